This is an optimization exercise on Yosys and OpenROAD, whose aim is small area, not a production implementation. Only simulation tests tie the RTL to the original design; equivalence was not proved. Runs are listed by start time; runs that overlapped did not see each other's results, and the first one shown may already differ from the original design. Not every run is shown, and edits may drop behaviour that the tests do not exercise. Power figures rest on the tool's default switching activity, not on a simulated workload.

### design.v
module comp_cic_rom
#(parameter ADDR_WIDTH=13,  
  parameter DATA_WIDTH=14)  
(
	input [ADDR_WIDTH-1:0] ic_addr,			 
	input clk, 
	output signed [DATA_WIDTH-1:0] od_rom		 
);
reg signed [DATA_WIDTH-1:0] rom [0:2**ADDR_WIDTH-1];
logic [DATA_WIDTH-1:0] b0_rom_r;
initial begin
    $readmemb("rom_coefs_comp_cic.mem", rom);
end
always_ff@ (posedge clk) 
    b0_rom_r <= rom[ic_addr];
assign od_rom = b0_rom_r;
endmodule
module comp_cic_control #(parameter Num_coef = 17) (
    input clk, 
    input ic_rst, 
    input ic_val_data, 
    output reg oc_val_data, 
    output reg oc_en_acc, 
    output reg oc_rst_acc, 
    output reg oc_en_reg, 
    output [$clog2(Num_coef)-1:0] oc_addr 
);
enum logic [2:0] {IDLE, START_COUNTER, WAIT, FINISH_COUNTER, DONE} state;
logic [$clog2(Num_coef)-1:0] counter;
always_comb begin
    case(state)
    IDLE: begin
        oc_en_acc = 0;
        oc_rst_acc = 1;
        oc_en_reg = 0;
        oc_val_data = 0;
    end
    START_COUNTER: begin
        oc_en_acc = 0;
        oc_rst_acc = 1;
        oc_en_reg = 0;
        oc_val_data = 0;
    end
    WAIT: begin
        oc_en_acc = 1;
        oc_rst_acc = 0;
        oc_en_reg = 0;
        oc_val_data = 0;
    end
    FINISH_COUNTER: begin
        oc_en_acc = 1;
        oc_rst_acc = 0;
        oc_en_reg = 0;
        oc_val_data = 0;
    end
    DONE: begin 
        oc_en_acc = 0;
        oc_rst_acc = 0;
        oc_en_reg = 1;
        oc_val_data = 1;
    end
    default: begin
        oc_en_acc = 0;
        oc_rst_acc = 1;
        oc_en_reg = 0;
        oc_val_data = 0;
    end
    endcase
end
always_ff @(posedge clk) begin
    if(ic_rst) begin
        state <= IDLE;
    end else begin
        case(state)
        IDLE: begin
            if(ic_val_data) begin
                state <= START_COUNTER;
            end else begin
                state <= IDLE;
            end
        end
        START_COUNTER: state <= WAIT; 
        WAIT: begin
            if(counter == Num_coef - 1) begin
                state <= FINISH_COUNTER;
            end else begin
                state <= WAIT;
            end
        end
        FINISH_COUNTER: state <= DONE;
        DONE: state <= IDLE;
        default: state <= IDLE;
        endcase
    end
end
always_ff @(posedge clk) begin
    if(ic_rst) begin
        counter <= 0;
    end else begin
        if(state == IDLE) begin
            counter <= 0;
        end
        if(state == START_COUNTER || state == WAIT) begin
            if(counter < Num_coef - 1) begin
                counter <= counter + 1;
            end
        end
    end
end
assign oc_addr = counter;
endmodule
module comp_cic_reg_desp #(parameter Win = 16, parameter Num_coef = 17) (
    input clk,
    input ic_rst,
    input [Win-1:0] id_data,
    input ic_val_data,
    input [$clog2(Num_coef)-1:0] ic_addr,
    output [Win-1:0] od_reg_desp
);
logic [Num_coef-1:0][Win-1:0] desp_reg_r;  
logic [Win-1:0] reg_desp_out;
always_ff @(posedge clk) begin
    if(ic_rst) begin
        desp_reg_r <= '0;
    end else if(ic_val_data) begin
        for(int i = Num_coef-1; i >= 1; i--) begin
            desp_reg_r[i] <= desp_reg_r[i-1];    
        end
        desp_reg_r[0] <= id_data;
    end
    reg_desp_out <= desp_reg_r[ic_addr];
end
assign od_reg_desp = reg_desp_out;
endmodule
module comp_cic_mac #(
    parameter Win = 16, 
    parameter Wcoef = 18, 
    parameter Wmultout = 34, 
    parameter Waccum = 34) (
    input signed [Win-1:0] ic_reg_desp,
    input signed [Wcoef-1:0] ic_rom_coef,
    input clk,
    input ic_en_acc,
    input ic_rst_acc,
    output signed [Waccum-1:0] od_out
);
    logic signed [Wmultout-1:0] mult_res_s;
    logic signed [Waccum-1:0] accum_r;
    assign mult_res_s = ic_reg_desp * ic_rom_coef;
    always_ff @(posedge clk) begin
        if(ic_rst_acc) begin
            accum_r <= 0;
        end else begin
            if(ic_en_acc) begin
                accum_r <= accum_r + mult_res_s;  
            end
        end
    end
    assign od_out = accum_r;
endmodule
module comp_cic_pc
#(  parameter Win=16,      
    parameter Wcoef = 18,  
    parameter Num_coef=17)    
(input  signed [Win-1:0] id_data_filter,  
 input ic_val_data,
 input ic_rst,
 input  clk, 
 output signed [Win+Wcoef-1:0] od_data_filter,  
 output oc_val_data); 
logic [$clog2(Num_coef)-1:0] control_addr_s;
logic control_en_acc_s;
logic control_rst_acc_s;
logic control_en_reg_s;
logic control_control_val_data_s;
comp_cic_control #(.Num_coef(Num_coef)) control (
    .clk(clk),
    .ic_rst(ic_rst),
    .ic_val_data(ic_val_data),
    .oc_addr(control_addr_s),
    .oc_en_acc(control_en_acc_s),
    .oc_rst_acc(control_rst_acc_s),
    .oc_en_reg(control_en_reg_s),
    .oc_val_data(control_control_val_data_s)
);
logic signed [Win-1:0] reg_desp_s;
comp_cic_reg_desp #(.Win(Win), .Num_coef(Num_coef)) reg_desp (
    .clk(clk),
    .ic_rst(ic_rst),
    .id_data(id_data_filter),
    .ic_val_data(ic_val_data),
    .ic_addr(control_addr_s),
    .od_reg_desp(reg_desp_s)
);
logic signed [Wcoef-1:0] current_coef_s;
comp_cic_rom #(.ADDR_WIDTH($clog2(Num_coef)), .DATA_WIDTH(Wcoef)) rom (
    .clk(clk),
    .ic_addr(control_addr_s),
    .od_rom(current_coef_s)
);
logic signed [Win+Wcoef-1:0] mac_od_out_s;
comp_cic_mac #(
    .Win(Win), 
    .Wcoef(Wcoef), 
    .Wmultout(Win+Wcoef), 
    .Waccum(Win+Wcoef)) mac (
        .clk(clk),
        .ic_reg_desp(reg_desp_s),
        .ic_rom_coef(current_coef_s),
        .ic_en_acc(control_en_acc_s),
        .ic_rst_acc(control_rst_acc_s),
        .od_out(mac_od_out_s)
    );
logic signed [Win+Wcoef-1:0] od_data_r;
logic oc_val_data_r;
always_ff @(posedge clk) begin
    if(control_en_reg_s) begin
        od_data_r <= mac_od_out_s;        
    end
    if(ic_rst) begin
        oc_val_data_r <= 1'b0;
    end else begin
        oc_val_data_r <= control_control_val_data_s;
    end
end
assign od_data_filter = od_data_r;
assign oc_val_data = oc_val_data_r;
function integer log2;
   input integer value;
   begin
     value = value-1;
     for (log2=0; value>0; log2=log2+1)
       value = value>>1;
   end
 endfunction
endmodule
module comp_cic
#(  parameter Win=16,      
    parameter Wcoef = 18,  
    parameter Wout = 18,   
    parameter Num_coef=17)    
(input  signed [Win-1:0] id_data_filter,  
 input ic_val_data,
 input ic_rst,
 input  clk, 
 output signed [Wout-1:0] od_data_filter,  
 output oc_val_data); 
logic [Win+Wcoef-1:0] out_data_s;
logic out_val_s;
comp_cic_pc #(.Win(Win), .Wcoef(Wcoef), .Num_coef(Num_coef)) UUT (
	.id_data_filter(id_data_filter),
	.ic_val_data(ic_val_data),
	.ic_rst(ic_rst),
	.clk(clk),
	.od_data_filter(out_data_s),
	.oc_val_data(out_val_s)
);
assign od_data_filter = out_data_s[31+3-1:30-15+1];        
assign oc_val_data = out_val_s;
function integer log2;
   input integer value;
   begin
     value = value-1;
     for (log2=0; value>0; log2=log2+1)
       value = value>>1;
   end
 endfunction
endmodule
### rom_coefs_comp_cic.mem
000000001011110001
000000001101000100
111111101101111001
000000010111001011
111111101010111101
111111111110001010
000001010001111100
111010100000101101
011000101111011010
111010100000101101
000001010001111100
111111111110001010
111111101010111101
000000010111001011
111111101101111001
000000001101000100
000000001011110001
000000000000000000
000000000000000000
000000000000000000
000000000000000000
000000000000000000
000000000000000000
000000000000000000
000000000000000000
000000000000000000
000000000000000000
000000000000000000
000000000000000000
000000000000000000
000000000000000000
000000000000000000
### constraint.sdc
create_clock -name core_clock -period 10.0 [get_ports {clk}]
set_input_delay 2.0000 -clock core_clock [delete_from_list [all_inputs] [get_ports {clk}]]
set_output_delay 2.0000 -clock core_clock [all_outputs]
set_load 0.01 [all_outputs]
### run.sh
#!/bin/bash
# synth_recipe.tcl (not shown) runs the flow's synth.tcl, then flattens the netlist and writes it again
# the make line also repeats each setting of config.mk as NAME=value (left out here)
make -C /OpenROAD-flow-scripts/flow DESIGN_CONFIG=/design/flow/config.mk WORK_HOME=/design/flow/orfs CLKGATE_MAP_FILE= SYNTH_SCRIPT=/design/flow/synth_recipe.tcl finish
### config.mk
export PLATFORM = sky130hd
export DESIGN_NAME = comp_cic
export DESIGN_NICKNAME = comp_cic
export VERILOG_FILES = /design/flow/design.v
export SDC_FILE = /design/flow/constraint.sdc
export NUM_CORES = 4
export LEC_CHECK = 0
export CAP_MARGIN = 20
export CORE_MARGIN = 2
export CORE_UTILIZATION = 40
export SLEW_MARGIN = 20
export SYNTH_MEMORY_MAX_BITS = 4096
==> results by group, run 1 <==
Pwr
  • Reg power frac: 34.0%
  • Switch Pwr: 1.64 mW
  • Internal Pwr Total: 3.10 mW
  • Worst vdd ir: 0.104 mV
  • Pwr dens: roughly 160 nW/um^2
  • Switch share: 34.6%
  • Lkg Pwr: 13.1 nW
  • Combinational share of power: 32.4%
  • Clock share of power: 33.6%

Yosys
  • Count of cell types in the netlist: 56
  • Share of the synthesized area in the top cell type: around a quarter
  • Number of synthesized flops with an enable pin: 18
  • Yosys top cell by area: dfxtp_1
  • Synth Warn #: 5
  • Synthesis-stage register bit count: 364
  • Register area share after synthesis: 28.5%
  • Syn Area/Cell: about 10 sq um
  • Synth Flop Type: dfxtp_1
  • Post-Syn Area: about 26000 sq um
  • Cell count after synthesis: roughly 2500
  • Synth top area cells: dfxtp_1 (26%), fa_1 (25%), mux2i_1 (11%)
  • Synthesized Nets: approximately 3000
  • Ys async rst share: 0%

Drt
  • 1st-iter DRT viols: 1000
  • DR pass1 iterations: 7
  • Vias: 17000
  • DR vias/cell: 5.00
  • ANT nets after route: 0
  • Wire per inst: about 17 microns
  • # DRC: 0
  • Post-Route WL: 56200 microns

Final layout
  • Share of cells above drive strength 1: 7.12%
  • P&R area growth vs syn: 9.84%
  • Most common cell after layout, fill and taps aside: inv_1
  • Diode count: 0
  • Post-route cell area: roughly 29000 sq um
  • NumNets Final: 2960
  • Non-filler instance count after layout: approximately 3400
  • Leading cell types in the layout, fill and taps excluded: inv_1 (396), dfxtp_1 (343), fa_1 (321), nor2_1 (306), mux2i_1 (276)

Floorplan
  • Total core area: approximately 65000 sq um
  • Die Span Y: 260 microns
  • Die Width: 260 microns
  • Row count: just over 90
  • Starting Density: 40.5%
  • IO Pins: 38
  • Die area: 67500 sq um

Global routing
  • Gr usage total: 17.3%
  • Initial antenna violation count: 2
  • Gr ovfl total: 0
  • Global-route wire length before repair: 94800 microns
  • Vias in the first global route: ~18000
  • Maximum number of pins on one net before global-route repair: ~200

Critical path
  • Kind of critical path: reg2reg
  • FF-to-FF setup slack: ~3.1 ns
  • FF-to-FF path depth: 20
  • Worst path arrival time: 7.36 ns
  • CP most frequent cell: fa_1
  • Slowest library cell on the worst path: dfxtp_1
  • Crit path max fanout: 15
  • RR Startpoint: UUT.reg_desp.reg_desp_out[7]
  • Crit start category: register
  • Worst-path cell chain: nand2_1 -> fa_1 -> inv_1 -> fa_1 -> fa_1 -> fa_1 -> fa_1 -> inv_1 -> fa_1 -> inv_1 -> ha_1 -> and3_1 -> nand2_1 -> o21ai_0 -> o221a_2 -> nor3_2 -> o21ai_2 -> a2111oi_1 -> or4_1 -> nand3_1
  • CP required: 10.47 ns
  • RR Endpoint: UUT.mac.accum_r[32]
  • Crit end category: register
  • Slowest cell delay on critical path: 0.77 ns

Timing
  • Setup TNS: 0 ns
  • Worst-Margin Slew: 1.08 ns
  • F_max: 145 MHz
  • Final clock skew: 0.0256 ns
  • Unrepaired setup endpoints after global routing: no
  • Setup WS post-layout: 3.11 ns
  • Max transition margin: 27.9%
  • Final hold violations: 0
  • Min Tclk post-route: 6.89 ns
  • Period utilisation layout: between 60 and 70%
  • Max Slew Vio Count: 0
  • Final setup fails: 0

Clocking
  • TritonCTS clock tree: built
  • Cts hold-fix bufs: 0
  • Clk root buf: clkbuf_16
  • Max clock buf depth: 3
  • TritonCTS buffer count: 42
  • # resized after CTS: 0
  • Clock latency (worst-skew pair): 0.59 ns
  • Sink Count: 364
  • H-tree Lvls: 2
  • Clock Pin Slew Worst Setup and Hold Paths: around 0.06 ns
  • Post-CTS setup buffer count: 0

Place
  • Pre-CTS setup slack: ~3.0 ns
  • Post-DP Area: roughly 27000 sq um
  • Dpl cells: 3320
  • Dpl hpwl: approximately 40000 microns
  • Routability Congestion: 0.862
  • Port Buf Inserts: 37

Hold path
  • Worst hold start: UUT.reg_desp.desp_reg_r[269]
  • WHS Path Cells: 2
  • Worst min-delay path category: reg2reg
  • Hold endpoint: UUT.reg_desp.reg_desp_out[13]

Status
  • Status: finished clean

Run
  • Max-cap violations: 0
[layout make-up]
class	instances	area, sq um
well taps	855	1070
flip-flops and latches	364	7480
inverters	396	1490
fillers	6036	35800
clock buffers	63	1290
clock inverters	12	164
repair buffers	51	518
multi-input cells	1655	16700
[power groups by stage]
stage | clock (mW) | combinational (mW) | sequential [mW]
floorplan | 0 | 1.23 | 1.58
global placement | 0 | 1.50 | 1.64
detailed placement | 0 | 1.54 | 1.64
CTS | 1.63 | 1.54 | 1.61
global route | 1.70 | 1.77 | 1.62
finish | 1.59 | 1.53 | 1.61
[routing by layer]
metal | share of wire, % | GRT usage (%) | up-vias
met5 | 0 | 0 | -
met4 | 2.4 | 4.84 | 0
li1 | - | - | 8043
met3 | 3.5 | 2.07 | 88
met2 | 49 | 30.3 | 263
met1 | 45 | 22.7 | 8592
[metrics by stage]
step                      util [%]  power, mW  hold WS, ns
after floorplan                  -       2.80        0.424
after global placement        42.2       3.14        0.444
after detailed placement      42.2       3.18        0.455
after CTS                     44.5       4.79        0.467
after global routing          44.5       5.09        0.489
final                         44.5       4.74        0.462
[worst max-delay path by stage]
stage	startpoint	to	slack, ns
after detailed placement	UUT.reg_desp.reg_desp_out[8]	UUT.mac.accum_r[32]	3.03
after global routing	UUT.rom.b0_rom_r[10]	UUT.mac.accum_r[33]	2.60
after global placement	UUT.reg_desp.reg_desp_out[8]	UUT.mac.accum_r[32]	3.16
after CTS	UUT.reg_desp.reg_desp_out[8]	UUT.mac.accum_r[32]	3.02
after floorplan	UUT.rom.b0_rom_r[13]	UUT.mac.accum_r[32]	3.78
final	UUT.reg_desp.reg_desp_out[7]	UUT.mac.accum_r[32]	3.11
[Yosys cell counts (20+ instances only)]
cell        n
a21oi_1    39
and2_1    105
buf_1      29
clkbuf_1   96
dfxtp_1   346
fa_1      321
ha_1      110
inv_1     396
mux2i_1   276
mux4_2     82
nand2_1   188
nand2b_1   20
nor2_1    306
o21ai_0    58
xnor2_1    22
[worst max-delay path, delay by kind of cell (launching register included)]
kind	cells	cell delay, ns
simple gates	6	1.28
compound gates	4	1.15
flops	1	0.77
fa+ha+maj	7	3.43
buf+inv	3	0.14
[sequential cells by signal (all words and copies together), names as in the netlist]
name                       count
UUT.control.counter            5
UUT.control.state              3
UUT.mac.accum_r               34
UUT.oc_val_data_r              1
UUT.od_data_r                 18
UUT.reg_desp.desp_reg_r      272
UUT.reg_desp.reg_desp_out     16
UUT.rom.b0_rom_r              15
[kinds of logic (layout without fill, tap and decap cells)]
group	Yosys count	count (layout)	share of synthesized area [%]
flip-flops	364	364	28.5
adder cells (fa/ha/maj)	431	431	29.8
buffers and inverters	527	522	7.59
AO/OA/AOI/OAI	156	156	3.79
AND/OR/NAND/NOR	671	671	11.3
multiplexers	358	358	17.6
XOR/XNOR	39	39	1.31
==> run 2: changes to the inputs <==
==> design.v (replaced) <==
module comp_cic_mac (
  input  [8:0] t,
  input  [18:0] rin,
  output [18:0] rn
);
  wire s1;
  wire c2;
  assign s1 = rin[1] ^ t[0];
  assign c2 = rin[1] & t[0];
  wire s3;
  wire c4;
  assign s3 = rin[3] ^ t[1];
  assign c4 = rin[3] & t[1];
  wire s5;
  wire c6;
  assign s5 = rin[11] ^ t[0] ^ t[1];
  assign c6 = (rin[11] & t[0]) | (rin[11] & t[1]) | (t[0] & t[1]);
  wire s7;
  wire c8;
  assign s7 = t[2] ^ ~t[3] ^ t[4];
  assign c8 = (t[2] & ~t[3]) | (t[2] & t[4]) | (~t[3] & t[4]);
  wire s9;
  wire c10;
  assign s9 = rin[2] ^ t[5];
  assign c10 = rin[2] & t[5];
  wire s11;
  wire c12;
  assign s11 = ~t[3] ^ ~t[4] ^ ~t[6];
  assign c12 = (~t[3] & ~t[4]) | (~t[3] & ~t[6]) | (~t[4] & ~t[6]);
  wire s13;
  wire c14;
  assign s13 = ~t[7] ^ 1'b1;
  assign c14 = ~t[7] & 1'b1;
  wire s15;
  wire c16;
  assign s15 = rin[4] ^ ~t[2] ^ t[5];
  assign c16 = (rin[4] & ~t[2]) | (rin[4] & t[5]) | (~t[2] & t[5]);
  wire s17;
  wire c18;
  assign s17 = ~t[8] ^ 1'b1 ^ c4;
  assign c18 = (~t[8] & 1'b1) | (~t[8] & c4) | (1'b1 & c4);
  wire s19;
  wire c20;
  assign s19 = rin[5] ^ ~t[0] ^ t[3];
  assign c20 = (rin[5] & ~t[0]) | (rin[5] & t[3]) | (~t[0] & t[3]);
  wire s21;
  wire c22;
  assign s21 = ~t[7] ^ 1'b1;
  assign c22 = ~t[7] & 1'b1;
  wire s23;
  wire c24;
  assign s23 = rin[6] ^ ~t[8];
  assign c24 = rin[6] & ~t[8];
  wire s25;
  wire c26;
  assign s25 = rin[7] ^ t[1] ^ ~t[3];
  assign c26 = (rin[7] & t[1]) | (rin[7] & ~t[3]) | (t[1] & ~t[3]);
  wire s27;
  wire c28;
  assign s27 = ~t[4] ^ t[7];
  assign c28 = ~t[4] & t[7];
  wire s29;
  wire c30;
  assign s29 = rin[8] ^ ~t[2] ^ ~t[5];
  assign c30 = (rin[8] & ~t[2]) | (rin[8] & ~t[5]) | (~t[2] & ~t[5]);
  wire s31;
  wire c32;
  assign s31 = t[6] ^ 1'b1;
  assign c32 = t[6] & 1'b1;
  wire s33;
  wire c34;
  assign s33 = rin[9] ^ ~t[0] ^ ~t[1];
  assign c34 = (rin[9] & ~t[0]) | (rin[9] & ~t[1]) | (~t[0] & ~t[1]);
  wire s35;
  wire c36;
  assign s35 = ~t[4] ^ 1'b1;
  assign c36 = ~t[4] & 1'b1;
  wire s37;
  wire c38;
  assign s37 = rin[10] ^ ~t[3];
  assign c38 = rin[10] & ~t[3];
  wire s39;
  wire c40;
  assign s39 = ~t[2] ^ ~t[4] ^ t[6];
  assign c40 = (~t[2] & ~t[4]) | (~t[2] & t[6]) | (~t[4] & t[6]);
  wire s41;
  wire c42;
  assign s41 = ~t[8] ^ 1'b1;
  assign c42 = ~t[8] & 1'b1;
  wire s43;
  wire c44;
  assign s43 = rin[12] ^ t[3] ^ t[7];
  assign c44 = (rin[12] & t[3]) | (rin[12] & t[7]) | (t[3] & t[7]);
  wire s45;
  wire c46;
  assign s45 = t[7] ^ 1'b1;
  assign c46 = t[7] & 1'b1;
  wire s47;
  wire c48;
  assign s47 = t[8] ^ c2 ^ s9;
  assign c48 = (t[8] & c2) | (t[8] & s9) | (c2 & s9);
  wire s49;
  wire c50;
  assign s49 = s3 ^ s11 ^ s13;
  assign c50 = (s3 & s11) | (s3 & s13) | (s11 & s13);
  wire s51;
  wire c52;
  assign s51 = s15 ^ s17 ^ c12;
  assign c52 = (s15 & s17) | (s15 & c12) | (s17 & c12);
  wire s53;
  wire c54;
  assign s53 = s19 ^ s21 ^ c16;
  assign c54 = (s19 & s21) | (s19 & c16) | (s21 & c16);
  wire s55;
  wire c56;
  assign s55 = 1'b1 ^ s23 ^ c20;
  assign c56 = (1'b1 & s23) | (1'b1 & c20) | (s23 & c20);
  wire s57;
  wire c58;
  assign s57 = 1'b1 ^ s25 ^ s27;
  assign c58 = (1'b1 & s25) | (1'b1 & s27) | (s25 & s27);
  wire s59;
  wire c60;
  assign s59 = s29 ^ s31 ^ c26;
  assign c60 = (s29 & s31) | (s29 & c26) | (s31 & c26);
  wire s61;
  wire c62;
  assign s61 = s33 ^ s35 ^ c30;
  assign c62 = (s33 & s35) | (s33 & c30) | (s35 & c30);
  wire s63;
  wire c64;
  assign s63 = 1'b1 ^ s37 ^ c34;
  assign c64 = (1'b1 & s37) | (1'b1 & c34) | (s37 & c34);
  wire s65;
  wire c66;
  assign s65 = s5 ^ s39 ^ s41;
  assign c66 = (s5 & s39) | (s5 & s41) | (s39 & s41);
  wire s67;
  wire c68;
  assign s67 = c6 ^ s43 ^ c40;
  assign c68 = (c6 & s43) | (c6 & c40) | (s43 & c40);
  wire s69;
  wire c70;
  assign s69 = rin[13] ^ t[6] ^ t[8];
  assign c70 = (rin[13] & t[6]) | (rin[13] & t[8]) | (t[6] & t[8]);
  wire s71;
  wire c72;
  assign s71 = s1 ^ s7;
  assign c72 = s1 & s7;
  wire s73;
  wire c74;
  assign s73 = c8 ^ s47 ^ c46;
  assign c74 = (c8 & s47) | (c8 & c46) | (s47 & c46);
  wire s75;
  wire c76;
  assign s75 = c10 ^ s49 ^ c48;
  assign c76 = (c10 & s49) | (c10 & c48) | (s49 & c48);
  wire s77;
  wire c78;
  assign s77 = c14 ^ s51 ^ c50;
  assign c78 = (c14 & s51) | (c14 & c50) | (s51 & c50);
  wire s79;
  wire c80;
  assign s79 = c18 ^ s53 ^ c52;
  assign c80 = (c18 & s53) | (c18 & c52) | (s53 & c52);
  wire s81;
  wire c82;
  assign s81 = c22 ^ s55 ^ c54;
  assign c82 = (c22 & s55) | (c22 & c54) | (s55 & c54);
  wire s83;
  wire c84;
  assign s83 = c24 ^ s57 ^ c56;
  assign c84 = (c24 & s57) | (c24 & c56) | (s57 & c56);
  wire s85;
  wire c86;
  assign s85 = c28 ^ s59 ^ c58;
  assign c86 = (c28 & s59) | (c28 & c58) | (s59 & c58);
  wire s87;
  wire c88;
  assign s87 = c32 ^ s61 ^ c60;
  assign c88 = (c32 & s61) | (c32 & c60) | (s61 & c60);
  wire s89;
  wire c90;
  assign s89 = c36 ^ s63 ^ c62;
  assign c90 = (c36 & s63) | (c36 & c62) | (s63 & c62);
  wire s91;
  wire c92;
  assign s91 = c38 ^ s65 ^ c64;
  assign c92 = (c38 & s65) | (c38 & c64) | (s65 & c64);
  wire s93;
  wire c94;
  assign s93 = c42 ^ s67 ^ c66;
  assign c94 = (c42 & s67) | (c42 & c66) | (s67 & c66);
  wire s95;
  wire c96;
  assign s95 = c44 ^ s69 ^ c68;
  assign c96 = (c44 & s69) | (c44 & c68) | (s69 & c68);
  wire s97;
  wire c98;
  assign s97 = rin[14] ^ t[7] ^ c70;
  assign c98 = (rin[14] & t[7]) | (rin[14] & c70) | (t[7] & c70);
  wire s99;
  wire c100;
  assign s99 = rin[15] ^ 1'b1;
  assign c100 = rin[15] & 1'b1;
  wire s101;
  wire c102;
  assign s101 = rin[16] ^ ~t[7] ^ ~t[8];
  assign c102 = (rin[16] & ~t[7]) | (rin[16] & ~t[8]) | (~t[7] & ~t[8]);
  wire s103;
  wire c104;
  assign s103 = rin[18] ^ t[8];
  assign c104 = rin[18] & t[8];
  wire s105;
  wire c106;
  assign s105 = rin[18] ^ 1'b1;
  assign c106 = rin[18] & 1'b1;
  wire s107;
  wire c108;
  assign s107 = s45 ^ s71;
  assign c108 = s45 & s71;
  wire s109;
  wire c110;
  assign s109 = s73 ^ c72 ^ c108;
  assign c110 = (s73 & c72) | (s73 & c108) | (c72 & c108);
  wire s111;
  wire c112;
  assign s111 = s75 ^ c74 ^ c110;
  assign c112 = (s75 & c74) | (s75 & c110) | (c74 & c110);
  wire s113;
  wire c114;
  assign s113 = s77 ^ c76 ^ c112;
  assign c114 = (s77 & c76) | (s77 & c112) | (c76 & c112);
  wire s115;
  wire c116;
  assign s115 = s79 ^ c78 ^ c114;
  assign c116 = (s79 & c78) | (s79 & c114) | (c78 & c114);
  wire s117;
  wire c118;
  assign s117 = s81 ^ c80 ^ c116;
  assign c118 = (s81 & c80) | (s81 & c116) | (c80 & c116);
  wire s119;
  wire c120;
  assign s119 = s83 ^ c82 ^ c118;
  assign c120 = (s83 & c82) | (s83 & c118) | (c82 & c118);
  wire s121;
  wire c122;
  assign s121 = s85 ^ c84 ^ c120;
  assign c122 = (s85 & c84) | (s85 & c120) | (c84 & c120);
  wire s123;
  wire c124;
  assign s123 = s87 ^ c86 ^ c122;
  assign c124 = (s87 & c86) | (s87 & c122) | (c86 & c122);
  wire s125;
  wire c126;
  assign s125 = s89 ^ c88 ^ c124;
  assign c126 = (s89 & c88) | (s89 & c124) | (c88 & c124);
  wire s127;
  wire c128;
  assign s127 = s91 ^ c90 ^ c126;
  assign c128 = (s91 & c90) | (s91 & c126) | (c90 & c126);
  wire s129;
  wire c130;
  assign s129 = s93 ^ c92 ^ c128;
  assign c130 = (s93 & c92) | (s93 & c128) | (c92 & c128);
  wire s131;
  wire c132;
  assign s131 = s95 ^ c94 ^ c130;
  assign c132 = (s95 & c94) | (s95 & c130) | (c94 & c130);
  wire s133;
  wire c134;
  assign s133 = s97 ^ c96 ^ c132;
  assign c134 = (s97 & c96) | (s97 & c132) | (c96 & c132);
  wire s135;
  wire c136;
  assign s135 = s99 ^ c98 ^ c134;
  assign c136 = (s99 & c98) | (s99 & c134) | (c98 & c134);
  wire s137;
  wire c138;
  assign s137 = s101 ^ c100 ^ c136;
  assign c138 = (s101 & c100) | (s101 & c136) | (c100 & c136);
  wire s139;
  wire c140;
  assign s139 = rin[17] ^ c102 ^ c138;
  assign c140 = (rin[17] & c102) | (rin[17] & c138) | (c102 & c138);
  wire s141;
  wire c142;
  assign s141 = 1'b1 ^ s103 ^ c140;
  assign c142 = (1'b1 & s103) | (1'b1 & c140) | (s103 & c140);
  wire s143;
  wire c144;
  assign s143 = s105 ^ c104 ^ c142;
  assign c144 = (s105 & c104) | (s105 & c142) | (c104 & c142);
  assign rn[0] = s107;
  assign rn[1] = s109;
  assign rn[2] = s111;
  assign rn[3] = s113;
  assign rn[4] = s115;
  assign rn[5] = s117;
  assign rn[6] = s119;
  assign rn[7] = s121;
  assign rn[8] = s123;
  assign rn[9] = s125;
  assign rn[10] = s127;
  assign rn[11] = s129;
  assign rn[12] = s131;
  assign rn[13] = s133;
  assign rn[14] = s135;
  assign rn[15] = s137;
  assign rn[16] = s139;
  assign rn[17] = s141;
  assign rn[18] = s143;
endmodule
module comp_cic
#(  parameter Win=16,
    parameter Wcoef = 18,
    parameter Wout = 18,
    parameter Num_coef=17)
(input  signed [Win-1:0] id_data_filter,
 input ic_val_data,
 input ic_rst,
 input  clk,
 output signed [Wout-1:0] od_data_filter,
 output oc_val_data);
logic [1:0] ph;           
logic [1:0] qc;           
logic run, tail, pend, vld;
logic [4:0] cnt;          
logic [15:0] xin;         
logic [255:0] ring;       
logic [8:0] cr;           
logic [18:0] acc;
wire start = (ic_val_data | pend) & (ph == 2'd3);
wire l15   = run & (qc == 2'd3) & (ph == 2'd3);
wire first = run & (qc == 2'd0) & (ph == 2'd0);
wire inbit = xin[{qc, ph}];
logic [16:0] tap;
always_comb begin
    tap[0] = inbit & run;
    for (int w = 1; w <= 16; w++)
        tap[w] = ring[(w-1)*16 + qc*4] & run & (cnt >= w);
end
logic [8:0] t, crn;
always_comb begin
    for (int k = 0; k <= 8; k++) begin
        logic a, b, c;
        a = tap[k];
        b = (k < 8) ? tap[16-k] : 1'b0;
        c = cr[k];
        t[k] = a ^ b ^ c;
        if (l15) crn[k] = (a ~^ b) ? ~a : c;    
        else     crn[k] = (a & b) | (a & c) | (b & c);
    end
end
logic [18:0] rin, rn;
assign rin = first ? 19'd46524 : acc;
comp_cic_mac tree (.t(t), .rin(rin), .rn(rn));
always_ff @(posedge clk) begin
    cr  <= crn;
    acc <= rn;
    if (ic_val_data) xin <= id_data_filter;
    for (int w = 1; w <= 16; w++)
        for (int q = 0; q < 4; q++) begin
            ring[(w-1)*16 + q*4 +: 3] <= ring[(w-1)*16 + q*4 + 1 +: 3];
            if (run && qc == q)
                ring[(w-1)*16 + q*4 + 3] <= (w == 1) ? inbit : ring[(w-2)*16 + q*4];
            else
                ring[(w-1)*16 + q*4 + 3] <= ring[(w-1)*16 + q*4];
        end
end
always_ff @(posedge clk) begin
    if (ic_rst) begin
        ph <= 2'd0; qc <= 2'd0;
        run <= 1'b0; tail <= 1'b0; pend <= 1'b0; vld <= 1'b0;
        cnt <= 5'd0;
    end else begin
        ph   <= ph + 2'd1;
        tail <= l15;
        vld  <= tail;
        if (start) begin
            run <= 1'b1; pend <= 1'b0;
        end else if (ic_val_data)
            pend <= 1'b1;
        if (run && ph == 2'd3) begin
            qc <= qc + 2'd1;
            if (qc == 2'd3) begin
                run <= 1'b0;
                if (!cnt[4]) cnt <= cnt + 5'd1;
            end
        end
    end
end
assign od_data_filter = acc[17:0];
assign oc_val_data = vld;
endmodule
removed: rom_coefs_comp_cic.mem
==> run 2 against run 1 <==
- register-to-register slack worse by 2.7 ns
- power down 36%
- sequential power down 16%
- sequential share of layout area up 28 points
- final cell count down 66%
- combinational power down 64%
- area after synthesis down 60%
- die area down 59%
- critical path depth up 10
- routed wire length down 69%
- worst setup slack worse by 2.7 ns
- non-clock buffer count up 2
- largest power group unchanged
- highest routed layer unchanged
==> results by group, run 2 <==
Yosys
  • Syn Area/Cell: around 14 sq um
  • Synth Warn #: 1
  • Synthesized Nets: 847
  • Share of the synthesized area in the top cell type: 55.0%
  • Count of cell types in the netlist: 45
  • Yosys top cell by area: dfxtp_1
  • Most frequent cell after synthesis: dfxtp_1
  • Synth top area cells: dfxtp_1 (55%), fa_1 (9.9%), edfxtp_1 (7.2%)
  • Synth Flop Type: dfxtp_1
  • Number of synthesized flops with an enable pin: 25
  • Register area share after synthesis: 62.2%
  • Cell count after synthesis: 743
  • Synthesis-stage register bit count: 313
  • Post-Syn Area: 10500 sq um
  • Synth cell count leaders: dfxtp_1 (288), inv_1 (62), mux2_1 (58)
  • Ys async rst share: 0%

Global routing
  • Global-route wire length before repair: 28300 microns
  • Maximum number of pins on one net before global-route repair: 20
  • Vias in the first global route: 5207
  • Gr ovfl total: 0
  • Gr usage total: 12.9%
  • Initial antenna violation count: 0

Final layout
  • Flip-flop count of the largest register after layout: 256
  • NumNets Final: approximately 890
  • Most common cell after layout, fill and taps aside: dfxtp_1
  • P&R area growth vs syn: 15.9%
  • Non-filler instance count after layout: 1143
  • Top reg by flops: ring
  • Share of cells above drive strength 1: 11.6%
  • Diode count: 0
  • Leading cell types in the layout, fill and taps excluded: dfxtp_1 (285), inv_1 (60), mux2_1 (58), fa_1 (52), nand2_1 (38)
  • Largest regs: ring: 256 flops, acc: 19 flops, xin: 16 flops
  • Post-route cell area: 12100 sq um

Critical path
  • Crit path max fanout: 8
  • Slowest library cell on the worst path: fa_1
  • CP required: 10.41 ns
  • Worst path arrival time: 10.01 ns
  • Crit start category: register
  • Slowest cell delay on critical path: 0.56 ns
  • Kind of critical path: reg2reg
  • CP startpoint: qc[0]
  • CP most frequent cell: fa_1
  • Crit end category: register
  • RR Startpoint: qc[0]

Place
  • Dpl cells: about 1100
  • Pre-CTS setup slack: 0.248 ns
  • Port Buf Inserts: 37
  • Dpl hpwl: 12300 microns
  • Routability Congestion: 0.808
  • Post-DP Area: 11100 sq um

Floorplan
  • Die area: 27500 sq um
  • Die Width: 166 microns
  • Starting Density: 40.4%
  • Die Span Y: approximately 170 microns
  • IO Pins: 38
  • Total core area: 25900 sq um
  • Row count: 59

Clocking
  • Clock latency (worst-skew pair): roughly 0.56 ns
  • H-tree Lvls: 1
  • Sink Count: 313
  • TritonCTS buffer count: 30
  • Max clock buf depth: 3
  • Clock Pin Slew Worst Setup and Hold Paths: 0.06 ns
  • Clk root buf: clkbuf_16
  • TritonCTS clock tree: built

Drt
  • DR pass1 iterations: 4
  • DR vias/cell: about 4.4
  • Vias: 5009
  • Wire per inst: 15.3 microns
  • ANT nets after route: 0
  • 1st-iter DRT viols: 163
  • Post-Route WL: 17500 microns
  • # DRC: 0

Timing
  • Max transition margin: 49.4%
  • Max Slew Vio Count: 0
  • Min Tclk post-route: 9.60 ns
  • Final clock skew: about 0.035 ns
  • Worst-Margin Slew: 0.756 ns
  • Setup WS post-layout: approximately 0.4 ns
  • F_max: 104 MHz
  • Final hold violations: 0
  • Setup TNS: 0 ns
  • Final setup fails: 0
  • Period utilisation layout: between 90% and 100%

Pwr
  • Worst vdd ir: 0.184 mV
  • Power, Total: 3.02 mW
  • Lkg Pwr: ~5.2 nW
  • Pwr dens: 248 nW/um^2

Run
  • Max-cap violations: 0

Hold path
  • Worst hold start: ring[14]
  • Worst min-delay path category: reg2reg

Status
  • Status: finished clean
run 2: cell count changes in the layout (fill, tap and decap cells not counted), moves of 65 or more:
| cell | delta |
|---|---|
| inv_1 | -336 |
| nor2_1 | -281 |
| mux2i_1 | -270 |
| fa_1 | -269 |
| nand2_1 | -150 |
| and2_1 | -101 |
| ha_1 | -77 |
| mux4_2 | -65 |
run 2: cell type report:
cell class | instances | area [sq um]
Clock inverter | 12 | 140
Sequential cell | 313 | 6520
Multi-Input combinational cell | 326 | 3480
Timing Repair Buffer | 53 | 507
Tap cell | 335 | 419
Fill cell | 2287 | 13800
Inverter | 63 | 239
Clock buffer | 41 | 842
run 2: kinds of logic after synthesis:
kind of cell / Yosys count / synth area share [%]
flip-flops: 313 / 62.2
buffers and inverters: 104 / 4.69
AND/OR/NAND/NOR: 104 / 4.74
adder cells (fa/ha/maj): 87 / 14.1
multiplexers: 83 / 10.7
AO/OA/AOI/OAI: 40 / 2.64
XOR/XNOR: 12 / 1.00
run 2: where the power goes:
part,switching [mW],total [mW],internal (mW)
combinational,0.274,0.551,0.277
sequential,0.0292,1.36,1.34
clock,0.460,1.10,0.642
total,0.763,3.02,2.25
run 2: worst max-delay path: cells and delay by family (launching register included):
family,cells,cell delay [ns]
multiplexers,1,0.52
buffers and inverters,7,0.52
AND/OR/NAND/NOR,1,0.24
adder cells (fa/ha/maj),21,7.80
flip-flops,1,0.36
run 2: final timing paths:
path                   end  slack, ns  depth (start not counted)
hold reg to reg   ring[13]       0.30                          0
setup / recovery   acc[17]       0.40                         30
setup reg to reg   acc[17]       0.40                         30
hold / removal    ring[13]       0.30                          0
run 2: layer usage:
layer  wire (microns)  global-route usage, %  vias up
met5                0                      0        -
met4              369                   3.71        0
met3              544                   2.26       26
met2             7770                   20.4       69
met1             8860                   18.4     2417
li1                 -                      -     2497
run 2: per-stage QoR:
stage	hold WS, ns	utilization [%]
4_1_cts	0.296	46.7
2_1_floorplan	0.310	-
5_1_grt	0.324	46.9
3_3_place_gp	0.310	42.9
6_report	0.304	46.9
3_5_place_dp	0.312	42.9
run 2: timing repair:
action,4_1_cts,5_1_grt
setup endpoints to repair,0,2
hold buffers,0,0
buffers inserted,0,1
gates resized for setup,0,10
==> run 3: changes to the inputs <==
--- a/config.mk
+++ b/config.mk
@@ -5,6 +5,7 @@
 export SDC_FILE = /design/flow/constraint.sdc
 export NUM_CORES = 4
 export LEC_CHECK = 0
+export ABC_AREA = 1
 export CAP_MARGIN = 20
 export CORE_MARGIN = 2
 export CORE_UTILIZATION = 40
==> run 3 against run 2 <==
- sequential share of layout area decreased by 0.62 points
- clock skew decreased by 0.018 ns
- combinational power increased by 5.4%
- global-route usage increased by 1.4 points
- hold slack improved by 0.013 ns
- synthesized cell count increased by 36%
- largest cell class unchanged
==> results by group, run 3 <==
Timing
  • Worst-Margin Slew: 0.759 ns
  • Unrepaired setup endpoints after global routing: no
  • F_max: 105 MHz
  • Final clock skew: between 0.015 and 0.02 ns
  • Setup TNS: 0 ns
  • Max transition margin: 49.3%
  • Max Slew Vio Count: 0
  • Final hold violations: 0
  • Period utilisation layout: around 96%
  • Final setup fails: 0
  • Min Tclk post-route: 9.55 ns

Drt
  • DR vias/cell: around 4.4
  • ANT nets after route: 0
  • DR pass1 iterations: 15
  • 1st-iter DRT viols: 390
  • Vias: 6156
  • # DRC: 0
  • Wire per inst: 13.9 microns
  • Post-Route WL: 19400 microns

Floorplan
  • IO Pins: 38
  • Total core area: 26100 sq um
  • Row count: 59
  • Die Width: 168 microns
  • Starting Density: ~41%
  • Die area: 28100 sq um
  • Die Span Y: ~170 microns

Yosys
  • Post-Syn Area: 10700 sq um
  • Number of synthesized flops with an enable pin: 25
  • Cell count after synthesis: 1009
  • Yosys top cell by area: dfxtp_1
  • Syn Area/Cell: about 11 sq um
  • Ys async rst share: 0%
  • Synth Flop Type: dfxtp_1
  • Register area share after synthesis: 60.9%
  • Synth cell count leaders: dfxtp_1 (288), nand2_1 (224), inv_1 (138)
  • Share of the synthesized area in the top cell type: 53.9%
  • Synthesis-stage register bit count: 313
  • Synth Warn #: 1
  • Synthesized Nets: ~1100
  • Synth top area cells: dfxtp_1 (54%), fa_1 (9.7%), nand2_1 (7.9%)
  • Count of cell types in the netlist: 32
  • Most frequent cell after synthesis: dfxtp_1

Critical path
  • CP required: 10.42 ns
  • Buf+Inv Stages, Crit Path: 7
  • Slowest cell delay on critical path: 0.58 ns
  • Worst path arrival time: 9.97 ns
  • Kind of critical path: reg2reg
  • CP most frequent cell: fa_1
  • Crit start category: register
  • Slowest library cell on the worst path: fa_1
  • CP top delay family: adder cells
  • Worst path depth: 30
  • Crit end category: register
  • FF-to-FF path depth: 30
  • Crit path max fanout: 44

Pwr
  • Clock share of power: 36.3%
  • Worst vdd ir: 0.153 mV
  • Combinational share of power: 18.5%
  • Reg power frac: 45.2%
  • Lkg Pwr: roughly 5.5 nW
  • Pwr dens: 256 nW/um^2
  • Power, Total: 3.14 mW
  • Switch share: approximately a quarter
  • Switch Pwr: 807 uW
  • Internal Pwr Total: ~2.3 mW

Final layout
  • Leading cell types in the layout, fill and taps excluded: dfxtp_1 (286), nand2_1 (224), inv_1 (138), o21ai_0 (73), fa_1 (51)
  • Top reg by flops: ring
  • NumNets Final: 1144
  • Diode count: 0
  • Filler instances: ~2400
  • Flip-flop count of the largest register after layout: 256
  • Share of cells above drive strength 1: roughly 7.7%
  • Largest regs: ring: 256 flops, acc: 19 flops, xin: 16 flops
  • P&R area growth vs syn: 14.9%
  • Most common cell after layout, fill and taps aside: dfxtp_1

Clocking
  • Sink Count: 313
  • TritonCTS buffer count: 29
  • Clock latency (worst-skew pair): 0.55 ns
  • H-tree Lvls: 1
  • TritonCTS clock tree: built
  • Clock Pin Slew Worst Setup and Hold Paths: approximately 0.060 ns
  • Max clock buf depth: 3
  • Clk root buf: clkbuf_16

Global routing
  • Vias in the first global route: 5979
  • Initial antenna violation count: 0
  • Global-route wire length before repair: approximately 32000 microns
  • Gr ovfl total: 0
  • Gr usage total: 14.3%
  • Maximum number of pins on one net before global-route repair: 45

Hold path
  • Worst min-delay path category: reg2reg
  • WHS Path Cells: 0

Place
  • Routability Congestion: 0.827
  • Dpl hpwl: 14100 microns
  • Port Buf Inserts: 37

Run
  • Max-cap violations: 0

Status
  • Status: finished clean
[run 3: cell types whose count changed after synthesis, moves of 7 or more]
cell	before	now
a21oi_1	9	42
and3_1	9	1
inv_1	62	138
inv_2	0	9
mux2_1	58	0
mux4_2	17	0
nand2_1	38	224
nand3_1	2	24
nor2_1	25	17
nor2b_1	10	0
o21ai_0	4	73
or2_1	7	0
xnor2_1	8	1
[run 3: kinds of logic after synthesis]
family	share of synthesized area, %
simple gates	10.7
xor+xnor	0.491
buf+inv	8.07
flops	60.9
compound gates	6.24
fa+ha+maj	13.6
[run 3: routing by layer]
layer	up-vias	track usage [%]	wire [microns]
met4	0	5.60	670
li1	3162	-	-
met2	98	22.2	8450
met3	48	2.46	722
met1	2848	20.1	9560
met5	-	0	0
[run 3: metrics by stage]
step	instance area [sq um]	std cells	utilization, %	setup slack [ns]	hold WS, ns
after floorplan	10700	1009	-	0.736	0.310
after global placement	11300	1344	43.1	0.423	0.310
after detailed placement	11300	1344	43.1	0.326	0.312
after CTS	12300	1397	47.0	0.313	0.324
after global routing	12300	1397	47.0	0.00790	0.327
final	12300	1397	47.0	0.448	0.317
[run 3: final cells by class]
| type | count | area (sq um) | share of cell area [%] |
|---|---|---|---|
| Clock buffer | 40 | 858 | 6.99 |
| Clock inverter | 13 | 161 | 1.31 |
| Tap cell | 335 | 419 | 3.41 |
| Timing Repair Buffer | 46 | 442 | 3.59 |
| Multi-Input combinational cell | 501 | 3320 | 27.0 |
| Inverter | 149 | 567 | 4.61 |
| Sequential cell | 313 | 6520 | 53.1 |
[run 3: power by group through the flow]
| stage | Clock (mW) | Combinational (mW) | Sequential [mW] |
|---|---|---|---|
| finish | 1.14 | 0.581 | 1.42 |
| global route | 1.22 | 0.690 | 1.43 |
| CTS | 1.17 | 0.597 | 1.42 |
| detailed placement | 0 | 0.596 | 1.45 |
| global placement | 0 | 0.582 | 1.45 |
| floorplan | 0 | 0.456 | 1.43 |
[run 3: repair_timing]
item	4_1_cts	5_1_grt
hold buffers	0	0
setup buffers	0	0
gates resized for setup	0	8
setup endpoints to repair	0	2
[run 3: final timing paths]
kind	from	to	slack, ns
setup / recovery	qc[0]	acc[17]	0.45
hold / removal	ring[38]	ring[37]	0.32
setup reg to reg	qc[0]	acc[17]	0.45
hold reg to reg	ring[38]	ring[37]	0.32
==> run 4: changes to the inputs <==
--- a/design.v
+++ b/design.v
@@ -338,7 +338,7 @@
 always_comb begin
     tap[0] = inbit & run;
     for (int w = 1; w <= 16; w++)
-        tap[w] = ring[(w-1)*16 + qc*4] & run & (cnt >= w);
+        tap[w] = ring[(w-1)*16] & run & (cnt >= w);
 end
 logic [8:0] t, crn;
 always_comb begin
@@ -362,10 +362,12 @@
     for (int w = 1; w <= 16; w++)
         for (int q = 0; q < 4; q++) begin
             ring[(w-1)*16 + q*4 +: 3] <= ring[(w-1)*16 + q*4 + 1 +: 3];
-            if (run && qc == q)
-                ring[(w-1)*16 + q*4 + 3] <= (w == 1) ? inbit : ring[(w-2)*16 + q*4];
-            else
+            if (!run)
                 ring[(w-1)*16 + q*4 + 3] <= ring[(w-1)*16 + q*4];
+            else if (q < 3)
+                ring[(w-1)*16 + q*4 + 3] <= ring[(w-1)*16 + q*4 + 4];
+            else
+                ring[(w-1)*16 + q*4 + 3] <= (w == 1) ? inbit : ring[(w-2)*16];
         end
 end
 always_ff @(posedge clk) begin
==> flow/run.sh (new file) <==
#!/bin/bash
# The standard layout (standard.sh), with the clock tree built from
# clkbuf_4 cells and no dummy loads, and buf_1 cells as the port buffers.
set -euo pipefail
export CTS_ARGS="-sink_clustering_enable -repair_clock_nets -dont_use_dummy_load -buf_list sky130_fd_sc_hd__clkbuf_4"
export BUFFER_PORTS_ARGS="-buffer_cell sky130_fd_sc_hd__buf_1"
bash standard.sh > standard_flow.log 2>&1
==> standard.sh (new file) <==
#!/bin/bash
# synth_recipe.tcl (not shown) runs the flow's synth.tcl, then flattens the netlist and writes it again
# the make line also repeats each setting of config.mk as NAME=value (left out here)
make -C /OpenROAD-flow-scripts/flow DESIGN_CONFIG=/design/flow/config.mk WORK_HOME=/design/flow/orfs CLKGATE_MAP_FILE= SYNTH_SCRIPT=/design/flow/synth_recipe.tcl "${@:-finish}"
--- a/config.mk
+++ b/config.mk
@@ -5,7 +5,6 @@
 export SDC_FILE = /design/flow/constraint.sdc
 export NUM_CORES = 4
 export LEC_CHECK = 0
-export ABC_AREA = 1
 export CAP_MARGIN = 20
 export CORE_MARGIN = 2
 export CORE_UTILIZATION = 40
removed: run.sh
==> run 4 against run 3 <==
- global-route usage decreased by 2.4 points
- non-clock buffer count increased by 8
- clock-buffer cell count increased by 38
- largest power group unchanged
- clock power decreased by 33%
- combinational power decreased by 8.4%
- worst setup slack got worse by 0.040 ns
- critical path depth increased by 1
- critical path type unchanged
==> results by group, run 4 <==
Status
  • Status: finished clean

Final layout
  • Filler instances: 2240
  • Largest regs: ring: 256 flops, acc: 19 flops, xin: 16 flops
  • P&R area growth vs syn: 10.4%
  • Top reg by flops: ring
  • Most common cell after layout, fill and taps aside: dfxtp_1
  • Final core utilization: 45.1%
  • Multi-input logic area: around 3000 sq um
  • Post-route cell area: 11000 sq um
  • Flip-flop count of the largest register after layout: 256
  • NumNets Final: 934
  • Leading cell types in the layout, fill and taps excluded: dfxtp_1 (285), inv_1 (78), clkbuf_4 (78), mux2_2 (51), fa_1 (50)
  • Non-filler instance count after layout: 1155
  • Share of cells above drive strength 1: 18.7%
  • Register area: 6520 sq um

Clocking
  • Clk root buf: clkbuf_4
  • Max clock buf depth: 3
  • TritonCTS buffer count: 78
  • Clock Pin Slew Worst Setup and Hold Paths: ~0.060 ns
  • Clock latency (worst-skew pair): 0.67 ns
  • Sink Count: 313
  • TritonCTS clock tree: built
  • Cts hold-fix bufs: 0
  • H-tree Lvls: 3

Drt
  • DR pass1 iterations: 4
  • # DRC: 0
  • ANT nets after route: 0
  • Wire per inst: 12.5 microns
  • Post-Route WL: 14500 microns
  • 1st-iter DRT viols: between 150 and 200
  • Vias: 4920
  • DR vias/cell: roughly 4.3

Pwr
  • Reg power frac: 55.6%
  • Internal Pwr Total: between 2 and 2.5 mW
  • Switch Pwr: 769 uW
  • Pwr dens: 264 nW/um^2
  • Combinational share of power: 18.3%
  • Lkg Pwr: ~4.7 nW
  • Clock share of power: 26.1%
  • Power, Total: between 2 and 3 mW
  • Worst vdd ir: around 0.14 mV
  • Switch share: 26.4%

Timing
  • Max transition margin: 43.3%
  • Final setup fails: 0
  • Final clock skew: 0.0831 ns
  • Final hold violations: 0
  • F_max: 104 MHz
  • Period utilisation layout: 95.9%
  • WHS: around 0.26 ns
  • Setup WS post-layout: 0.408 ns
  • Worst-Margin Slew: 0.851 ns
  • Setup TNS: 0 ns
  • Max Slew Vio Count: 0
  • Min Tclk post-route: 9.59 ns

Place
  • Post-DP Area: 10400 sq um
  • Port Buf Inserts: 37
  • Dpl cells: 1076
  • Dpl hpwl: 9770 microns
  • Routability Congestion: 0.784
  • Pre-CTS setup slack: 0.318 ns

Critical path
  • Slowest cell delay on critical path: 0.58 ns
  • Slowest library cell on the worst path: fa_2
  • CP most frequent cell: fa_1
  • Crit path max fanout: 3
  • CP required: 10.51 ns
  • Worst path arrival time: ~10 ns
  • Crit start category: register
  • CP startpoint: xin[13]
  • Kind of critical path: reg2reg
  • RR Startpoint: xin[13]
  • Crit end category: register

Global routing
  • Gr ovfl total: 0
  • Vias in the first global route: ~5100
  • Global-route wire length before repair: 24600 microns
  • Initial antenna violation count: 1
  • Maximum number of pins on one net before global-route repair: 23
  • Gr usage total: 12.0%

Yosys
  • Synthesis-stage register bit count: 313
  • Post-Synth XOR/XNOR Area: between 1 and 1.5%
  • Ys async rst share: 0%
  • Synthesized Nets: 840
  • Synth cell count leaders: dfxtp_1 (288), inv_1 (78), fa_1 (52)
  • Synth Warn #: 1
  • Post-Syn Area: between 10000 and 15000 sq um
  • Synth Flop Type: dfxtp_1
  • Syn Area/Cell: 13.6 sq um
  • Register area share after synthesis: 65.1%
  • Post-synthesis adder-cell area fraction: 14.5%
  • Most frequent cell after synthesis: dfxtp_1
  • Count of cell types in the netlist: 39
  • Share of the synthesized area in the top cell type: 57.6%
  • Synth Area in Compound Gates: around 3%
  • Largest family of logic cells by synthesized area: adder cells
  • Simple-gate portion of the synthesized area: under 10%
  • Post-synthesis mux area share: 6.44%
  • Cell count after synthesis: 738
  • Number of synthesized flops with an enable pin: 25
  • Yosys top cell by area: dfxtp_1
  • Synth top area cells: dfxtp_1 (58%), fa_1 (10%), edfxtp_1 (7.5%)

Floorplan
  • Die Span Y: 162 microns
  • Total core area: 24500 sq um
  • Starting Density: 40.9%
  • IO Pins: 38
  • Row count: 57
  • Die area: 26300 sq um
  • Die Width: 162 microns

Hold path
  • Worst hold start: ring[54]
  • Worst min-delay path category: reg2reg

Run
  • Max-cap violations: 0
[run 4: changes by cell type after synthesis, sizes merged, moves of 3 or more]
cell and delta:
nand2 -185, nand3 -18, nor2b +3, o21ai -55, nand2b +9, xnor2 +6, buf -12, and2 +8
clkbuf +6, a21oi -23, mux2 +52, inv -71
[run 4: logic make-up (layout without fill, tap and decap cells)]
logic type,after synthesis,after routing
DFF,313,313
buffers and inverters,118,210
and+or+nand+nor,101,101
adders and majority gates,85,85
muxes,55,55
AOI/OAI and AO/OA,54,54
xor gates and xnor gates,12,12
other,0,1
[run 4: critical path, delay by kind of cell (launching register included)]
family          cells  cell delay (ns)
compound gates      2             0.29
fa+ha+maj          21             7.72
buf+inv             6             0.37
flops               1             0.37
mux                 1             0.47
simple gates        1             0.21
[run 4: routing by layer]
metal,vias up,wire length [microns],GRT usage [%]
li1,2502,-,-
met4,0,401,7.12
met2,96,6180,17.3
met1,2287,7180,15.7
met3,35,715,3.93
met5,-,0,0
[run 4: worst paths after layout]
| kind | endpoint | slack [ns] | cells after the start |
|---|---|---|---|
| worst max-delay path | acc[17] | 0.41 | 31 |
| worst max register to register | acc[17] | 0.41 | 31 |
| worst min-delay path | ring[53] | 0.26 | 0 |
| worst min register to register | ring[53] | 0.26 | 0 |
[run 4: layout make-up]
| type | instances | area share [%] |
|---|---|---|
| Sequential cell | 313 | 59.1 |
| Multi-Input combinational cell | 307 | 26.9 |
| Clock buffer | 78 | 5.30 |
| Tap cell | 324 | 3.67 |
| Inverter | 78 | 2.65 |
| Timing Repair Buffer | 54 | 2.41 |
| Antenna cell | 1 | 0.0227 |
[run 4: power groups by stage]
stage / Clock [mW] / Sequential, mW / Combinational [mW]
after CTS: 0.807 / 1.62 / 0.547
final: 0.761 / 1.62 / 0.532
after detailed placement: 0 / 1.65 / 0.544
after global routing: 0.864 / 1.65 / 0.650
after global placement: 0 / 1.64 / 0.537
after floorplan: 0 / 1.61 / 0.470
[run 4: what timing repair did]
item | 4_1_cts | 5_1_grt
endpoints found under the setup margin | 0 | 2
gates resized for setup | 0 | 4
setup buffers | 0 | 0
==> run 5: changes to the inputs <==
==> run.sh (new file) <==
#!/bin/bash
# synth_recipe.tcl (not shown) runs the flow's synth.tcl, then flattens the netlist and writes it again
# the make line also repeats each setting of config.mk as NAME=value (left out here)
make -C /OpenROAD-flow-scripts/flow DESIGN_CONFIG=/design/flow/config.mk WORK_HOME=/design/flow/orfs CLKGATE_MAP_FILE= SYNTH_SCRIPT=/design/flow/synth_recipe.tcl finish
removed: flow/run.sh
removed: standard.sh
==> run 5 against run 4 <==
- synthesized cell count unchanged
- non-clock buffer count fell by 3
- power grew 16%
- largest cell class unchanged
- combinational power up 11%
- sequential share of layout area is 3.5 points lower
- highest routed layer unchanged
- clock-buffer cell count is 39 lower
==> results by group, run 5 <==
Global routing
  • Global-route wire length before repair: 24700 microns
  • Maximum number of pins on one net before global-route repair: 28
  • Gr ovfl total: 0
  • Initial antenna violation count: 0
  • Gr usage total: 11.7%
  • Vias in the first global route: about 4900

Critical path
  • CP startpoint: ph[0]
  • Slowest cell delay on critical path: 0.59 ns
  • RR Startpoint: ph[0]
  • CP most frequent cell: fa_1
  • Crit path max fanout: 3
  • Crit start category: register
  • Crit end category: register
  • Kind of critical path: reg2reg
  • CP required: 10.42 ns
  • Slowest library cell on the worst path: fa_2
  • Worst path arrival time: 9.94 ns

Floorplan
  • IO Pins: 38
  • Row count: between 50 and 60
  • Die Width: 162 microns
  • Die area: 26300 sq um
  • Starting Density: 40.9%
  • Die Span Y: 162 microns
  • Total core area: 24500 sq um

Drt
  • Vias: approximately 4700
  • ANT nets after route: 0
  • DR pass1 iterations: 4
  • Post-Route WL: 14600 microns
  • DR vias/cell: 4.19
  • # DRC: 0
  • 1st-iter DRT viols: 243
  • Wire per inst: 12.9 microns

Final layout
  • Diode count: 0
  • Most common cell after layout, fill and taps aside: dfxtp_1
  • Share of cells above drive strength 1: 16.3%
  • P&R area growth vs syn: 17.2%
  • NumNets Final: 883
  • Filler instances: 2140
  • Largest regs: ring: 256 flops, acc: 19 flops, xin: 16 flops
  • Post-route cell area: ~12000 sq um
  • Top reg by flops: ring
  • Final core utilization: about 48%
  • Flip-flop count of the largest register after layout: 256
  • Leading cell types in the layout, fill and taps excluded: dfxtp_1 (285), inv_1 (78), mux2_2 (51), fa_1 (48), nand2_1 (43)

Yosys
  • Post-Syn Area: 10000 sq um
  • Number of synthesized flops with an enable pin: 25
  • Ys async rst share: 0%
  • Synth Flop Type: dfxtp_1
  • Synth cell count leaders: dfxtp_1 (288), inv_1 (78), fa_1 (52)
  • Register area share after synthesis: 65.1%
  • Most frequent cell after synthesis: dfxtp_1
  • Yosys top cell by area: dfxtp_1
  • Synthesis-stage register bit count: 313
  • Syn Area/Cell: ~14 sq um
  • Synth Warn #: 1
  • Synthesized Nets: 840
  • Synth top area cells: dfxtp_1 (58%), fa_1 (10%), edfxtp_1 (7.5%)
  • Share of the synthesized area in the top cell type: 57.6%
  • Cell count after synthesis: 738
  • Count of cell types in the netlist: 39

Clocking
  • TritonCTS clock tree: built
  • Clk root buf: clkbuf_16
  • Clock Pin Slew Worst Setup and Hold Paths: 0.06 ns
  • TritonCTS buffer count: 30
  • Clock latency (worst-skew pair): 0.55 ns
  • Sink Count: 313
  • H-tree Lvls: 1
  • Max clock buf depth: 3
  • Cts hold-fix bufs: 0

Timing
  • Worst-Margin Slew: 0.752 ns
  • Period utilisation layout: 95.2%
  • Final setup fails: 0
  • Min Tclk post-route: 9.52 ns
  • Final clock skew: 0.0126 ns
  • Max Slew Vio Count: 0
  • WHS: 0.317 ns
  • Setup TNS: 0 ns
  • Final hold violations: 0
  • Max transition margin: 49.7%
  • Unrepaired setup endpoints after global routing: no
  • F_max: 105 MHz

Hold path
  • Worst hold start: ring[218]
  • Worst min-delay path category: reg2reg

Pwr
  • Lkg Pwr: 4.94 nW
  • Power, Total: 3.38 mW
  • Pwr dens: 288 nW/um^2
  • Worst vdd ir: 0.151 mV

Place
  • Dpl hpwl: 9840 microns
  • Routability Congestion: 0.762
  • Post-DP Area: 10600 sq um
  • Port Buf Inserts: 37

Run
  • Max-cap violations: 0

Status
  • Status: finished clean
-- run 5: critical path, delay by kind of cell (launching register included) --
| kind | cells | cell delay [ns] |
|---|---|---|
| buffers and inverters | 6 | 0.37 |
| AOI/OAI and AO/OA | 2 | 0.30 |
| muxes | 1 | 0.52 |
| DFF | 1 | 0.37 |
| adders and majority gates | 21 | 7.64 |
| and+or+nand+nor | 1 | 0.20 |
-- run 5: where the power goes --
group	switching (mW)	leakage, nW	internal [mW]
Combinational	0.285	1.78	0.304
Sequential	0.0816	2.64	1.54
Clock	0.461	0.519	0.707
Total	0.828	4.94	2.55
-- run 5: cell families (layout without fill, tap and decap cells) --
| kind of cell | after synthesis | count (layout) | synth area share, % |
|---|---|---|---|
| flops | 313 | 313 | 65.1 |
| buf+inv | 118 | 183 | 5.25 |
| simple gates | 101 | 101 | 4.68 |
| fa+ha+maj | 85 | 85 | 14.5 |
| mux | 55 | 55 | 6.44 |
| compound gates | 54 | 54 | 2.95 |
| xor+xnor | 12 | 12 | 1.05 |
-- run 5: area by class of cell --
class                      count  area (sq um)  share of cell area [%]
multi-input combinational    307          2990                    25.5
tap                          324           405                    3.46
sequential                   313          6520                    55.6
clock buffer                  39           857                    7.31
inverter                      78           293                    2.50
timing repair buffer          51           475                    4.05
clock inverter                15           190                    1.62
-- run 5: path summary, 6_finish.rpt --
check                                  to  slack (ns)  cells past startpoint
worst max-delay path              acc[17]        0.48                     31
worst min-delay path            ring[217]        0.32                      0
worst max register to register    acc[17]        0.48                     31
worst min register to register  ring[217]        0.32                      0
-- run 5: metal layers --
layer | part of all wire (%) | up-vias | GRT usage, %
li1 | - | 2414 | -
met1 | 50 | 2187 | 16.3
met2 | 42 | 87 | 18.1
met3 | 4.6 | 34 | 2.66
met4 | 2.5 | 0 | 4.02
met5 | 0 | - | 0
-- run 5: metrics by stage --
stage                     instances  setup WS [ns]
after CTS                      1126          0.262
after detailed placement       1072          0.276
after global placement         1072          0.388
final                          1127          0.478
after floorplan                 738          0.466
after global routing           1127         0.0449
-- run 5: timing repair --
action | CTS | global route
setup endpoints to repair | 0 | 2
resized for setup | 0 | 9
buffers inserted | 0 | 1
==> run 6: changes to the inputs <==
==> flow/run.sh (new file) <==
#!/bin/bash
# The standard layout (standard.sh), with the clock tree built from
# clkbuf_4 cells and no dummy loads, and buf_1 cells as the port buffers.
set -euo pipefail
export CTS_ARGS="-sink_clustering_enable -repair_clock_nets -dont_use_dummy_load -buf_list sky130_fd_sc_hd__clkbuf_8 -sink_clustering_size 20 -sink_clustering_max_diameter 100"
export BUFFER_PORTS_ARGS="-buffer_cell sky130_fd_sc_hd__buf_1"
bash standard.sh > standard_flow.log 2>&1
==> standard.sh (new file) <==
#!/bin/bash
# synth_recipe.tcl (not shown) runs the flow's synth.tcl, then flattens the netlist and writes it again
# the make line also repeats each setting of config.mk as NAME=value (left out here)
make -C /OpenROAD-flow-scripts/flow DESIGN_CONFIG=/design/flow/config.mk WORK_HOME=/design/flow/orfs CLKGATE_MAP_FILE= SYNTH_SCRIPT=/design/flow/synth_recipe.tcl "${@:-finish}"
removed: run.sh
==> run 6 against run 5 <==
- clock-buffer cell count fell by 19
- via count fell by 2.0%
- cell area fell by 8.4%
- die area did not move
- still clean on timing, DRC and antenna
- synthesized cell count did not move
- area after synthesis did not move
- register-to-register slack got worse by 0.10 ns
- clock power fell by 55%
- sequential power barely moved
- power fell by 21%
==> results by group, run 6 <==
Floorplan
  • Die Span Y: 162 microns
  • IO Pins: 38
  • Total core area: 24500 sq um
  • Starting Density: 40.9%
  • Die area: ~26000 sq um
  • Die Width: 162 microns
  • Row count: 57

Yosys
  • Syn Area/Cell: 13.6 sq um
  • Number of synthesized flops with an enable pin: 25
  • Share of the synthesized area in the top cell type: about 58%
  • Synth Warn #: 1
  • Ys async rst share: 0%
  • Post-Syn Area: between 10000 and 15000 sq um
  • Count of cell types in the netlist: 39
  • Cell count after synthesis: approximately 740
  • Register area share after synthesis: between 60 and 70%
  • Synthesis-stage register bit count: 313
  • Synth top area cells: dfxtp_1 (58%), fa_1 (10%), edfxtp_1 (7.5%)
  • Most frequent cell after synthesis: dfxtp_1
  • Synth cell count leaders: dfxtp_1 (288), inv_1 (78), fa_1 (52)
  • Synthesized Nets: 840
  • Yosys top cell by area: dfxtp_1
  • Synth Flop Type: dfxtp_1

Global routing
  • Gr ovfl total: 0
  • Met1 Use GR: about 16%
  • Global-route wire length before repair: 23600 microns
  • Grt peak-use layer: met2
  • Initial antenna violation count: 0
  • Met2 usage in global routing: 17.1%
  • Met3 Resource Use GR: under 10%
  • Gr usage total: 11.2%
  • Maximum number of pins on one net before global-route repair: 23
  • Vias in the first global route: 4597

Drt
  • Post-Route WL: 13900 microns
  • 1st-iter DRT viols: 207
  • DR vias/cell: 4.22
  • Vias: around 4600
  • # DRC: 0
  • Wire per inst: roughly 13 microns
  • DR pass1 iterations: 4
  • ANT nets after route: 0

Final layout
  • Top reg by flops: ring
  • Largest regs: ring: 256 flops, acc: 19 flops, xin: 16 flops
  • NumNets Final: 877
  • Final core utilization: 43.9%
  • P&R area growth vs syn: 7.41%
  • Share of cells above drive strength 1: 13.1%
  • Most common cell after layout, fill and taps aside: dfxtp_1
  • Filler instances: 2242
  • Flip-flop count of the largest register after layout: 256
  • Multi-input logic area: 2970 sq um
  • Register area: approximately 6500 sq um
  • Leading cell types in the layout, fill and taps excluded: dfxtp_1 (283), inv_1 (78), mux2_2 (51), fa_1 (49), nand2_1 (43)
  • Diode count: 0

Critical path
  • Slowest cell delay on critical path: 0.58 ns
  • Crit path max fanout: 3
  • Buf+Inv Stages, Crit Path: 6
  • Slowest library cell on the worst path: fa_2
  • CP most frequent cell: fa_1
  • CP required: between 10 and 15 ns
  • Crit end category: register
  • Crit start category: register
  • Kind of critical path: reg2reg
  • Worst path arrival time: roughly 10 ns
  • CP top delay family: adder cells

Timing
  • Setup WS post-layout: 0.374 ns
  • Min Tclk post-route: 9.63 ns
  • F_max: about 100 MHz
  • Unrepaired setup endpoints after global routing: no
  • Period utilisation layout: between 90% and 100%
  • Final clock skew: 0.0612 ns
  • Final setup fails: 0
  • Max transition margin: a little over two fifths
  • Worst-Margin Slew: a little under 0.9 ns
  • Final hold violations: 0
  • Setup TNS: 0 ns
  • Max Slew Vio Count: 0

Clocking
  • Clk root buf: clkbuf_8
  • Max clock buf depth: 3
  • Clock latency (worst-skew pair): approximately 0.53 ns
  • TritonCTS clock tree: built
  • TritonCTS buffer count: 20
  • Clock Pin Slew Worst Setup and Hold Paths: 0.11 ns
  • H-tree Lvls: 1
  • Sink Count: 313

Pwr
  • Clock share of power: 19.8%
  • Combinational share of power: 19.9%
  • Internal Pwr Total: 1.97 mW
  • Switch share: 26.5%
  • Pwr dens: 249 nW/um^2
  • Worst vdd ir: roughly 0.16 mV
  • Switch Pwr: roughly 710 uW
  • Lkg Pwr: 4.48 nW
  • Reg power frac: 60.4%

Hold path
  • Worst min-delay path category: reg2reg

Place
  • Dpl hpwl: 9770 microns
  • Port Buf Inserts: 37
  • Pre-CTS setup slack: 0.318 ns
  • Routability Congestion: between 0.7 and 0.8

Run
  • Max-cap violations: 0

Status
  • Status: finished clean
[run 6: metrics by stage]
stage                     cells  power (mW)  instance area, sq um  hold slack [ns]
after global routing       1097        2.90                 10700            0.281
after global placement     1076        2.18                 10400            0.310
after CTS                  1096        2.73                 10700            0.281
after floorplan             738        2.08                 10000            0.310
after detailed placement   1076        2.19                 10400            0.312
final                      1097        2.68                 10700            0.278
[run 6: timing repair]
| item | in CTS | in global routing |
|---|---|---|
| setup buffers | 0 | 1 |
| hold buffers | 0 | 0 |
| gates resized for setup | 0 | 8 |
| endpoints found under the setup margin | 0 | 2 |
[run 6: cell families after synthesis]
kind of cell / Yosys count / share of synthesized area (%)
and+or+nand+nor: 101 / 4.68
adders and majority gates: 85 / 14.5
xor gates and xnor gates: 12 / 1.05
muxes: 55 / 6.44
AOI/OAI and AO/OA: 54 / 2.95
DFF: 313 / 65.1
buffers and inverters: 118 / 5.25
[run 6: worst paths after layout]
| kind | from | slack (ns) | endpoint | cells after the start |
|---|---|---|---|---|
| max | ph[0] | 0.37 | acc[17] | 31 |
| min | ring[90] | 0.28 | ring[89] | 0 |
| max reg2reg | ph[0] | 0.37 | acc[17] | 31 |
| min reg2reg | ring[90] | 0.28 | ring[89] | 0 |
[run 6: worst register-to-register path: cells and delay by family (launching register included)]
kind            cells  cell delay, ns
buf+inv             6            0.37
simple gates        1            0.21
fa+ha+maj          21            7.72
mux                 1            0.50
flops               1            0.38
compound gates      2            0.29
[run 6: final cells by class]
cell class,instances,area share [%]
inverter,78,2.73
multi-input combinational,307,27.6
timing repair buffer,55,2.55
clock buffer,20,2.56
sequential,313,60.8
tap,324,3.77
[run 6: power by group through the flow]
stage / Combinational [mW] / Sequential [mW] / Clock [mW]
after detailed placement: 0.544 / 1.65 / 0
after global placement: 0.537 / 1.64 / 0
after floorplan: 0.470 / 1.61 / 0
after CTS: 0.547 / 1.62 / 0.562
after global routing: 0.650 / 1.65 / 0.603
final: 0.532 / 1.62 / 0.529
[run 6: metal layers]
layer / vias to the layer above / routed length, microns
met1: 2171 / 7270
met2: 58 / 5840
met4: 0 / 399
li1: 2369 / -
met3: 28 / 421
met5: - / 0
==> run 7: changes to the inputs <==
==> design.v (replaced) <==
module comp_cic_mac (
  input  [8:0] t,
  input  [18:0] rin,
  output [18:0] rn
);
  wire s1;
  wire c2;
  assign s1 = rin[11] ^ t[0];
  assign c2 = rin[11] & t[0];
  wire s3;
  wire c4;
  assign s3 = rin[1] ^ t[0] ^ t[2];
  assign c4 = (rin[1] & t[0]) | (rin[1] & t[2]) | (t[0] & t[2]);
  wire s5;
  wire c6;
  assign s5 = rin[2] ^ ~t[4];
  assign c6 = rin[2] & ~t[4];
  wire s7;
  wire c8;
  assign s7 = rin[3] ^ t[1] ^ ~t[3];
  assign c8 = (rin[3] & t[1]) | (rin[3] & ~t[3]) | (t[1] & ~t[3]);
  wire s9;
  wire c10;
  assign s9 = ~t[6] ^ ~t[7];
  assign c10 = ~t[6] & ~t[7];
  wire s11;
  wire c12;
  assign s11 = rin[4] ^ ~t[2];
  assign c12 = rin[4] & ~t[2];
  wire s13;
  wire c14;
  assign s13 = rin[5] ^ ~t[0];
  assign c14 = rin[5] & ~t[0];
  wire s15;
  wire c16;
  assign s15 = rin[7] ^ t[1];
  assign c16 = rin[7] & t[1];
  wire s17;
  wire c18;
  assign s17 = rin[8] ^ ~t[2];
  assign c18 = rin[8] & ~t[2];
  wire s19;
  wire c20;
  assign s19 = rin[9] ^ ~t[0];
  assign c20 = rin[9] & ~t[0];
  wire s21;
  wire c22;
  assign s21 = t[1] ^ ~t[2] ^ ~t[4];
  assign c22 = (t[1] & ~t[2]) | (t[1] & ~t[4]) | (~t[2] & ~t[4]);
  wire s23;
  wire c24;
  assign s23 = rin[12] ^ ~t[3];
  assign c24 = rin[12] & ~t[3];
  wire s25;
  wire c26;
  assign s25 = rin[13] ^ t[3];
  assign c26 = rin[13] & t[3];
  wire s27;
  wire c28;
  assign s27 = ~t[3] ^ ~t[4];
  assign c28 = ~t[3] & ~t[4];
  wire s29;
  wire c30;
  assign s29 = t[5] ^ ~t[8] ^ s5;
  assign c30 = (t[5] & ~t[8]) | (t[5] & s5) | (~t[8] & s5);
  wire s31;
  wire c32;
  assign s31 = ~t[8] ^ s7 ^ s9;
  assign c32 = (~t[8] & s7) | (~t[8] & s9) | (s7 & s9);
  wire s33;
  wire c34;
  assign s33 = t[5] ^ s11 ^ c8;
  assign c34 = (t[5] & s11) | (t[5] & c8) | (s11 & c8);
  wire s35;
  wire c36;
  assign s35 = t[3] ^ ~t[7] ^ s13;
  assign c36 = (t[3] & ~t[7]) | (t[3] & s13) | (~t[7] & s13);
  wire s37;
  wire c38;
  assign s37 = rin[6] ^ ~t[8];
  assign c38 = rin[6] & ~t[8];
  wire s39;
  wire c40;
  assign s39 = ~t[3] ^ ~t[4] ^ t[7];
  assign c40 = (~t[3] & ~t[4]) | (~t[3] & t[7]) | (~t[4] & t[7]);
  wire s41;
  wire c42;
  assign s41 = ~t[5] ^ t[6] ^ s17;
  assign c42 = (~t[5] & t[6]) | (~t[5] & s17) | (t[6] & s17);
  wire s43;
  wire c44;
  assign s43 = ~t[1] ^ ~t[4] ^ s19;
  assign c44 = (~t[1] & ~t[4]) | (~t[1] & s19) | (~t[4] & s19);
  wire s45;
  wire c46;
  assign s45 = rin[10] ^ ~t[3];
  assign c46 = rin[10] & ~t[3];
  wire s47;
  wire c48;
  assign s47 = t[6] ^ ~t[8] ^ s1;
  assign c48 = (t[6] & ~t[8]) | (t[6] & s1) | (~t[8] & s1);
  wire s49;
  wire c50;
  assign s49 = t[7] ^ c2 ^ s23;
  assign c50 = (t[7] & c2) | (t[7] & s23) | (c2 & s23);
  wire s51;
  wire c52;
  assign s51 = t[6] ^ t[8] ^ s25;
  assign c52 = (t[6] & t[8]) | (t[6] & s25) | (t[8] & s25);
  wire s53;
  wire c54;
  assign s53 = rin[14] ^ t[7];
  assign c54 = rin[14] & t[7];
  wire s55;
  wire c56;
  assign s55 = t[7] ^ s3;
  assign c56 = t[7] & s3;
  wire s57;
  wire c58;
  assign s57 = c4 ^ s29 ^ c28;
  assign c58 = (c4 & s29) | (c4 & c28) | (s29 & c28);
  wire s59;
  wire c60;
  assign s59 = c6 ^ s31 ^ c30;
  assign c60 = (c6 & s31) | (c6 & c30) | (s31 & c30);
  wire s61;
  wire c62;
  assign s61 = c10 ^ s33 ^ c32;
  assign c62 = (c10 & s33) | (c10 & c32) | (s33 & c32);
  wire s63;
  wire c64;
  assign s63 = c12 ^ s35 ^ c34;
  assign c64 = (c12 & s35) | (c12 & c34) | (s35 & c34);
  wire s65;
  wire c66;
  assign s65 = c14 ^ s37 ^ c36;
  assign c66 = (c14 & s37) | (c14 & c36) | (s37 & c36);
  wire s67;
  wire c68;
  assign s67 = s15 ^ s39 ^ c38;
  assign c68 = (s15 & s39) | (s15 & c38) | (s39 & c38);
  wire s69;
  wire c70;
  assign s69 = c16 ^ s41 ^ c40;
  assign c70 = (c16 & s41) | (c16 & c40) | (s41 & c40);
  wire s71;
  wire c72;
  assign s71 = c18 ^ s43 ^ c42;
  assign c72 = (c18 & s43) | (c18 & c42) | (s43 & c42);
  wire s73;
  wire c74;
  assign s73 = c20 ^ s45 ^ c44;
  assign c74 = (c20 & s45) | (c20 & c44) | (s45 & c44);
  wire s75;
  wire c76;
  assign s75 = s21 ^ s47 ^ c46;
  assign c76 = (s21 & s47) | (s21 & c46) | (s47 & c46);
  wire s77;
  wire c78;
  assign s77 = c22 ^ s49 ^ c48;
  assign c78 = (c22 & s49) | (c22 & c48) | (s49 & c48);
  wire s79;
  wire c80;
  assign s79 = c24 ^ s51 ^ c50;
  assign c80 = (c24 & s51) | (c24 & c50) | (s51 & c50);
  wire s81;
  wire c82;
  assign s81 = c26 ^ s53 ^ c52;
  assign c82 = (c26 & s53) | (c26 & c52) | (s53 & c52);
  wire s83;
  wire c84;
  assign s83 = rin[15] ^ 1'b1 ^ c54;
  assign c84 = (rin[15] & 1'b1) | (rin[15] & c54) | (1'b1 & c54);
  wire s85;
  wire c86;
  assign s85 = rin[16] ^ ~t[7] ^ ~t[8];
  assign c86 = (rin[16] & ~t[7]) | (rin[16] & ~t[8]) | (~t[7] & ~t[8]);
  wire s87;
  wire c88;
  assign s87 = s27 ^ s55;
  assign c88 = s27 & s55;
  wire s89;
  wire c90;
  assign s89 = s57 ^ c56 ^ c88;
  assign c90 = (s57 & c56) | (s57 & c88) | (c56 & c88);
  wire s91;
  wire c92;
  assign s91 = s59 ^ c58 ^ c90;
  assign c92 = (s59 & c58) | (s59 & c90) | (c58 & c90);
  wire s93;
  wire c94;
  assign s93 = s61 ^ c60 ^ c92;
  assign c94 = (s61 & c60) | (s61 & c92) | (c60 & c92);
  wire s95;
  wire c96;
  assign s95 = s63 ^ c62 ^ c94;
  assign c96 = (s63 & c62) | (s63 & c94) | (c62 & c94);
  wire s97;
  wire c98;
  assign s97 = s65 ^ c64 ^ c96;
  assign c98 = (s65 & c64) | (s65 & c96) | (c64 & c96);
  wire s99;
  wire c100;
  assign s99 = s67 ^ c66 ^ c98;
  assign c100 = (s67 & c66) | (s67 & c98) | (c66 & c98);
  wire s101;
  wire c102;
  assign s101 = s69 ^ c68 ^ c100;
  assign c102 = (s69 & c68) | (s69 & c100) | (c68 & c100);
  wire s103;
  wire c104;
  assign s103 = s71 ^ c70 ^ c102;
  assign c104 = (s71 & c70) | (s71 & c102) | (c70 & c102);
  wire s105;
  wire c106;
  assign s105 = s73 ^ c72 ^ c104;
  assign c106 = (s73 & c72) | (s73 & c104) | (c72 & c104);
  wire s107;
  wire c108;
  assign s107 = s75 ^ c74 ^ c106;
  assign c108 = (s75 & c74) | (s75 & c106) | (c74 & c106);
  wire s109;
  wire c110;
  assign s109 = s77 ^ c76 ^ c108;
  assign c110 = (s77 & c76) | (s77 & c108) | (c76 & c108);
  wire s111;
  wire c112;
  assign s111 = s79 ^ c78 ^ c110;
  assign c112 = (s79 & c78) | (s79 & c110) | (c78 & c110);
  wire s113;
  wire c114;
  assign s113 = s81 ^ c80 ^ c112;
  assign c114 = (s81 & c80) | (s81 & c112) | (c80 & c112);
  wire s115;
  wire c116;
  assign s115 = s83 ^ c82 ^ c114;
  assign c116 = (s83 & c82) | (s83 & c114) | (c82 & c114);
  wire s117;
  wire c118;
  assign s117 = s85 ^ c84 ^ c116;
  assign c118 = (s85 & c84) | (s85 & c116) | (c84 & c116);
  wire s119;
  wire c120;
  assign s119 = rin[17] ^ c86 ^ c118;
  assign c120 = (rin[17] & c86) | (rin[17] & c118) | (c86 & c118);
  wire s121;
  wire c122;
  assign s121 = rin[18] ^ ~t[8] ^ c120;
  assign c122 = (rin[18] & ~t[8]) | (rin[18] & c120) | (~t[8] & c120);
  wire s123;
  wire c124;
  assign s123 = rin[18] ^ ~t[8] ^ c122;
  assign c124 = (rin[18] & ~t[8]) | (rin[18] & c122) | (~t[8] & c122);
  assign rn[0] = s87;
  assign rn[1] = s89;
  assign rn[2] = s91;
  assign rn[3] = s93;
  assign rn[4] = s95;
  assign rn[5] = s97;
  assign rn[6] = s99;
  assign rn[7] = s101;
  assign rn[8] = s103;
  assign rn[9] = s105;
  assign rn[10] = s107;
  assign rn[11] = s109;
  assign rn[12] = s111;
  assign rn[13] = s113;
  assign rn[14] = s115;
  assign rn[15] = s117;
  assign rn[16] = s119;
  assign rn[17] = s121;
  assign rn[18] = s123;
endmodule
module comp_cic
#(  parameter Win=16,
    parameter Wcoef = 18,
    parameter Wout = 18,
    parameter Num_coef=17)
(input  signed [Win-1:0] id_data_filter,
 input ic_val_data,
 input ic_rst,
 input  clk,
 output signed [Wout-1:0] od_data_filter,
 output oc_val_data);
logic [1:0] ph;           
logic [1:0] qc;           
logic run, tail, pend, vld;
logic [4:0] cnt;          
logic [15:0] xin;         
logic [255:0] ring;       
logic [8:0] cr;           
logic [18:0] acc;
wire start = (ic_val_data | pend) & (ph == 2'd3);
wire l15   = run & (qc == 2'd3) & (ph == 2'd3);
wire first = run & (qc == 2'd0) & (ph == 2'd0);
wire inbit = xin[{qc, ph}];
logic [16:0] tap;
always_comb begin
    tap[0] = inbit & run;
    for (int w = 1; w <= 16; w++)
        tap[w] = ring[(w-1)*16] & run & (cnt >= w);
end
logic [8:0] t, crn;
always_comb begin
    for (int k = 0; k <= 8; k++) begin
        logic a, b, c;
        a = tap[k];
        b = (k < 8) ? tap[16-k] : 1'b0;
        c = cr[k];
        t[k] = a ^ b ^ c;
        if (l15) crn[k] = (a ~^ b) ? ~a : c;    
        else     crn[k] = (a & b) | (a & c) | (b & c);
    end
end
logic [18:0] rin, rn;
assign rin = first ? 19'd46524 : acc;
comp_cic_mac tree (.t(t), .rin(rin), .rn(rn));
always_ff @(posedge clk) begin
    cr  <= crn;
    acc <= rn;
    if (ic_val_data) xin <= id_data_filter;
    for (int w = 1; w <= 16; w++)
        for (int q = 0; q < 4; q++) begin
            ring[(w-1)*16 + q*4 +: 3] <= ring[(w-1)*16 + q*4 + 1 +: 3];
            if (!run)
                ring[(w-1)*16 + q*4 + 3] <= ring[(w-1)*16 + q*4];
            else if (q < 3)
                ring[(w-1)*16 + q*4 + 3] <= ring[(w-1)*16 + q*4 + 4];
            else
                ring[(w-1)*16 + q*4 + 3] <= (w == 1) ? inbit : ring[(w-2)*16];
        end
end
always_ff @(posedge clk) begin
    if (ic_rst) begin
        ph <= 2'd0; qc <= 2'd0;
        run <= 1'b0; tail <= 1'b0; pend <= 1'b0; vld <= 1'b0;
        cnt <= 5'd0;
    end else begin
        ph   <= ph + 2'd1;
        tail <= l15;
        vld  <= tail;
        if (start) begin
            run <= 1'b1; pend <= 1'b0;
        end else if (ic_val_data)
            pend <= 1'b1;
        if (run && ph == 2'd3) begin
            qc <= qc + 2'd1;
            if (qc == 2'd3) begin
                run <= 1'b0;
                if (!cnt[4]) cnt <= cnt + 5'd1;
            end
        end
    end
end
assign od_data_filter = acc[17:0];
assign oc_val_data = vld;
endmodule
==> flow/run.sh (replaced) <==
#!/bin/bash
# The standard layout (standard.sh), with the clock tree built from
# clkbuf_8 cells in clusters of up to 20 sinks and no dummy loads, and buf_1 cells as the port buffers.
set -euo pipefail
export CTS_ARGS="-sink_clustering_enable -repair_clock_nets -dont_use_dummy_load -buf_list sky130_fd_sc_hd__clkbuf_16 -sink_clustering_size 30 -sink_clustering_max_diameter 100"
export BUFFER_PORTS_ARGS="-buffer_cell sky130_fd_sc_hd__buf_1"
bash standard.sh > standard_flow.log 2>&1
==> run 7 against run 6 <==
- still clean
- flip-flop and latch count did not move
- synthesized cell count fell by 3.9%
- cell area fell by 1.4%
- die area fell by 1.5%
- maximum frequency rose by 1.2%
- critical path type unchanged
==> results by group, run 7 <==
Place
  • Dpl hpwl: between 9000 and 10000 microns
  • Port Buf Inserts: 37
  • Post-DP Area: between 10000 and 15000 sq um
  • Dpl cells: roughly 1000
  • Routability Congestion: roughly 0.78

Floorplan
  • Die Span Y: 161 microns
  • IO Pins: 38
  • Starting Density: approximately 40%
  • Die area: roughly 26000 sq um
  • Row count: between 50 and 60
  • Die Width: 161 microns
  • Total core area: 24200 sq um

Critical path
  • Crit start category: register
  • Slowest library cell on the worst path: fa_1
  • Crit path max fanout: 11
  • Crit end category: register
  • CP most frequent cell: fa_1
  • Worst path arrival time: 9.85 ns
  • Kind of critical path: reg2reg
  • Slowest cell delay on critical path: ~0.53 ns
  • CP required: 10.34 ns

Final layout
  • Filler instances: 2224
  • Most common cell after layout, fill and taps aside: dfxtp_1
  • Diode count: 0
  • Share of cells above drive strength 1: between 10% and 20%
  • Flip-flop count of the largest register after layout: ~260
  • Non-filler instance count after layout: 1053
  • Top reg by flops: ring
  • NumNets Final: 835
  • Post-route cell area: 10600 sq um
  • Largest regs: ring: 256 flops, acc: 19 flops, xin: 16 flops
  • Leading cell types in the layout, fill and taps excluded: dfxtp_1 (286), inv_1 (68), fa_1 (52), mux2_2 (50), nand2_1 (41)
  • P&R area growth vs syn: 7.51%

Yosys
  • Number of synthesized flops with an enable pin: 25
  • Post-Syn Area: 9850 sq um
  • Syn Area/Cell: approximately 14 sq um
  • Synth top area cells: dfxtp_1 (59%), fa_1 (11%), edfxtp_1 (7.6%)
  • Ys async rst share: 0%
  • Synth Warn #: 1
  • Synth Flop Type: dfxtp_1
  • Cell count after synthesis: 709
  • Most frequent cell after synthesis: dfxtp_1
  • Synthesis-stage register bit count: 313
  • Count of cell types in the netlist: 36
  • Register area share after synthesis: about two thirds
  • Share of the synthesized area in the top cell type: 58.5%
  • Yosys top cell by area: dfxtp_1
  • Synth cell count leaders: dfxtp_1 (288), inv_1 (68), fa_1 (52)
  • Synthesized Nets: 813

Timing
  • Period utilisation layout: a little over nine tenths
  • Final hold violations: 0
  • Min Tclk post-route: around 9.5 ns
  • Unrepaired setup endpoints after global routing: no
  • Final setup fails: 0
  • Worst-Margin Slew: ~0.84 ns
  • Max Slew Vio Count: 0
  • Final clock skew: 0.0285 ns
  • Max transition margin: ~44%
  • WHS: 0.324 ns
  • Setup TNS: 0 ns
  • F_max: 105 MHz

Pwr
  • Pwr dens: 262 nW/um^2
  • Lkg Pwr: between 4 and 5 nW
  • Worst vdd ir: about 0.12 mV

Global routing
  • Global-route wire length before repair: 22900 microns
  • Maximum number of pins on one net before global-route repair: 31
  • Gr ovfl total: 0
  • Initial antenna violation count: 0
  • Vias in the first global route: 4480
  • Gr usage total: 10.9%

Drt
  • Vias: 4494
  • # DRC: 0
  • DR vias/cell: 4.27
  • 1st-iter DRT viols: ~270
  • Wire per inst: 13.1 microns
  • Post-Route WL: 13800 microns
  • DR pass1 iterations: 6
  • ANT nets after route: 0

Clocking
  • Max clock buf depth: 3
  • Sink Count: 313
  • H-tree Lvls: 1
  • Clock Pin Slew Worst Setup and Hold Paths: 0.10 ns
  • Clk root buf: clkbuf_16
  • Post-CTS setup buffer count: 0
  • TritonCTS buffer count: 14
  • Clock latency (worst-skew pair): 0.48 ns
  • TritonCTS clock tree: built

Status
  • Status: finished clean

Run
  • Max-cap violations: 0

Hold path
  • Worst min-delay path category: reg2reg
## run 7: where the power goes
group / switching, mW / internal, mW
logic: 0.293 / 0.264
registers: 0.0833 / 1.54
clock network: 0.346 / 0.254
total: 0.721 / 2.06
## run 7: layer usage
layer  part of all wire, %  vias up  global-route usage (%)
met4                   1.5        0                    2.68
li1                      -     2258                       -
met1                    53     2158                    16.4
met3                   3.8       16                    1.81
met5                     0        -                       0
met2                    42       62                    16.5
## run 7: timing repair
item                                    in CTS  in global routing
resized for setup                            0                  1
endpoints found under the setup margin       0                  1
hold buffers                                 0                  0
## run 7: kinds of logic (layout without fill, tap and decap cells)
logic type                 count (synthesis)  in the layout  synth area share (%)
buffers and inverters                    106            126                  4.75
adders and majority gates                 85             85                  14.8
xor gates and xnor gates                   6              6                 0.533
DFF                                      313            313                  66.2
muxes                                     56             56                  6.72
AOI/OAI and AO/OA                         47             47                  2.63
and+or+nand+nor                           96             96                  4.46
## run 7: cell type report
class                           instances  area (sq um)  area share (%)
Clock buffer                           14           350            3.31
Inverter                               68           255            2.41
Multi-Input combinational cell        290          2870            27.1
Sequential cell                       313          6520            61.6
Tap cell                              324           405            3.83
Timing Repair Buffer                   44           191            1.81
## run 7: metrics by stage
step / setup WS [ns] / power [mW] / utilization (%)
2_1_floorplan: 0.599 / 2.09 / -
3_3_place_gp: 0.512 / 2.21 / 42.2
3_5_place_dp: 0.383 / 2.22 / 42.2
4_1_cts: 0.352 / 2.83 / 43.7
5_1_grt: 0.0802 / 2.98 / 43.7
6_report: 0.486 / 2.78 / 43.7
## run 7: worst paths after layout
| check | to | cells past startpoint | slack [ns] | startpoint |
|---|---|---|---|---|
| setup / recovery | acc[17] | 30 | 0.49 | cnt[1] |
| hold / removal | ring[217] | 0 | 0.32 | ring[218] |
| setup reg to reg | acc[17] | 30 | 0.49 | cnt[1] |
| hold reg to reg | ring[217] | 0 | 0.32 | ring[218] |
## run 7: critical path, delay by kind of cell (launching register included)
kind / cells / cell delay, ns
DFF: 1 / 0.44
adders and majority gates: 21 / 7.98
buffers and inverters: 6 / 0.41
and+or+nand+nor: 2 / 0.41
AOI/OAI and AO/OA: 1 / 0.11
==> run 8: changes to the inputs <==
==> flow/run.sh (replaced) <==
#!/bin/bash
# The standard layout (standard.sh), with the clock tree built from
# clkbuf_8 cells in clusters of up to 20 sinks and no dummy loads, and buf_1 cells as the port buffers.
set -euo pipefail
export CTS_ARGS="-sink_clustering_enable -repair_clock_nets -dont_use_dummy_load -buf_list sky130_fd_sc_hd__clkbuf_8 -sink_clustering_size 16 -sink_clustering_max_diameter 60"
export BUFFER_PORTS_ARGS="-buffer_cell sky130_fd_sc_hd__buf_1"
bash standard.sh > standard_flow.log 2>&1
==> run 8 against run 7 <==
- power down 0.77%
- die area unchanged
- hold slack worse by 0.0056 ns
- via count up 0.73%
- register-to-register slack about the same
- core utilization about the same
- final cell count up 1.0%
- clock skew up 0.017 ns
- clock-buffer cell count up 11
- critical path type unchanged
- largest cell class unchanged
==> results by group, run 8 <==
Yosys
  • Synth Area in Compound Gates: about 2.6%
  • Synth top area cells: dfxtp_1 (59%), fa_1 (11%), edfxtp_1 (7.6%)
  • Post-Syn Area: roughly 9900 sq um
  • Syn Area/Cell: about 14 sq um
  • Ys async rst share: 0%
  • Post-synthesis adder-cell area fraction: 14.8%
  • Share of the synthesized area in the top cell type: between 50% and 60%
  • Number of synthesized flops with an enable pin: 25
  • Synth cell count leaders: dfxtp_1 (288), inv_1 (68), fa_1 (52)
  • Synth Flop Type: dfxtp_1
  • Post-synthesis mux area share: 6.72%
  • Most frequent cell after synthesis: dfxtp_1
  • Cell count after synthesis: 709
  • Register area share after synthesis: 66.2%
  • Simple-gate portion of the synthesized area: 4.46%
  • Largest family of logic cells by synthesized area: adder cells
  • Post-Synth XOR/XNOR Area: less than 1%
  • Synthesis-stage register bit count: 313
  • Synthesized Nets: 813
  • Synth Warn #: 1
  • Count of cell types in the netlist: 36
  • Yosys top cell by area: dfxtp_1

Global routing
  • Gr ovfl total: 0
  • Initial antenna violation count: 0
  • Gr usage total: 11.2%
  • Global-route wire length before repair: 23200 microns
  • Vias in the first global route: 4583
  • Maximum number of pins on one net before global-route repair: 23

Pwr
  • Pwr dens: 260 nW/um^2
  • Worst vdd ir: 0.126 mV
  • Lkg Pwr: roughly 4.4 nW

Drt
  • Top layer in use: met4
  • ANT nets after route: 0
  • DR pass1 iterations: 4
  • 1st-iter DRT viols: between 150 and 200
  • Metal1 wirelength: 7340 microns
  • DR vias/cell: roughly 4.3
  • Met2 WL: between 5000 and 6000 microns
  • Post-Route WL: 13900 microns
  • # DRC: 0
  • Routed wl met3: 438 microns
  • Vias: 4527
  • Wire per inst: 13.1 microns

Clocking
  • Cts hold-fix bufs: 0
  • Max clock buf depth: 3
  • Clock latency (worst-skew pair): 0.54 ns
  • Clock Pin Slew Worst Setup and Hold Paths: 0.09 ns
  • TritonCTS clock tree: built
  • H-tree Lvls: 1
  • Clk root buf: clkbuf_8
  • TritonCTS buffer count: 25
  • Sink Count: 313

Floorplan
  • IO Pins: 38
  • Starting Density: 40.6%
  • Die Width: 161 microns
  • Die Span Y: 161 microns
  • Total core area: 24200 sq um
  • Die area: 25900 sq um
  • Row count: 57

Critical path
  • FF-to-FF setup slack: 0.48 ns
  • CP required: 10.38 ns
  • Kind of critical path: reg2reg
  • Crit start category: register
  • Crit end category: register
  • Crit path max fanout: 11
  • RR Startpoint: cnt[1]
  • Slowest cell delay on critical path: ~0.53 ns
  • Slowest library cell on the worst path: fa_1
  • CP most frequent cell: fa_1
  • CP startpoint: cnt[1]
  • Worst path arrival time: between 9 and 10 ns

Timing
  • Final clock skew: 0.0457 ns
  • Final setup fails: 0
  • Max Slew Vio Count: 0
  • Setup WS post-layout: roughly 0.48 ns
  • Worst-Margin Slew: 0.853 ns
  • Setup TNS: 0 ns
  • Min Tclk post-route: 9.52 ns
  • Final hold violations: 0
  • Max transition margin: 43.2%
  • Period utilisation layout: between 90% and 100%
  • Unrepaired setup endpoints after global routing: no
  • F_max: ~110 MHz

Final layout
  • Share of cells above drive strength 1: 12.0%
  • Largest regs: ring: 256 flops, acc: 19 flops, xin: 16 flops
  • Final core utilization: 43.6%
  • NumNets Final: 846
  • Leading cell types in the layout, fill and taps excluded: dfxtp_1 (286), inv_1 (68), fa_1 (52), mux2_2 (50), nand2_1 (41)
  • Top reg by flops: ring
  • P&R area growth vs syn: 7.44%
  • Diode count: 0
  • Most common cell after layout, fill and taps aside: dfxtp_1
  • Flip-flop count of the largest register after layout: 256

Place
  • Pre-CTS setup slack: 0.383 ns
  • Dpl hpwl: 9750 microns
  • Routability Congestion: just under 0.8
  • Port Buf Inserts: 37

Hold path
  • Worst min-delay path category: reg2reg
  • Worst hold start: ring[6]

Status
  • Status: finished clean

Run
  • Max-cap violations: 0
-- run 8: final cells by class --
type / count / area, sq um
multi-input combinational: 290 / 2870
tap: 324 / 405
clock buffer: 25 / 344
fill: 2230 / 13700
sequential: 313 / 6520
inverter: 68 / 255
timing repair buffer: 44 / 191
-- run 8: metal layers --
layer,vias up,track usage [%]
met5,-,0
met2,53,16.7
li1,2276,-
met3,24,2.30
met4,0,3.41
met1,2174,16.4
-- run 8: report_power, final --
| group | leakage (nW) | internal [mW] | switching, mW |
|---|---|---|---|
| Sequential | 2.64 | 1.54 | 0.0830 |
| Clock | 0.180 | 0.224 | 0.354 |
| Combinational | 1.57 | 0.264 | 0.293 |
| Total | 4.39 | 2.03 | 0.730 |
-- run 8: what timing repair did --
item / CTS / global route
endpoints found under the setup margin: 0 / 1
setup buffers: 0 / 0
resized for setup: 0 / 1
endpoints found under the hold margin: 0 / 0
-- run 8: final timing paths --
kind	to	depth (start not counted)
worst max-delay path	acc[17]	30
worst min-delay path	ring[5]	0
worst max register to register	acc[17]	30
worst min register to register	ring[5]	0
-- run 8: stage by stage --
step	area, sq um	power (mW)	hold WS, ns	cells
finish	10600	2.76	0.318	1064
global route	10600	2.96	0.328	1064
CTS	10600	2.81	0.324	1064
detailed placement	10200	2.22	0.312	1039
global placement	10200	2.21	0.310	1039
floorplan	9850	2.09	0.310	709
-- run 8: kinds of logic (layout without fill, tap and decap cells) --
logic type | count (synthesis) | in the layout
AO/OA/AOI/OAI | 47 | 47
XOR/XNOR | 6 | 6
adder cells (fa/ha/maj) | 85 | 85
buffers and inverters | 106 | 137
flip-flops | 313 | 313
multiplexers | 56 | 56
AND/OR/NAND/NOR | 96 | 96
-- run 8: critical path, delay by kind of cell (launching register included) --
family                     cells  cell delay (ns)
DFF                            1             0.43
AOI/OAI and AO/OA              1             0.11
adders and majority gates     21             7.97
and+or+nand+nor                2             0.43
buffers and inverters          6             0.42
==> run 9: changes to the inputs <==
==> flow/run.sh (replaced) <==
#!/bin/bash
# The standard layout (standard.sh), with the clock tree built from
# clkbuf_8 cells in clusters of up to 20 sinks and no dummy loads, and buf_1 cells as the port buffers.
set -euo pipefail
export CTS_ARGS="-sink_clustering_enable -repair_clock_nets -dont_use_dummy_load -buf_list sky130_fd_sc_hd__clkbuf_8 -sink_clustering_size 24 -sink_clustering_max_diameter 50"
export BUFFER_PORTS_ARGS="-buffer_cell sky130_fd_sc_hd__buf_1"
bash standard.sh > standard_flow.log 2>&1
==> run 9 against run 8 <==
- maximum frequency decreased by 0.97%
- critical path type unchanged
- critical endpoint unchanged
- critical path depth unchanged
- core utilization increased by 0.11 points
- still clean on timing, DRC and antenna
- area after synthesis unchanged
- largest power group unchanged
- hold slack got worse by 0.094 ns
==> results by group, run 9 <==
Yosys
  • Synth Warn #: 1
  • Synth Area in Compound Gates: 2.63%
  • Post-Synth XOR/XNOR Area: 0.533%
  • Most frequent cell after synthesis: dfxtp_1
  • Register area share after synthesis: between 60 and 70%
  • Share of the synthesized area in the top cell type: 58.5%
  • Synthesized Nets: approximately 810
  • Ys async rst share: 0%
  • Synth top area cells: dfxtp_1 (59%), fa_1 (11%), edfxtp_1 (7.6%)
  • Yosys top cell by area: dfxtp_1
  • Cell count after synthesis: 709
  • Syn Area/Cell: 13.9 sq um
  • Post-synthesis adder-cell area fraction: between 10 and 15%
  • Largest family of logic cells by synthesized area: adder cells
  • Synth cell count leaders: dfxtp_1 (288), inv_1 (68), fa_1 (52)
  • Post-synthesis mux area share: ~6.7%
  • Post-Syn Area: 9850 sq um
  • Count of cell types in the netlist: 36
  • Simple-gate portion of the synthesized area: 4.46%
  • Synth Flop Type: dfxtp_1
  • Number of synthesized flops with an enable pin: 25
  • Synthesis-stage register bit count: ~310

Timing
  • Unrepaired setup endpoints after global routing: no
  • Max transition margin: 42.4%
  • Final clock skew: 0.0836 ns
  • Max Slew Vio Count: 0
  • WHS: about 0.22 ns
  • Setup WS post-layout: 0.385 ns
  • Min Tclk post-route: 9.61 ns
  • Final setup fails: 0
  • Worst-Margin Slew: 0.864 ns
  • Setup TNS: 0 ns
  • Period utilisation layout: 96.1%
  • F_max: 104 MHz
  • Final hold violations: 0

Global routing
  • Met3 Resource Use GR: 2.48%
  • Grt peak-use layer: met2
  • Initial antenna violation count: 0
  • Maximum number of pins on one net before global-route repair: 25
  • Met2 usage in global routing: between 10% and 20%
  • Global-route wire length before repair: approximately 23000 microns
  • Gr ovfl total: 0
  • Met1 Use GR: 16.4%
  • Vias in the first global route: around 4600
  • Gr usage total: 11.2%

Drt
  • ANT nets after route: 0
  • Post-Route WL: 14000 microns
  • DR pass1 iterations: 4
  • # DRC: 0
  • Wire per inst: 13.2 microns
  • DR vias/cell: 4.27
  • Vias: 4554
  • 1st-iter DRT viols: 204

Clocking
  • Sink Count: 313
  • Clk root buf: clkbuf_8
  • Clock Pin Slew Worst Setup and Hold Paths: ~0.13 ns
  • TritonCTS clock tree: built
  • H-tree Lvls: 1
  • # resized after CTS: 0
  • Clock latency (worst-skew pair): 0.56 ns
  • Post-CTS setup buffer count: 0
  • Max clock buf depth: 3
  • Cts hold-fix bufs: 0
  • TritonCTS buffer count: 27

Critical path
  • Slowest library cell on the worst path: dfxtp_1
  • CP most frequent cell: fa_1
  • Worst path arrival time: 10.04 ns
  • Crit path max fanout: 11
  • Crit end category: register
  • Crit start category: register
  • Slowest cell delay on critical path: ~0.53 ns
  • Kind of critical path: reg2reg
  • CP required: 10.42 ns

Final layout
  • Most common cell after layout, fill and taps aside: dfxtp_1
  • Largest regs: ring: 256 flops, acc: 19 flops, xin: 16 flops
  • Diode count: 0
  • NumNets Final: between 800 and 900
  • Post-route cell area: ~11000 sq um
  • P&R area growth vs syn: 7.71%
  • Top reg by flops: ring
  • Flip-flop count of the largest register after layout: 256
  • Non-filler instance count after layout: 1066
  • Final core utilization: 43.8%
  • Share of cells above drive strength 1: 12.1%
  • Leading cell types in the layout, fill and taps excluded: dfxtp_1 (287), inv_1 (68), fa_1 (52), mux2_2 (50), nand2_1 (41)

Pwr
  • Power, Total: ~2.8 mW
  • Lkg Pwr: 4.40 nW
  • Worst vdd ir: 0.126 mV
  • Pwr dens: 262 nW/um^2

Hold path
  • Worst min-delay path category: reg2reg

Floorplan
  • Die area: 25900 sq um
  • IO Pins: 38
  • Row count: between 50 and 60
  • Total core area: 24200 sq um
  • Die Width: 161 microns
  • Die Span Y: 161 microns
  • Starting Density: 40.6%

Run
  • Max-cap violations: 0

Place
  • Routability Congestion: approximately 0.78
  • Port Buf Inserts: 37
  • Dpl cells: 1039
  • Dpl hpwl: 9750 microns
  • Pre-CTS setup slack: 0.383 ns
  • Post-DP Area: 10200 sq um

Status
  • Status: finished clean
-- run 9: critical path: cells and delay by family (launching register included) --
kind / cells / cell delay (ns)
adders and majority gates: 21 / 7.99
and+or+nand+nor: 2 / 0.41
DFF: 1 / 0.53
AOI/OAI and AO/OA: 1 / 0.12
buffers and inverters: 6 / 0.44
-- run 9: per-layer routing --
layer  wire length, microns  vias to the layer above  part of all wire [%]
met5                      0                        -                     0
met4                    344                        0                   2.4
met3                    484                       28                   3.4
met2                   5860                       54                    42
met1                   7360                     2186                    52
li1                       -                     2286                     -
-- run 9: layout make-up --
cell class | count | area, sq um
well taps | 324 | 405
inverters | 68 | 255
clock buffers | 27 | 372
flip-flops and latches | 313 | 6520
fillers | 2233 | 13600
multi-input cells | 290 | 2870
repair buffers | 44 | 191
-- run 9: where the power goes --
group	internal [mW]	total [mW]	switching, mW
clock network	0.240	0.600	0.360
logic	0.265	0.558	0.293
registers	1.54	1.62	0.0832
total	2.04	2.78	0.737
-- run 9: path summary, 6_finish.rpt --
| kind | startpoint | to | slack, ns | depth (start not counted) |
|---|---|---|---|---|
| setup / recovery | cnt[1] | acc[17] | 0.39 | 30 |
| hold / removal | ring[58] | ring[57] | 0.22 | 0 |
| setup reg to reg | cnt[1] | acc[17] | 0.39 | 30 |
| hold reg to reg | ring[58] | ring[57] | 0.22 | 0 |
-- run 9: logic make-up after synthesis --
family | after synthesis
compound gates | 47
xor+xnor | 6
fa+ha+maj | 85
buf+inv | 106
flops | 313
mux | 56
simple gates | 96
==> run 10: changes to the inputs <==
==> design.v (replaced) <==
module comp_cic_mac (
  input  [8:0] t,
  input  [18:0] rin,
  output [18:0] rn
);
  wire s1;
  wire c2;
  assign s1 = rin[1] ^ t[0] ^ t[2];
  assign c2 = (rin[1] & t[0]) | (rin[1] & t[2]) | (t[0] & t[2]);
  wire s3;
  wire c4;
  assign s3 = ~t[3] ^ ~t[4] ^ t[7];
  assign c4 = (~t[3] & ~t[4]) | (~t[3] & t[7]) | (~t[4] & t[7]);
  wire s5;
  wire c6;
  assign s5 = rin[2] ^ ~t[4] ^ t[5];
  assign c6 = (rin[2] & ~t[4]) | (rin[2] & t[5]) | (~t[4] & t[5]);
  wire s7;
  wire c8;
  assign s7 = rin[3] ^ t[1] ^ ~t[3];
  assign c8 = (rin[3] & t[1]) | (rin[3] & ~t[3]) | (t[1] & ~t[3]);
  wire s9;
  wire c10;
  assign s9 = ~t[6] ^ ~t[7] ^ ~t[8];
  assign c10 = (~t[6] & ~t[7]) | (~t[6] & ~t[8]) | (~t[7] & ~t[8]);
  wire s11;
  wire c12;
  assign s11 = rin[4] ^ ~t[2] ^ t[5];
  assign c12 = (rin[4] & ~t[2]) | (rin[4] & t[5]) | (~t[2] & t[5]);
  wire s13;
  wire c14;
  assign s13 = rin[5] ^ ~t[0] ^ t[3];
  assign c14 = (rin[5] & ~t[0]) | (rin[5] & t[3]) | (~t[0] & t[3]);
  wire s15;
  wire c16;
  assign s15 = rin[7] ^ t[1] ^ ~t[3];
  assign c16 = (rin[7] & t[1]) | (rin[7] & ~t[3]) | (t[1] & ~t[3]);
  wire s17;
  wire c18;
  assign s17 = rin[8] ^ ~t[2] ^ ~t[5];
  assign c18 = (rin[8] & ~t[2]) | (rin[8] & ~t[5]) | (~t[2] & ~t[5]);
  wire s19;
  wire c20;
  assign s19 = rin[9] ^ ~t[0] ^ ~t[1];
  assign c20 = (rin[9] & ~t[0]) | (rin[9] & ~t[1]) | (~t[0] & ~t[1]);
  wire s21;
  wire c22;
  assign s21 = rin[11] ^ t[0] ^ t[1];
  assign c22 = (rin[11] & t[0]) | (rin[11] & t[1]) | (t[0] & t[1]);
  wire s23;
  wire c24;
  assign s23 = ~t[2] ^ ~t[4] ^ t[6];
  assign c24 = (~t[2] & ~t[4]) | (~t[2] & t[6]) | (~t[4] & t[6]);
  wire s25;
  wire c26;
  assign s25 = rin[12] ^ ~t[3] ^ t[7];
  assign c26 = (rin[12] & ~t[3]) | (rin[12] & t[7]) | (~t[3] & t[7]);
  wire s27;
  wire c28;
  assign s27 = rin[13] ^ t[3] ^ t[6];
  assign c28 = (rin[13] & t[3]) | (rin[13] & t[6]) | (t[3] & t[6]);
  wire s29;
  wire c30;
  assign s29 = rin[16] ^ ~t[7] ^ ~t[8];
  assign c30 = (rin[16] & ~t[7]) | (rin[16] & ~t[8]) | (~t[7] & ~t[8]);
  wire s31;
  wire c32;
  assign s31 = c2 ^ c4 ^ s5;
  assign c32 = (c2 & c4) | (c2 & s5) | (c4 & s5);
  wire s33;
  wire c34;
  assign s33 = c6 ^ s7 ^ s9;
  assign c34 = (c6 & s7) | (c6 & s9) | (s7 & s9);
  wire s35;
  wire c36;
  assign s35 = c8 ^ c10 ^ s11;
  assign c36 = (c8 & c10) | (c8 & s11) | (c10 & s11);
  wire s37;
  wire c38;
  assign s37 = c12 ^ s13 ^ ~t[7];
  assign c38 = (c12 & s13) | (c12 & ~t[7]) | (s13 & ~t[7]);
  wire s39;
  wire c40;
  assign s39 = c14 ^ rin[6] ^ ~t[8];
  assign c40 = (c14 & rin[6]) | (c14 & ~t[8]) | (rin[6] & ~t[8]);
  wire s41;
  wire c42;
  assign s41 = s15 ^ ~t[4] ^ t[7];
  assign c42 = (s15 & ~t[4]) | (s15 & t[7]) | (~t[4] & t[7]);
  wire s43;
  wire c44;
  assign s43 = c16 ^ s17 ^ t[6];
  assign c44 = (c16 & s17) | (c16 & t[6]) | (s17 & t[6]);
  wire s45;
  wire c46;
  assign s45 = c18 ^ s19 ^ ~t[4];
  assign c46 = (c18 & s19) | (c18 & ~t[4]) | (s19 & ~t[4]);
  wire s47;
  wire c48;
  assign s47 = c20 ^ rin[10] ^ ~t[3];
  assign c48 = (c20 & rin[10]) | (c20 & ~t[3]) | (rin[10] & ~t[3]);
  wire s49;
  wire c50;
  assign s49 = s21 ^ s23 ^ ~t[8];
  assign c50 = (s21 & s23) | (s21 & ~t[8]) | (s23 & ~t[8]);
  wire s51;
  wire c52;
  assign s51 = c22 ^ c24 ^ s25;
  assign c52 = (c22 & c24) | (c22 & s25) | (c24 & s25);
  wire s53;
  wire c54;
  assign s53 = c26 ^ s27 ^ t[8];
  assign c54 = (c26 & s27) | (c26 & t[8]) | (s27 & t[8]);
  wire s55;
  wire c56;
  assign s55 = c28 ^ rin[14] ^ t[7];
  assign c56 = (c28 & rin[14]) | (c28 & t[7]) | (rin[14] & t[7]);
  wire s57;
  wire c58;
  assign s57 = c56 ^ rin[15] ^ 1'b1;
  assign c58 = (c56 & rin[15]) | (c56 & 1'b1) | (rin[15] & 1'b1);
  wire s59;
  wire c60;
  assign s59 = s1 ^ s3;
  assign c60 = s1 & s3;
  wire s61;
  wire c62;
  assign s61 = s31 ^ ~t[8] ^ c60;
  assign c62 = (s31 & ~t[8]) | (s31 & c60) | (~t[8] & c60);
  wire s63;
  wire c64;
  assign s63 = c32 ^ s33 ^ c62;
  assign c64 = (c32 & s33) | (c32 & c62) | (s33 & c62);
  wire s65;
  wire c66;
  assign s65 = c34 ^ s35 ^ c64;
  assign c66 = (c34 & s35) | (c34 & c64) | (s35 & c64);
  wire s67;
  wire c68;
  assign s67 = c36 ^ s37 ^ c66;
  assign c68 = (c36 & s37) | (c36 & c66) | (s37 & c66);
  wire s69;
  wire c70;
  assign s69 = c38 ^ s39 ^ c68;
  assign c70 = (c38 & s39) | (c38 & c68) | (s39 & c68);
  wire s71;
  wire c72;
  assign s71 = c40 ^ s41 ^ c70;
  assign c72 = (c40 & s41) | (c40 & c70) | (s41 & c70);
  wire s73;
  wire c74;
  assign s73 = c42 ^ s43 ^ c72;
  assign c74 = (c42 & s43) | (c42 & c72) | (s43 & c72);
  wire s75;
  wire c76;
  assign s75 = c44 ^ s45 ^ c74;
  assign c76 = (c44 & s45) | (c44 & c74) | (s45 & c74);
  wire s77;
  wire c78;
  assign s77 = c46 ^ s47 ^ c76;
  assign c78 = (c46 & s47) | (c46 & c76) | (s47 & c76);
  wire s79;
  wire c80;
  assign s79 = c48 ^ s49 ^ c78;
  assign c80 = (c48 & s49) | (c48 & c78) | (s49 & c78);
  wire s81;
  wire c82;
  assign s81 = c50 ^ s51 ^ c80;
  assign c82 = (c50 & s51) | (c50 & c80) | (s51 & c80);
  wire s83;
  wire c84;
  assign s83 = c52 ^ s53 ^ c82;
  assign c84 = (c52 & s53) | (c52 & c82) | (s53 & c82);
  wire s85;
  wire c86;
  assign s85 = c54 ^ s55 ^ c84;
  assign c86 = (c54 & s55) | (c54 & c84) | (s55 & c84);
  wire s87;
  wire c88;
  assign s87 = s57 ^ c86;
  assign c88 = s57 & c86;
  wire s89;
  wire c90;
  assign s89 = c58 ^ s29 ^ c88;
  assign c90 = (c58 & s29) | (c58 & c88) | (s29 & c88);
  wire s91;
  wire c92;
  assign s91 = c30 ^ rin[17] ^ c90;
  assign c92 = (c30 & rin[17]) | (c30 & c90) | (rin[17] & c90);
  wire s93;
  wire c94;
  assign s93 = rin[18] ^ ~t[8] ^ c92;
  assign c94 = (rin[18] & ~t[8]) | (rin[18] & c92) | (~t[8] & c92);
  wire s95;
  wire c96;
  assign s95 = rin[18] ^ ~t[8] ^ c94;
  assign c96 = (rin[18] & ~t[8]) | (rin[18] & c94) | (~t[8] & c94);
  assign rn[0] = s59;
  assign rn[1] = s61;
  assign rn[2] = s63;
  assign rn[3] = s65;
  assign rn[4] = s67;
  assign rn[5] = s69;
  assign rn[6] = s71;
  assign rn[7] = s73;
  assign rn[8] = s75;
  assign rn[9] = s77;
  assign rn[10] = s79;
  assign rn[11] = s81;
  assign rn[12] = s83;
  assign rn[13] = s85;
  assign rn[14] = s87;
  assign rn[15] = s89;
  assign rn[16] = s91;
  assign rn[17] = s93;
  assign rn[18] = s95;
endmodule
module comp_cic
#(  parameter Win=16,
    parameter Wcoef = 18,
    parameter Wout = 18,
    parameter Num_coef=17)
(input  signed [Win-1:0] id_data_filter,
 input ic_val_data,
 input ic_rst,
 input  clk,
 output signed [Wout-1:0] od_data_filter,
 output oc_val_data);
logic [1:0] ph;           
logic [1:0] qc;           
logic run, tail, pend, vld;
logic [4:0] cnt;          
logic [15:0] xin;         
logic [255:0] ring;       
logic [8:0] cr;           
logic [18:0] acc;
wire start = (ic_val_data | pend) & (ph == 2'd3);
wire l15   = run & (qc == 2'd3) & (ph == 2'd3);
wire first = run & (qc == 2'd0) & (ph == 2'd0);
wire inbit = xin[{qc, ph}];
logic [16:0] tap;
always_comb begin
    tap[0] = inbit & run;
    for (int w = 1; w <= 16; w++)
        tap[w] = ring[(w-1)*16] & run & (cnt >= w);
end
logic [8:0] t, crn;
always_comb begin
    for (int k = 0; k <= 8; k++) begin
        logic a, b, c;
        a = tap[k];
        b = (k < 8) ? tap[16-k] : 1'b0;
        c = cr[k];
        t[k] = a ^ b ^ c;
        if (l15) crn[k] = (a ~^ b) ? ~a : c;    
        else     crn[k] = (a & b) | (a & c) | (b & c);
    end
end
logic [18:0] rin, rn;
assign rin = first ? 19'd46524 : acc;
comp_cic_mac tree (.t(t), .rin(rin), .rn(rn));
always_ff @(posedge clk) begin
    cr  <= crn;
    acc <= rn;
    if (ic_val_data) xin <= id_data_filter;
    for (int w = 1; w <= 16; w++)
        for (int q = 0; q < 4; q++) begin
            ring[(w-1)*16 + q*4 +: 3] <= ring[(w-1)*16 + q*4 + 1 +: 3];
            if (!run)
                ring[(w-1)*16 + q*4 + 3] <= ring[(w-1)*16 + q*4];
            else if (q < 3)
                ring[(w-1)*16 + q*4 + 3] <= ring[(w-1)*16 + q*4 + 4];
            else
                ring[(w-1)*16 + q*4 + 3] <= (w == 1) ? inbit : ring[(w-2)*16];
        end
end
always_ff @(posedge clk) begin
    if (ic_rst) begin
        ph <= 2'd0; qc <= 2'd0;
        run <= 1'b0; tail <= 1'b0; pend <= 1'b0; vld <= 1'b0;
        cnt <= 5'd0;
    end else begin
        ph   <= ph + 2'd1;
        tail <= l15;
        vld  <= tail;
        if (start) begin
            run <= 1'b1; pend <= 1'b0;
        end else if (ic_val_data)
            pend <= 1'b1;
        if (run && ph == 2'd3) begin
            qc <= qc + 2'd1;
            if (qc == 2'd3) begin
                run <= 1'b0;
                if (!cnt[4]) cnt <= cnt + 5'd1;
            end
        end
    end
end
assign od_data_filter = acc[17:0];
assign oc_val_data = vld;
endmodule
==> flow/run.sh (replaced) <==
#!/bin/bash
# The standard layout (standard.sh), with the clock tree built from
# clkbuf_8 cells in clusters of up to 16 sinks and no dummy loads, and buf_1 cells as the port buffers.
set -euo pipefail
export CTS_ARGS="-sink_clustering_enable -repair_clock_nets -dont_use_dummy_load -buf_list sky130_fd_sc_hd__clkbuf_8 -sink_clustering_size 16 -sink_clustering_max_diameter 60"
export BUFFER_PORTS_ARGS="-buffer_cell sky130_fd_sc_hd__buf_1"
bash standard.sh > standard_flow.log 2>&1
==> run 10 against run 9 <==
- power down 7.4%
- clock-buffer cell count down 4
- area after synthesis down 1.9%
- critical endpoint unchanged
- die area down 1.8%
- highest routed layer unchanged
- synthesized cell count down 2.4%
- register-to-register slack better by 0.17 ns
- flip-flop and latch count unchanged
- worst setup slack better by 0.17 ns
- sequential power about the same
- non-clock buffer count down 4
- clock skew down 0.069 ns
- largest cell class unchanged
- hold slack better by 0.10 ns
==> results by group, run 10 <==
Timing
  • Final setup fails: 0
  • Period utilisation layout: between 90% and 100%
  • Max transition margin: about two fifths
  • WHS: 0.324 ns
  • F_max: 106 MHz
  • Worst-Margin Slew: 0.882 ns
  • Final clock skew: around 0.015 ns
  • Unrepaired setup endpoints after global routing: no
  • Setup TNS: 0 ns
  • Min Tclk post-route: 9.45 ns
  • Max Slew Vio Count: 0
  • Final hold violations: 0

Critical path
  • Buf+Inv Stages, Crit Path: 4
  • CP endpoint: acc[17]
  • FF-to-FF setup slack: 0.55 ns
  • Kind of critical path: reg2reg
  • Crit start category: register
  • RR Startpoint: ph[0]
  • CP most frequent cell: fa_1
  • Slowest library cell on the worst path: fa_1
  • Worst path arrival time: 9.86 ns
  • CP required: 10.41 ns
  • CP startpoint: ph[0]
  • CP top delay family: adder cells
  • FF-to-FF path depth: 28
  • Crit path max fanout: 8
  • RR Endpoint: acc[17]
  • Slowest cell delay on critical path: 0.58 ns
  • Crit end category: register
  • Worst path depth: 28

Hold path
  • Worst min-delay path category: reg2reg

Global routing
  • Maximum number of pins on one net before global-route repair: 42
  • Global-route wire length before repair: 24000 microns
  • Initial antenna violation count: 0
  • Gr usage total: between 10% and 20%
  • Vias in the first global route: 4727
  • Gr ovfl total: 0

Floorplan
  • Die area: between 20000 and 30000 sq um
  • Row count: 56
  • Total core area: 23600 sq um
  • Starting Density: around two fifths
  • Die Width: around 160 microns
  • Die Span Y: 159 microns
  • IO Pins: 38

Yosys
  • Post-Syn Area: 9670 sq um
  • Yosys top cell by area: dfxtp_1
  • Synth cell count leaders: dfxtp_1 (288), inv_1 (63), fa_1 (50), mux2_2 (50), nand2_1 (39)
  • Synth top area cells: dfxtp_1 (60%), fa_1 (10%), edfxtp_1 (7.8%)
  • Number of synthesized flops with an enable pin: 25
  • Synth Flop Type: dfxtp_1
  • Synth Warn #: 1
  • Ys async rst share: 0%
  • Most frequent cell after synthesis: dfxtp_1
  • Syn Area/Cell: 14.0 sq um
  • Cell count after synthesis: 692
  • Share of the synthesized area in the top cell type: 59.6%
  • Synthesis-stage register bit count: 313
  • Count of cell types in the netlist: 38
  • Register area share after synthesis: 67.4%
  • Synthesized Nets: roughly 800

Final layout
  • Share of cells above drive strength 1: 11.7%
  • Diode count: 0
  • NumNets Final: 808
  • Leading cell types in the layout, fill and taps excluded: dfxtp_1 (286), inv_1 (63), mux2_2 (50), fa_1 (50), nand2_1 (39)
  • Flip-flop count of the largest register after layout: 256
  • P&R area growth vs syn: 6.90%
  • Largest regs: ring: 256 flops, acc: 19 flops, xin: 16 flops
  • Top reg by flops: ring
  • Most common cell after layout, fill and taps aside: dfxtp_1

Place
  • Port Buf Inserts: 37
  • Routability Congestion: 0.801
  • Dpl hpwl: roughly 9700 microns

Clocking
  • TritonCTS clock tree: built
  • Cts hold-fix bufs: 0
  • Clock Pin Slew Worst Setup and Hold Paths: 0.10 ns
  • Post-CTS setup buffer count: 0
  • Sink Count: 313
  • Max clock buf depth: 3
  • Clk root buf: clkbuf_8
  • H-tree Lvls: 1
  • Clock latency (worst-skew pair): 0.53 ns
  • TritonCTS buffer count: 23

Pwr
  • Lkg Pwr: 4.22 nW
  • Pwr dens: 249 nW/um^2
  • Worst vdd ir: 0.0829 mV

Drt
  • ANT nets after route: 0
  • DR pass1 iterations: 4
  • 1st-iter DRT viols: between 150 and 200
  • Post-Route WL: 14100 microns
  • DR vias/cell: 4.28
  • Vias: between 4000 and 5000
  • Wire per inst: 13.6 microns
  • # DRC: 0

Run
  • Max-cap violations: 0

Status
  • Status: finished clean
[run 10: changes by cell type after synthesis, moves of 3 or more]
cell,before,now
a21oi_1,16,13
nor2_1,19,28
ha_1,33,20
nand2b_1,10,6
inv_1,68,63
[run 10: per-stage QoR]
step	total power [mW]	area, sq um	setup WS, ns	util [%]	std cells
finish	2.57	10300	0.551	43.8	1036
global route	2.75	10300	0.145	43.8	1036
CTS	2.61	10300	0.390	43.8	1036
detailed placement	2.06	10000	0.397	42.4	1013
global placement	2.03	10000	0.548	42.4	1013
floorplan	1.96	9670	0.902	-	692
[run 10: worst min-delay path by stage]
stage	startpoint	end	slack, ns	cells past startpoint
2_1_floorplan	ring[1]	ring[0]	0.31	0
3_3_place_gp	ring[57]	ring[56]	0.31	0
3_5_place_dp	ring[121]	ring[120]	0.31	0
4_1_cts	ring[238]	ring[237]	0.33	0
5_1_grt	ring[39]	ring[38]	0.34	0
6_report	ring[238]	ring[237]	0.32	0
[run 10: kinds of logic after synthesis]
| family | count (synthesis) | share of synthesized area [%] |
|---|---|---|
| AND/OR/NAND/NOR | 97 | 4.48 |
| buffers and inverters | 101 | 4.67 |
| XOR/XNOR | 9 | 0.815 |
| adder cells (fa/ha/maj) | 72 | 13.1 |
| AO/OA/AOI/OAI | 43 | 2.54 |
| flip-flops | 313 | 67.4 |
| multiplexers | 57 | 6.95 |
[run 10: report_power, final]
group          internal, mW  switching, mW  total [mW]
sequential             1.52         0.0852        1.60
combinational         0.194          0.222       0.416
clock                 0.207          0.348       0.555
[run 10: repair_timing]
action | in CTS | in global routing
hold endpoints to repair | 0 | 0
setup endpoints to repair | 0 | 1
gates resized for setup | 0 | 1
[run 10: final cells by class]
cell class,instances,area (sq um)
Fill cell,2139,13300
Inverter,63,236
Sequential cell,313,6520
Clock buffer,23,317
Tap cell,319,399
Timing Repair Buffer,40,161
Multi-Input combinational cell,278,2700
[run 10: per-layer routing]
layer,up-vias,share of wire (%),GRT usage (%)
met5,-,0,0
met4,0,1.8,3.14
met3,28,4.2,2.32
met2,59,45,18.4
met1,2156,49,16.1
li1,2195,-,-
==> run 11: changes to the inputs <==
==> flow/run.sh (replaced) <==
#!/bin/bash
# The standard layout (standard.sh), with the clock tree built from
# clkbuf_8 cells in clusters of up to 16 sinks and no dummy loads, and buf_1 cells as the port buffers.
set -euo pipefail
export CTS_ARGS="-sink_clustering_enable -repair_clock_nets -dont_use_dummy_load -buf_list sky130_fd_sc_hd__clkbuf_16 -sink_clustering_size 24 -sink_clustering_max_diameter 50"
export BUFFER_PORTS_ARGS="-buffer_cell sky130_fd_sc_hd__buf_1"
bash standard.sh > standard_flow.log 2>&1
==> run 11 against run 10 <==
- final cell count up 0.19%
- sequential power about the same
- power up 10%
- first-iteration DRC count up 17%
- flip-flop and latch count unchanged
- area after synthesis unchanged
- clock power up 48%
- sequential share of layout area down 1.8 points
- cell area up 3.0%
- hold slack worse by 0.039 ns
- worst setup slack worse by 0.028 ns
- critical endpoint unchanged
- largest power group unchanged
==> results by group, run 11 <==
Yosys
  • Post-synthesis mux area share: a little under 7%
  • Synth Flop Type: dfxtp_1
  • Share of the synthesized area in the top cell type: 59.6%
  • Synthesized Nets: roughly 780
  • Simple-gate portion of the synthesized area: 4.48%
  • Yosys top cell by area: dfxtp_1
  • Post-Synth XOR/XNOR Area: less than 1%
  • Synth top area cells: dfxtp_1 (60%), fa_1 (10%), edfxtp_1 (7.8%)
  • Most frequent cell after synthesis: dfxtp_1
  • Number of synthesized flops with an enable pin: 25
  • Cell count after synthesis: 692
  • Synth cell count leaders: dfxtp_1 (288), inv_1 (63), fa_1 (50), mux2_2 (50), nand2_1 (39)
  • Synth Area in Compound Gates: 2.54%
  • Post-synthesis adder-cell area fraction: 13.1%
  • Largest family of logic cells by synthesized area: adder cells
  • Ys async rst share: 0%
  • Count of cell types in the netlist: 38
  • Post-Syn Area: 9670 sq um
  • Synth Warn #: 1
  • Syn Area/Cell: ~14 sq um
  • Register area share after synthesis: 67.4%
  • Synthesis-stage register bit count: 313

Drt
  • DR vias/cell: around 4.3
  • Vias: 4424
  • # DRC: 0
  • 1st-iter DRT viols: 189
  • DR pass1 iterations: 4
  • Wire per inst: about 14 microns
  • Post-Route WL: 14200 microns
  • ANT nets after route: 0

Clocking
  • Clk root buf: clkbuf_16
  • TritonCTS buffer count: 25
  • Cts hold-fix bufs: 0
  • Max clock buf depth: 3
  • TritonCTS clock tree: built
  • Sink Count: 313
  • Clock Pin Slew Worst Setup and Hold Paths: 0.08 ns
  • H-tree Lvls: 1
  • Clock latency (worst-skew pair): ~0.52 ns

Critical path
  • Crit path max fanout: 8
  • Crit end category: register
  • Slowest library cell on the worst path: fa_1
  • CP required: 10.36 ns
  • CP most frequent cell: fa_1
  • Slowest cell delay on critical path: 0.58 ns
  • Worst path arrival time: a little under 10 ns
  • Buf+Inv Stages, Crit Path: 4
  • Kind of critical path: reg2reg
  • Crit start category: register
  • CP top delay family: adder cells

Final layout
  • Top reg by flops: ring
  • Leading cell types in the layout, fill and taps excluded: dfxtp_1 (286), inv_1 (63), mux2_2 (50), fa_1 (50), nand2_1 (39)
  • Share of cells above drive strength 1: 12.0%
  • Diode count: 0
  • Largest regs: ring: 256 flops, acc: 19 flops, xin: 16 flops
  • Flip-flop count of the largest register after layout: ~260
  • Most common cell after layout, fill and taps aside: dfxtp_1
  • P&R area growth vs syn: 10.1%
  • NumNets Final: 810
  • Non-filler instance count after layout: 1038
  • Post-route cell area: about 11000 sq um

Timing
  • Final setup fails: 0
  • Max transition margin: about 40%
  • F_max: 106 MHz
  • Period utilisation layout: between 90 and 100%
  • Final clock skew: 0.0431 ns
  • Max Slew Vio Count: 0
  • Final hold violations: 0
  • Min Tclk post-route: 9.48 ns
  • Setup TNS: 0 ns
  • Unrepaired setup endpoints after global routing: no
  • Worst-Margin Slew: 0.882 ns

Floorplan
  • IO Pins: 38
  • Row count: 56
  • Starting Density: between 40% and 50%
  • Die Span Y: 159 microns
  • Die area: roughly 25000 sq um
  • Total core area: 23600 sq um
  • Die Width: 159 microns

Place
  • Post-DP Area: 10000 sq um
  • Port Buf Inserts: 37
  • Dpl hpwl: 9750 microns
  • Dpl cells: 1013
  • Routability Congestion: 0.801

Pwr
  • Pwr dens: 267 nW/um^2
  • Worst vdd ir: around 0.12 mV
  • Lkg Pwr: 4.37 nW

Global routing
  • Initial antenna violation count: 0
  • Gr usage total: 11.7%
  • Met3 Resource Use GR: 2.40%
  • Grt peak-use layer: met2
  • Vias in the first global route: 4761
  • Met2 usage in global routing: 18.7%
  • Maximum number of pins on one net before global-route repair: 42
  • Met1 Use GR: 16.1%
  • Global-route wire length before repair: 24400 microns
  • Gr ovfl total: 0

Run
  • Max-cap violations: 0

Status
  • Status: finished clean

Hold path
  • Worst min-delay path category: reg2reg
==> run 11: worst register-to-register path: cells and delay by family, from the launching register on <==
family          cells  cell delay, ns
fa+ha+maj          20            7.39
compound gates      1            0.23
flops               1            0.46
simple gates        1            0.11
mux                 2            0.80
buf+inv             4            0.33
==> run 11: kinds of logic (layout without fill, tap and decap cells) <==
family,count (synthesis),in the layout
compound gates,43,43
xor+xnor,9,9
fa+ha+maj,72,72
buf+inv,101,128
flops,313,313
mux,57,57
simple gates,97,97
==> run 11: metal layers <==
metal  vias up  wire (microns)
met5         -               0
met4         0             280
met3        25             509
met2        55            6420
met1      2137            7020
li1       2207               -
==> run 11: layout make-up <==
| class | count | area [sq um] |
|---|---|---|
| Fill cell | 2110 | 13000 |
| Sequential cell | 313 | 6520 |
| Multi-Input combinational cell | 278 | 2700 |
| Clock buffer | 25 | 626 |
| Tap cell | 319 | 399 |
| Inverter | 63 | 236 |
| Timing Repair Buffer | 40 | 161 |
==> run 11: final timing paths <==
kind	to	startpoint	slack [ns]	cells after the start
worst max-delay path	acc[17]	ph[0]	0.52	28
worst min-delay path	ring[73]	ring[74]	0.29	0
worst max register to register	acc[17]	ph[0]	0.52	28
worst min register to register	ring[73]	ring[74]	0.29	0
==> run 11: per-stage QoR <==
stage / power [mW] / utilization (%) / hold slack, ns / setup WS, ns
final: 2.84 / 45.1 / 0.285 / 0.523
after global routing: 3.03 / 45.1 / 0.290 / 0.129
after CTS: 2.88 / 45.1 / 0.290 / 0.361
after detailed placement: 2.06 / 42.4 / 0.312 / 0.397
after global placement: 2.03 / 42.4 / 0.310 / 0.548
after floorplan: 1.96 / - / 0.310 / 0.902
==> run 11: repair_timing <==
action,4_1_cts,5_1_grt
endpoints found under the setup margin,0,1
hold endpoints to repair,0,0
gates resized for setup,0,1
setup buffers,0,0
==> run 11: power by group <==
| group | switching (mW) | internal (mW) | total, mW |
|---|---|---|---|
| registers | 0.0854 | 1.52 | 1.61 |
| logic | 0.221 | 0.193 | 0.415 |
| clock network | 0.383 | 0.438 | 0.821 |
| total | 0.690 | 2.15 | 2.84 |
==> run 12: changes to the inputs <==
==> flow/run.sh (replaced) <==
#!/bin/bash
# The standard layout (standard.sh), with the clock tree built from
# clkbuf_8 cells in clusters of up to 16 sinks and no dummy loads, and buf_1 cells as the port buffers.
set -euo pipefail
export CTS_ARGS="-sink_clustering_enable -repair_clock_nets -dont_use_dummy_load -buf_list sky130_fd_sc_hd__clkbuf_8 -sink_clustering_size 18 -sink_clustering_max_diameter 50"
export BUFFER_PORTS_ARGS="-buffer_cell sky130_fd_sc_hd__buf_1"
bash standard.sh > standard_flow.log 2>&1
==> run 12 against run 11 <==
- hold slack hardly changed
- synthesized cell count unchanged
- sequential power about the same
- worst setup slack worse by 0.028 ns
- area after synthesis is the same
- combinational power about the same
- first-iteration DRC count is 5.8% higher
- clock-buffer cell count stayed put
- die area stayed put
- critical endpoint unchanged
==> results by group, run 12 <==
Global routing
  • Grt peak-use layer: met2
  • Gr ovfl total: 0
  • Met2 usage in global routing: 18.5%
  • Gr usage total: 11.7%
  • Maximum number of pins on one net before global-route repair: between 40 and 50
  • Met3 Resource Use GR: 2.29%
  • Met1 Use GR: 16.1%
  • Global-route wire length before repair: 24300 microns
  • Initial antenna violation count: 0
  • Vias in the first global route: 4753

Drt
  • # DRC: 0
  • DR pass1 iterations: 4
  • Post-Route WL: 14200 microns
  • ANT nets after route: 0
  • DR vias/cell: 4.28
  • Wire per inst: roughly 14 microns
  • 1st-iter DRT viols: 200
  • Vias: 4438

Final layout
  • NumNets Final: 810
  • Share of cells above drive strength 1: 12.0%
  • Post-route cell area: ~10000 sq um
  • Most common cell after layout, fill and taps aside: dfxtp_1
  • P&R area growth vs syn: 7.18%
  • Largest regs: ring: 256 flops, acc: 19 flops, xin: 16 flops
  • Flip-flop count of the largest register after layout: about 260
  • Top reg by flops: ring
  • Diode count: 0
  • Leading cell types in the layout, fill and taps excluded: dfxtp_1 (286), inv_1 (63), mux2_2 (50), fa_1 (50), nand2_1 (39)

Timing
  • Min Tclk post-route: 9.50 ns
  • Period utilisation layout: 95.0%
  • Final setup fails: 0
  • Final hold violations: 0
  • F_max: 105 MHz
  • Max transition margin: 41.9%
  • Final clock skew: 0.0573 ns
  • Max Slew Vio Count: 0
  • Setup TNS: 0 ns
  • Worst-Margin Slew: between 0.8 and 0.9 ns
  • Unrepaired setup endpoints after global routing: no

Yosys
  • Yosys top cell by area: dfxtp_1
  • Count of cell types in the netlist: 38
  • Most frequent cell after synthesis: dfxtp_1
  • Synth top area cells: dfxtp_1 (60%), fa_1 (10%), edfxtp_1 (7.8%)
  • Synth Flop Type: dfxtp_1
  • Register area share after synthesis: 67.4%
  • Syn Area/Cell: 14.0 sq um
  • Ys async rst share: 0%
  • Post-Syn Area: between 9000 and 10000 sq um
  • Synthesis-stage register bit count: 313
  • Number of synthesized flops with an enable pin: 25
  • Share of the synthesized area in the top cell type: between 50% and 60%
  • Synth cell count leaders: dfxtp_1 (288), inv_1 (63), fa_1 (50), mux2_2 (50), nand2_1 (39)
  • Synth Warn #: 1
  • Cell count after synthesis: ~700
  • Synthesized Nets: 781

Floorplan
  • Starting Density: 40.9%
  • Die Span Y: 159 microns
  • Row count: 56
  • Total core area: 23600 sq um
  • Die area: approximately 25000 sq um
  • IO Pins: 38
  • Die Width: 159 microns

Critical path
  • FF-to-FF path depth: 28
  • CP most frequent cell: fa_1
  • Slowest cell delay on critical path: 0.58 ns
  • Worst path arrival time: 9.90 ns
  • Crit path max fanout: 8
  • Slowest library cell on the worst path: fa_1
  • RR Startpoint: ph[0]
  • FF-to-FF setup slack: 0.50 ns
  • CP required: slightly above 10 ns
  • Crit start category: register
  • Kind of critical path: reg2reg
  • RR Endpoint: acc[17]
  • Crit end category: register

Pwr
  • Lkg Pwr: 4.24 nW
  • Worst vdd ir: around 0.09 mV
  • Pwr dens: 251 nW/um^2

Clocking
  • Clock Pin Slew Worst Setup and Hold Paths: 0.08 ns
  • Sink Count: roughly 310
  • TritonCTS buffer count: 25
  • Clk root buf: clkbuf_8
  • Clock latency (worst-skew pair): 0.57 ns
  • Max clock buf depth: 3
  • H-tree Lvls: 1
  • Post-CTS setup buffer count: 0
  • TritonCTS clock tree: built

Place
  • Routability Congestion: 0.801
  • Post-DP Area: approximately 10000 sq um
  • Port Buf Inserts: 37
  • Dpl hpwl: 9750 microns

Run
  • Max-cap violations: 0

Hold path
  • WHS Path Cells: 0
  • Hold endpoint: ring[14]
  • Worst hold start: ring[15]
  • Worst min-delay path category: reg2reg

Status
  • Status: finished clean
-- run 12: repair_timing --
item	in CTS	in global routing
hold buffers	0	0
resized for setup	0	1
hold endpoints to repair	0	0
endpoints found under the setup margin	0	2
-- run 12: power breakdown --
group / total (mW) / internal [mW] / switching, mW
Combinational: 0.418 / 0.195 / 0.223
Clock: 0.580 / 0.223 / 0.357
Sequential: 1.60 / 1.52 / 0.0847
-- run 12: cell type report --
class,count,area (sq um)
clock buffers,25,344
fillers,2128,13300
well taps,319,399
inverters,63,236
flip-flops and latches,313,6520
repair buffers,40,161
multi-input cells,278,2700
-- run 12: cell families (layout without fill, tap and decap cells) --
| logic type | after synthesis | in the layout | synth area share [%] |
|---|---|---|---|
| flops | 313 | 313 | 67.4 |
| mux | 57 | 57 | 6.95 |
| fa+ha+maj | 72 | 72 | 13.1 |
| buf+inv | 101 | 128 | 4.67 |
| compound gates | 43 | 43 | 2.54 |
| xor+xnor | 9 | 9 | 0.815 |
| simple gates | 97 | 97 | 4.48 |
-- run 12: worst max path at each step --
| stage | from | endpoint | slack, ns | cells past startpoint |
|---|---|---|---|---|
| 4_1_cts | ph[0] | acc[17] | 0.32 | 28 |
| 2_1_floorplan | ph[0] | acc[17] | 0.90 | 29 |
| 5_1_grt | ph[0] | acc[17] | 0.1 | 28 |
| 3_3_place_gp | ph[0] | acc[17] | 0.55 | 28 |
| 3_5_place_dp | ph[0] | acc[17] | 0.40 | 28 |
| 6_report | ph[0] | acc[17] | 0.50 | 28 |
-- run 12: worst max-delay path: cells and delay by family (launching register included) --
| kind | cells | cell delay (ns) |
|---|---|---|
| mux | 2 | 0.80 |
| flops | 1 | 0.46 |
| compound gates | 1 | 0.22 |
| simple gates | 1 | 0.11 |
| buf+inv | 4 | 0.33 |
| fa+ha+maj | 20 | 7.40 |
-- run 12: metal layers --
layer  vias to the layer above  part of all wire (%)  wire length [microns]
li1                       2196                     -                      -
met1                      2153                    49                   6940
met2                        55                    44                   6310
met3                        34                   4.0                    574
met4                         0                   2.7                    386
met5                         -                     0                      0
-- run 12: through the flow --
step	hold WS [ns]	utilization [%]	total power, mW	setup WS (ns)	instances
CTS	0.286	43.9	2.64	0.317	1038
global route	0.286	43.9	2.78	0.0950	1038
finish	0.285	43.9	2.60	0.495	1038
detailed placement	0.312	42.4	2.06	0.397	1013
floorplan	0.310	-	1.96	0.902	692
global placement	0.310	42.4	2.03	0.548	1013
==> run 13: changes to the inputs <==
==> flow/run.sh (replaced) <==
#!/bin/bash
# The standard layout (standard.sh) with these changes:
# - after the standard synthesis, flow/invpol.py rewrites the netlist to
#   remove inverters between full adders (it only re-polarises full adders
#   and rebuilds inverters; registers are untouched);
# - the clock tree is built from clkbuf_8 cells in clusters of up to 16 sinks,
#   without dummy loads;
# - the port buffers are buf_1 cells.
set -euo pipefail
export CTS_ARGS="-sink_clustering_enable -repair_clock_nets -dont_use_dummy_load -buf_list sky130_fd_sc_hd__clkbuf_8 -sink_clustering_size 16 -sink_clustering_max_diameter 60"
export BUFFER_PORTS_ARGS="-buffer_cell sky130_fd_sc_hd__buf_1"
bash standard.sh synth > standard_synth.log 2>&1
NET=orfs/results/$FLOW_PLATFORM/comp_cic/base/1_2_yosys.v
cp "$NET" 1_2_yosys.before_invpol.v
python3 flow/invpol.py "$NET" > invpol.log 2>&1
rm -f orfs/results/$FLOW_PLATFORM/comp_cic/base/1_synth.odb orfs/results/$FLOW_PLATFORM/comp_cic/base/1_synth.sdc
bash standard.sh > standard_flow.log 2>&1
==> flow/invpol.py (new file) <==
#!/usr/bin/env python3
"""Inverter clean-up on a flat sky130hd netlist written by Yosys.

A full adder is self-dual: FA(~a, ~b, ~c) = ~FA(a, b, c) on both outputs.
Synthesis leaves inverters between full adders.  This script chooses, for
every full adder, whether to use it as is or in its dual form (inverted
inputs and outputs), so that as few logic values as possible are needed in
both polarities, and then rebuilds the inverters: one inv_1 per value that is
needed in the polarity its driver does not give.  Registers, ports and all
other cells are left as they are.

usage: invpol.py NETLIST.v   (rewrites the file in place; prints a summary)
"""
import re
import sys
import random

OUT_PINS = {'X', 'Y', 'Q', 'Q_N', 'SUM', 'COUT', 'HI', 'LO'}
INV = re.compile(r'sky130_fd_sc_hd__inv_\d+$')
FA = re.compile(r'sky130_fd_sc_hd__fa_\d+$')

path = sys.argv[1]
text = open(path).read()
m = re.search(r'^module .*?;\n', text, re.S | re.M)
head_end = m.end()
end = text.rindex('endmodule')
body = text[head_end:end]

cell_re = re.compile(r'^  (sky130_fd_sc_hd__\w+) (\S+|\\\S+ ) \(\n(.*?)\n  \);\n', re.S | re.M)
pin_re = re.compile(r'\.(\w+)\((.*?)\)(?:,|$)', re.M)

cells = []
decl_lines = []
pos = 0
for cm in cell_re.finditer(body):
    decl_lines.append(body[pos:cm.start()])
    pos = cm.end()
    ctype, name, pins_txt = cm.group(1), cm.group(2), cm.group(3)
    pins = [(p, n.strip() if not n.strip().startswith('\\') else n.lstrip()) for p, n in pin_re.findall(pins_txt)]
    # keep escaped names exactly (they end with a space)
    pins = []
    for line in pins_txt.split('\n'):
        pm = re.match(r'\s*\.(\w+)\((.*)\),?$', line)
        assert pm, line
        pins.append([pm.group(1), pm.group(2)])
    cells.append({'type': ctype, 'name': name, 'pins': pins})
rest = body[pos:]
assert rest.strip() == '', rest[:200]
decls = ''.join(decl_lines)

ports_out = set()
ports_in = set()
for dm in re.finditer(r'^\s*(input|output)\s*(\[(\d+):(\d+)\])?\s*(\S+);', text[:head_end] + decls, re.M):
    kind, rng, hi, lo, nm = dm.groups()
    names = [nm] if not rng else ['%s[%d]' % (nm, i) for i in range(int(lo), int(hi) + 1)]
    (ports_out if kind == 'output' else ports_in).update(names)

def is_port(n):
    return n in ports_out or n in ports_in

# drivers
driver = {}
for c in cells:
    for p, n in c['pins']:
        if p in OUT_PINS:
            driver[n] = (c, p)

# inverters we may remove: inv cells with plain internal nets on both sides
def removable(c):
    if not INV.match(c['type']):
        return False
    d = dict(c['pins'])
    return not is_port(d['A']) and not is_port(d['Y'])

rem = [c for c in cells if removable(c)]
rem_ids = set(id(c) for c in rem)

root_cache = {}
def root(n):
    """(root net, parity) of net n through removable inverters."""
    if n in root_cache:
        return root_cache[n]
    d = driver.get(n)
    if d and id(d[0]) in rem_ids:
        r, par = root(dict(d[0]['pins'])['A'])
        res = (r, par ^ 1)
    else:
        res = (n, 0)
    root_cache[n] = res
    return res

fas = [c for c in cells if FA.match(c['type'])]
fa_idx = {id(c): i for i, c in enumerate(fas)}
# demands: list of (root, parity, fa index or -1)
demands = []
for c in cells:
    if id(c) in rem_ids:
        continue
    for k, (p, n) in enumerate(c['pins']):
        if p in OUT_PINS:
            continue
        if n.startswith("1'") or n not in driver and not is_port(n):
            continue
        r, par = root(n)
        demands.append((r, par, fa_idx.get(id(c), -1), c, k))
for n in ports_out:
    if n in driver and id(driver[n][0]) in rem_ids:
        raise SystemExit('output port driven by a removable inverter')

# root provider: FA output roots depend on the FA's flip
prov_fa = {}
for i, c in enumerate(fas):
    for p, n in c['pins']:
        if p in OUT_PINS:
            prov_fa[n] = i

by_root = {}
for d in demands:
    by_root.setdefault(d[0], []).append(d)
fa_roots = {i: set() for i in range(len(fas))}
for r, ds in by_root.items():
    if r in prov_fa:
        fa_roots[prov_fa[r]].add(r)
    for d in ds:
        if d[2] >= 0:
            fa_roots[d[2]].add(r)

def root_cost(r, flip):
    pi = flip[prov_fa[r]] if r in prov_fa else 0
    need = set(d[1] ^ (flip[d[2]] if d[2] >= 0 else 0) for d in by_root[r])
    return 1 if (pi ^ 1) in need else 0

def total(flip):
    return sum(root_cost(r, flip) for r in by_root)

best_flip = [0] * len(fas)
best = total(best_flip)
start_cost = best
rng = random.Random(1)
for trial in range(40):
    flip = [0] * len(fas) if trial == 0 else [rng.randint(0, 1) for _ in fas]
    cur = total(flip)
    improved = True
    while improved:
        improved = False
        order = list(range(len(fas)))
        rng.shuffle(order)
        for i in order:
            rs = fa_roots[i]
            before = sum(root_cost(r, flip) for r in rs)
            flip[i] ^= 1
            after = sum(root_cost(r, flip) for r in rs)
            if after < before:
                cur += after - before
                improved = True
            else:
                flip[i] ^= 1
    if cur < best:
        best, best_flip = cur, flip[:]
flip = best_flip

# rebuild: remove removable inverters, add one inverter per root needing it
new_cells = [c for c in cells if id(c) not in rem_ids]
inv_net = {}
new_wires = []
added = []
for r, ds in sorted(by_root.items()):
    pi = flip[prov_fa[r]] if r in prov_fa else 0
    for d in ds:
        want = d[1] ^ (flip[d[2]] if d[2] >= 0 else 0)
        c, k = d[3], d[4]
        if want == pi:
            c['pins'][k][1] = r
        else:
            if r not in inv_net:
                nn = '_invpol_%d_' % len(inv_net)
                inv_net[r] = nn
                new_wires.append('  wire %s;\n' % nn)
                added.append({'type': 'sky130_fd_sc_hd__inv_1', 'name': '_invpol_cell_%d_' % len(added),
                              'pins': [['A', r], ['Y', nn]]})
            c['pins'][k][1] = inv_net[r]
new_cells += added

out = [text[:head_end], decls]
out += new_wires
for c in new_cells:
    out.append('  %s %s (\n%s\n  );\n' % (c['type'], c['name'],
               ',\n'.join('    .%s(%s)' % (p, n) for p, n in c['pins'])))
out.append(text[end:])
open(path, 'w').write(''.join(out))
print('full adders: %d, flipped: %d' % (len(fas), sum(flip)))
print('inverters removed: %d, added: %d (values needing an inverter: %d before the search, %d after)'
      % (len(rem), len(added), start_cost, best))
==> run 13 against run 12 <==
- still clean
- clock skew is 0.0093 ns lower
- power is 0.41% lower
- combinational power hardly changed
- area after synthesis is 0.58% lower
- final cell count is 0.77% lower
- hold slack worse by 0.019 ns
- global-route usage is 0.35 points lower
- non-clock buffer count is 7 higher
- sequential power hardly changed
- critical path type unchanged
- critical endpoint unchanged
- largest power group unchanged
- highest routed layer unchanged
==> results by group, run 13 <==
Status
  • Status: finished clean

Final layout
  • Final core utilization: 44.1%
  • Diode count: 0
  • Most common cell after layout, fill and taps aside: dfxtp_1
  • Flip-flop count of the largest register after layout: 256
  • Top reg by flops: ring
  • Largest regs: ring: 256 flops, acc: 19 flops, xin: 16 flops
  • NumNets Final: 802
  • Share of cells above drive strength 1: approximately 14%
  • Leading cell types in the layout, fill and taps excluded: dfxtp_1 (285), mux2_2 (50), inv_1 (48), fa_1 (45), nand2_1 (39)
  • P&R area growth vs syn: 8.07%

Clocking
  • TritonCTS clock tree: built
  • H-tree Lvls: 1
  • Clock latency (worst-skew pair): 0.54 ns
  • Max clock buf depth: 3
  • Clock Pin Slew Worst Setup and Hold Paths: 0.10 ns
  • Clk root buf: clkbuf_8
  • Cts hold-fix bufs: 0
  • Sink Count: 313
  • TritonCTS buffer count: 25

Pwr
  • Lkg Pwr: 4.20 nW
  • Worst vdd ir: around 0.081 mV
  • Pwr dens: 249 nW/um^2

Hold path
  • Worst min-delay path category: reg2reg

Place
  • Routability Congestion: 0.821
  • Port Buf Inserts: 37
  • Dpl hpwl: 9650 microns

Drt
  • 1st-iter DRT viols: 162
  • # DRC: 0
  • ANT nets after route: 0
  • DR vias/cell: 4.33
  • Vias: approximately 4500
  • Wire per inst: between 10 and 15 microns
  • DR pass1 iterations: 4
  • Post-Route WL: 14000 microns

Global routing
  • Global-route wire length before repair: 23800 microns
  • Gr usage total: 11.4%
  • Vias in the first global route: 4847
  • Initial antenna violation count: 0
  • Maximum number of pins on one net before global-route repair: between 40 and 50
  • Gr ovfl total: 0

Timing
  • Min Tclk post-route: 9.70 ns
  • Max Slew Vio Count: 0
  • Final setup fails: 0
  • Max transition margin: 39.6%
  • Period utilisation layout: just under 100%
  • Worst-Margin Slew: ~0.91 ns
  • F_max: around 100 MHz
  • Unrepaired setup endpoints after global routing: no
  • Final hold violations: 0
  • Setup TNS: 0 ns
  • Final clock skew: 0.0480 ns

Floorplan
  • Die Span Y: 159 microns
  • Die Width: 159 microns
  • Row count: 56
  • Total core area: 23500 sq um
  • Die area: approximately 25000 sq um
  • Starting Density: roughly two fifths
  • IO Pins: 38

Critical path
  • Slowest library cell on the worst path: fa_2
  • Worst path arrival time: 10.11 ns
  • Slowest cell delay on critical path: 0.52 ns
  • RR Startpoint: ph[0]
  • CP required: 10.41 ns
  • Kind of critical path: reg2reg
  • CP startpoint: ph[0]
  • FF-to-FF setup slack: 0.30 ns
  • Worst-path cell chain: mux4_2 -> mux2_2 -> a22oi_2 -> nor2b_1 -> fa_2 -> fa_2 -> fa_1 -> fa_1 -> fa_1 -> fa_1 -> fa_1 -> fa_1 -> fa_1 -> fa_1 -> fa_1 -> fa_1 -> fa_1 -> fa_1 -> fa_1 -> fa_1 -> ha_1 -> fa_1 -> fa_2 -> fa_1
  • FF-to-FF path depth: 24
  • Crit path max fanout: 4
  • CP most frequent cell: fa_1
  • Crit end category: register
  • Crit start category: register
  • CP endpoint: acc[17]
  • RR Endpoint: acc[17]

Run
  • Max-cap violations: 0

Yosys
  • Synth Warn #: 1
  • Post-Syn Area: just under 10000 sq um
  • Cell count after synthesis: 677
  • Syn Area/Cell: roughly 14 sq um
  • Synthesized Nets: around 770
run 13: what timing repair did:
action                     CTS  global route
setup endpoints to repair    0             2
resized for setup            0             8
buffers inserted             0             1
run 13: layout make-up:
type | count | area, sq um
fill | 2161 | 13200
sequential | 313 | 6530
multi-input combinational | 278 | 2710
tap | 319 | 399
clock buffer | 25 | 344
timing repair buffer | 47 | 226
inverter | 48 | 180
run 13: where the power goes:
part	leakage (nW)	internal, mW	switching, mW
Clock	0.180	0.223	0.354
Combinational	1.38	0.199	0.219
Sequential	2.64	1.52	0.0773
Total	4.20	1.94	0.650
run 13: how the worst min path moves through the flow:
stage               from   endpoint  slack (ns)  depth (start not counted)
6_report       ring[145]  ring[144]        0.27                          0
3_5_place_dp   ring[249]  ring[248]        0.31                          0
5_1_grt        ring[145]  ring[144]        0.26                          0
2_1_floorplan    ring[1]    ring[0]        0.31                          0
4_1_cts        ring[145]  ring[144]        0.27                          0
3_3_place_gp   ring[195]  ring[194]        0.31                          0
run 13: worst max-delay path, delay by kind of cell (launching register included):
family	cells	cell delay, ns
simple gates	1	0.11
flops	1	0.39
fa+ha+maj	20	8.09
compound gates	1	0.21
mux	2	0.77
run 13: metal layers:
layer	GRT usage (%)	wire length (microns)
met2	19.1	6480
met4	2.85	297
met1	14.8	6600
met5	0	0
met3	2.74	584
run 13: stage by stage:
step                hold WS (ns)  instance area [sq um]  worst slack (ns)  instances  total power, mW
global route               0.264                  10400          0.000791       1030             2.77
global placement           0.310                  10000             0.182       1004             2.02
CTS                        0.265                  10400           0.00669       1029             2.64
floorplan                  0.310                   9610             0.386        677             1.95
finish                     0.266                  10400             0.301       1030             2.59
detailed placement         0.312                  10000            0.0304       1004             2.05
==> run 14: changes to the inputs <==
==> flow/run.sh (replaced) <==
#!/bin/bash
# The standard layout (standard.sh), with the clock tree built from
# clkbuf_8 cells in clusters of up to 16 sinks and no dummy loads, and buf_1 cells as the port buffers.
set -euo pipefail
export CTS_ARGS="-sink_clustering_enable -repair_clock_nets -dont_use_dummy_load -buf_list sky130_fd_sc_hd__clkbuf_4 -sink_clustering_size 10 -sink_clustering_max_diameter 40"
export BUFFER_PORTS_ARGS="-buffer_cell sky130_fd_sc_hd__buf_1"
bash standard.sh > standard_flow.log 2>&1
removed: flow/invpol.py
==> run 14 against run 13 <==
- flip-flop and latch count is the same
- combinational power down 1%
- area after synthesis up 0.59%
- hold slack better by 0.027 ns
- clock-buffer cell count rose by 16
- sequential power about the same
- core utilization decreased by 0.39 points
- worst setup slack gained 0.19 ns
- largest power group unchanged
- global-route usage grew 0.57 points
- final cell count grew 2.3%
- power down 0.83%
- clock power is 4.3% lower
==> results by group, run 14 <==
Status
  • Status: finished clean

Clocking
  • TritonCTS clock tree: built
  • TritonCTS buffer count: 41
  • Clock latency (worst-skew pair): 0.65 ns
  • Clock Pin Slew Worst Setup and Hold Paths: 0.10 ns
  • Clk root buf: clkbuf_4
  • H-tree Lvls: 2
  • Cts hold-fix bufs: 0
  • Max clock buf depth: 3
  • Sink Count: 313

Final layout
  • Leading cell types in the layout, fill and taps excluded: dfxtp_1 (286), inv_1 (63), mux2_2 (50), fa_1 (50), clkbuf_4 (41)
  • Share of cells above drive strength 1: 13.9%
  • Multi-input logic area: 2700 sq um
  • Register area: around 6500 sq um
  • Post-route cell area: 10300 sq um
  • Diode count: 0
  • Final core utilization: 43.7%
  • Most common cell after layout, fill and taps aside: dfxtp_1
  • Flip-flop count of the largest register after layout: 256
  • Filler instances: 2144
  • Top reg by flops: ring
  • P&R area growth vs syn: 6.81%
  • Largest regs: ring: 256 flops, acc: 19 flops, xin: 16 flops
  • NumNets Final: 826

Yosys
  • Synth cell count leaders: dfxtp_1 (288), inv_1 (63), fa_1 (50), mux2_2 (50), nand2_1 (39)
  • Post-Syn Area: roughly 9700 sq um
  • Most frequent cell after synthesis: dfxtp_1
  • Register area share after synthesis: between 60% and 70%
  • Synth Warn #: 1
  • Synth Area in Compound Gates: ~2.5%
  • Ys async rst share: 0%
  • Synthesis-stage register bit count: 313
  • Synth Flop Type: dfxtp_1
  • Post-synthesis mux area share: 6.95%
  • Count of cell types in the netlist: 38
  • Cell count after synthesis: around 700
  • Number of synthesized flops with an enable pin: 25
  • Share of the synthesized area in the top cell type: 59.6%
  • Simple-gate portion of the synthesized area: 4.48%
  • Synth top area cells: dfxtp_1 (60%), fa_1 (10%), edfxtp_1 (7.8%)
  • Synthesized Nets: between 700 and 800
  • Syn Area/Cell: roughly 14 sq um
  • Largest family of logic cells by synthesized area: adder cells
  • Yosys top cell by area: dfxtp_1
  • Post-synthesis adder-cell area fraction: 13.1%
  • Post-Synth XOR/XNOR Area: 0.815%

Pwr
  • Pwr dens: about 250 nW/um^2
  • Lkg Pwr: 4.25 nW
  • Worst vdd ir: between 0.09 and 0.1 mV

Hold path
  • Worst min-delay path category: reg2reg

Critical path
  • Crit start category: register
  • Slowest library cell on the worst path: fa_1
  • Worst path arrival time: 9.99 ns
  • Crit end category: register
  • Crit path max fanout: 8
  • CP required: 10.47 ns
  • Slowest cell delay on critical path: ~0.58 ns
  • CP most frequent cell: fa_1
  • Kind of critical path: reg2reg

Floorplan
  • Die Span Y: between 150 and 200 microns
  • Row count: 56
  • Die Width: 159 microns
  • Total core area: approximately 24000 sq um
  • IO Pins: 38
  • Die area: 25400 sq um
  • Starting Density: 40.9%

Drt
  • 1st-iter DRT viols: ~150
  • # DRC: 0
  • Wire per inst: 13.5 microns
  • DR pass1 iterations: 4
  • DR vias/cell: 4.28
  • ANT nets after route: 0
  • Post-Route WL: about 14000 microns
  • Vias: ~4500

Timing
  • Max Slew Vio Count: 0
  • Final hold violations: 0
  • Worst-Margin Slew: 0.868 ns
  • Setup TNS: 0 ns
  • Max transition margin: 42.1%
  • WHS: 0.293 ns
  • Min Tclk post-route: approximately 9.5 ns
  • F_max: 105 MHz
  • Final clock skew: 0.0701 ns
  • Period utilisation layout: between 90% and 100%
  • Final setup fails: 0
  • Unrepaired setup endpoints after global routing: no

Place
  • Routability Congestion: approximately 0.8
  • Post-DP Area: 10000 sq um
  • Dpl hpwl: 9750 microns
  • Port Buf Inserts: 37

Global routing
  • Initial antenna violation count: 0
  • Gr ovfl total: 0
  • Maximum number of pins on one net before global-route repair: 42
  • Global-route wire length before repair: 24600 microns
  • Vias in the first global route: roughly 5000
  • Gr usage total: 11.9%

Run
  • Max-cap violations: 0
[run 14: area by class of cell]
class / instances / share of cell area, %
sequential: 313 / 63.2
multi-input combinational: 278 / 26.1
tap: 319 / 3.87
clock buffer: 41 / 2.98
inverter: 63 / 2.29
timing repair buffer: 40 / 1.56
[run 14: cell families after synthesis]
logic type | count (synthesis)
flops | 313
buf+inv | 101
simple gates | 97
fa+ha+maj | 72
mux | 57
compound gates | 43
xor+xnor | 9
[run 14: worst max-delay path: cells and delay by family, from the launching register on]
| kind | cells | cell delay, ns |
|---|---|---|
| compound gates | 1 | 0.22 |
| mux | 2 | 0.80 |
| flops | 1 | 0.47 |
| simple gates | 1 | 0.11 |
| buf+inv | 4 | 0.33 |
| fa+ha+maj | 20 | 7.39 |
[run 14: worst paths after layout]
path | startpoint | to | slack (ns) | cells past startpoint
setup reg to reg | ph[0] | acc[17] | 0.49 | 28
setup / recovery | ph[0] | acc[17] | 0.49 | 28
hold / removal | ring[85] | ring[84] | 0.29 | 0
hold reg to reg | ring[85] | ring[84] | 0.29 | 0
[run 14: power by group]
part | switching (mW) | leakage, nW | internal [mW] | total (mW)
combinational | 0.221 | 1.42 | 0.193 | 0.414
sequential | 0.0846 | 2.64 | 1.52 | 1.60
clock | 0.363 | 0.189 | 0.189 | 0.552
total | 0.668 | 4.25 | 1.90 | 2.57
[run 14: metal layers]
layer	up-vias	part of all wire, %	track usage, %
met5	-	0	0
met4	0	2.6	4.42
met3	36	4.2	3.18
met2	67	44	18.4
met1	2165	49	16.1
li1	2247	-	-
[run 14: timing repair]
| item | in CTS | in global routing |
|---|---|---|
| gates resized for setup | 0 | 1 |
| buffers inserted | 0 | 0 |
| endpoints found under the setup margin | 0 | 1 |
[run 14: through the flow]
stage          power [mW]  setup WS [ns]  instances
6_report             2.57          0.488       1054
5_1_grt              2.76          0.106       1054
4_1_cts              2.61          0.327       1054
3_5_place_dp         2.06          0.397       1013
3_3_place_gp         2.03          0.548       1013
2_1_floorplan        1.96          0.902        692
==> run 15: changes to the inputs <==
--- a/design.v
+++ b/design.v
@@ -229,7 +229,7 @@
 logic [1:0] ph;           
 logic [1:0] qc;           
 logic run, tail, pend, vld;
-logic [4:0] cnt;          
+logic fresh;              
 logic [15:0] xin;         
 logic [255:0] ring;       
 logic [8:0] cr;           
@@ -238,11 +238,12 @@
 wire l15   = run & (qc == 2'd3) & (ph == 2'd3);
 wire first = run & (qc == 2'd0) & (ph == 2'd0);
 wire inbit = xin[{qc, ph}];
+wire rd = run & ~fresh;
 logic [16:0] tap;
 always_comb begin
     tap[0] = inbit & run;
     for (int w = 1; w <= 16; w++)
-        tap[w] = ring[(w-1)*16] & run & (cnt >= w);
+        tap[w] = ring[(w-1)*16] & rd;
 end
 logic [8:0] t, crn;
 always_comb begin
@@ -271,14 +272,14 @@
             else if (q < 3)
                 ring[(w-1)*16 + q*4 + 3] <= ring[(w-1)*16 + q*4 + 4];
             else
-                ring[(w-1)*16 + q*4 + 3] <= (w == 1) ? inbit : ring[(w-2)*16];
+                ring[(w-1)*16 + q*4 + 3] <= (w == 1) ? inbit : tap[w-1];
         end
 end
 always_ff @(posedge clk) begin
     if (ic_rst) begin
         ph <= 2'd0; qc <= 2'd0;
         run <= 1'b0; tail <= 1'b0; pend <= 1'b0; vld <= 1'b0;
-        cnt <= 5'd0;
+        fresh <= 1'b1;
     end else begin
         ph   <= ph + 2'd1;
         tail <= l15;
@@ -291,7 +292,7 @@
             qc <= qc + 2'd1;
             if (qc == 2'd3) begin
                 run <= 1'b0;
-                if (!cnt[4]) cnt <= cnt + 5'd1;
+                fresh <= 1'b0;
             end
         end
     end
==> flow/run.sh (replaced) <==
#!/bin/bash
# The standard layout (standard.sh), with the clock tree built from
# clkbuf_8 cells in clusters of up to 16 sinks and no dummy loads, and buf_1 cells as the port buffers.
set -euo pipefail
export CTS_ARGS="-sink_clustering_enable -repair_clock_nets -dont_use_dummy_load -buf_list sky130_fd_sc_hd__clkbuf_8 -sink_clustering_size 16 -sink_clustering_max_diameter 60"
export BUFFER_PORTS_ARGS="-buffer_cell sky130_fd_sc_hd__buf_1"
bash standard.sh > standard_flow.log 2>&1
==> run 15 against run 14 <==
- sequential share of layout area up 0.74 points
- register-to-register slack better by 0.10 ns
- worst setup slack better by 0.10 ns
- final cell count down 6.7%
- via count down 6.6%
- power down 8.6%
- non-clock buffer count up 1
- critical path type unchanged
==> results by group, run 15 <==
Yosys
  • Post-Syn Area: 9380 sq um
  • Number of synthesized flops with an enable pin: 25
  • Synthesized Nets: 718
  • Syn Area/Cell: 14.9 sq um
  • Synth Warn #: 1
  • Cell count after synthesis: between 600 and 700
  • Yosys top cell by area: dfxtp_1
  • Synthesis-stage register bit count: just over 300
  • Synth Flop Type: dfxtp_1
  • Count of cell types in the netlist: 35
  • Synth cell count leaders: dfxtp_1 (284), inv_1 (51), fa_1 (50)
  • Register area share after synthesis: 68.6%
  • Synth top area cells: dfxtp_1 (61%), fa_1 (11%), edfxtp_1 (8.0%)
  • Share of the synthesized area in the top cell type: roughly 61%
  • Most frequent cell after synthesis: dfxtp_1
  • Ys async rst share: 0%

Final layout
  • Post-route cell area: 10100 sq um
  • Flip-flop count of the largest register after layout: ~260
  • Most common cell after layout, fill and taps aside: dfxtp_1
  • Largest regs: ring: 256 flops, acc: 19 flops, xin: 16 flops
  • Leading cell types in the layout, fill and taps excluded: dfxtp_1 (283), inv_1 (51), fa_1 (50), mux2_2 (48), buf_1 (37)
  • Top reg by flops: ring
  • Share of cells above drive strength 1: 12.7%
  • Final core utilization: 43.3%
  • Non-filler instance count after layout: around 980
  • P&R area growth vs syn: 7.43%
  • NumNets Final: approximately 750
  • Diode count: 0

Drt
  • Wire per inst: 14.3 microns
  • Vias: 4216
  • ANT nets after route: 0
  • 1st-iter DRT viols: 186
  • DR vias/cell: 4.29
  • Post-Route WL: 14100 microns
  • DR pass1 iterations: 6
  • # DRC: 0

Clocking
  • Clk root buf: clkbuf_8
  • Sink Count: a little over 300
  • TritonCTS buffer count: 24
  • Max clock buf depth: 3
  • Cts hold-fix bufs: 0
  • Clock latency (worst-skew pair): 0.54 ns
  • # resized after CTS: 0
  • Post-CTS setup buffer count: 0
  • H-tree Lvls: 1
  • TritonCTS clock tree: built
  • Clock Pin Slew Worst Setup and Hold Paths: 0.09 ns

Global routing
  • Maximum number of pins on one net before global-route repair: 24
  • Global-route wire length before repair: 23700 microns
  • Gr usage total: around an eighth
  • Initial antenna violation count: 0
  • Vias in the first global route: 4630
  • Gr ovfl total: 0

Floorplan
  • Die Width: 157 microns
  • Total core area: 23300 sq um
  • Die area: 24700 sq um
  • Starting Density: a little over 40%
  • IO Pins: 38
  • Die Span Y: between 150 and 200 microns
  • Row count: 56

Timing
  • Final clock skew: 0.0326 ns
  • WHS: around 0.31 ns
  • Setup TNS: 0 ns
  • Min Tclk post-route: about 9.4 ns
  • Period utilisation layout: 94.1%
  • Final hold violations: 0
  • Unrepaired setup endpoints after global routing: no
  • Max transition margin: 40.6%
  • Final setup fails: 0
  • Max Slew Vio Count: 0
  • F_max: 106 MHz
  • Setup WS post-layout: 0.591 ns
  • Worst-Margin Slew: 0.891 ns

Critical path
  • Crit path max fanout: 7
  • Crit start category: register
  • Crit end category: register
  • Kind of critical path: reg2reg
  • CP required: 10.40 ns
  • Worst path arrival time: ~10 ns

Hold path
  • Worst min-delay path category: reg2reg

Place
  • Dpl cells: roughly 960
  • Port Buf Inserts: 37
  • Routability Congestion: 0.816
  • Pre-CTS setup slack: about 0.57 ns
  • Dpl hpwl: 9940 microns
  • Post-DP Area: 9740 sq um

Run
  • Max-cap violations: 0

Pwr
  • Lkg Pwr: 4.21 nW
  • Power, Total: 2.35 mW
  • Pwr dens: 233 nW/um^2
  • Worst vdd ir: between 0.09 and 0.1 mV

Status
  • Status: finished clean
run 15: changes by cell type after synthesis, sizes merged, moves of 4 or more:
| cell | before | now |
|---|---|---|
| nor2 | 28 | 13 |
| a21o | 1 | 13 |
| clkbuf | 15 | 6 |
| dfxtp | 288 | 284 |
| o21ai | 21 | 7 |
| inv | 63 | 51 |
| a21oi | 13 | 8 |
| nand2 | 39 | 26 |
| and2 | 4 | 16 |
run 15: kinds of logic after synthesis:
logic type,synth area share [%]
AND/OR/NAND/NOR,3.96
AO/OA/AOI/OAI,2.62
multiplexers,6.94
adder cells (fa/ha/maj),13.2
buffers and inverters,4.20
flip-flops,68.6
XOR/XNOR,0.467
run 15: worst paths after layout:
kind	from	to	slack (ns)	cells past startpoint
min reg2reg	ring[5]	ring[4]	0.31	0
max	ph[0]	acc[17]	0.59	27
max reg2reg	ph[0]	acc[17]	0.59	27
min	ring[5]	ring[4]	0.31	0
run 15: report_power, final:
part | total, mW | leakage [nW] | switching (mW) | internal [mW]
registers | 1.39 | 2.57 | 0.0402 | 1.35
clock network | 0.560 | 0.173 | 0.345 | 0.215
logic | 0.400 | 1.46 | 0.220 | 0.180
total | 2.35 | 4.21 | 0.606 | 1.74
run 15: area by class of cell:
type	count	area, sq um
clock buffers	24	330
fillers	2152	13200
inverters	51	191
multi-input cells	239	2550
flip-flops and latches	309	6440
well taps	319	399
repair buffers	41	169
run 15: critical path: stages, from the launching register on:
cell and delay, ns:
dfxtp_1 0.53, mux4_2 0.58, a22oi_2 0.20, a21oi_1 0.14, fa_1 0.63, inv_1 0.12, maj3_1 0.38, fa_1 0.59
fa_1 0.19, fa_1 0.17, inv_1 0.05, fa_1 0.38, fa_1 0.40, fa_1 0.39, fa_1 0.39, fa_1 0.39
fa_1 0.41, fa_1 0.41, fa_1 0.40, fa_1 0.39, fa_1 0.41, fa_1 0.37, ha_1 0.20, fa_1 0.36
inv_1 0.09, fa_1 0.17, inv_1 0.07, fa_1 0.42
run 15: metal layers:
metal	wire (microns)	GRT usage (%)
met5	0	0
met1	6590	15.9
met2	6460	20.1
met3	652	2.70
met4	347	4.42
==> run 16: changes to the inputs <==
==> design.v (replaced) <==
module comp_cic_mac (
  input  [8:0] t,
  input  [18:0] rin,
  output [18:0] rn
);
  wire s1;
  wire c2;
  assign s1 = rin[1] ^ t[0] ^ t[2];
  assign c2 = (rin[1] & t[0]) | (rin[1] & t[2]) | (t[0] & t[2]);
  wire s3;
  wire c4;
  assign s3 = ~t[3] ^ t[4] ^ t[7];
  assign c4 = (~t[3] & t[4]) | (~t[3] & t[7]) | (t[4] & t[7]);
  wire s5;
  wire c6;
  assign s5 = rin[2] ^ t[5] ^ t[8];
  assign c6 = (rin[2] & t[5]) | (rin[2] & t[8]) | (t[5] & t[8]);
  wire s7;
  wire c8;
  assign s7 = rin[3] ^ t[1] ^ ~t[3];
  assign c8 = (rin[3] & t[1]) | (rin[3] & ~t[3]) | (t[1] & ~t[3]);
  wire s9;
  wire c10;
  assign s9 = ~t[4] ^ ~t[6] ^ t[7];
  assign c10 = (~t[4] & ~t[6]) | (~t[4] & t[7]) | (~t[6] & t[7]);
  wire s11;
  wire c12;
  assign s11 = rin[4] ^ t[2] ^ t[5];
  assign c12 = (rin[4] & t[2]) | (rin[4] & t[5]) | (t[2] & t[5]);
  wire s13;
  wire c14;
  assign s13 = rin[5] ^ ~t[0] ^ ~t[2];
  assign c14 = (rin[5] & ~t[0]) | (rin[5] & ~t[2]) | (~t[0] & ~t[2]);
  wire s15;
  wire c16;
  assign s15 = rin[6] ^ t[7] ^ ~t[8];
  assign c16 = (rin[6] & t[7]) | (rin[6] & ~t[8]) | (t[7] & ~t[8]);
  wire s17;
  wire c18;
  assign s17 = rin[7] ^ t[1] ^ ~t[3];
  assign c18 = (rin[7] & t[1]) | (rin[7] & ~t[3]) | (t[1] & ~t[3]);
  wire s19;
  wire c20;
  assign s19 = rin[8] ^ ~t[2] ^ ~t[5];
  assign c20 = (rin[8] & ~t[2]) | (rin[8] & ~t[5]) | (~t[2] & ~t[5]);
  wire s21;
  wire c22;
  assign s21 = rin[9] ^ t[0] ^ ~t[1];
  assign c22 = (rin[9] & t[0]) | (rin[9] & ~t[1]) | (t[0] & ~t[1]);
  wire s23;
  wire c24;
  assign s23 = rin[10] ^ t[0] ^ ~t[3];
  assign c24 = (rin[10] & t[0]) | (rin[10] & ~t[3]) | (t[0] & ~t[3]);
  wire s25;
  wire c26;
  assign s25 = rin[11] ^ t[1] ^ ~t[2];
  assign c26 = (rin[11] & t[1]) | (rin[11] & ~t[2]) | (t[1] & ~t[2]);
  wire s27;
  wire c28;
  assign s27 = ~t[4] ^ t[6] ^ t[8];
  assign c28 = (~t[4] & t[6]) | (~t[4] & t[8]) | (t[6] & t[8]);
  wire s29;
  wire c30;
  assign s29 = rin[12] ^ t[3] ^ t[7];
  assign c30 = (rin[12] & t[3]) | (rin[12] & t[7]) | (t[3] & t[7]);
  wire s31;
  wire c32;
  assign s31 = rin[13] ^ t[6] ^ 1'b1;
  assign c32 = (rin[13] & t[6]) | (rin[13] & 1'b1) | (t[6] & 1'b1);
  wire s33;
  wire c34;
  assign s33 = rin[15] ^ ~t[7] ^ 1'b1;
  assign c34 = (rin[15] & ~t[7]) | (rin[15] & 1'b1) | (~t[7] & 1'b1);
  wire s35;
  wire c36;
  assign s35 = rin[16] ^ ~t[8] ^ 1'b1;
  assign c36 = (rin[16] & ~t[8]) | (rin[16] & 1'b1) | (~t[8] & 1'b1);
  wire s37;
  wire c38;
  assign s37 = c2 ^ c4 ^ s5;
  assign c38 = (c2 & c4) | (c2 & s5) | (c4 & s5);
  wire s39;
  wire c40;
  assign s39 = c6 ^ s7 ^ s9;
  assign c40 = (c6 & s7) | (c6 & s9) | (s7 & s9);
  wire s41;
  wire c42;
  assign s41 = c8 ^ c10 ^ s11;
  assign c42 = (c8 & c10) | (c8 & s11) | (c10 & s11);
  wire s43;
  wire c44;
  assign s43 = c12 ^ s13 ^ t[3];
  assign c44 = (c12 & s13) | (c12 & t[3]) | (s13 & t[3]);
  wire s45;
  wire c46;
  assign s45 = c16 ^ s17 ^ ~t[4];
  assign c46 = (c16 & s17) | (c16 & ~t[4]) | (s17 & ~t[4]);
  wire s47;
  wire c48;
  assign s47 = c18 ^ s19 ^ t[6];
  assign c48 = (c18 & s19) | (c18 & t[6]) | (s19 & t[6]);
  wire s49;
  wire c50;
  assign s49 = c20 ^ s21 ^ ~t[4];
  assign c50 = (c20 & s21) | (c20 & ~t[4]) | (s21 & ~t[4]);
  wire s51;
  wire c52;
  assign s51 = c24 ^ s25 ^ s27;
  assign c52 = (c24 & s25) | (c24 & s27) | (s25 & s27);
  wire s53;
  wire c54;
  assign s53 = c26 ^ c28 ^ s29;
  assign c54 = (c26 & c28) | (c26 & s29) | (c28 & s29);
  wire s55;
  wire c56;
  assign s55 = c32 ^ rin[14] ^ ~t[7];
  assign c56 = (c32 & rin[14]) | (c32 & ~t[7]) | (rin[14] & ~t[7]);
  wire s57;
  wire c58;
  assign s57 = c40 ^ s41 ^ t[7];
  assign c58 = (c40 & s41) | (c40 & t[7]) | (s41 & t[7]);
  wire s59;
  wire c60;
  assign s59 = c44 ^ c14 ^ s15;
  assign c60 = (c44 & c14) | (c44 & s15) | (c14 & s15);
  wire s61;
  wire c62;
  assign s61 = c50 ^ c22 ^ s23;
  assign c62 = (c50 & c22) | (c50 & s23) | (c22 & s23);
  wire s63;
  wire c64;
  assign s63 = c52 ^ s53 ^ t[8];
  assign c64 = (c52 & s53) | (c52 & t[8]) | (s53 & t[8]);
  wire s65;
  wire c66;
  assign s65 = c54 ^ c30 ^ s31;
  assign c66 = (c54 & c30) | (c54 & s31) | (c30 & s31);
  wire s67;
  wire c68;
  assign s67 = c58 ^ c42 ^ s43;
  assign c68 = (c58 & c42) | (c58 & s43) | (c42 & s43);
  wire s69;
  wire c70;
  assign s69 = s1 ^ s3;
  assign c70 = s1 & s3;
  wire s71;
  wire c72;
  assign s71 = s37 ^ c70;
  assign c72 = s37 & c70;
  wire s73;
  wire c74;
  assign s73 = c38 ^ s39 ^ c72;
  assign c74 = (c38 & s39) | (c38 & c72) | (s39 & c72);
  wire s75;
  wire c76;
  assign s75 = s57 ^ ~t[8] ^ c74;
  assign c76 = (s57 & ~t[8]) | (s57 & c74) | (~t[8] & c74);
  wire s77;
  wire c78;
  assign s77 = s67 ^ c76;
  assign c78 = s67 & c76;
  wire s79;
  wire c80;
  assign s79 = c68 ^ s59 ^ c78;
  assign c80 = (c68 & s59) | (c68 & c78) | (s59 & c78);
  wire s81;
  wire c82;
  assign s81 = c60 ^ s45 ^ c80;
  assign c82 = (c60 & s45) | (c60 & c80) | (s45 & c80);
  wire s83;
  wire c84;
  assign s83 = c46 ^ s47 ^ c82;
  assign c84 = (c46 & s47) | (c46 & c82) | (s47 & c82);
  wire s85;
  wire c86;
  assign s85 = c48 ^ s49 ^ c84;
  assign c86 = (c48 & s49) | (c48 & c84) | (s49 & c84);
  wire s87;
  wire c88;
  assign s87 = s61 ^ c86;
  assign c88 = s61 & c86;
  wire s89;
  wire c90;
  assign s89 = c62 ^ s51 ^ c88;
  assign c90 = (c62 & s51) | (c62 & c88) | (s51 & c88);
  wire s91;
  wire c92;
  assign s91 = s63 ^ c90;
  assign c92 = s63 & c90;
  wire s93;
  wire c94;
  assign s93 = c64 ^ s65 ^ c92;
  assign c94 = (c64 & s65) | (c64 & c92) | (s65 & c92);
  wire s95;
  wire c96;
  assign s95 = c66 ^ s55 ^ c94;
  assign c96 = (c66 & s55) | (c66 & c94) | (s55 & c94);
  wire s97;
  wire c98;
  assign s97 = c56 ^ s33 ^ c96;
  assign c98 = (c56 & s33) | (c56 & c96) | (s33 & c96);
  wire s99;
  wire c100;
  assign s99 = c34 ^ s35 ^ c98;
  assign c100 = (c34 & s35) | (c34 & c98) | (s35 & c98);
  wire s101;
  wire c102;
  assign s101 = c36 ^ rin[17] ^ c100;
  assign c102 = (c36 & rin[17]) | (c36 & c100) | (rin[17] & c100);
  wire s103;
  wire c104;
  assign s103 = rin[18] ^ ~t[8] ^ c102;
  assign c104 = (rin[18] & ~t[8]) | (rin[18] & c102) | (~t[8] & c102);
  wire s105;
  wire c106;
  assign s105 = rin[18] ^ ~t[8] ^ c104;
  assign c106 = (rin[18] & ~t[8]) | (rin[18] & c104) | (~t[8] & c104);
  assign rn[0] = s69;
  assign rn[1] = s71;
  assign rn[2] = s73;
  assign rn[3] = s75;
  assign rn[4] = s77;
  assign rn[5] = s79;
  assign rn[6] = s81;
  assign rn[7] = s83;
  assign rn[8] = s85;
  assign rn[9] = s87;
  assign rn[10] = s89;
  assign rn[11] = s91;
  assign rn[12] = s93;
  assign rn[13] = s95;
  assign rn[14] = s97;
  assign rn[15] = s99;
  assign rn[16] = s101;
  assign rn[17] = s103;
  assign rn[18] = s105;
endmodule
module comp_cic
#(  parameter Win=16,
    parameter Wcoef = 18,
    parameter Wout = 18,
    parameter Num_coef=17)
(input  signed [Win-1:0] id_data_filter,
 input ic_val_data,
 input ic_rst,
 input  clk,
 output signed [Wout-1:0] od_data_filter,
 output oc_val_data);
logic [1:0] ph;           
logic [1:0] qc;           
logic run, tail, pend, vld;
logic fresh;              
logic [15:0] xin;         
logic [255:0] ring;       
logic [8:0] cr;           
logic [18:0] acc;
wire start = (ic_val_data | pend) & (ph == 2'd3);
wire j15   = (qc == 2'd3) & (ph == 2'd3);
wire l15   = run & j15;
wire first = run & (qc == 2'd0) & (ph == 2'd0);
wire inbit = xin[{qc, ph}];
wire rd = run & ~fresh;
wire zb = run & fresh & j15;    
logic [16:0] tap;
always_comb begin
    tap[0] = inbit & run;
    for (int w = 1; w <= 16; w++)
        tap[w] = (ring[(w-1)*16] & rd) | zb;
end
logic [8:0] t, crn;
always_comb begin
    for (int k = 0; k <= 8; k++) begin
        logic a, b, c;
        a = tap[k];
        b = (k < 8) ? tap[16-k] : 1'b0;
        c = cr[k];
        t[k] = a ^ b ^ c;
        crn[k] = (a & b) | (a & c) | (b & c);
    end
end
logic [18:0] rin, rn;
assign rin = first ? 19'd490410 : acc;
comp_cic_mac tree (.t(t), .rin(rin), .rn(rn));
always_ff @(posedge clk) begin
    cr  <= crn;
    acc <= rn;
    if (ic_val_data) xin <= {~id_data_filter[15], id_data_filter[14:0]};
    for (int w = 1; w <= 16; w++)
        for (int q = 0; q < 4; q++) begin
            ring[(w-1)*16 + q*4 +: 3] <= ring[(w-1)*16 + q*4 + 1 +: 3];
            if (!run)
                ring[(w-1)*16 + q*4 + 3] <= ring[(w-1)*16 + q*4];
            else if (q < 3)
                ring[(w-1)*16 + q*4 + 3] <= ring[(w-1)*16 + q*4 + 4];
            else
                ring[(w-1)*16 + q*4 + 3] <= (w == 1) ? inbit : tap[w-1];
        end
end
always_ff @(posedge clk) begin
    if (ic_rst) begin
        ph <= 2'd0; qc <= 2'd0;
        run <= 1'b0; tail <= 1'b0; pend <= 1'b0; vld <= 1'b0;
        fresh <= 1'b1;
    end else begin
        ph   <= ph + 2'd1;
        tail <= l15;
        vld  <= tail;
        if (start) begin
            run <= 1'b1; pend <= 1'b0;
        end else if (ic_val_data)
            pend <= 1'b1;
        if (run && ph == 2'd3) begin
            qc <= qc + 2'd1;
            if (qc == 2'd3) begin
                run <= 1'b0;
                fresh <= 1'b0;
            end
        end
    end
end
assign od_data_filter = acc[17:0];
assign oc_val_data = vld;
endmodule
==> run 16 against run 15 <==
- still clean
- synthesized cell count is 3.5% lower
- combinational power increased by 2%
- clock skew is 0.032 ns higher
- hold slack worse by 0.027 ns
- area after synthesis is 2.2% lower
- clock power increased by 3.9%
- sequential power decreased by 4%
- clock-buffer cell count up 2
- critical path type unchanged
- highest routed layer unchanged
==> results by group, run 16 <==
Clocking
  • Clk root buf: clkbuf_8
  • Max clock buf depth: 3
  • Clock Pin Slew Worst Setup and Hold Paths: ~0.090 ns
  • H-tree Lvls: 1
  • TritonCTS clock tree: built
  • Sink Count: just over 300
  • # resized after CTS: 0
  • TritonCTS buffer count: 26
  • Clock latency (worst-skew pair): 0.55 ns
  • Post-CTS setup buffer count: 0
  • Cts hold-fix bufs: 0

Final layout
  • Post-route cell area: 9820 sq um
  • Share of cells above drive strength 1: between 10% and 20%
  • Top reg by flops: ring
  • Leading cell types in the layout, fill and taps excluded: dfxtp_1 (292), inv_1 (49), fa_1 (47), mux2_2 (37), buf_1 (37)
  • NumNets Final: 723
  • Largest regs: ring: 256 flops, acc: 19 flops, xin: 16 flops
  • P&R area growth vs syn: 7.15%
  • Flip-flop count of the largest register after layout: 256
  • Most common cell after layout, fill and taps aside: dfxtp_1
  • Diode count: 0

Drt
  • ANT nets after route: 0
  • # DRC: 0
  • 1st-iter DRT viols: 157
  • Vias: approximately 4000
  • Post-Route WL: ~13000 microns
  • Wire per inst: between 10 and 15 microns
  • DR vias/cell: roughly 4.3
  • DR pass1 iterations: 4

Yosys
  • Syn Area/Cell: around 15 sq um
  • Count of cell types in the netlist: 39
  • Synth top area cells: dfxtp_1 (64%), fa_1 (10%), edfxtp_1 (5.2%)
  • Number of synthesized flops with an enable pin: 16
  • Register area share after synthesis: 69.2%
  • Synth Flop Type: dfxtp_1
  • Synth cell count leaders: dfxtp_1 (293), inv_1 (49), fa_1 (47)
  • Yosys top cell by area: dfxtp_1
  • Cell count after synthesis: a little over 600
  • Most frequent cell after synthesis: dfxtp_1
  • Synthesis-stage register bit count: 309
  • Ys async rst share: 0%
  • Synthesized Nets: between 600 and 700
  • Synth Warn #: 1
  • Share of the synthesized area in the top cell type: 64.0%
  • Post-Syn Area: approximately 9000 sq um

Place
  • Port Buf Inserts: 37
  • Dpl hpwl: around 8800 microns
  • Post-DP Area: 9470 sq um
  • Routability Congestion: between 0.8 and 0.9

Timing
  • Final clock skew: 0.0646 ns
  • Min Tclk post-route: 9.11 ns
  • Period utilisation layout: 91.1%
  • Unrepaired setup endpoints after global routing: no
  • Max transition margin: 39.5%
  • Final hold violations: 0
  • F_max: 110 MHz
  • Worst-Margin Slew: 0.908 ns
  • Max Slew Vio Count: 0
  • Setup TNS: 0 ns
  • Final setup fails: 0

Floorplan
  • IO Pins: 38
  • Total core area: 22600 sq um
  • Die Width: 155 microns
  • Starting Density: between 40% and 50%
  • Row count: between 50 and 60
  • Die Span Y: 155 microns
  • Die area: about 24000 sq um

Global routing
  • Gr ovfl total: 0
  • Initial antenna violation count: 0
  • Maximum number of pins on one net before global-route repair: 35
  • Vias in the first global route: 4255
  • Global-route wire length before repair: 21700 microns
  • Gr usage total: between 10% and 20%

Critical path
  • CP required: 10.48 ns
  • CP most frequent cell: fa_1
  • Crit start category: register
  • FF-to-FF path depth: 31
  • Slowest library cell on the worst path: nor2_2
  • Crit path max fanout: 16
  • CP top delay family: adder cells
  • RR Endpoint: acc[17]
  • Buf+Inv Stages, Crit Path: 8
  • Crit end category: register
  • RR Startpoint: ph[1]
  • Kind of critical path: reg2reg
  • Worst path arrival time: 9.59 ns
  • FF-to-FF setup slack: 0.89 ns
  • Slowest cell delay on critical path: 0.59 ns

Pwr
  • Lkg Pwr: roughly 4.3 nW
  • Worst vdd ir: just over 0.1 mV
  • Power, Total: 2.33 mW
  • Pwr dens: 237 nW/um^2

Hold path
  • Worst hold start: ring[15]
  • Worst min-delay path category: reg2reg
  • Hold endpoint: ring[14]
  • WHS Path Cells: 0

Status
  • Status: finished clean

Run
  • Max-cap violations: 0
## run 16: changes by cell type after synthesis, moves of 11 or more
cell and change:
mux2_1 +12, and2_1 -15, a21o_1 +19, mux2_2 -11
nand2_1 -16
## run 16: how the worst max path moves through the flow
| stage | to | cells after the start | slack (ns) | start |
|---|---|---|---|---|
| finish | acc[17] | 31 | 0.89 | ph[1] |
| global route | acc[17] | 31 | 0.40 | ph[1] |
| CTS | acc[17] | 31 | 0.81 | ph[1] |
| detailed placement | acc[17] | 31 | 0.81 | ph[1] |
| global placement | acc[17] | 31 | 1.09 | ph[1] |
| floorplan | acc[17] | 33 | 1.82 | qc[0] |
## run 16: metal layers
layer,GRT usage [%],part of all wire [%]
met3,2.70,4.7
met4,3.19,1.7
met2,17.4,44
met1,15.5,50
met5,0,0
## run 16: cells by family (layout without fill, tap and decap cells)
family                     after synthesis  after routing  share of synthesized area (%)
buffers and inverters                   83            115                           4.38
xor gates and xnor gates                11             11                           1.05
and+or+nand+nor                         45             45                           2.37
AOI/OAI and AO/OA                       42             42                           3.38
adders and majority gates               64             64                           12.5
DFF                                    309            309                           69.2
muxes                                   55             55                           7.08
## run 16: report_power, final
| part | switching [mW] | internal, mW |
|---|---|---|
| registers | 0.0280 | 1.31 |
| clock network | 0.350 | 0.232 |
| logic | 0.228 | 0.180 |
| total | 0.606 | 1.72 |
## run 16: per-stage QoR
stage	setup WS, ns	hold WS [ns]	instances	utilization (%)
after global routing	0.396	0.304	926	43.5
final	0.890	0.285	926	43.5
after global placement	1.09	0.310	900	41.9
after floorplan	1.82	0.310	609	-
after detailed placement	0.814	0.312	900	41.9
after CTS	0.812	0.286	926	43.5
## run 16: cell type report
type / count / area, sq um
Inverter: 50 / 188
Timing Repair Buffer: 39 / 154
Multi-Input combinational cell: 217 / 2420
Tap cell: 285 / 357
Sequential cell: 309 / 6350
Fill cell: 2018 / 12700
Clock buffer: 26 / 358
## run 16: worst reg2reg max path: cells and delay by family, from the launching register on
family,cells,cell delay (ns)
DFF,1,0.54
buffers and inverters,8,0.75
AOI/OAI and AO/OA,1,0.20
adders and majority gates,20,6.83
and+or+nand+nor,2,0.76
==> run 17: changes to the inputs <==
==> flow/run.sh (replaced) <==
#!/bin/bash
# The standard layout (standard.sh) with these changes:
# - after the standard synthesis, flow/invpol.py rewrites the netlist to
#   remove inverters between full adders (it only re-polarises full adders
#   and rebuilds inverters; registers are untouched);
# - the clock tree is built from clkbuf_8 cells in clusters of up to 16 sinks,
#   without dummy loads;
# - the port buffers are buf_1 cells.
set -euo pipefail
export CTS_ARGS="-sink_clustering_enable -repair_clock_nets -dont_use_dummy_load -buf_list sky130_fd_sc_hd__clkbuf_8 -sink_clustering_size 16 -sink_clustering_max_diameter 60"
export BUFFER_PORTS_ARGS="-buffer_cell sky130_fd_sc_hd__buf_1"
bash standard.sh synth > standard_synth.log 2>&1
NET=orfs/results/$FLOW_PLATFORM/comp_cic/base/1_2_yosys.v
cp "$NET" 1_2_yosys.before_invpol.v
python3 flow/invpol.py "$NET" > invpol.log 2>&1
rm -f orfs/results/$FLOW_PLATFORM/comp_cic/base/1_synth.odb orfs/results/$FLOW_PLATFORM/comp_cic/base/1_synth.sdc
bash standard.sh > standard_flow.log 2>&1
==> flow/invpol.py (new file) <==
#!/usr/bin/env python3
"""Inverter clean-up on a flat sky130hd netlist written by Yosys.

A full adder is self-dual: FA(~a, ~b, ~c) = ~FA(a, b, c) on both outputs.
Synthesis leaves inverters between full adders.  This script chooses, for
every full adder, whether to use it as is or in its dual form (inverted
inputs and outputs), so that as few logic values as possible are needed in
both polarities, and then rebuilds the inverters: one inv_1 per value that is
needed in the polarity its driver does not give.  A half or full adder with
an unused output is then replaced by the gate for its used output (xor2,
and2 or maj3).  Registers, ports and all other cells are left as they are.

usage: invpol.py NETLIST.v   (rewrites the file in place; prints a summary)
"""
import re
import sys
import random

OUT_PINS = {'X', 'Y', 'Q', 'Q_N', 'SUM', 'COUT', 'HI', 'LO'}
INV = re.compile(r'sky130_fd_sc_hd__inv_\d+$')
FA = re.compile(r'sky130_fd_sc_hd__fa_\d+$')

path = sys.argv[1]
text = open(path).read()
m = re.search(r'^module .*?;\n', text, re.S | re.M)
head_end = m.end()
end = text.rindex('endmodule')
body = text[head_end:end]

cell_re = re.compile(r'^  (sky130_fd_sc_hd__\w+) (\S+|\\\S+ ) \(\n(.*?)\n  \);\n', re.S | re.M)
pin_re = re.compile(r'\.(\w+)\((.*?)\)(?:,|$)', re.M)

cells = []
decl_lines = []
pos = 0
for cm in cell_re.finditer(body):
    decl_lines.append(body[pos:cm.start()])
    pos = cm.end()
    ctype, name, pins_txt = cm.group(1), cm.group(2), cm.group(3)
    pins = [(p, n.strip() if not n.strip().startswith('\\') else n.lstrip()) for p, n in pin_re.findall(pins_txt)]
    # keep escaped names exactly (they end with a space)
    pins = []
    for line in pins_txt.split('\n'):
        pm = re.match(r'\s*\.(\w+)\((.*)\),?$', line)
        assert pm, line
        pins.append([pm.group(1), pm.group(2)])
    cells.append({'type': ctype, 'name': name, 'pins': pins})
rest = body[pos:]
assert rest.strip() == '', rest[:200]
decls = ''.join(decl_lines)

ports_out = set()
ports_in = set()
for dm in re.finditer(r'^\s*(input|output)\s*(\[(\d+):(\d+)\])?\s*(\S+);', text[:head_end] + decls, re.M):
    kind, rng, hi, lo, nm = dm.groups()
    names = [nm] if not rng else ['%s[%d]' % (nm, i) for i in range(int(lo), int(hi) + 1)]
    (ports_out if kind == 'output' else ports_in).update(names)

def is_port(n):
    return n in ports_out or n in ports_in

# drivers
driver = {}
for c in cells:
    for p, n in c['pins']:
        if p in OUT_PINS:
            driver[n] = (c, p)

# inverters we may remove: inv cells with plain internal nets on both sides
def removable(c):
    if not INV.match(c['type']):
        return False
    d = dict(c['pins'])
    return not is_port(d['A']) and not is_port(d['Y'])

rem = [c for c in cells if removable(c)]
rem_ids = set(id(c) for c in rem)

root_cache = {}
def root(n):
    """(root net, parity) of net n through removable inverters."""
    if n in root_cache:
        return root_cache[n]
    d = driver.get(n)
    if d and id(d[0]) in rem_ids:
        r, par = root(dict(d[0]['pins'])['A'])
        res = (r, par ^ 1)
    else:
        res = (n, 0)
    root_cache[n] = res
    return res

fas = [c for c in cells if FA.match(c['type'])]
fa_idx = {id(c): i for i, c in enumerate(fas)}
# demands: list of (root, parity, fa index or -1)
demands = []
for c in cells:
    if id(c) in rem_ids:
        continue
    for k, (p, n) in enumerate(c['pins']):
        if p in OUT_PINS:
            continue
        if n.startswith("1'") or n not in driver and not is_port(n):
            continue
        r, par = root(n)
        demands.append((r, par, fa_idx.get(id(c), -1), c, k))
for n in ports_out:
    if n in driver and id(driver[n][0]) in rem_ids:
        raise SystemExit('output port driven by a removable inverter')

# root provider: FA output roots depend on the FA's flip
prov_fa = {}
for i, c in enumerate(fas):
    for p, n in c['pins']:
        if p in OUT_PINS:
            prov_fa[n] = i

by_root = {}
for d in demands:
    by_root.setdefault(d[0], []).append(d)
fa_roots = {i: set() for i in range(len(fas))}
for r, ds in by_root.items():
    if r in prov_fa:
        fa_roots[prov_fa[r]].add(r)
    for d in ds:
        if d[2] >= 0:
            fa_roots[d[2]].add(r)

def root_cost(r, flip):
    pi = flip[prov_fa[r]] if r in prov_fa else 0
    need = set(d[1] ^ (flip[d[2]] if d[2] >= 0 else 0) for d in by_root[r])
    return 1 if (pi ^ 1) in need else 0

def total(flip):
    return sum(root_cost(r, flip) for r in by_root)

best_flip = [0] * len(fas)
best = total(best_flip)
start_cost = best
rng = random.Random(1)
for trial in range(40):
    flip = [0] * len(fas) if trial == 0 else [rng.randint(0, 1) for _ in fas]
    cur = total(flip)
    improved = True
    while improved:
        improved = False
        order = list(range(len(fas)))
        rng.shuffle(order)
        for i in order:
            rs = fa_roots[i]
            before = sum(root_cost(r, flip) for r in rs)
            flip[i] ^= 1
            after = sum(root_cost(r, flip) for r in rs)
            if after < before:
                cur += after - before
                improved = True
            else:
                flip[i] ^= 1
    if cur < best:
        best, best_flip = cur, flip[:]
flip = best_flip

# rebuild: remove removable inverters, add one inverter per root needing it
new_cells = [c for c in cells if id(c) not in rem_ids]
inv_net = {}
new_wires = []
added = []
for r, ds in sorted(by_root.items()):
    pi = flip[prov_fa[r]] if r in prov_fa else 0
    for d in ds:
        want = d[1] ^ (flip[d[2]] if d[2] >= 0 else 0)
        c, k = d[3], d[4]
        if want == pi:
            c['pins'][k][1] = r
        else:
            if r not in inv_net:
                nn = '_invpol_%d_' % len(inv_net)
                inv_net[r] = nn
                new_wires.append('  wire %s;\n' % nn)
                added.append({'type': 'sky130_fd_sc_hd__inv_1', 'name': '_invpol_cell_%d_' % len(added),
                              'pins': [['A', r], ['Y', nn]]})
            c['pins'][k][1] = inv_net[r]
new_cells += added

# cells with an unused output: half adder -> xor2 or and2, full adder -> maj3
loads = {}
for c in new_cells:
    for p, n in c['pins']:
        if p not in OUT_PINS:
            loads[n] = loads.get(n, 0) + 1
def unused(n):
    return loads.get(n, 0) == 0 and not is_port(n)
swapped = 0
for c in new_cells:
    d = dict(c['pins'])
    if re.match(r'sky130_fd_sc_hd__ha_\d+$', c['type']):
        if unused(d['COUT']) and not unused(d['SUM']):
            c['type'] = 'sky130_fd_sc_hd__xor2_1'
            c['pins'] = [['A', d['A']], ['B', d['B']], ['X', d['SUM']]]
            swapped += 1
        elif unused(d['SUM']) and not unused(d['COUT']):
            c['type'] = 'sky130_fd_sc_hd__and2_1'
            c['pins'] = [['A', d['A']], ['B', d['B']], ['X', d['COUT']]]
            swapped += 1
    elif FA.match(c['type']):
        if unused(d['SUM']) and not unused(d['COUT']):
            c['type'] = 'sky130_fd_sc_hd__maj3_1'
            c['pins'] = [['A', d['A']], ['B', d['B']], ['C', d['CIN']], ['X', d['COUT']]]
            swapped += 1

out = [text[:head_end], decls]
out += new_wires
for c in new_cells:
    out.append('  %s %s (\n%s\n  );\n' % (c['type'], c['name'],
               ',\n'.join('    .%s(%s)' % (p, n) for p, n in c['pins'])))
out.append(text[end:])
open(path, 'w').write(''.join(out))
print('full adders: %d, flipped: %d' % (len(fas), sum(flip)))
print('adders with an unused output replaced by a smaller cell: %d' % swapped)
print('inverters removed: %d, added: %d (values needing an inverter: %d before the search, %d after)'
      % (len(rem), len(added), start_cost, best))
==> run 17 against run 16 <==
- sequential share of layout area up 0.64 points
- clock power is essentially flat
- routed wire length rose by 5.3%
- critical path type unchanged
- highest routed layer unchanged
==> results by group, run 17 <==
Critical path
  • Crit end category: register
  • Slowest cell delay on critical path: 0.64 ns
  • CP required: 10.45 ns
  • Crit start category: register
  • Buf+Inv Stages, Crit Path: 2
  • Worst-path cell chain: inv_1 -> nor2_2 -> a21o_1 -> fa_1 -> inv_1 -> fa_1 -> fa_1 -> fa_1 -> fa_1 -> ha_1 -> fa_1 -> fa_1 -> fa_1 -> fa_1 -> ha_1 -> fa_1 -> ha_1 -> fa_1 -> fa_1 -> fa_1 -> fa_1 -> fa_1 -> fa_1
  • Worst path arrival time: 9.91 ns
  • CP most frequent cell: fa_1
  • Slowest library cell on the worst path: nor2_2
  • Worst path depth: 23
  • Kind of critical path: reg2reg
  • FF-to-FF path depth: 23
  • Crit path max fanout: 18
  • CP top delay family: adder cells

Drt
  • 1st-iter DRT viols: 165
  • Wire per inst: between 10 and 15 microns
  • Post-Route WL: 13500 microns
  • ANT nets after route: 0
  • # DRC: 0
  • DR vias/cell: 4.39
  • Vias: 3984
  • DR pass1 iterations: 4

Final layout
  • Largest regs: ring: 256 flops, acc: 19 flops, xin: 16 flops
  • Share of cells above drive strength 1: 11.9%
  • P&R area growth vs syn: 7.15%
  • Top reg by flops: ring
  • Flip-flop count of the largest register after layout: 256
  • Multi-input logic area: approximately 2400 sq um
  • Post-route cell area: a little under 10000 sq um
  • NumNets Final: 702
  • Diode count: 0
  • Leading cell types in the layout, fill and taps excluded: dfxtp_1 (292), fa_1 (46), mux2_2 (37), buf_1 (37)
  • Register area: between 6000 and 7000 sq um
  • Most common cell after layout, fill and taps aside: dfxtp_1
  • Filler instances: 2009

Pwr
  • Pwr dens: 237 nW/um^2
  • Combinational share of power: 16.8%
  • Reg power frac: 58.1%
  • Switch share: between 20% and 30%
  • Lkg Pwr: 4.17 nW
  • Worst vdd ir: ~0.093 mV
  • Internal Pwr Total: between 1.5 and 2 mW
  • Switch Pwr: between 500 and 600 uW
  • Clock share of power: roughly a quarter

Clocking
  • # resized after CTS: 0
  • TritonCTS buffer count: 25
  • H-tree Lvls: 1
  • Sink Count: roughly 310
  • Clk root buf: clkbuf_8
  • Clock Pin Slew Worst Setup and Hold Paths: approximately 0.09 ns
  • Cts hold-fix bufs: 0
  • Clock latency (worst-skew pair): 0.56 ns
  • Post-CTS setup buffer count: 0
  • TritonCTS clock tree: built
  • Max clock buf depth: 3

Timing
  • Period utilisation layout: 94.7%
  • Max transition margin: 39.5%
  • Setup WS post-layout: about 0.53 ns
  • Min Tclk post-route: 9.47 ns
  • Setup TNS: 0 ns
  • Unrepaired setup endpoints after global routing: no
  • Max Slew Vio Count: 0
  • Final hold violations: 0
  • Final setup fails: 0
  • F_max: 106 MHz
  • Final clock skew: between 0.05 and 0.06 ns
  • Worst-Margin Slew: 0.908 ns

Place
  • Routability Congestion: 0.829
  • Pre-CTS setup slack: 0.449 ns
  • Post-DP Area: 9380 sq um
  • Dpl hpwl: 9250 microns
  • Port Buf Inserts: 37

Global routing
  • Maximum number of pins on one net before global-route repair: 43
  • Initial antenna violation count: 0
  • Global-route wire length before repair: 22400 microns
  • Gr usage total: 11.7%
  • Vias in the first global route: 4296
  • Gr ovfl total: 0

Status
  • Status: finished clean

Hold path
  • Worst min-delay path category: reg2reg
  • WHS Path Cells: 0

Run
  • Max-cap violations: 0

Floorplan
  • IO Pins: 38
  • Die area: 23900 sq um
  • Row count: 55
  • Total core area: 22400 sq um
  • Starting Density: 40.5%
  • Die Span Y: 155 microns
  • Die Width: 155 microns

Yosys
  • Synthesized Nets: 668
  • Synth Warn #: 1
  • Post-Syn Area: 9080 sq um
  • Syn Area/Cell: 15.4 sq um
  • Cell count after synthesis: 591
[run 17: power by group through the flow]
stage / clock (mW) / sequential [mW] / combinational [mW]
5_1_grt: 0.651 / 1.35 / 0.457
6_report: 0.579 / 1.34 / 0.387
2_1_floorplan: 0 / 1.35 / 0.325
3_5_place_dp: 0 / 1.37 / 0.398
3_3_place_gp: 0 / 1.36 / 0.391
4_1_cts: 0.607 / 1.34 / 0.399
[run 17: cell type report]
type	count	share of cell area (%)
inverter	32	1.23
tap	285	3.67
multi-input combinational	217	24.7
clock buffer	25	3.54
sequential	309	65.2
timing repair buffer	40	1.66
[run 17: metrics by stage]
stage          hold slack [ns]  power, mW  utilization (%)  cells
2_1_floorplan            0.310       1.68                -    591
3_3_place_gp             0.310       1.76             41.8    883
3_5_place_dp             0.312       1.77             41.8    883
4_1_cts                  0.286       2.34             43.4    908
5_1_grt                  0.284       2.45             43.4    908
6_report                 0.284       2.30             43.4    908
[run 17: worst paths after layout]
path / startpoint / slack (ns) / end
setup / recovery: run / 0.53 / acc[17]
setup reg to reg: run / 0.53 / acc[17]
hold / removal: ring[35] / 0.28 / ring[34]
hold reg to reg: ring[35] / 0.28 / ring[34]
[run 17: metal layers]
metal	global-route usage (%)	vias up	share of wire (%)
met5	0	-	0
met4	3.88	0	2.9
met3	2.72	30	4.6
met2	19.0	75	45
met1	15.7	1933	48
li1	-	1946	-
==> run 18: changes to the inputs <==
--- a/flow/run.sh
+++ b/flow/run.sh
@@ -7,7 +7,7 @@
 #   without dummy loads;
 # - the port buffers are buf_1 cells.
 set -euo pipefail
-export CTS_ARGS="-sink_clustering_enable -repair_clock_nets -dont_use_dummy_load -buf_list sky130_fd_sc_hd__clkbuf_8 -sink_clustering_size 16 -sink_clustering_max_diameter 60"
+export CTS_ARGS="-sink_clustering_enable -repair_clock_nets -dont_use_dummy_load -buf_list sky130_fd_sc_hd__clkbuf_8 -sink_clustering_size 20 -sink_clustering_max_diameter 40"
 export BUFFER_PORTS_ARGS="-buffer_cell sky130_fd_sc_hd__buf_1"
 bash standard.sh synth > standard_synth.log 2>&1
 NET=orfs/results/$FLOW_PLATFORM/comp_cic/base/1_2_yosys.v
==> run 18 against run 17 <==
- critical endpoint unchanged
- routed wire length shrank 0.87%
- register-to-register slack lost 0.03 ns
- worst setup slack lost 0.032 ns
- clock-buffer cell count grew 6
==> results by group, run 18 <==
Final layout
  • Top reg by flops: ring
  • Filler instances: 2001
  • Flip-flop count of the largest register after layout: 256
  • Diode count: 0
  • Final core utilization: 43.7%
  • Share of cells above drive strength 1: 12.7%
  • P&R area growth vs syn: 8.06%
  • Post-route cell area: 9810 sq um
  • NumNets Final: slightly above 700
  • Largest regs: ring: 256 flops, acc: 19 flops, xin: 16 flops
  • Most common cell after layout, fill and taps aside: dfxtp_1
  • Leading cell types in the layout, fill and taps excluded: dfxtp_1 (292), fa_1 (46), mux2_2 (37), buf_1 (37)

Floorplan
  • Die area: roughly 24000 sq um
  • Row count: between 50 and 60
  • Total core area: 22400 sq um
  • Die Span Y: 155 microns
  • IO Pins: 38
  • Starting Density: 40.5%
  • Die Width: 155 microns

Critical path
  • FF-to-FF path depth: 23
  • Slowest library cell on the worst path: nor2_2
  • Slowest cell delay on critical path: 0.64 ns
  • Worst-path cell chain: inv_1 -> nor2_2 -> a21o_1 -> fa_1 -> inv_1 -> fa_1 -> fa_1 -> fa_1 -> fa_1 -> ha_1 -> fa_1 -> fa_1 -> fa_1 -> fa_1 -> ha_1 -> fa_1 -> ha_1 -> fa_1 -> fa_1 -> fa_1 -> fa_1 -> fa_1 -> fa_1
  • CP required: around 10 ns
  • Worst path arrival time: around 10 ns
  • CP startpoint: run
  • Crit end category: register
  • RR Startpoint: run
  • CP most frequent cell: fa_1
  • RR Endpoint: acc[17]
  • Crit path max fanout: 18
  • Kind of critical path: reg2reg
  • Crit start category: register
  • FF-to-FF setup slack: ~0.5 ns

Yosys
  • Post-Syn Area: 9080 sq um
  • Synth Warn #: 1
  • Syn Area/Cell: 15.4 sq um
  • Synthesized Nets: 668
  • Cell count after synthesis: a little under 600

Pwr
  • Pwr dens: 241 nW/um^2
  • Lkg Pwr: about 4.2 nW
  • Worst vdd ir: 0.100 mV

Timing
  • F_max: 105 MHz
  • Worst-Margin Slew: 0.899 ns
  • Setup WS post-layout: 0.501 ns
  • Final hold violations: 0
  • Max transition margin: 40.1%
  • Setup TNS: 0 ns
  • Max Slew Vio Count: 0
  • Period utilisation layout: 95.0%
  • Final clock skew: 0.105 ns
  • Final setup fails: 0
  • Min Tclk post-route: 9.50 ns
  • Unrepaired setup endpoints after global routing: no

Clocking
  • Sink Count: 309
  • Cts hold-fix bufs: 0
  • Clock latency (worst-skew pair): roughly 0.6 ns
  • Clk root buf: clkbuf_8
  • # resized after CTS: 0
  • Clock Pin Slew Worst Setup and Hold Paths: 0.08 ns
  • Max clock buf depth: 3
  • H-tree Lvls: 1
  • TritonCTS buffer count: 31
  • Post-CTS setup buffer count: 0
  • TritonCTS clock tree: built

Drt
  • Post-Route WL: roughly 13000 microns
  • Routed wl met3: around 610 microns
  • Wire per inst: 14.6 microns
  • Met2 WL: 6000 microns
  • Metal1 wirelength: around 6400 microns
  • DR vias/cell: 4.40
  • 1st-iter DRT viols: 132
  • # DRC: 0
  • Vias: 4019
  • ANT nets after route: 0
  • Top layer in use: met4
  • DR pass1 iterations: 4

Place
  • Routability Congestion: 0.829
  • Pre-CTS setup slack: between 0.4 and 0.5 ns
  • Post-DP Area: roughly 9400 sq um
  • Dpl hpwl: between 9000 and 10000 microns
  • Port Buf Inserts: 37

Global routing
  • Global-route wire length before repair: 22400 microns
  • Maximum number of pins on one net before global-route repair: 43
  • Initial antenna violation count: 0
  • Gr usage total: a little under an eighth
  • Gr ovfl total: 0
  • Vias in the first global route: 4338

Hold path
  • Hold endpoint: ring[36]
  • Worst hold start: ring[37]
  • WHS Path Cells: 0
  • Worst min-delay path category: reg2reg

Run
  • Max-cap violations: 0

Status
  • Status: finished clean
-- run 18: metal layers --
| metal | vias to the layer above | track usage, % |
|---|---|---|
| li1 | 1954 | - |
| met1 | 1968 | 15.6 |
| met2 | 68 | 18.7 |
| met3 | 29 | 2.55 |
| met4 | 0 | 4.81 |
| met5 | - | 0 |
-- run 18: how the worst max path moves through the flow --
stage,end,cells after the start
final,acc[17],23
after global routing,acc[17],23
after CTS,acc[17],23
after detailed placement,acc[17],23
after global placement,acc[17],24
after floorplan,acc[17],27
-- run 18: worst max-delay path, delay by kind of cell, from the launching register on --
kind / cells / cell delay, ns
adders and majority gates: 19 / 7.25
and+or+nand+nor: 1 / 0.64
AOI/OAI and AO/OA: 1 / 0.26
DFF: 1 / 0.54
buffers and inverters: 2 / 0.63
-- run 18: cell type report --
type	count	area (sq um)	share of cell area, %
inverter	32	120	1.22
sequential	309	6350	64.7
tap	285	357	3.63
clock buffer	31	427	4.35
multi-input combinational	217	2400	24.4
timing repair buffer	40	161	1.65
-- run 18: through the flow --
step                      hold WS (ns)  cells  power, mW
final                            0.229    914       2.36
after detailed placement         0.312    883       1.77
after floorplan                  0.310    591       1.68
after global placement           0.310    883       1.76
after global routing             0.235    914       2.51
after CTS                        0.231    914       2.40
-- run 18: power by group --
group	internal (mW)	switching [mW]	total (mW)	leakage, nW
Clock	0.273	0.360	0.633	0.223
Sequential	1.31	0.0297	1.34	2.53
Combinational	0.176	0.213	0.389	1.46
==> run 19: changes to the inputs <==
--- a/flow/run.sh
+++ b/flow/run.sh
@@ -7,7 +7,7 @@
 #   without dummy loads;
 # - the port buffers are buf_1 cells.
 set -euo pipefail
-export CTS_ARGS="-sink_clustering_enable -repair_clock_nets -dont_use_dummy_load -buf_list sky130_fd_sc_hd__clkbuf_8 -sink_clustering_size 20 -sink_clustering_max_diameter 40"
+export CTS_ARGS="-sink_clustering_enable -repair_clock_nets -dont_use_dummy_load -buf_list sky130_fd_sc_hd__clkbuf_8 -sink_clustering_size 20 -sink_clustering_max_diameter 50"
 export BUFFER_PORTS_ARGS="-buffer_cell sky130_fd_sc_hd__buf_1"
 bash standard.sh synth > standard_synth.log 2>&1
 NET=orfs/results/$FLOW_PLATFORM/comp_cic/base/1_2_yosys.v
==> run 19 against run 18 <==
- die area did not move
- power fell by 2.4%
- synthesized cell count stayed put
- non-clock buffer count unchanged
- area after synthesis stayed put
- critical endpoint unchanged
- highest routed layer unchanged
==> results by group, run 19 <==
Critical path
  • Slowest library cell on the worst path: nor2_2
  • Crit path max fanout: 16
  • Worst-path cell chain: and2_1 -> nand3_1 -> nor2_2 -> a21o_1 -> fa_1 -> inv_1 -> fa_1 -> fa_1 -> fa_1 -> fa_1 -> ha_1 -> fa_1 -> fa_1 -> fa_1 -> fa_1 -> ha_1 -> fa_1 -> ha_1 -> fa_1 -> fa_1 -> fa_1 -> fa_1 -> fa_1 -> fa_1
  • Worst path arrival time: 9.89 ns
  • Crit end category: register
  • Kind of critical path: reg2reg
  • CP required: roughly 10 ns
  • CP most frequent cell: fa_1
  • Slowest cell delay on critical path: 0.61 ns
  • Crit start category: register

Floorplan
  • Die area: 23900 sq um
  • Row count: 55
  • Total core area: 22400 sq um
  • Die Span Y: roughly 150 microns
  • Die Width: 155 microns
  • IO Pins: 38
  • Starting Density: 40.5%

Timing
  • Setup WS post-layout: 0.520 ns
  • Max Slew Vio Count: 0
  • Max transition margin: 40.8%
  • Final setup fails: 0
  • Final hold violations: 0
  • Period utilisation layout: 94.8%
  • Unrepaired setup endpoints after global routing: no
  • Worst-Margin Slew: 0.888 ns
  • F_max: 105 MHz
  • Setup TNS: 0 ns
  • Min Tclk post-route: ~9.5 ns
  • Final clock skew: 0.0648 ns

Final layout
  • Top reg by flops: ring
  • P&R area growth vs syn: 7.30%
  • NumNets Final: 703
  • Most common cell after layout, fill and taps aside: dfxtp_1
  • Share of cells above drive strength 1: 12.0%
  • Diode count: 0
  • Register area: 6350 sq um
  • Filler instances: 2013
  • Largest regs: ring: 256 flops, acc: 19 flops, xin: 16 flops
  • Leading cell types in the layout, fill and taps excluded: dfxtp_1 (292), fa_1 (46), mux2_2 (37), buf_1 (37)
  • Flip-flop count of the largest register after layout: 256
  • Multi-input logic area: 2400 sq um
  • Non-filler instance count after layout: 909

Global routing
  • Global-route wire length before repair: 22100 microns
  • Initial antenna violation count: 0
  • Vias in the first global route: 4286
  • Maximum number of pins on one net before global-route repair: 43
  • Gr ovfl total: 0
  • Gr usage total: 11.6%

Pwr
  • Pwr dens: between 200 and 250 nW/um^2
  • Lkg Pwr: roughly 4.2 nW
  • Worst vdd ir: 0.115 mV

Clocking
  • TritonCTS buffer count: 26
  • Post-CTS setup buffer count: 0
  • Sink Count: 309
  • Max clock buf depth: 3
  • Clk root buf: clkbuf_8
  • Cts hold-fix bufs: 0
  • Clock Pin Slew Worst Setup and Hold Paths: 0.10 ns
  • Clock latency (worst-skew pair): 0.57 ns
  • TritonCTS clock tree: built
  • H-tree Lvls: 1
  • # resized after CTS: 0

Drt
  • DR pass1 iterations: 4
  • Wire per inst: 14.6 microns
  • DR vias/cell: roughly 4.4
  • Post-Route WL: ~13000 microns
  • Vias: 3989
  • 1st-iter DRT viols: ~180
  • ANT nets after route: 0
  • # DRC: 0

Place
  • Port Buf Inserts: 37
  • Pre-CTS setup slack: 0.449 ns
  • Dpl hpwl: 9250 microns
  • Routability Congestion: just over 0.8
  • Dpl cells: 883

Hold path
  • Worst min-delay path category: reg2reg

Yosys
  • Post-Syn Area: around 9100 sq um
  • Syn Area/Cell: approximately 15 sq um
  • Cell count after synthesis: 591
  • Synthesized Nets: 668
  • Synth Warn #: 1

Status
  • Status: finished clean

Run
  • Max-cap violations: 0
run 19: worst max-delay path: cells and delay by family (launching register included):
kind	cells	cell delay, ns
adder cells (fa/ha/maj)	19	7.26
flip-flops	1	0.56
buffers and inverters	1	0.25
AND/OR/NAND/NOR	3	1.06
AO/OA/AOI/OAI	1	0.20
run 19: report_power, final:
part	switching [mW]	total, mW	internal (mW)
clock network	0.346	0.578	0.231
logic	0.213	0.388	0.175
registers	0.0294	1.34	1.31
run 19: path summary, 6_finish.rpt:
kind         startpoint        end  slack (ns)  depth (start not counted)
max reg2reg       ph[1]    acc[17]        0.52                         24
min           ring[141]  ring[140]        0.28                          0
max               ph[1]    acc[17]        0.52                         24
min reg2reg   ring[141]  ring[140]        0.28                          0
run 19: stage by stage:
step	utilization (%)	power [mW]	instance area [sq um]	hold WS (ns)
after CTS	43.4	2.34	9740	0.280
after detailed placement	41.8	1.77	9380	0.312
after floorplan	-	1.68	9080	0.310
after global routing	43.4	2.45	9740	0.274
after global placement	41.8	1.76	9380	0.310
final	43.4	2.30	9740	0.278
run 19: per-layer routing:
layer	share of wire (%)	global-route usage, %
met1	47	15.4
met4	3.0	4.06
met2	45	18.8
met5	0	0
met3	4.7	2.52
run 19: cell type report:
| cell class | instances | area share (%) |
|---|---|---|
| Clock buffer | 26 | 3.67 |
| Inverter | 32 | 1.23 |
| Multi-Input combinational cell | 217 | 24.6 |
| Sequential cell | 309 | 65.2 |
| Tap cell | 285 | 3.66 |
| Timing Repair Buffer | 40 | 1.66 |
==> run 20: changes to the inputs <==
--- a/design.v
+++ b/design.v
@@ -252,7 +252,7 @@
 logic fresh;              
 logic [15:0] xin;         
 logic [255:0] ring;       
-logic [8:0] cr;           
+logic [7:0] cr;           
 logic [18:0] acc;
 wire start = (ic_val_data | pend) & (ph == 2'd3);
 wire j15   = (qc == 2'd3) & (ph == 2'd3);
@@ -267,17 +267,18 @@
     for (int w = 1; w <= 16; w++)
         tap[w] = (ring[(w-1)*16] & rd) | zb;
 end
-logic [8:0] t, crn;
+logic [7:0] tp, crn;
 always_comb begin
-    for (int k = 0; k <= 8; k++) begin
+    for (int k = 0; k < 8; k++) begin
         logic a, b, c;
         a = tap[k];
-        b = (k < 8) ? tap[16-k] : 1'b0;
+        b = tap[16-k];
         c = cr[k];
-        t[k] = a ^ b ^ c;
+        tp[k] = a ^ b ^ c;
         crn[k] = (a & b) | (a & c) | (b & c);
     end
 end
+wire [8:0] t = {tap[8], tp};
 logic [18:0] rin, rn;
 assign rin = first ? 19'd490410 : acc;
 comp_cic_mac tree (.t(t), .rin(rin), .rn(rn));
--- a/flow/run.sh
+++ b/flow/run.sh
@@ -7,7 +7,7 @@
 #   without dummy loads;
 # - the port buffers are buf_1 cells.
 set -euo pipefail
-export CTS_ARGS="-sink_clustering_enable -repair_clock_nets -dont_use_dummy_load -buf_list sky130_fd_sc_hd__clkbuf_8 -sink_clustering_size 20 -sink_clustering_max_diameter 50"
+export CTS_ARGS="-sink_clustering_enable -repair_clock_nets -dont_use_dummy_load -buf_list sky130_fd_sc_hd__clkbuf_8 -sink_clustering_size 16 -sink_clustering_max_diameter 60"
 export BUFFER_PORTS_ARGS="-buffer_cell sky130_fd_sc_hd__buf_1"
 bash standard.sh synth > standard_synth.log 2>&1
 NET=orfs/results/$FLOW_PLATFORM/comp_cic/base/1_2_yosys.v
==> run 20 against run 19 <==
- still clean on timing, DRC and antenna
- power decreased by 1.1%
- via count decreased by 2.5%
- flip-flop and latch count decreased by 1
- hold slack improved by 0.040 ns
- clock-buffer cell count decreased by 2
- global-route usage decreased by 0.16 points
- core utilization increased by 0.50 points
- cell area decreased by 0.99%
- sequential power about the same
- combinational power increased by 3%
- critical path type unchanged
- critical endpoint unchanged
==> results by group, run 20 <==
Timing
  • Max transition margin: between 40 and 50%
  • Min Tclk post-route: between 9 and 10 ns
  • Setup TNS: 0 ns
  • Final clock skew: 0.0357 ns
  • F_max: ~110 MHz
  • Period utilisation layout: 93.2%
  • Max Slew Vio Count: 0
  • Worst-Margin Slew: 0.843 ns
  • WHS: ~0.32 ns
  • Final hold violations: 0
  • Unrepaired setup endpoints after global routing: no
  • Final setup fails: 0

Final layout
  • Diode count: 0
  • Top reg by flops: ring
  • Non-filler instance count after layout: 898
  • Share of cells above drive strength 1: 6.80%
  • P&R area growth vs syn: 7.00%
  • Flip-flop count of the largest register after layout: around 260
  • NumNets Final: 696
  • Filler instances: 1914
  • Leading cell types in the layout, fill and taps excluded: dfxtp_1 (291), fa_1 (46), mux2_1 (38), buf_1 (37), a21o_1 (31)
  • Most common cell after layout, fill and taps aside: dfxtp_1
  • Largest regs: ring: 256 flops, acc: 19 flops, xin: 16 flops

Yosys
  • Post-Syn Area: 9010 sq um
  • Syn Area/Cell: between 15 and 20 sq um
  • Synthesized Nets: 663
  • Synth Warn #: 1
  • Cell count after synthesis: 587

Global routing
  • Maximum number of pins on one net before global-route repair: 59
  • Met2 usage in global routing: 17.2%
  • Met1 Use GR: between 15 and 20%
  • Gr usage total: 11.4%
  • Grt peak-use layer: met2
  • Gr ovfl total: 0
  • Global-route wire length before repair: 21700 microns
  • Initial antenna violation count: 0
  • Vias in the first global route: roughly 4200
  • Met3 Resource Use GR: 2.62%

Clocking
  • Sink Count: 308
  • TritonCTS buffer count: 24
  • TritonCTS clock tree: built
  • Clock latency (worst-skew pair): around 0.53 ns
  • H-tree Lvls: 1
  • Clock Pin Slew Worst Setup and Hold Paths: 0.09 ns
  • Clk root buf: clkbuf_8
  • Post-CTS setup buffer count: 0
  • Max clock buf depth: 3
  • Cts hold-fix bufs: 0
  • # resized after CTS: 0

Hold path
  • Worst hold start: ring[86]
  • Worst min-delay path category: reg2reg
  • WHS Path Cells: 0
  • Hold endpoint: ring[85]

Place
  • Port Buf Inserts: 37
  • Dpl hpwl: 9000 microns
  • Dpl cells: 874
  • Routability Congestion: about 0.8

Critical path
  • Crit end category: register
  • FF-to-FF path depth: 23
  • CP required: 10.40 ns
  • Crit start category: register
  • Worst path arrival time: approximately 10 ns
  • FF-to-FF setup slack: 0.68 ns
  • RR Endpoint: acc[17]
  • Crit path max fanout: 9
  • RR Startpoint: ph[1]
  • Kind of critical path: reg2reg

Drt
  • Post-Route WL: 13000 microns
  • Wire per inst: about 14 microns
  • ANT nets after route: 0
  • # DRC: 0
  • Vias: 3889
  • DR vias/cell: 4.33
  • DR pass1 iterations: 4
  • 1st-iter DRT viols: 110

Status
  • Status: finished clean

Floorplan
  • Die area: 23800 sq um
  • IO Pins: 38
  • Die Span Y: 154 microns
  • Total core area: about 22000 sq um
  • Die Width: approximately 150 microns
  • Row count: 54
  • Starting Density: 41.1%

Run
  • Max-cap violations: 0

Pwr
  • Pwr dens: 236 nW/um^2
  • Lkg Pwr: 4.17 nW
  • Worst vdd ir: 0.105 mV
## run 20: final cells by class
| class | instances | area, sq um | area share, % |
|---|---|---|---|
| Tap cell | 280 | 350 | 3.63 |
| Clock buffer | 24 | 330 | 3.42 |
| Inverter | 30 | 113 | 1.17 |
| Sequential cell | 308 | 6330 | 65.6 |
| Timing Repair Buffer | 41 | 169 | 1.75 |
| Multi-Input combinational cell | 215 | 2360 | 24.4 |
## run 20: critical path: stages, from the launching register on
cell and delay, ns:
dfxtp_1 0.55, and2_1 0.31, and4_1 0.44, buf_4 0.25, a21o_1 0.15, fa_1 0.56, fa_1 0.61, fa_1 0.44
fa_1 0.41, fa_1 0.49, ha_1 0.22, fa_1 0.38, fa_1 0.38, fa_1 0.39, fa_1 0.39, ha_1 0.20
fa_1 0.37, ha_1 0.23, fa_1 0.39, fa_1 0.39, fa_1 0.41, fa_1 0.39, fa_1 0.40, fa_1 0.44
## run 20: how the worst max path moves through the flow
stage,from,to,slack (ns),cells past startpoint
2_1_floorplan,ph[0],acc[17],1.26,25
3_3_place_gp,ph[1],acc[17],0.83,23
3_5_place_dp,ph[1],acc[17],0.67,23
6_report,ph[1],acc[17],0.68,23
4_1_cts,ph[1],acc[17],0.61,23
5_1_grt,ph[1],acc[17],0.26,23
## run 20: per-stage QoR
step | total power, mW | util, % | area [sq um] | setup slack [ns]
after global placement | 1.76 | 42.4 | 9320 | 0.832
after floorplan | 1.66 | - | 9010 | 1.26
final | 2.28 | 43.9 | 9650 | 0.681
after detailed placement | 1.75 | 42.4 | 9320 | 0.668
after global routing | 2.42 | 43.9 | 9650 | 0.263
after CTS | 2.32 | 43.9 | 9650 | 0.613
## run 20: where the power goes
group	internal [mW]	total (mW)	switching [mW]
Sequential	1.30	1.32	0.0253
Clock	0.215	0.557	0.342
Combinational	0.178	0.400	0.222
Total	1.69	2.28	0.590
## run 20: per-layer routing
layer | up-vias | routed length [microns]
met3 | 21 | 687
li1 | 1912 | -
met4 | 0 | 206
met1 | 1889 | 6590
met5 | - | 0
met2 | 67 | 5510
==> run 21: changes to the inputs <==
--- a/flow/run.sh
+++ b/flow/run.sh
@@ -7,7 +7,7 @@
 #   without dummy loads;
 # - the port buffers are buf_1 cells.
 set -euo pipefail
-export CTS_ARGS="-sink_clustering_enable -repair_clock_nets -dont_use_dummy_load -buf_list sky130_fd_sc_hd__clkbuf_8 -sink_clustering_size 16 -sink_clustering_max_diameter 60"
+export CTS_ARGS="-sink_clustering_enable -repair_clock_nets -dont_use_dummy_load -buf_list sky130_fd_sc_hd__clkbuf_8 -sink_clustering_size 16 -sink_clustering_max_diameter 70"
 export BUFFER_PORTS_ARGS="-buffer_cell sky130_fd_sc_hd__buf_1"
 bash standard.sh synth > standard_synth.log 2>&1
 NET=orfs/results/$FLOW_PLATFORM/comp_cic/base/1_2_yosys.v
==> run 21 against run 20 <==
- critical path depth did not move
- routed wire length rose by 0.84%
- still clean
- core utilization is 0.063 points lower
- sequential power is essentially flat
- worst setup slack improved by 0.038 ns
- first-iteration DRC count decreased by 18%
- critical path type unchanged
- global-route usage is essentially flat
==> results by group, run 21 <==
Final layout
  • Non-filler instance count after layout: 897
  • Most common cell after layout, fill and taps aside: dfxtp_1
  • Diode count: 0
  • NumNets Final: a little under 700
  • Post-route cell area: 9630 sq um
  • Largest regs: ring: 256 flops, acc: 19 flops, xin: 16 flops
  • P&R area growth vs syn: 6.84%
  • Filler instances: 1911
  • Final core utilization: 43.9%
  • Share of cells above drive strength 1: 6.65%
  • Flip-flop count of the largest register after layout: 256
  • Top reg by flops: ring
  • Register area: approximately 6300 sq um
  • Multi-input logic area: 2360 sq um
  • Leading cell types in the layout, fill and taps excluded: dfxtp_1 (291), fa_1 (46), mux2_1 (38), buf_1 (37), a21o_1 (31)

Floorplan
  • Total core area: 22000 sq um
  • Row count: 54
  • Die area: 23800 sq um
  • IO Pins: 38
  • Die Width: ~150 microns
  • Die Span Y: between 150 and 200 microns
  • Starting Density: 41.1%

Place
  • Post-DP Area: 9320 sq um
  • Routability Congestion: 0.803
  • Dpl cells: around 900
  • Dpl hpwl: 9000 microns
  • Port Buf Inserts: 37

Critical path
  • Crit end category: register
  • Kind of critical path: reg2reg
  • Worst path arrival time: about 9.7 ns
  • CP required: 10.44 ns
  • Crit start category: register
  • Crit path max fanout: 9

Timing
  • Period utilisation layout: between 90 and 100%
  • Final clock skew: 0.0457 ns
  • Max Slew Vio Count: 0
  • F_max: 108 MHz
  • WHS: 0.271 ns
  • Worst-Margin Slew: between 0.8 and 0.9 ns
  • Max transition margin: a little over two fifths
  • Min Tclk post-route: 9.28 ns
  • Setup TNS: 0 ns
  • Unrepaired setup endpoints after global routing: no
  • Final hold violations: 0
  • Final setup fails: 0

Clocking
  • Clock Pin Slew Worst Setup and Hold Paths: 0.11 ns
  • H-tree Lvls: 1
  • Max clock buf depth: 3
  • Cts hold-fix bufs: 0
  • # resized after CTS: 0
  • Post-CTS setup buffer count: 0
  • Clk root buf: clkbuf_8
  • Sink Count: 308
  • TritonCTS clock tree: built
  • TritonCTS buffer count: 23
  • Clock latency (worst-skew pair): around 0.54 ns

Yosys
  • Post-Syn Area: 9010 sq um
  • Synthesized Nets: between 600 and 700
  • Synth Warn #: 1
  • Cell count after synthesis: 587
  • Syn Area/Cell: 15.4 sq um

Pwr
  • Pwr dens: 236 nW/um^2
  • Worst vdd ir: between 0.09 and 0.1 mV
  • Lkg Pwr: 4.17 nW

Global routing
  • Global-route wire length before repair: between 20000 and 25000 microns
  • Vias in the first global route: between 4000 and 5000
  • Maximum number of pins on one net before global-route repair: 59
  • Initial antenna violation count: 0
  • Gr ovfl total: 0
  • Gr usage total: 11.4%

Drt
  • ANT nets after route: 0
  • Wire per inst: 14.6 microns
  • 1st-iter DRT viols: 90
  • Vias: 3870
  • # DRC: 0
  • DR vias/cell: 4.31
  • Post-Route WL: around 13000 microns
  • DR pass1 iterations: 4

Hold path
  • Worst min-delay path category: reg2reg

Run
  • Max-cap violations: 0

Status
  • Status: finished clean
run 21: cell count changes in the layout (fill, tap and decap cells not counted):
| cell | before | now |
|---|---|---|
| clkbuf_8 | 24 | 23 |
run 21: worst paths after layout:
check                  from   endpoint  slack [ns]  cells after the start
hold reg to reg   ring[229]  ring[228]        0.27                      0
hold / removal    ring[229]  ring[228]        0.27                      0
setup reg to reg      ph[1]    acc[17]        0.72                     23
setup / recovery      ph[1]    acc[17]        0.72                     23
run 21: worst max-delay path: stages, from the launching register on:
cell and delay, ns:
dfxtp_1 0.55, and2_1 0.30, and4_1 0.44, buf_4 0.25, a21o_1 0.15, fa_1 0.56
fa_1 0.61, fa_1 0.44, fa_1 0.41, fa_1 0.49, ha_1 0.22, fa_1 0.38
fa_1 0.38, fa_1 0.39, fa_1 0.39, ha_1 0.20, fa_1 0.37, ha_1 0.23
fa_1 0.39, fa_1 0.39, fa_1 0.41, fa_1 0.39, fa_1 0.40, fa_1 0.44
run 21: area by class of cell:
| type | count | area share, % |
|---|---|---|
| repair buffers | 41 | 1.75 |
| flip-flops and latches | 308 | 65.7 |
| clock buffers | 23 | 3.29 |
| well taps | 280 | 3.64 |
| inverters | 30 | 1.17 |
| multi-input cells | 215 | 24.5 |
run 21: per-stage QoR:
step                      setup WS (ns)  power, mW
after floorplan                    1.26       1.66
after global placement            0.832       1.76
after detailed placement          0.668       1.75
after CTS                         0.682       2.31
after global routing              0.324       2.41
final                             0.719       2.27
run 21: per-layer routing:
layer / global-route usage [%] / routed length (microns)
met5: 0 / 0
met4: 3.47 / 249
met3: 2.48 / 690
met2: 17.0 / 5510
met1: 16.6 / 6660
run 21: power by group:
group | internal (mW) | switching, mW | leakage [nW]
combinational | 0.177 | 0.221 | 1.48
clock | 0.207 | 0.345 | 0.165
sequential | 1.30 | 0.0253 | 2.52
==> run 22: changes to the inputs <==
--- a/flow/run.sh
+++ b/flow/run.sh
@@ -7,7 +7,7 @@
 #   without dummy loads;
 # - the port buffers are buf_1 cells.
 set -euo pipefail
-export CTS_ARGS="-sink_clustering_enable -repair_clock_nets -dont_use_dummy_load -buf_list sky130_fd_sc_hd__clkbuf_8 -sink_clustering_size 16 -sink_clustering_max_diameter 70"
+export CTS_ARGS="-sink_clustering_enable -repair_clock_nets -dont_use_dummy_load -buf_list {sky130_fd_sc_hd__clkbuf_4 sky130_fd_sc_hd__clkbuf_8} -root_buf sky130_fd_sc_hd__clkbuf_8 -sink_clustering_buffer sky130_fd_sc_hd__clkbuf_4 -sink_clustering_size 12 -sink_clustering_max_diameter 50"
 export BUFFER_PORTS_ARGS="-buffer_cell sky130_fd_sc_hd__buf_1"
 bash standard.sh synth > standard_synth.log 2>&1
 NET=orfs/results/$FLOW_PLATFORM/comp_cic/base/1_2_yosys.v
==> run 22 against run 21 <==
- clock skew rose by 0.0047 ns
- first-iteration DRC count fell by 12%
- final cell count rose by 0.89%
- synthesized cell count did not move
- non-clock buffer count did not move
- critical path type unchanged
- critical endpoint unchanged
==> results by group, run 22 <==
Global routing
  • Initial antenna violation count: 0
  • Gr ovfl total: 0
  • Gr usage total: 11.4%
  • Global-route wire length before repair: between 20000 and 25000 microns
  • Vias in the first global route: 4185
  • Maximum number of pins on one net before global-route repair: 59

Critical path
  • Slowest cell delay on critical path: 0.61 ns
  • CP most frequent cell: fa_1
  • Crit path max fanout: 9
  • FF-to-FF setup slack: around 0.65 ns
  • RR Startpoint: ph[1]
  • RR Endpoint: acc[17]
  • CP required: a little over 10 ns
  • Worst path arrival time: around 10 ns
  • Slowest library cell on the worst path: fa_1
  • Crit start category: register
  • CP endpoint: acc[17]
  • FF-to-FF path depth: 23
  • CP startpoint: ph[1]
  • Crit end category: register
  • Kind of critical path: reg2reg
  • Worst-path cell chain: and2_1 -> and4_1 -> buf_4 -> a21o_1 -> fa_1 -> fa_1 -> fa_1 -> fa_1 -> fa_1 -> ha_1 -> fa_1 -> fa_1 -> fa_1 -> fa_1 -> ha_1 -> fa_1 -> ha_1 -> fa_1 -> fa_1 -> fa_1 -> fa_1 -> fa_1 -> fa_1

Timing
  • Setup WS post-layout: around 0.65 ns
  • Final clock skew: 0.0505 ns
  • Final setup fails: 0
  • Min Tclk post-route: 9.35 ns
  • Setup TNS: 0 ns
  • Final hold violations: 0
  • F_max: 107 MHz
  • Max transition margin: 43.9%
  • Period utilisation layout: 93.5%
  • Unrepaired setup endpoints after global routing: no
  • Max Slew Vio Count: 0
  • Worst-Margin Slew: 0.842 ns

Drt
  • # DRC: 0
  • Wire per inst: roughly 15 microns
  • Post-Route WL: between 10000 and 15000 microns
  • ANT nets after route: 0
  • DR pass1 iterations: 4
  • Vias: 3916
  • 1st-iter DRT viols: 79
  • DR vias/cell: 4.33

Pwr
  • Pwr dens: 232 nW/um^2
  • Lkg Pwr: approximately 4.2 nW
  • Worst vdd ir: 0.101 mV
  • Power, Total: between 2 and 2.5 mW

Yosys
  • Cell count after synthesis: 587
  • Syn Area/Cell: 15.4 sq um
  • Post-Syn Area: 9010 sq um
  • Synthesized Nets: 663
  • Synth Warn #: 1

Clocking
  • Max clock buf depth: 3
  • Clock latency (worst-skew pair): 0.54 ns
  • Post-CTS setup buffer count: 0
  • H-tree Lvls: 1
  • Clk root buf: clkbuf_8
  • Cts hold-fix bufs: 0
  • TritonCTS buffer count: 31
  • # resized after CTS: 0
  • TritonCTS clock tree: built
  • Clock Pin Slew Worst Setup and Hold Paths: 0.12 ns
  • Sink Count: 308

Place
  • Pre-CTS setup slack: 0.668 ns
  • Dpl cells: 874
  • Port Buf Inserts: 37
  • Routability Congestion: 0.803
  • Dpl hpwl: 9000 microns

Final layout
  • Most common cell after layout, fill and taps aside: dfxtp_1
  • Largest regs: ring: 256 flops, acc: 19 flops, xin: 16 flops
  • Top reg by flops: ring
  • Diode count: 0
  • Share of cells above drive strength 1: 7.84%
  • NumNets Final: 703
  • Flip-flop count of the largest register after layout: 256
  • Leading cell types in the layout, fill and taps excluded: dfxtp_1 (291), fa_1 (46), mux2_1 (38), buf_1 (37), a21o_1 (31)
  • Non-filler instance count after layout: 905
  • P&R area growth vs syn: 6.12%
  • Final core utilization: 43.6%
  • Filler instances: 1931

Floorplan
  • Row count: 54
  • Die Width: 154 microns
  • Starting Density: between 40% and 50%
  • Die area: 23800 sq um
  • IO Pins: 38
  • Total core area: between 20000 and 25000 sq um
  • Die Span Y: 154 microns

Hold path
  • Worst min-delay path category: reg2reg

Status
  • Status: finished clean

Run
  • Max-cap violations: 0
==> run 22: cell count changes in the layout (fill, tap and decap cells not counted), sizes merged <==
cell | previous run | this run
clkbuf | 23 | 31
==> run 22: critical path: cells and delay by family, from the launching register on <==
kind                       cells  cell delay [ns]
adders and majority gates     19             7.49
AOI/OAI and AO/OA              1             0.15
buffers and inverters          1             0.25
and+or+nand+nor                2             0.75
DFF                            1             0.56
==> run 22: how the worst min path moves through the flow <==
stage	from	endpoint	slack, ns	cells after the start
2_1_floorplan	ring[1]	ring[0]	0.31	0
3_3_place_gp	ring[142]	ring[141]	0.31	0
3_5_place_dp	ring[81]	ring[80]	0.31	0
4_1_cts	ring[173]	ring[172]	0.29	0
5_1_grt	ring[173]	ring[172]	0.30	0
6_report	ring[173]	ring[172]	0.29	0
==> run 22: cell type report <==
| cell class | count | area (sq um) | share of cell area, % |
|---|---|---|---|
| clock buffers | 31 | 251 | 2.63 |
| repair buffers | 41 | 169 | 1.77 |
| well taps | 280 | 350 | 3.66 |
| multi-input cells | 215 | 2360 | 24.6 |
| inverters | 30 | 113 | 1.18 |
| flip-flops and latches | 308 | 6330 | 66.1 |
==> run 22: per-layer routing <==
layer | routed length [microns] | global-route usage [%]
met1 | 6690 | 16.6
met2 | 5500 | 17.1
met3 | 751 | 2.79
met4 | 210 | 3.34
met5 | 0 | 0
==> run 22: per-stage QoR <==
stage                     area, sq um  hold slack, ns
final                            9570           0.291
after global routing             9570           0.299
after CTS                        9570           0.294
after detailed placement         9320           0.312
after global placement           9320           0.311
after floorplan                  9010           0.310
==> run 22: power by group <==
part	switching (mW)	leakage [nW]	internal [mW]
Sequential	0.0251	2.52	1.30
Clock	0.341	0.150	0.158
Combinational	0.221	1.48	0.177
Total	0.587	4.15	1.63
==> run 23: changes to the inputs <==
--- a/flow/run.sh
+++ b/flow/run.sh
@@ -7,7 +7,7 @@
 #   without dummy loads;
 # - the port buffers are buf_1 cells.
 set -euo pipefail
-export CTS_ARGS="-sink_clustering_enable -repair_clock_nets -dont_use_dummy_load -buf_list {sky130_fd_sc_hd__clkbuf_4 sky130_fd_sc_hd__clkbuf_8} -root_buf sky130_fd_sc_hd__clkbuf_8 -sink_clustering_buffer sky130_fd_sc_hd__clkbuf_4 -sink_clustering_size 12 -sink_clustering_max_diameter 50"
+export CTS_ARGS="-sink_clustering_enable -repair_clock_nets -dont_use_dummy_load -buf_list sky130_fd_sc_hd__clkbuf_16 -sink_clustering_size 30 -sink_clustering_max_diameter 50"
 export BUFFER_PORTS_ARGS="-buffer_cell sky130_fd_sc_hd__buf_1"
 bash standard.sh synth > standard_synth.log 2>&1
 NET=orfs/results/$FLOW_PLATFORM/comp_cic/base/1_2_yosys.v
==> run 23 against run 22 <==
- largest power group unchanged
- synthesized cell count stayed put
- routed wire length fell by 0.47%
- sequential share of layout area decreased by 2.5 points
- critical endpoint unchanged
- core utilization rose by 1.7 points
- critical path type unchanged
- global-route usage about the same
- still clean
- clock-buffer cell count is 6 lower
==> results by group, run 23 <==
Drt
  • Metal1 wirelength: 6650 microns
  • Vias: slightly below 4000
  • Routed wl met3: 653 microns
  • Post-Route WL: 13100 microns
  • DR pass1 iterations: 4
  • Met2 WL: 5580 microns
  • DR vias/cell: about 4.3
  • Top layer in use: met4
  • 1st-iter DRT viols: 107
  • # DRC: 0
  • ANT nets after route: 0
  • Wire per inst: 14.6 microns

Place
  • Routability Congestion: 0.803
  • Port Buf Inserts: 37
  • Dpl hpwl: 9000 microns
  • Post-DP Area: 9320 sq um
  • Dpl cells: 874

Final layout
  • Largest regs: ring: 256 flops, acc: 19 flops, xin: 16 flops
  • NumNets Final: 697
  • P&R area growth vs syn: 10.3%
  • Share of cells above drive strength 1: 6.95%
  • Filler instances: roughly 1900
  • Multi-input logic area: approximately 2400 sq um
  • Final core utilization: 45.3%
  • Non-filler instance count after layout: 899
  • Flip-flop count of the largest register after layout: 256
  • Top reg by flops: ring
  • Leading cell types in the layout, fill and taps excluded: dfxtp_1 (291), fa_1 (46), mux2_1 (38), buf_1 (37), a21o_1 (31)
  • Diode count: 0
  • Post-route cell area: 9940 sq um
  • Most common cell after layout, fill and taps aside: dfxtp_1
  • Register area: 6330 sq um

Clocking
  • TritonCTS buffer count: 25
  • H-tree Lvls: 1
  • Cts hold-fix bufs: 0
  • Clock latency (worst-skew pair): 0.52 ns
  • Max clock buf depth: 3
  • # resized after CTS: 0
  • Clk root buf: clkbuf_16
  • TritonCTS clock tree: built
  • Sink Count: 308
  • Post-CTS setup buffer count: 0
  • Clock Pin Slew Worst Setup and Hold Paths: 0.08 ns

Timing
  • Unrepaired setup endpoints after global routing: no
  • Final setup fails: 0
  • Period utilisation layout: 93.1%
  • Min Tclk post-route: just over 9 ns
  • Max transition margin: 42.4%
  • Final hold violations: 0
  • Max Slew Vio Count: 0
  • Worst-Margin Slew: 0.864 ns
  • Setup TNS: 0 ns
  • Final clock skew: 0.0404 ns
  • F_max: ~110 MHz

Floorplan
  • Die area: ~24000 sq um
  • Starting Density: 41.1%
  • Total core area: 22000 sq um
  • IO Pins: 38
  • Die Width: 154 microns
  • Row count: 54
  • Die Span Y: 154 microns

Yosys
  • Cell count after synthesis: ~590
  • Synth Warn #: 1
  • Synthesized Nets: 663
  • Post-Syn Area: 9010 sq um
  • Syn Area/Cell: roughly 15 sq um

Global routing
  • Vias in the first global route: 4177
  • Gr ovfl total: 0
  • Global-route wire length before repair: around 22000 microns
  • Initial antenna violation count: 0
  • Gr usage total: between 10% and 20%
  • Maximum number of pins on one net before global-route repair: just under 60

Critical path
  • CP most frequent cell: fa_1
  • Crit path max fanout: 9
  • Crit start category: register
  • Worst-path cell chain: and2_1 -> and4_1 -> buf_4 -> a21o_1 -> fa_1 -> fa_1 -> fa_1 -> fa_1 -> fa_1 -> ha_1 -> fa_1 -> fa_1 -> fa_1 -> fa_1 -> ha_1 -> fa_1 -> ha_1 -> fa_1 -> fa_1 -> fa_1 -> fa_1 -> fa_1 -> fa_1
  • FF-to-FF path depth: 23
  • Slowest cell delay on critical path: ~0.61 ns
  • RR Endpoint: acc[17]
  • Slowest library cell on the worst path: fa_1
  • CP required: around 10 ns
  • Kind of critical path: reg2reg
  • Worst path arrival time: 9.67 ns
  • RR Startpoint: ph[1]
  • FF-to-FF setup slack: 0.69 ns
  • Crit end category: register

Pwr
  • Worst vdd ir: 0.125 mV
  • Lkg Pwr: 4.31 nW
  • Pwr dens: 255 nW/um^2
  • Power, Total: 2.54 mW

Hold path
  • Hold endpoint: ring[156]
  • WHS Path Cells: 0
  • Worst min-delay path category: reg2reg
  • Worst hold start: ring[157]

Run
  • Max-cap violations: 0

Status
  • Status: finished clean
-- run 23: power breakdown --
part	internal, mW	total, mW	leakage [nW]	switching, mW
registers	1.30	1.32	2.52	0.0254
clock network	0.438	0.812	0.308	0.373
logic	0.178	0.401	1.48	0.223
total	1.91	2.54	4.31	0.622
-- run 23: area by class of cell --
class / instances / area share [%]
Sequential cell: 308 / 63.7
Multi-Input combinational cell: 215 / 23.7
Clock buffer: 25 / 6.29
Tap cell: 280 / 3.52
Timing Repair Buffer: 41 / 1.70
Inverter: 30 / 1.13
-- run 23: worst max path at each step --
stage / start / end / slack [ns] / cells after the start
floorplan: ph[0] / acc[17] / 1.26 / 25
global placement: ph[1] / acc[17] / 0.83 / 23
detailed placement: ph[1] / acc[17] / 0.67 / 23
CTS: ph[1] / acc[17] / 0.63 / 23
global route: ph[1] / acc[17] / 0.29 / 23
finish: ph[1] / acc[17] / 0.69 / 23
-- run 23: worst max-delay path: cells and delay by family (launching register included) --
kind                       cells  cell delay (ns)
DFF                            1             0.53
buffers and inverters          1             0.25
AOI/OAI and AO/OA              1             0.15
and+or+nand+nor                2             0.75
adders and majority gates     19             7.49
-- run 23: metrics by stage --
stage               worst slack, ns  hold WS (ns)
floorplan                      1.26         0.310
global placement              0.832         0.311
detailed placement            0.668         0.312
CTS                           0.631         0.315
global route                  0.293         0.308
finish                        0.687         0.307
-- run 23: routing by layer --
metal	vias up	track usage, %
li1	1926	-
met2	78	17.3
met4	0	3.34
met3	16	2.56
met5	-	0
met1	1859	16.5
==> run 24: changes to the inputs <==
--- a/flow/run.sh
+++ b/flow/run.sh
@@ -7,7 +7,7 @@
 #   without dummy loads;
 # - the port buffers are buf_1 cells.
 set -euo pipefail
-export CTS_ARGS="-sink_clustering_enable -repair_clock_nets -dont_use_dummy_load -buf_list sky130_fd_sc_hd__clkbuf_16 -sink_clustering_size 30 -sink_clustering_max_diameter 50"
+export CTS_ARGS="-sink_clustering_enable -repair_clock_nets -dont_use_dummy_load -buf_list {sky130_fd_sc_hd__clkbuf_4 sky130_fd_sc_hd__clkbuf_8} -root_buf sky130_fd_sc_hd__clkbuf_8 -sink_clustering_buffer sky130_fd_sc_hd__clkbuf_4 -sink_clustering_size 10 -sink_clustering_max_diameter 50"
 export BUFFER_PORTS_ARGS="-buffer_cell sky130_fd_sc_hd__buf_1"
 bash standard.sh synth > standard_synth.log 2>&1
 NET=orfs/results/$FLOW_PLATFORM/comp_cic/base/1_2_yosys.v
==> run 24 against run 23 <==
- die area is the same
- clock-buffer cell count grew 13
- power shrank 10%
- sequential power is essentially flat
- first-iteration DRC count shrank 5.6%
- non-clock buffer count is the same
- combinational power is essentially flat
- critical endpoint unchanged
- sequential share of layout area grew 2.0 points
- still clean
- largest cell class unchanged
- synthesized cell count is the same
==> results by group, run 24 <==
Status
  • Status: finished clean

Drt
  • Wire per inst: 14.6 microns
  • DR pass1 iterations: 4
  • Vias: 3956
  • 1st-iter DRT viols: 101
  • ANT nets after route: 0
  • # DRC: 0
  • DR vias/cell: 4.34
  • Post-Route WL: 13300 microns

Floorplan
  • Die Span Y: 154 microns
  • Total core area: 22000 sq um
  • Die Width: 154 microns
  • Row count: 54
  • IO Pins: 38
  • Starting Density: 41.1%
  • Die area: 23800 sq um

Critical path
  • Crit path max fanout: 9
  • Slowest library cell on the worst path: fa_1
  • CP most frequent cell: fa_1
  • Kind of critical path: reg2reg
  • RR Startpoint: ph[1]
  • Worst path arrival time: around 9.7 ns
  • CP required: about 10 ns
  • Worst-path cell chain: and2_1 -> and4_1 -> buf_4 -> a21o_1 -> fa_1 -> fa_1 -> fa_1 -> fa_1 -> fa_1 -> ha_1 -> fa_1 -> fa_1 -> fa_1 -> fa_1 -> ha_1 -> fa_1 -> ha_1 -> fa_1 -> fa_1 -> fa_1 -> fa_1 -> fa_1 -> fa_1
  • Crit start category: register
  • CP startpoint: ph[1]
  • Slowest cell delay on critical path: about 0.6 ns
  • CP top delay family: adder cells
  • Crit end category: register
  • Buf+Inv Stages, Crit Path: 1

Clocking
  • Clk root buf: clkbuf_8
  • TritonCTS clock tree: built
  • TritonCTS buffer count: 38
  • Cts hold-fix bufs: 0
  • Clock latency (worst-skew pair): 0.52 ns
  • Max clock buf depth: 3
  • Post-CTS setup buffer count: 0
  • H-tree Lvls: 2
  • Sink Count: about 310
  • # resized after CTS: 0
  • Clock Pin Slew Worst Setup and Hold Paths: 0.10 ns

Timing
  • Final hold violations: 0
  • WHS: 0.310 ns
  • Period utilisation layout: ~93%
  • F_max: 107 MHz
  • Final clock skew: 0.0375 ns
  • Max Slew Vio Count: 0
  • Final setup fails: 0
  • Worst-Margin Slew: 0.843 ns
  • Min Tclk post-route: 9.32 ns
  • Max transition margin: between 40% and 50%
  • Setup TNS: 0 ns
  • Unrepaired setup endpoints after global routing: no

Hold path
  • Worst min-delay path category: reg2reg
  • Worst hold start: ring[50]

Final layout
  • Non-filler instance count after layout: 912
  • Filler instances: 1911
  • Final core utilization: 43.9%
  • P&R area growth vs syn: 6.84%
  • Largest regs: ring: 256 flops, acc: 19 flops, xin: 16 flops
  • Most common cell after layout, fill and taps aside: dfxtp_1
  • NumNets Final: approximately 700
  • Share of cells above drive strength 1: 8.86%
  • Diode count: 0
  • Top reg by flops: ring
  • Leading cell types in the layout, fill and taps excluded: dfxtp_1 (291), fa_1 (46), mux2_1 (38), buf_1 (37), clkbuf_4 (33)
  • Flip-flop count of the largest register after layout: about 260

Yosys
  • Syn Area/Cell: ~15 sq um
  • Synthesized Nets: 663
  • Post-Syn Area: 9010 sq um
  • Cell count after synthesis: approximately 590
  • Synth Warn #: 1

Global routing
  • Initial antenna violation count: 0
  • Global-route wire length before repair: 22100 microns
  • Gr ovfl total: 0
  • Vias in the first global route: 4277
  • Gr usage total: approximately an eighth
  • Maximum number of pins on one net before global-route repair: roughly 60

Place
  • Port Buf Inserts: 37
  • Dpl hpwl: 9000 microns
  • Routability Congestion: 0.803
  • Dpl cells: 874

Pwr
  • Pwr dens: 236 nW/um^2
  • Worst vdd ir: 0.0908 mV
  • Lkg Pwr: approximately 4.2 nW

Run
  • Max-cap violations: 0
-- run 24: cell count changes in the layout (fill, tap and decap cells not counted), sizes merged --
cell,before,now
clkbuf,25,38
-- run 24: worst paths after layout --
| check | end | cells after the start | slack (ns) |
|---|---|---|---|
| max | acc[17] | 23 | 0.68 |
| min | ring[49] | 0 | 0.31 |
| max reg2reg | acc[17] | 23 | 0.68 |
| min reg2reg | ring[49] | 0 | 0.31 |
-- run 24: where the power goes --
group          total [mW]  internal (mW)  switching [mW]
combinational       0.398          0.177           0.221
clock               0.554          0.199           0.355
sequential           1.32           1.30          0.0250
-- run 24: layout make-up --
type / instances / area [sq um] / share of cell area [%]
multi-input combinational: 215 / 2360 / 24.5
sequential: 308 / 6330 / 65.7
timing repair buffer: 41 / 169 / 1.75
inverter: 30 / 113 / 1.17
clock buffer: 38 / 317 / 3.29
tap: 280 / 350 / 3.64
-- run 24: per-stage QoR --
stage                     setup WS (ns)  instance area, sq um  power [mW]
after floorplan                    1.26                  9010        1.66
after global placement            0.832                  9320        1.76
after detailed placement          0.668                  9320        1.75
after CTS                         0.632                  9630        2.32
after global routing              0.278                  9630        2.42
final                             0.678                  9630        2.27
-- run 24: per-layer routing --
layer | share of wire [%] | up-vias | track usage (%) | wire [microns]
li1 | - | 1954 | - | -
met1 | 51 | 1896 | 16.6 | 6760
met4 | 1.9 | 0 | 4.23 | 249
met5 | 0 | - | 0 | 0
met3 | 5.3 | 23 | 3.58 | 712
met2 | 42 | 83 | 17.2 | 5610
==> run 25: changes to the inputs <==
==> flow/run.sh (replaced) <==
#!/bin/bash
# The standard layout (standard.sh) with these changes:
# - after the standard synthesis, flow/invpol.py rewrites the netlist to
#   remove inverters between full adders and to replace adders with an
#   unused output by a smaller gate (it only re-polarises full adders,
#   rebuilds inverters and swaps those adders; registers are untouched);
# - the clock tree has clkbuf_4 cells driving clusters of up to 12 registers
#   and clkbuf_8 cells above them, without dummy loads;
# - the port buffers are buf_1 cells.
set -euo pipefail
export CTS_ARGS="-sink_clustering_enable -repair_clock_nets -dont_use_dummy_load -buf_list {sky130_fd_sc_hd__clkbuf_4 sky130_fd_sc_hd__clkbuf_8} -root_buf sky130_fd_sc_hd__clkbuf_8 -sink_clustering_buffer sky130_fd_sc_hd__clkbuf_4 -sink_clustering_size 12 -sink_clustering_max_diameter 50"
export BUFFER_PORTS_ARGS="-buffer_cell sky130_fd_sc_hd__buf_1"
bash standard.sh synth > standard_synth.log 2>&1
NET=orfs/results/$FLOW_PLATFORM/comp_cic/base/1_2_yosys.v
cp "$NET" 1_2_yosys.before_invpol.v
python3 flow/invpol.py "$NET" > invpol.log 2>&1
rm -f orfs/results/$FLOW_PLATFORM/comp_cic/base/1_synth.odb orfs/results/$FLOW_PLATFORM/comp_cic/base/1_synth.sdc
bash standard.sh > standard_flow.log 2>&1
==> run 25 against run 24 <==
- still clean on timing, DRC and antenna
- critical path type unchanged
- critical endpoint unchanged
- via count fell by 1.0%
- register-to-register slack got worse by 0.03 ns
- non-clock buffer count unchanged
- combinational power hardly changed
- global-route usage decreased by 0.35 points
==> results by group, run 25 <==
Status
  • Status: finished clean

Place
  • Pre-CTS setup slack: approximately 0.67 ns
  • Post-DP Area: 9320 sq um
  • Dpl hpwl: about 9000 microns
  • Port Buf Inserts: 37
  • Routability Congestion: 0.803
  • Dpl cells: 874

Global routing
  • Gr ovfl total: 0
  • Vias in the first global route: 4185
  • Maximum number of pins on one net before global-route repair: 59
  • Global-route wire length before repair: 21800 microns
  • Initial antenna violation count: 0
  • Gr usage total: a little under an eighth

Critical path
  • Slowest cell delay on critical path: 0.61 ns
  • CP top delay family: adder cells
  • Crit path max fanout: 9
  • Crit end category: register
  • Worst path arrival time: 9.75 ns
  • Worst-path cell chain: and2_1 -> and4_1 -> buf_4 -> a21o_1 -> fa_1 -> fa_1 -> fa_1 -> fa_1 -> fa_1 -> ha_1 -> fa_1 -> fa_1 -> fa_1 -> fa_1 -> ha_1 -> fa_1 -> ha_1 -> fa_1 -> fa_1 -> fa_1 -> fa_1 -> fa_1 -> fa_1
  • Kind of critical path: reg2reg
  • Slowest library cell on the worst path: fa_1
  • Buf+Inv Stages, Crit Path: 1
  • CP required: 10.39 ns
  • CP most frequent cell: fa_1
  • Crit start category: register

Final layout
  • Flip-flop count of the largest register after layout: approximately 260
  • Filler instances: 1931
  • Share of cells above drive strength 1: 7.84%
  • Largest regs: ring: 256 flops, acc: 19 flops, xin: 16 flops
  • Most common cell after layout, fill and taps aside: dfxtp_1
  • Top reg by flops: ring
  • Final core utilization: 43.6%
  • Post-route cell area: 9570 sq um
  • Non-filler instance count after layout: 905
  • NumNets Final: 703
  • Diode count: 0
  • Leading cell types in the layout, fill and taps excluded: dfxtp_1 (291), fa_1 (46), mux2_1 (38), buf_1 (37), a21o_1 (31)
  • P&R area growth vs syn: 6.12%

Drt
  • DR vias/cell: approximately 4.3
  • DR pass1 iterations: 4
  • Vias: 3916
  • 1st-iter DRT viols: 79
  • # DRC: 0
  • ANT nets after route: 0
  • Post-Route WL: about 13000 microns
  • Wire per inst: 14.5 microns

Pwr
  • Power, Total: 2.22 mW
  • Lkg Pwr: 4.15 nW
  • Worst vdd ir: between 0.1 and 0.15 mV
  • Pwr dens: around 230 nW/um^2

Clocking
  • Clk root buf: clkbuf_8
  • TritonCTS buffer count: 31
  • Cts hold-fix bufs: 0
  • # resized after CTS: 0
  • TritonCTS clock tree: built
  • Clock latency (worst-skew pair): between 0.5 and 0.6 ns
  • H-tree Lvls: 1
  • Sink Count: 308
  • Post-CTS setup buffer count: 0
  • Max clock buf depth: 3
  • Clock Pin Slew Worst Setup and Hold Paths: between 0.1 and 0.15 ns

Timing
  • Worst-Margin Slew: between 0.8 and 0.9 ns
  • Unrepaired setup endpoints after global routing: no
  • Max transition margin: 43.9%
  • Min Tclk post-route: 9.35 ns
  • Setup TNS: 0 ns
  • Final hold violations: 0
  • Max Slew Vio Count: 0
  • Period utilisation layout: 93.5%
  • WHS: 0.291 ns
  • Final setup fails: 0
  • Final clock skew: ~0.05 ns
  • F_max: 107 MHz
  • Setup WS post-layout: about 0.65 ns

Yosys
  • Synthesized Nets: 663
  • Synth Warn #: 1
  • Cell count after synthesis: 587
  • Post-Syn Area: about 9000 sq um
  • Syn Area/Cell: ~15 sq um

Floorplan
  • Die Width: 154 microns
  • IO Pins: 38
  • Starting Density: 41.1%
  • Die area: 23800 sq um
  • Total core area: between 20000 and 25000 sq um
  • Row count: 54
  • Die Span Y: 154 microns

Run
  • Max-cap violations: 0

Hold path
  • Worst min-delay path category: reg2reg
-- run 25: changes by cell type in the layout (fill, tap and decap cells not counted), sizes merged --
| cell | change |
|---|---|
| clkbuf | -7 |
-- run 25: worst paths after layout --
kind             start   endpoint  slack (ns)  cells past startpoint
min          ring[173]  ring[172]        0.29                      0
max reg2reg      ph[1]    acc[17]        0.65                     23
min reg2reg  ring[173]  ring[172]        0.29                      0
max              ph[1]    acc[17]        0.65                     23
-- run 25: where the power goes --
group,leakage [nW],internal (mW),switching (mW)
registers,2.52,1.30,0.0251
logic,1.48,0.177,0.221
clock network,0.150,0.158,0.341
total,4.15,1.63,0.587
-- run 25: layout make-up --
type | count | area (sq um) | area share (%)
clock buffer | 31 | 251 | 2.63
sequential | 308 | 6330 | 66.1
timing repair buffer | 41 | 169 | 1.77
multi-input combinational | 215 | 2360 | 24.6
inverter | 30 | 113 | 1.18
tap | 280 | 350 | 3.66
-- run 25: metal layers --
metal / track usage, % / vias to the layer above / wire (microns) / part of all wire [%]
met5: 0 / - / 0 / 0
met4: 3.34 / 0 / 210 / 1.6
met3: 2.79 / 18 / 751 / 5.7
met2: 17.1 / 78 / 5500 / 42
met1: 16.6 / 1879 / 6690 / 51
li1: - / 1941 / - / -
==> run 26: changes to the inputs <==
--- a/config.mk
+++ b/config.mk
@@ -5,8 +5,8 @@
 export SDC_FILE = /design/flow/constraint.sdc
 export NUM_CORES = 4
 export LEC_CHECK = 0
-export CAP_MARGIN = 20
+export CAP_MARGIN = 0
 export CORE_MARGIN = 2
 export CORE_UTILIZATION = 40
-export SLEW_MARGIN = 20
+export SLEW_MARGIN = 0
 export SYNTH_MEMORY_MAX_BITS = 4096
==> run 26 against run 25 <==
- synthesized cell count unchanged
- flip-flop and latch count unchanged
- critical path depth unchanged
- largest power group unchanged
- area after synthesis unchanged
- combinational power about the same
- still clean on timing, DRC and antenna
- routed wire length unchanged
==> results by group, run 26 <==
Status
  • Status: finished clean

Place
  • Dpl hpwl: approximately 9000 microns
  • Routability Congestion: ~0.80
  • Port Buf Inserts: 37

Floorplan
  • Die Span Y: 154 microns
  • Starting Density: 41.1%
  • Total core area: 22000 sq um
  • Die Width: 154 microns
  • Row count: 54
  • Die area: ~24000 sq um
  • IO Pins: 38

Drt
  • 1st-iter DRT viols: 79
  • Post-Route WL: 13200 microns
  • DR vias/cell: 4.33
  • Vias: between 3000 and 4000
  • # DRC: 0
  • DR pass1 iterations: 4
  • ANT nets after route: 0
  • Wire per inst: 14.5 microns

Yosys
  • Cell count after synthesis: 587
  • Synthesized Nets: 663
  • Synth Warn #: 1
  • Post-Syn Area: 9010 sq um
  • Syn Area/Cell: 15.4 sq um

Clocking
  • Cts hold-fix bufs: 0
  • Sink Count: 308
  • TritonCTS buffer count: 31
  • # resized after CTS: 0
  • Post-CTS setup buffer count: 0
  • Max clock buf depth: 3
  • TritonCTS clock tree: built
  • Clk root buf: clkbuf_8
  • Clock Pin Slew Worst Setup and Hold Paths: 0.12 ns
  • Clock latency (worst-skew pair): ~0.54 ns
  • H-tree Lvls: 1

Global routing
  • Global-route wire length before repair: 21800 microns
  • Gr ovfl total: 0
  • Maximum number of pins on one net before global-route repair: 59
  • Vias in the first global route: 4185
  • Initial antenna violation count: 0
  • Gr usage total: 11.4%

Critical path
  • CP required: 10.39 ns
  • Crit path max fanout: 9
  • Crit start category: register
  • Crit end category: register
  • Worst path arrival time: between 9 and 10 ns
  • Kind of critical path: reg2reg

Timing
  • Setup TNS: 0 ns
  • WHS: 0.291 ns
  • Max transition margin: between 40% and 50%
  • Max Slew Vio Count: 0
  • Final setup fails: 0
  • Min Tclk post-route: 9.35 ns
  • Period utilisation layout: 93.5%
  • Unrepaired setup endpoints after global routing: no
  • Final hold violations: 0
  • Final clock skew: 0.0505 ns
  • Worst-Margin Slew: 0.842 ns
  • F_max: 107 MHz

Final layout
  • Most common cell after layout, fill and taps aside: dfxtp_1
  • Diode count: 0
  • Leading cell types in the layout, fill and taps excluded: dfxtp_1 (291), fa_1 (46), mux2_1 (38), buf_1 (37), a21o_1 (31)
  • Register area: around 6300 sq um
  • NumNets Final: around 700
  • Flip-flop count of the largest register after layout: 256
  • Multi-input logic area: 2360 sq um
  • Largest regs: ring: 256 flops, acc: 19 flops, xin: 16 flops
  • Share of cells above drive strength 1: 7.84%
  • Filler instances: 1931
  • P&R area growth vs syn: 6.12%
  • Top reg by flops: ring

Pwr
  • Pwr dens: 232 nW/um^2
  • Worst vdd ir: 0.101 mV
  • Lkg Pwr: 4.15 nW

Run
  • Max-cap violations: 0

Hold path
  • Worst min-delay path category: reg2reg
## run 26: area by class of cell
| class | instances | area share (%) |
|---|---|---|
| clock buffers | 31 | 2.63 |
| inverters | 30 | 1.18 |
| multi-input cells | 215 | 24.6 |
| flip-flops and latches | 308 | 66.1 |
| well taps | 280 | 3.66 |
| repair buffers | 41 | 1.77 |
## run 26: worst paths after layout
kind	slack [ns]	end	from	cells after the start
setup reg to reg	0.65	acc[17]	ph[1]	23
hold / removal	0.29	ring[172]	ring[173]	0
setup / recovery	0.65	acc[17]	ph[1]	23
hold reg to reg	0.29	ring[172]	ring[173]	0
## run 26: through the flow
step	cell area [sq um]	power [mW]	std cells	util, %	worst slack [ns]
6_report	9570	2.22	905	43.6	0.649
2_1_floorplan	9010	1.66	587	-	1.26
3_5_place_dp	9320	1.75	874	42.4	0.668
3_3_place_gp	9320	1.76	874	42.4	0.832
5_1_grt	9570	2.36	905	43.6	0.232
4_1_cts	9570	2.26	905	43.6	0.593
## run 26: routing by layer
metal | up-vias | wire length (microns) | track usage [%]
met5 | - | 0 | 0
met3 | 18 | 751 | 2.79
met4 | 0 | 210 | 3.34
li1 | 1941 | - | -
met2 | 78 | 5500 | 17.1
met1 | 1879 | 6690 | 16.6
## run 26: critical path, cell delays in order (launching register included)
cell     delay (ns)
dfxtp_1        0.56
and2_1         0.31
and4_1         0.44
buf_4          0.25
a21o_1         0.15
fa_1           0.56
fa_1           0.61
fa_1           0.44
fa_1           0.41
fa_1           0.49
ha_1           0.22
fa_1           0.38
fa_1           0.38
fa_1           0.39
fa_1           0.39
ha_1           0.20
fa_1           0.37
ha_1           0.23
fa_1           0.39
fa_1           0.39
fa_1           0.41
fa_1           0.39
fa_1           0.40
fa_1           0.44
## run 26: report_power, final
part,internal (mW),total (mW),leakage (nW),switching (mW)
combinational,0.177,0.398,1.48,0.221
sequential,1.30,1.32,2.52,0.0251
clock,0.158,0.499,0.150,0.341
==> run 27: changes to the inputs <==
--- a/config.mk
+++ b/config.mk
@@ -5,8 +5,9 @@
 export SDC_FILE = /design/flow/constraint.sdc
 export NUM_CORES = 4
 export LEC_CHECK = 0
-export CAP_MARGIN = 0
+export CAP_MARGIN = 20
 export CORE_MARGIN = 2
 export CORE_UTILIZATION = 40
-export SLEW_MARGIN = 0
+export GPL_TIMING_DRIVEN = 0
+export SLEW_MARGIN = 20
 export SYNTH_MEMORY_MAX_BITS = 4096
==> run 27 against run 26 <==
- flip-flop and latch count unchanged
- power increased by 1.1%
- cell area increased by 1.9%
- core utilization grew 0.84 points
- hold slack improved by 0.0069 ns
- still clean
- clock-buffer cell count did not move
- maximum frequency decreased by 1.9%
- clock power is essentially flat
- register-to-register slack got worse by 0.18 ns
==> results by group, run 27 <==
Hold path
  • WHS Path Cells: 0
  • Worst min-delay path category: reg2reg

Clocking
  • H-tree Lvls: 1
  • Sink Count: 308
  • Max clock buf depth: 3
  • Cts hold-fix bufs: 0
  • TritonCTS buffer count: 31
  • TritonCTS clock tree: built
  • Clk root buf: clkbuf_8
  • Clock Pin Slew Worst Setup and Hold Paths: 0.12 ns
  • Post-CTS setup buffer count: 0
  • # resized after CTS: 0
  • Clock latency (worst-skew pair): ~0.56 ns

Drt
  • # DRC: 0
  • DR vias/cell: between 4 and 5
  • 1st-iter DRT viols: about 120
  • ANT nets after route: 0
  • Post-Route WL: 13100 microns
  • Wire per inst: 14.0 microns
  • Vias: 4063
  • DR pass1 iterations: 6

Yosys
  • Synth Warn #: 1
  • Cell count after synthesis: 587
  • Synthesized Nets: about 660
  • Post-Syn Area: 9010 sq um
  • Syn Area/Cell: 15.4 sq um

Critical path
  • Buf+Inv Stages, Crit Path: 3
  • Slowest library cell on the worst path: fa_1
  • Crit path max fanout: 10
  • Slowest cell delay on critical path: 0.78 ns
  • CP top delay family: adder cells
  • Worst path depth: 25
  • FF-to-FF path depth: 25
  • Kind of critical path: reg2reg
  • Crit start category: register
  • CP required: 10.45 ns
  • Crit end category: register
  • CP most frequent cell: fa_1
  • Worst path arrival time: 9.98 ns

Place
  • Dpl hpwl: 8850 microns
  • Pre-CTS setup slack: a little over 0.4 ns
  • Port Buf Inserts: 36
  • Routability Congestion: 0.755

Timing
  • Period utilisation layout: 95.3%
  • Unrepaired setup endpoints after global routing: no
  • WHS: 0.297 ns
  • Final setup fails: 0
  • Worst-Margin Slew: 0.810 ns
  • Max transition margin: 46.0%
  • Final clock skew: 0.0355 ns
  • Final hold violations: 0
  • Min Tclk post-route: 9.53 ns
  • Setup WS post-layout: between 0.4 and 0.5 ns
  • Setup TNS: 0 ns
  • F_max: 105 MHz
  • Max Slew Vio Count: 0

Final layout
  • Flip-flop count of the largest register after layout: 256
  • Diode count: 0
  • P&R area growth vs syn: 8.17%
  • Largest regs: ring: 256 flops, acc: 19 flops, xin: 16 flops
  • Share of cells above drive strength 1: 11.5%
  • Top reg by flops: ring
  • Most common cell after layout, fill and taps aside: dfxtp_1
  • NumNets Final: 732
  • Leading cell types in the layout, fill and taps excluded: dfxtp_1 (292), fa_1 (46), mux2_1 (38), buf_1 (36), a21o_1 (31)
  • Final core utilization: 44.4%

Global routing
  • Vias in the first global route: 4376
  • Maximum number of pins on one net before global-route repair: 18
  • Initial antenna violation count: 0
  • Gr ovfl total: 0
  • Gr usage total: a little under an eighth
  • Global-route wire length before repair: around 22000 microns

Floorplan
  • Total core area: 22000 sq um
  • Starting Density: 41.1%
  • IO Pins: 38
  • Die Width: 154 microns
  • Die Span Y: ~150 microns
  • Row count: 54
  • Die area: 23800 sq um

Pwr
  • Worst vdd ir: 0.0925 mV
  • Lkg Pwr: 4.29 nW
  • Pwr dens: about 230 nW/um^2
  • Power, Total: about 2.2 mW

Status
  • Status: finished clean

Run
  • Max-cap violations: 0
run 27: worst reg2reg max path, stage by stage (launching register included):
cell and delay (ns):
dfxtp_1 0.39, and2_1 0.23, and4_1 0.22, buf_2 0.19, buf_4 0.22, a21o_1 0.21
fa_1 0.78, inv_1 0.26, fa_1 0.55, fa_1 0.43, fa_1 0.43, fa_1 0.50
ha_1 0.22, fa_1 0.38, fa_1 0.39, fa_1 0.39, fa_1 0.40, ha_1 0.21
fa_1 0.39, ha_1 0.21, fa_1 0.40, fa_1 0.40, fa_1 0.41, fa_1 0.40
fa_1 0.42, fa_1 0.43
run 27: worst paths after layout:
check                  from   endpoint  slack (ns)
setup / recovery      ph[0]    acc[17]        0.47
hold / removal    ring[114]  ring[113]        0.30
setup reg to reg      ph[0]    acc[17]        0.47
hold reg to reg   ring[114]  ring[113]        0.30
run 27: layout make-up:
class | instances | area (sq um)
Fill cell | 1961 | 12200
Sequential cell | 308 | 6330
Multi-Input combinational cell | 215 | 2360
Tap cell | 280 | 350
Clock buffer | 31 | 251
Buffer | 34 | 220
Timing Repair Buffer | 36 | 135
Inverter | 30 | 113
run 27: report_power, final:
group          switching, mW  internal (mW)  leakage (nW)
logic                  0.209          0.208          1.62
registers             0.0263           1.30          2.52
clock network          0.345          0.158         0.150
total                  0.580           1.66          4.29
run 27: metal layers:
layer / up-vias / track usage, % / part of all wire (%)
met1: 1957 / 15.8 / 50
met3: 18 / 2.90 / 4.5
met4: 0 / 2.80 / 1.7
met5: - / 0 / 0
met2: 76 / 18.6 / 44
li1: 2012 / - / -
run 27: metrics by stage:
step | cells | area [sq um]
3_5_place_dp | 903 | 9500
4_1_cts | 934 | 9750
3_3_place_gp | 903 | 9500
2_1_floorplan | 587 | 9010
6_report | 934 | 9750
5_1_grt | 934 | 9750
==> run 28: changes to the inputs <==
--- a/design.v
+++ b/design.v
@@ -249,6 +249,7 @@
 logic [1:0] ph;           
 logic [1:0] qc;           
 logic run, tail, pend, vld;
+logic idle;               
 logic fresh;              
 logic [15:0] xin;         
 logic [255:0] ring;       
@@ -289,31 +290,30 @@
     for (int w = 1; w <= 16; w++)
         for (int q = 0; q < 4; q++) begin
             ring[(w-1)*16 + q*4 +: 3] <= ring[(w-1)*16 + q*4 + 1 +: 3];
-            if (!run)
-                ring[(w-1)*16 + q*4 + 3] <= ring[(w-1)*16 + q*4];
-            else if (q < 3)
-                ring[(w-1)*16 + q*4 + 3] <= ring[(w-1)*16 + q*4 + 4];
+            if (q < 3)
+                ring[(w-1)*16 + q*4 + 3] <= (run & ring[(w-1)*16 + q*4 + 4])
+                                          | (idle & ring[(w-1)*16 + q*4]);
             else
-                ring[(w-1)*16 + q*4 + 3] <= (w == 1) ? inbit : tap[w-1];
+                ring[(w-1)*16 + q*4 + 3] <= tap[w-1] | (idle & ring[(w-1)*16 + q*4]);
         end
 end
 always_ff @(posedge clk) begin
     if (ic_rst) begin
         ph <= 2'd0; qc <= 2'd0;
-        run <= 1'b0; tail <= 1'b0; pend <= 1'b0; vld <= 1'b0;
+        run <= 1'b0; idle <= 1'b1; tail <= 1'b0; pend <= 1'b0; vld <= 1'b0;
         fresh <= 1'b1;
     end else begin
         ph   <= ph + 2'd1;
         tail <= l15;
         vld  <= tail;
         if (start) begin
-            run <= 1'b1; pend <= 1'b0;
+            run <= 1'b1; idle <= 1'b0; pend <= 1'b0;
         end else if (ic_val_data)
             pend <= 1'b1;
         if (run && ph == 2'd3) begin
             qc <= qc + 2'd1;
             if (qc == 2'd3) begin
-                run <= 1'b0;
+                run <= 1'b0; idle <= 1'b1;
                 fresh <= 1'b0;
             end
         end
--- a/config.mk
+++ b/config.mk
@@ -8,6 +8,5 @@
 export CAP_MARGIN = 20
 export CORE_MARGIN = 2
 export CORE_UTILIZATION = 40
-export GPL_TIMING_DRIVEN = 0
 export SLEW_MARGIN = 20
 export SYNTH_MEMORY_MAX_BITS = 4096
==> run 28 against run 27 <==
- register-to-register slack gained 0.23 ns
- largest power group unchanged
- sequential power about the same
- cell area is 2.8% lower
==> results by group, run 28 <==
Clocking
  • TritonCTS clock tree: built
  • Clk root buf: clkbuf_8
  • Sink Count: about 300
  • Clock latency (worst-skew pair): between 0.5 and 0.6 ns
  • Max clock buf depth: 3
  • # resized after CTS: 0
  • H-tree Lvls: 1
  • Cts hold-fix bufs: 0
  • Clock Pin Slew Worst Setup and Hold Paths: 0.12 ns
  • TritonCTS buffer count: 30
  • Post-CTS setup buffer count: 0

Critical path
  • Kind of critical path: reg2reg
  • Worst path arrival time: 9.81 ns
  • FF-to-FF path depth: 26
  • CP required: 10.51 ns
  • Crit start category: register
  • RR Startpoint: ph[0]
  • FF-to-FF setup slack: 0.70 ns
  • RR Endpoint: acc[17]
  • Crit path max fanout: 16
  • Crit end category: register

Timing
  • Max transition margin: between 50% and 60%
  • F_max: 107 MHz
  • Worst-Margin Slew: just over 0.7 ns
  • Final setup fails: 0
  • Unrepaired setup endpoints after global routing: no
  • Period utilisation layout: between 90% and 100%
  • Final clock skew: 0.0542 ns
  • Max Slew Vio Count: 0
  • Setup TNS: 0 ns
  • Final hold violations: 0
  • Min Tclk post-route: 9.30 ns

Final layout
  • Flip-flop count of the largest register after layout: about 260
  • Leading cell types in the layout, fill and taps excluded: dfxtp_1 (291), a22o_1 (48), fa_1 (46), buf_1 (37), inv_1 (31)
  • Final core utilization: 43.3%
  • Most common cell after layout, fill and taps aside: dfxtp_1
  • Share of cells above drive strength 1: roughly 6.8%
  • NumNets Final: just over 700
  • Diode count: 0
  • Top reg by flops: ring
  • Largest regs: ring: 256 flops, acc: 19 flops, xin: 16 flops
  • P&R area growth vs syn: 6.03%
  • Filler instances: 2021

Drt
  • # DRC: 0
  • Wire per inst: 14.8 microns
  • Post-Route WL: 13500 microns
  • DR pass1 iterations: 4
  • 1st-iter DRT viols: between 150 and 200
  • DR vias/cell: 4.53
  • ANT nets after route: 0
  • Vias: 4119

Place
  • Dpl hpwl: 8850 microns
  • Port Buf Inserts: 37
  • Routability Congestion: 0.816

Global routing
  • Gr usage total: 11.9%
  • Initial antenna violation count: 0
  • Vias in the first global route: 4530
  • Gr ovfl total: 0
  • Global-route wire length before repair: 22900 microns
  • Maximum number of pins on one net before global-route repair: 66

Pwr
  • Worst vdd ir: 0.0793 mV
  • Pwr dens: 233 nW/um^2
  • Switch Pwr: 577 uW
  • Combinational share of power: 17.6%
  • Internal Pwr Total: roughly 1.6 mW
  • Lkg Pwr: 4.01 nW
  • Clock share of power: between 20% and 30%
  • Switch share: 26.1%
  • Reg power frac: 60.2%

Yosys
  • Synthesized Nets: around 670
  • Cell count after synthesis: 595
  • Synth Warn #: 1
  • Syn Area/Cell: 15.0 sq um
  • Post-Syn Area: 8940 sq um

Hold path
  • Hold endpoint: ring[62]
  • Worst min-delay path category: reg2reg
  • Worst hold start: ring[63]
  • WHS Path Cells: 0

Run
  • Max-cap violations: 0

Floorplan
  • Die area: between 20000 and 25000 sq um
  • Die Span Y: 153 microns
  • IO Pins: 38
  • Starting Density: 40.8%
  • Row count: 54
  • Die Width: 153 microns
  • Total core area: about 22000 sq um

Status
  • Status: finished clean
[run 28: cell types whose count changed in the layout (fill, tap and decap cells not counted), moves of 2 or more]
cell	delta
clkbuf_1	-3
buf_4	-13
mux2_2	-10
dfxtp_2	+2
a21oi_1	-2
buf_2	-11
mux2_1	-38
a22o_1	+48
[run 28: worst max path at each step]
stage,start,endpoint,slack (ns),cells past startpoint
2_1_floorplan,ph[1],acc[17],1.13,28
3_5_place_dp,ph[0],acc[17],0.64,26
3_3_place_gp,ph[0],acc[17],0.86,26
4_1_cts,ph[0],acc[17],0.61,26
6_report,ph[0],acc[17],0.70,26
5_1_grt,ph[0],acc[17],0.26,26
[run 28: routing by layer]
layer | vias up | part of all wire (%) | track usage [%] | routed length (microns)
li1 | 1999 | - | - | -
met2 | 84 | 45 | 18.8 | 6080
met3 | 22 | 5.6 | 3.07 | 751
met4 | 0 | 2.1 | 3.93 | 288
met1 | 2014 | 47 | 16.0 | 6350
met5 | - | 0 | 0 | 0
[run 28: area by class of cell]
| type | count | area [sq um] | share of cell area, % |
|---|---|---|---|
| Sequential cell | 309 | 6350 | 67.0 |
| Multi-Input combinational cell | 216 | 2240 | 23.6 |
| Tap cell | 280 | 350 | 3.70 |
| Clock buffer | 30 | 244 | 2.57 |
| Timing Repair Buffer | 43 | 184 | 1.94 |
| Inverter | 31 | 116 | 1.23 |
[run 28: worst max-delay path, stage by stage, from the launching register on]
cell and delay, ns:
dfxtp_1 0.58, and2_1 0.30, and3_4 0.22, and2_4 0.27, a21o_1 0.17, fa_1 0.55
inv_1 0.25, fa_1 0.45, fa_1 0.44, fa_1 0.43, fa_1 0.51, ha_1 0.23
fa_1 0.38, fa_1 0.40, fa_1 0.40, fa_1 0.40, ha_1 0.20, fa_1 0.36
ha_1 0.20, fa_1 0.38, fa_1 0.38, fa_1 0.38, fa_1 0.41, fa_1 0.38
inv_1 0.09, fa_1 0.42, inv_1 0.06
[run 28: power by group through the flow]
stage	Sequential [mW]	Combinational (mW)	Clock (mW)
global route	1.34	0.461	0.569
floorplan	1.35	0.328	0
global placement	1.36	0.394	0
CTS	1.33	0.402	0.519
detailed placement	1.36	0.399	0
finish	1.33	0.388	0.490
[run 28: stage by stage]
| step | cells | area [sq um] | power, mW | hold slack, ns | setup WS (ns) |
|---|---|---|---|---|---|
| 2_1_floorplan | 595 | 8940 | 1.68 | 0.310 | 1.13 |
| 3_3_place_gp | 879 | 9240 | 1.75 | 0.310 | 0.864 |
| 3_5_place_dp | 879 | 9240 | 1.76 | 0.312 | 0.636 |
| 4_1_cts | 909 | 9480 | 2.25 | 0.293 | 0.609 |
| 5_1_grt | 909 | 9480 | 2.37 | 0.281 | 0.260 |
| 6_report | 909 | 9480 | 2.21 | 0.293 | 0.697 |
==> run 29: changes to the inputs <==
==> flow/run.sh (replaced) <==
#!/bin/bash
# The standard layout (standard.sh) with these changes:
# - after the standard synthesis, flow/invpol.py rewrites the netlist to
#   remove inverters between full adders and to replace adders with an
#   unused output by a smaller gate (it only re-polarises full adders,
#   rebuilds inverters and swaps those adders; registers are untouched);
# - the clock tree is built from clkbuf_8 cells, in clusters of up to 16
#   registers, without dummy loads;
# - the port buffers are buf_1 cells.
set -euo pipefail
export CTS_ARGS="-sink_clustering_enable -repair_clock_nets -dont_use_dummy_load -buf_list sky130_fd_sc_hd__clkbuf_8 -sink_clustering_size 16 -sink_clustering_max_diameter 60"
export BUFFER_PORTS_ARGS="-buffer_cell sky130_fd_sc_hd__buf_1"
bash standard.sh synth > standard_synth.log 2>&1
NET=orfs/results/$FLOW_PLATFORM/comp_cic/base/1_2_yosys.v
cp "$NET" 1_2_yosys.before_invpol.v
python3 flow/invpol.py "$NET" > invpol.log 2>&1
rm -f orfs/results/$FLOW_PLATFORM/comp_cic/base/1_synth.odb orfs/results/$FLOW_PLATFORM/comp_cic/base/1_synth.sdc
bash standard.sh > standard_flow.log 2>&1
==> run 29 against run 28 <==
- area after synthesis did not move
- combinational power barely moved
- clock skew down 0.0095 ns
- first-iteration DRC count up 12%
- flip-flop and latch count unchanged
- register-to-register slack gained 0.04 ns
- global-route usage down 0.090 points
- die area is the same
- non-clock buffer count is the same
- critical path depth did not move
- largest power group unchanged
- critical endpoint unchanged
- clock power rose by 15%
- core utilization grew 0.39 points
==> results by group, run 29 <==
Global routing
  • Vias in the first global route: 4432
  • Global-route wire length before repair: 22600 microns
  • Gr ovfl total: 0
  • Maximum number of pins on one net before global-route repair: 66
  • Gr usage total: 11.8%
  • Initial antenna violation count: 0

Drt
  • 1st-iter DRT viols: 188
  • DR vias/cell: 4.52
  • Vias: 4080
  • # DRC: 0
  • DR pass1 iterations: 4
  • ANT nets after route: 0
  • Routed wl met3: 530 microns
  • Wire per inst: 15.0 microns
  • Metal1 wirelength: 6670 microns
  • Met2 WL: 5930 microns
  • Top layer in use: met4
  • Post-Route WL: 13500 microns

Timing
  • Max transition margin: between 50% and 60%
  • Worst-Margin Slew: roughly 0.73 ns
  • Final clock skew: 0.0446 ns
  • Setup TNS: 0 ns
  • Final setup fails: 0
  • F_max: 108 MHz
  • Unrepaired setup endpoints after global routing: no
  • Max Slew Vio Count: 0
  • Period utilisation layout: 92.7%
  • Setup WS post-layout: 0.733 ns
  • Min Tclk post-route: 9.27 ns
  • Final hold violations: 0

Yosys
  • Syn Area/Cell: approximately 15 sq um
  • Synth Warn #: 1
  • Cell count after synthesis: 595
  • Post-Syn Area: a little under 9000 sq um
  • Synthesized Nets: about 670

Floorplan
  • Total core area: 21900 sq um
  • Row count: 54
  • Starting Density: about 41%
  • IO Pins: 38
  • Die Span Y: between 150 and 200 microns
  • Die Width: 153 microns
  • Die area: 23600 sq um

Final layout
  • P&R area growth vs syn: 7.00%
  • Multi-input logic area: ~2200 sq um
  • Largest regs: ring: 256 flops, acc: 19 flops, xin: 16 flops
  • Top reg by flops: ring
  • Flip-flop count of the largest register after layout: 256
  • Register area: 6350 sq um
  • NumNets Final: 701
  • Diode count: 0
  • Most common cell after layout, fill and taps aside: dfxtp_1
  • Leading cell types in the layout, fill and taps excluded: dfxtp_1 (291), a22o_1 (48), fa_1 (46), buf_1 (37), inv_1 (31)
  • Share of cells above drive strength 1: 5.94%
  • Filler instances: 1997

Clocking
  • Max clock buf depth: 3
  • Post-CTS setup buffer count: 0
  • Cts hold-fix bufs: 0
  • Clock latency (worst-skew pair): roughly 0.54 ns
  • # resized after CTS: 0
  • TritonCTS clock tree: built
  • H-tree Lvls: 1
  • Clock Pin Slew Worst Setup and Hold Paths: 0.10 ns
  • TritonCTS buffer count: 24
  • Clk root buf: clkbuf_8
  • Sink Count: around 310

Critical path
  • Worst path arrival time: 9.77 ns
  • Crit path max fanout: 16
  • Kind of critical path: reg2reg
  • Crit end category: register
  • Crit start category: register
  • CP required: 10.50 ns

Place
  • Routability Congestion: 0.816
  • Pre-CTS setup slack: approximately 0.64 ns
  • Port Buf Inserts: 37
  • Dpl hpwl: 8850 microns

Pwr
  • Lkg Pwr: 4.03 nW
  • Worst vdd ir: 0.0760 mV
  • Reg power frac: approximately three fifths
  • Internal Pwr Total: 1.69 mW
  • Switch share: roughly a quarter
  • Switch Pwr: 589 uW
  • Pwr dens: 239 nW/um^2
  • Power, Total: about 2.3 mW
  • Clock share of power: roughly 25%
  • Combinational share of power: 17.1%

Hold path
  • Worst min-delay path category: reg2reg

Run
  • Max-cap violations: 0

Status
  • Status: finished clean
==> run 29: final timing paths <==
path              cells past startpoint   endpoint  slack, ns       from
hold / removal                        0  ring[174]       0.30  ring[175]
setup reg to reg                     26    acc[17]       0.73      ph[0]
setup / recovery                     26    acc[17]       0.73      ph[0]
hold reg to reg                       0  ring[174]       0.30  ring[175]
==> run 29: critical path: stages (launching register included) <==
cell	delay, ns
dfxtp_1	0.58
and2_1	0.29
and3_4	0.22
and2_4	0.27
a21o_1	0.17
fa_1	0.55
inv_1	0.25
fa_1	0.45
fa_1	0.44
fa_1	0.43
fa_1	0.51
ha_1	0.23
fa_1	0.38
fa_1	0.40
fa_1	0.40
fa_1	0.40
ha_1	0.20
fa_1	0.36
ha_1	0.20
fa_1	0.38
fa_1	0.38
fa_1	0.38
fa_1	0.41
fa_1	0.38
inv_1	0.09
fa_1	0.42
inv_1	0.06
==> run 29: layout make-up <==
type                    count  area share (%)
flip-flops and latches    309            66.4
repair buffers             43            1.92
inverters                  31            1.22
well taps                 280            3.66
multi-input cells         216            23.4
clock buffers              24            3.45
==> run 29: routing by layer <==
| layer | vias up | global-route usage, % |
|---|---|---|
| li1 | 1973 | - |
| met1 | 2013 | 16.6 |
| met2 | 71 | 18.1 |
| met3 | 23 | 2.65 |
| met4 | 0 | 3.89 |
| met5 | - | 0 |
==> run 29: power by group through the flow <==
| stage | registers, mW | clock network, mW | logic, mW |
|---|---|---|---|
| final | 1.33 | 0.563 | 0.390 |
| after global routing | 1.34 | 0.635 | 0.461 |
| after CTS | 1.33 | 0.590 | 0.402 |
| after detailed placement | 1.36 | 0 | 0.399 |
| after global placement | 1.36 | 0 | 0.394 |
| after floorplan | 1.35 | 0 | 0.328 |
==> run 29: per-stage QoR <==
stage / hold slack [ns] / util (%) / instance area [sq um] / instances
3_3_place_gp: 0.310 / 42.2 / 9240 / 879
4_1_cts: 0.297 / 43.7 / 9570 / 903
6_report: 0.301 / 43.7 / 9570 / 903
2_1_floorplan: 0.310 / - / 8940 / 595
3_5_place_dp: 0.312 / 42.2 / 9240 / 879
5_1_grt: 0.302 / 43.7 / 9570 / 903
==> run 30: changes to the inputs <==
--- a/flow/run.sh
+++ b/flow/run.sh
@@ -4,11 +4,11 @@
 #   remove inverters between full adders and to replace adders with an
 #   unused output by a smaller gate (it only re-polarises full adders,
 #   rebuilds inverters and swaps those adders; registers are untouched);
-# - the clock tree is built from clkbuf_8 cells, in clusters of up to 16
-#   registers, without dummy loads;
+# - the clock tree has clkbuf_4 cells driving clusters of up to 10 registers
+#   and clkbuf_8 cells above them, without dummy loads;
 # - the port buffers are buf_1 cells.
 set -euo pipefail
-export CTS_ARGS="-sink_clustering_enable -repair_clock_nets -dont_use_dummy_load -buf_list sky130_fd_sc_hd__clkbuf_8 -sink_clustering_size 16 -sink_clustering_max_diameter 60"
+export CTS_ARGS="-sink_clustering_enable -repair_clock_nets -dont_use_dummy_load -buf_list {sky130_fd_sc_hd__clkbuf_4 sky130_fd_sc_hd__clkbuf_8} -root_buf sky130_fd_sc_hd__clkbuf_8 -sink_clustering_buffer sky130_fd_sc_hd__clkbuf_4 -sink_clustering_size 10 -sink_clustering_max_diameter 50"
 export BUFFER_PORTS_ARGS="-buffer_cell sky130_fd_sc_hd__buf_1"
 bash standard.sh synth > standard_synth.log 2>&1
 NET=orfs/results/$FLOW_PLATFORM/comp_cic/base/1_2_yosys.v
==> run 30 against run 29 <==
- via count increased by 2.0%
- die area unchanged
- core utilization fell by 0.097 points
- power fell by 0.74%
- maximum frequency shrank 0.34%
- register-to-register slack worse by 0.03 ns
- cell area shrank 0.22%
- clock power is 3% lower
- critical endpoint unchanged
- largest power group unchanged
- highest routed layer unchanged
==> results by group, run 30 <==
Drt
  • Met2 WL: between 5000 and 6000 microns
  • Vias: between 4000 and 5000
  • 1st-iter DRT viols: 162
  • Wire per inst: about 15 microns
  • DR vias/cell: 4.54
  • Top layer in use: met4
  • Metal1 wirelength: 6590 microns
  • Routed wl met3: 660 microns
  • DR pass1 iterations: 4
  • # DRC: 0
  • ANT nets after route: 0
  • Post-Route WL: 13600 microns

Pwr
  • Worst vdd ir: 0.0737 mV
  • Lkg Pwr: ~4 nW
  • Pwr dens: approximately 240 nW/um^2
  • Power, Total: 2.27 mW

Final layout
  • Share of cells above drive strength 1: 7.86%
  • P&R area growth vs syn: 6.76%
  • Filler instances: 2000
  • Most common cell after layout, fill and taps aside: dfxtp_1
  • Diode count: 0
  • Multi-input logic area: 2240 sq um
  • Register area: 6350 sq um
  • Top reg by flops: ring
  • NumNets Final: 714
  • Flip-flop count of the largest register after layout: 256
  • Leading cell types in the layout, fill and taps excluded: dfxtp_1 (291), a22o_1 (48), fa_1 (46), buf_1 (37), clkbuf_4 (32)
  • Largest regs: ring: 256 flops, acc: 19 flops, xin: 16 flops

Floorplan
  • Die Span Y: 153 microns
  • Starting Density: approximately 40%
  • Row count: 54
  • Die Width: 153 microns
  • Total core area: 21900 sq um
  • Die area: 23600 sq um
  • IO Pins: 38

Run
  • Max-cap violations: 0

Global routing
  • Global-route wire length before repair: 23000 microns
  • Gr usage total: roughly 12%
  • Vias in the first global route: 4548
  • Maximum number of pins on one net before global-route repair: 66
  • Gr ovfl total: 0
  • Initial antenna violation count: 0

Timing
  • Final setup fails: 0
  • Unrepaired setup endpoints after global routing: no
  • Min Tclk post-route: roughly 9.3 ns
  • Max Slew Vio Count: 0
  • Setup TNS: 0 ns
  • Final clock skew: 0.0551 ns
  • Max transition margin: 52.5%
  • F_max: 108 MHz
  • Final hold violations: 0
  • Worst-Margin Slew: about 0.71 ns
  • Period utilisation layout: between 90 and 100%

Clocking
  • TritonCTS buffer count: 37
  • Clock latency (worst-skew pair): 0.51 ns
  • Sink Count: 309
  • H-tree Lvls: 2
  • Clk root buf: clkbuf_8
  • Max clock buf depth: 3
  • Post-CTS setup buffer count: 0
  • # resized after CTS: 0
  • Cts hold-fix bufs: 0
  • Clock Pin Slew Worst Setup and Hold Paths: 0.10 ns
  • TritonCTS clock tree: built

Critical path
  • Crit path max fanout: 16
  • Worst path arrival time: approximately 10 ns
  • Crit start category: register
  • CP required: between 10 and 15 ns
  • Crit end category: register
  • Kind of critical path: reg2reg

Yosys
  • Synthesized Nets: 671
  • Cell count after synthesis: 595
  • Post-Syn Area: slightly below 9000 sq um
  • Synth Warn #: 1
  • Syn Area/Cell: about 15 sq um

Place
  • Routability Congestion: 0.816
  • Dpl hpwl: 8850 microns
  • Port Buf Inserts: 37

Hold path
  • Worst min-delay path category: reg2reg

Status
  • Status: finished clean
==> run 30: power by group <==
| group | internal (mW) | switching [mW] | leakage, nW | total (mW) |
|---|---|---|---|---|
| Clock | 0.195 | 0.353 | 0.183 | 0.548 |
| Sequential | 1.31 | 0.0253 | 2.52 | 1.33 |
| Combinational | 0.174 | 0.215 | 1.34 | 0.389 |
==> run 30: worst max-delay path, stage by stage, from the launching register on <==
cell and delay [ns]:
dfxtp_1 0.58, and2_1 0.30, and3_4 0.22, and2_4 0.27
a21o_1 0.17, fa_1 0.55, inv_1 0.25, fa_1 0.45
fa_1 0.44, fa_1 0.43, fa_1 0.51, ha_1 0.23
fa_1 0.38, fa_1 0.40, fa_1 0.40, fa_1 0.40
ha_1 0.20, fa_1 0.36, ha_1 0.20, fa_1 0.38
fa_1 0.38, fa_1 0.38, fa_1 0.41, fa_1 0.37
inv_1 0.09, fa_1 0.42, inv_1 0.06
==> run 30: per-layer routing <==
| layer | up-vias | GRT usage (%) |
|---|---|---|
| met5 | - | 0 |
| met4 | 0 | 5.16 |
| met3 | 30 | 3.58 |
| met2 | 83 | 18.0 |
| met1 | 2035 | 16.5 |
| li1 | 2014 | - |
==> run 30: per-stage QoR <==
| stage | util [%] | cell area, sq um | instances | setup WS [ns] | hold WS, ns |
|---|---|---|---|---|---|
| 3_3_place_gp | 42.2 | 9240 | 879 | 0.864 | 0.310 |
| 6_report | 43.6 | 9540 | 916 | 0.701 | 0.294 |
| 4_1_cts | 43.6 | 9540 | 916 | 0.614 | 0.300 |
| 2_1_floorplan | - | 8940 | 595 | 1.13 | 0.310 |
| 3_5_place_dp | 42.2 | 9240 | 879 | 0.636 | 0.312 |
| 5_1_grt | 43.6 | 9540 | 916 | 0.251 | 0.279 |
==> run 30: final timing paths <==
path	endpoint	slack (ns)	start	cells past startpoint
worst max-delay path	acc[17]	0.70	ph[0]	26
worst max register to register	acc[17]	0.70	ph[0]	26
worst min-delay path	ring[174]	0.29	ring[175]	0
worst min register to register	ring[174]	0.29	ring[175]	0
==> run 30: final cells by class <==
type / instances / share of cell area, %
Clock buffer: 37 / 3.24
Sequential cell: 309 / 66.5
Tap cell: 280 / 3.67
Timing Repair Buffer: 43 / 1.93
Inverter: 31 / 1.22
Multi-Input combinational cell: 216 / 23.4
==> run 31: changes to the inputs <==
==> flow/run.sh (replaced) <==
#!/bin/bash
# The standard layout (standard.sh) with these changes:
# - after the standard synthesis, flow/invpol.py rewrites the netlist to
#   remove inverters between full adders and to replace adders with an
#   unused output by a smaller gate (it only re-polarises full adders,
#   rebuilds inverters and swaps those adders; registers are untouched);
# - the clock tree has clkbuf_4 cells driving clusters of up to 12 registers
#   and clkbuf_8 cells above them, without dummy loads;
# - the port buffers are buf_1 cells.
set -euo pipefail
export CTS_ARGS="-sink_clustering_enable -repair_clock_nets -dont_use_dummy_load -buf_list {sky130_fd_sc_hd__clkbuf_4 sky130_fd_sc_hd__clkbuf_8} -root_buf sky130_fd_sc_hd__clkbuf_8 -sink_clustering_buffer sky130_fd_sc_hd__clkbuf_4 -sink_clustering_size 12 -sink_clustering_max_diameter 50"
export BUFFER_PORTS_ARGS="-buffer_cell sky130_fd_sc_hd__buf_1"
bash standard.sh synth > standard_synth.log 2>&1
NET=orfs/results/$FLOW_PLATFORM/comp_cic/base/1_2_yosys.v
cp "$NET" 1_2_yosys.before_invpol.v
python3 flow/invpol.py "$NET" > invpol.log 2>&1
rm -f orfs/results/$FLOW_PLATFORM/comp_cic/base/1_synth.odb orfs/results/$FLOW_PLATFORM/comp_cic/base/1_synth.sdc
bash standard.sh > standard_flow.log 2>&1
--- a/config.mk
+++ b/config.mk
@@ -7,6 +7,7 @@
 export LEC_CHECK = 0
 export CAP_MARGIN = 20
 export CORE_MARGIN = 2
-export CORE_UTILIZATION = 40
+export CORE_UTILIZATION = 65
+export PLACE_DENSITY = 0.75
 export SLEW_MARGIN = 20
 export SYNTH_MEMORY_MAX_BITS = 4096
==> run 31 against run 30 <==
- first-iteration DRC count rose by 19%
- combinational power barely moved
- clock-buffer cell count fell by 7
- non-clock buffer count fell by 1
- maximum frequency rose by 0.80%
- routed wire length fell by 5.1%
- die area fell by 38%
- core utilization rose by 26 points
- final cell count fell by 12%
- sequential share of layout area rose by 1.4 points
- area after synthesis did not move
- synthesized cell count did not move
- largest cell class unchanged
==> results by group, run 31 <==
Status
  • Status: finished clean

Critical path
  • CP required: 10.49 ns
  • Crit end category: register
  • Worst path arrival time: 9.72 ns
  • Slowest cell delay on critical path: around 0.60 ns
  • Crit start category: register
  • Slowest library cell on the worst path: dfxtp_2
  • Crit path max fanout: 22
  • CP most frequent cell: fa_1
  • Kind of critical path: reg2reg

Global routing
  • Gr ovfl total: 0
  • Maximum number of pins on one net before global-route repair: 56
  • Global-route wire length before repair: 22200 microns
  • Initial antenna violation count: 0
  • Gr usage total: 19.3%
  • Vias in the first global route: 4433

Timing
  • WHS: 0.315 ns
  • F_max: 108 MHz
  • Setup TNS: 0 ns
  • Final hold violations: 0
  • Min Tclk post-route: 9.22 ns
  • Max Slew Vio Count: 0
  • Worst-Margin Slew: 0.687 ns
  • Unrepaired setup endpoints after global routing: no
  • Setup WS post-layout: roughly 0.78 ns
  • Final setup fails: 0
  • Period utilisation layout: 92.2%
  • Final clock skew: 0.0548 ns
  • Max transition margin: 54.1%

Place
  • Post-DP Area: 9100 sq um
  • Pre-CTS setup slack: 0.695 ns
  • Port Buf Inserts: 37
  • Routability Congestion: 0.855
  • Dpl cells: 774
  • Dpl hpwl: 8700 microns

Floorplan
  • Row count: 42
  • IO Pins: 38
  • Starting Density: roughly 67%
  • Die Width: 121 microns
  • Total core area: 13300 sq um
  • Die area: 14700 sq um
  • Die Span Y: 121 microns

Final layout
  • Most common cell after layout, fill and taps aside: dfxtp_1
  • Flip-flop count of the largest register after layout: 256
  • Final core utilization: 70.0%
  • Top reg by flops: ring
  • Non-filler instance count after layout: approximately 800
  • P&R area growth vs syn: 4.49%
  • Largest regs: ring: 256 flops, acc: 19 flops, xin: 16 flops
  • Share of cells above drive strength 1: around 6.7%
  • Leading cell types in the layout, fill and taps excluded: dfxtp_1 (291), a22o_1 (48), fa_1 (46), buf_1 (37), inv_1 (31)
  • Post-route cell area: 9340 sq um
  • Diode count: 0
  • NumNets Final: 706

Clocking
  • Clock latency (worst-skew pair): 0.54 ns
  • Post-CTS setup buffer count: 0
  • Max clock buf depth: 3
  • TritonCTS clock tree: built
  • Clk root buf: clkbuf_8
  • # resized after CTS: 0
  • H-tree Lvls: 1
  • TritonCTS buffer count: 30
  • Cts hold-fix bufs: 0
  • Clock Pin Slew Worst Setup and Hold Paths: 0.11 ns
  • Sink Count: 309

Yosys
  • Synthesized Nets: around 670
  • Syn Area/Cell: 15.0 sq um
  • Synth Warn #: 1
  • Post-Syn Area: just under 9000 sq um
  • Cell count after synthesis: 595

Hold path
  • Worst min-delay path category: reg2reg

Pwr
  • Power, Total: 2.21 mW
  • Switch Pwr: 577 uW
  • Reg power frac: 60.2%
  • Pwr dens: 237 nW/um^2
  • Switch share: 26.1%
  • Clock share of power: 22.1%
  • Worst vdd ir: 0.125 mV
  • Internal Pwr Total: between 1.5 and 2 mW
  • Lkg Pwr: 4.00 nW
  • Combinational share of power: 17.7%

Run
  • Max-cap violations: 0

Drt
  • Vias: between 4000 and 5000
  • # DRC: 0
  • 1st-iter DRT viols: 193
  • Post-Route WL: 12900 microns
  • ANT nets after route: 0
  • DR vias/cell: 5.06
  • Wire per inst: 16.0 microns
  • DR pass1 iterations: 4
[run 31: path summary, 6_finish.rpt]
| check | start | end | slack, ns | cells past startpoint |
|---|---|---|---|---|
| min reg2reg | ring[114] | ring[113] | 0.31 | 0 |
| min | ring[114] | ring[113] | 0.31 | 0 |
| max | run | acc[17] | 0.78 | 25 |
| max reg2reg | run | acc[17] | 0.78 | 25 |
[run 31: final cells by class]
cell class,instances,area [sq um]
inverters,31,116
repair buffers,42,176
flip-flops and latches,309,6350
well taps,176,220
multi-input cells,216,2240
fillers,959,4010
clock buffers,30,244
[run 31: power groups by stage]
| stage | clock network (mW) | registers, mW | logic, mW |
|---|---|---|---|
| after global routing | 0.559 | 1.34 | 0.456 |
| after floorplan | 0 | 1.35 | 0.328 |
| after detailed placement | 0 | 1.36 | 0.398 |
| after CTS | 0.507 | 1.33 | 0.399 |
| final | 0.490 | 1.33 | 0.391 |
| after global placement | 0 | 1.36 | 0.390 |
[run 31: routing by layer]
layer / wire [microns] / up-vias / GRT usage [%]
li1: - / 2004 / -
met5: 0 / - / 0
met1: 6130 / 1963 / 27.6
met4: 330 / 0 / 6.47
met3: 516 / 27 / 3.67
met2: 5890 / 73 / 30.2
[run 31: worst max-delay path, delay by kind of cell (launching register included)]
kind,cells,cell delay (ns)
flops,1,0.60
buf+inv,4,0.53
simple gates,1,0.55
fa+ha+maj,19,7.24
compound gates,1,0.26
==> run 32: changes to the inputs <==
==> flow/run.sh (replaced) <==
#!/bin/bash
# The standard layout (standard.sh) with these changes:
# - after the standard synthesis, flow/invpol.py rewrites the netlist to
#   remove inverters between full adders and to replace adders with an
#   unused output by a smaller gate (it only re-polarises full adders,
#   rebuilds inverters and swaps those adders; registers are untouched);
# - the clock tree has clkbuf_4 cells driving clusters of up to 11 registers
#   and clkbuf_8 cells above them, without dummy loads;
# - the port buffers are buf_1 cells.
set -euo pipefail
export CTS_ARGS="-sink_clustering_enable -repair_clock_nets -dont_use_dummy_load -buf_list {sky130_fd_sc_hd__clkbuf_4 sky130_fd_sc_hd__clkbuf_8} -root_buf sky130_fd_sc_hd__clkbuf_8 -sink_clustering_buffer sky130_fd_sc_hd__clkbuf_4 -sink_clustering_size 11 -sink_clustering_max_diameter 40"
export BUFFER_PORTS_ARGS="-buffer_cell sky130_fd_sc_hd__buf_1"
bash standard.sh synth > standard_synth.log 2>&1
NET=orfs/results/$FLOW_PLATFORM/comp_cic/base/1_2_yosys.v
cp "$NET" 1_2_yosys.before_invpol.v
python3 flow/invpol.py "$NET" > invpol.log 2>&1
rm -f orfs/results/$FLOW_PLATFORM/comp_cic/base/1_synth.odb orfs/results/$FLOW_PLATFORM/comp_cic/base/1_synth.sdc
bash standard.sh > standard_flow.log 2>&1
--- a/config.mk
+++ b/config.mk
@@ -7,7 +7,7 @@
 export LEC_CHECK = 0
 export CAP_MARGIN = 20
 export CORE_MARGIN = 2
-export CORE_UTILIZATION = 65
-export PLACE_DENSITY = 0.75
+export CORE_UTILIZATION = 70
+export PLACE_DENSITY = 0.8
 export SLEW_MARGIN = 20
 export SYNTH_MEMORY_MAX_BITS = 4096
==> run 32 against run 31 <==
- critical path depth did not move
- hold slack got worse by 0.0023 ns
- routed wire length rose by 2.1%
- flip-flop and latch count did not move
- power rose by 2.4%
- via count rose by 1.5%
- maximum frequency fell by 1.9%
- final cell count fell by 0.12%
- core utilization rose by 4.6 points
- synthesized cell count did not move
- critical path type unchanged
==> results by group, run 32 <==
Global routing
  • Initial antenna violation count: 0
  • Gr ovfl total: 0
  • Global-route wire length before repair: 21900 microns
  • Grt peak-use layer: met2
  • Met3 Resource Use GR: 4.79%
  • Vias in the first global route: 4482
  • Gr usage total: 21.0%
  • Maximum number of pins on one net before global-route repair: 42
  • Met1 Use GR: 28.4%
  • Met2 usage in global routing: approximately a third

Critical path
  • Worst path arrival time: 9.86 ns
  • Crit path max fanout: 26
  • CP required: 10.46 ns
  • Slowest cell delay on critical path: 0.64 ns
  • Crit end category: register
  • CP most frequent cell: fa_1
  • Crit start category: register
  • Kind of critical path: reg2reg
  • Slowest library cell on the worst path: dfxtp_2

Timing
  • Period utilisation layout: 94.0%
  • F_max: 106 MHz
  • Final hold violations: 0
  • Min Tclk post-route: 9.40 ns
  • Final setup fails: 0
  • Unrepaired setup endpoints after global routing: no
  • Worst-Margin Slew: between 0.9 and 1 ns
  • Final clock skew: 0.0597 ns
  • Max Slew Vio Count: 0
  • Setup TNS: 0 ns
  • Setup WS post-layout: 0.601 ns
  • Max transition margin: a little under two fifths

Final layout
  • Diode count: 0
  • Flip-flop count of the largest register after layout: 256
  • Leading cell types in the layout, fill and taps excluded: dfxtp_1 (291), a22o_1 (48), fa_1 (46), buf_1 (37)
  • Top reg by flops: ring
  • NumNets Final: 709
  • Share of cells above drive strength 1: approximately 7.1%
  • Register area: 6350 sq um
  • Filler instances: ~800
  • Most common cell after layout, fill and taps aside: dfxtp_1
  • Multi-input logic area: 2240 sq um
  • Largest regs: ring: 256 flops, acc: 19 flops, xin: 16 flops
  • P&R area growth vs syn: 4.83%

Clocking
  • Post-CTS setup buffer count: 0
  • Clock Pin Slew Worst Setup and Hold Paths: 0.11 ns
  • Max clock buf depth: 3
  • H-tree Lvls: 2
  • Clk root buf: clkbuf_8
  • Cts hold-fix bufs: 0
  • Clock latency (worst-skew pair): around 0.5 ns
  • TritonCTS buffer count: 36
  • # resized after CTS: 0
  • Sink Count: roughly 310
  • TritonCTS clock tree: built

Floorplan
  • IO Pins: 38
  • Die Width: 117 microns
  • Row count: 41
  • Die area: 13700 sq um
  • Die Span Y: 117 microns
  • Starting Density: 71.1%
  • Total core area: roughly 13000 sq um

Yosys
  • Synthesized Nets: 671
  • Cell count after synthesis: 595
  • Post-Syn Area: 8940 sq um
  • Synth Warn #: 1
  • Syn Area/Cell: 15.0 sq um

Pwr
  • Lkg Pwr: around 4 nW
  • Worst vdd ir: around 0.15 mV
  • Pwr dens: around 240 nW/um^2

Run
  • Max-cap violations: 0

Drt
  • DR vias/cell: 5.14
  • 1st-iter DRT viols: 154
  • Vias: 4126
  • Wire per inst: 16.4 microns
  • DR pass1 iterations: 4
  • # DRC: 0
  • ANT nets after route: 0
  • Post-Route WL: 13100 microns

Status
  • Status: finished clean

Place
  • Routability Congestion: roughly 0.80
  • Port Buf Inserts: 37
  • Pre-CTS setup slack: approximately 0.57 ns
  • Dpl hpwl: 8950 microns

Hold path
  • Worst min-delay path category: reg2reg
[run 32: critical path, delay by kind of cell (launching register included)]
family	cells	cell delay, ns
flip-flops	1	0.64
buffers and inverters	4	0.55
AND/OR/NAND/NOR	1	0.56
adder cells (fa/ha/maj)	19	7.35
AO/OA/AOI/OAI	1	0.26
[run 32: layout make-up]
cell class,count,share of cell area [%]
sequential,309,67.7
multi-input combinational,216,23.9
clock buffer,36,3.22
tap,172,2.30
timing repair buffer,39,1.64
inverter,31,1.24
[run 32: metrics by stage]
step	cell area (sq um)	hold slack (ns)	util (%)	power (mW)	instances
6_report	9370	0.312	74.6	2.27	803
4_1_cts	9370	0.307	74.6	2.30	803
3_5_place_dp	9070	0.312	72.2	1.77	767
5_1_grt	9370	0.317	74.6	2.41	803
3_3_place_gp	9070	0.310	72.2	1.74	767
2_1_floorplan	8940	0.310	-	1.68	595
[run 32: layer usage]
metal,vias to the layer above,wire (microns)
met5,-,0
met4,0,244
met3,21,521
met2,70,6290
met1,2025,6070
li1,2010,-
[run 32: final timing paths]
check	from	to	slack (ns)	cells after the start
setup reg to reg	run	acc[17]	0.60	25
setup / recovery	run	acc[17]	0.60	25
hold / removal	ring[137]	ring[136]	0.31	0
hold reg to reg	ring[137]	ring[136]	0.31	0
[run 32: power by group]
| group | total (mW) | switching (mW) | internal, mW |
|---|---|---|---|
| registers | 1.33 | 0.0278 | 1.31 |
| clock network | 0.534 | 0.344 | 0.190 |
| logic | 0.399 | 0.218 | 0.181 |
| total | 2.27 | 0.591 | 1.68 |
==> run 33: changes to the inputs <==
--- a/config.mk
+++ b/config.mk
@@ -7,7 +7,7 @@
 export LEC_CHECK = 0
 export CAP_MARGIN = 20
 export CORE_MARGIN = 2
-export CORE_UTILIZATION = 70
-export PLACE_DENSITY = 0.8
+export CORE_UTILIZATION = 65
+export PLACE_DENSITY = 0.75
 export SLEW_MARGIN = 20
 export SYNTH_MEMORY_MAX_BITS = 4096
==> run 33 against run 32 <==
- clock skew down 0.0065 ns
- hold slack got worse by 0.012 ns
- sequential share of layout area decreased by 0.20 points
- via count decreased by 0.65%
- critical path depth unchanged
- final cell count grew 0.87%
- combinational power decreased by 2%
- non-clock buffer count increased by 3
- first-iteration DRC count grew 34%
- die area rose by 7.4%
- synthesized cell count did not move
- largest power group unchanged
==> results by group, run 33 <==
Yosys
  • Cell count after synthesis: 595
  • Post-Syn Area: roughly 8900 sq um
  • Synthesized Nets: 671
  • Synth Warn #: 1
  • Syn Area/Cell: 15.0 sq um

Global routing
  • Gr ovfl total: 0
  • Gr usage total: approximately a fifth
  • Maximum number of pins on one net before global-route repair: between 50 and 60
  • Initial antenna violation count: 0
  • Met1 Use GR: 27.6%
  • Vias in the first global route: 4522
  • Met2 usage in global routing: 30.1%
  • Grt peak-use layer: met2
  • Global-route wire length before repair: 22400 microns
  • Met3 Resource Use GR: 4.65%

Final layout
  • Multi-input logic area: 2240 sq um
  • Most common cell after layout, fill and taps aside: dfxtp_1
  • P&R area growth vs syn: 5.14%
  • NumNets Final: 712
  • Filler instances: 956
  • Largest regs: ring: 256 flops, acc: 19 flops, xin: 16 flops
  • Top reg by flops: ring
  • Register area: 6350 sq um
  • Diode count: 0
  • Leading cell types in the layout, fill and taps excluded: dfxtp_1 (291), a22o_1 (48), fa_1 (46), buf_1 (37)
  • Post-route cell area: 9400 sq um
  • Non-filler instance count after layout: ~800
  • Final core utilization: 70.4%
  • Share of cells above drive strength 1: 7.57%
  • Flip-flop count of the largest register after layout: 256

Place
  • Routability Congestion: 0.855
  • Dpl cells: 774
  • Pre-CTS setup slack: 0.695 ns
  • Port Buf Inserts: 37
  • Dpl hpwl: 8700 microns
  • Post-DP Area: 9100 sq um

Hold path
  • Worst min-delay path category: reg2reg
  • Hold endpoint: ring[197]
  • WHS Path Cells: 0
  • Worst hold start: ring[198]

Drt
  • # DRC: 0
  • ANT nets after route: 0
  • 1st-iter DRT viols: 207
  • DR pass1 iterations: 4
  • Wire per inst: ~16 microns
  • Post-Route WL: 13100 microns
  • Vias: between 4000 and 5000
  • DR vias/cell: 5.06

Clocking
  • TritonCTS buffer count: 36
  • TritonCTS clock tree: built
  • Sink Count: approximately 310
  • # resized after CTS: 0
  • H-tree Lvls: 2
  • Clk root buf: clkbuf_8
  • Clock Pin Slew Worst Setup and Hold Paths: 0.11 ns
  • Cts hold-fix bufs: 0
  • Clock latency (worst-skew pair): 0.52 ns
  • Post-CTS setup buffer count: 0
  • Max clock buf depth: 3

Floorplan
  • Starting Density: 67.0%
  • Die area: 14700 sq um
  • Die Width: 121 microns
  • Row count: 42
  • IO Pins: 38
  • Total core area: 13300 sq um
  • Die Span Y: 121 microns

Timing
  • F_max: 108 MHz
  • Final hold violations: 0
  • Final setup fails: 0
  • Worst-Margin Slew: 0.699 ns
  • Unrepaired setup endpoints after global routing: no
  • Final clock skew: 0.0532 ns
  • Max Slew Vio Count: 0
  • Period utilisation layout: 92.6%
  • Max transition margin: 53.3%
  • Min Tclk post-route: 9.26 ns
  • Setup TNS: 0 ns
  • Setup WS post-layout: 0.739 ns
  • WHS: 0.301 ns

Critical path
  • Crit start category: register
  • RR Endpoint: acc[17]
  • Crit end category: register
  • FF-to-FF path depth: 25
  • Kind of critical path: reg2reg
  • Worst path arrival time: 9.72 ns
  • FF-to-FF setup slack: 0.74 ns
  • CP required: 10.45 ns
  • Crit path max fanout: 22
  • RR Startpoint: run

Pwr
  • Lkg Pwr: 4.04 nW
  • Pwr dens: 240 nW/um^2
  • Worst vdd ir: 0.143 mV
  • Power, Total: 2.26 mW

Status
  • Status: finished clean

Run
  • Max-cap violations: 0
-- run 33: how the worst max path moves through the flow --
stage | slack (ns) | startpoint | end | cells after the start
2_1_floorplan | 1.13 | ph[1] | acc[17] | 28
3_3_place_gp | 0.88 | ph[0] | acc[17] | 27
3_5_place_dp | 0.69 | ph[0] | acc[17] | 26
4_1_cts | 0.66 | run | acc[17] | 25
5_1_grt | 0.24 | run | acc[17] | 25
6_report | 0.74 | run | acc[17] | 25
-- run 33: layer usage --
metal  part of all wire, %  wire, microns
met5                     0              0
met1                    47           6150
met4                   2.7            352
met3                   4.1            533
met2                    46           6030
-- run 33: power breakdown --
group,internal (mW),total (mW),switching [mW]
Clock,0.190,0.535,0.344
Combinational,0.179,0.393,0.215
Sequential,1.31,1.33,0.0269
-- run 33: layout make-up --
type	count	share of cell area, %
flip-flops and latches	309	67.5
multi-input cells	216	23.8
clock buffers	36	3.21
well taps	176	2.34
repair buffers	42	1.88
inverters	31	1.24
-- run 33: critical path: stages (launching register included) --
cell and delay (ns):
dfxtp_2 0.60, inv_1 0.13, nor2_2 0.56, a21o_1 0.26
fa_1 0.55, inv_1 0.27, fa_1 0.46, fa_1 0.43
fa_1 0.43, fa_1 0.49, ha_1 0.23, fa_1 0.38
fa_1 0.38, fa_1 0.40, fa_1 0.40, ha_1 0.20
fa_1 0.37, ha_1 0.20, fa_1 0.37, fa_1 0.39
fa_1 0.39, fa_1 0.39, fa_1 0.37, inv_1 0.08
fa_1 0.41, inv_1 0.05
==> run 34: changes to the inputs <==
==> flow/run.sh (replaced) <==
#!/bin/bash
# The standard layout (standard.sh) with these changes:
# - after the standard synthesis, flow/invpol.py rewrites the netlist to
#   remove inverters between full adders and to replace adders with an
#   unused output by a smaller gate (it only re-polarises full adders,
#   rebuilds inverters and swaps those adders; registers are untouched);
# - the clock tree has clkbuf_4 cells driving clusters of up to 12 registers
#   and clkbuf_8 cells above them, without dummy loads;
# - the port buffers are buf_1 cells;
set -euo pipefail
export CTS_ARGS="-sink_clustering_enable -repair_clock_nets -dont_use_dummy_load -buf_list {sky130_fd_sc_hd__clkbuf_4 sky130_fd_sc_hd__clkbuf_8} -root_buf sky130_fd_sc_hd__clkbuf_8 -sink_clustering_buffer sky130_fd_sc_hd__clkbuf_4 -sink_clustering_size 12 -sink_clustering_max_diameter 50"
export BUFFER_PORTS_ARGS="-buffer_cell sky130_fd_sc_hd__buf_1"
bash standard.sh synth > standard_synth.log 2>&1
NET=orfs/results/$FLOW_PLATFORM/comp_cic/base/1_2_yosys.v
cp "$NET" 1_2_yosys.before_invpol.v
python3 flow/invpol.py "$NET" > invpol.log 2>&1
rm -f orfs/results/$FLOW_PLATFORM/comp_cic/base/1_synth.odb orfs/results/$FLOW_PLATFORM/comp_cic/base/1_synth.sdc
bash standard.sh > standard_flow.log 2>&1
==> run 34 against run 33 <==
- non-clock buffer count did not move
- clock skew rose by 0.0015 ns
- largest cell class unchanged
- sequential share of layout area rose by 0.42 points
- critical path depth did not move
- worst setup slack improved by 0.036 ns
- sequential power barely moved
- power fell by 2.1%
- still clean on timing, DRC and antenna
- via count fell by 0.78%
- final cell count fell by 0.74%
- register-to-register slack improved by 0.04 ns
- clock-buffer cell count fell by 6
==> results by group, run 34 <==
Drt
  • ANT nets after route: 0
  • DR vias/cell: 5.06
  • DR pass1 iterations: 4
  • Vias: 4067
  • Post-Route WL: 12900 microns
  • 1st-iter DRT viols: between 150 and 200
  • # DRC: 0
  • Wire per inst: 16.0 microns

Final layout
  • Top reg by flops: ring
  • Leading cell types in the layout, fill and taps excluded: dfxtp_1 (291), a22o_1 (48), fa_1 (46), buf_1 (37), inv_1 (31)
  • P&R area growth vs syn: 4.49%
  • Largest regs: ring: 256 flops, acc: 19 flops, xin: 16 flops
  • Diode count: 0
  • Most common cell after layout, fill and taps aside: dfxtp_1
  • NumNets Final: 706
  • Share of cells above drive strength 1: 6.69%
  • Flip-flop count of the largest register after layout: 256

Timing
  • Period utilisation layout: 92.2%
  • Min Tclk post-route: 9.22 ns
  • Max Slew Vio Count: 0
  • Final hold violations: 0
  • Final clock skew: between 0.05 and 0.06 ns
  • F_max: 108 MHz
  • Unrepaired setup endpoints after global routing: no
  • Setup TNS: 0 ns
  • Final setup fails: 0
  • WHS: 0.315 ns
  • Max transition margin: approximately 54%
  • Worst-Margin Slew: 0.687 ns

Yosys
  • Syn Area/Cell: 15.0 sq um
  • Cell count after synthesis: 595
  • Post-Syn Area: 8940 sq um
  • Synth Warn #: 1
  • Synthesized Nets: 671

Critical path
  • RR Endpoint: acc[17]
  • CP required: approximately 10 ns
  • Crit end category: register
  • Crit path max fanout: 22
  • Worst path arrival time: 9.72 ns
  • FF-to-FF path depth: 25
  • Kind of critical path: reg2reg
  • FF-to-FF setup slack: 0.78 ns
  • RR Startpoint: run
  • Crit start category: register

Pwr
  • Power, Total: 2.21 mW
  • Pwr dens: approximately 240 nW/um^2
  • Worst vdd ir: 0.125 mV
  • Lkg Pwr: 4.00 nW

Floorplan
  • Die Span Y: 121 microns
  • IO Pins: 38
  • Die area: 14700 sq um
  • Total core area: 13300 sq um
  • Starting Density: 67.0%
  • Die Width: 121 microns
  • Row count: 42

Global routing
  • Vias in the first global route: 4433
  • Gr usage total: 19.3%
  • Gr ovfl total: 0
  • Global-route wire length before repair: about 22000 microns
  • Initial antenna violation count: 0
  • Maximum number of pins on one net before global-route repair: 56

Clocking
  • Clock Pin Slew Worst Setup and Hold Paths: 0.11 ns
  • Post-CTS setup buffer count: 0
  • Cts hold-fix bufs: 0
  • Clk root buf: clkbuf_8
  • Sink Count: 309
  • TritonCTS clock tree: built
  • # resized after CTS: 0
  • TritonCTS buffer count: 30
  • H-tree Lvls: 1
  • Clock latency (worst-skew pair): between 0.5 and 0.6 ns
  • Max clock buf depth: 3

Run
  • Max-cap violations: 0

Place
  • Port Buf Inserts: 37
  • Dpl hpwl: around 8700 microns
  • Routability Congestion: 0.855

Hold path
  • Worst min-delay path category: reg2reg
  • Worst hold start: ring[114]
  • WHS Path Cells: 0
  • Hold endpoint: ring[113]

Status
  • Status: finished clean
[run 34: worst max-delay path by stage]
stage / slack [ns] / cells past startpoint / end / start
after floorplan: 1.13 / 28 / acc[17] / ph[1]
after global placement: 0.88 / 27 / acc[17] / ph[0]
after detailed placement: 0.69 / 26 / acc[17] / ph[0]
after CTS: 0.68 / 25 / acc[17] / run
after global routing: 0.25 / 26 / acc[17] / ph[0]
final: 0.78 / 25 / acc[17] / run
[run 34: per-stage QoR]
step           utilization [%]  setup slack [ns]  cells  instance area (sq um)
2_1_floorplan                -              1.13    595                   8940
3_3_place_gp              68.2             0.881    774                   9100
3_5_place_dp              68.2             0.695    774                   9100
4_1_cts                   70.0             0.683    804                   9340
5_1_grt                   70.0             0.248    804                   9340
6_report                  70.0             0.775    804                   9340
[run 34: critical path: stages (launching register included)]
cell and delay, ns:
dfxtp_2 0.60, inv_1 0.13, nor2_2 0.55, a21o_1 0.26, fa_1 0.55, inv_1 0.27, fa_1 0.46, fa_1 0.43
fa_1 0.43, fa_1 0.49, ha_1 0.23, fa_1 0.38, fa_1 0.38, fa_1 0.40, fa_1 0.40, ha_1 0.20
fa_1 0.37, ha_1 0.20, fa_1 0.37, fa_1 0.39, fa_1 0.39, fa_1 0.39, fa_1 0.37, inv_1 0.08
fa_1 0.41, inv_1 0.05
[run 34: layout make-up]
class / count / area (sq um)
Inverter: 31 / 116
Multi-Input combinational cell: 216 / 2240
Fill cell: 959 / 4010
Sequential cell: 309 / 6350
Tap cell: 176 / 220
Clock buffer: 30 / 244
Timing Repair Buffer: 42 / 176
[run 34: power by group]
part           switching (mW)  internal (mW)
sequential             0.0269           1.31
clock                   0.337          0.153
combinational           0.213          0.178
total                   0.577           1.64
[run 34: layer usage]
layer  routed length (microns)  share of wire, %  global-route usage, %
met1                      6130                48                   27.6
met2                      5890                46                   30.2
met3                       516               4.0                   3.67
met4                       330               2.6                   6.47
met5                         0                 0                      0

==> re-timing with driven ports <==
The results above use ideal ports. As a check the final layouts listed here were re-extracted and re-timed, cells and wires unchanged.
Step 1, drivers: a clkbuf_16 drives clk and a buf_2 each remaining input, both assumed.
Step 2 times the ports against the registers' clock, not the clock port: input delays grow and output delays shrink by t, the midpoint of the rising clock arrivals with the driver on.
a / b / c = ideal / step 1 / step 2; a / b = the first two.
run	t (ns)	setup slack, ns	hold slack, ns	clock arrival spread, ns
run 1	0.631	3.106 / 3.106 / 3.106	0.462 / 0.462 / 0.462	0.031 / 0.031
run 2	0.597	0.400 / 0.400 / 0.400	0.304 / 0.304 / 0.304	0.036 / 0.035
run 3	0.587	0.448 / 0.448 / 0.448	0.317 / 0.317 / 0.317	0.019 / 0.018
run 4	0.664	0.408 / 0.408 / 0.408	0.256 / 0.256 / 0.256	0.098 / 0.098
run 5	0.585	0.478 / 0.478 / 0.478	0.317 / 0.317 / 0.317	0.015 / 0.015
run 6	0.543	0.374 / 0.374 / 0.374	0.278 / 0.278 / 0.278	0.065 / 0.065
run 7	0.506	0.486 / 0.486 / 0.486	0.324 / 0.324 / 0.324	0.029 / 0.028
run 8	0.556	0.478 / 0.478 / 0.478	0.318 / 0.318 / 0.318	0.046 / 0.045
run 9	0.566	0.385 / 0.385 / 0.385	0.224 / 0.224 / 0.224	0.105 / 0.104
run 10	0.559	0.551 / 0.551 / 0.551	0.324 / 0.324 / 0.324	0.016 / 0.015
run 11	0.541	0.523 / 0.523 / 0.523	0.285 / 0.285 / 0.285	0.044 / 0.044
run 12	0.580	0.495 / 0.495 / 0.495	0.285 / 0.285 / 0.285	0.058 / 0.057
run 13	0.554	0.301 / 0.301 / 0.301	0.266 / 0.266 / 0.266	0.048 / 0.049
run 14	0.646	0.488 / 0.488 / 0.488	0.293 / 0.293 / 0.293	0.071 / 0.070
run 15	0.571	0.591 / 0.591 / 0.591	0.312 / 0.312 / 0.312	0.033 / 0.033
run 16	0.556	0.890 / 0.890 / 0.890	0.285 / 0.285 / 0.285	0.065 / 0.064
run 17	0.569	0.533 / 0.533 / 0.533	0.284 / 0.284 / 0.284	0.068 / 0.068
run 18	0.592	0.501 / 0.501 / 0.501	0.229 / 0.229 / 0.229	0.106 / 0.105
run 19	0.565	0.520 / 0.520 / 0.520	0.278 / 0.278 / 0.278	0.085 / 0.086
run 20	0.546	0.681 / 0.681 / 0.681	0.318 / 0.318 / 0.318	0.036 / 0.036
run 21	0.561	0.719 / 0.719 / 0.719	0.271 / 0.271 / 0.271	0.055 / 0.055
run 22	0.550	0.649 / 0.649 / 0.649	0.291 / 0.291 / 0.291	0.051 / 0.051
run 23	0.538	0.687 / 0.687 / 0.687	0.307 / 0.307 / 0.307	0.041 / 0.041
run 24	0.538	0.678 / 0.678 / 0.678	0.310 / 0.310 / 0.310	0.038 / 0.037
run 25	0.550	0.649 / 0.649 / 0.649	0.291 / 0.291 / 0.291	0.051 / 0.051
run 26	0.550	0.649 / 0.649 / 0.649	0.291 / 0.291 / 0.291	0.051 / 0.051
run 27	0.566	0.470 / 0.470 / 0.470	0.297 / 0.297 / 0.297	0.053 / 0.053
run 28	0.568	0.697 / 0.697 / 0.697	0.293 / 0.293 / 0.293	0.055 / 0.055
run 29	0.562	0.733 / 0.733 / 0.733	0.301 / 0.301 / 0.301	0.048 / 0.048
run 30	0.527	0.701 / 0.701 / 0.701	0.294 / 0.294 / 0.294	0.058 / 0.058
run 31	0.550	0.775 / 0.775 / 0.775	0.315 / 0.315 / 0.315	0.058 / 0.059
run 32	0.512	0.601 / 0.601 / 0.601	0.312 / 0.312 / 0.312	0.064 / 0.064
run 33	0.525	0.739 / 0.739 / 0.739	0.301 / 0.301 / 0.301	0.053 / 0.054
run 34	0.550	0.775 / 0.775 / 0.775	0.315 / 0.315 / 0.315	0.058 / 0.059
After both steps every run listed still meets setup and hold.
